Background: an optimization exercise with open tools, aiming at small area. Do not read the settings as production practice. RTL that was checked went through simulation tests only; none was proved equivalent to the original. The runs stand in the order in which they began. Some may have run side by side, so a run need not build on the results above it, and the first need not be the original design. The series may have gaps, and a smaller design here may also do less where the tests do not look. No functional check of the RTL was part of run 1. Power is estimated from default activity; no workload was simulated.

<file path="design/flow/run.sh">
#!/bin/bash
# synth_recipe.tcl (not shown) runs the flow's synth.tcl, then flattens the netlist and writes it again
# the make line also repeats each setting of config.mk as NAME=value (left out here)
make -C /OpenROAD-flow-scripts/flow DESIGN_CONFIG=/design/flow/config.mk WORK_HOME=/design/flow/orfs CLKGATE_MAP_FILE= SYNTH_SCRIPT=/design/flow/synth_recipe.tcl finish
</file>
<file path="design/flow/config.mk">
export PLATFORM = sky130hd
export DESIGN_NAME = CNNEngine
export DESIGN_NICKNAME = CNNEngine
export VERILOG_FILES = /design/flow/design.v
export SDC_FILE = /design/flow/constraint.sdc
export NUM_CORES = 8
export LEC_CHECK = 0
export CAP_MARGIN = 20
export CORE_MARGIN = 2
export CORE_UTILIZATION = 40
export SLEW_MARGIN = 20
</file>
<file path="design/flow/constraint.sdc">
create_clock -name core_clock -period 18.0 [get_ports {clock}]
set_input_delay 3.6000 -clock core_clock [delete_from_list [all_inputs] [get_ports {clock}]]
set_output_delay 3.6000 -clock core_clock [all_outputs]
set_load 0.01 [all_outputs]
</file>
<file path="design/flow/design.v">
module full_subber(
  input  [4:0] io_in_a,
  input  [4:0] io_in_b,
  output [4:0] io_out_s,
  output       io_out_c
);
  wire [5:0] _result_T = io_in_a - io_in_b;  
  wire [6:0] _result_T_2 = _result_T - 6'h0;  
  wire [5:0] result = _result_T_2[5:0];  
  assign io_out_s = result[4:0];  
  assign io_out_c = result[5];  
endmodule
module twoscomplement(
  input  [4:0] io_in,
  output [4:0] io_out
);
  wire [4:0] x = ~io_in;  
  assign io_out = x + 5'h1;  
endmodule
module full_adder(
  input  [10:0] io_in_a,
  input  [10:0] io_in_b,
  output [10:0] io_out_s,
  output        io_out_c
);
  wire [11:0] _result_T = io_in_a + io_in_b;  
  wire [12:0] _result_T_1 = {{1'd0}, _result_T};  
  wire [11:0] result = _result_T_1[11:0];  
  assign io_out_s = result[10:0];  
  assign io_out_c = result[11];  
endmodule
module twoscomplement_1(
  input  [10:0] io_in,
  output [10:0] io_out
);
  wire [10:0] x = ~io_in;  
  assign io_out = x + 11'h1;  
endmodule
module shifter(
  input  [10:0] io_in_a,
  input  [3:0]  io_in_b,
  output [10:0] io_out_s
);
  wire [10:0] _result_T = io_in_a >> io_in_b;  
  wire [25:0] _GEN_0 = {{15'd0}, _result_T};  
  assign io_out_s = _GEN_0[10:0];  
endmodule
module leadingOneDetector(
  input  [10:0] io_in,
  output [3:0]  io_out
);
  wire [1:0] _hotValue_T = io_in[1] ? 2'h2 : 2'h1;  
  wire [1:0] _hotValue_T_1 = io_in[2] ? 2'h3 : _hotValue_T;  
  wire [2:0] _hotValue_T_2 = io_in[3] ? 3'h4 : {{1'd0}, _hotValue_T_1};  
  wire [2:0] _hotValue_T_3 = io_in[4] ? 3'h5 : _hotValue_T_2;  
  wire [2:0] _hotValue_T_4 = io_in[5] ? 3'h6 : _hotValue_T_3;  
  wire [2:0] _hotValue_T_5 = io_in[6] ? 3'h7 : _hotValue_T_4;  
  wire [3:0] _hotValue_T_6 = io_in[7] ? 4'h8 : {{1'd0}, _hotValue_T_5};  
  wire [3:0] _hotValue_T_7 = io_in[8] ? 4'h9 : _hotValue_T_6;  
  wire [3:0] _hotValue_T_8 = io_in[9] ? 4'ha : _hotValue_T_7;  
  assign io_out = io_in[10] ? 4'hb : _hotValue_T_8;  
endmodule
module FP_adder(
  input         clock,
  input         reset,
  input  [15:0] io_in_a,
  input  [15:0] io_in_b,
  output [15:0] io_out_s
);
  wire [4:0] subber_io_in_a;  
  wire [4:0] subber_io_in_b;  
  wire [4:0] subber_io_out_s;  
  wire  subber_io_out_c;  
  wire [4:0] complement_io_in;  
  wire [4:0] complement_io_out;  
  wire [10:0] adder_io_in_a;  
  wire [10:0] adder_io_in_b;  
  wire [10:0] adder_io_out_s;  
  wire  adder_io_out_c;  
  wire [10:0] complementN_0_io_in;  
  wire [10:0] complementN_0_io_out;  
  wire [10:0] complementN_1_io_in;  
  wire [10:0] complementN_1_io_out;  
  wire [10:0] shifter_io_in_a;  
  wire [3:0] shifter_io_in_b;  
  wire [10:0] shifter_io_out_s;  
  wire [10:0] complementN_2_io_in;  
  wire [10:0] complementN_2_io_out;  
  wire [10:0] leadingOneFinder_io_in;  
  wire [3:0] leadingOneFinder_io_out;  
  wire [4:0] subber2_io_in_a;  
  wire [4:0] subber2_io_in_b;  
  wire [4:0] subber2_io_out_s;  
  wire  subber2_io_out_c;  
  wire  sign_0 = io_in_a[15];  
  wire  sign_1 = io_in_b[15];  
  wire [5:0] _T_2 = 6'h20 - 6'h2;  
  wire [5:0] _GEN_31 = {{1'd0}, io_in_a[14:10]};  
  wire [5:0] _GEN_0 = _GEN_31 > _T_2 ? _T_2 : {{1'd0}, io_in_a[14:10]};  
  wire [5:0] _GEN_32 = {{1'd0}, io_in_b[14:10]};  
  wire [5:0] _GEN_1 = _GEN_32 > _T_2 ? _T_2 : {{1'd0}, io_in_b[14:10]};  
  wire [9:0] frac_0 = io_in_a[9:0];  
  wire [9:0] frac_1 = io_in_b[9:0];  
  wire [10:0] whole_frac_0 = {1'h1,frac_0};  
  wire [10:0] whole_frac_1 = {1'h1,frac_1};  
  wire [4:0] exp_1 = _GEN_1[4:0];  
  wire [4:0] exp_0 = _GEN_0[4:0];  
  wire [4:0] out_exp = subber_io_out_c ? exp_1 : exp_0;  
  wire [4:0] sub_exp = subber_io_out_c ? complement_io_out : subber_io_out_s;  
  wire  out_s = subber_io_out_c ? sign_1 : sign_0;  
  wire [9:0] out_frac = subber_io_out_c ? frac_1 : frac_0;  
  wire [10:0] _GEN_8 = subber_io_out_c ? shifter_io_out_s : whole_frac_0;  
  wire [10:0] _GEN_9 = subber_io_out_c ? whole_frac_1 : shifter_io_out_s;  
  wire  _new_s_T = ~adder_io_out_c;  
  wire  _D_T_1 = sign_0 ^ sign_1;  
  wire  D = _new_s_T | sign_0 ^ sign_1;  
  wire  E = _new_s_T & ~adder_io_out_s[10] | _new_s_T & ~_D_T_1 | adder_io_out_c & adder_io_out_s[10] & _D_T_1;  
  wire  _GEN_25 = sub_exp >= 5'ha ? out_s : ~adder_io_out_c & sign_0 | sign_0 & sign_1 | ~adder_io_out_c & sign_1;  
  wire  new_s = io_in_a[14:0] == 15'h0 & io_in_b[14:0] == 15'h0 ? 1'h0 : _GEN_25;  
  wire [10:0] adder_result = new_s & sign_0 != sign_1 ? complementN_2_io_out : adder_io_out_s;  
  wire [3:0] _subber2_io_in_b_T_1 = 4'hb - leadingOneFinder_io_out;  
  wire [5:0] _GEN_33 = {{1'd0}, out_exp};  
  wire [10:0] _new_out_frac_T_2 = 11'h400 - 11'h1;  
  wire [4:0] _new_out_exp_T_3 = out_exp + 5'h1;  
  wire [5:0] _GEN_13 = _GEN_33 == _T_2 ? _T_2 : {{1'd0}, _new_out_exp_T_3};  
  wire [10:0] _GEN_14 = _GEN_33 == _T_2 ? _new_out_frac_T_2 : {{1'd0}, adder_result[10:1]};  
  wire [24:0] _GEN_2 = {{15'd0}, adder_result[9:0]};  
  wire [24:0] _new_out_frac_T_7 = _GEN_2 << _subber2_io_in_b_T_1;  
  wire [4:0] _GEN_15 = subber2_io_out_c ? 5'h1 : subber2_io_out_s;  
  wire [24:0] _GEN_16 = subber2_io_out_c ? 25'h200 : _new_out_frac_T_7;  
  wire [4:0] _GEN_17 = leadingOneFinder_io_out == 4'h1 & adder_result == 11'h0 & (_D_T_1 & io_in_a[14:0] == io_in_b[14:0
    ]) ? 5'h0 : _GEN_15;  
  wire [24:0] _GEN_18 = leadingOneFinder_io_out == 4'h1 & adder_result == 11'h0 & (_D_T_1 & io_in_a[14:0] == io_in_b[14:
    0]) ? 25'h0 : _GEN_16;  
  wire [4:0] _GEN_19 = D ? _GEN_17 : 5'h0;  
  wire [24:0] _GEN_20 = D ? _GEN_18 : 25'h0;  
  wire [5:0] _GEN_21 = ~D ? _GEN_13 : {{1'd0}, _GEN_19};  
  wire [24:0] _GEN_22 = ~D ? {{14'd0}, _GEN_14} : _GEN_20;  
  wire [5:0] _GEN_23 = E ? {{1'd0}, out_exp} : _GEN_21;  
  wire [24:0] _GEN_24 = E ? {{15'd0}, adder_result[9:0]} : _GEN_22;  
  wire [24:0] _GEN_26 = sub_exp >= 5'ha ? {{15'd0}, out_frac} : _GEN_24;  
  wire [5:0] _GEN_27 = sub_exp >= 5'ha ? {{1'd0}, out_exp} : _GEN_23;  
  wire [5:0] _GEN_29 = io_in_a[14:0] == 15'h0 & io_in_b[14:0] == 15'h0 ? 6'h0 : _GEN_27;  
  wire [24:0] _GEN_30 = io_in_a[14:0] == 15'h0 & io_in_b[14:0] == 15'h0 ? 25'h0 : _GEN_26;  
  reg [15:0] reg_out_s;  
  wire [4:0] new_out_exp = _GEN_29[4:0];  
  wire [9:0] new_out_frac = _GEN_30[9:0];  
  wire [15:0] _reg_out_s_T_1 = {new_s,new_out_exp,new_out_frac};  
  full_subber subber (  
    .io_in_a(subber_io_in_a),
    .io_in_b(subber_io_in_b),
    .io_out_s(subber_io_out_s),
    .io_out_c(subber_io_out_c)
  );
  twoscomplement complement (  
    .io_in(complement_io_in),
    .io_out(complement_io_out)
  );
  full_adder adder (  
    .io_in_a(adder_io_in_a),
    .io_in_b(adder_io_in_b),
    .io_out_s(adder_io_out_s),
    .io_out_c(adder_io_out_c)
  );
  twoscomplement_1 complementN_0 (  
    .io_in(complementN_0_io_in),
    .io_out(complementN_0_io_out)
  );
  twoscomplement_1 complementN_1 (  
    .io_in(complementN_1_io_in),
    .io_out(complementN_1_io_out)
  );
  shifter shifter (  
    .io_in_a(shifter_io_in_a),
    .io_in_b(shifter_io_in_b),
    .io_out_s(shifter_io_out_s)
  );
  twoscomplement_1 complementN_2 (  
    .io_in(complementN_2_io_in),
    .io_out(complementN_2_io_out)
  );
  leadingOneDetector leadingOneFinder (  
    .io_in(leadingOneFinder_io_in),
    .io_out(leadingOneFinder_io_out)
  );
  full_subber subber2 (  
    .io_in_a(subber2_io_in_a),
    .io_in_b(subber2_io_in_b),
    .io_out_s(subber2_io_out_s),
    .io_out_c(subber2_io_out_c)
  );
  assign io_out_s = reg_out_s;  
  assign subber_io_in_a = _GEN_0[4:0];  
  assign subber_io_in_b = _GEN_1[4:0];  
  assign complement_io_in = subber_io_out_s;  
  assign adder_io_in_a = sign_0 & ~sign_1 ? complementN_0_io_out : _GEN_8;  
  assign adder_io_in_b = sign_1 & ~sign_0 ? complementN_1_io_out : _GEN_9;  
  assign complementN_0_io_in = subber_io_out_c ? shifter_io_out_s : whole_frac_0;  
  assign complementN_1_io_in = subber_io_out_c ? whole_frac_1 : shifter_io_out_s;  
  assign shifter_io_in_a = subber_io_out_c ? whole_frac_0 : whole_frac_1;  
  assign shifter_io_in_b = sub_exp[3:0];
  assign complementN_2_io_in = adder_io_out_s;  
  assign leadingOneFinder_io_in = new_s & sign_0 != sign_1 ? complementN_2_io_out : adder_io_out_s;  
  assign subber2_io_in_a = subber_io_out_c ? exp_1 : exp_0;  
  assign subber2_io_in_b = {{1'd0}, _subber2_io_in_b_T_1};  
  always @(posedge clock) begin
    if (reset) begin  
      reg_out_s <= 16'h0;  
    end else begin
      reg_out_s <= _reg_out_s_T_1;  
    end
  end
endmodule
module multiplier(
  input  [10:0] io_in_a,
  input  [10:0] io_in_b,
  output [21:0] io_out_s
);
  assign io_out_s = io_in_a * io_in_b;  
endmodule
module full_adder_1(
  input  [4:0] io_in_a,
  input  [4:0] io_in_b,
  output [4:0] io_out_s
);
  wire [5:0] _result_T = io_in_a + io_in_b;  
  wire [6:0] _result_T_1 = {{1'd0}, _result_T};  
  wire [5:0] result = _result_T_1[5:0];  
  assign io_out_s = result[4:0];  
endmodule
module FP_multiplier(
  input         clock,
  input         reset,
  input  [15:0] io_in_a,
  input  [15:0] io_in_b,
  output [15:0] io_out_s
);
  wire [10:0] multiplier_io_in_a;  
  wire [10:0] multiplier_io_in_b;  
  wire [21:0] multiplier_io_out_s;  
  wire [4:0] subber_io_in_a;  
  wire [4:0] subber_io_in_b;  
  wire [4:0] subber_io_out_s;  
  wire  subber_io_out_c;  
  wire [4:0] complementN_io_in;  
  wire [4:0] complementN_io_out;  
  wire [4:0] adderN_io_in_a;  
  wire [4:0] adderN_io_in_b;  
  wire [4:0] adderN_io_out_s;  
  wire  s_0 = io_in_a[15];  
  wire  s_1 = io_in_b[15];  
  wire [5:0] _T_2 = 6'h20 - 6'h2;  
  wire [5:0] _GEN_13 = {{1'd0}, io_in_a[14:10]};  
  wire [5:0] _GEN_0 = _GEN_13 > _T_2 ? _T_2 : {{1'd0}, io_in_a[14:10]};  
  wire [5:0] _GEN_14 = {{1'd0}, io_in_b[14:10]};  
  wire [5:0] _GEN_1 = _GEN_14 > _T_2 ? _T_2 : {{1'd0}, io_in_b[14:10]};  
  wire [9:0] exp_check_0 = {{5'd0}, io_in_a[14:10]};  
  wire [9:0] _cond_holder_T_1 = exp_check_0 + 10'h1;  
  wire [9:0] exp_check_1 = {{5'd0}, io_in_b[14:10]};  
  wire [9:0] _cond_holder_T_3 = 10'hf - exp_check_1;  
  wire [9:0] _cond_holder_T_4 = ~_cond_holder_T_3;  
  wire [9:0] _cond_holder_T_6 = _cond_holder_T_1 + _cond_holder_T_4;  
  wire [9:0] frac_0 = io_in_a[9:0];  
  wire [9:0] frac_1 = io_in_b[9:0];  
  wire  new_s = s_0 ^ s_1;  
  wire [4:0] _new_exp_T_1 = adderN_io_out_s + 5'h1;  
  wire [9:0] _cond_holder_T_8 = exp_check_0 + 10'h2;  
  wire [9:0] _cond_holder_T_13 = _cond_holder_T_8 + _cond_holder_T_4;  
  wire [10:0] _new_mant_T_2 = {multiplier_io_out_s[20:11], 1'h0};  
  wire [4:0] _GEN_2 = multiplier_io_out_s[21] ? _new_exp_T_1 : adderN_io_out_s;  
  wire [9:0] cond_holder = multiplier_io_out_s[21] ? _cond_holder_T_13 : _cond_holder_T_6;  
  wire [10:0] _GEN_5 = multiplier_io_out_s[21] ? {{1'd0}, multiplier_io_out_s[20:11]} : _new_mant_T_2;  
  reg [15:0] reg_out_s;  
  wire [9:0] _T_12 = ~cond_holder;  
  wire [9:0] _T_14 = 10'h1 + _T_12;  
  wire [9:0] _GEN_15 = {{4'd0}, _T_2};  
  wire [5:0] _GEN_6 = cond_holder > _GEN_15 ? _T_2 : {{1'd0}, _GEN_2};  
  wire [5:0] _GEN_9 = _GEN_15 >= _T_14 ? 6'h1 : _GEN_6;  
  wire [4:0] new_exp = _GEN_9[4:0];  
  wire [10:0] _new_mant_T_4 = 11'h400 - 11'h1;  
  wire [10:0] _GEN_7 = cond_holder > _GEN_15 ? _new_mant_T_4 : _GEN_5;  
  wire [10:0] _GEN_10 = _GEN_15 >= _T_14 ? 11'h200 : _GEN_7;  
  wire [9:0] new_mant = _GEN_10[9:0];  
  wire [15:0] _reg_out_s_T_1 = {new_s,new_exp,new_mant};  
  wire [4:0] exp_0 = _GEN_0[4:0];  
  wire [4:0] exp_1 = _GEN_1[4:0];  
  multiplier multiplier (  
    .io_in_a(multiplier_io_in_a),
    .io_in_b(multiplier_io_in_b),
    .io_out_s(multiplier_io_out_s)
  );
  full_subber subber (  
    .io_in_a(subber_io_in_a),
    .io_in_b(subber_io_in_b),
    .io_out_s(subber_io_out_s),
    .io_out_c(subber_io_out_c)
  );
  twoscomplement complementN (  
    .io_in(complementN_io_in),
    .io_out(complementN_io_out)
  );
  full_adder_1 adderN (  
    .io_in_a(adderN_io_in_a),
    .io_in_b(adderN_io_in_b),
    .io_out_s(adderN_io_out_s)
  );
  assign io_out_s = reg_out_s;  
  assign multiplier_io_in_a = {1'h1,frac_0};  
  assign multiplier_io_in_b = {1'h1,frac_1};  
  assign subber_io_in_a = 5'hf;  
  assign subber_io_in_b = _GEN_1[4:0];  
  assign complementN_io_in = subber_io_out_s;  
  assign adderN_io_in_a = _GEN_0[4:0];  
  assign adderN_io_in_b = complementN_io_out;  
  always @(posedge clock) begin
    if (reset) begin  
      reg_out_s <= 16'h0;  
    end else if (exp_0 == 5'h0 | exp_1 == 5'h0) begin  
      reg_out_s <= 16'h0;  
    end else begin
      reg_out_s <= _reg_out_s_T_1;  
    end
  end
endmodule
module FP_multiply_sum(
  input         clock,
  input         reset,
  input  [15:0] io_in_a_0,
  input  [15:0] io_in_a_1,
  input  [15:0] io_in_a_2,
  input  [15:0] io_in_a_3,
  input  [15:0] io_in_a_4,
  input  [15:0] io_in_a_5,
  input  [15:0] io_in_a_6,
  input  [15:0] io_in_a_7,
  input  [15:0] io_in_a_8,
  input  [15:0] io_in_b_0,
  input  [15:0] io_in_b_1,
  input  [15:0] io_in_b_2,
  input  [15:0] io_in_b_3,
  input  [15:0] io_in_b_4,
  input  [15:0] io_in_b_5,
  input  [15:0] io_in_b_6,
  input  [15:0] io_in_b_7,
  input  [15:0] io_in_b_8,
  output [15:0] io_out_s
);
  wire  FP_multipliers_0_clock;  
  wire  FP_multipliers_0_reset;  
  wire [15:0] FP_multipliers_0_io_in_a;  
  wire [15:0] FP_multipliers_0_io_in_b;  
  wire [15:0] FP_multipliers_0_io_out_s;  
  wire  FP_multipliers_1_clock;  
  wire  FP_multipliers_1_reset;  
  wire [15:0] FP_multipliers_1_io_in_a;  
  wire [15:0] FP_multipliers_1_io_in_b;  
  wire [15:0] FP_multipliers_1_io_out_s;  
  wire  FP_multipliers_2_clock;  
  wire  FP_multipliers_2_reset;  
  wire [15:0] FP_multipliers_2_io_in_a;  
  wire [15:0] FP_multipliers_2_io_in_b;  
  wire [15:0] FP_multipliers_2_io_out_s;  
  wire  FP_multipliers_3_clock;  
  wire  FP_multipliers_3_reset;  
  wire [15:0] FP_multipliers_3_io_in_a;  
  wire [15:0] FP_multipliers_3_io_in_b;  
  wire [15:0] FP_multipliers_3_io_out_s;  
  wire  FP_multipliers_4_clock;  
  wire  FP_multipliers_4_reset;  
  wire [15:0] FP_multipliers_4_io_in_a;  
  wire [15:0] FP_multipliers_4_io_in_b;  
  wire [15:0] FP_multipliers_4_io_out_s;  
  wire  FP_multipliers_5_clock;  
  wire  FP_multipliers_5_reset;  
  wire [15:0] FP_multipliers_5_io_in_a;  
  wire [15:0] FP_multipliers_5_io_in_b;  
  wire [15:0] FP_multipliers_5_io_out_s;  
  wire  FP_multipliers_6_clock;  
  wire  FP_multipliers_6_reset;  
  wire [15:0] FP_multipliers_6_io_in_a;  
  wire [15:0] FP_multipliers_6_io_in_b;  
  wire [15:0] FP_multipliers_6_io_out_s;  
  wire  FP_multipliers_7_clock;  
  wire  FP_multipliers_7_reset;  
  wire [15:0] FP_multipliers_7_io_in_a;  
  wire [15:0] FP_multipliers_7_io_in_b;  
  wire [15:0] FP_multipliers_7_io_out_s;  
  wire  FP_multipliers_8_clock;  
  wire  FP_multipliers_8_reset;  
  wire [15:0] FP_multipliers_8_io_in_a;  
  wire [15:0] FP_multipliers_8_io_in_b;  
  wire [15:0] FP_multipliers_8_io_out_s;  
  wire  FP_adders_0_clock;  
  wire  FP_adders_0_reset;  
  wire [15:0] FP_adders_0_io_in_a;  
  wire [15:0] FP_adders_0_io_in_b;  
  wire [15:0] FP_adders_0_io_out_s;  
  wire  FP_adders_1_clock;  
  wire  FP_adders_1_reset;  
  wire [15:0] FP_adders_1_io_in_a;  
  wire [15:0] FP_adders_1_io_in_b;  
  wire [15:0] FP_adders_1_io_out_s;  
  wire  FP_adders_2_clock;  
  wire  FP_adders_2_reset;  
  wire [15:0] FP_adders_2_io_in_a;  
  wire [15:0] FP_adders_2_io_in_b;  
  wire [15:0] FP_adders_2_io_out_s;  
  wire  FP_adders_3_clock;  
  wire  FP_adders_3_reset;  
  wire [15:0] FP_adders_3_io_in_a;  
  wire [15:0] FP_adders_3_io_in_b;  
  wire [15:0] FP_adders_3_io_out_s;  
  wire  FP_adders_4_clock;  
  wire  FP_adders_4_reset;  
  wire [15:0] FP_adders_4_io_in_a;  
  wire [15:0] FP_adders_4_io_in_b;  
  wire [15:0] FP_adders_4_io_out_s;  
  wire  FP_adders_5_clock;  
  wire  FP_adders_5_reset;  
  wire [15:0] FP_adders_5_io_in_a;  
  wire [15:0] FP_adders_5_io_in_b;  
  wire [15:0] FP_adders_5_io_out_s;  
  wire  FP_adders_6_clock;  
  wire  FP_adders_6_reset;  
  wire [15:0] FP_adders_6_io_in_a;  
  wire [15:0] FP_adders_6_io_in_b;  
  wire [15:0] FP_adders_6_io_out_s;  
  wire  FP_adders_7_clock;  
  wire  FP_adders_7_reset;  
  wire [15:0] FP_adders_7_io_in_a;  
  wire [15:0] FP_adders_7_io_in_b;  
  wire [15:0] FP_adders_7_io_out_s;  
  FP_multiplier FP_multipliers_0 (  
    .clock(FP_multipliers_0_clock),
    .reset(FP_multipliers_0_reset),
    .io_in_a(FP_multipliers_0_io_in_a),
    .io_in_b(FP_multipliers_0_io_in_b),
    .io_out_s(FP_multipliers_0_io_out_s)
  );
  FP_multiplier FP_multipliers_1 (  
    .clock(FP_multipliers_1_clock),
    .reset(FP_multipliers_1_reset),
    .io_in_a(FP_multipliers_1_io_in_a),
    .io_in_b(FP_multipliers_1_io_in_b),
    .io_out_s(FP_multipliers_1_io_out_s)
  );
  FP_multiplier FP_multipliers_2 (  
    .clock(FP_multipliers_2_clock),
    .reset(FP_multipliers_2_reset),
    .io_in_a(FP_multipliers_2_io_in_a),
    .io_in_b(FP_multipliers_2_io_in_b),
    .io_out_s(FP_multipliers_2_io_out_s)
  );
  FP_multiplier FP_multipliers_3 (  
    .clock(FP_multipliers_3_clock),
    .reset(FP_multipliers_3_reset),
    .io_in_a(FP_multipliers_3_io_in_a),
    .io_in_b(FP_multipliers_3_io_in_b),
    .io_out_s(FP_multipliers_3_io_out_s)
  );
  FP_multiplier FP_multipliers_4 (  
    .clock(FP_multipliers_4_clock),
    .reset(FP_multipliers_4_reset),
    .io_in_a(FP_multipliers_4_io_in_a),
    .io_in_b(FP_multipliers_4_io_in_b),
    .io_out_s(FP_multipliers_4_io_out_s)
  );
  FP_multiplier FP_multipliers_5 (  
    .clock(FP_multipliers_5_clock),
    .reset(FP_multipliers_5_reset),
    .io_in_a(FP_multipliers_5_io_in_a),
    .io_in_b(FP_multipliers_5_io_in_b),
    .io_out_s(FP_multipliers_5_io_out_s)
  );
  FP_multiplier FP_multipliers_6 (  
    .clock(FP_multipliers_6_clock),
    .reset(FP_multipliers_6_reset),
    .io_in_a(FP_multipliers_6_io_in_a),
    .io_in_b(FP_multipliers_6_io_in_b),
    .io_out_s(FP_multipliers_6_io_out_s)
  );
  FP_multiplier FP_multipliers_7 (  
    .clock(FP_multipliers_7_clock),
    .reset(FP_multipliers_7_reset),
    .io_in_a(FP_multipliers_7_io_in_a),
    .io_in_b(FP_multipliers_7_io_in_b),
    .io_out_s(FP_multipliers_7_io_out_s)
  );
  FP_multiplier FP_multipliers_8 (  
    .clock(FP_multipliers_8_clock),
    .reset(FP_multipliers_8_reset),
    .io_in_a(FP_multipliers_8_io_in_a),
    .io_in_b(FP_multipliers_8_io_in_b),
    .io_out_s(FP_multipliers_8_io_out_s)
  );
  FP_adder FP_adders_0 (  
    .clock(FP_adders_0_clock),
    .reset(FP_adders_0_reset),
    .io_in_a(FP_adders_0_io_in_a),
    .io_in_b(FP_adders_0_io_in_b),
    .io_out_s(FP_adders_0_io_out_s)
  );
  FP_adder FP_adders_1 (  
    .clock(FP_adders_1_clock),
    .reset(FP_adders_1_reset),
    .io_in_a(FP_adders_1_io_in_a),
    .io_in_b(FP_adders_1_io_in_b),
    .io_out_s(FP_adders_1_io_out_s)
  );
  FP_adder FP_adders_2 (  
    .clock(FP_adders_2_clock),
    .reset(FP_adders_2_reset),
    .io_in_a(FP_adders_2_io_in_a),
    .io_in_b(FP_adders_2_io_in_b),
    .io_out_s(FP_adders_2_io_out_s)
  );
  FP_adder FP_adders_3 (  
    .clock(FP_adders_3_clock),
    .reset(FP_adders_3_reset),
    .io_in_a(FP_adders_3_io_in_a),
    .io_in_b(FP_adders_3_io_in_b),
    .io_out_s(FP_adders_3_io_out_s)
  );
  FP_adder FP_adders_4 (  
    .clock(FP_adders_4_clock),
    .reset(FP_adders_4_reset),
    .io_in_a(FP_adders_4_io_in_a),
    .io_in_b(FP_adders_4_io_in_b),
    .io_out_s(FP_adders_4_io_out_s)
  );
  FP_adder FP_adders_5 (  
    .clock(FP_adders_5_clock),
    .reset(FP_adders_5_reset),
    .io_in_a(FP_adders_5_io_in_a),
    .io_in_b(FP_adders_5_io_in_b),
    .io_out_s(FP_adders_5_io_out_s)
  );
  FP_adder FP_adders_6 (  
    .clock(FP_adders_6_clock),
    .reset(FP_adders_6_reset),
    .io_in_a(FP_adders_6_io_in_a),
    .io_in_b(FP_adders_6_io_in_b),
    .io_out_s(FP_adders_6_io_out_s)
  );
  FP_adder FP_adders_7 (  
    .clock(FP_adders_7_clock),
    .reset(FP_adders_7_reset),
    .io_in_a(FP_adders_7_io_in_a),
    .io_in_b(FP_adders_7_io_in_b),
    .io_out_s(FP_adders_7_io_out_s)
  );
  assign io_out_s = FP_adders_7_io_out_s;  
  assign FP_multipliers_0_clock = clock;
  assign FP_multipliers_0_reset = reset;
  assign FP_multipliers_0_io_in_a = io_in_a_0;  
  assign FP_multipliers_0_io_in_b = io_in_b_0;  
  assign FP_multipliers_1_clock = clock;
  assign FP_multipliers_1_reset = reset;
  assign FP_multipliers_1_io_in_a = io_in_a_1;  
  assign FP_multipliers_1_io_in_b = io_in_b_1;  
  assign FP_multipliers_2_clock = clock;
  assign FP_multipliers_2_reset = reset;
  assign FP_multipliers_2_io_in_a = io_in_a_2;  
  assign FP_multipliers_2_io_in_b = io_in_b_2;  
  assign FP_multipliers_3_clock = clock;
  assign FP_multipliers_3_reset = reset;
  assign FP_multipliers_3_io_in_a = io_in_a_3;  
  assign FP_multipliers_3_io_in_b = io_in_b_3;  
  assign FP_multipliers_4_clock = clock;
  assign FP_multipliers_4_reset = reset;
  assign FP_multipliers_4_io_in_a = io_in_a_4;  
  assign FP_multipliers_4_io_in_b = io_in_b_4;  
  assign FP_multipliers_5_clock = clock;
  assign FP_multipliers_5_reset = reset;
  assign FP_multipliers_5_io_in_a = io_in_a_5;  
  assign FP_multipliers_5_io_in_b = io_in_b_5;  
  assign FP_multipliers_6_clock = clock;
  assign FP_multipliers_6_reset = reset;
  assign FP_multipliers_6_io_in_a = io_in_a_6;  
  assign FP_multipliers_6_io_in_b = io_in_b_6;  
  assign FP_multipliers_7_clock = clock;
  assign FP_multipliers_7_reset = reset;
  assign FP_multipliers_7_io_in_a = io_in_a_7;  
  assign FP_multipliers_7_io_in_b = io_in_b_7;  
  assign FP_multipliers_8_clock = clock;
  assign FP_multipliers_8_reset = reset;
  assign FP_multipliers_8_io_in_a = io_in_a_8;  
  assign FP_multipliers_8_io_in_b = io_in_b_8;  
  assign FP_adders_0_clock = clock;
  assign FP_adders_0_reset = reset;
  assign FP_adders_0_io_in_a = FP_multipliers_0_io_out_s;  
  assign FP_adders_0_io_in_b = FP_multipliers_1_io_out_s;  
  assign FP_adders_1_clock = clock;
  assign FP_adders_1_reset = reset;
  assign FP_adders_1_io_in_a = FP_multipliers_2_io_out_s;  
  assign FP_adders_1_io_in_b = FP_multipliers_3_io_out_s;  
  assign FP_adders_2_clock = clock;
  assign FP_adders_2_reset = reset;
  assign FP_adders_2_io_in_a = FP_multipliers_4_io_out_s;  
  assign FP_adders_2_io_in_b = FP_multipliers_5_io_out_s;  
  assign FP_adders_3_clock = clock;
  assign FP_adders_3_reset = reset;
  assign FP_adders_3_io_in_a = FP_multipliers_6_io_out_s;  
  assign FP_adders_3_io_in_b = FP_multipliers_7_io_out_s;  
  assign FP_adders_4_clock = clock;
  assign FP_adders_4_reset = reset;
  assign FP_adders_4_io_in_a = FP_adders_0_io_out_s;  
  assign FP_adders_4_io_in_b = FP_adders_1_io_out_s;  
  assign FP_adders_5_clock = clock;
  assign FP_adders_5_reset = reset;
  assign FP_adders_5_io_in_a = FP_adders_2_io_out_s;  
  assign FP_adders_5_io_in_b = FP_adders_3_io_out_s;  
  assign FP_adders_6_clock = clock;
  assign FP_adders_6_reset = reset;
  assign FP_adders_6_io_in_a = FP_adders_4_io_out_s;  
  assign FP_adders_6_io_in_b = FP_adders_5_io_out_s;  
  assign FP_adders_7_clock = clock;
  assign FP_adders_7_reset = reset;
  assign FP_adders_7_io_in_a = FP_adders_6_io_out_s;  
  reg [15:0] odd_dly_0;
  reg [15:0] odd_dly_1;
  reg [15:0] odd_dly_2;
  always @(posedge clock) begin
    if (reset) begin
      odd_dly_0 <= 16'h0;
      odd_dly_1 <= 16'h0;
      odd_dly_2 <= 16'h0;
    end else begin
      odd_dly_0 <= FP_multipliers_8_io_out_s;
      odd_dly_1 <= odd_dly_0;
      odd_dly_2 <= odd_dly_1;
    end
  end
  assign FP_adders_7_io_in_b = odd_dly_2;
endmodule
module MatMult1(
  input         clock,
  input         reset,
  input  [15:0] io_matA_0,
  input  [15:0] io_matA_1,
  input  [15:0] io_matA_2,
  input  [15:0] io_matA_3,
  input  [15:0] io_matA_4,
  input  [15:0] io_matA_5,
  input  [15:0] io_matA_6,
  input  [15:0] io_matA_7,
  input  [15:0] io_matA_8,
  input  [15:0] io_matB_0,
  input  [15:0] io_matB_1,
  input  [15:0] io_matB_2,
  input  [15:0] io_matB_3,
  input  [15:0] io_matB_4,
  input  [15:0] io_matB_5,
  input  [15:0] io_matB_6,
  input  [15:0] io_matB_7,
  input  [15:0] io_matB_8,
  output [15:0] io_f_mac
);
  wire  f_adder_clock;  
  wire  f_adder_reset;  
  wire [15:0] f_adder_io_in_a;  
  wire [15:0] f_adder_io_in_b;  
  wire [15:0] f_adder_io_out_s;  
  wire  mul_clock;  
  wire  mul_reset;  
  wire [15:0] mul_io_in_a_0;  
  wire [15:0] mul_io_in_a_1;  
  wire [15:0] mul_io_in_a_2;  
  wire [15:0] mul_io_in_a_3;  
  wire [15:0] mul_io_in_a_4;  
  wire [15:0] mul_io_in_a_5;  
  wire [15:0] mul_io_in_a_6;  
  wire [15:0] mul_io_in_a_7;  
  wire [15:0] mul_io_in_a_8;  
  wire [15:0] mul_io_in_b_0;  
  wire [15:0] mul_io_in_b_1;  
  wire [15:0] mul_io_in_b_2;  
  wire [15:0] mul_io_in_b_3;  
  wire [15:0] mul_io_in_b_4;  
  wire [15:0] mul_io_in_b_5;  
  wire [15:0] mul_io_in_b_6;  
  wire [15:0] mul_io_in_b_7;  
  wire [15:0] mul_io_in_b_8;  
  wire [15:0] mul_io_out_s;  
  FP_adder f_adder (  
    .clock(f_adder_clock),
    .reset(f_adder_reset),
    .io_in_a(f_adder_io_in_a),
    .io_in_b(f_adder_io_in_b),
    .io_out_s(f_adder_io_out_s)
  );
  FP_multiply_sum mul (  
    .clock(mul_clock),
    .reset(mul_reset),
    .io_in_a_0(mul_io_in_a_0),
    .io_in_a_1(mul_io_in_a_1),
    .io_in_a_2(mul_io_in_a_2),
    .io_in_a_3(mul_io_in_a_3),
    .io_in_a_4(mul_io_in_a_4),
    .io_in_a_5(mul_io_in_a_5),
    .io_in_a_6(mul_io_in_a_6),
    .io_in_a_7(mul_io_in_a_7),
    .io_in_a_8(mul_io_in_a_8),
    .io_in_b_0(mul_io_in_b_0),
    .io_in_b_1(mul_io_in_b_1),
    .io_in_b_2(mul_io_in_b_2),
    .io_in_b_3(mul_io_in_b_3),
    .io_in_b_4(mul_io_in_b_4),
    .io_in_b_5(mul_io_in_b_5),
    .io_in_b_6(mul_io_in_b_6),
    .io_in_b_7(mul_io_in_b_7),
    .io_in_b_8(mul_io_in_b_8),
    .io_out_s(mul_io_out_s)
  );
  assign io_f_mac = f_adder_io_out_s[15] ? 16'h0 : f_adder_io_out_s;  
  assign f_adder_clock = clock;
  assign f_adder_reset = reset;
  assign f_adder_io_in_a = 16'h0;  
  assign f_adder_io_in_b = mul_io_out_s;  
  assign mul_clock = clock;
  assign mul_reset = reset;
  assign mul_io_in_a_0 = io_matA_0;  
  assign mul_io_in_a_1 = io_matA_1;  
  assign mul_io_in_a_2 = io_matA_2;  
  assign mul_io_in_a_3 = io_matA_3;  
  assign mul_io_in_a_4 = io_matA_4;  
  assign mul_io_in_a_5 = io_matA_5;  
  assign mul_io_in_a_6 = io_matA_6;  
  assign mul_io_in_a_7 = io_matA_7;  
  assign mul_io_in_a_8 = io_matA_8;  
  assign mul_io_in_b_0 = io_matB_0;  
  assign mul_io_in_b_1 = io_matB_1;  
  assign mul_io_in_b_2 = io_matB_2;  
  assign mul_io_in_b_3 = io_matB_3;  
  assign mul_io_in_b_4 = io_matB_4;  
  assign mul_io_in_b_5 = io_matB_5;  
  assign mul_io_in_b_6 = io_matB_6;  
  assign mul_io_in_b_7 = io_matB_7;  
  assign mul_io_in_b_8 = io_matB_8;  
endmodule
module demux1_8(
  input         clock,
  input  [15:0] io_in,
  input  [2:0]  io_sel,
  input         io_enable_0,
  input         io_enable_1,
  input         io_enable_2,
  input         io_enable_3,
  input         io_enable_4,
  input         io_enable_5,
  input         io_enable_6,
  input         io_enable_7,
  output [15:0] io_out_0,
  output [15:0] io_out_1,
  output [15:0] io_out_2,
  output [15:0] io_out_3,
  output [15:0] io_out_4,
  output [15:0] io_out_5,
  output [15:0] io_out_6,
  output [15:0] io_out_7
);
  reg [15:0] enableReg_0;  
  reg [15:0] enableReg_1;  
  reg [15:0] enableReg_2;  
  reg [15:0] enableReg_3;  
  reg [15:0] enableReg_4;  
  reg [15:0] enableReg_5;  
  reg [15:0] enableReg_6;  
  reg [15:0] enableReg_7;  
  wire [15:0] _GEN_0 = io_sel == 3'h6 ? io_in : 16'h0;  
  wire [15:0] _GEN_1 = io_sel == 3'h6 ? 16'h0 : io_in;  
  wire [15:0] _GEN_2 = io_sel == 3'h5 ? io_in : 16'h0;  
  wire [15:0] _GEN_3 = io_sel == 3'h5 ? 16'h0 : _GEN_0;  
  wire [15:0] _GEN_4 = io_sel == 3'h5 ? 16'h0 : _GEN_1;  
  wire [15:0] _GEN_5 = io_sel == 3'h4 ? io_in : 16'h0;  
  wire [15:0] _GEN_6 = io_sel == 3'h4 ? 16'h0 : _GEN_2;  
  wire [15:0] _GEN_7 = io_sel == 3'h4 ? 16'h0 : _GEN_3;  
  wire [15:0] _GEN_8 = io_sel == 3'h4 ? 16'h0 : _GEN_4;  
  wire [15:0] _GEN_9 = io_sel == 3'h3 ? io_in : 16'h0;  
  wire [15:0] _GEN_10 = io_sel == 3'h3 ? 16'h0 : _GEN_5;  
  wire [15:0] _GEN_11 = io_sel == 3'h3 ? 16'h0 : _GEN_6;  
  wire [15:0] _GEN_12 = io_sel == 3'h3 ? 16'h0 : _GEN_7;  
  wire [15:0] _GEN_13 = io_sel == 3'h3 ? 16'h0 : _GEN_8;  
  assign io_out_0 = enableReg_0;  
  assign io_out_1 = enableReg_1;  
  assign io_out_2 = enableReg_2;  
  assign io_out_3 = enableReg_3;  
  assign io_out_4 = enableReg_4;  
  assign io_out_5 = enableReg_5;  
  assign io_out_6 = enableReg_6;  
  assign io_out_7 = enableReg_7;  
  always @(posedge clock) begin
    if (io_enable_0) begin  
      if (io_sel == 3'h0) begin  
        enableReg_0 <= io_in;  
      end else begin
        enableReg_0 <= 16'h0;  
      end
    end
    if (io_enable_1) begin  
      if (io_sel == 3'h0) begin  
        enableReg_1 <= 16'h0;  
      end else if (io_sel == 3'h1) begin  
        enableReg_1 <= io_in;  
      end else begin
        enableReg_1 <= 16'h0;  
      end
    end
    if (io_enable_2) begin  
      if (io_sel == 3'h0) begin  
        enableReg_2 <= 16'h0;  
      end else if (io_sel == 3'h1) begin  
        enableReg_2 <= 16'h0;  
      end else if (io_sel == 3'h2) begin  
        enableReg_2 <= io_in;  
      end else begin
        enableReg_2 <= 16'h0;  
      end
    end
    if (io_enable_3) begin  
      if (io_sel == 3'h0) begin  
        enableReg_3 <= 16'h0;  
      end else if (io_sel == 3'h1) begin  
        enableReg_3 <= 16'h0;  
      end else if (io_sel == 3'h2) begin  
        enableReg_3 <= 16'h0;  
      end else begin
        enableReg_3 <= _GEN_9;
      end
    end
    if (io_enable_4) begin  
      if (io_sel == 3'h0) begin  
        enableReg_4 <= 16'h0;  
      end else if (io_sel == 3'h1) begin  
        enableReg_4 <= 16'h0;  
      end else if (io_sel == 3'h2) begin  
        enableReg_4 <= 16'h0;  
      end else begin
        enableReg_4 <= _GEN_10;
      end
    end
    if (io_enable_5) begin  
      if (io_sel == 3'h0) begin  
        enableReg_5 <= 16'h0;  
      end else if (io_sel == 3'h1) begin  
        enableReg_5 <= 16'h0;  
      end else if (io_sel == 3'h2) begin  
        enableReg_5 <= 16'h0;  
      end else begin
        enableReg_5 <= _GEN_11;
      end
    end
    if (io_enable_6) begin  
      if (io_sel == 3'h0) begin  
        enableReg_6 <= 16'h0;  
      end else if (io_sel == 3'h1) begin  
        enableReg_6 <= 16'h0;  
      end else if (io_sel == 3'h2) begin  
        enableReg_6 <= 16'h0;  
      end else begin
        enableReg_6 <= _GEN_12;
      end
    end
    if (io_enable_7) begin  
      if (io_sel == 3'h0) begin  
        enableReg_7 <= 16'h0;  
      end else if (io_sel == 3'h1) begin  
        enableReg_7 <= 16'h0;  
      end else if (io_sel == 3'h2) begin  
        enableReg_7 <= 16'h0;  
      end else begin
        enableReg_7 <= _GEN_13;
      end
    end
  end
endmodule
module full_subber_28(
  input  [9:0] io_in_a,
  input  [9:0] io_in_b,
  output       io_out_c
);
  wire [10:0] _result_T = io_in_a - io_in_b;  
  wire [11:0] _result_T_2 = _result_T - 11'h0;  
  wire [10:0] result = _result_T_2[10:0];  
  assign io_out_c = result[10];  
endmodule
module FP_Comparitor(
  input  [15:0] io_in_a,
  input  [15:0] io_in_b,
  output [15:0] io_out_s
);
  wire [4:0] full_subber_io_in_a;  
  wire [4:0] full_subber_io_in_b;  
  wire [4:0] full_subber_io_out_s;  
  wire  full_subber_io_out_c;  
  wire [9:0] full_subber_1_io_in_a;  
  wire [9:0] full_subber_1_io_in_b;  
  wire  full_subber_1_io_out_c;  
  wire [5:0] _T_2 = 6'h20 - 6'h2;  
  wire [5:0] _GEN_5 = {{1'd0}, io_in_a[14:10]};  
  wire [5:0] _GEN_0 = _GEN_5 > _T_2 ? _T_2 : {{1'd0}, io_in_a[14:10]};  
  wire [5:0] _GEN_6 = {{1'd0}, io_in_b[14:10]};  
  wire [5:0] _GEN_1 = _GEN_6 > _T_2 ? _T_2 : {{1'd0}, io_in_b[14:10]};  
  wire [15:0] _GEN_2 = full_subber_1_io_out_c ? io_in_b : io_in_a;  
  wire [15:0] _GEN_3 = full_subber_io_out_s > 5'h0 ? io_in_a : _GEN_2;  
  full_subber full_subber (  
    .io_in_a(full_subber_io_in_a),
    .io_in_b(full_subber_io_in_b),
    .io_out_s(full_subber_io_out_s),
    .io_out_c(full_subber_io_out_c)
  );
  full_subber_28 full_subber_1 (  
    .io_in_a(full_subber_1_io_in_a),
    .io_in_b(full_subber_1_io_in_b),
    .io_out_c(full_subber_1_io_out_c)
  );
  assign io_out_s = full_subber_io_out_c ? io_in_b : _GEN_3;  
  assign full_subber_io_in_a = _GEN_0[4:0];  
  assign full_subber_io_in_b = _GEN_1[4:0];  
  assign full_subber_1_io_in_a = io_in_a[9:0];  
  assign full_subber_1_io_in_b = io_in_b[9:0];  
endmodule
module Max_Pooling(
  input  [15:0] io_pixel1,
  input  [15:0] io_pixel2,
  input  [15:0] io_pixel3,
  input  [15:0] io_pixel4,
  output [15:0] io_f_max
);
  wire [15:0] fp1_io_in_a;  
  wire [15:0] fp1_io_in_b;  
  wire [15:0] fp1_io_out_s;  
  wire [15:0] fp2_io_in_a;  
  wire [15:0] fp2_io_in_b;  
  wire [15:0] fp2_io_out_s;  
  wire [15:0] fp3_io_in_a;  
  wire [15:0] fp3_io_in_b;  
  wire [15:0] fp3_io_out_s;  
  FP_Comparitor fp1 (  
    .io_in_a(fp1_io_in_a),
    .io_in_b(fp1_io_in_b),
    .io_out_s(fp1_io_out_s)
  );
  FP_Comparitor fp2 (  
    .io_in_a(fp2_io_in_a),
    .io_in_b(fp2_io_in_b),
    .io_out_s(fp2_io_out_s)
  );
  FP_Comparitor fp3 (  
    .io_in_a(fp3_io_in_a),
    .io_in_b(fp3_io_in_b),
    .io_out_s(fp3_io_out_s)
  );
  assign io_f_max = fp3_io_out_s;  
  assign fp1_io_in_a = io_pixel1;  
  assign fp1_io_in_b = io_pixel2;  
  assign fp2_io_in_a = io_pixel3;  
  assign fp2_io_in_b = io_pixel4;  
  assign fp3_io_in_a = fp1_io_out_s;  
  assign fp3_io_in_b = fp2_io_out_s;  
endmodule
module Pooling_Controller(
  input  [15:0] io_InputMatrix_0,
  input  [15:0] io_InputMatrix_1,
  input  [15:0] io_InputMatrix_2,
  input  [15:0] io_InputMatrix_3,
  input  [15:0] io_InputMatrix_4,
  input  [15:0] io_InputMatrix_5,
  input  [15:0] io_InputMatrix_6,
  input  [15:0] io_InputMatrix_7,
  input  [15:0] io_InputMatrix_8,
  input  [15:0] io_InputMatrix_9,
  input  [15:0] io_InputMatrix_10,
  input  [15:0] io_InputMatrix_11,
  input  [15:0] io_InputMatrix_12,
  input  [15:0] io_InputMatrix_13,
  input  [15:0] io_InputMatrix_14,
  input  [15:0] io_InputMatrix_15,
  input  [15:0] io_InputMatrix_16,
  input  [15:0] io_InputMatrix_17,
  input  [15:0] io_InputMatrix_18,
  input  [15:0] io_InputMatrix_19,
  input  [15:0] io_InputMatrix_20,
  input  [15:0] io_InputMatrix_21,
  input  [15:0] io_InputMatrix_22,
  input  [15:0] io_InputMatrix_23,
  input  [15:0] io_InputMatrix_24,
  input  [15:0] io_InputMatrix_25,
  input  [15:0] io_InputMatrix_26,
  input  [15:0] io_InputMatrix_27,
  input  [15:0] io_InputMatrix_28,
  input  [15:0] io_InputMatrix_29,
  input  [15:0] io_InputMatrix_30,
  input  [15:0] io_InputMatrix_31,
  input  [15:0] io_InputMatrix_32,
  input  [15:0] io_InputMatrix_33,
  input  [15:0] io_InputMatrix_34,
  input  [15:0] io_InputMatrix_35,
  input  [15:0] io_InputMatrix_36,
  input  [15:0] io_InputMatrix_37,
  input  [15:0] io_InputMatrix_38,
  input  [15:0] io_InputMatrix_39,
  input  [15:0] io_InputMatrix_40,
  input  [15:0] io_InputMatrix_41,
  input  [15:0] io_InputMatrix_42,
  input  [15:0] io_InputMatrix_43,
  input  [15:0] io_InputMatrix_44,
  input  [15:0] io_InputMatrix_45,
  input  [15:0] io_InputMatrix_46,
  input  [15:0] io_InputMatrix_47,
  input  [15:0] io_InputMatrix_48,
  input  [15:0] io_InputMatrix_49,
  input  [15:0] io_InputMatrix_50,
  input  [15:0] io_InputMatrix_51,
  input  [15:0] io_InputMatrix_52,
  input  [15:0] io_InputMatrix_53,
  input  [15:0] io_InputMatrix_54,
  input  [15:0] io_InputMatrix_55,
  input  [15:0] io_InputMatrix_56,
  input  [15:0] io_InputMatrix_57,
  input  [15:0] io_InputMatrix_58,
  input  [15:0] io_InputMatrix_59,
  input  [15:0] io_InputMatrix_60,
  input  [15:0] io_InputMatrix_61,
  input  [15:0] io_InputMatrix_62,
  input  [15:0] io_InputMatrix_63,
  output [15:0] io_single_out_0,
  output [15:0] io_single_out_1,
  output [15:0] io_single_out_2,
  output [15:0] io_single_out_3,
  output [15:0] io_single_out_4,
  output [15:0] io_single_out_5,
  output [15:0] io_single_out_6,
  output [15:0] io_single_out_7,
  output [15:0] io_single_out_8,
  output [15:0] io_single_out_9,
  output [15:0] io_single_out_10,
  output [15:0] io_single_out_11,
  output [15:0] io_single_out_12,
  output [15:0] io_single_out_13,
  output [15:0] io_single_out_14,
  output [15:0] io_single_out_15
);
  wire [15:0] Max_Poolings_0_io_pixel1;  
  wire [15:0] Max_Poolings_0_io_pixel2;  
  wire [15:0] Max_Poolings_0_io_pixel3;  
  wire [15:0] Max_Poolings_0_io_pixel4;  
  wire [15:0] Max_Poolings_0_io_f_max;  
  wire [15:0] Max_Poolings_1_io_pixel1;  
  wire [15:0] Max_Poolings_1_io_pixel2;  
  wire [15:0] Max_Poolings_1_io_pixel3;  
  wire [15:0] Max_Poolings_1_io_pixel4;  
  wire [15:0] Max_Poolings_1_io_f_max;  
  wire [15:0] Max_Poolings_2_io_pixel1;  
  wire [15:0] Max_Poolings_2_io_pixel2;  
  wire [15:0] Max_Poolings_2_io_pixel3;  
  wire [15:0] Max_Poolings_2_io_pixel4;  
  wire [15:0] Max_Poolings_2_io_f_max;  
  wire [15:0] Max_Poolings_3_io_pixel1;  
  wire [15:0] Max_Poolings_3_io_pixel2;  
  wire [15:0] Max_Poolings_3_io_pixel3;  
  wire [15:0] Max_Poolings_3_io_pixel4;  
  wire [15:0] Max_Poolings_3_io_f_max;  
  wire [15:0] Max_Poolings_4_io_pixel1;  
  wire [15:0] Max_Poolings_4_io_pixel2;  
  wire [15:0] Max_Poolings_4_io_pixel3;  
  wire [15:0] Max_Poolings_4_io_pixel4;  
  wire [15:0] Max_Poolings_4_io_f_max;  
  wire [15:0] Max_Poolings_5_io_pixel1;  
  wire [15:0] Max_Poolings_5_io_pixel2;  
  wire [15:0] Max_Poolings_5_io_pixel3;  
  wire [15:0] Max_Poolings_5_io_pixel4;  
  wire [15:0] Max_Poolings_5_io_f_max;  
  wire [15:0] Max_Poolings_6_io_pixel1;  
  wire [15:0] Max_Poolings_6_io_pixel2;  
  wire [15:0] Max_Poolings_6_io_pixel3;  
  wire [15:0] Max_Poolings_6_io_pixel4;  
  wire [15:0] Max_Poolings_6_io_f_max;  
  wire [15:0] Max_Poolings_7_io_pixel1;  
  wire [15:0] Max_Poolings_7_io_pixel2;  
  wire [15:0] Max_Poolings_7_io_pixel3;  
  wire [15:0] Max_Poolings_7_io_pixel4;  
  wire [15:0] Max_Poolings_7_io_f_max;  
  wire [15:0] Max_Poolings_8_io_pixel1;  
  wire [15:0] Max_Poolings_8_io_pixel2;  
  wire [15:0] Max_Poolings_8_io_pixel3;  
  wire [15:0] Max_Poolings_8_io_pixel4;  
  wire [15:0] Max_Poolings_8_io_f_max;  
  wire [15:0] Max_Poolings_9_io_pixel1;  
  wire [15:0] Max_Poolings_9_io_pixel2;  
  wire [15:0] Max_Poolings_9_io_pixel3;  
  wire [15:0] Max_Poolings_9_io_pixel4;  
  wire [15:0] Max_Poolings_9_io_f_max;  
  wire [15:0] Max_Poolings_10_io_pixel1;  
  wire [15:0] Max_Poolings_10_io_pixel2;  
  wire [15:0] Max_Poolings_10_io_pixel3;  
  wire [15:0] Max_Poolings_10_io_pixel4;  
  wire [15:0] Max_Poolings_10_io_f_max;  
  wire [15:0] Max_Poolings_11_io_pixel1;  
  wire [15:0] Max_Poolings_11_io_pixel2;  
  wire [15:0] Max_Poolings_11_io_pixel3;  
  wire [15:0] Max_Poolings_11_io_pixel4;  
  wire [15:0] Max_Poolings_11_io_f_max;  
  wire [15:0] Max_Poolings_12_io_pixel1;  
  wire [15:0] Max_Poolings_12_io_pixel2;  
  wire [15:0] Max_Poolings_12_io_pixel3;  
  wire [15:0] Max_Poolings_12_io_pixel4;  
  wire [15:0] Max_Poolings_12_io_f_max;  
  wire [15:0] Max_Poolings_13_io_pixel1;  
  wire [15:0] Max_Poolings_13_io_pixel2;  
  wire [15:0] Max_Poolings_13_io_pixel3;  
  wire [15:0] Max_Poolings_13_io_pixel4;  
  wire [15:0] Max_Poolings_13_io_f_max;  
  wire [15:0] Max_Poolings_14_io_pixel1;  
  wire [15:0] Max_Poolings_14_io_pixel2;  
  wire [15:0] Max_Poolings_14_io_pixel3;  
  wire [15:0] Max_Poolings_14_io_pixel4;  
  wire [15:0] Max_Poolings_14_io_f_max;  
  wire [15:0] Max_Poolings_15_io_pixel1;  
  wire [15:0] Max_Poolings_15_io_pixel2;  
  wire [15:0] Max_Poolings_15_io_pixel3;  
  wire [15:0] Max_Poolings_15_io_pixel4;  
  wire [15:0] Max_Poolings_15_io_f_max;  
  Max_Pooling Max_Poolings_0 (  
    .io_pixel1(Max_Poolings_0_io_pixel1),
    .io_pixel2(Max_Poolings_0_io_pixel2),
    .io_pixel3(Max_Poolings_0_io_pixel3),
    .io_pixel4(Max_Poolings_0_io_pixel4),
    .io_f_max(Max_Poolings_0_io_f_max)
  );
  Max_Pooling Max_Poolings_1 (  
    .io_pixel1(Max_Poolings_1_io_pixel1),
    .io_pixel2(Max_Poolings_1_io_pixel2),
    .io_pixel3(Max_Poolings_1_io_pixel3),
    .io_pixel4(Max_Poolings_1_io_pixel4),
    .io_f_max(Max_Poolings_1_io_f_max)
  );
  Max_Pooling Max_Poolings_2 (  
    .io_pixel1(Max_Poolings_2_io_pixel1),
    .io_pixel2(Max_Poolings_2_io_pixel2),
    .io_pixel3(Max_Poolings_2_io_pixel3),
    .io_pixel4(Max_Poolings_2_io_pixel4),
    .io_f_max(Max_Poolings_2_io_f_max)
  );
  Max_Pooling Max_Poolings_3 (  
    .io_pixel1(Max_Poolings_3_io_pixel1),
    .io_pixel2(Max_Poolings_3_io_pixel2),
    .io_pixel3(Max_Poolings_3_io_pixel3),
    .io_pixel4(Max_Poolings_3_io_pixel4),
    .io_f_max(Max_Poolings_3_io_f_max)
  );
  Max_Pooling Max_Poolings_4 (  
    .io_pixel1(Max_Poolings_4_io_pixel1),
    .io_pixel2(Max_Poolings_4_io_pixel2),
    .io_pixel3(Max_Poolings_4_io_pixel3),
    .io_pixel4(Max_Poolings_4_io_pixel4),
    .io_f_max(Max_Poolings_4_io_f_max)
  );
  Max_Pooling Max_Poolings_5 (  
    .io_pixel1(Max_Poolings_5_io_pixel1),
    .io_pixel2(Max_Poolings_5_io_pixel2),
    .io_pixel3(Max_Poolings_5_io_pixel3),
    .io_pixel4(Max_Poolings_5_io_pixel4),
    .io_f_max(Max_Poolings_5_io_f_max)
  );
  Max_Pooling Max_Poolings_6 (  
    .io_pixel1(Max_Poolings_6_io_pixel1),
    .io_pixel2(Max_Poolings_6_io_pixel2),
    .io_pixel3(Max_Poolings_6_io_pixel3),
    .io_pixel4(Max_Poolings_6_io_pixel4),
    .io_f_max(Max_Poolings_6_io_f_max)
  );
  Max_Pooling Max_Poolings_7 (  
    .io_pixel1(Max_Poolings_7_io_pixel1),
    .io_pixel2(Max_Poolings_7_io_pixel2),
    .io_pixel3(Max_Poolings_7_io_pixel3),
    .io_pixel4(Max_Poolings_7_io_pixel4),
    .io_f_max(Max_Poolings_7_io_f_max)
  );
  Max_Pooling Max_Poolings_8 (  
    .io_pixel1(Max_Poolings_8_io_pixel1),
    .io_pixel2(Max_Poolings_8_io_pixel2),
    .io_pixel3(Max_Poolings_8_io_pixel3),
    .io_pixel4(Max_Poolings_8_io_pixel4),
    .io_f_max(Max_Poolings_8_io_f_max)
  );
  Max_Pooling Max_Poolings_9 (  
    .io_pixel1(Max_Poolings_9_io_pixel1),
    .io_pixel2(Max_Poolings_9_io_pixel2),
    .io_pixel3(Max_Poolings_9_io_pixel3),
    .io_pixel4(Max_Poolings_9_io_pixel4),
    .io_f_max(Max_Poolings_9_io_f_max)
  );
  Max_Pooling Max_Poolings_10 (  
    .io_pixel1(Max_Poolings_10_io_pixel1),
    .io_pixel2(Max_Poolings_10_io_pixel2),
    .io_pixel3(Max_Poolings_10_io_pixel3),
    .io_pixel4(Max_Poolings_10_io_pixel4),
    .io_f_max(Max_Poolings_10_io_f_max)
  );
  Max_Pooling Max_Poolings_11 (  
    .io_pixel1(Max_Poolings_11_io_pixel1),
    .io_pixel2(Max_Poolings_11_io_pixel2),
    .io_pixel3(Max_Poolings_11_io_pixel3),
    .io_pixel4(Max_Poolings_11_io_pixel4),
    .io_f_max(Max_Poolings_11_io_f_max)
  );
  Max_Pooling Max_Poolings_12 (  
    .io_pixel1(Max_Poolings_12_io_pixel1),
    .io_pixel2(Max_Poolings_12_io_pixel2),
    .io_pixel3(Max_Poolings_12_io_pixel3),
    .io_pixel4(Max_Poolings_12_io_pixel4),
    .io_f_max(Max_Poolings_12_io_f_max)
  );
  Max_Pooling Max_Poolings_13 (  
    .io_pixel1(Max_Poolings_13_io_pixel1),
    .io_pixel2(Max_Poolings_13_io_pixel2),
    .io_pixel3(Max_Poolings_13_io_pixel3),
    .io_pixel4(Max_Poolings_13_io_pixel4),
    .io_f_max(Max_Poolings_13_io_f_max)
  );
  Max_Pooling Max_Poolings_14 (  
    .io_pixel1(Max_Poolings_14_io_pixel1),
    .io_pixel2(Max_Poolings_14_io_pixel2),
    .io_pixel3(Max_Poolings_14_io_pixel3),
    .io_pixel4(Max_Poolings_14_io_pixel4),
    .io_f_max(Max_Poolings_14_io_f_max)
  );
  Max_Pooling Max_Poolings_15 (  
    .io_pixel1(Max_Poolings_15_io_pixel1),
    .io_pixel2(Max_Poolings_15_io_pixel2),
    .io_pixel3(Max_Poolings_15_io_pixel3),
    .io_pixel4(Max_Poolings_15_io_pixel4),
    .io_f_max(Max_Poolings_15_io_f_max)
  );
  assign io_single_out_0 = Max_Poolings_0_io_f_max;  
  assign io_single_out_1 = Max_Poolings_1_io_f_max;  
  assign io_single_out_2 = Max_Poolings_2_io_f_max;  
  assign io_single_out_3 = Max_Poolings_3_io_f_max;  
  assign io_single_out_4 = Max_Poolings_4_io_f_max;  
  assign io_single_out_5 = Max_Poolings_5_io_f_max;  
  assign io_single_out_6 = Max_Poolings_6_io_f_max;  
  assign io_single_out_7 = Max_Poolings_7_io_f_max;  
  assign io_single_out_8 = Max_Poolings_8_io_f_max;  
  assign io_single_out_9 = Max_Poolings_9_io_f_max;  
  assign io_single_out_10 = Max_Poolings_10_io_f_max;  
  assign io_single_out_11 = Max_Poolings_11_io_f_max;  
  assign io_single_out_12 = Max_Poolings_12_io_f_max;  
  assign io_single_out_13 = Max_Poolings_13_io_f_max;  
  assign io_single_out_14 = Max_Poolings_14_io_f_max;  
  assign io_single_out_15 = Max_Poolings_15_io_f_max;  
  assign Max_Poolings_0_io_pixel1 = io_InputMatrix_0;  
  assign Max_Poolings_0_io_pixel2 = io_InputMatrix_1;  
  assign Max_Poolings_0_io_pixel3 = io_InputMatrix_8;  
  assign Max_Poolings_0_io_pixel4 = io_InputMatrix_9;  
  assign Max_Poolings_1_io_pixel1 = io_InputMatrix_2;  
  assign Max_Poolings_1_io_pixel2 = io_InputMatrix_3;  
  assign Max_Poolings_1_io_pixel3 = io_InputMatrix_10;  
  assign Max_Poolings_1_io_pixel4 = io_InputMatrix_11;  
  assign Max_Poolings_2_io_pixel1 = io_InputMatrix_4;  
  assign Max_Poolings_2_io_pixel2 = io_InputMatrix_5;  
  assign Max_Poolings_2_io_pixel3 = io_InputMatrix_12;  
  assign Max_Poolings_2_io_pixel4 = io_InputMatrix_13;  
  assign Max_Poolings_3_io_pixel1 = io_InputMatrix_6;  
  assign Max_Poolings_3_io_pixel2 = io_InputMatrix_7;  
  assign Max_Poolings_3_io_pixel3 = io_InputMatrix_14;  
  assign Max_Poolings_3_io_pixel4 = io_InputMatrix_15;  
  assign Max_Poolings_4_io_pixel1 = io_InputMatrix_16;  
  assign Max_Poolings_4_io_pixel2 = io_InputMatrix_17;  
  assign Max_Poolings_4_io_pixel3 = io_InputMatrix_24;  
  assign Max_Poolings_4_io_pixel4 = io_InputMatrix_25;  
  assign Max_Poolings_5_io_pixel1 = io_InputMatrix_18;  
  assign Max_Poolings_5_io_pixel2 = io_InputMatrix_19;  
  assign Max_Poolings_5_io_pixel3 = io_InputMatrix_26;  
  assign Max_Poolings_5_io_pixel4 = io_InputMatrix_27;  
  assign Max_Poolings_6_io_pixel1 = io_InputMatrix_20;  
  assign Max_Poolings_6_io_pixel2 = io_InputMatrix_21;  
  assign Max_Poolings_6_io_pixel3 = io_InputMatrix_28;  
  assign Max_Poolings_6_io_pixel4 = io_InputMatrix_29;  
  assign Max_Poolings_7_io_pixel1 = io_InputMatrix_22;  
  assign Max_Poolings_7_io_pixel2 = io_InputMatrix_23;  
  assign Max_Poolings_7_io_pixel3 = io_InputMatrix_30;  
  assign Max_Poolings_7_io_pixel4 = io_InputMatrix_31;  
  assign Max_Poolings_8_io_pixel1 = io_InputMatrix_32;  
  assign Max_Poolings_8_io_pixel2 = io_InputMatrix_33;  
  assign Max_Poolings_8_io_pixel3 = io_InputMatrix_40;  
  assign Max_Poolings_8_io_pixel4 = io_InputMatrix_41;  
  assign Max_Poolings_9_io_pixel1 = io_InputMatrix_34;  
  assign Max_Poolings_9_io_pixel2 = io_InputMatrix_35;  
  assign Max_Poolings_9_io_pixel3 = io_InputMatrix_42;  
  assign Max_Poolings_9_io_pixel4 = io_InputMatrix_43;  
  assign Max_Poolings_10_io_pixel1 = io_InputMatrix_36;  
  assign Max_Poolings_10_io_pixel2 = io_InputMatrix_37;  
  assign Max_Poolings_10_io_pixel3 = io_InputMatrix_44;  
  assign Max_Poolings_10_io_pixel4 = io_InputMatrix_45;  
  assign Max_Poolings_11_io_pixel1 = io_InputMatrix_38;  
  assign Max_Poolings_11_io_pixel2 = io_InputMatrix_39;  
  assign Max_Poolings_11_io_pixel3 = io_InputMatrix_46;  
  assign Max_Poolings_11_io_pixel4 = io_InputMatrix_47;  
  assign Max_Poolings_12_io_pixel1 = io_InputMatrix_48;  
  assign Max_Poolings_12_io_pixel2 = io_InputMatrix_49;  
  assign Max_Poolings_12_io_pixel3 = io_InputMatrix_56;  
  assign Max_Poolings_12_io_pixel4 = io_InputMatrix_57;  
  assign Max_Poolings_13_io_pixel1 = io_InputMatrix_50;  
  assign Max_Poolings_13_io_pixel2 = io_InputMatrix_51;  
  assign Max_Poolings_13_io_pixel3 = io_InputMatrix_58;  
  assign Max_Poolings_13_io_pixel4 = io_InputMatrix_59;  
  assign Max_Poolings_14_io_pixel1 = io_InputMatrix_52;  
  assign Max_Poolings_14_io_pixel2 = io_InputMatrix_53;  
  assign Max_Poolings_14_io_pixel3 = io_InputMatrix_60;  
  assign Max_Poolings_14_io_pixel4 = io_InputMatrix_61;  
  assign Max_Poolings_15_io_pixel1 = io_InputMatrix_54;  
  assign Max_Poolings_15_io_pixel2 = io_InputMatrix_55;  
  assign Max_Poolings_15_io_pixel3 = io_InputMatrix_62;  
  assign Max_Poolings_15_io_pixel4 = io_InputMatrix_63;  
endmodule
module FP_multiply_sum_1(
  input         clock,
  input         reset,
  input  [15:0] io_in_a_0,
  input  [15:0] io_in_a_1,
  input  [15:0] io_in_a_2,
  input  [15:0] io_in_a_3,
  input  [15:0] io_in_a_4,
  input  [15:0] io_in_a_5,
  input  [15:0] io_in_a_6,
  input  [15:0] io_in_a_7,
  input  [15:0] io_in_a_8,
  input  [15:0] io_in_a_9,
  input  [15:0] io_in_a_10,
  input  [15:0] io_in_a_11,
  input  [15:0] io_in_a_12,
  input  [15:0] io_in_a_13,
  input  [15:0] io_in_a_14,
  input  [15:0] io_in_a_15,
  input  [15:0] io_in_b_0,
  input  [15:0] io_in_b_1,
  input  [15:0] io_in_b_2,
  input  [15:0] io_in_b_3,
  input  [15:0] io_in_b_4,
  input  [15:0] io_in_b_5,
  input  [15:0] io_in_b_6,
  input  [15:0] io_in_b_7,
  input  [15:0] io_in_b_8,
  input  [15:0] io_in_b_9,
  input  [15:0] io_in_b_10,
  input  [15:0] io_in_b_11,
  input  [15:0] io_in_b_12,
  input  [15:0] io_in_b_13,
  input  [15:0] io_in_b_14,
  input  [15:0] io_in_b_15,
  output [15:0] io_out_s
);
  wire  FP_multipliers_0_clock;  
  wire  FP_multipliers_0_reset;  
  wire [15:0] FP_multipliers_0_io_in_a;  
  wire [15:0] FP_multipliers_0_io_in_b;  
  wire [15:0] FP_multipliers_0_io_out_s;  
  wire  FP_multipliers_1_clock;  
  wire  FP_multipliers_1_reset;  
  wire [15:0] FP_multipliers_1_io_in_a;  
  wire [15:0] FP_multipliers_1_io_in_b;  
  wire [15:0] FP_multipliers_1_io_out_s;  
  wire  FP_multipliers_2_clock;  
  wire  FP_multipliers_2_reset;  
  wire [15:0] FP_multipliers_2_io_in_a;  
  wire [15:0] FP_multipliers_2_io_in_b;  
  wire [15:0] FP_multipliers_2_io_out_s;  
  wire  FP_multipliers_3_clock;  
  wire  FP_multipliers_3_reset;  
  wire [15:0] FP_multipliers_3_io_in_a;  
  wire [15:0] FP_multipliers_3_io_in_b;  
  wire [15:0] FP_multipliers_3_io_out_s;  
  wire  FP_multipliers_4_clock;  
  wire  FP_multipliers_4_reset;  
  wire [15:0] FP_multipliers_4_io_in_a;  
  wire [15:0] FP_multipliers_4_io_in_b;  
  wire [15:0] FP_multipliers_4_io_out_s;  
  wire  FP_multipliers_5_clock;  
  wire  FP_multipliers_5_reset;  
  wire [15:0] FP_multipliers_5_io_in_a;  
  wire [15:0] FP_multipliers_5_io_in_b;  
  wire [15:0] FP_multipliers_5_io_out_s;  
  wire  FP_multipliers_6_clock;  
  wire  FP_multipliers_6_reset;  
  wire [15:0] FP_multipliers_6_io_in_a;  
  wire [15:0] FP_multipliers_6_io_in_b;  
  wire [15:0] FP_multipliers_6_io_out_s;  
  wire  FP_multipliers_7_clock;  
  wire  FP_multipliers_7_reset;  
  wire [15:0] FP_multipliers_7_io_in_a;  
  wire [15:0] FP_multipliers_7_io_in_b;  
  wire [15:0] FP_multipliers_7_io_out_s;  
  wire  FP_multipliers_8_clock;  
  wire  FP_multipliers_8_reset;  
  wire [15:0] FP_multipliers_8_io_in_a;  
  wire [15:0] FP_multipliers_8_io_in_b;  
  wire [15:0] FP_multipliers_8_io_out_s;  
  wire  FP_multipliers_9_clock;  
  wire  FP_multipliers_9_reset;  
  wire [15:0] FP_multipliers_9_io_in_a;  
  wire [15:0] FP_multipliers_9_io_in_b;  
  wire [15:0] FP_multipliers_9_io_out_s;  
  wire  FP_multipliers_10_clock;  
  wire  FP_multipliers_10_reset;  
  wire [15:0] FP_multipliers_10_io_in_a;  
  wire [15:0] FP_multipliers_10_io_in_b;  
  wire [15:0] FP_multipliers_10_io_out_s;  
  wire  FP_multipliers_11_clock;  
  wire  FP_multipliers_11_reset;  
  wire [15:0] FP_multipliers_11_io_in_a;  
  wire [15:0] FP_multipliers_11_io_in_b;  
  wire [15:0] FP_multipliers_11_io_out_s;  
  wire  FP_multipliers_12_clock;  
  wire  FP_multipliers_12_reset;  
  wire [15:0] FP_multipliers_12_io_in_a;  
  wire [15:0] FP_multipliers_12_io_in_b;  
  wire [15:0] FP_multipliers_12_io_out_s;  
  wire  FP_multipliers_13_clock;  
  wire  FP_multipliers_13_reset;  
  wire [15:0] FP_multipliers_13_io_in_a;  
  wire [15:0] FP_multipliers_13_io_in_b;  
  wire [15:0] FP_multipliers_13_io_out_s;  
  wire  FP_multipliers_14_clock;  
  wire  FP_multipliers_14_reset;  
  wire [15:0] FP_multipliers_14_io_in_a;  
  wire [15:0] FP_multipliers_14_io_in_b;  
  wire [15:0] FP_multipliers_14_io_out_s;  
  wire  FP_multipliers_15_clock;  
  wire  FP_multipliers_15_reset;  
  wire [15:0] FP_multipliers_15_io_in_a;  
  wire [15:0] FP_multipliers_15_io_in_b;  
  wire [15:0] FP_multipliers_15_io_out_s;  
  wire  FP_adders_0_clock;  
  wire  FP_adders_0_reset;  
  wire [15:0] FP_adders_0_io_in_a;  
  wire [15:0] FP_adders_0_io_in_b;  
  wire [15:0] FP_adders_0_io_out_s;  
  wire  FP_adders_1_clock;  
  wire  FP_adders_1_reset;  
  wire [15:0] FP_adders_1_io_in_a;  
  wire [15:0] FP_adders_1_io_in_b;  
  wire [15:0] FP_adders_1_io_out_s;  
  wire  FP_adders_2_clock;  
  wire  FP_adders_2_reset;  
  wire [15:0] FP_adders_2_io_in_a;  
  wire [15:0] FP_adders_2_io_in_b;  
  wire [15:0] FP_adders_2_io_out_s;  
  wire  FP_adders_3_clock;  
  wire  FP_adders_3_reset;  
  wire [15:0] FP_adders_3_io_in_a;  
  wire [15:0] FP_adders_3_io_in_b;  
  wire [15:0] FP_adders_3_io_out_s;  
  wire  FP_adders_4_clock;  
  wire  FP_adders_4_reset;  
  wire [15:0] FP_adders_4_io_in_a;  
  wire [15:0] FP_adders_4_io_in_b;  
  wire [15:0] FP_adders_4_io_out_s;  
  wire  FP_adders_5_clock;  
  wire  FP_adders_5_reset;  
  wire [15:0] FP_adders_5_io_in_a;  
  wire [15:0] FP_adders_5_io_in_b;  
  wire [15:0] FP_adders_5_io_out_s;  
  wire  FP_adders_6_clock;  
  wire  FP_adders_6_reset;  
  wire [15:0] FP_adders_6_io_in_a;  
  wire [15:0] FP_adders_6_io_in_b;  
  wire [15:0] FP_adders_6_io_out_s;  
  wire  FP_adders_7_clock;  
  wire  FP_adders_7_reset;  
  wire [15:0] FP_adders_7_io_in_a;  
  wire [15:0] FP_adders_7_io_in_b;  
  wire [15:0] FP_adders_7_io_out_s;  
  wire  FP_adders_8_clock;  
  wire  FP_adders_8_reset;  
  wire [15:0] FP_adders_8_io_in_a;  
  wire [15:0] FP_adders_8_io_in_b;  
  wire [15:0] FP_adders_8_io_out_s;  
  wire  FP_adders_9_clock;  
  wire  FP_adders_9_reset;  
  wire [15:0] FP_adders_9_io_in_a;  
  wire [15:0] FP_adders_9_io_in_b;  
  wire [15:0] FP_adders_9_io_out_s;  
  wire  FP_adders_10_clock;  
  wire  FP_adders_10_reset;  
  wire [15:0] FP_adders_10_io_in_a;  
  wire [15:0] FP_adders_10_io_in_b;  
  wire [15:0] FP_adders_10_io_out_s;  
  wire  FP_adders_11_clock;  
  wire  FP_adders_11_reset;  
  wire [15:0] FP_adders_11_io_in_a;  
  wire [15:0] FP_adders_11_io_in_b;  
  wire [15:0] FP_adders_11_io_out_s;  
  wire  FP_adders_12_clock;  
  wire  FP_adders_12_reset;  
  wire [15:0] FP_adders_12_io_in_a;  
  wire [15:0] FP_adders_12_io_in_b;  
  wire [15:0] FP_adders_12_io_out_s;  
  wire  FP_adders_13_clock;  
  wire  FP_adders_13_reset;  
  wire [15:0] FP_adders_13_io_in_a;  
  wire [15:0] FP_adders_13_io_in_b;  
  wire [15:0] FP_adders_13_io_out_s;  
  wire  FP_adders_14_clock;  
  wire  FP_adders_14_reset;  
  wire [15:0] FP_adders_14_io_in_a;  
  wire [15:0] FP_adders_14_io_in_b;  
  wire [15:0] FP_adders_14_io_out_s;  
  FP_multiplier FP_multipliers_0 (  
    .clock(FP_multipliers_0_clock),
    .reset(FP_multipliers_0_reset),
    .io_in_a(FP_multipliers_0_io_in_a),
    .io_in_b(FP_multipliers_0_io_in_b),
    .io_out_s(FP_multipliers_0_io_out_s)
  );
  FP_multiplier FP_multipliers_1 (  
    .clock(FP_multipliers_1_clock),
    .reset(FP_multipliers_1_reset),
    .io_in_a(FP_multipliers_1_io_in_a),
    .io_in_b(FP_multipliers_1_io_in_b),
    .io_out_s(FP_multipliers_1_io_out_s)
  );
  FP_multiplier FP_multipliers_2 (  
    .clock(FP_multipliers_2_clock),
    .reset(FP_multipliers_2_reset),
    .io_in_a(FP_multipliers_2_io_in_a),
    .io_in_b(FP_multipliers_2_io_in_b),
    .io_out_s(FP_multipliers_2_io_out_s)
  );
  FP_multiplier FP_multipliers_3 (  
    .clock(FP_multipliers_3_clock),
    .reset(FP_multipliers_3_reset),
    .io_in_a(FP_multipliers_3_io_in_a),
    .io_in_b(FP_multipliers_3_io_in_b),
    .io_out_s(FP_multipliers_3_io_out_s)
  );
  FP_multiplier FP_multipliers_4 (  
    .clock(FP_multipliers_4_clock),
    .reset(FP_multipliers_4_reset),
    .io_in_a(FP_multipliers_4_io_in_a),
    .io_in_b(FP_multipliers_4_io_in_b),
    .io_out_s(FP_multipliers_4_io_out_s)
  );
  FP_multiplier FP_multipliers_5 (  
    .clock(FP_multipliers_5_clock),
    .reset(FP_multipliers_5_reset),
    .io_in_a(FP_multipliers_5_io_in_a),
    .io_in_b(FP_multipliers_5_io_in_b),
    .io_out_s(FP_multipliers_5_io_out_s)
  );
  FP_multiplier FP_multipliers_6 (  
    .clock(FP_multipliers_6_clock),
    .reset(FP_multipliers_6_reset),
    .io_in_a(FP_multipliers_6_io_in_a),
    .io_in_b(FP_multipliers_6_io_in_b),
    .io_out_s(FP_multipliers_6_io_out_s)
  );
  FP_multiplier FP_multipliers_7 (  
    .clock(FP_multipliers_7_clock),
    .reset(FP_multipliers_7_reset),
    .io_in_a(FP_multipliers_7_io_in_a),
    .io_in_b(FP_multipliers_7_io_in_b),
    .io_out_s(FP_multipliers_7_io_out_s)
  );
  FP_multiplier FP_multipliers_8 (  
    .clock(FP_multipliers_8_clock),
    .reset(FP_multipliers_8_reset),
    .io_in_a(FP_multipliers_8_io_in_a),
    .io_in_b(FP_multipliers_8_io_in_b),
    .io_out_s(FP_multipliers_8_io_out_s)
  );
  FP_multiplier FP_multipliers_9 (  
    .clock(FP_multipliers_9_clock),
    .reset(FP_multipliers_9_reset),
    .io_in_a(FP_multipliers_9_io_in_a),
    .io_in_b(FP_multipliers_9_io_in_b),
    .io_out_s(FP_multipliers_9_io_out_s)
  );
  FP_multiplier FP_multipliers_10 (  
    .clock(FP_multipliers_10_clock),
    .reset(FP_multipliers_10_reset),
    .io_in_a(FP_multipliers_10_io_in_a),
    .io_in_b(FP_multipliers_10_io_in_b),
    .io_out_s(FP_multipliers_10_io_out_s)
  );
  FP_multiplier FP_multipliers_11 (  
    .clock(FP_multipliers_11_clock),
    .reset(FP_multipliers_11_reset),
    .io_in_a(FP_multipliers_11_io_in_a),
    .io_in_b(FP_multipliers_11_io_in_b),
    .io_out_s(FP_multipliers_11_io_out_s)
  );
  FP_multiplier FP_multipliers_12 (  
    .clock(FP_multipliers_12_clock),
    .reset(FP_multipliers_12_reset),
    .io_in_a(FP_multipliers_12_io_in_a),
    .io_in_b(FP_multipliers_12_io_in_b),
    .io_out_s(FP_multipliers_12_io_out_s)
  );
  FP_multiplier FP_multipliers_13 (  
    .clock(FP_multipliers_13_clock),
    .reset(FP_multipliers_13_reset),
    .io_in_a(FP_multipliers_13_io_in_a),
    .io_in_b(FP_multipliers_13_io_in_b),
    .io_out_s(FP_multipliers_13_io_out_s)
  );
  FP_multiplier FP_multipliers_14 (  
    .clock(FP_multipliers_14_clock),
    .reset(FP_multipliers_14_reset),
    .io_in_a(FP_multipliers_14_io_in_a),
    .io_in_b(FP_multipliers_14_io_in_b),
    .io_out_s(FP_multipliers_14_io_out_s)
  );
  FP_multiplier FP_multipliers_15 (  
    .clock(FP_multipliers_15_clock),
    .reset(FP_multipliers_15_reset),
    .io_in_a(FP_multipliers_15_io_in_a),
    .io_in_b(FP_multipliers_15_io_in_b),
    .io_out_s(FP_multipliers_15_io_out_s)
  );
  FP_adder FP_adders_0 (  
    .clock(FP_adders_0_clock),
    .reset(FP_adders_0_reset),
    .io_in_a(FP_adders_0_io_in_a),
    .io_in_b(FP_adders_0_io_in_b),
    .io_out_s(FP_adders_0_io_out_s)
  );
  FP_adder FP_adders_1 (  
    .clock(FP_adders_1_clock),
    .reset(FP_adders_1_reset),
    .io_in_a(FP_adders_1_io_in_a),
    .io_in_b(FP_adders_1_io_in_b),
    .io_out_s(FP_adders_1_io_out_s)
  );
  FP_adder FP_adders_2 (  
    .clock(FP_adders_2_clock),
    .reset(FP_adders_2_reset),
    .io_in_a(FP_adders_2_io_in_a),
    .io_in_b(FP_adders_2_io_in_b),
    .io_out_s(FP_adders_2_io_out_s)
  );
  FP_adder FP_adders_3 (  
    .clock(FP_adders_3_clock),
    .reset(FP_adders_3_reset),
    .io_in_a(FP_adders_3_io_in_a),
    .io_in_b(FP_adders_3_io_in_b),
    .io_out_s(FP_adders_3_io_out_s)
  );
  FP_adder FP_adders_4 (  
    .clock(FP_adders_4_clock),
    .reset(FP_adders_4_reset),
    .io_in_a(FP_adders_4_io_in_a),
    .io_in_b(FP_adders_4_io_in_b),
    .io_out_s(FP_adders_4_io_out_s)
  );
  FP_adder FP_adders_5 (  
    .clock(FP_adders_5_clock),
    .reset(FP_adders_5_reset),
    .io_in_a(FP_adders_5_io_in_a),
    .io_in_b(FP_adders_5_io_in_b),
    .io_out_s(FP_adders_5_io_out_s)
  );
  FP_adder FP_adders_6 (  
    .clock(FP_adders_6_clock),
    .reset(FP_adders_6_reset),
    .io_in_a(FP_adders_6_io_in_a),
    .io_in_b(FP_adders_6_io_in_b),
    .io_out_s(FP_adders_6_io_out_s)
  );
  FP_adder FP_adders_7 (  
    .clock(FP_adders_7_clock),
    .reset(FP_adders_7_reset),
    .io_in_a(FP_adders_7_io_in_a),
    .io_in_b(FP_adders_7_io_in_b),
    .io_out_s(FP_adders_7_io_out_s)
  );
  FP_adder FP_adders_8 (  
    .clock(FP_adders_8_clock),
    .reset(FP_adders_8_reset),
    .io_in_a(FP_adders_8_io_in_a),
    .io_in_b(FP_adders_8_io_in_b),
    .io_out_s(FP_adders_8_io_out_s)
  );
  FP_adder FP_adders_9 (  
    .clock(FP_adders_9_clock),
    .reset(FP_adders_9_reset),
    .io_in_a(FP_adders_9_io_in_a),
    .io_in_b(FP_adders_9_io_in_b),
    .io_out_s(FP_adders_9_io_out_s)
  );
  FP_adder FP_adders_10 (  
    .clock(FP_adders_10_clock),
    .reset(FP_adders_10_reset),
    .io_in_a(FP_adders_10_io_in_a),
    .io_in_b(FP_adders_10_io_in_b),
    .io_out_s(FP_adders_10_io_out_s)
  );
  FP_adder FP_adders_11 (  
    .clock(FP_adders_11_clock),
    .reset(FP_adders_11_reset),
    .io_in_a(FP_adders_11_io_in_a),
    .io_in_b(FP_adders_11_io_in_b),
    .io_out_s(FP_adders_11_io_out_s)
  );
  FP_adder FP_adders_12 (  
    .clock(FP_adders_12_clock),
    .reset(FP_adders_12_reset),
    .io_in_a(FP_adders_12_io_in_a),
    .io_in_b(FP_adders_12_io_in_b),
    .io_out_s(FP_adders_12_io_out_s)
  );
  FP_adder FP_adders_13 (  
    .clock(FP_adders_13_clock),
    .reset(FP_adders_13_reset),
    .io_in_a(FP_adders_13_io_in_a),
    .io_in_b(FP_adders_13_io_in_b),
    .io_out_s(FP_adders_13_io_out_s)
  );
  FP_adder FP_adders_14 (  
    .clock(FP_adders_14_clock),
    .reset(FP_adders_14_reset),
    .io_in_a(FP_adders_14_io_in_a),
    .io_in_b(FP_adders_14_io_in_b),
    .io_out_s(FP_adders_14_io_out_s)
  );
  assign io_out_s = FP_adders_14_io_out_s;  
  assign FP_multipliers_0_clock = clock;
  assign FP_multipliers_0_reset = reset;
  assign FP_multipliers_0_io_in_a = io_in_a_0;  
  assign FP_multipliers_0_io_in_b = io_in_b_0;  
  assign FP_multipliers_1_clock = clock;
  assign FP_multipliers_1_reset = reset;
  assign FP_multipliers_1_io_in_a = io_in_a_1;  
  assign FP_multipliers_1_io_in_b = io_in_b_1;  
  assign FP_multipliers_2_clock = clock;
  assign FP_multipliers_2_reset = reset;
  assign FP_multipliers_2_io_in_a = io_in_a_2;  
  assign FP_multipliers_2_io_in_b = io_in_b_2;  
  assign FP_multipliers_3_clock = clock;
  assign FP_multipliers_3_reset = reset;
  assign FP_multipliers_3_io_in_a = io_in_a_3;  
  assign FP_multipliers_3_io_in_b = io_in_b_3;  
  assign FP_multipliers_4_clock = clock;
  assign FP_multipliers_4_reset = reset;
  assign FP_multipliers_4_io_in_a = io_in_a_4;  
  assign FP_multipliers_4_io_in_b = io_in_b_4;  
  assign FP_multipliers_5_clock = clock;
  assign FP_multipliers_5_reset = reset;
  assign FP_multipliers_5_io_in_a = io_in_a_5;  
  assign FP_multipliers_5_io_in_b = io_in_b_5;  
  assign FP_multipliers_6_clock = clock;
  assign FP_multipliers_6_reset = reset;
  assign FP_multipliers_6_io_in_a = io_in_a_6;  
  assign FP_multipliers_6_io_in_b = io_in_b_6;  
  assign FP_multipliers_7_clock = clock;
  assign FP_multipliers_7_reset = reset;
  assign FP_multipliers_7_io_in_a = io_in_a_7;  
  assign FP_multipliers_7_io_in_b = io_in_b_7;  
  assign FP_multipliers_8_clock = clock;
  assign FP_multipliers_8_reset = reset;
  assign FP_multipliers_8_io_in_a = io_in_a_8;  
  assign FP_multipliers_8_io_in_b = io_in_b_8;  
  assign FP_multipliers_9_clock = clock;
  assign FP_multipliers_9_reset = reset;
  assign FP_multipliers_9_io_in_a = io_in_a_9;  
  assign FP_multipliers_9_io_in_b = io_in_b_9;  
  assign FP_multipliers_10_clock = clock;
  assign FP_multipliers_10_reset = reset;
  assign FP_multipliers_10_io_in_a = io_in_a_10;  
  assign FP_multipliers_10_io_in_b = io_in_b_10;  
  assign FP_multipliers_11_clock = clock;
  assign FP_multipliers_11_reset = reset;
  assign FP_multipliers_11_io_in_a = io_in_a_11;  
  assign FP_multipliers_11_io_in_b = io_in_b_11;  
  assign FP_multipliers_12_clock = clock;
  assign FP_multipliers_12_reset = reset;
  assign FP_multipliers_12_io_in_a = io_in_a_12;  
  assign FP_multipliers_12_io_in_b = io_in_b_12;  
  assign FP_multipliers_13_clock = clock;
  assign FP_multipliers_13_reset = reset;
  assign FP_multipliers_13_io_in_a = io_in_a_13;  
  assign FP_multipliers_13_io_in_b = io_in_b_13;  
  assign FP_multipliers_14_clock = clock;
  assign FP_multipliers_14_reset = reset;
  assign FP_multipliers_14_io_in_a = io_in_a_14;  
  assign FP_multipliers_14_io_in_b = io_in_b_14;  
  assign FP_multipliers_15_clock = clock;
  assign FP_multipliers_15_reset = reset;
  assign FP_multipliers_15_io_in_a = io_in_a_15;  
  assign FP_multipliers_15_io_in_b = io_in_b_15;  
  assign FP_adders_0_clock = clock;
  assign FP_adders_0_reset = reset;
  assign FP_adders_0_io_in_a = FP_multipliers_0_io_out_s;  
  assign FP_adders_0_io_in_b = FP_multipliers_1_io_out_s;  
  assign FP_adders_1_clock = clock;
  assign FP_adders_1_reset = reset;
  assign FP_adders_1_io_in_a = FP_multipliers_2_io_out_s;  
  assign FP_adders_1_io_in_b = FP_multipliers_3_io_out_s;  
  assign FP_adders_2_clock = clock;
  assign FP_adders_2_reset = reset;
  assign FP_adders_2_io_in_a = FP_multipliers_4_io_out_s;  
  assign FP_adders_2_io_in_b = FP_multipliers_5_io_out_s;  
  assign FP_adders_3_clock = clock;
  assign FP_adders_3_reset = reset;
  assign FP_adders_3_io_in_a = FP_multipliers_6_io_out_s;  
  assign FP_adders_3_io_in_b = FP_multipliers_7_io_out_s;  
  assign FP_adders_4_clock = clock;
  assign FP_adders_4_reset = reset;
  assign FP_adders_4_io_in_a = FP_multipliers_8_io_out_s;  
  assign FP_adders_4_io_in_b = FP_multipliers_9_io_out_s;  
  assign FP_adders_5_clock = clock;
  assign FP_adders_5_reset = reset;
  assign FP_adders_5_io_in_a = FP_multipliers_10_io_out_s;  
  assign FP_adders_5_io_in_b = FP_multipliers_11_io_out_s;  
  assign FP_adders_6_clock = clock;
  assign FP_adders_6_reset = reset;
  assign FP_adders_6_io_in_a = FP_multipliers_12_io_out_s;  
  assign FP_adders_6_io_in_b = FP_multipliers_13_io_out_s;  
  assign FP_adders_7_clock = clock;
  assign FP_adders_7_reset = reset;
  assign FP_adders_7_io_in_a = FP_multipliers_14_io_out_s;  
  assign FP_adders_7_io_in_b = FP_multipliers_15_io_out_s;  
  assign FP_adders_8_clock = clock;
  assign FP_adders_8_reset = reset;
  assign FP_adders_8_io_in_a = FP_adders_0_io_out_s;  
  assign FP_adders_8_io_in_b = FP_adders_1_io_out_s;  
  assign FP_adders_9_clock = clock;
  assign FP_adders_9_reset = reset;
  assign FP_adders_9_io_in_a = FP_adders_2_io_out_s;  
  assign FP_adders_9_io_in_b = FP_adders_3_io_out_s;  
  assign FP_adders_10_clock = clock;
  assign FP_adders_10_reset = reset;
  assign FP_adders_10_io_in_a = FP_adders_4_io_out_s;  
  assign FP_adders_10_io_in_b = FP_adders_5_io_out_s;  
  assign FP_adders_11_clock = clock;
  assign FP_adders_11_reset = reset;
  assign FP_adders_11_io_in_a = FP_adders_6_io_out_s;  
  assign FP_adders_11_io_in_b = FP_adders_7_io_out_s;  
  assign FP_adders_12_clock = clock;
  assign FP_adders_12_reset = reset;
  assign FP_adders_12_io_in_a = FP_adders_8_io_out_s;  
  assign FP_adders_12_io_in_b = FP_adders_9_io_out_s;  
  assign FP_adders_13_clock = clock;
  assign FP_adders_13_reset = reset;
  assign FP_adders_13_io_in_a = FP_adders_10_io_out_s;  
  assign FP_adders_13_io_in_b = FP_adders_11_io_out_s;  
  assign FP_adders_14_clock = clock;
  assign FP_adders_14_reset = reset;
  assign FP_adders_14_io_in_a = FP_adders_12_io_out_s;  
  assign FP_adders_14_io_in_b = FP_adders_13_io_out_s;  
endmodule
module Mux4(
  input  [15:0] io_in_0,
  input  [15:0] io_in_1,
  input  [15:0] io_in_2,
  input  [15:0] io_in_3,
  input  [1:0]  io_sel,
  output [15:0] io_out
);
  wire [15:0] _io_out_T_2 = io_sel[0] ? io_in_3 : io_in_2;  
  wire [15:0] _io_out_T_4 = io_sel[0] ? io_in_1 : io_in_0;  
  assign io_out = io_sel[1] ? _io_out_T_2 : _io_out_T_4;  
endmodule
module Mux2(
  input  [15:0] io_in_0,
  input  [15:0] io_in_1,
  input         io_sel,
  output [15:0] io_out
);
  assign io_out = io_sel ? io_in_1 : io_in_0;  
endmodule
module Demux1_4(
  input         clock,
  input  [15:0] io_in,
  input  [1:0]  io_sel,
  input         io_enable_0,
  input         io_enable_1,
  input         io_enable_2,
  input         io_enable_3,
  output [15:0] io_out_0,
  output [15:0] io_out_1,
  output [15:0] io_out_2,
  output [15:0] io_out_3
);
  reg [15:0] enableReg_0;  
  reg [15:0] enableReg_1;  
  reg [15:0] enableReg_2;  
  reg [15:0] enableReg_3;  
  assign io_out_0 = enableReg_0;  
  assign io_out_1 = enableReg_1;  
  assign io_out_2 = enableReg_2;  
  assign io_out_3 = enableReg_3;  
  always @(posedge clock) begin
    if (io_enable_0) begin  
      if (io_sel == 2'h0) begin  
        enableReg_0 <= io_in;  
      end else begin
        enableReg_0 <= 16'h0;  
      end
    end
    if (io_enable_1) begin  
      if (io_sel == 2'h0) begin  
        enableReg_1 <= 16'h0;  
      end else if (io_sel == 2'h1) begin  
        enableReg_1 <= io_in;  
      end else begin
        enableReg_1 <= 16'h0;  
      end
    end
    if (io_enable_2) begin  
      if (io_sel == 2'h0) begin  
        enableReg_2 <= 16'h0;  
      end else if (io_sel == 2'h1) begin  
        enableReg_2 <= 16'h0;  
      end else if (io_sel == 2'h2) begin  
        enableReg_2 <= io_in;  
      end else begin
        enableReg_2 <= 16'h0;  
      end
    end
    if (io_enable_3) begin  
      if (io_sel == 2'h0) begin  
        enableReg_3 <= 16'h0;  
      end else if (io_sel == 2'h1) begin  
        enableReg_3 <= 16'h0;  
      end else if (io_sel == 2'h2) begin  
        enableReg_3 <= 16'h0;  
      end else begin
        enableReg_3 <= io_in;  
      end
    end
  end
endmodule
module Demux1_2(
  input         clock,
  input  [15:0] io_in,
  input         io_sel,
  input         io_enable_0,
  input         io_enable_1,
  output [15:0] io_out_0,
  output [15:0] io_out_1
);
  reg [15:0] enableReg_0;  
  reg [15:0] enableReg_1;  
  assign io_out_0 = enableReg_0;  
  assign io_out_1 = enableReg_1;  
  always @(posedge clock) begin
    if (io_enable_0) begin  
      if (~io_sel) begin  
        enableReg_0 <= io_in;  
      end else begin
        enableReg_0 <= 16'h0;  
      end
    end
    if (io_enable_1) begin  
      if (~io_sel) begin  
        enableReg_1 <= 16'h0;  
      end else begin
        enableReg_1 <= io_in;  
      end
    end
  end
endmodule
module FC(
  input         clock,
  input         reset,
  input  [15:0] io_matB_0,
  input  [15:0] io_matB_1,
  input  [15:0] io_matB_2,
  input  [15:0] io_matB_3,
  input  [15:0] io_matB_4,
  input  [15:0] io_matB_5,
  input  [15:0] io_matB_6,
  input  [15:0] io_matB_7,
  input  [15:0] io_matB_8,
  input  [15:0] io_matB_9,
  input  [15:0] io_matB_10,
  input  [15:0] io_matB_11,
  input  [15:0] io_matB_12,
  input  [15:0] io_matB_13,
  input  [15:0] io_matB_14,
  input  [15:0] io_matB_15,
  input  [1:0]  io_MuxSel,
  input         io_DemuxEn_0,
  input         io_DemuxEn_1,
  input         io_DemuxEn_2,
  input         io_DemuxEn_3,
  output [15:0] io_fC_out_0,
  output [15:0] io_fC_out_1,
  output [15:0] io_fC_out_2,
  output [15:0] io_fC_out_3,
  output [15:0] io_fC_out_4,
  output [15:0] io_fC_out_5,
  output [15:0] io_fC_out_6,
  output [15:0] io_fC_out_7,
  output [15:0] io_fC_out_8,
  output [15:0] io_fC_out_9
);
  wire  mul1_0_clock;  
  wire  mul1_0_reset;  
  wire [15:0] mul1_0_io_in_a_0;  
  wire [15:0] mul1_0_io_in_a_1;  
  wire [15:0] mul1_0_io_in_a_2;  
  wire [15:0] mul1_0_io_in_a_3;  
  wire [15:0] mul1_0_io_in_a_4;  
  wire [15:0] mul1_0_io_in_a_5;  
  wire [15:0] mul1_0_io_in_a_6;  
  wire [15:0] mul1_0_io_in_a_7;  
  wire [15:0] mul1_0_io_in_a_8;  
  wire [15:0] mul1_0_io_in_a_9;  
  wire [15:0] mul1_0_io_in_a_10;  
  wire [15:0] mul1_0_io_in_a_11;  
  wire [15:0] mul1_0_io_in_a_12;  
  wire [15:0] mul1_0_io_in_a_13;  
  wire [15:0] mul1_0_io_in_a_14;  
  wire [15:0] mul1_0_io_in_a_15;  
  wire [15:0] mul1_0_io_in_b_0;  
  wire [15:0] mul1_0_io_in_b_1;  
  wire [15:0] mul1_0_io_in_b_2;  
  wire [15:0] mul1_0_io_in_b_3;  
  wire [15:0] mul1_0_io_in_b_4;  
  wire [15:0] mul1_0_io_in_b_5;  
  wire [15:0] mul1_0_io_in_b_6;  
  wire [15:0] mul1_0_io_in_b_7;  
  wire [15:0] mul1_0_io_in_b_8;  
  wire [15:0] mul1_0_io_in_b_9;  
  wire [15:0] mul1_0_io_in_b_10;  
  wire [15:0] mul1_0_io_in_b_11;  
  wire [15:0] mul1_0_io_in_b_12;  
  wire [15:0] mul1_0_io_in_b_13;  
  wire [15:0] mul1_0_io_in_b_14;  
  wire [15:0] mul1_0_io_in_b_15;  
  wire [15:0] mul1_0_io_out_s;  
  wire  mul1_1_clock;  
  wire  mul1_1_reset;  
  wire [15:0] mul1_1_io_in_a_0;  
  wire [15:0] mul1_1_io_in_a_1;  
  wire [15:0] mul1_1_io_in_a_2;  
  wire [15:0] mul1_1_io_in_a_3;  
  wire [15:0] mul1_1_io_in_a_4;  
  wire [15:0] mul1_1_io_in_a_5;  
  wire [15:0] mul1_1_io_in_a_6;  
  wire [15:0] mul1_1_io_in_a_7;  
  wire [15:0] mul1_1_io_in_a_8;  
  wire [15:0] mul1_1_io_in_a_9;  
  wire [15:0] mul1_1_io_in_a_10;  
  wire [15:0] mul1_1_io_in_a_11;  
  wire [15:0] mul1_1_io_in_a_12;  
  wire [15:0] mul1_1_io_in_a_13;  
  wire [15:0] mul1_1_io_in_a_14;  
  wire [15:0] mul1_1_io_in_a_15;  
  wire [15:0] mul1_1_io_in_b_0;  
  wire [15:0] mul1_1_io_in_b_1;  
  wire [15:0] mul1_1_io_in_b_2;  
  wire [15:0] mul1_1_io_in_b_3;  
  wire [15:0] mul1_1_io_in_b_4;  
  wire [15:0] mul1_1_io_in_b_5;  
  wire [15:0] mul1_1_io_in_b_6;  
  wire [15:0] mul1_1_io_in_b_7;  
  wire [15:0] mul1_1_io_in_b_8;  
  wire [15:0] mul1_1_io_in_b_9;  
  wire [15:0] mul1_1_io_in_b_10;  
  wire [15:0] mul1_1_io_in_b_11;  
  wire [15:0] mul1_1_io_in_b_12;  
  wire [15:0] mul1_1_io_in_b_13;  
  wire [15:0] mul1_1_io_in_b_14;  
  wire [15:0] mul1_1_io_in_b_15;  
  wire [15:0] mul1_1_io_out_s;  
  wire  mul1_2_clock;  
  wire  mul1_2_reset;  
  wire [15:0] mul1_2_io_in_a_0;  
  wire [15:0] mul1_2_io_in_a_1;  
  wire [15:0] mul1_2_io_in_a_2;  
  wire [15:0] mul1_2_io_in_a_3;  
  wire [15:0] mul1_2_io_in_a_4;  
  wire [15:0] mul1_2_io_in_a_5;  
  wire [15:0] mul1_2_io_in_a_6;  
  wire [15:0] mul1_2_io_in_a_7;  
  wire [15:0] mul1_2_io_in_a_8;  
  wire [15:0] mul1_2_io_in_a_9;  
  wire [15:0] mul1_2_io_in_a_10;  
  wire [15:0] mul1_2_io_in_a_11;  
  wire [15:0] mul1_2_io_in_a_12;  
  wire [15:0] mul1_2_io_in_a_13;  
  wire [15:0] mul1_2_io_in_a_14;  
  wire [15:0] mul1_2_io_in_a_15;  
  wire [15:0] mul1_2_io_in_b_0;  
  wire [15:0] mul1_2_io_in_b_1;  
  wire [15:0] mul1_2_io_in_b_2;  
  wire [15:0] mul1_2_io_in_b_3;  
  wire [15:0] mul1_2_io_in_b_4;  
  wire [15:0] mul1_2_io_in_b_5;  
  wire [15:0] mul1_2_io_in_b_6;  
  wire [15:0] mul1_2_io_in_b_7;  
  wire [15:0] mul1_2_io_in_b_8;  
  wire [15:0] mul1_2_io_in_b_9;  
  wire [15:0] mul1_2_io_in_b_10;  
  wire [15:0] mul1_2_io_in_b_11;  
  wire [15:0] mul1_2_io_in_b_12;  
  wire [15:0] mul1_2_io_in_b_13;  
  wire [15:0] mul1_2_io_in_b_14;  
  wire [15:0] mul1_2_io_in_b_15;  
  wire [15:0] mul1_2_io_out_s;  
  wire  sum_0_clock;  
  wire  sum_0_reset;  
  wire [15:0] sum_0_io_in_a;  
  wire [15:0] sum_0_io_in_b;  
  wire [15:0] sum_0_io_out_s;  
  wire  sum_1_clock;  
  wire  sum_1_reset;  
  wire [15:0] sum_1_io_in_a;  
  wire [15:0] sum_1_io_in_b;  
  wire [15:0] sum_1_io_out_s;  
  wire  sum_2_clock;  
  wire  sum_2_reset;  
  wire [15:0] sum_2_io_in_a;  
  wire [15:0] sum_2_io_in_b;  
  wire [15:0] sum_2_io_out_s;  
  wire [15:0] Muxinst1_0_io_in_0;  
  wire [15:0] Muxinst1_0_io_in_1;  
  wire [15:0] Muxinst1_0_io_in_2;  
  wire [15:0] Muxinst1_0_io_in_3;  
  wire [1:0] Muxinst1_0_io_sel;  
  wire [15:0] Muxinst1_0_io_out;  
  wire [15:0] Muxinst1_1_io_in_0;  
  wire [15:0] Muxinst1_1_io_in_1;  
  wire [15:0] Muxinst1_1_io_in_2;  
  wire [15:0] Muxinst1_1_io_in_3;  
  wire [1:0] Muxinst1_1_io_sel;  
  wire [15:0] Muxinst1_1_io_out;  
  wire [15:0] Muxinst1_2_io_in_0;  
  wire [15:0] Muxinst1_2_io_in_1;  
  wire [15:0] Muxinst1_2_io_in_2;  
  wire [15:0] Muxinst1_2_io_in_3;  
  wire [1:0] Muxinst1_2_io_sel;  
  wire [15:0] Muxinst1_2_io_out;  
  wire [15:0] Muxinst1_3_io_in_0;  
  wire [15:0] Muxinst1_3_io_in_1;  
  wire [15:0] Muxinst1_3_io_in_2;  
  wire [15:0] Muxinst1_3_io_in_3;  
  wire [1:0] Muxinst1_3_io_sel;  
  wire [15:0] Muxinst1_3_io_out;  
  wire [15:0] Muxinst1_4_io_in_0;  
  wire [15:0] Muxinst1_4_io_in_1;  
  wire [15:0] Muxinst1_4_io_in_2;  
  wire [15:0] Muxinst1_4_io_in_3;  
  wire [1:0] Muxinst1_4_io_sel;  
  wire [15:0] Muxinst1_4_io_out;  
  wire [15:0] Muxinst1_5_io_in_0;  
  wire [15:0] Muxinst1_5_io_in_1;  
  wire [15:0] Muxinst1_5_io_in_2;  
  wire [15:0] Muxinst1_5_io_in_3;  
  wire [1:0] Muxinst1_5_io_sel;  
  wire [15:0] Muxinst1_5_io_out;  
  wire [15:0] Muxinst1_6_io_in_0;  
  wire [15:0] Muxinst1_6_io_in_1;  
  wire [15:0] Muxinst1_6_io_in_2;  
  wire [15:0] Muxinst1_6_io_in_3;  
  wire [1:0] Muxinst1_6_io_sel;  
  wire [15:0] Muxinst1_6_io_out;  
  wire [15:0] Muxinst1_7_io_in_0;  
  wire [15:0] Muxinst1_7_io_in_1;  
  wire [15:0] Muxinst1_7_io_in_2;  
  wire [15:0] Muxinst1_7_io_in_3;  
  wire [1:0] Muxinst1_7_io_sel;  
  wire [15:0] Muxinst1_7_io_out;  
  wire [15:0] Muxinst1_8_io_in_0;  
  wire [15:0] Muxinst1_8_io_in_1;  
  wire [15:0] Muxinst1_8_io_in_2;  
  wire [15:0] Muxinst1_8_io_in_3;  
  wire [1:0] Muxinst1_8_io_sel;  
  wire [15:0] Muxinst1_8_io_out;  
  wire [15:0] Muxinst1_9_io_in_0;  
  wire [15:0] Muxinst1_9_io_in_1;  
  wire [15:0] Muxinst1_9_io_in_2;  
  wire [15:0] Muxinst1_9_io_in_3;  
  wire [1:0] Muxinst1_9_io_sel;  
  wire [15:0] Muxinst1_9_io_out;  
  wire [15:0] Muxinst1_10_io_in_0;  
  wire [15:0] Muxinst1_10_io_in_1;  
  wire [15:0] Muxinst1_10_io_in_2;  
  wire [15:0] Muxinst1_10_io_in_3;  
  wire [1:0] Muxinst1_10_io_sel;  
  wire [15:0] Muxinst1_10_io_out;  
  wire [15:0] Muxinst1_11_io_in_0;  
  wire [15:0] Muxinst1_11_io_in_1;  
  wire [15:0] Muxinst1_11_io_in_2;  
  wire [15:0] Muxinst1_11_io_in_3;  
  wire [1:0] Muxinst1_11_io_sel;  
  wire [15:0] Muxinst1_11_io_out;  
  wire [15:0] Muxinst1_12_io_in_0;  
  wire [15:0] Muxinst1_12_io_in_1;  
  wire [15:0] Muxinst1_12_io_in_2;  
  wire [15:0] Muxinst1_12_io_in_3;  
  wire [1:0] Muxinst1_12_io_sel;  
  wire [15:0] Muxinst1_12_io_out;  
  wire [15:0] Muxinst1_13_io_in_0;  
  wire [15:0] Muxinst1_13_io_in_1;  
  wire [15:0] Muxinst1_13_io_in_2;  
  wire [15:0] Muxinst1_13_io_in_3;  
  wire [1:0] Muxinst1_13_io_sel;  
  wire [15:0] Muxinst1_13_io_out;  
  wire [15:0] Muxinst1_14_io_in_0;  
  wire [15:0] Muxinst1_14_io_in_1;  
  wire [15:0] Muxinst1_14_io_in_2;  
  wire [15:0] Muxinst1_14_io_in_3;  
  wire [1:0] Muxinst1_14_io_sel;  
  wire [15:0] Muxinst1_14_io_out;  
  wire [15:0] Muxinst1_15_io_in_0;  
  wire [15:0] Muxinst1_15_io_in_1;  
  wire [15:0] Muxinst1_15_io_in_2;  
  wire [15:0] Muxinst1_15_io_in_3;  
  wire [1:0] Muxinst1_15_io_sel;  
  wire [15:0] Muxinst1_15_io_out;  
  wire [15:0] Muxinst2_0_io_in_0;  
  wire [15:0] Muxinst2_0_io_in_1;  
  wire [15:0] Muxinst2_0_io_in_2;  
  wire [15:0] Muxinst2_0_io_in_3;  
  wire [1:0] Muxinst2_0_io_sel;  
  wire [15:0] Muxinst2_0_io_out;  
  wire [15:0] Muxinst2_1_io_in_0;  
  wire [15:0] Muxinst2_1_io_in_1;  
  wire [15:0] Muxinst2_1_io_in_2;  
  wire [15:0] Muxinst2_1_io_in_3;  
  wire [1:0] Muxinst2_1_io_sel;  
  wire [15:0] Muxinst2_1_io_out;  
  wire [15:0] Muxinst2_2_io_in_0;  
  wire [15:0] Muxinst2_2_io_in_1;  
  wire [15:0] Muxinst2_2_io_in_2;  
  wire [15:0] Muxinst2_2_io_in_3;  
  wire [1:0] Muxinst2_2_io_sel;  
  wire [15:0] Muxinst2_2_io_out;  
  wire [15:0] Muxinst2_3_io_in_0;  
  wire [15:0] Muxinst2_3_io_in_1;  
  wire [15:0] Muxinst2_3_io_in_2;  
  wire [15:0] Muxinst2_3_io_in_3;  
  wire [1:0] Muxinst2_3_io_sel;  
  wire [15:0] Muxinst2_3_io_out;  
  wire [15:0] Muxinst2_4_io_in_0;  
  wire [15:0] Muxinst2_4_io_in_1;  
  wire [15:0] Muxinst2_4_io_in_2;  
  wire [15:0] Muxinst2_4_io_in_3;  
  wire [1:0] Muxinst2_4_io_sel;  
  wire [15:0] Muxinst2_4_io_out;  
  wire [15:0] Muxinst2_5_io_in_0;  
  wire [15:0] Muxinst2_5_io_in_1;  
  wire [15:0] Muxinst2_5_io_in_2;  
  wire [15:0] Muxinst2_5_io_in_3;  
  wire [1:0] Muxinst2_5_io_sel;  
  wire [15:0] Muxinst2_5_io_out;  
  wire [15:0] Muxinst2_6_io_in_0;  
  wire [15:0] Muxinst2_6_io_in_1;  
  wire [15:0] Muxinst2_6_io_in_2;  
  wire [15:0] Muxinst2_6_io_in_3;  
  wire [1:0] Muxinst2_6_io_sel;  
  wire [15:0] Muxinst2_6_io_out;  
  wire [15:0] Muxinst2_7_io_in_0;  
  wire [15:0] Muxinst2_7_io_in_1;  
  wire [15:0] Muxinst2_7_io_in_2;  
  wire [15:0] Muxinst2_7_io_in_3;  
  wire [1:0] Muxinst2_7_io_sel;  
  wire [15:0] Muxinst2_7_io_out;  
  wire [15:0] Muxinst2_8_io_in_0;  
  wire [15:0] Muxinst2_8_io_in_1;  
  wire [15:0] Muxinst2_8_io_in_2;  
  wire [15:0] Muxinst2_8_io_in_3;  
  wire [1:0] Muxinst2_8_io_sel;  
  wire [15:0] Muxinst2_8_io_out;  
  wire [15:0] Muxinst2_9_io_in_0;  
  wire [15:0] Muxinst2_9_io_in_1;  
  wire [15:0] Muxinst2_9_io_in_2;  
  wire [15:0] Muxinst2_9_io_in_3;  
  wire [1:0] Muxinst2_9_io_sel;  
  wire [15:0] Muxinst2_9_io_out;  
  wire [15:0] Muxinst2_10_io_in_0;  
  wire [15:0] Muxinst2_10_io_in_1;  
  wire [15:0] Muxinst2_10_io_in_2;  
  wire [15:0] Muxinst2_10_io_in_3;  
  wire [1:0] Muxinst2_10_io_sel;  
  wire [15:0] Muxinst2_10_io_out;  
  wire [15:0] Muxinst2_11_io_in_0;  
  wire [15:0] Muxinst2_11_io_in_1;  
  wire [15:0] Muxinst2_11_io_in_2;  
  wire [15:0] Muxinst2_11_io_in_3;  
  wire [1:0] Muxinst2_11_io_sel;  
  wire [15:0] Muxinst2_11_io_out;  
  wire [15:0] Muxinst2_12_io_in_0;  
  wire [15:0] Muxinst2_12_io_in_1;  
  wire [15:0] Muxinst2_12_io_in_2;  
  wire [15:0] Muxinst2_12_io_in_3;  
  wire [1:0] Muxinst2_12_io_sel;  
  wire [15:0] Muxinst2_12_io_out;  
  wire [15:0] Muxinst2_13_io_in_0;  
  wire [15:0] Muxinst2_13_io_in_1;  
  wire [15:0] Muxinst2_13_io_in_2;  
  wire [15:0] Muxinst2_13_io_in_3;  
  wire [1:0] Muxinst2_13_io_sel;  
  wire [15:0] Muxinst2_13_io_out;  
  wire [15:0] Muxinst2_14_io_in_0;  
  wire [15:0] Muxinst2_14_io_in_1;  
  wire [15:0] Muxinst2_14_io_in_2;  
  wire [15:0] Muxinst2_14_io_in_3;  
  wire [1:0] Muxinst2_14_io_sel;  
  wire [15:0] Muxinst2_14_io_out;  
  wire [15:0] Muxinst2_15_io_in_0;  
  wire [15:0] Muxinst2_15_io_in_1;  
  wire [15:0] Muxinst2_15_io_in_2;  
  wire [15:0] Muxinst2_15_io_in_3;  
  wire [1:0] Muxinst2_15_io_sel;  
  wire [15:0] Muxinst2_15_io_out;  
  wire [15:0] Muxinst3_0_io_in_0;  
  wire [15:0] Muxinst3_0_io_in_1;  
  wire  Muxinst3_0_io_sel;  
  wire [15:0] Muxinst3_0_io_out;  
  wire [15:0] Muxinst3_1_io_in_0;  
  wire [15:0] Muxinst3_1_io_in_1;  
  wire  Muxinst3_1_io_sel;  
  wire [15:0] Muxinst3_1_io_out;  
  wire [15:0] Muxinst3_2_io_in_0;  
  wire [15:0] Muxinst3_2_io_in_1;  
  wire  Muxinst3_2_io_sel;  
  wire [15:0] Muxinst3_2_io_out;  
  wire [15:0] Muxinst3_3_io_in_0;  
  wire [15:0] Muxinst3_3_io_in_1;  
  wire  Muxinst3_3_io_sel;  
  wire [15:0] Muxinst3_3_io_out;  
  wire [15:0] Muxinst3_4_io_in_0;  
  wire [15:0] Muxinst3_4_io_in_1;  
  wire  Muxinst3_4_io_sel;  
  wire [15:0] Muxinst3_4_io_out;  
  wire [15:0] Muxinst3_5_io_in_0;  
  wire [15:0] Muxinst3_5_io_in_1;  
  wire  Muxinst3_5_io_sel;  
  wire [15:0] Muxinst3_5_io_out;  
  wire [15:0] Muxinst3_6_io_in_0;  
  wire [15:0] Muxinst3_6_io_in_1;  
  wire  Muxinst3_6_io_sel;  
  wire [15:0] Muxinst3_6_io_out;  
  wire [15:0] Muxinst3_7_io_in_0;  
  wire [15:0] Muxinst3_7_io_in_1;  
  wire  Muxinst3_7_io_sel;  
  wire [15:0] Muxinst3_7_io_out;  
  wire [15:0] Muxinst3_8_io_in_0;  
  wire [15:0] Muxinst3_8_io_in_1;  
  wire  Muxinst3_8_io_sel;  
  wire [15:0] Muxinst3_8_io_out;  
  wire [15:0] Muxinst3_9_io_in_0;  
  wire [15:0] Muxinst3_9_io_in_1;  
  wire  Muxinst3_9_io_sel;  
  wire [15:0] Muxinst3_9_io_out;  
  wire [15:0] Muxinst3_10_io_in_0;  
  wire [15:0] Muxinst3_10_io_in_1;  
  wire  Muxinst3_10_io_sel;  
  wire [15:0] Muxinst3_10_io_out;  
  wire [15:0] Muxinst3_11_io_in_0;  
  wire [15:0] Muxinst3_11_io_in_1;  
  wire  Muxinst3_11_io_sel;  
  wire [15:0] Muxinst3_11_io_out;  
  wire [15:0] Muxinst3_12_io_in_0;  
  wire [15:0] Muxinst3_12_io_in_1;  
  wire  Muxinst3_12_io_sel;  
  wire [15:0] Muxinst3_12_io_out;  
  wire [15:0] Muxinst3_13_io_in_0;  
  wire [15:0] Muxinst3_13_io_in_1;  
  wire  Muxinst3_13_io_sel;  
  wire [15:0] Muxinst3_13_io_out;  
  wire [15:0] Muxinst3_14_io_in_0;  
  wire [15:0] Muxinst3_14_io_in_1;  
  wire  Muxinst3_14_io_sel;  
  wire [15:0] Muxinst3_14_io_out;  
  wire [15:0] Muxinst3_15_io_in_0;  
  wire [15:0] Muxinst3_15_io_in_1;  
  wire  Muxinst3_15_io_sel;  
  wire [15:0] Muxinst3_15_io_out;  
  wire  DemuxInst_1_clock;  
  wire [15:0] DemuxInst_1_io_in;  
  wire [1:0] DemuxInst_1_io_sel;  
  wire  DemuxInst_1_io_enable_0;  
  wire  DemuxInst_1_io_enable_1;  
  wire  DemuxInst_1_io_enable_2;  
  wire  DemuxInst_1_io_enable_3;  
  wire [15:0] DemuxInst_1_io_out_0;  
  wire [15:0] DemuxInst_1_io_out_1;  
  wire [15:0] DemuxInst_1_io_out_2;  
  wire [15:0] DemuxInst_1_io_out_3;  
  wire  DemuxInst_2_clock;  
  wire [15:0] DemuxInst_2_io_in;  
  wire [1:0] DemuxInst_2_io_sel;  
  wire  DemuxInst_2_io_enable_0;  
  wire  DemuxInst_2_io_enable_1;  
  wire  DemuxInst_2_io_enable_2;  
  wire  DemuxInst_2_io_enable_3;  
  wire [15:0] DemuxInst_2_io_out_0;  
  wire [15:0] DemuxInst_2_io_out_1;  
  wire [15:0] DemuxInst_2_io_out_2;  
  wire [15:0] DemuxInst_2_io_out_3;  
  wire  DemuxInst_3_clock;  
  wire [15:0] DemuxInst_3_io_in;  
  wire  DemuxInst_3_io_sel;  
  wire  DemuxInst_3_io_enable_0;  
  wire  DemuxInst_3_io_enable_1;  
  wire [15:0] DemuxInst_3_io_out_0;  
  wire [15:0] DemuxInst_3_io_out_1;  
  wire [15:0] MuxInst1_io_in_0;  
  wire [15:0] MuxInst1_io_in_1;  
  wire [15:0] MuxInst1_io_in_2;  
  wire [15:0] MuxInst1_io_in_3;  
  wire [1:0] MuxInst1_io_sel;  
  wire [15:0] MuxInst1_io_out;  
  wire [15:0] MuxInst2_io_in_0;  
  wire [15:0] MuxInst2_io_in_1;  
  wire [15:0] MuxInst2_io_in_2;  
  wire [15:0] MuxInst2_io_in_3;  
  wire [1:0] MuxInst2_io_sel;  
  wire [15:0] MuxInst2_io_out;  
  wire [15:0] MuxInst3_io_in_0;  
  wire [15:0] MuxInst3_io_in_1;  
  wire  MuxInst3_io_sel;  
  wire [15:0] MuxInst3_io_out;  
  FP_multiply_sum_1 mul1_0 (  
    .clock(mul1_0_clock),
    .reset(mul1_0_reset),
    .io_in_a_0(mul1_0_io_in_a_0),
    .io_in_a_1(mul1_0_io_in_a_1),
    .io_in_a_2(mul1_0_io_in_a_2),
    .io_in_a_3(mul1_0_io_in_a_3),
    .io_in_a_4(mul1_0_io_in_a_4),
    .io_in_a_5(mul1_0_io_in_a_5),
    .io_in_a_6(mul1_0_io_in_a_6),
    .io_in_a_7(mul1_0_io_in_a_7),
    .io_in_a_8(mul1_0_io_in_a_8),
    .io_in_a_9(mul1_0_io_in_a_9),
    .io_in_a_10(mul1_0_io_in_a_10),
    .io_in_a_11(mul1_0_io_in_a_11),
    .io_in_a_12(mul1_0_io_in_a_12),
    .io_in_a_13(mul1_0_io_in_a_13),
    .io_in_a_14(mul1_0_io_in_a_14),
    .io_in_a_15(mul1_0_io_in_a_15),
    .io_in_b_0(mul1_0_io_in_b_0),
    .io_in_b_1(mul1_0_io_in_b_1),
    .io_in_b_2(mul1_0_io_in_b_2),
    .io_in_b_3(mul1_0_io_in_b_3),
    .io_in_b_4(mul1_0_io_in_b_4),
    .io_in_b_5(mul1_0_io_in_b_5),
    .io_in_b_6(mul1_0_io_in_b_6),
    .io_in_b_7(mul1_0_io_in_b_7),
    .io_in_b_8(mul1_0_io_in_b_8),
    .io_in_b_9(mul1_0_io_in_b_9),
    .io_in_b_10(mul1_0_io_in_b_10),
    .io_in_b_11(mul1_0_io_in_b_11),
    .io_in_b_12(mul1_0_io_in_b_12),
    .io_in_b_13(mul1_0_io_in_b_13),
    .io_in_b_14(mul1_0_io_in_b_14),
    .io_in_b_15(mul1_0_io_in_b_15),
    .io_out_s(mul1_0_io_out_s)
  );
  FP_multiply_sum_1 mul1_1 (  
    .clock(mul1_1_clock),
    .reset(mul1_1_reset),
    .io_in_a_0(mul1_1_io_in_a_0),
    .io_in_a_1(mul1_1_io_in_a_1),
    .io_in_a_2(mul1_1_io_in_a_2),
    .io_in_a_3(mul1_1_io_in_a_3),
    .io_in_a_4(mul1_1_io_in_a_4),
    .io_in_a_5(mul1_1_io_in_a_5),
    .io_in_a_6(mul1_1_io_in_a_6),
    .io_in_a_7(mul1_1_io_in_a_7),
    .io_in_a_8(mul1_1_io_in_a_8),
    .io_in_a_9(mul1_1_io_in_a_9),
    .io_in_a_10(mul1_1_io_in_a_10),
    .io_in_a_11(mul1_1_io_in_a_11),
    .io_in_a_12(mul1_1_io_in_a_12),
    .io_in_a_13(mul1_1_io_in_a_13),
    .io_in_a_14(mul1_1_io_in_a_14),
    .io_in_a_15(mul1_1_io_in_a_15),
    .io_in_b_0(mul1_1_io_in_b_0),
    .io_in_b_1(mul1_1_io_in_b_1),
    .io_in_b_2(mul1_1_io_in_b_2),
    .io_in_b_3(mul1_1_io_in_b_3),
    .io_in_b_4(mul1_1_io_in_b_4),
    .io_in_b_5(mul1_1_io_in_b_5),
    .io_in_b_6(mul1_1_io_in_b_6),
    .io_in_b_7(mul1_1_io_in_b_7),
    .io_in_b_8(mul1_1_io_in_b_8),
    .io_in_b_9(mul1_1_io_in_b_9),
    .io_in_b_10(mul1_1_io_in_b_10),
    .io_in_b_11(mul1_1_io_in_b_11),
    .io_in_b_12(mul1_1_io_in_b_12),
    .io_in_b_13(mul1_1_io_in_b_13),
    .io_in_b_14(mul1_1_io_in_b_14),
    .io_in_b_15(mul1_1_io_in_b_15),
    .io_out_s(mul1_1_io_out_s)
  );
  FP_multiply_sum_1 mul1_2 (  
    .clock(mul1_2_clock),
    .reset(mul1_2_reset),
    .io_in_a_0(mul1_2_io_in_a_0),
    .io_in_a_1(mul1_2_io_in_a_1),
    .io_in_a_2(mul1_2_io_in_a_2),
    .io_in_a_3(mul1_2_io_in_a_3),
    .io_in_a_4(mul1_2_io_in_a_4),
    .io_in_a_5(mul1_2_io_in_a_5),
    .io_in_a_6(mul1_2_io_in_a_6),
    .io_in_a_7(mul1_2_io_in_a_7),
    .io_in_a_8(mul1_2_io_in_a_8),
    .io_in_a_9(mul1_2_io_in_a_9),
    .io_in_a_10(mul1_2_io_in_a_10),
    .io_in_a_11(mul1_2_io_in_a_11),
    .io_in_a_12(mul1_2_io_in_a_12),
    .io_in_a_13(mul1_2_io_in_a_13),
    .io_in_a_14(mul1_2_io_in_a_14),
    .io_in_a_15(mul1_2_io_in_a_15),
    .io_in_b_0(mul1_2_io_in_b_0),
    .io_in_b_1(mul1_2_io_in_b_1),
    .io_in_b_2(mul1_2_io_in_b_2),
    .io_in_b_3(mul1_2_io_in_b_3),
    .io_in_b_4(mul1_2_io_in_b_4),
    .io_in_b_5(mul1_2_io_in_b_5),
    .io_in_b_6(mul1_2_io_in_b_6),
    .io_in_b_7(mul1_2_io_in_b_7),
    .io_in_b_8(mul1_2_io_in_b_8),
    .io_in_b_9(mul1_2_io_in_b_9),
    .io_in_b_10(mul1_2_io_in_b_10),
    .io_in_b_11(mul1_2_io_in_b_11),
    .io_in_b_12(mul1_2_io_in_b_12),
    .io_in_b_13(mul1_2_io_in_b_13),
    .io_in_b_14(mul1_2_io_in_b_14),
    .io_in_b_15(mul1_2_io_in_b_15),
    .io_out_s(mul1_2_io_out_s)
  );
  FP_adder sum_0 (  
    .clock(sum_0_clock),
    .reset(sum_0_reset),
    .io_in_a(sum_0_io_in_a),
    .io_in_b(sum_0_io_in_b),
    .io_out_s(sum_0_io_out_s)
  );
  FP_adder sum_1 (  
    .clock(sum_1_clock),
    .reset(sum_1_reset),
    .io_in_a(sum_1_io_in_a),
    .io_in_b(sum_1_io_in_b),
    .io_out_s(sum_1_io_out_s)
  );
  FP_adder sum_2 (  
    .clock(sum_2_clock),
    .reset(sum_2_reset),
    .io_in_a(sum_2_io_in_a),
    .io_in_b(sum_2_io_in_b),
    .io_out_s(sum_2_io_out_s)
  );
  Mux4 Muxinst1_0 (  
    .io_in_0(Muxinst1_0_io_in_0),
    .io_in_1(Muxinst1_0_io_in_1),
    .io_in_2(Muxinst1_0_io_in_2),
    .io_in_3(Muxinst1_0_io_in_3),
    .io_sel(Muxinst1_0_io_sel),
    .io_out(Muxinst1_0_io_out)
  );
  Mux4 Muxinst1_1 (  
    .io_in_0(Muxinst1_1_io_in_0),
    .io_in_1(Muxinst1_1_io_in_1),
    .io_in_2(Muxinst1_1_io_in_2),
    .io_in_3(Muxinst1_1_io_in_3),
    .io_sel(Muxinst1_1_io_sel),
    .io_out(Muxinst1_1_io_out)
  );
  Mux4 Muxinst1_2 (  
    .io_in_0(Muxinst1_2_io_in_0),
    .io_in_1(Muxinst1_2_io_in_1),
    .io_in_2(Muxinst1_2_io_in_2),
    .io_in_3(Muxinst1_2_io_in_3),
    .io_sel(Muxinst1_2_io_sel),
    .io_out(Muxinst1_2_io_out)
  );
  Mux4 Muxinst1_3 (  
    .io_in_0(Muxinst1_3_io_in_0),
    .io_in_1(Muxinst1_3_io_in_1),
    .io_in_2(Muxinst1_3_io_in_2),
    .io_in_3(Muxinst1_3_io_in_3),
    .io_sel(Muxinst1_3_io_sel),
    .io_out(Muxinst1_3_io_out)
  );
  Mux4 Muxinst1_4 (  
    .io_in_0(Muxinst1_4_io_in_0),
    .io_in_1(Muxinst1_4_io_in_1),
    .io_in_2(Muxinst1_4_io_in_2),
    .io_in_3(Muxinst1_4_io_in_3),
    .io_sel(Muxinst1_4_io_sel),
    .io_out(Muxinst1_4_io_out)
  );
  Mux4 Muxinst1_5 (  
    .io_in_0(Muxinst1_5_io_in_0),
    .io_in_1(Muxinst1_5_io_in_1),
    .io_in_2(Muxinst1_5_io_in_2),
    .io_in_3(Muxinst1_5_io_in_3),
    .io_sel(Muxinst1_5_io_sel),
    .io_out(Muxinst1_5_io_out)
  );
  Mux4 Muxinst1_6 (  
    .io_in_0(Muxinst1_6_io_in_0),
    .io_in_1(Muxinst1_6_io_in_1),
    .io_in_2(Muxinst1_6_io_in_2),
    .io_in_3(Muxinst1_6_io_in_3),
    .io_sel(Muxinst1_6_io_sel),
    .io_out(Muxinst1_6_io_out)
  );
  Mux4 Muxinst1_7 (  
    .io_in_0(Muxinst1_7_io_in_0),
    .io_in_1(Muxinst1_7_io_in_1),
    .io_in_2(Muxinst1_7_io_in_2),
    .io_in_3(Muxinst1_7_io_in_3),
    .io_sel(Muxinst1_7_io_sel),
    .io_out(Muxinst1_7_io_out)
  );
  Mux4 Muxinst1_8 (  
    .io_in_0(Muxinst1_8_io_in_0),
    .io_in_1(Muxinst1_8_io_in_1),
    .io_in_2(Muxinst1_8_io_in_2),
    .io_in_3(Muxinst1_8_io_in_3),
    .io_sel(Muxinst1_8_io_sel),
    .io_out(Muxinst1_8_io_out)
  );
  Mux4 Muxinst1_9 (  
    .io_in_0(Muxinst1_9_io_in_0),
    .io_in_1(Muxinst1_9_io_in_1),
    .io_in_2(Muxinst1_9_io_in_2),
    .io_in_3(Muxinst1_9_io_in_3),
    .io_sel(Muxinst1_9_io_sel),
    .io_out(Muxinst1_9_io_out)
  );
  Mux4 Muxinst1_10 (  
    .io_in_0(Muxinst1_10_io_in_0),
    .io_in_1(Muxinst1_10_io_in_1),
    .io_in_2(Muxinst1_10_io_in_2),
    .io_in_3(Muxinst1_10_io_in_3),
    .io_sel(Muxinst1_10_io_sel),
    .io_out(Muxinst1_10_io_out)
  );
  Mux4 Muxinst1_11 (  
    .io_in_0(Muxinst1_11_io_in_0),
    .io_in_1(Muxinst1_11_io_in_1),
    .io_in_2(Muxinst1_11_io_in_2),
    .io_in_3(Muxinst1_11_io_in_3),
    .io_sel(Muxinst1_11_io_sel),
    .io_out(Muxinst1_11_io_out)
  );
  Mux4 Muxinst1_12 (  
    .io_in_0(Muxinst1_12_io_in_0),
    .io_in_1(Muxinst1_12_io_in_1),
    .io_in_2(Muxinst1_12_io_in_2),
    .io_in_3(Muxinst1_12_io_in_3),
    .io_sel(Muxinst1_12_io_sel),
    .io_out(Muxinst1_12_io_out)
  );
  Mux4 Muxinst1_13 (  
    .io_in_0(Muxinst1_13_io_in_0),
    .io_in_1(Muxinst1_13_io_in_1),
    .io_in_2(Muxinst1_13_io_in_2),
    .io_in_3(Muxinst1_13_io_in_3),
    .io_sel(Muxinst1_13_io_sel),
    .io_out(Muxinst1_13_io_out)
  );
  Mux4 Muxinst1_14 (  
    .io_in_0(Muxinst1_14_io_in_0),
    .io_in_1(Muxinst1_14_io_in_1),
    .io_in_2(Muxinst1_14_io_in_2),
    .io_in_3(Muxinst1_14_io_in_3),
    .io_sel(Muxinst1_14_io_sel),
    .io_out(Muxinst1_14_io_out)
  );
  Mux4 Muxinst1_15 (  
    .io_in_0(Muxinst1_15_io_in_0),
    .io_in_1(Muxinst1_15_io_in_1),
    .io_in_2(Muxinst1_15_io_in_2),
    .io_in_3(Muxinst1_15_io_in_3),
    .io_sel(Muxinst1_15_io_sel),
    .io_out(Muxinst1_15_io_out)
  );
  Mux4 Muxinst2_0 (  
    .io_in_0(Muxinst2_0_io_in_0),
    .io_in_1(Muxinst2_0_io_in_1),
    .io_in_2(Muxinst2_0_io_in_2),
    .io_in_3(Muxinst2_0_io_in_3),
    .io_sel(Muxinst2_0_io_sel),
    .io_out(Muxinst2_0_io_out)
  );
  Mux4 Muxinst2_1 (  
    .io_in_0(Muxinst2_1_io_in_0),
    .io_in_1(Muxinst2_1_io_in_1),
    .io_in_2(Muxinst2_1_io_in_2),
    .io_in_3(Muxinst2_1_io_in_3),
    .io_sel(Muxinst2_1_io_sel),
    .io_out(Muxinst2_1_io_out)
  );
  Mux4 Muxinst2_2 (  
    .io_in_0(Muxinst2_2_io_in_0),
    .io_in_1(Muxinst2_2_io_in_1),
    .io_in_2(Muxinst2_2_io_in_2),
    .io_in_3(Muxinst2_2_io_in_3),
    .io_sel(Muxinst2_2_io_sel),
    .io_out(Muxinst2_2_io_out)
  );
  Mux4 Muxinst2_3 (  
    .io_in_0(Muxinst2_3_io_in_0),
    .io_in_1(Muxinst2_3_io_in_1),
    .io_in_2(Muxinst2_3_io_in_2),
    .io_in_3(Muxinst2_3_io_in_3),
    .io_sel(Muxinst2_3_io_sel),
    .io_out(Muxinst2_3_io_out)
  );
  Mux4 Muxinst2_4 (  
    .io_in_0(Muxinst2_4_io_in_0),
    .io_in_1(Muxinst2_4_io_in_1),
    .io_in_2(Muxinst2_4_io_in_2),
    .io_in_3(Muxinst2_4_io_in_3),
    .io_sel(Muxinst2_4_io_sel),
    .io_out(Muxinst2_4_io_out)
  );
  Mux4 Muxinst2_5 (  
    .io_in_0(Muxinst2_5_io_in_0),
    .io_in_1(Muxinst2_5_io_in_1),
    .io_in_2(Muxinst2_5_io_in_2),
    .io_in_3(Muxinst2_5_io_in_3),
    .io_sel(Muxinst2_5_io_sel),
    .io_out(Muxinst2_5_io_out)
  );
  Mux4 Muxinst2_6 (  
    .io_in_0(Muxinst2_6_io_in_0),
    .io_in_1(Muxinst2_6_io_in_1),
    .io_in_2(Muxinst2_6_io_in_2),
    .io_in_3(Muxinst2_6_io_in_3),
    .io_sel(Muxinst2_6_io_sel),
    .io_out(Muxinst2_6_io_out)
  );
  Mux4 Muxinst2_7 (  
    .io_in_0(Muxinst2_7_io_in_0),
    .io_in_1(Muxinst2_7_io_in_1),
    .io_in_2(Muxinst2_7_io_in_2),
    .io_in_3(Muxinst2_7_io_in_3),
    .io_sel(Muxinst2_7_io_sel),
    .io_out(Muxinst2_7_io_out)
  );
  Mux4 Muxinst2_8 (  
    .io_in_0(Muxinst2_8_io_in_0),
    .io_in_1(Muxinst2_8_io_in_1),
    .io_in_2(Muxinst2_8_io_in_2),
    .io_in_3(Muxinst2_8_io_in_3),
    .io_sel(Muxinst2_8_io_sel),
    .io_out(Muxinst2_8_io_out)
  );
  Mux4 Muxinst2_9 (  
    .io_in_0(Muxinst2_9_io_in_0),
    .io_in_1(Muxinst2_9_io_in_1),
    .io_in_2(Muxinst2_9_io_in_2),
    .io_in_3(Muxinst2_9_io_in_3),
    .io_sel(Muxinst2_9_io_sel),
    .io_out(Muxinst2_9_io_out)
  );
  Mux4 Muxinst2_10 (  
    .io_in_0(Muxinst2_10_io_in_0),
    .io_in_1(Muxinst2_10_io_in_1),
    .io_in_2(Muxinst2_10_io_in_2),
    .io_in_3(Muxinst2_10_io_in_3),
    .io_sel(Muxinst2_10_io_sel),
    .io_out(Muxinst2_10_io_out)
  );
  Mux4 Muxinst2_11 (  
    .io_in_0(Muxinst2_11_io_in_0),
    .io_in_1(Muxinst2_11_io_in_1),
    .io_in_2(Muxinst2_11_io_in_2),
    .io_in_3(Muxinst2_11_io_in_3),
    .io_sel(Muxinst2_11_io_sel),
    .io_out(Muxinst2_11_io_out)
  );
  Mux4 Muxinst2_12 (  
    .io_in_0(Muxinst2_12_io_in_0),
    .io_in_1(Muxinst2_12_io_in_1),
    .io_in_2(Muxinst2_12_io_in_2),
    .io_in_3(Muxinst2_12_io_in_3),
    .io_sel(Muxinst2_12_io_sel),
    .io_out(Muxinst2_12_io_out)
  );
  Mux4 Muxinst2_13 (  
    .io_in_0(Muxinst2_13_io_in_0),
    .io_in_1(Muxinst2_13_io_in_1),
    .io_in_2(Muxinst2_13_io_in_2),
    .io_in_3(Muxinst2_13_io_in_3),
    .io_sel(Muxinst2_13_io_sel),
    .io_out(Muxinst2_13_io_out)
  );
  Mux4 Muxinst2_14 (  
    .io_in_0(Muxinst2_14_io_in_0),
    .io_in_1(Muxinst2_14_io_in_1),
    .io_in_2(Muxinst2_14_io_in_2),
    .io_in_3(Muxinst2_14_io_in_3),
    .io_sel(Muxinst2_14_io_sel),
    .io_out(Muxinst2_14_io_out)
  );
  Mux4 Muxinst2_15 (  
    .io_in_0(Muxinst2_15_io_in_0),
    .io_in_1(Muxinst2_15_io_in_1),
    .io_in_2(Muxinst2_15_io_in_2),
    .io_in_3(Muxinst2_15_io_in_3),
    .io_sel(Muxinst2_15_io_sel),
    .io_out(Muxinst2_15_io_out)
  );
  Mux2 Muxinst3_0 (  
    .io_in_0(Muxinst3_0_io_in_0),
    .io_in_1(Muxinst3_0_io_in_1),
    .io_sel(Muxinst3_0_io_sel),
    .io_out(Muxinst3_0_io_out)
  );
  Mux2 Muxinst3_1 (  
    .io_in_0(Muxinst3_1_io_in_0),
    .io_in_1(Muxinst3_1_io_in_1),
    .io_sel(Muxinst3_1_io_sel),
    .io_out(Muxinst3_1_io_out)
  );
  Mux2 Muxinst3_2 (  
    .io_in_0(Muxinst3_2_io_in_0),
    .io_in_1(Muxinst3_2_io_in_1),
    .io_sel(Muxinst3_2_io_sel),
    .io_out(Muxinst3_2_io_out)
  );
  Mux2 Muxinst3_3 (  
    .io_in_0(Muxinst3_3_io_in_0),
    .io_in_1(Muxinst3_3_io_in_1),
    .io_sel(Muxinst3_3_io_sel),
    .io_out(Muxinst3_3_io_out)
  );
  Mux2 Muxinst3_4 (  
    .io_in_0(Muxinst3_4_io_in_0),
    .io_in_1(Muxinst3_4_io_in_1),
    .io_sel(Muxinst3_4_io_sel),
    .io_out(Muxinst3_4_io_out)
  );
  Mux2 Muxinst3_5 (  
    .io_in_0(Muxinst3_5_io_in_0),
    .io_in_1(Muxinst3_5_io_in_1),
    .io_sel(Muxinst3_5_io_sel),
    .io_out(Muxinst3_5_io_out)
  );
  Mux2 Muxinst3_6 (  
    .io_in_0(Muxinst3_6_io_in_0),
    .io_in_1(Muxinst3_6_io_in_1),
    .io_sel(Muxinst3_6_io_sel),
    .io_out(Muxinst3_6_io_out)
  );
  Mux2 Muxinst3_7 (  
    .io_in_0(Muxinst3_7_io_in_0),
    .io_in_1(Muxinst3_7_io_in_1),
    .io_sel(Muxinst3_7_io_sel),
    .io_out(Muxinst3_7_io_out)
  );
  Mux2 Muxinst3_8 (  
    .io_in_0(Muxinst3_8_io_in_0),
    .io_in_1(Muxinst3_8_io_in_1),
    .io_sel(Muxinst3_8_io_sel),
    .io_out(Muxinst3_8_io_out)
  );
  Mux2 Muxinst3_9 (  
    .io_in_0(Muxinst3_9_io_in_0),
    .io_in_1(Muxinst3_9_io_in_1),
    .io_sel(Muxinst3_9_io_sel),
    .io_out(Muxinst3_9_io_out)
  );
  Mux2 Muxinst3_10 (  
    .io_in_0(Muxinst3_10_io_in_0),
    .io_in_1(Muxinst3_10_io_in_1),
    .io_sel(Muxinst3_10_io_sel),
    .io_out(Muxinst3_10_io_out)
  );
  Mux2 Muxinst3_11 (  
    .io_in_0(Muxinst3_11_io_in_0),
    .io_in_1(Muxinst3_11_io_in_1),
    .io_sel(Muxinst3_11_io_sel),
    .io_out(Muxinst3_11_io_out)
  );
  Mux2 Muxinst3_12 (  
    .io_in_0(Muxinst3_12_io_in_0),
    .io_in_1(Muxinst3_12_io_in_1),
    .io_sel(Muxinst3_12_io_sel),
    .io_out(Muxinst3_12_io_out)
  );
  Mux2 Muxinst3_13 (  
    .io_in_0(Muxinst3_13_io_in_0),
    .io_in_1(Muxinst3_13_io_in_1),
    .io_sel(Muxinst3_13_io_sel),
    .io_out(Muxinst3_13_io_out)
  );
  Mux2 Muxinst3_14 (  
    .io_in_0(Muxinst3_14_io_in_0),
    .io_in_1(Muxinst3_14_io_in_1),
    .io_sel(Muxinst3_14_io_sel),
    .io_out(Muxinst3_14_io_out)
  );
  Mux2 Muxinst3_15 (  
    .io_in_0(Muxinst3_15_io_in_0),
    .io_in_1(Muxinst3_15_io_in_1),
    .io_sel(Muxinst3_15_io_sel),
    .io_out(Muxinst3_15_io_out)
  );
  Demux1_4 DemuxInst_1 (  
    .clock(DemuxInst_1_clock),
    .io_in(DemuxInst_1_io_in),
    .io_sel(DemuxInst_1_io_sel),
    .io_enable_0(DemuxInst_1_io_enable_0),
    .io_enable_1(DemuxInst_1_io_enable_1),
    .io_enable_2(DemuxInst_1_io_enable_2),
    .io_enable_3(DemuxInst_1_io_enable_3),
    .io_out_0(DemuxInst_1_io_out_0),
    .io_out_1(DemuxInst_1_io_out_1),
    .io_out_2(DemuxInst_1_io_out_2),
    .io_out_3(DemuxInst_1_io_out_3)
  );
  Demux1_4 DemuxInst_2 (  
    .clock(DemuxInst_2_clock),
    .io_in(DemuxInst_2_io_in),
    .io_sel(DemuxInst_2_io_sel),
    .io_enable_0(DemuxInst_2_io_enable_0),
    .io_enable_1(DemuxInst_2_io_enable_1),
    .io_enable_2(DemuxInst_2_io_enable_2),
    .io_enable_3(DemuxInst_2_io_enable_3),
    .io_out_0(DemuxInst_2_io_out_0),
    .io_out_1(DemuxInst_2_io_out_1),
    .io_out_2(DemuxInst_2_io_out_2),
    .io_out_3(DemuxInst_2_io_out_3)
  );
  Demux1_2 DemuxInst_3 (  
    .clock(DemuxInst_3_clock),
    .io_in(DemuxInst_3_io_in),
    .io_sel(DemuxInst_3_io_sel),
    .io_enable_0(DemuxInst_3_io_enable_0),
    .io_enable_1(DemuxInst_3_io_enable_1),
    .io_out_0(DemuxInst_3_io_out_0),
    .io_out_1(DemuxInst_3_io_out_1)
  );
  Mux4 MuxInst1 (  
    .io_in_0(MuxInst1_io_in_0),
    .io_in_1(MuxInst1_io_in_1),
    .io_in_2(MuxInst1_io_in_2),
    .io_in_3(MuxInst1_io_in_3),
    .io_sel(MuxInst1_io_sel),
    .io_out(MuxInst1_io_out)
  );
  Mux4 MuxInst2 (  
    .io_in_0(MuxInst2_io_in_0),
    .io_in_1(MuxInst2_io_in_1),
    .io_in_2(MuxInst2_io_in_2),
    .io_in_3(MuxInst2_io_in_3),
    .io_sel(MuxInst2_io_sel),
    .io_out(MuxInst2_io_out)
  );
  Mux2 MuxInst3 (  
    .io_in_0(MuxInst3_io_in_0),
    .io_in_1(MuxInst3_io_in_1),
    .io_sel(MuxInst3_io_sel),
    .io_out(MuxInst3_io_out)
  );
  assign io_fC_out_0 = DemuxInst_1_io_out_0;  
  assign io_fC_out_1 = DemuxInst_1_io_out_1;  
  assign io_fC_out_2 = DemuxInst_1_io_out_2;  
  assign io_fC_out_3 = DemuxInst_1_io_out_3;  
  assign io_fC_out_4 = DemuxInst_2_io_out_0;  
  assign io_fC_out_5 = DemuxInst_2_io_out_1;  
  assign io_fC_out_6 = DemuxInst_2_io_out_2;  
  assign io_fC_out_7 = DemuxInst_2_io_out_3;  
  assign io_fC_out_8 = DemuxInst_3_io_out_0;  
  assign io_fC_out_9 = DemuxInst_3_io_out_1;  
  assign mul1_0_clock = clock;
  assign mul1_0_reset = reset;
  assign mul1_0_io_in_a_0 = Muxinst1_0_io_out;  
  assign mul1_0_io_in_a_1 = Muxinst1_1_io_out;  
  assign mul1_0_io_in_a_2 = Muxinst1_2_io_out;  
  assign mul1_0_io_in_a_3 = Muxinst1_3_io_out;  
  assign mul1_0_io_in_a_4 = Muxinst1_4_io_out;  
  assign mul1_0_io_in_a_5 = Muxinst1_5_io_out;  
  assign mul1_0_io_in_a_6 = Muxinst1_6_io_out;  
  assign mul1_0_io_in_a_7 = Muxinst1_7_io_out;  
  assign mul1_0_io_in_a_8 = Muxinst1_8_io_out;  
  assign mul1_0_io_in_a_9 = Muxinst1_9_io_out;  
  assign mul1_0_io_in_a_10 = Muxinst1_10_io_out;  
  assign mul1_0_io_in_a_11 = Muxinst1_11_io_out;  
  assign mul1_0_io_in_a_12 = Muxinst1_12_io_out;  
  assign mul1_0_io_in_a_13 = Muxinst1_13_io_out;  
  assign mul1_0_io_in_a_14 = Muxinst1_14_io_out;  
  assign mul1_0_io_in_a_15 = Muxinst1_15_io_out;  
  assign mul1_0_io_in_b_0 = io_matB_0;  
  assign mul1_0_io_in_b_1 = io_matB_1;  
  assign mul1_0_io_in_b_2 = io_matB_2;  
  assign mul1_0_io_in_b_3 = io_matB_3;  
  assign mul1_0_io_in_b_4 = io_matB_4;  
  assign mul1_0_io_in_b_5 = io_matB_5;  
  assign mul1_0_io_in_b_6 = io_matB_6;  
  assign mul1_0_io_in_b_7 = io_matB_7;  
  assign mul1_0_io_in_b_8 = io_matB_8;  
  assign mul1_0_io_in_b_9 = io_matB_9;  
  assign mul1_0_io_in_b_10 = io_matB_10;  
  assign mul1_0_io_in_b_11 = io_matB_11;  
  assign mul1_0_io_in_b_12 = io_matB_12;  
  assign mul1_0_io_in_b_13 = io_matB_13;  
  assign mul1_0_io_in_b_14 = io_matB_14;  
  assign mul1_0_io_in_b_15 = io_matB_15;  
  assign mul1_1_clock = clock;
  assign mul1_1_reset = reset;
  assign mul1_1_io_in_a_0 = Muxinst2_0_io_out;  
  assign mul1_1_io_in_a_1 = Muxinst2_1_io_out;  
  assign mul1_1_io_in_a_2 = Muxinst2_2_io_out;  
  assign mul1_1_io_in_a_3 = Muxinst2_3_io_out;  
  assign mul1_1_io_in_a_4 = Muxinst2_4_io_out;  
  assign mul1_1_io_in_a_5 = Muxinst2_5_io_out;  
  assign mul1_1_io_in_a_6 = Muxinst2_6_io_out;  
  assign mul1_1_io_in_a_7 = Muxinst2_7_io_out;  
  assign mul1_1_io_in_a_8 = Muxinst2_8_io_out;  
  assign mul1_1_io_in_a_9 = Muxinst2_9_io_out;  
  assign mul1_1_io_in_a_10 = Muxinst2_10_io_out;  
  assign mul1_1_io_in_a_11 = Muxinst2_11_io_out;  
  assign mul1_1_io_in_a_12 = Muxinst2_12_io_out;  
  assign mul1_1_io_in_a_13 = Muxinst2_13_io_out;  
  assign mul1_1_io_in_a_14 = Muxinst2_14_io_out;  
  assign mul1_1_io_in_a_15 = Muxinst2_15_io_out;  
  assign mul1_1_io_in_b_0 = io_matB_0;  
  assign mul1_1_io_in_b_1 = io_matB_1;  
  assign mul1_1_io_in_b_2 = io_matB_2;  
  assign mul1_1_io_in_b_3 = io_matB_3;  
  assign mul1_1_io_in_b_4 = io_matB_4;  
  assign mul1_1_io_in_b_5 = io_matB_5;  
  assign mul1_1_io_in_b_6 = io_matB_6;  
  assign mul1_1_io_in_b_7 = io_matB_7;  
  assign mul1_1_io_in_b_8 = io_matB_8;  
  assign mul1_1_io_in_b_9 = io_matB_9;  
  assign mul1_1_io_in_b_10 = io_matB_10;  
  assign mul1_1_io_in_b_11 = io_matB_11;  
  assign mul1_1_io_in_b_12 = io_matB_12;  
  assign mul1_1_io_in_b_13 = io_matB_13;  
  assign mul1_1_io_in_b_14 = io_matB_14;  
  assign mul1_1_io_in_b_15 = io_matB_15;  
  assign mul1_2_clock = clock;
  assign mul1_2_reset = reset;
  assign mul1_2_io_in_a_0 = Muxinst3_0_io_out;  
  assign mul1_2_io_in_a_1 = Muxinst3_1_io_out;  
  assign mul1_2_io_in_a_2 = Muxinst3_2_io_out;  
  assign mul1_2_io_in_a_3 = Muxinst3_3_io_out;  
  assign mul1_2_io_in_a_4 = Muxinst3_4_io_out;  
  assign mul1_2_io_in_a_5 = Muxinst3_5_io_out;  
  assign mul1_2_io_in_a_6 = Muxinst3_6_io_out;  
  assign mul1_2_io_in_a_7 = Muxinst3_7_io_out;  
  assign mul1_2_io_in_a_8 = Muxinst3_8_io_out;  
  assign mul1_2_io_in_a_9 = Muxinst3_9_io_out;  
  assign mul1_2_io_in_a_10 = Muxinst3_10_io_out;  
  assign mul1_2_io_in_a_11 = Muxinst3_11_io_out;  
  assign mul1_2_io_in_a_12 = Muxinst3_12_io_out;  
  assign mul1_2_io_in_a_13 = Muxinst3_13_io_out;  
  assign mul1_2_io_in_a_14 = Muxinst3_14_io_out;  
  assign mul1_2_io_in_a_15 = Muxinst3_15_io_out;  
  assign mul1_2_io_in_b_0 = io_matB_0;  
  assign mul1_2_io_in_b_1 = io_matB_1;  
  assign mul1_2_io_in_b_2 = io_matB_2;  
  assign mul1_2_io_in_b_3 = io_matB_3;  
  assign mul1_2_io_in_b_4 = io_matB_4;  
  assign mul1_2_io_in_b_5 = io_matB_5;  
  assign mul1_2_io_in_b_6 = io_matB_6;  
  assign mul1_2_io_in_b_7 = io_matB_7;  
  assign mul1_2_io_in_b_8 = io_matB_8;  
  assign mul1_2_io_in_b_9 = io_matB_9;  
  assign mul1_2_io_in_b_10 = io_matB_10;  
  assign mul1_2_io_in_b_11 = io_matB_11;  
  assign mul1_2_io_in_b_12 = io_matB_12;  
  assign mul1_2_io_in_b_13 = io_matB_13;  
  assign mul1_2_io_in_b_14 = io_matB_14;  
  assign mul1_2_io_in_b_15 = io_matB_15;  
  assign sum_0_clock = clock;
  assign sum_0_reset = reset;
  assign sum_0_io_in_a = mul1_0_io_out_s;  
  assign sum_0_io_in_b = MuxInst1_io_out;  
  assign sum_1_clock = clock;
  assign sum_1_reset = reset;
  assign sum_1_io_in_a = mul1_1_io_out_s;  
  assign sum_1_io_in_b = MuxInst2_io_out;  
  assign sum_2_clock = clock;
  assign sum_2_reset = reset;
  assign sum_2_io_in_a = mul1_2_io_out_s;  
  assign sum_2_io_in_b = MuxInst3_io_out;  
  assign Muxinst1_0_io_in_0 = 16'h2e60;  
  assign Muxinst1_0_io_in_1 = 16'h2fa0;  
  assign Muxinst1_0_io_in_2 = 16'h3ce1;  
  assign Muxinst1_0_io_in_3 = 16'h3c70;  
  assign Muxinst1_0_io_sel = io_MuxSel;  
  assign Muxinst1_1_io_in_0 = 16'h2e60;  
  assign Muxinst1_1_io_in_1 = 16'h33a8;  
  assign Muxinst1_1_io_in_2 = 16'h4233;  
  assign Muxinst1_1_io_in_3 = 16'h3b1e;  
  assign Muxinst1_1_io_sel = io_MuxSel;  
  assign Muxinst1_2_io_in_0 = 16'h3308;  
  assign Muxinst1_2_io_in_1 = 16'h2f00;  
  assign Muxinst1_2_io_in_2 = 16'h461c;  
  assign Muxinst1_2_io_in_3 = 16'h4199;  
  assign Muxinst1_2_io_sel = io_MuxSel;  
  assign Muxinst1_3_io_in_0 = 16'h2e60;  
  assign Muxinst1_3_io_in_1 = 16'h3b1e;  
  assign Muxinst1_3_io_in_2 = 16'h488e;  
  assign Muxinst1_3_io_in_3 = 16'h4070;  
  assign Muxinst1_3_io_sel = io_MuxSel;  
  assign Muxinst1_4_io_in_0 = 16'h2f00;  
  assign Muxinst1_4_io_in_1 = 16'h4199;  
  assign Muxinst1_4_io_in_2 = 16'h4038;  
  assign Muxinst1_4_io_in_3 = 16'h4499;  
  assign Muxinst1_4_io_sel = io_MuxSel;  
  assign Muxinst1_5_io_in_0 = 16'h2f00;  
  assign Muxinst1_5_io_in_1 = 16'h3308;  
  assign Muxinst1_5_io_in_2 = 16'h3c01;  
  assign Muxinst1_5_io_in_3 = 16'h3c51;  
  assign Muxinst1_5_io_sel = io_MuxSel;  
  assign Muxinst1_6_io_in_0 = 16'h2f00;  
  assign Muxinst1_6_io_in_1 = 16'h4499;  
  assign Muxinst1_6_io_in_2 = 16'h4266;  
  assign Muxinst1_6_io_in_3 = 16'h40ae;  
  assign Muxinst1_6_io_sel = io_MuxSel;  
  assign Muxinst1_7_io_in_0 = 16'h3c01;  
  assign Muxinst1_7_io_in_1 = 16'h3c51;  
  assign Muxinst1_7_io_in_2 = 16'h46b3;  
  assign Muxinst1_7_io_in_3 = 16'h403d;  
  assign Muxinst1_7_io_sel = io_MuxSel;  
  assign Muxinst1_8_io_in_0 = 16'h3260;  
  assign Muxinst1_8_io_in_1 = 16'h3570;  
  assign Muxinst1_8_io_in_2 = 16'h4808;  
  assign Muxinst1_8_io_in_3 = 16'h47a3;  
  assign Muxinst1_8_io_sel = io_MuxSel;  
  assign Muxinst1_9_io_in_0 = 16'h3998;  
  assign Muxinst1_9_io_in_1 = 16'h403d;  
  assign Muxinst1_9_io_in_2 = 16'h4033;  
  assign Muxinst1_9_io_in_3 = 16'h4885;  
  assign Muxinst1_9_io_sel = io_MuxSel;  
  assign Muxinst1_10_io_in_0 = 16'h2c70;  
  assign Muxinst1_10_io_in_1 = 16'h391e;  
  assign Muxinst1_10_io_in_2 = 16'h3ceb;  
  assign Muxinst1_10_io_in_3 = 16'h40ae;  
  assign Muxinst1_10_io_sel = io_MuxSel;  
  assign Muxinst1_11_io_in_0 = 16'h2e60;  
  assign Muxinst1_11_io_in_1 = 16'h2900;  
  assign Muxinst1_11_io_in_2 = 16'h427a;  
  assign Muxinst1_11_io_in_3 = 16'h3ceb;  
  assign Muxinst1_11_io_sel = io_MuxSel;  
  assign Muxinst1_12_io_in_0 = 16'h3358;  
  assign Muxinst1_12_io_in_1 = 16'h3570;  
  assign Muxinst1_12_io_in_2 = 16'h3ceb;  
  assign Muxinst1_12_io_in_3 = 16'h4033;  
  assign Muxinst1_12_io_sel = io_MuxSel;  
  assign Muxinst1_13_io_in_0 = 16'h33a8;  
  assign Muxinst1_13_io_in_1 = 16'h3ceb;  
  assign Muxinst1_13_io_in_2 = 16'h4270;  
  assign Muxinst1_13_io_in_3 = 16'h3c66;  
  assign Muxinst1_13_io_sel = io_MuxSel;  
  assign Muxinst1_14_io_in_0 = 16'h3358;  
  assign Muxinst1_14_io_in_1 = 16'h4033;  
  assign Muxinst1_14_io_in_2 = 16'h451e;  
  assign Muxinst1_14_io_in_3 = 16'h3ce1;  
  assign Muxinst1_14_io_sel = io_MuxSel;  
  assign Muxinst1_15_io_in_0 = 16'h3308;  
  assign Muxinst1_15_io_in_1 = 16'h3c66;  
  assign Muxinst1_15_io_in_2 = 16'h427a;  
  assign Muxinst1_15_io_in_3 = 16'h4233;  
  assign Muxinst1_15_io_sel = io_MuxSel;  
  assign Muxinst2_0_io_in_0 = 16'h461c;  
  assign Muxinst2_0_io_in_1 = 16'h4199;  
  assign Muxinst2_0_io_in_2 = 16'h4038;  
  assign Muxinst2_0_io_in_3 = 16'h4499;  
  assign Muxinst2_0_io_sel = io_MuxSel;  
  assign Muxinst2_1_io_in_0 = 16'h488e;  
  assign Muxinst2_1_io_in_1 = 16'h4070;  
  assign Muxinst2_1_io_in_2 = 16'h3c01;  
  assign Muxinst2_1_io_in_3 = 16'h3c51;  
  assign Muxinst2_1_io_sel = io_MuxSel;  
  assign Muxinst2_2_io_in_0 = 16'h4038;  
  assign Muxinst2_2_io_in_1 = 16'h4499;  
  assign Muxinst2_2_io_in_2 = 16'h4266;  
  assign Muxinst2_2_io_in_3 = 16'h40ae;  
  assign Muxinst2_2_io_sel = io_MuxSel;  
  assign Muxinst2_3_io_in_0 = 16'h3c01;  
  assign Muxinst2_3_io_in_1 = 16'h3c51;  
  assign Muxinst2_3_io_in_2 = 16'h46b3;  
  assign Muxinst2_3_io_in_3 = 16'h403d;  
  assign Muxinst2_3_io_sel = io_MuxSel;  
  assign Muxinst2_4_io_in_0 = 16'h4266;  
  assign Muxinst2_4_io_in_1 = 16'h40ae;  
  assign Muxinst2_4_io_in_2 = 16'h4808;  
  assign Muxinst2_4_io_in_3 = 16'h47a3;  
  assign Muxinst2_4_io_sel = io_MuxSel;  
  assign Muxinst2_5_io_in_0 = 16'h46b3;  
  assign Muxinst2_5_io_in_1 = 16'h403d;  
  assign Muxinst2_5_io_in_2 = 16'h4033;  
  assign Muxinst2_5_io_in_3 = 16'h4885;  
  assign Muxinst2_5_io_sel = io_MuxSel;  
  assign Muxinst2_6_io_in_0 = 16'h4808;  
  assign Muxinst2_6_io_in_1 = 16'h47a3;  
  assign Muxinst2_6_io_in_2 = 16'h3ceb;  
  assign Muxinst2_6_io_in_3 = 16'h40ae;  
  assign Muxinst2_6_io_sel = io_MuxSel;  
  assign Muxinst2_7_io_in_0 = 16'h4033;  
  assign Muxinst2_7_io_in_1 = 16'h4885;  
  assign Muxinst2_7_io_in_2 = 16'h427a;  
  assign Muxinst2_7_io_in_3 = 16'h3ceb;  
  assign Muxinst2_7_io_sel = io_MuxSel;  
  assign Muxinst2_8_io_in_0 = 16'h3ceb;  
  assign Muxinst2_8_io_in_1 = 16'h40ae;  
  assign Muxinst2_8_io_in_2 = 16'h3ceb;  
  assign Muxinst2_8_io_in_3 = 16'h4033;  
  assign Muxinst2_8_io_sel = io_MuxSel;  
  assign Muxinst2_9_io_in_0 = 16'h427a;  
  assign Muxinst2_9_io_in_1 = 16'h3ceb;  
  assign Muxinst2_9_io_in_2 = 16'h4270;  
  assign Muxinst2_9_io_in_3 = 16'h3c66;  
  assign Muxinst2_9_io_sel = io_MuxSel;  
  assign Muxinst2_10_io_in_0 = 16'h3ceb;  
  assign Muxinst2_10_io_in_1 = 16'h4033;  
  assign Muxinst2_10_io_in_2 = 16'h451e;  
  assign Muxinst2_10_io_in_3 = 16'h3ce1;  
  assign Muxinst2_10_io_sel = io_MuxSel;  
  assign Muxinst2_11_io_in_0 = 16'h4270;  
  assign Muxinst2_11_io_in_1 = 16'h3c66;  
  assign Muxinst2_11_io_in_2 = 16'h427a;  
  assign Muxinst2_11_io_in_3 = 16'h4233;  
  assign Muxinst2_11_io_sel = io_MuxSel;  
  assign Muxinst2_12_io_in_0 = 16'h451e;  
  assign Muxinst2_12_io_in_1 = 16'h3ce1;  
  assign Muxinst2_12_io_in_2 = 16'h3c70;  
  assign Muxinst2_12_io_in_3 = 16'h461c;  
  assign Muxinst2_12_io_sel = io_MuxSel;  
  assign Muxinst2_13_io_in_0 = 16'h427a;  
  assign Muxinst2_13_io_in_1 = 16'h4233;  
  assign Muxinst2_13_io_in_2 = 16'h3b1e;  
  assign Muxinst2_13_io_in_3 = 16'h488e;  
  assign Muxinst2_13_io_sel = io_MuxSel;  
  assign Muxinst2_14_io_in_0 = 16'h3c70;  
  assign Muxinst2_14_io_in_1 = 16'h461c;  
  assign Muxinst2_14_io_in_2 = 16'h4199;  
  assign Muxinst2_14_io_in_3 = 16'h4038;  
  assign Muxinst2_14_io_sel = io_MuxSel;  
  assign Muxinst2_15_io_in_0 = 16'h3b1e;  
  assign Muxinst2_15_io_in_1 = 16'h488e;  
  assign Muxinst2_15_io_in_2 = 16'h4070;  
  assign Muxinst2_15_io_in_3 = 16'h3c01;  
  assign Muxinst2_15_io_sel = io_MuxSel;  
  assign Muxinst3_0_io_in_0 = 16'h4266;  
  assign Muxinst3_0_io_in_1 = 16'h40ae;  
  assign Muxinst3_0_io_sel = io_MuxSel[1];  
  assign Muxinst3_1_io_in_0 = 16'h46b3;  
  assign Muxinst3_1_io_in_1 = 16'h403d;  
  assign Muxinst3_1_io_sel = io_MuxSel[1];  
  assign Muxinst3_2_io_in_0 = 16'h4808;  
  assign Muxinst3_2_io_in_1 = 16'h47a3;  
  assign Muxinst3_2_io_sel = io_MuxSel[1];  
  assign Muxinst3_3_io_in_0 = 16'h4033;  
  assign Muxinst3_3_io_in_1 = 16'h4885;  
  assign Muxinst3_3_io_sel = io_MuxSel[1];  
  assign Muxinst3_4_io_in_0 = 16'h3ceb;  
  assign Muxinst3_4_io_in_1 = 16'h40ae;  
  assign Muxinst3_4_io_sel = io_MuxSel[1];  
  assign Muxinst3_5_io_in_0 = 16'h427a;  
  assign Muxinst3_5_io_in_1 = 16'h3ceb;  
  assign Muxinst3_5_io_sel = io_MuxSel[1];  
  assign Muxinst3_6_io_in_0 = 16'h3ceb;  
  assign Muxinst3_6_io_in_1 = 16'h3ceb;  
  assign Muxinst3_6_io_sel = io_MuxSel[1];  
  assign Muxinst3_7_io_in_0 = 16'h4270;  
  assign Muxinst3_7_io_in_1 = 16'h443d;  
  assign Muxinst3_7_io_sel = io_MuxSel[1];  
  assign Muxinst3_8_io_in_0 = 16'h451e;  
  assign Muxinst3_8_io_in_1 = 16'h468f;  
  assign Muxinst3_8_io_sel = io_MuxSel[1];  
  assign Muxinst3_9_io_in_0 = 16'h427a;  
  assign Muxinst3_9_io_in_1 = 16'h4000;  
  assign Muxinst3_9_io_sel = io_MuxSel[1];  
  assign Muxinst3_10_io_in_0 = 16'h3c70;  
  assign Muxinst3_10_io_in_1 = 16'h3c00;  
  assign Muxinst3_10_io_sel = io_MuxSel[1];  
  assign Muxinst3_11_io_in_0 = 16'h3b1e;  
  assign Muxinst3_11_io_in_1 = 16'h4200;  
  assign Muxinst3_11_io_sel = io_MuxSel[1];  
  assign Muxinst3_12_io_in_0 = 16'h4199;  
  assign Muxinst3_12_io_in_1 = 16'h4400;  
  assign Muxinst3_12_io_sel = io_MuxSel[1];  
  assign Muxinst3_13_io_in_0 = 16'h4070;  
  assign Muxinst3_13_io_in_1 = 16'h4500;  
  assign Muxinst3_13_io_sel = io_MuxSel[1];  
  assign Muxinst3_14_io_in_0 = 16'h4499;  
  assign Muxinst3_14_io_in_1 = 16'h4600;  
  assign Muxinst3_14_io_sel = io_MuxSel[1];  
  assign Muxinst3_15_io_in_0 = 16'h3c51;  
  assign Muxinst3_15_io_in_1 = 16'h4700;  
  assign Muxinst3_15_io_sel = io_MuxSel[1];  
  assign DemuxInst_1_clock = clock;
  assign DemuxInst_1_io_in = sum_0_io_out_s;  
  assign DemuxInst_1_io_sel = io_MuxSel;  
  assign DemuxInst_1_io_enable_0 = io_DemuxEn_0;  
  assign DemuxInst_1_io_enable_1 = io_DemuxEn_1;  
  assign DemuxInst_1_io_enable_2 = io_DemuxEn_2;  
  assign DemuxInst_1_io_enable_3 = io_DemuxEn_3;  
  assign DemuxInst_2_clock = clock;
  assign DemuxInst_2_io_in = sum_1_io_out_s;  
  assign DemuxInst_2_io_sel = io_MuxSel;  
  assign DemuxInst_2_io_enable_0 = io_DemuxEn_0;  
  assign DemuxInst_2_io_enable_1 = io_DemuxEn_1;  
  assign DemuxInst_2_io_enable_2 = io_DemuxEn_2;  
  assign DemuxInst_2_io_enable_3 = io_DemuxEn_3;  
  assign DemuxInst_3_clock = clock;
  assign DemuxInst_3_io_in = sum_2_io_out_s;  
  assign DemuxInst_3_io_sel = io_MuxSel[1];  
  assign DemuxInst_3_io_enable_0 = io_DemuxEn_0;  
  assign DemuxInst_3_io_enable_1 = io_DemuxEn_2;  
  assign MuxInst1_io_in_0 = 16'h3c00;  
  assign MuxInst1_io_in_1 = 16'h3260;  
  assign MuxInst1_io_in_2 = 16'h2e60;  
  assign MuxInst1_io_in_3 = 16'h34cc;  
  assign MuxInst1_io_sel = io_MuxSel;  
  assign MuxInst2_io_in_0 = 16'h4500;  
  assign MuxInst2_io_in_1 = 16'h4600;  
  assign MuxInst2_io_in_2 = 16'h4700;  
  assign MuxInst2_io_in_3 = 16'h4800;  
  assign MuxInst2_io_sel = io_MuxSel;  
  assign MuxInst3_io_in_0 = 16'h4033;  
  assign MuxInst3_io_in_1 = 16'h3c00;  
  assign MuxInst3_io_sel = io_MuxSel[1];  
endmodule
module DigitPrediction(
  input         clock,
  input  [15:0] io_input_0,
  input  [15:0] io_input_1,
  input  [15:0] io_input_2,
  input  [15:0] io_input_3,
  input  [15:0] io_input_4,
  input  [15:0] io_input_5,
  input  [15:0] io_input_6,
  input  [15:0] io_input_7,
  input  [15:0] io_input_8,
  input  [15:0] io_input_9,
  output [3:0]  io_Digit
);
  wire [15:0] fp1_io_in_a;  
  wire [15:0] fp1_io_in_b;  
  wire [15:0] fp1_io_out_s;  
  wire [15:0] fp2_io_in_a;  
  wire [15:0] fp2_io_in_b;  
  wire [15:0] fp2_io_out_s;  
  wire [15:0] fp3_io_in_a;  
  wire [15:0] fp3_io_in_b;  
  wire [15:0] fp3_io_out_s;  
  wire [15:0] fp4_io_in_a;  
  wire [15:0] fp4_io_in_b;  
  wire [15:0] fp4_io_out_s;  
  wire [15:0] fp5_io_in_a;  
  wire [15:0] fp5_io_in_b;  
  wire [15:0] fp5_io_out_s;  
  wire [15:0] fp6_io_in_a;  
  wire [15:0] fp6_io_in_b;  
  wire [15:0] fp6_io_out_s;  
  wire [15:0] fp7_io_in_a;  
  wire [15:0] fp7_io_in_b;  
  wire [15:0] fp7_io_out_s;  
  wire [15:0] fp8_io_in_a;  
  wire [15:0] fp8_io_in_b;  
  wire [15:0] fp8_io_out_s;  
  wire [15:0] fp9_io_in_a;  
  wire [15:0] fp9_io_in_b;  
  wire [15:0] fp9_io_out_s;  
  reg [3:0] Digit;  
  wire [15:0] maximum = fp9_io_out_s;  
  wire [3:0] _GEN_0 = maximum == io_input_8 ? 4'h8 : 4'h9;  
  wire [3:0] _GEN_1 = maximum == io_input_7 ? 4'h7 : _GEN_0;  
  wire [3:0] _GEN_2 = maximum == io_input_6 ? 4'h6 : _GEN_1;  
  wire [3:0] _GEN_3 = maximum == io_input_5 ? 4'h5 : _GEN_2;  
  wire [3:0] _GEN_4 = maximum == io_input_4 ? 4'h4 : _GEN_3;  
  FP_Comparitor fp1 (  
    .io_in_a(fp1_io_in_a),
    .io_in_b(fp1_io_in_b),
    .io_out_s(fp1_io_out_s)
  );
  FP_Comparitor fp2 (  
    .io_in_a(fp2_io_in_a),
    .io_in_b(fp2_io_in_b),
    .io_out_s(fp2_io_out_s)
  );
  FP_Comparitor fp3 (  
    .io_in_a(fp3_io_in_a),
    .io_in_b(fp3_io_in_b),
    .io_out_s(fp3_io_out_s)
  );
  FP_Comparitor fp4 (  
    .io_in_a(fp4_io_in_a),
    .io_in_b(fp4_io_in_b),
    .io_out_s(fp4_io_out_s)
  );
  FP_Comparitor fp5 (  
    .io_in_a(fp5_io_in_a),
    .io_in_b(fp5_io_in_b),
    .io_out_s(fp5_io_out_s)
  );
  FP_Comparitor fp6 (  
    .io_in_a(fp6_io_in_a),
    .io_in_b(fp6_io_in_b),
    .io_out_s(fp6_io_out_s)
  );
  FP_Comparitor fp7 (  
    .io_in_a(fp7_io_in_a),
    .io_in_b(fp7_io_in_b),
    .io_out_s(fp7_io_out_s)
  );
  FP_Comparitor fp8 (  
    .io_in_a(fp8_io_in_a),
    .io_in_b(fp8_io_in_b),
    .io_out_s(fp8_io_out_s)
  );
  FP_Comparitor fp9 (  
    .io_in_a(fp9_io_in_a),
    .io_in_b(fp9_io_in_b),
    .io_out_s(fp9_io_out_s)
  );
  assign io_Digit = Digit;  
  assign fp1_io_in_a = io_input_0;  
  assign fp1_io_in_b = io_input_1;  
  assign fp2_io_in_a = io_input_2;  
  assign fp2_io_in_b = io_input_3;  
  assign fp3_io_in_a = io_input_4;  
  assign fp3_io_in_b = io_input_5;  
  assign fp4_io_in_a = io_input_6;  
  assign fp4_io_in_b = io_input_7;  
  assign fp5_io_in_a = io_input_8;  
  assign fp5_io_in_b = io_input_9;  
  assign fp6_io_in_a = fp1_io_out_s;  
  assign fp6_io_in_b = fp2_io_out_s;  
  assign fp7_io_in_a = fp3_io_out_s;  
  assign fp7_io_in_b = fp4_io_out_s;  
  assign fp8_io_in_a = fp6_io_out_s;  
  assign fp8_io_in_b = fp7_io_out_s;  
  assign fp9_io_in_a = fp8_io_out_s;  
  assign fp9_io_in_b = fp5_io_out_s;  
  always @(posedge clock) begin
    if (maximum == io_input_0) begin  
      Digit <= 4'h0;  
    end else if (maximum == io_input_1) begin  
      Digit <= 4'h1;  
    end else if (maximum == io_input_2) begin  
      Digit <= 4'h2;  
    end else if (maximum == io_input_3) begin  
      Digit <= 4'h3;  
    end else begin
      Digit <= _GEN_4;
    end
  end
endmodule
module CNNEngine(
  input         clock,
  input         reset,
  input  [15:0] io_inputA_0,
  input  [15:0] io_inputA_1,
  input  [15:0] io_inputA_2,
  input  [15:0] io_inputA_3,
  input  [15:0] io_inputA_4,
  input  [15:0] io_inputA_5,
  input  [15:0] io_inputA_6,
  input  [15:0] io_inputA_7,
  input  [15:0] io_inputA_8,
  input  [15:0] io_inputB_0,
  input  [15:0] io_inputB_1,
  input  [15:0] io_inputB_2,
  input  [15:0] io_inputB_3,
  input  [15:0] io_inputB_4,
  input  [15:0] io_inputB_5,
  input  [15:0] io_inputB_6,
  input  [15:0] io_inputB_7,
  input  [15:0] io_inputB_8,
  input  [2:0]  io_DemuxSel0,
  input  [2:0]  io_DemuxSel,
  input         io_DemuxEn0_0,
  input         io_DemuxEn0_1,
  input         io_DemuxEn0_2,
  input         io_DemuxEn0_3,
  input         io_DemuxEn0_4,
  input         io_DemuxEn0_5,
  input         io_DemuxEn0_6,
  input         io_DemuxEn0_7,
  input         io_DemuxEn_0,
  input         io_DemuxEn_1,
  input         io_DemuxEn_2,
  input         io_DemuxEn_3,
  input         io_DemuxEn_4,
  input         io_DemuxEn_5,
  input         io_DemuxEn_6,
  input         io_DemuxEn_7,
  input         io_DemuxEn_8,
  input         io_DemuxEn_9,
  input         io_DemuxEn_10,
  input         io_DemuxEn_11,
  input         io_DemuxEn_12,
  input         io_DemuxEn_13,
  input         io_DemuxEn_14,
  input         io_DemuxEn_15,
  input         io_DemuxEn_16,
  input         io_DemuxEn_17,
  input         io_DemuxEn_18,
  input         io_DemuxEn_19,
  input         io_DemuxEn_20,
  input         io_DemuxEn_21,
  input         io_DemuxEn_22,
  input         io_DemuxEn_23,
  input         io_DemuxEn_24,
  input         io_DemuxEn_25,
  input         io_DemuxEn_26,
  input         io_DemuxEn_27,
  input         io_DemuxEn_28,
  input         io_DemuxEn_29,
  input         io_DemuxEn_30,
  input         io_DemuxEn_31,
  input         io_DemuxEn_32,
  input         io_DemuxEn_33,
  input         io_DemuxEn_34,
  input         io_DemuxEn_35,
  input         io_DemuxEn_36,
  input         io_DemuxEn_37,
  input         io_DemuxEn_38,
  input         io_DemuxEn_39,
  input         io_DemuxEn_40,
  input         io_DemuxEn_41,
  input         io_DemuxEn_42,
  input         io_DemuxEn_43,
  input         io_DemuxEn_44,
  input         io_DemuxEn_45,
  input         io_DemuxEn_46,
  input         io_DemuxEn_47,
  input         io_DemuxEn_48,
  input         io_DemuxEn_49,
  input         io_DemuxEn_50,
  input         io_DemuxEn_51,
  input         io_DemuxEn_52,
  input         io_DemuxEn_53,
  input         io_DemuxEn_54,
  input         io_DemuxEn_55,
  input         io_DemuxEn_56,
  input         io_DemuxEn_57,
  input         io_DemuxEn_58,
  input         io_DemuxEn_59,
  input         io_DemuxEn_60,
  input         io_DemuxEn_61,
  input         io_DemuxEn_62,
  input         io_DemuxEn_63,
  input  [1:0]  io_FCMuxSel,
  input         io_FCDemuxEn_0,
  input         io_FCDemuxEn_1,
  input         io_FCDemuxEn_2,
  input         io_FCDemuxEn_3,
  output [3:0]  io_Digit,
  output [15:0] io_Scores_0,
  output [15:0] io_Scores_1,
  output [15:0] io_Scores_2,
  output [15:0] io_Scores_3,
  output [15:0] io_Scores_4,
  output [15:0] io_Scores_5,
  output [15:0] io_Scores_6,
  output [15:0] io_Scores_7,
  output [15:0] io_Scores_8,
  output [15:0] io_Scores_9,
  output [15:0] io_ConvOut
);
  wire  MatrixMuls_0_clock;  
  wire  MatrixMuls_0_reset;  
  wire [15:0] MatrixMuls_0_io_matA_0;  
  wire [15:0] MatrixMuls_0_io_matA_1;  
  wire [15:0] MatrixMuls_0_io_matA_2;  
  wire [15:0] MatrixMuls_0_io_matA_3;  
  wire [15:0] MatrixMuls_0_io_matA_4;  
  wire [15:0] MatrixMuls_0_io_matA_5;  
  wire [15:0] MatrixMuls_0_io_matA_6;  
  wire [15:0] MatrixMuls_0_io_matA_7;  
  wire [15:0] MatrixMuls_0_io_matA_8;  
  wire [15:0] MatrixMuls_0_io_matB_0;  
  wire [15:0] MatrixMuls_0_io_matB_1;  
  wire [15:0] MatrixMuls_0_io_matB_2;  
  wire [15:0] MatrixMuls_0_io_matB_3;  
  wire [15:0] MatrixMuls_0_io_matB_4;  
  wire [15:0] MatrixMuls_0_io_matB_5;  
  wire [15:0] MatrixMuls_0_io_matB_6;  
  wire [15:0] MatrixMuls_0_io_matB_7;  
  wire [15:0] MatrixMuls_0_io_matB_8;  
  wire [15:0] MatrixMuls_0_io_f_mac;  
  wire  demuxinst0_0_clock;  
  wire [15:0] demuxinst0_0_io_in;  
  wire [2:0] demuxinst0_0_io_sel;  
  wire  demuxinst0_0_io_enable_0;  
  wire  demuxinst0_0_io_enable_1;  
  wire  demuxinst0_0_io_enable_2;  
  wire  demuxinst0_0_io_enable_3;  
  wire  demuxinst0_0_io_enable_4;  
  wire  demuxinst0_0_io_enable_5;  
  wire  demuxinst0_0_io_enable_6;  
  wire  demuxinst0_0_io_enable_7;  
  wire [15:0] demuxinst0_0_io_out_0;  
  wire [15:0] demuxinst0_0_io_out_1;  
  wire [15:0] demuxinst0_0_io_out_2;  
  wire [15:0] demuxinst0_0_io_out_3;  
  wire [15:0] demuxinst0_0_io_out_4;  
  wire [15:0] demuxinst0_0_io_out_5;  
  wire [15:0] demuxinst0_0_io_out_6;  
  wire [15:0] demuxinst0_0_io_out_7;  
  wire  demuxinst1_0_clock;  
  wire [15:0] demuxinst1_0_io_in;  
  wire [2:0] demuxinst1_0_io_sel;  
  wire  demuxinst1_0_io_enable_0;  
  wire  demuxinst1_0_io_enable_1;  
  wire  demuxinst1_0_io_enable_2;  
  wire  demuxinst1_0_io_enable_3;  
  wire  demuxinst1_0_io_enable_4;  
  wire  demuxinst1_0_io_enable_5;  
  wire  demuxinst1_0_io_enable_6;  
  wire  demuxinst1_0_io_enable_7;  
  wire [15:0] demuxinst1_0_io_out_0;  
  wire [15:0] demuxinst1_0_io_out_1;  
  wire [15:0] demuxinst1_0_io_out_2;  
  wire [15:0] demuxinst1_0_io_out_3;  
  wire [15:0] demuxinst1_0_io_out_4;  
  wire [15:0] demuxinst1_0_io_out_5;  
  wire [15:0] demuxinst1_0_io_out_6;  
  wire [15:0] demuxinst1_0_io_out_7;  
  wire  demuxinst1_1_clock;  
  wire [15:0] demuxinst1_1_io_in;  
  wire [2:0] demuxinst1_1_io_sel;  
  wire  demuxinst1_1_io_enable_0;  
  wire  demuxinst1_1_io_enable_1;  
  wire  demuxinst1_1_io_enable_2;  
  wire  demuxinst1_1_io_enable_3;  
  wire  demuxinst1_1_io_enable_4;  
  wire  demuxinst1_1_io_enable_5;  
  wire  demuxinst1_1_io_enable_6;  
  wire  demuxinst1_1_io_enable_7;  
  wire [15:0] demuxinst1_1_io_out_0;  
  wire [15:0] demuxinst1_1_io_out_1;  
  wire [15:0] demuxinst1_1_io_out_2;  
  wire [15:0] demuxinst1_1_io_out_3;  
  wire [15:0] demuxinst1_1_io_out_4;  
  wire [15:0] demuxinst1_1_io_out_5;  
  wire [15:0] demuxinst1_1_io_out_6;  
  wire [15:0] demuxinst1_1_io_out_7;  
  wire  demuxinst1_2_clock;  
  wire [15:0] demuxinst1_2_io_in;  
  wire [2:0] demuxinst1_2_io_sel;  
  wire  demuxinst1_2_io_enable_0;  
  wire  demuxinst1_2_io_enable_1;  
  wire  demuxinst1_2_io_enable_2;  
  wire  demuxinst1_2_io_enable_3;  
  wire  demuxinst1_2_io_enable_4;  
  wire  demuxinst1_2_io_enable_5;  
  wire  demuxinst1_2_io_enable_6;  
  wire  demuxinst1_2_io_enable_7;  
  wire [15:0] demuxinst1_2_io_out_0;  
  wire [15:0] demuxinst1_2_io_out_1;  
  wire [15:0] demuxinst1_2_io_out_2;  
  wire [15:0] demuxinst1_2_io_out_3;  
  wire [15:0] demuxinst1_2_io_out_4;  
  wire [15:0] demuxinst1_2_io_out_5;  
  wire [15:0] demuxinst1_2_io_out_6;  
  wire [15:0] demuxinst1_2_io_out_7;  
  wire  demuxinst1_3_clock;  
  wire [15:0] demuxinst1_3_io_in;  
  wire [2:0] demuxinst1_3_io_sel;  
  wire  demuxinst1_3_io_enable_0;  
  wire  demuxinst1_3_io_enable_1;  
  wire  demuxinst1_3_io_enable_2;  
  wire  demuxinst1_3_io_enable_3;  
  wire  demuxinst1_3_io_enable_4;  
  wire  demuxinst1_3_io_enable_5;  
  wire  demuxinst1_3_io_enable_6;  
  wire  demuxinst1_3_io_enable_7;  
  wire [15:0] demuxinst1_3_io_out_0;  
  wire [15:0] demuxinst1_3_io_out_1;  
  wire [15:0] demuxinst1_3_io_out_2;  
  wire [15:0] demuxinst1_3_io_out_3;  
  wire [15:0] demuxinst1_3_io_out_4;  
  wire [15:0] demuxinst1_3_io_out_5;  
  wire [15:0] demuxinst1_3_io_out_6;  
  wire [15:0] demuxinst1_3_io_out_7;  
  wire  demuxinst1_4_clock;  
  wire [15:0] demuxinst1_4_io_in;  
  wire [2:0] demuxinst1_4_io_sel;  
  wire  demuxinst1_4_io_enable_0;  
  wire  demuxinst1_4_io_enable_1;  
  wire  demuxinst1_4_io_enable_2;  
  wire  demuxinst1_4_io_enable_3;  
  wire  demuxinst1_4_io_enable_4;  
  wire  demuxinst1_4_io_enable_5;  
  wire  demuxinst1_4_io_enable_6;  
  wire  demuxinst1_4_io_enable_7;  
  wire [15:0] demuxinst1_4_io_out_0;  
  wire [15:0] demuxinst1_4_io_out_1;  
  wire [15:0] demuxinst1_4_io_out_2;  
  wire [15:0] demuxinst1_4_io_out_3;  
  wire [15:0] demuxinst1_4_io_out_4;  
  wire [15:0] demuxinst1_4_io_out_5;  
  wire [15:0] demuxinst1_4_io_out_6;  
  wire [15:0] demuxinst1_4_io_out_7;  
  wire  demuxinst1_5_clock;  
  wire [15:0] demuxinst1_5_io_in;  
  wire [2:0] demuxinst1_5_io_sel;  
  wire  demuxinst1_5_io_enable_0;  
  wire  demuxinst1_5_io_enable_1;  
  wire  demuxinst1_5_io_enable_2;  
  wire  demuxinst1_5_io_enable_3;  
  wire  demuxinst1_5_io_enable_4;  
  wire  demuxinst1_5_io_enable_5;  
  wire  demuxinst1_5_io_enable_6;  
  wire  demuxinst1_5_io_enable_7;  
  wire [15:0] demuxinst1_5_io_out_0;  
  wire [15:0] demuxinst1_5_io_out_1;  
  wire [15:0] demuxinst1_5_io_out_2;  
  wire [15:0] demuxinst1_5_io_out_3;  
  wire [15:0] demuxinst1_5_io_out_4;  
  wire [15:0] demuxinst1_5_io_out_5;  
  wire [15:0] demuxinst1_5_io_out_6;  
  wire [15:0] demuxinst1_5_io_out_7;  
  wire  demuxinst1_6_clock;  
  wire [15:0] demuxinst1_6_io_in;  
  wire [2:0] demuxinst1_6_io_sel;  
  wire  demuxinst1_6_io_enable_0;  
  wire  demuxinst1_6_io_enable_1;  
  wire  demuxinst1_6_io_enable_2;  
  wire  demuxinst1_6_io_enable_3;  
  wire  demuxinst1_6_io_enable_4;  
  wire  demuxinst1_6_io_enable_5;  
  wire  demuxinst1_6_io_enable_6;  
  wire  demuxinst1_6_io_enable_7;  
  wire [15:0] demuxinst1_6_io_out_0;  
  wire [15:0] demuxinst1_6_io_out_1;  
  wire [15:0] demuxinst1_6_io_out_2;  
  wire [15:0] demuxinst1_6_io_out_3;  
  wire [15:0] demuxinst1_6_io_out_4;  
  wire [15:0] demuxinst1_6_io_out_5;  
  wire [15:0] demuxinst1_6_io_out_6;  
  wire [15:0] demuxinst1_6_io_out_7;  
  wire  demuxinst1_7_clock;  
  wire [15:0] demuxinst1_7_io_in;  
  wire [2:0] demuxinst1_7_io_sel;  
  wire  demuxinst1_7_io_enable_0;  
  wire  demuxinst1_7_io_enable_1;  
  wire  demuxinst1_7_io_enable_2;  
  wire  demuxinst1_7_io_enable_3;  
  wire  demuxinst1_7_io_enable_4;  
  wire  demuxinst1_7_io_enable_5;  
  wire  demuxinst1_7_io_enable_6;  
  wire  demuxinst1_7_io_enable_7;  
  wire [15:0] demuxinst1_7_io_out_0;  
  wire [15:0] demuxinst1_7_io_out_1;  
  wire [15:0] demuxinst1_7_io_out_2;  
  wire [15:0] demuxinst1_7_io_out_3;  
  wire [15:0] demuxinst1_7_io_out_4;  
  wire [15:0] demuxinst1_7_io_out_5;  
  wire [15:0] demuxinst1_7_io_out_6;  
  wire [15:0] demuxinst1_7_io_out_7;  
  wire [15:0] PoolingControl_io_InputMatrix_0;  
  wire [15:0] PoolingControl_io_InputMatrix_1;  
  wire [15:0] PoolingControl_io_InputMatrix_2;  
  wire [15:0] PoolingControl_io_InputMatrix_3;  
  wire [15:0] PoolingControl_io_InputMatrix_4;  
  wire [15:0] PoolingControl_io_InputMatrix_5;  
  wire [15:0] PoolingControl_io_InputMatrix_6;  
  wire [15:0] PoolingControl_io_InputMatrix_7;  
  wire [15:0] PoolingControl_io_InputMatrix_8;  
  wire [15:0] PoolingControl_io_InputMatrix_9;  
  wire [15:0] PoolingControl_io_InputMatrix_10;  
  wire [15:0] PoolingControl_io_InputMatrix_11;  
  wire [15:0] PoolingControl_io_InputMatrix_12;  
  wire [15:0] PoolingControl_io_InputMatrix_13;  
  wire [15:0] PoolingControl_io_InputMatrix_14;  
  wire [15:0] PoolingControl_io_InputMatrix_15;  
  wire [15:0] PoolingControl_io_InputMatrix_16;  
  wire [15:0] PoolingControl_io_InputMatrix_17;  
  wire [15:0] PoolingControl_io_InputMatrix_18;  
  wire [15:0] PoolingControl_io_InputMatrix_19;  
  wire [15:0] PoolingControl_io_InputMatrix_20;  
  wire [15:0] PoolingControl_io_InputMatrix_21;  
  wire [15:0] PoolingControl_io_InputMatrix_22;  
  wire [15:0] PoolingControl_io_InputMatrix_23;  
  wire [15:0] PoolingControl_io_InputMatrix_24;  
  wire [15:0] PoolingControl_io_InputMatrix_25;  
  wire [15:0] PoolingControl_io_InputMatrix_26;  
  wire [15:0] PoolingControl_io_InputMatrix_27;  
  wire [15:0] PoolingControl_io_InputMatrix_28;  
  wire [15:0] PoolingControl_io_InputMatrix_29;  
  wire [15:0] PoolingControl_io_InputMatrix_30;  
  wire [15:0] PoolingControl_io_InputMatrix_31;  
  wire [15:0] PoolingControl_io_InputMatrix_32;  
  wire [15:0] PoolingControl_io_InputMatrix_33;  
  wire [15:0] PoolingControl_io_InputMatrix_34;  
  wire [15:0] PoolingControl_io_InputMatrix_35;  
  wire [15:0] PoolingControl_io_InputMatrix_36;  
  wire [15:0] PoolingControl_io_InputMatrix_37;  
  wire [15:0] PoolingControl_io_InputMatrix_38;  
  wire [15:0] PoolingControl_io_InputMatrix_39;  
  wire [15:0] PoolingControl_io_InputMatrix_40;  
  wire [15:0] PoolingControl_io_InputMatrix_41;  
  wire [15:0] PoolingControl_io_InputMatrix_42;  
  wire [15:0] PoolingControl_io_InputMatrix_43;  
  wire [15:0] PoolingControl_io_InputMatrix_44;  
  wire [15:0] PoolingControl_io_InputMatrix_45;  
  wire [15:0] PoolingControl_io_InputMatrix_46;  
  wire [15:0] PoolingControl_io_InputMatrix_47;  
  wire [15:0] PoolingControl_io_InputMatrix_48;  
  wire [15:0] PoolingControl_io_InputMatrix_49;  
  wire [15:0] PoolingControl_io_InputMatrix_50;  
  wire [15:0] PoolingControl_io_InputMatrix_51;  
  wire [15:0] PoolingControl_io_InputMatrix_52;  
  wire [15:0] PoolingControl_io_InputMatrix_53;  
  wire [15:0] PoolingControl_io_InputMatrix_54;  
  wire [15:0] PoolingControl_io_InputMatrix_55;  
  wire [15:0] PoolingControl_io_InputMatrix_56;  
  wire [15:0] PoolingControl_io_InputMatrix_57;  
  wire [15:0] PoolingControl_io_InputMatrix_58;  
  wire [15:0] PoolingControl_io_InputMatrix_59;  
  wire [15:0] PoolingControl_io_InputMatrix_60;  
  wire [15:0] PoolingControl_io_InputMatrix_61;  
  wire [15:0] PoolingControl_io_InputMatrix_62;  
  wire [15:0] PoolingControl_io_InputMatrix_63;  
  wire [15:0] PoolingControl_io_single_out_0;  
  wire [15:0] PoolingControl_io_single_out_1;  
  wire [15:0] PoolingControl_io_single_out_2;  
  wire [15:0] PoolingControl_io_single_out_3;  
  wire [15:0] PoolingControl_io_single_out_4;  
  wire [15:0] PoolingControl_io_single_out_5;  
  wire [15:0] PoolingControl_io_single_out_6;  
  wire [15:0] PoolingControl_io_single_out_7;  
  wire [15:0] PoolingControl_io_single_out_8;  
  wire [15:0] PoolingControl_io_single_out_9;  
  wire [15:0] PoolingControl_io_single_out_10;  
  wire [15:0] PoolingControl_io_single_out_11;  
  wire [15:0] PoolingControl_io_single_out_12;  
  wire [15:0] PoolingControl_io_single_out_13;  
  wire [15:0] PoolingControl_io_single_out_14;  
  wire [15:0] PoolingControl_io_single_out_15;  
  wire  FullyConnected_clock;  
  wire  FullyConnected_reset;  
  wire [15:0] FullyConnected_io_matB_0;  
  wire [15:0] FullyConnected_io_matB_1;  
  wire [15:0] FullyConnected_io_matB_2;  
  wire [15:0] FullyConnected_io_matB_3;  
  wire [15:0] FullyConnected_io_matB_4;  
  wire [15:0] FullyConnected_io_matB_5;  
  wire [15:0] FullyConnected_io_matB_6;  
  wire [15:0] FullyConnected_io_matB_7;  
  wire [15:0] FullyConnected_io_matB_8;  
  wire [15:0] FullyConnected_io_matB_9;  
  wire [15:0] FullyConnected_io_matB_10;  
  wire [15:0] FullyConnected_io_matB_11;  
  wire [15:0] FullyConnected_io_matB_12;  
  wire [15:0] FullyConnected_io_matB_13;  
  wire [15:0] FullyConnected_io_matB_14;  
  wire [15:0] FullyConnected_io_matB_15;  
  wire [1:0] FullyConnected_io_MuxSel;  
  wire  FullyConnected_io_DemuxEn_0;  
  wire  FullyConnected_io_DemuxEn_1;  
  wire  FullyConnected_io_DemuxEn_2;  
  wire  FullyConnected_io_DemuxEn_3;  
  wire [15:0] FullyConnected_io_fC_out_0;  
  wire [15:0] FullyConnected_io_fC_out_1;  
  wire [15:0] FullyConnected_io_fC_out_2;  
  wire [15:0] FullyConnected_io_fC_out_3;  
  wire [15:0] FullyConnected_io_fC_out_4;  
  wire [15:0] FullyConnected_io_fC_out_5;  
  wire [15:0] FullyConnected_io_fC_out_6;  
  wire [15:0] FullyConnected_io_fC_out_7;  
  wire [15:0] FullyConnected_io_fC_out_8;  
  wire [15:0] FullyConnected_io_fC_out_9;  
  wire  SoftMaxModule_clock;  
  wire [15:0] SoftMaxModule_io_input_0;  
  wire [15:0] SoftMaxModule_io_input_1;  
  wire [15:0] SoftMaxModule_io_input_2;  
  wire [15:0] SoftMaxModule_io_input_3;  
  wire [15:0] SoftMaxModule_io_input_4;  
  wire [15:0] SoftMaxModule_io_input_5;  
  wire [15:0] SoftMaxModule_io_input_6;  
  wire [15:0] SoftMaxModule_io_input_7;  
  wire [15:0] SoftMaxModule_io_input_8;  
  wire [15:0] SoftMaxModule_io_input_9;  
  wire [3:0] SoftMaxModule_io_Digit;  
  reg [15:0] reginA_0;  
  reg [15:0] reginA_1;  
  reg [15:0] reginA_2;  
  reg [15:0] reginA_3;  
  reg [15:0] reginA_4;  
  reg [15:0] reginA_5;  
  reg [15:0] reginA_6;  
  reg [15:0] reginA_7;  
  reg [15:0] reginA_8;  
  reg [15:0] reginB_0;  
  reg [15:0] reginB_1;  
  reg [15:0] reginB_2;  
  reg [15:0] reginB_3;  
  reg [15:0] reginB_4;  
  reg [15:0] reginB_5;  
  reg [15:0] reginB_6;  
  reg [15:0] reginB_7;  
  reg [15:0] reginB_8;  
  MatMult1 MatrixMuls_0 (  
    .clock(MatrixMuls_0_clock),
    .reset(MatrixMuls_0_reset),
    .io_matA_0(MatrixMuls_0_io_matA_0),
    .io_matA_1(MatrixMuls_0_io_matA_1),
    .io_matA_2(MatrixMuls_0_io_matA_2),
    .io_matA_3(MatrixMuls_0_io_matA_3),
    .io_matA_4(MatrixMuls_0_io_matA_4),
    .io_matA_5(MatrixMuls_0_io_matA_5),
    .io_matA_6(MatrixMuls_0_io_matA_6),
    .io_matA_7(MatrixMuls_0_io_matA_7),
    .io_matA_8(MatrixMuls_0_io_matA_8),
    .io_matB_0(MatrixMuls_0_io_matB_0),
    .io_matB_1(MatrixMuls_0_io_matB_1),
    .io_matB_2(MatrixMuls_0_io_matB_2),
    .io_matB_3(MatrixMuls_0_io_matB_3),
    .io_matB_4(MatrixMuls_0_io_matB_4),
    .io_matB_5(MatrixMuls_0_io_matB_5),
    .io_matB_6(MatrixMuls_0_io_matB_6),
    .io_matB_7(MatrixMuls_0_io_matB_7),
    .io_matB_8(MatrixMuls_0_io_matB_8),
    .io_f_mac(MatrixMuls_0_io_f_mac)
  );
  demux1_8 demuxinst0_0 (  
    .clock(demuxinst0_0_clock),
    .io_in(demuxinst0_0_io_in),
    .io_sel(demuxinst0_0_io_sel),
    .io_enable_0(demuxinst0_0_io_enable_0),
    .io_enable_1(demuxinst0_0_io_enable_1),
    .io_enable_2(demuxinst0_0_io_enable_2),
    .io_enable_3(demuxinst0_0_io_enable_3),
    .io_enable_4(demuxinst0_0_io_enable_4),
    .io_enable_5(demuxinst0_0_io_enable_5),
    .io_enable_6(demuxinst0_0_io_enable_6),
    .io_enable_7(demuxinst0_0_io_enable_7),
    .io_out_0(demuxinst0_0_io_out_0),
    .io_out_1(demuxinst0_0_io_out_1),
    .io_out_2(demuxinst0_0_io_out_2),
    .io_out_3(demuxinst0_0_io_out_3),
    .io_out_4(demuxinst0_0_io_out_4),
    .io_out_5(demuxinst0_0_io_out_5),
    .io_out_6(demuxinst0_0_io_out_6),
    .io_out_7(demuxinst0_0_io_out_7)
  );
  demux1_8 demuxinst1_0 (  
    .clock(demuxinst1_0_clock),
    .io_in(demuxinst1_0_io_in),
    .io_sel(demuxinst1_0_io_sel),
    .io_enable_0(demuxinst1_0_io_enable_0),
    .io_enable_1(demuxinst1_0_io_enable_1),
    .io_enable_2(demuxinst1_0_io_enable_2),
    .io_enable_3(demuxinst1_0_io_enable_3),
    .io_enable_4(demuxinst1_0_io_enable_4),
    .io_enable_5(demuxinst1_0_io_enable_5),
    .io_enable_6(demuxinst1_0_io_enable_6),
    .io_enable_7(demuxinst1_0_io_enable_7),
    .io_out_0(demuxinst1_0_io_out_0),
    .io_out_1(demuxinst1_0_io_out_1),
    .io_out_2(demuxinst1_0_io_out_2),
    .io_out_3(demuxinst1_0_io_out_3),
    .io_out_4(demuxinst1_0_io_out_4),
    .io_out_5(demuxinst1_0_io_out_5),
    .io_out_6(demuxinst1_0_io_out_6),
    .io_out_7(demuxinst1_0_io_out_7)
  );
  demux1_8 demuxinst1_1 (  
    .clock(demuxinst1_1_clock),
    .io_in(demuxinst1_1_io_in),
    .io_sel(demuxinst1_1_io_sel),
    .io_enable_0(demuxinst1_1_io_enable_0),
    .io_enable_1(demuxinst1_1_io_enable_1),
    .io_enable_2(demuxinst1_1_io_enable_2),
    .io_enable_3(demuxinst1_1_io_enable_3),
    .io_enable_4(demuxinst1_1_io_enable_4),
    .io_enable_5(demuxinst1_1_io_enable_5),
    .io_enable_6(demuxinst1_1_io_enable_6),
    .io_enable_7(demuxinst1_1_io_enable_7),
    .io_out_0(demuxinst1_1_io_out_0),
    .io_out_1(demuxinst1_1_io_out_1),
    .io_out_2(demuxinst1_1_io_out_2),
    .io_out_3(demuxinst1_1_io_out_3),
    .io_out_4(demuxinst1_1_io_out_4),
    .io_out_5(demuxinst1_1_io_out_5),
    .io_out_6(demuxinst1_1_io_out_6),
    .io_out_7(demuxinst1_1_io_out_7)
  );
  demux1_8 demuxinst1_2 (  
    .clock(demuxinst1_2_clock),
    .io_in(demuxinst1_2_io_in),
    .io_sel(demuxinst1_2_io_sel),
    .io_enable_0(demuxinst1_2_io_enable_0),
    .io_enable_1(demuxinst1_2_io_enable_1),
    .io_enable_2(demuxinst1_2_io_enable_2),
    .io_enable_3(demuxinst1_2_io_enable_3),
    .io_enable_4(demuxinst1_2_io_enable_4),
    .io_enable_5(demuxinst1_2_io_enable_5),
    .io_enable_6(demuxinst1_2_io_enable_6),
    .io_enable_7(demuxinst1_2_io_enable_7),
    .io_out_0(demuxinst1_2_io_out_0),
    .io_out_1(demuxinst1_2_io_out_1),
    .io_out_2(demuxinst1_2_io_out_2),
    .io_out_3(demuxinst1_2_io_out_3),
    .io_out_4(demuxinst1_2_io_out_4),
    .io_out_5(demuxinst1_2_io_out_5),
    .io_out_6(demuxinst1_2_io_out_6),
    .io_out_7(demuxinst1_2_io_out_7)
  );
  demux1_8 demuxinst1_3 (  
    .clock(demuxinst1_3_clock),
    .io_in(demuxinst1_3_io_in),
    .io_sel(demuxinst1_3_io_sel),
    .io_enable_0(demuxinst1_3_io_enable_0),
    .io_enable_1(demuxinst1_3_io_enable_1),
    .io_enable_2(demuxinst1_3_io_enable_2),
    .io_enable_3(demuxinst1_3_io_enable_3),
    .io_enable_4(demuxinst1_3_io_enable_4),
    .io_enable_5(demuxinst1_3_io_enable_5),
    .io_enable_6(demuxinst1_3_io_enable_6),
    .io_enable_7(demuxinst1_3_io_enable_7),
    .io_out_0(demuxinst1_3_io_out_0),
    .io_out_1(demuxinst1_3_io_out_1),
    .io_out_2(demuxinst1_3_io_out_2),
    .io_out_3(demuxinst1_3_io_out_3),
    .io_out_4(demuxinst1_3_io_out_4),
    .io_out_5(demuxinst1_3_io_out_5),
    .io_out_6(demuxinst1_3_io_out_6),
    .io_out_7(demuxinst1_3_io_out_7)
  );
  demux1_8 demuxinst1_4 (  
    .clock(demuxinst1_4_clock),
    .io_in(demuxinst1_4_io_in),
    .io_sel(demuxinst1_4_io_sel),
    .io_enable_0(demuxinst1_4_io_enable_0),
    .io_enable_1(demuxinst1_4_io_enable_1),
    .io_enable_2(demuxinst1_4_io_enable_2),
    .io_enable_3(demuxinst1_4_io_enable_3),
    .io_enable_4(demuxinst1_4_io_enable_4),
    .io_enable_5(demuxinst1_4_io_enable_5),
    .io_enable_6(demuxinst1_4_io_enable_6),
    .io_enable_7(demuxinst1_4_io_enable_7),
    .io_out_0(demuxinst1_4_io_out_0),
    .io_out_1(demuxinst1_4_io_out_1),
    .io_out_2(demuxinst1_4_io_out_2),
    .io_out_3(demuxinst1_4_io_out_3),
    .io_out_4(demuxinst1_4_io_out_4),
    .io_out_5(demuxinst1_4_io_out_5),
    .io_out_6(demuxinst1_4_io_out_6),
    .io_out_7(demuxinst1_4_io_out_7)
  );
  demux1_8 demuxinst1_5 (  
    .clock(demuxinst1_5_clock),
    .io_in(demuxinst1_5_io_in),
    .io_sel(demuxinst1_5_io_sel),
    .io_enable_0(demuxinst1_5_io_enable_0),
    .io_enable_1(demuxinst1_5_io_enable_1),
    .io_enable_2(demuxinst1_5_io_enable_2),
    .io_enable_3(demuxinst1_5_io_enable_3),
    .io_enable_4(demuxinst1_5_io_enable_4),
    .io_enable_5(demuxinst1_5_io_enable_5),
    .io_enable_6(demuxinst1_5_io_enable_6),
    .io_enable_7(demuxinst1_5_io_enable_7),
    .io_out_0(demuxinst1_5_io_out_0),
    .io_out_1(demuxinst1_5_io_out_1),
    .io_out_2(demuxinst1_5_io_out_2),
    .io_out_3(demuxinst1_5_io_out_3),
    .io_out_4(demuxinst1_5_io_out_4),
    .io_out_5(demuxinst1_5_io_out_5),
    .io_out_6(demuxinst1_5_io_out_6),
    .io_out_7(demuxinst1_5_io_out_7)
  );
  demux1_8 demuxinst1_6 (  
    .clock(demuxinst1_6_clock),
    .io_in(demuxinst1_6_io_in),
    .io_sel(demuxinst1_6_io_sel),
    .io_enable_0(demuxinst1_6_io_enable_0),
    .io_enable_1(demuxinst1_6_io_enable_1),
    .io_enable_2(demuxinst1_6_io_enable_2),
    .io_enable_3(demuxinst1_6_io_enable_3),
    .io_enable_4(demuxinst1_6_io_enable_4),
    .io_enable_5(demuxinst1_6_io_enable_5),
    .io_enable_6(demuxinst1_6_io_enable_6),
    .io_enable_7(demuxinst1_6_io_enable_7),
    .io_out_0(demuxinst1_6_io_out_0),
    .io_out_1(demuxinst1_6_io_out_1),
    .io_out_2(demuxinst1_6_io_out_2),
    .io_out_3(demuxinst1_6_io_out_3),
    .io_out_4(demuxinst1_6_io_out_4),
    .io_out_5(demuxinst1_6_io_out_5),
    .io_out_6(demuxinst1_6_io_out_6),
    .io_out_7(demuxinst1_6_io_out_7)
  );
  demux1_8 demuxinst1_7 (  
    .clock(demuxinst1_7_clock),
    .io_in(demuxinst1_7_io_in),
    .io_sel(demuxinst1_7_io_sel),
    .io_enable_0(demuxinst1_7_io_enable_0),
    .io_enable_1(demuxinst1_7_io_enable_1),
    .io_enable_2(demuxinst1_7_io_enable_2),
    .io_enable_3(demuxinst1_7_io_enable_3),
    .io_enable_4(demuxinst1_7_io_enable_4),
    .io_enable_5(demuxinst1_7_io_enable_5),
    .io_enable_6(demuxinst1_7_io_enable_6),
    .io_enable_7(demuxinst1_7_io_enable_7),
    .io_out_0(demuxinst1_7_io_out_0),
    .io_out_1(demuxinst1_7_io_out_1),
    .io_out_2(demuxinst1_7_io_out_2),
    .io_out_3(demuxinst1_7_io_out_3),
    .io_out_4(demuxinst1_7_io_out_4),
    .io_out_5(demuxinst1_7_io_out_5),
    .io_out_6(demuxinst1_7_io_out_6),
    .io_out_7(demuxinst1_7_io_out_7)
  );
  Pooling_Controller PoolingControl (  
    .io_InputMatrix_0(PoolingControl_io_InputMatrix_0),
    .io_InputMatrix_1(PoolingControl_io_InputMatrix_1),
    .io_InputMatrix_2(PoolingControl_io_InputMatrix_2),
    .io_InputMatrix_3(PoolingControl_io_InputMatrix_3),
    .io_InputMatrix_4(PoolingControl_io_InputMatrix_4),
    .io_InputMatrix_5(PoolingControl_io_InputMatrix_5),
    .io_InputMatrix_6(PoolingControl_io_InputMatrix_6),
    .io_InputMatrix_7(PoolingControl_io_InputMatrix_7),
    .io_InputMatrix_8(PoolingControl_io_InputMatrix_8),
    .io_InputMatrix_9(PoolingControl_io_InputMatrix_9),
    .io_InputMatrix_10(PoolingControl_io_InputMatrix_10),
    .io_InputMatrix_11(PoolingControl_io_InputMatrix_11),
    .io_InputMatrix_12(PoolingControl_io_InputMatrix_12),
    .io_InputMatrix_13(PoolingControl_io_InputMatrix_13),
    .io_InputMatrix_14(PoolingControl_io_InputMatrix_14),
    .io_InputMatrix_15(PoolingControl_io_InputMatrix_15),
    .io_InputMatrix_16(PoolingControl_io_InputMatrix_16),
    .io_InputMatrix_17(PoolingControl_io_InputMatrix_17),
    .io_InputMatrix_18(PoolingControl_io_InputMatrix_18),
    .io_InputMatrix_19(PoolingControl_io_InputMatrix_19),
    .io_InputMatrix_20(PoolingControl_io_InputMatrix_20),
    .io_InputMatrix_21(PoolingControl_io_InputMatrix_21),
    .io_InputMatrix_22(PoolingControl_io_InputMatrix_22),
    .io_InputMatrix_23(PoolingControl_io_InputMatrix_23),
    .io_InputMatrix_24(PoolingControl_io_InputMatrix_24),
    .io_InputMatrix_25(PoolingControl_io_InputMatrix_25),
    .io_InputMatrix_26(PoolingControl_io_InputMatrix_26),
    .io_InputMatrix_27(PoolingControl_io_InputMatrix_27),
    .io_InputMatrix_28(PoolingControl_io_InputMatrix_28),
    .io_InputMatrix_29(PoolingControl_io_InputMatrix_29),
    .io_InputMatrix_30(PoolingControl_io_InputMatrix_30),
    .io_InputMatrix_31(PoolingControl_io_InputMatrix_31),
    .io_InputMatrix_32(PoolingControl_io_InputMatrix_32),
    .io_InputMatrix_33(PoolingControl_io_InputMatrix_33),
    .io_InputMatrix_34(PoolingControl_io_InputMatrix_34),
    .io_InputMatrix_35(PoolingControl_io_InputMatrix_35),
    .io_InputMatrix_36(PoolingControl_io_InputMatrix_36),
    .io_InputMatrix_37(PoolingControl_io_InputMatrix_37),
    .io_InputMatrix_38(PoolingControl_io_InputMatrix_38),
    .io_InputMatrix_39(PoolingControl_io_InputMatrix_39),
    .io_InputMatrix_40(PoolingControl_io_InputMatrix_40),
    .io_InputMatrix_41(PoolingControl_io_InputMatrix_41),
    .io_InputMatrix_42(PoolingControl_io_InputMatrix_42),
    .io_InputMatrix_43(PoolingControl_io_InputMatrix_43),
    .io_InputMatrix_44(PoolingControl_io_InputMatrix_44),
    .io_InputMatrix_45(PoolingControl_io_InputMatrix_45),
    .io_InputMatrix_46(PoolingControl_io_InputMatrix_46),
    .io_InputMatrix_47(PoolingControl_io_InputMatrix_47),
    .io_InputMatrix_48(PoolingControl_io_InputMatrix_48),
    .io_InputMatrix_49(PoolingControl_io_InputMatrix_49),
    .io_InputMatrix_50(PoolingControl_io_InputMatrix_50),
    .io_InputMatrix_51(PoolingControl_io_InputMatrix_51),
    .io_InputMatrix_52(PoolingControl_io_InputMatrix_52),
    .io_InputMatrix_53(PoolingControl_io_InputMatrix_53),
    .io_InputMatrix_54(PoolingControl_io_InputMatrix_54),
    .io_InputMatrix_55(PoolingControl_io_InputMatrix_55),
    .io_InputMatrix_56(PoolingControl_io_InputMatrix_56),
    .io_InputMatrix_57(PoolingControl_io_InputMatrix_57),
    .io_InputMatrix_58(PoolingControl_io_InputMatrix_58),
    .io_InputMatrix_59(PoolingControl_io_InputMatrix_59),
    .io_InputMatrix_60(PoolingControl_io_InputMatrix_60),
    .io_InputMatrix_61(PoolingControl_io_InputMatrix_61),
    .io_InputMatrix_62(PoolingControl_io_InputMatrix_62),
    .io_InputMatrix_63(PoolingControl_io_InputMatrix_63),
    .io_single_out_0(PoolingControl_io_single_out_0),
    .io_single_out_1(PoolingControl_io_single_out_1),
    .io_single_out_2(PoolingControl_io_single_out_2),
    .io_single_out_3(PoolingControl_io_single_out_3),
    .io_single_out_4(PoolingControl_io_single_out_4),
    .io_single_out_5(PoolingControl_io_single_out_5),
    .io_single_out_6(PoolingControl_io_single_out_6),
    .io_single_out_7(PoolingControl_io_single_out_7),
    .io_single_out_8(PoolingControl_io_single_out_8),
    .io_single_out_9(PoolingControl_io_single_out_9),
    .io_single_out_10(PoolingControl_io_single_out_10),
    .io_single_out_11(PoolingControl_io_single_out_11),
    .io_single_out_12(PoolingControl_io_single_out_12),
    .io_single_out_13(PoolingControl_io_single_out_13),
    .io_single_out_14(PoolingControl_io_single_out_14),
    .io_single_out_15(PoolingControl_io_single_out_15)
  );
  FC FullyConnected (  
    .clock(FullyConnected_clock),
    .reset(FullyConnected_reset),
    .io_matB_0(FullyConnected_io_matB_0),
    .io_matB_1(FullyConnected_io_matB_1),
    .io_matB_2(FullyConnected_io_matB_2),
    .io_matB_3(FullyConnected_io_matB_3),
    .io_matB_4(FullyConnected_io_matB_4),
    .io_matB_5(FullyConnected_io_matB_5),
    .io_matB_6(FullyConnected_io_matB_6),
    .io_matB_7(FullyConnected_io_matB_7),
    .io_matB_8(FullyConnected_io_matB_8),
    .io_matB_9(FullyConnected_io_matB_9),
    .io_matB_10(FullyConnected_io_matB_10),
    .io_matB_11(FullyConnected_io_matB_11),
    .io_matB_12(FullyConnected_io_matB_12),
    .io_matB_13(FullyConnected_io_matB_13),
    .io_matB_14(FullyConnected_io_matB_14),
    .io_matB_15(FullyConnected_io_matB_15),
    .io_MuxSel(FullyConnected_io_MuxSel),
    .io_DemuxEn_0(FullyConnected_io_DemuxEn_0),
    .io_DemuxEn_1(FullyConnected_io_DemuxEn_1),
    .io_DemuxEn_2(FullyConnected_io_DemuxEn_2),
    .io_DemuxEn_3(FullyConnected_io_DemuxEn_3),
    .io_fC_out_0(FullyConnected_io_fC_out_0),
    .io_fC_out_1(FullyConnected_io_fC_out_1),
    .io_fC_out_2(FullyConnected_io_fC_out_2),
    .io_fC_out_3(FullyConnected_io_fC_out_3),
    .io_fC_out_4(FullyConnected_io_fC_out_4),
    .io_fC_out_5(FullyConnected_io_fC_out_5),
    .io_fC_out_6(FullyConnected_io_fC_out_6),
    .io_fC_out_7(FullyConnected_io_fC_out_7),
    .io_fC_out_8(FullyConnected_io_fC_out_8),
    .io_fC_out_9(FullyConnected_io_fC_out_9)
  );
  DigitPrediction SoftMaxModule (  
    .clock(SoftMaxModule_clock),
    .io_input_0(SoftMaxModule_io_input_0),
    .io_input_1(SoftMaxModule_io_input_1),
    .io_input_2(SoftMaxModule_io_input_2),
    .io_input_3(SoftMaxModule_io_input_3),
    .io_input_4(SoftMaxModule_io_input_4),
    .io_input_5(SoftMaxModule_io_input_5),
    .io_input_6(SoftMaxModule_io_input_6),
    .io_input_7(SoftMaxModule_io_input_7),
    .io_input_8(SoftMaxModule_io_input_8),
    .io_input_9(SoftMaxModule_io_input_9),
    .io_Digit(SoftMaxModule_io_Digit)
  );
  assign io_Digit = SoftMaxModule_io_Digit;  
  assign MatrixMuls_0_clock = clock;
  assign MatrixMuls_0_reset = reset;
  assign MatrixMuls_0_io_matA_0 = reginA_0;  
  assign MatrixMuls_0_io_matA_1 = reginA_1;  
  assign MatrixMuls_0_io_matA_2 = reginA_2;  
  assign MatrixMuls_0_io_matA_3 = reginA_3;  
  assign MatrixMuls_0_io_matA_4 = reginA_4;  
  assign MatrixMuls_0_io_matA_5 = reginA_5;  
  assign MatrixMuls_0_io_matA_6 = reginA_6;  
  assign MatrixMuls_0_io_matA_7 = reginA_7;  
  assign MatrixMuls_0_io_matA_8 = reginA_8;  
  assign MatrixMuls_0_io_matB_0 = reginB_0;  
  assign MatrixMuls_0_io_matB_1 = reginB_1;  
  assign MatrixMuls_0_io_matB_2 = reginB_2;  
  assign MatrixMuls_0_io_matB_3 = reginB_3;  
  assign MatrixMuls_0_io_matB_4 = reginB_4;  
  assign MatrixMuls_0_io_matB_5 = reginB_5;  
  assign MatrixMuls_0_io_matB_6 = reginB_6;  
  assign MatrixMuls_0_io_matB_7 = reginB_7;  
  assign MatrixMuls_0_io_matB_8 = reginB_8;  
  assign demuxinst0_0_clock = clock;
  assign demuxinst0_0_io_in = MatrixMuls_0_io_f_mac;  
  assign demuxinst0_0_io_sel = io_DemuxSel0;  
  assign demuxinst0_0_io_enable_0 = io_DemuxEn0_0;  
  assign demuxinst0_0_io_enable_1 = io_DemuxEn0_1;  
  assign demuxinst0_0_io_enable_2 = io_DemuxEn0_2;  
  assign demuxinst0_0_io_enable_3 = io_DemuxEn0_3;  
  assign demuxinst0_0_io_enable_4 = io_DemuxEn0_4;  
  assign demuxinst0_0_io_enable_5 = io_DemuxEn0_5;  
  assign demuxinst0_0_io_enable_6 = io_DemuxEn0_6;  
  assign demuxinst0_0_io_enable_7 = io_DemuxEn0_7;  
  assign demuxinst1_0_clock = clock;
  assign demuxinst1_0_io_in = demuxinst0_0_io_out_0;  
  assign demuxinst1_0_io_sel = io_DemuxSel;  
  assign demuxinst1_0_io_enable_0 = io_DemuxEn_0;  
  assign demuxinst1_0_io_enable_1 = io_DemuxEn_1;  
  assign demuxinst1_0_io_enable_2 = io_DemuxEn_2;  
  assign demuxinst1_0_io_enable_3 = io_DemuxEn_3;  
  assign demuxinst1_0_io_enable_4 = io_DemuxEn_4;  
  assign demuxinst1_0_io_enable_5 = io_DemuxEn_5;  
  assign demuxinst1_0_io_enable_6 = io_DemuxEn_6;  
  assign demuxinst1_0_io_enable_7 = io_DemuxEn_7;  
  assign demuxinst1_1_clock = clock;
  assign demuxinst1_1_io_in = demuxinst0_0_io_out_1;  
  assign demuxinst1_1_io_sel = io_DemuxSel;  
  assign demuxinst1_1_io_enable_0 = io_DemuxEn_8;  
  assign demuxinst1_1_io_enable_1 = io_DemuxEn_9;  
  assign demuxinst1_1_io_enable_2 = io_DemuxEn_10;  
  assign demuxinst1_1_io_enable_3 = io_DemuxEn_11;  
  assign demuxinst1_1_io_enable_4 = io_DemuxEn_12;  
  assign demuxinst1_1_io_enable_5 = io_DemuxEn_13;  
  assign demuxinst1_1_io_enable_6 = io_DemuxEn_14;  
  assign demuxinst1_1_io_enable_7 = io_DemuxEn_15;  
  assign demuxinst1_2_clock = clock;
  assign demuxinst1_2_io_in = demuxinst0_0_io_out_2;  
  assign demuxinst1_2_io_sel = io_DemuxSel;  
  assign demuxinst1_2_io_enable_0 = io_DemuxEn_16;  
  assign demuxinst1_2_io_enable_1 = io_DemuxEn_17;  
  assign demuxinst1_2_io_enable_2 = io_DemuxEn_18;  
  assign demuxinst1_2_io_enable_3 = io_DemuxEn_19;  
  assign demuxinst1_2_io_enable_4 = io_DemuxEn_20;  
  assign demuxinst1_2_io_enable_5 = io_DemuxEn_21;  
  assign demuxinst1_2_io_enable_6 = io_DemuxEn_22;  
  assign demuxinst1_2_io_enable_7 = io_DemuxEn_23;  
  assign demuxinst1_3_clock = clock;
  assign demuxinst1_3_io_in = demuxinst0_0_io_out_3;  
  assign demuxinst1_3_io_sel = io_DemuxSel;  
  assign demuxinst1_3_io_enable_0 = io_DemuxEn_24;  
  assign demuxinst1_3_io_enable_1 = io_DemuxEn_25;  
  assign demuxinst1_3_io_enable_2 = io_DemuxEn_26;  
  assign demuxinst1_3_io_enable_3 = io_DemuxEn_27;  
  assign demuxinst1_3_io_enable_4 = io_DemuxEn_28;  
  assign demuxinst1_3_io_enable_5 = io_DemuxEn_29;  
  assign demuxinst1_3_io_enable_6 = io_DemuxEn_30;  
  assign demuxinst1_3_io_enable_7 = io_DemuxEn_31;  
  assign demuxinst1_4_clock = clock;
  assign demuxinst1_4_io_in = demuxinst0_0_io_out_4;  
  assign demuxinst1_4_io_sel = io_DemuxSel;  
  assign demuxinst1_4_io_enable_0 = io_DemuxEn_32;  
  assign demuxinst1_4_io_enable_1 = io_DemuxEn_33;  
  assign demuxinst1_4_io_enable_2 = io_DemuxEn_34;  
  assign demuxinst1_4_io_enable_3 = io_DemuxEn_35;  
  assign demuxinst1_4_io_enable_4 = io_DemuxEn_36;  
  assign demuxinst1_4_io_enable_5 = io_DemuxEn_37;  
  assign demuxinst1_4_io_enable_6 = io_DemuxEn_38;  
  assign demuxinst1_4_io_enable_7 = io_DemuxEn_39;  
  assign demuxinst1_5_clock = clock;
  assign demuxinst1_5_io_in = demuxinst0_0_io_out_5;  
  assign demuxinst1_5_io_sel = io_DemuxSel;  
  assign demuxinst1_5_io_enable_0 = io_DemuxEn_40;  
  assign demuxinst1_5_io_enable_1 = io_DemuxEn_41;  
  assign demuxinst1_5_io_enable_2 = io_DemuxEn_42;  
  assign demuxinst1_5_io_enable_3 = io_DemuxEn_43;  
  assign demuxinst1_5_io_enable_4 = io_DemuxEn_44;  
  assign demuxinst1_5_io_enable_5 = io_DemuxEn_45;  
  assign demuxinst1_5_io_enable_6 = io_DemuxEn_46;  
  assign demuxinst1_5_io_enable_7 = io_DemuxEn_47;  
  assign demuxinst1_6_clock = clock;
  assign demuxinst1_6_io_in = demuxinst0_0_io_out_6;  
  assign demuxinst1_6_io_sel = io_DemuxSel;  
  assign demuxinst1_6_io_enable_0 = io_DemuxEn_48;  
  assign demuxinst1_6_io_enable_1 = io_DemuxEn_49;  
  assign demuxinst1_6_io_enable_2 = io_DemuxEn_50;  
  assign demuxinst1_6_io_enable_3 = io_DemuxEn_51;  
  assign demuxinst1_6_io_enable_4 = io_DemuxEn_52;  
  assign demuxinst1_6_io_enable_5 = io_DemuxEn_53;  
  assign demuxinst1_6_io_enable_6 = io_DemuxEn_54;  
  assign demuxinst1_6_io_enable_7 = io_DemuxEn_55;  
  assign demuxinst1_7_clock = clock;
  assign demuxinst1_7_io_in = demuxinst0_0_io_out_7;  
  assign demuxinst1_7_io_sel = io_DemuxSel;  
  assign demuxinst1_7_io_enable_0 = io_DemuxEn_56;  
  assign demuxinst1_7_io_enable_1 = io_DemuxEn_57;  
  assign demuxinst1_7_io_enable_2 = io_DemuxEn_58;  
  assign demuxinst1_7_io_enable_3 = io_DemuxEn_59;  
  assign demuxinst1_7_io_enable_4 = io_DemuxEn_60;  
  assign demuxinst1_7_io_enable_5 = io_DemuxEn_61;  
  assign demuxinst1_7_io_enable_6 = io_DemuxEn_62;  
  assign demuxinst1_7_io_enable_7 = io_DemuxEn_63;  
  assign PoolingControl_io_InputMatrix_0 = demuxinst1_0_io_out_0;  
  assign PoolingControl_io_InputMatrix_1 = demuxinst1_1_io_out_0;  
  assign PoolingControl_io_InputMatrix_2 = demuxinst1_2_io_out_0;  
  assign PoolingControl_io_InputMatrix_3 = demuxinst1_3_io_out_0;  
  assign PoolingControl_io_InputMatrix_4 = demuxinst1_4_io_out_0;  
  assign PoolingControl_io_InputMatrix_5 = demuxinst1_5_io_out_0;  
  assign PoolingControl_io_InputMatrix_6 = demuxinst1_6_io_out_0;  
  assign PoolingControl_io_InputMatrix_7 = demuxinst1_7_io_out_0;  
  assign PoolingControl_io_InputMatrix_8 = demuxinst1_0_io_out_1;  
  assign PoolingControl_io_InputMatrix_9 = demuxinst1_1_io_out_1;  
  assign PoolingControl_io_InputMatrix_10 = demuxinst1_2_io_out_1;  
  assign PoolingControl_io_InputMatrix_11 = demuxinst1_3_io_out_1;  
  assign PoolingControl_io_InputMatrix_12 = demuxinst1_4_io_out_1;  
  assign PoolingControl_io_InputMatrix_13 = demuxinst1_5_io_out_1;  
  assign PoolingControl_io_InputMatrix_14 = demuxinst1_6_io_out_1;  
  assign PoolingControl_io_InputMatrix_15 = demuxinst1_7_io_out_1;  
  assign PoolingControl_io_InputMatrix_16 = demuxinst1_0_io_out_2;  
  assign PoolingControl_io_InputMatrix_17 = demuxinst1_1_io_out_2;  
  assign PoolingControl_io_InputMatrix_18 = demuxinst1_2_io_out_2;  
  assign PoolingControl_io_InputMatrix_19 = demuxinst1_3_io_out_2;  
  assign PoolingControl_io_InputMatrix_20 = demuxinst1_4_io_out_2;  
  assign PoolingControl_io_InputMatrix_21 = demuxinst1_5_io_out_2;  
  assign PoolingControl_io_InputMatrix_22 = demuxinst1_6_io_out_2;  
  assign PoolingControl_io_InputMatrix_23 = demuxinst1_7_io_out_2;  
  assign PoolingControl_io_InputMatrix_24 = demuxinst1_0_io_out_3;  
  assign PoolingControl_io_InputMatrix_25 = demuxinst1_1_io_out_3;  
  assign PoolingControl_io_InputMatrix_26 = demuxinst1_2_io_out_3;  
  assign PoolingControl_io_InputMatrix_27 = demuxinst1_3_io_out_3;  
  assign PoolingControl_io_InputMatrix_28 = demuxinst1_4_io_out_3;  
  assign PoolingControl_io_InputMatrix_29 = demuxinst1_5_io_out_3;  
  assign PoolingControl_io_InputMatrix_30 = demuxinst1_6_io_out_3;  
  assign PoolingControl_io_InputMatrix_31 = demuxinst1_7_io_out_3;  
  assign PoolingControl_io_InputMatrix_32 = demuxinst1_0_io_out_4;  
  assign PoolingControl_io_InputMatrix_33 = demuxinst1_1_io_out_4;  
  assign PoolingControl_io_InputMatrix_34 = demuxinst1_2_io_out_4;  
  assign PoolingControl_io_InputMatrix_35 = demuxinst1_3_io_out_4;  
  assign PoolingControl_io_InputMatrix_36 = demuxinst1_4_io_out_4;  
  assign PoolingControl_io_InputMatrix_37 = demuxinst1_5_io_out_4;  
  assign PoolingControl_io_InputMatrix_38 = demuxinst1_6_io_out_4;  
  assign PoolingControl_io_InputMatrix_39 = demuxinst1_7_io_out_4;  
  assign PoolingControl_io_InputMatrix_40 = demuxinst1_0_io_out_5;  
  assign PoolingControl_io_InputMatrix_41 = demuxinst1_1_io_out_5;  
  assign PoolingControl_io_InputMatrix_42 = demuxinst1_2_io_out_5;  
  assign PoolingControl_io_InputMatrix_43 = demuxinst1_3_io_out_5;  
  assign PoolingControl_io_InputMatrix_44 = demuxinst1_4_io_out_5;  
  assign PoolingControl_io_InputMatrix_45 = demuxinst1_5_io_out_5;  
  assign PoolingControl_io_InputMatrix_46 = demuxinst1_6_io_out_5;  
  assign PoolingControl_io_InputMatrix_47 = demuxinst1_7_io_out_5;  
  assign PoolingControl_io_InputMatrix_48 = demuxinst1_0_io_out_6;  
  assign PoolingControl_io_InputMatrix_49 = demuxinst1_1_io_out_6;  
  assign PoolingControl_io_InputMatrix_50 = demuxinst1_2_io_out_6;  
  assign PoolingControl_io_InputMatrix_51 = demuxinst1_3_io_out_6;  
  assign PoolingControl_io_InputMatrix_52 = demuxinst1_4_io_out_6;  
  assign PoolingControl_io_InputMatrix_53 = demuxinst1_5_io_out_6;  
  assign PoolingControl_io_InputMatrix_54 = demuxinst1_6_io_out_6;  
  assign PoolingControl_io_InputMatrix_55 = demuxinst1_7_io_out_6;  
  assign PoolingControl_io_InputMatrix_56 = demuxinst1_0_io_out_7;  
  assign PoolingControl_io_InputMatrix_57 = demuxinst1_1_io_out_7;  
  assign PoolingControl_io_InputMatrix_58 = demuxinst1_2_io_out_7;  
  assign PoolingControl_io_InputMatrix_59 = demuxinst1_3_io_out_7;  
  assign PoolingControl_io_InputMatrix_60 = demuxinst1_4_io_out_7;  
  assign PoolingControl_io_InputMatrix_61 = demuxinst1_5_io_out_7;  
  assign PoolingControl_io_InputMatrix_62 = demuxinst1_6_io_out_7;  
  assign PoolingControl_io_InputMatrix_63 = demuxinst1_7_io_out_7;  
  assign FullyConnected_clock = clock;
  assign FullyConnected_reset = reset;
  assign FullyConnected_io_matB_0 = PoolingControl_io_single_out_0;  
  assign FullyConnected_io_matB_1 = PoolingControl_io_single_out_1;  
  assign FullyConnected_io_matB_2 = PoolingControl_io_single_out_2;  
  assign FullyConnected_io_matB_3 = PoolingControl_io_single_out_3;  
  assign FullyConnected_io_matB_4 = PoolingControl_io_single_out_4;  
  assign FullyConnected_io_matB_5 = PoolingControl_io_single_out_5;  
  assign FullyConnected_io_matB_6 = PoolingControl_io_single_out_6;  
  assign FullyConnected_io_matB_7 = PoolingControl_io_single_out_7;  
  assign FullyConnected_io_matB_8 = PoolingControl_io_single_out_8;  
  assign FullyConnected_io_matB_9 = PoolingControl_io_single_out_9;  
  assign FullyConnected_io_matB_10 = PoolingControl_io_single_out_10;  
  assign FullyConnected_io_matB_11 = PoolingControl_io_single_out_11;  
  assign FullyConnected_io_matB_12 = PoolingControl_io_single_out_12;  
  assign FullyConnected_io_matB_13 = PoolingControl_io_single_out_13;  
  assign FullyConnected_io_matB_14 = PoolingControl_io_single_out_14;  
  assign FullyConnected_io_matB_15 = PoolingControl_io_single_out_15;  
  assign FullyConnected_io_MuxSel = io_FCMuxSel;  
  assign FullyConnected_io_DemuxEn_0 = io_FCDemuxEn_0;  
  assign FullyConnected_io_DemuxEn_1 = io_FCDemuxEn_1;  
  assign FullyConnected_io_DemuxEn_2 = io_FCDemuxEn_2;  
  assign FullyConnected_io_DemuxEn_3 = io_FCDemuxEn_3;  
  assign SoftMaxModule_clock = clock;
  assign SoftMaxModule_io_input_0 = FullyConnected_io_fC_out_0;  
  assign SoftMaxModule_io_input_1 = FullyConnected_io_fC_out_1;  
  assign SoftMaxModule_io_input_2 = FullyConnected_io_fC_out_2;  
  assign SoftMaxModule_io_input_3 = FullyConnected_io_fC_out_3;  
  assign SoftMaxModule_io_input_4 = FullyConnected_io_fC_out_4;  
  assign SoftMaxModule_io_input_5 = FullyConnected_io_fC_out_5;  
  assign SoftMaxModule_io_input_6 = FullyConnected_io_fC_out_6;  
  assign SoftMaxModule_io_input_7 = FullyConnected_io_fC_out_7;  
  assign SoftMaxModule_io_input_8 = FullyConnected_io_fC_out_8;  
  assign SoftMaxModule_io_input_9 = FullyConnected_io_fC_out_9;  
  always @(posedge clock) begin
    reginA_0 <= io_inputA_0;  
    reginA_1 <= io_inputA_1;  
    reginA_2 <= io_inputA_2;  
    reginA_3 <= io_inputA_3;  
    reginA_4 <= io_inputA_4;  
    reginA_5 <= io_inputA_5;  
    reginA_6 <= io_inputA_6;  
    reginA_7 <= io_inputA_7;  
    reginA_8 <= io_inputA_8;  
    reginB_0 <= io_inputB_0;  
    reginB_1 <= io_inputB_1;  
    reginB_2 <= io_inputB_2;  
    reginB_3 <= io_inputB_3;  
    reginB_4 <= io_inputB_4;  
    reginB_5 <= io_inputB_5;  
    reginB_6 <= io_inputB_6;  
    reginB_7 <= io_inputB_7;  
    reginB_8 <= io_inputB_8;  
  end
  assign io_Scores_0 = FullyConnected_io_fC_out_0;  
  assign io_Scores_1 = FullyConnected_io_fC_out_1;  
  assign io_Scores_2 = FullyConnected_io_fC_out_2;  
  assign io_Scores_3 = FullyConnected_io_fC_out_3;  
  assign io_Scores_4 = FullyConnected_io_fC_out_4;  
  assign io_Scores_5 = FullyConnected_io_fC_out_5;  
  assign io_Scores_6 = FullyConnected_io_fC_out_6;  
  assign io_Scores_7 = FullyConnected_io_fC_out_7;  
  assign io_Scores_8 = FullyConnected_io_fC_out_8;  
  assign io_Scores_9 = FullyConnected_io_fC_out_9;  
  assign io_ConvOut = MatrixMuls_0_io_f_mac;  
endmodule
</file>
==> results of run 1 <==
[worst max path at each step]
stage / start / end / slack, ns / cells after the start
6_report: demuxinst1_7.enableReg_6[11] / register / 1.41 / 61
5_1_grt: demuxinst1_3.enableReg_0[11] / register / 0.12 / 59
4_1_cts: demuxinst1_7.enableReg_6[11] / register / 1.68 / 62
3_5_place_dp: demuxinst1_7.enableReg_6[11] / register / 1.66 / 61
3_3_place_gp: demuxinst1_7.enableReg_6[11] / register / 1.74 / 61
2_1_floorplan: io_FCMuxSel[1] / register / 0.54 / 51
[routing by layer]
metal	global-route usage, %	vias to the layer above
met2	40.0	12800
met1	35.6	183000
met3	5.10	2071
met5	0	-
li1	-	183000
met4	9.54	72
[worst max-delay path: cells and delay by family, from the launching register on]
| kind | cells | cell delay [ns] |
|---|---|---|
| and+or+nand+nor | 12 | 3.19 |
| muxes | 2 | 0.80 |
| adders and majority gates | 11 | 4.20 |
| xor gates and xnor gates | 1 | 0.16 |
| buffers and inverters | 9 | 1.29 |
| AOI/OAI and AO/OA | 26 | 6.41 |
| DFF | 1 | 0.42 |
[final cells by class]
cell class | instances | share of cell area [%]
diodes | 174 | 0.0881
clock inverters | 244 | 0.575
inverters | 7460 | 5.68
clock buffers | 515 | 2.27
multi-input cells | 41000 | 69.2
well taps | 15100 | 3.83
repair buffers | 1467 | 2.53
flip-flops and latches | 3298 | 15.8
[synthesized netlist by cell type, drive strengths merged, types with 328 or more instances]
cell / n
ha: 6353
clkbuf: 2095
xor2: 814
nand3: 725
a211oi: 695
nor4: 558
nor2b: 550
o21bai: 476
and2: 2034
a311oi: 600
edfxtp: 1230
a21oi: 3414
a21o: 861
dfxtp: 2068
inv: 7407
a31oi: 389
fa: 3529
nand4: 488
o21ai: 2201
nand2b: 362
o21a: 328
xnor2: 1937
nor3: 836
nand2: 4793
nor2: 4129
mux2i: 2160
[kinds of logic (layout without fill, tap and decap cells)]
| group | after synthesis | after routing |
|---|---|---|
| DFF | 3298 | 3298 |
| adders and majority gates | 9886 | 9886 |
| other | 2 | 232 |
| xor gates and xnor gates | 2751 | 2751 |
| muxes | 2385 | 2385 |
| and+or+nand+nor | 15400 | 15400 |
| AOI/OAI and AO/OA | 10500 | 10500 |
| buffers and inverters | 9809 | 9686 |
[through the flow]
| stage | area, um2 | cells |
|---|---|---|
| floorplan | 455000 | 54100 |
| global placement | 479000 | 68400 |
| detailed placement | 480000 | 68400 |
| CTS | 494000 | 69100 |
| global route | 494000 | 69200 |
| finish | 494000 | 69300 |
==> flow_summary.toml, run 1 <==
[floorplan]
dieArea_um2 = 1150000
fp.dieH_mm = 1.07
core-area_um2 = 1130000
die_width_mm = 1.07
num_rows = 391
io_pins = 554
start_util_pct = 40.1

[min_path]
min_from = "MatrixMuls_0.mul.odd_dly_0[11]"
hp-class = "reg -> reg"
holdPathStages = 1
hold_path_end = "MatrixMuls_0.mul.odd_dly_1[11]"

[outcome]
status = "finished clean"

[global_routing]
antenna_found_initial = 210
grt_pass1_vias = 365000
grt_overflow_total = 0
grt_pass1_wl_mm = 2290
track_usage_pct = 25.8
grt_max_degree = 67

[final_layout]
final_cell_mix = "inv_1 (7358), ha_1 (6345), nand2_1 (4789)"
fillers = 113000
multi_input_area_um2 = 342000
final_core_util_pct = 43.6
regArea_um2 = 78300
mostFrequentLayoutCell = "inv_1"
area_delta_synth_final_pct = 8.71
final_nets = 63900
layout-drive-gt1-share_pct = 4.89

[critical_path]
startpoint_type = "register"
r2r_slack_ns = 1.41
critPathMostFrequentCell = "inv_1"
arrival_ns = 17.58
criticalPathCategory = "reg -> reg"
timing.rr.start = "demuxinst1_7.enableReg_6[11]"
worst_r2r_path_depth = 61
critPathRequiredTime_ns = 18.99
slowest_stage = "a2111oi_0"
endpoint_kind = "register"
worstPathMaxFanout = 25
crit_path_max_incr_delay_ns = 0.89

[timing]
skew_ns = 0.126
setup_viol = 0
rsz0062_at_grt = "no"
fin_ws_ns = 1.41
worst_hold_slack_ns = 0.427
worstMarginPinSlew_ns = 1.34
period_share_pct = 92.2
maxSlewViolCount = 0
fmax_mhz = 60.3
maxSlewHeadroom_pct = 10.1
hold_viol = 0
tns_ns = 0
fin_crit_ns = 16.59

[cts]
htree_levels = 5
holdBufCountCts = 0
cts_buffers = 413
cts_resized = 0
post_cts_buffers = 0
clkLatencyLatePin_ns = 1.19
cts_tree = "done"
root_buffer = "clkbuf_16"
clock-sinks = 3298
clkTransAtPathRegs_ns = 0.07
cts_buffer_depth = 5

[synthesis]
synth_cells = 54100
yosys.area.top_type = "ha_1"
syn_avg_cell_area_um2 = 8.41
yosys.area_share.adder_pct = 33.0
synthMuxAreaShare_pct = 5.41
synth_compound_area_share_pct = 14.7
ys_ff_latch = 3298
synth-edff-count = 1230
synth-seq-area-share_pct = 17.2
yosys-top-cells-area = "ha_1 (17%), fa_1 (16%), dfxtp_1 (9.1%), edfxtp_1 (8.1%), inv_1 (6.1%)"
synthDistinctLibCells = 143
synth.cell_area_um2 = 455000
synth-xor-area-share_pct = 5.33
synth_top_family_by_area = "adder cells"
yosys.area_share.simple_pct = 16.1
netlist.area_leader.share_pct = 17.5
synthFlopType = "dfxtp_1"
ys_warn_count = 8
async_flop_share_pct = 0

[detailed_routing]
drt_iter0_drc = 34100
wl_met1_mm = 675
top_layer = "met5"
wire_per_inst_um = 22.0
met2RoutedLength_mm = 658
drc = 0
vias = 381000
vias_per_cell = 5.50
wirelength_mm = 1530
wl_met3_mm = 129
detail-route-antenna-nets = 0
first_pass_iters = 7

[flow_run]
max_cap_violations = 0

[place]
hpwl_mm = 1250
pre_cts_ws_ns = 1.66
place.gp.congestion = 0.972
portBuffers = 542
Power of run 1 is not shown: default switching activity piles up to over one toggle a cycle in this logic, so the estimate is an artifact.
==> run 2: too many edits to list; what changed since run 1 <==
design/flow/design.v: 4492 -> 7178 lines; modules unchanged: 0
  rca: new, 18 lines
  ge_r: new, 15 lines
  fpadd: new, 49 lines
  fpmul_tail: new, 22 lines
  mant_mul: new, 327 lines, not shown
  fpmul: new, 9 lines
  mulc_0_0: new, 124 lines, not shown
  mulc_0_1: new, 125 lines, not shown
  mulc_0_2: new, 122 lines, not shown
  mulc_0_3: new, 124 lines, not shown
  mulc_0_4: new, 122 lines, not shown
  mulc_0_5: new, 122 lines, not shown
  mulc_0_6: new, 125 lines, not shown
  mulc_0_7: new, 118 lines, not shown
  mulc_0_8: new, 125 lines, not shown
  mulc_0_9: new, 125 lines, not shown
  mulc_0_10: new, 125 lines, not shown
  mulc_0_11: new, 125 lines, not shown
  mulc_0_12: new, 125 lines, not shown
  mulc_0_13: new, 125 lines, not shown
  mulc_0_14: new, 125 lines, not shown
  mulc_0_15: new, 125 lines, not shown
  mulc_1_0: new, 122 lines, not shown
  mulc_1_1: new, 105 lines, not shown
  mulc_1_2: new, 122 lines, not shown
  mulc_1_3: new, 118 lines, not shown
  mulc_1_4: new, 122 lines, not shown
  mulc_1_5: new, 121 lines, not shown
  mulc_1_6: new, 122 lines, not shown
  mulc_1_7: new, 122 lines, not shown
  CNNEngine: edited, 1041 -> 1100 lines, shown in part
  and 24 more new or edited modules, 4 of them shown
  removed: full_subber, twoscomplement, full_adder, twoscomplement_1, shifter, leadingOneDetector, FP_adder, multiplier, full_adder_1, FP_multiplier, FP_multiply_sum, MatMult1, demux1_8, full_subber_28, FP_Comparitor, Max_Pooling, Pooling_Controller, FP_multiply_sum_1, Mux4, Mux2, Demux1_4, Demux1_2, FC, DigitPrediction
==> module rca as of run 2 <==
module rca #(parameter N = 8) (
  input  [N-1:0] a,
  input  [N-1:0] b,
  input          ci,
  output [N-1:0] s,
  output         co
);
  wire [N:0] c;
  assign c[0] = ci;
  genvar i;
  generate
    for (i = 0; i < N; i = i + 1) begin : g
      assign s[i] = a[i] ^ b[i] ^ c[i];
      assign c[i+1] = (a[i] & b[i]) | (c[i] & (a[i] ^ b[i]));
    end
  endgenerate
  assign co = c[N];
endmodule
==> module ge_r as of run 2 <==
module ge_r #(parameter N = 15) (
  input  [N-1:0] a,
  input  [N-1:0] b,
  output         ge
);
  wire [N:0] c;
  assign c[0] = 1'b1;
  genvar i;
  generate
    for (i = 0; i < N; i = i + 1) begin : g
      assign c[i+1] = (a[i] & ~b[i]) | (a[i] & c[i]) | (~b[i] & c[i]);
    end
  endgenerate
  assign ge = c[N];
endmodule
==> module fpadd as of run 2 <==
module fpadd (
  input  [15:0] a,
  input  [15:0] b,
  output [15:0] y
);
  wire [4:0] ea = {a[14:11], a[10] & ~(&a[14:11])};
  wire [4:0] eb = {b[14:11], b[10] & ~(&b[14:11])};
  wire nswap;
  ge_r #(15) cmp (.a({ea, a[9:0]}), .b({eb, b[9:0]}), .ge(nswap));
  wire swap = ~nswap;
  wire [4:0] eB = swap ? eb : ea;
  wire [4:0] eS = swap ? ea : eb;
  wire [9:0] fB = swap ? b[9:0] : a[9:0];
  wire [9:0] fS = swap ? a[9:0] : b[9:0];
  wire       sB = swap ? b[15] : a[15];
  wire [4:0] d;
  wire       dco;
  rca #(5) dsub (.a(eB), .b(~eS), .ci(1'b1), .s(d), .co(dco));
  wire far = d[4] | (d[3] & (d[2] | d[1]));
  wire [10:0] mS = {1'b1, fS};
  wire [10:0] sh = far ? 11'd0 : (mS >> d[3:0]);
  wire X = a[15] ^ b[15];
  wire [10:0] s11;
  wire co;
  rca #(11) add (.a({1'b1, fB}), .b(sh ^ {11{X}}), .ci(X), .s(s11), .co(co));
  wire [11:0] S = {co & ~X, s11};
  wire z3 = ~|S[11:4];
  wire [11:0] Z1 = z3 ? {S[3:0], 8'd0} : S;
  wire z2 = ~|Z1[11:8];
  wire [11:0] Z2 = z2 ? {Z1[7:0], 4'd0} : Z1;
  wire z1 = ~|Z2[11:10];
  wire [11:0] Z3 = z1 ? {Z2[9:0], 2'd0} : Z2;
  wire z0 = ~Z3[11];
  wire [11:0] Z4 = z0 ? {Z3[10:0], 1'b0} : Z3;
  wire [3:0] L = {z3, z2, z1, z0};
  wire [5:0] E2 = {1'b0, eB} + 6'd1 - {2'b0, L};
  wire bothzero = ~|{a[14:0], b[14:0]};
  wire magzero = X & ~|s11;
  wire sign = X ? (sB & ~magzero) : a[15];
  reg [15:0] r;
  always @(*) begin
    if (bothzero) r = 16'h0;
    else if (magzero) r = (a[14:10] == b[14:10]) ? 16'h0 : 16'h5000;
    else if (L == 4'd0 && eB == 5'd30) r = {sign, 5'd30, 10'h3ff};
    else if (E2[5]) r = {sign, 5'd1, 10'h200};
    else r = {sign, E2[4:0], Z4[10:1]};
  end
  assign y = r;
endmodule
==> module fpmul_tail as of run 2 <==
module fpmul_tail (
  input  [15:0] a,
  input  [15:0] b,
  input  [10:0] ph,
  output [15:0] y
);
  wire [4:0] ra = a[14:10];
  wire [4:0] rb = b[14:10];
  wire [4:0] ea = {ra[4:1], ra[0] & ~(&ra[4:1])};
  wire [4:0] eb = {rb[4:1], rb[0] & ~(&rb[4:1])};
  wire        h = ph[10];
  wire [6:0] cond = {2'b0, ra} + {2'b0, rb} + {6'b0, h} - 7'd15;
  wire [4:0] e5 = ea + eb + {4'b0, h} - 5'd15;
  wire       under = cond[6] | (cond == 7'd0);
  wire       over  = ~cond[6] & (cond > 7'd30);
  wire [9:0] m = h ? ph[9:0] : {ph[8:0], 1'b0};
  wire       s = a[15] ^ b[15];
  assign y = ((ra == 5'd0) | (rb == 5'd0)) ? 16'h0 :
             under ? {s, 5'd1, 10'h200} :
             over  ? {s, 5'd30, 10'h3ff} :
                     {s, e5, m};
endmodule
==> module fpmul as of run 2 <==
module fpmul (
  input  [15:0] a,
  input  [15:0] b,
  output [15:0] y
);
  wire [10:0] ph;
  mant_mul mm (.fa(a[9:0]), .fb(b[9:0]), .ph(ph));
  fpmul_tail t (.a(a), .b(b), .ph(ph), .y(y));
endmodule
==> module mulc_2_3 as of run 2 <==
module mulc_2_3 (
  input  [14:0] x,
  input  [14:0] m1,
  input  [14:0] m3,
  input  [14:0] m5,
  input  [14:0] m7,
  input  [14:0] m9,
  input  [14:0] m11,
  input  [14:0] m13,
  input  [14:0] m15,
  input  [0:0] sel,
  output [15:0] y
);
  wire q0_0 = (((sel == 1'd0)) & m3[0]) | (((sel == 1'd1)) & m5[0]);
  wire q0_1 = (((sel == 1'd0)) & m3[1]) | (((sel == 1'd1)) & m5[1]);
  wire q0_2 = (((sel == 1'd0)) & m3[2]) | (((sel == 1'd1)) & m5[2]);
  wire q0_3 = (((sel == 1'd0)) & m3[3]) | (((sel == 1'd1)) & m5[3]);
  wire q0_4 = (((sel == 1'd0)) & m3[4]) | (((sel == 1'd1)) & m5[4]);
  wire q0_5 = (((sel == 1'd0)) & m3[5]) | (((sel == 1'd1)) & m5[5]);
  wire q0_6 = (((sel == 1'd0)) & m3[6]) | (((sel == 1'd1)) & m5[6]);
  wire q0_7 = (((sel == 1'd0)) & m3[7]) | (((sel == 1'd1)) & m5[7]);
  wire q0_8 = (((sel == 1'd0)) & m3[8]) | (((sel == 1'd1)) & m5[8]);
  wire q0_9 = (((sel == 1'd0)) & m3[9]) | (((sel == 1'd1)) & m5[9]);
  wire q0_10 = (((sel == 1'd0)) & m3[10]) | (((sel == 1'd1)) & m5[10]);
  wire q0_11 = (((sel == 1'd0)) & m3[11]) | (((sel == 1'd1)) & m5[11]);
  wire q0_12 = (((sel == 1'd0)) & m3[12]) | (((sel == 1'd1)) & m5[12]);
  wire q0_13 = (((sel == 1'd0)) & m3[13]) | (((sel == 1'd1)) & m5[13]);
  wire q0_14 = (((sel == 1'd0)) & m3[14]) | (((sel == 1'd1)) & m5[14]);
  wire q1_0 = (((sel == 1'd0)) & m3[0]);
  wire q1_1 = (((sel == 1'd0)) & m3[1]);
  wire q1_2 = (((sel == 1'd0)) & m3[2]);
  wire q1_3 = (((sel == 1'd0)) & m3[3]) | (((sel == 1'd1)) & m1[0]);
  wire q1_4 = (((sel == 1'd0)) & m3[4]) | (((sel == 1'd1)) & m1[1]);
  wire q1_5 = (((sel == 1'd0)) & m3[5]) | (((sel == 1'd1)) & m1[2]);
  wire q1_6 = (((sel == 1'd0)) & m3[6]) | (((sel == 1'd1)) & m1[3]);
  wire q1_7 = (((sel == 1'd0)) & m3[7]) | (((sel == 1'd1)) & m1[4]);
  wire q1_8 = (((sel == 1'd0)) & m3[8]) | (((sel == 1'd1)) & m1[5]);
  wire q1_9 = (((sel == 1'd0)) & m3[9]) | (((sel == 1'd1)) & m1[6]);
  wire q1_10 = (((sel == 1'd0)) & m3[10]) | (((sel == 1'd1)) & m1[7]);
  wire q1_11 = (((sel == 1'd0)) & m3[11]) | (((sel == 1'd1)) & m1[8]);
  wire q1_12 = (((sel == 1'd0)) & m3[12]) | (((sel == 1'd1)) & m1[9]);
  wire q1_13 = (((sel == 1'd0)) & m3[13]) | (((sel == 1'd1)) & m1[10]);
  wire q1_14 = (((sel == 1'd0)) & m3[14]) | (((sel == 1'd1)) & m1[11]);
  wire q1_15 = (((sel == 1'd1)) & m1[12]);
  wire t1 = q0_10 ^ q1_6;
  wire t2 = q0_10 & q1_6;
  wire t3 = q0_11 ^ q1_7 ^ m1[1];
  wire t4 = (q0_11 & q1_7) | (q0_11 & m1[1]) | (q1_7 & m1[1]);
  wire t5 = q0_12 ^ q1_8 ^ m1[2];
  wire t6 = (q0_12 & q1_8) | (q0_12 & m1[2]) | (q1_8 & m1[2]);
  wire t7 = q0_13 ^ q1_9 ^ m1[3];
  wire t8 = (q0_13 & q1_9) | (q0_13 & m1[3]) | (q1_9 & m1[3]);
  wire t9 = q0_14 ^ q1_10 ^ m1[4];
  wire t10 = (q0_14 & q1_10) | (q0_14 & m1[4]) | (q1_10 & m1[4]);
  wire t11 = q1_11 ^ m1[5];
  wire t12 = q1_11 & m1[5];
  wire t13 = q1_12 ^ m1[6];
  wire t14 = q1_12 & m1[6];
  wire t15 = q1_13 ^ m1[7];
  wire t16 = q1_13 & m1[7];
  wire t17 = q1_14 ^ m1[8];
  wire t18 = q1_14 & m1[8];
  wire t19 = q1_15 ^ m1[9];
  wire t20 = q1_15 & m1[9];
  wire t21 = q0_4 ^ q1_0;
  wire t22 = q0_4 & q1_0;
  wire t23 = q0_5 ^ q1_1 ^ t22;
  wire t24 = (q0_5 & q1_1) | (q0_5 & t22) | (q1_1 & t22);
  wire t25 = q0_6 ^ q1_2 ^ t24;
  wire t26 = (q0_6 & q1_2) | (q0_6 & t24) | (q1_2 & t24);
  wire t27 = q0_7 ^ q1_3 ^ t26;
  wire t28 = (q0_7 & q1_3) | (q0_7 & t26) | (q1_3 & t26);
  wire t29 = q0_8 ^ q1_4 ^ t28;
  wire t30 = (q0_8 & q1_4) | (q0_8 & t28) | (q1_4 & t28);
  wire t31 = q0_9 ^ q1_5 ^ t30;
  wire t32 = (q0_9 & q1_5) | (q0_9 & t30) | (q1_5 & t30);
  wire t33 = m1[0] ^ t1 ^ t32;
  wire t34 = (m1[0] & t1) | (m1[0] & t32) | (t1 & t32);
  wire t35 = t2 ^ t3 ^ t34;
  wire t36 = (t2 & t3) | (t2 & t34) | (t3 & t34);
  wire t37 = t4 ^ t5 ^ t36;
  wire t38 = (t4 & t5) | (t4 & t36) | (t5 & t36);
  wire t39 = t6 ^ t7 ^ t38;
  wire t40 = (t6 & t7) | (t6 & t38) | (t7 & t38);
  wire t41 = t8 ^ t9 ^ t40;
  wire t42 = (t8 & t9) | (t8 & t40) | (t9 & t40);
  wire t43 = t10 ^ t11 ^ t42;
  wire t44 = (t10 & t11) | (t10 & t42) | (t11 & t42);
  wire t45 = t12 ^ t13 ^ t44;
  wire t46 = (t12 & t13) | (t12 & t44) | (t13 & t44);
  wire t47 = t14 ^ t15 ^ t46;
  wire t48 = (t14 & t15) | (t14 & t46) | (t15 & t46);
  wire t49 = t16 ^ t17 ^ t48;
  wire t50 = (t16 & t17) | (t16 & t48) | (t17 & t48);
  wire t51 = t18 ^ t19 ^ t50;
  wire t52 = (t18 & t19) | (t18 & t50) | (t19 & t50);
  wire t53 = m1[10] ^ t20 ^ t52;
  wire t54 = (m1[10] & t20) | (m1[10] & t52) | (t20 & t52);
  wire t55 = m1[11] ^ t54;
  wire t56 = m1[11] & t54;
  wire [10:0] ph = {t55, t53, t51, t49, t47, t45, t43, t41, t39, t37, t35};
  wire [15:0] w = (sel == 1'd0) ? 16'h4033 : 16'h4885;
  fpmul_tail t (.a(w), .b({1'b0, x}), .ph(ph), .y(y));
endmodule
==> module mulc_2_6 as of run 2 <==
module mulc_2_6 (
  input  [14:0] x,
  input  [14:0] m1,
  input  [14:0] m3,
  input  [14:0] m5,
  input  [14:0] m7,
  input  [14:0] m9,
  input  [14:0] m11,
  input  [14:0] m13,
  input  [14:0] m15,
  input  [0:0] sel,
  output [15:0] y
);
  wire t1 = m11[10] ^ m7[5];
  wire t2 = m11[10] & m7[5];
  wire t3 = m11[11] ^ m7[6] ^ m1[1];
  wire t4 = (m11[11] & m7[6]) | (m11[11] & m1[1]) | (m7[6] & m1[1]);
  wire t5 = m11[12] ^ m7[7] ^ m1[2];
  wire t6 = (m11[12] & m7[7]) | (m11[12] & m1[2]) | (m7[7] & m1[2]);
  wire t7 = m11[13] ^ m7[8] ^ m1[3];
  wire t8 = (m11[13] & m7[8]) | (m11[13] & m1[3]) | (m7[8] & m1[3]);
  wire t9 = m11[14] ^ m7[9] ^ m1[4];
  wire t10 = (m11[14] & m7[9]) | (m11[14] & m1[4]) | (m7[9] & m1[4]);
  wire t11 = m7[10] ^ m1[5];
  wire t12 = m7[10] & m1[5];
  wire t13 = m7[11] ^ m1[6];
  wire t14 = m7[11] & m1[6];
  wire t15 = m7[12] ^ m1[7];
  wire t16 = m7[12] & m1[7];
  wire t17 = m7[13] ^ m1[8];
  wire t18 = m7[13] & m1[8];
  wire t19 = m7[14] ^ m1[9];
  wire t20 = m7[14] & m1[9];
  wire t21 = m11[5] ^ m7[0];
  wire t22 = m11[5] & m7[0];
  wire t23 = m11[6] ^ m7[1] ^ t22;
  wire t24 = (m11[6] & m7[1]) | (m11[6] & t22) | (m7[1] & t22);
  wire t25 = m11[7] ^ m7[2] ^ t24;
  wire t26 = (m11[7] & m7[2]) | (m11[7] & t24) | (m7[2] & t24);
  wire t27 = m11[8] ^ m7[3] ^ t26;
  wire t28 = (m11[8] & m7[3]) | (m11[8] & t26) | (m7[3] & t26);
  wire t29 = m11[9] ^ m7[4] ^ t28;
  wire t30 = (m11[9] & m7[4]) | (m11[9] & t28) | (m7[4] & t28);
  wire t31 = m1[0] ^ t1 ^ t30;
  wire t32 = (m1[0] & t1) | (m1[0] & t30) | (t1 & t30);
  wire t33 = t2 ^ t3 ^ t32;
  wire t34 = (t2 & t3) | (t2 & t32) | (t3 & t32);
  wire t35 = t4 ^ t5 ^ t34;
  wire t36 = (t4 & t5) | (t4 & t34) | (t5 & t34);
  wire t37 = t6 ^ t7 ^ t36;
  wire t38 = (t6 & t7) | (t6 & t36) | (t7 & t36);
  wire t39 = t8 ^ t9 ^ t38;
  wire t40 = (t8 & t9) | (t8 & t38) | (t9 & t38);
  wire t41 = t10 ^ t11 ^ t40;
  wire t42 = (t10 & t11) | (t10 & t40) | (t11 & t40);
  wire t43 = t12 ^ t13 ^ t42;
  wire t44 = (t12 & t13) | (t12 & t42) | (t13 & t42);
  wire t45 = t14 ^ t15 ^ t44;
  wire t46 = (t14 & t15) | (t14 & t44) | (t15 & t44);
  wire t47 = t16 ^ t17 ^ t46;
  wire t48 = (t16 & t17) | (t16 & t46) | (t17 & t46);
  wire t49 = t18 ^ t19 ^ t48;
  wire t50 = (t18 & t19) | (t18 & t48) | (t19 & t48);
  wire t51 = m1[10] ^ t20 ^ t50;
  wire t52 = (m1[10] & t20) | (m1[10] & t50) | (t20 & t50);
  wire t53 = m1[11] ^ t52;
  wire t54 = m1[11] & t52;
  wire [10:0] ph = {t53, t51, t49, t47, t45, t43, t41, t39, t37, t35, t33};
  wire [15:0] w = (sel == 1'd0) ? 16'h3ceb : 16'h3ceb;
  fpmul_tail t (.a(w), .b({1'b0, x}), .ph(ph), .y(y));
endmodule
==> module mulc_2_10 as of run 2 <==
module mulc_2_10 (
  input  [14:0] x,
  input  [14:0] m1,
  input  [14:0] m3,
  input  [14:0] m5,
  input  [14:0] m7,
  input  [14:0] m9,
  input  [14:0] m11,
  input  [14:0] m13,
  input  [14:0] m15,
  input  [0:0] sel,
  output [15:0] y
);
  wire q1_0 = (((sel == 1'd0)) & m7[0]);
  wire q1_1 = (((sel == 1'd0)) & m7[1]);
  wire q1_2 = (((sel == 1'd0)) & m7[2]);
  wire q1_3 = (((sel == 1'd0)) & m7[3]);
  wire q1_4 = (((sel == 1'd0)) & m7[4]);
  wire q1_5 = (((sel == 1'd0)) & m7[5]);
  wire q1_6 = (((sel == 1'd0)) & m7[6]);
  wire q1_7 = (((sel == 1'd0)) & m7[7]);
  wire q1_8 = (((sel == 1'd0)) & m7[8]);
  wire q1_9 = (((sel == 1'd0)) & m7[9]);
  wire q1_10 = (((sel == 1'd0)) & m7[10]);
  wire q1_11 = (((sel == 1'd0)) & m7[11]);
  wire q1_12 = (((sel == 1'd0)) & m7[12]);
  wire q1_13 = (((sel == 1'd0)) & m7[13]);
  wire q1_14 = (((sel == 1'd0)) & m7[14]);
  wire t1 = q1_6 ^ m1[0];
  wire t2 = q1_6 & m1[0];
  wire t3 = q1_7 ^ m1[1] ^ t2;
  wire t4 = (q1_7 & m1[1]) | (q1_7 & t2) | (m1[1] & t2);
  wire t5 = q1_8 ^ m1[2] ^ t4;
  wire t6 = (q1_8 & m1[2]) | (q1_8 & t4) | (m1[2] & t4);
  wire t7 = q1_9 ^ m1[3] ^ t6;
  wire t8 = (q1_9 & m1[3]) | (q1_9 & t6) | (m1[3] & t6);
  wire t9 = q1_10 ^ m1[4] ^ t8;
  wire t10 = (q1_10 & m1[4]) | (q1_10 & t8) | (m1[4] & t8);
  wire t11 = q1_11 ^ m1[5] ^ t10;
  wire t12 = (q1_11 & m1[5]) | (q1_11 & t10) | (m1[5] & t10);
  wire t13 = q1_12 ^ m1[6] ^ t12;
  wire t14 = (q1_12 & m1[6]) | (q1_12 & t12) | (m1[6] & t12);
  wire t15 = q1_13 ^ m1[7] ^ t14;
  wire t16 = (q1_13 & m1[7]) | (q1_13 & t14) | (m1[7] & t14);
  wire t17 = q1_14 ^ m1[8] ^ t16;
  wire t18 = (q1_14 & m1[8]) | (q1_14 & t16) | (m1[8] & t16);
  wire t19 = m1[9] ^ t18;
  wire t20 = m1[9] & t18;
  wire t21 = m1[10] ^ t20;
  wire t22 = m1[10] & t20;
  wire t23 = m1[11] ^ t22;
  wire t24 = m1[11] & t22;
  wire [10:0] ph = {t23, t21, t19, t17, t15, t13, t11, t9, t7, t5, t3};
  wire [15:0] w = (sel == 1'd0) ? 16'h3c70 : 16'h3c00;
  fpmul_tail t (.a(w), .b({1'b0, x}), .ph(ph), .y(y));
endmodule
==> module mulc_2_13 as of run 2 <==
module mulc_2_13 (
  input  [14:0] x,
  input  [14:0] m1,
  input  [14:0] m3,
  input  [14:0] m5,
  input  [14:0] m7,
  input  [14:0] m9,
  input  [14:0] m11,
  input  [14:0] m13,
  input  [14:0] m15,
  input  [0:0] sel,
  output [15:0] y
);
  wire q1_0 = (((sel == 1'd0)) & m7[0]);
  wire q1_1 = (((sel == 1'd0)) & m7[1]);
  wire q1_2 = (((sel == 1'd0)) & m7[2]);
  wire q1_3 = (((sel == 1'd0)) & m7[3]);
  wire q1_4 = (((sel == 1'd0)) & m7[4]);
  wire q1_5 = (((sel == 1'd0)) & m7[5]);
  wire q1_6 = (((sel == 1'd0)) & m7[6]);
  wire q1_7 = (((sel == 1'd0)) & m7[7]);
  wire q1_8 = (((sel == 1'd0)) & m7[8]);
  wire q1_9 = (((sel == 1'd0)) & m7[9]);
  wire q1_10 = (((sel == 1'd0)) & m7[10]);
  wire q1_11 = (((sel == 1'd0)) & m7[11]);
  wire q1_12 = (((sel == 1'd0)) & m7[12]);
  wire q1_13 = (((sel == 1'd0)) & m7[13]);
  wire q1_14 = (((sel == 1'd0)) & m7[14]);
  wire q2_0 = (((sel == 1'd1)) & m5[0]);
  wire q2_1 = (((sel == 1'd1)) & m5[1]);
  wire q2_2 = (((sel == 1'd0)) & m1[0]) | (((sel == 1'd1)) & m5[2]);
  wire q2_3 = (((sel == 1'd0)) & m1[1]) | (((sel == 1'd1)) & m5[3]);
  wire q2_4 = (((sel == 1'd0)) & m1[2]) | (((sel == 1'd1)) & m5[4]);
  wire q2_5 = (((sel == 1'd0)) & m1[3]) | (((sel == 1'd1)) & m5[5]);
  wire q2_6 = (((sel == 1'd0)) & m1[4]) | (((sel == 1'd1)) & m5[6]);
  wire q2_7 = (((sel == 1'd0)) & m1[5]) | (((sel == 1'd1)) & m5[7]);
  wire q2_8 = (((sel == 1'd0)) & m1[6]) | (((sel == 1'd1)) & m5[8]);
  wire q2_9 = (((sel == 1'd0)) & m1[7]) | (((sel == 1'd1)) & m5[9]);
  wire q2_10 = (((sel == 1'd0)) & m1[8]) | (((sel == 1'd1)) & m5[10]);
  wire q2_11 = (((sel == 1'd0)) & m1[9]) | (((sel == 1'd1)) & m5[11]);
  wire q2_12 = (((sel == 1'd0)) & m1[10]) | (((sel == 1'd1)) & m5[12]);
  wire q2_13 = (((sel == 1'd0)) & m1[11]) | (((sel == 1'd1)) & m5[13]);
  wire q2_14 = (((sel == 1'd0)) & m1[12]) | (((sel == 1'd1)) & m5[14]);
  wire q2_15 = (((sel == 1'd0)) & m1[13]);
  wire t1 = q1_4 ^ q2_0;
  wire t2 = q1_4 & q2_0;
  wire t3 = q1_5 ^ q2_1 ^ t2;
  wire t4 = (q1_5 & q2_1) | (q1_5 & t2) | (q2_1 & t2);
  wire t5 = q1_6 ^ q2_2 ^ t4;
  wire t6 = (q1_6 & q2_2) | (q1_6 & t4) | (q2_2 & t4);
  wire t7 = q1_7 ^ q2_3 ^ t6;
  wire t8 = (q1_7 & q2_3) | (q1_7 & t6) | (q2_3 & t6);
  wire t9 = q1_8 ^ q2_4 ^ t8;
  wire t10 = (q1_8 & q2_4) | (q1_8 & t8) | (q2_4 & t8);
  wire t11 = q1_9 ^ q2_5 ^ t10;
  wire t12 = (q1_9 & q2_5) | (q1_9 & t10) | (q2_5 & t10);
  wire t13 = q1_10 ^ q2_6 ^ t12;
  wire t14 = (q1_10 & q2_6) | (q1_10 & t12) | (q2_6 & t12);
  wire t15 = q1_11 ^ q2_7 ^ t14;
  wire t16 = (q1_11 & q2_7) | (q1_11 & t14) | (q2_7 & t14);
  wire t17 = q1_12 ^ q2_8 ^ t16;
  wire t18 = (q1_12 & q2_8) | (q1_12 & t16) | (q2_8 & t16);
  wire t19 = q1_13 ^ q2_9 ^ t18;
  wire t20 = (q1_13 & q2_9) | (q1_13 & t18) | (q2_9 & t18);
  wire t21 = q1_14 ^ q2_10 ^ t20;
  wire t22 = (q1_14 & q2_10) | (q1_14 & t20) | (q2_10 & t20);
  wire t23 = q2_11 ^ t22;
  wire t24 = q2_11 & t22;
  wire t25 = q2_12 ^ t24;
  wire t26 = q2_12 & t24;
  wire t27 = q2_13 ^ t26;
  wire t28 = q2_13 & t26;
  wire [10:0] ph = {t27, t25, t23, t21, t19, t17, t15, t13, t11, t9, t7};
  wire [15:0] w = (sel == 1'd0) ? 16'h4070 : 16'h4500;
  fpmul_tail t (.a(w), .b({1'b0, x}), .ph(ph), .y(y));
endmodule
==> module CNNEngine as of run 2, first 60 of 1100 lines <==
module CNNEngine(
  input         clock,
  input         reset,
  input  [15:0] io_inputA_0,
  input  [15:0] io_inputA_1,
  input  [15:0] io_inputA_2,
  input  [15:0] io_inputA_3,
  input  [15:0] io_inputA_4,
  input  [15:0] io_inputA_5,
  input  [15:0] io_inputA_6,
  input  [15:0] io_inputA_7,
  input  [15:0] io_inputA_8,
  input  [15:0] io_inputB_0,
  input  [15:0] io_inputB_1,
  input  [15:0] io_inputB_2,
  input  [15:0] io_inputB_3,
  input  [15:0] io_inputB_4,
  input  [15:0] io_inputB_5,
  input  [15:0] io_inputB_6,
  input  [15:0] io_inputB_7,
  input  [15:0] io_inputB_8,
  input  [2:0]  io_DemuxSel0,
  input  [2:0]  io_DemuxSel,
  input         io_DemuxEn0_0,
  input         io_DemuxEn0_1,
  input         io_DemuxEn0_2,
  input         io_DemuxEn0_3,
  input         io_DemuxEn0_4,
  input         io_DemuxEn0_5,
  input         io_DemuxEn0_6,
  input         io_DemuxEn0_7,
  input         io_DemuxEn_0,
  input         io_DemuxEn_1,
  input         io_DemuxEn_2,
  input         io_DemuxEn_3,
  input         io_DemuxEn_4,
  input         io_DemuxEn_5,
  input         io_DemuxEn_6,
  input         io_DemuxEn_7,
  input         io_DemuxEn_8,
  input         io_DemuxEn_9,
  input         io_DemuxEn_10,
  input         io_DemuxEn_11,
  input         io_DemuxEn_12,
  input         io_DemuxEn_13,
  input         io_DemuxEn_14,
  input         io_DemuxEn_15,
  input         io_DemuxEn_16,
  input         io_DemuxEn_17,
  input         io_DemuxEn_18,
  input         io_DemuxEn_19,
  input         io_DemuxEn_20,
  input         io_DemuxEn_21,
  input         io_DemuxEn_22,
  input         io_DemuxEn_23,
  input         io_DemuxEn_24,
  input         io_DemuxEn_25,
  input         io_DemuxEn_26,
  input         io_DemuxEn_27,
  input         io_DemuxEn_28,
==> flow_summary.toml, run 2 <==
[power_and_ir_drop]
ir_drop_mv = 0.304
power_frac_clock_pct = 16.5
cellLeakagePower_nw = 149
swShare_pct = 49.1
p_comb_share_pct = 67.2
seqPwrFrac_pct = 16.3
p_int_w = 0.0254
p_switching_w = 0.0245
power_density_nw_per_um2 = 136

[cts]
clkTransAtPathRegs_ns = 0.07
clock-sinks = 3032
post_cts_buffers = 0
cts_buffer_depth = 4
htree_levels = 5
cts_tree = "done"
cts_buffers = 366
root_buffer = "clkbuf_16"
clkLatencyLatePin_ns = 1.13

[timing]
period_share_pct = 95.8
maxSlewHeadroom_pct = 4.68
maxSlewViolCount = 0
setup_viol = 0
fmax_mhz = 58.0
hold_viol = 0
skew_ns = 0.147
rsz0062_at_grt = "no"
tns_ns = 0
worstMarginPinSlew_ns = 1.43
fin_crit_ns = 17.25

[floorplan]
fp.dieH_um = 925
start_util_pct = 40.1
num_rows = 338
io_pins = 554
die_width_um = 925
core-area_um2 = 846000
dieArea_um2 = 855000

[global_routing]
grt_max_degree = 102
grt_pass1_wl_mm = 1830
track_usage_pct = 27.1
grt_overflow_total = 0
grt_pass1_vias = 297000
antenna_found_initial = 119

[detailed_routing]
vias = 309000
detail-route-antenna-nets = 0
wirelength_mm = 1220
drc = 0
first_pass_iters = 10
drt_iter0_drc = 32900
wire_per_inst_um = 22.9
vias_per_cell = 5.82

[synthesis]
synth-xor-area-share_pct = 1.88
yosysMostFrequentCell = "inv_1"
yosys.area.top_type = "dfxtp_1"
synthFlopType = "dfxtp_1"
synth_cells = 42300
yosys-top-cells-area = "dfxtp_1 (17%), fa_1 (16%), ha_1 (9.1%), inv_1 (6.0%), mux2i_1 (5.8%)"
ys_ff_latch = 3032
synth_commonest_cells = "inv_1 (5440), nand2_1 (4729), a21oi_1 (3516)"
async_flop_share_pct = 0
synth_compound_area_share_pct = 19.8
netlist.area_leader.share_pct = 17.0
synth-seq-area-share_pct = 18.3
yosys.area_share.simple_pct = 16.4
synth_top_family_by_area = "adder cells"
synthDistinctLibCells = 135
ys_warn_count = 2
syn_avg_cell_area_um2 = 8.02
synthMuxAreaShare_pct = 8.51
yosys.area_share.adder_pct = 26.4
synth-edff-count = 150
synth.cell_area_um2 = 339000

[critical_path]
startpoint_type = "register"
critPathMostFrequentCell = "fa_1"
worstPathMaxFanout = 20
crit_path_max_incr_delay_ns = 0.91
slowest_stage = "mux2i_1"
r2r_slack_ns = 0.75
criticalPathCategory = "reg -> reg"
critPathRequiredTime_ns = 18.90
arrival_ns = 18.15
endpoint_kind = "register"

[place]
hpwl_mm = 978
portBuffers = 542
place.gp.congestion = 0.998
place_area_um2 = 354000

[min_path]
hp-class = "reg -> reg"

[final_layout]
mostFrequentLayoutCell = "inv_1"
layout-drive-gt1-share_pct = 5.77
final_nets = 47000
area_delta_synth_final_pct = 8.61
fin_area_um2 = 368000
final_cell_mix = "inv_1 (5433), nand2_1 (4724), a21oi_1 (3477)"
final_core_util_pct = 43.5

[flow_run]
max_cap_violations = 0

[outcome]
status = "finished clean"
run 2: cell types whose count changed after synthesis, sizes merged, moves of 552 or more:
cell    previous run  this run
ha              6353      2456
and2            2034       778
dfxtp           2068      2882
o22ai             68      1031
a311oi           600        48
xnor2           1937       400
inv             7407      5461
maj3               4       572
nor2            4129      2455
edfxtp          1230       150
fa              3529      2648
run 2: cell families (layout without fill, tap and decap cells):
family,after synthesis,after routing
and+or+nand+nor,11800,11800
other,2,108
adders and majority gates,5676,5676
muxes,2616,2616
xor gates and xnor gates,729,729
buffers and inverters,7669,7231
DFF,3032,3032
AOI/OAI and AO/OA,10700,10700
run 2: critical path: cells and delay by family (launching register included):
kind / cells / cell delay (ns)
fa+ha+maj: 25 / 9.69
compound gates: 12 / 2.72
simple gates: 5 / 1.75
buf+inv: 9 / 1.38
mux: 1 / 0.91
flops: 1 / 0.39
xor+xnor: 2 / 0.26
run 2: final timing paths:
| path | start | to | cells after the start |
|---|---|---|---|
| max | M_3_2[4] | fp_1_5[11] | 54 |
| min | cp_8[1] | c1_8[1] | 0 |
| max reg2reg | M_3_2[4] | fp_1_5[11] | 54 |
| min reg2reg | cp_8[1] | c1_8[1] | 0 |
run 2: stage by stage:
step	power (W)	cells	setup WS (ns)	hold slack (ns)
floorplan	0.0333	42300	2.23	0.310
global placement	0.0409	52300	1.08	0.310
detailed placement	0.0412	52400	0.821	0.312
CTS	0.0497	53000	0.775	0.320
global route	0.0544	53100	0.0189	0.326
finish	0.0500	53100	0.754	0.322
run 2: final cells by class:
class	count	area [um2]
inverters	5533	20800
diodes	95	238
well taps	11200	14000
clock buffers	482	10400
fillers	84100	478000
flip-flops and latches	3032	62200
repair buffers	1018	9130
clock inverters	198	2910
multi-input cells	31600	249000
run 2: per-layer routing:
metal / global-route usage, % / part of all wire, % / vias up
met5: 0 / 0.025 / -
met4: 10.3 / 4.5 / 46
met3: 5.38 / 8.5 / 2090
met2: 42.6 / 44 / 12000
met1: 36.8 / 43 / 150000
li1: - / - / 145000
run 2: timing repair:
item                                    in CTS  in global routing
gates resized for setup                      0                  4
endpoints found under the setup margin       0                 33
hold buffers                                 0                  0
run 2: power by group through the flow:
stage	Combinational [W]	Clock [W]	Sequential, W
after floorplan	0.0253	0	0.00800
after global placement	0.0326	0	0.00828
after detailed placement	0.0329	0	0.00829
after CTS	0.0332	0.00836	0.00815
after global routing	0.0376	0.00862	0.00821
final	0.0336	0.00822	0.00816
==> run 3: changes to the inputs <==
--- a/design/flow/design.v
+++ b/design/flow/design.v
@@ -82,2 +82,29 @@
 endmodule
+module fpadd_pos (
+  input  [14:0] a,
+  input  [14:0] b,
+  output [14:0] y
+);
+  wire [4:0] ea = a[14:10];
+  wire [4:0] eb = b[14:10];
+  wire [4:0] dab, dba;
+  wire cab, cba;
+  rca #(5) s1 (.a(ea), .b(~eb), .ci(1'b1), .s(dab), .co(cab));   
+  wire swap = ~cab;
+  wire [4:0] d = swap ? (5'd0 - dab) : dab;
+  wire [4:0] eB = swap ? eb : ea;
+  wire [9:0] fB = swap ? b[9:0] : a[9:0];
+  wire [9:0] fS = swap ? a[9:0] : b[9:0];
+  wire far = d[4] | (d[3] & (d[2] | d[1]));
+  wire [10:0] sh = far ? 11'd0 : ({1'b1, fS} >> d[3:0]);
+  wire [10:0] s11;
+  wire co;
+  rca #(11) add (.a({1'b1, fB}), .b(sh), .ci(1'b0), .s(s11), .co(co));
+  wire bothzero = ~|{a, b};
+  wire sat = co & (eB == 5'd30);
+  wire [4:0] e1 = eB + 5'd1;
+  assign y = bothzero ? 15'd0 :
+             sat ? {5'd30, 10'h3ff} :
+             co ? {e1, s11[10:1]} : {eB, s11[9:0]};
+endmodule
 module fpmul_tail (
@@ -6710,123 +6737,123 @@
   mulc_0_0 fm_0_0 (.x(pool_0), .m1(mm1_0), .m3(mm3_0), .m5(mm5_0), .m7(mm7_0), .m9(mm9_0), .m11(mm11_0), .m13(mm13_0), .m15(mm15_0), .sel(io_FCMuxSel), .y(fpw_0_0));
-  reg [15:0] fp_0_0;
-  always @(posedge clock) fp_0_0 <= fpw_0_0;
+  reg [14:0] fp_0_0;   
+  always @(posedge clock) fp_0_0 <= fpw_0_0[14:0];
   wire [15:0] fpw_0_1;
   mulc_0_1 fm_0_1 (.x(pool_1), .m1(mm1_1), .m3(mm3_1), .m5(mm5_1), .m7(mm7_1), .m9(mm9_1), .m11(mm11_1), .m13(mm13_1), .m15(mm15_1), .sel(io_FCMuxSel), .y(fpw_0_1));
-  reg [15:0] fp_0_1;
-  always @(posedge clock) fp_0_1 <= fpw_0_1;
+  reg [14:0] fp_0_1;   
+  always @(posedge clock) fp_0_1 <= fpw_0_1[14:0];
   wire [15:0] fpw_0_2;
   mulc_0_2 fm_0_2 (.x(pool_2), .m1(mm1_2), .m3(mm3_2), .m5(mm5_2), .m7(mm7_2), .m9(mm9_2), .m11(mm11_2), .m13(mm13_2), .m15(mm15_2), .sel(io_FCMuxSel), .y(fpw_0_2));
-  reg [15:0] fp_0_2;
-  always @(posedge clock) fp_0_2 <= fpw_0_2;
+  reg [14:0] fp_0_2;   
+  always @(posedge clock) fp_0_2 <= fpw_0_2[14:0];
   wire [15:0] fpw_0_3;
   mulc_0_3 fm_0_3 (.x(pool_3), .m1(mm1_3), .m3(mm3_3), .m5(mm5_3), .m7(mm7_3), .m9(mm9_3), .m11(mm11_3), .m13(mm13_3), .m15(mm15_3), .sel(io_FCMuxSel), .y(fpw_0_3));
-  reg [15:0] fp_0_3;
-  always @(posedge clock) fp_0_3 <= fpw_0_3;
+  reg [14:0] fp_0_3;   
+  always @(posedge clock) fp_0_3 <= fpw_0_3[14:0];
   wire [15:0] fpw_0_4;
   mulc_0_4 fm_0_4 (.x(pool_4), .m1(mm1_4), .m3(mm3_4), .m5(mm5_4), .m7(mm7_4), .m9(mm9_4), .m11(mm11_4), .m13(mm13_4), .m15(mm15_4), .sel(io_FCMuxSel), .y(fpw_0_4));
-  reg [15:0] fp_0_4;
-  always @(posedge clock) fp_0_4 <= fpw_0_4;
+  reg [14:0] fp_0_4;   
+  always @(posedge clock) fp_0_4 <= fpw_0_4[14:0];
   wire [15:0] fpw_0_5;
   mulc_0_5 fm_0_5 (.x(pool_5), .m1(mm1_5), .m3(mm3_5), .m5(mm5_5), .m7(mm7_5), .m9(mm9_5), .m11(mm11_5), .m13(mm13_5), .m15(mm15_5), .sel(io_FCMuxSel), .y(fpw_0_5));
-  reg [15:0] fp_0_5;
-  always @(posedge clock) fp_0_5 <= fpw_0_5;
+  reg [14:0] fp_0_5;   
+  always @(posedge clock) fp_0_5 <= fpw_0_5[14:0];
   wire [15:0] fpw_0_6;
   mulc_0_6 fm_0_6 (.x(pool_6), .m1(mm1_6), .m3(mm3_6), .m5(mm5_6), .m7(mm7_6), .m9(mm9_6), .m11(mm11_6), .m13(mm13_6), .m15(mm15_6), .sel(io_FCMuxSel), .y(fpw_0_6));
-  reg [15:0] fp_0_6;
-  always @(posedge clock) fp_0_6 <= fpw_0_6;
+  reg [14:0] fp_0_6;   
+  always @(posedge clock) fp_0_6 <= fpw_0_6[14:0];
   wire [15:0] fpw_0_7;
   mulc_0_7 fm_0_7 (.x(pool_7), .m1(mm1_7), .m3(mm3_7), .m5(mm5_7), .m7(mm7_7), .m9(mm9_7), .m11(mm11_7), .m13(mm13_7), .m15(mm15_7), .sel(io_FCMuxSel), .y(fpw_0_7));
-  reg [15:0] fp_0_7;
-  always @(posedge clock) fp_0_7 <= fpw_0_7;
+  reg [14:0] fp_0_7;   
+  always @(posedge clock) fp_0_7 <= fpw_0_7[14:0];
   wire [15:0] fpw_0_8;
   mulc_0_8 fm_0_8 (.x(pool_8), .m1(mm1_8), .m3(mm3_8), .m5(mm5_8), .m7(mm7_8), .m9(mm9_8), .m11(mm11_8), .m13(mm13_8), .m15(mm15_8), .sel(io_FCMuxSel), .y(fpw_0_8));
-  reg [15:0] fp_0_8;
-  always @(posedge clock) fp_0_8 <= fpw_0_8;
+  reg [14:0] fp_0_8;   
+  always @(posedge clock) fp_0_8 <= fpw_0_8[14:0];
   wire [15:0] fpw_0_9;
   mulc_0_9 fm_0_9 (.x(pool_9), .m1(mm1_9), .m3(mm3_9), .m5(mm5_9), .m7(mm7_9), .m9(mm9_9), .m11(mm11_9), .m13(mm13_9), .m15(mm15_9), .sel(io_FCMuxSel), .y(fpw_0_9));
-  reg [15:0] fp_0_9;
-  always @(posedge clock) fp_0_9 <= fpw_0_9;
+  reg [14:0] fp_0_9;   
+  always @(posedge clock) fp_0_9 <= fpw_0_9[14:0];
   wire [15:0] fpw_0_10;
   mulc_0_10 fm_0_10 (.x(pool_10), .m1(mm1_10), .m3(mm3_10), .m5(mm5_10), .m7(mm7_10), .m9(mm9_10), .m11(mm11_10), .m13(mm13_10), .m15(mm15_10), .sel(io_FCMuxSel), .y(fpw_0_10));
-  reg [15:0] fp_0_10;
-  always @(posedge clock) fp_0_10 <= fpw_0_10;
+  reg [14:0] fp_0_10;   
+  always @(posedge clock) fp_0_10 <= fpw_0_10[14:0];
   wire [15:0] fpw_0_11;
   mulc_0_11 fm_0_11 (.x(pool_11), .m1(mm1_11), .m3(mm3_11), .m5(mm5_11), .m7(mm7_11), .m9(mm9_11), .m11(mm11_11), .m13(mm13_11), .m15(mm15_11), .sel(io_FCMuxSel), .y(fpw_0_11));
-  reg [15:0] fp_0_11;
-  always @(posedge clock) fp_0_11 <= fpw_0_11;
+  reg [14:0] fp_0_11;   
+  always @(posedge clock) fp_0_11 <= fpw_0_11[14:0];
   wire [15:0] fpw_0_12;
   mulc_0_12 fm_0_12 (.x(pool_12), .m1(mm1_12), .m3(mm3_12), .m5(mm5_12), .m7(mm7_12), .m9(mm9_12), .m11(mm11_12), .m13(mm13_12), .m15(mm15_12), .sel(io_FCMuxSel), .y(fpw_0_12));
-  reg [15:0] fp_0_12;
-  always @(posedge clock) fp_0_12 <= fpw_0_12;
+  reg [14:0] fp_0_12;   
+  always @(posedge clock) fp_0_12 <= fpw_0_12[14:0];
   wire [15:0] fpw_0_13;
   mulc_0_13 fm_0_13 (.x(pool_13), .m1(mm1_13), .m3(mm3_13), .m5(mm5_13), .m7(mm7_13), .m9(mm9_13), .m11(mm11_13), .m13(mm13_13), .m15(mm15_13), .sel(io_FCMuxSel), .y(fpw_0_13));
-  reg [15:0] fp_0_13;
-  always @(posedge clock) fp_0_13 <= fpw_0_13;
+  reg [14:0] fp_0_13;   
+  always @(posedge clock) fp_0_13 <= fpw_0_13[14:0];
   wire [15:0] fpw_0_14;
   mulc_0_14 fm_0_14 (.x(pool_14), .m1(mm1_14), .m3(mm3_14), .m5(mm5_14), .m7(mm7_14), .m9(mm9_14), .m11(mm11_14), .m13(mm13_14), .m15(mm15_14), .sel(io_FCMuxSel), .y(fpw_0_14));
-  reg [15:0] fp_0_14;
-  always @(posedge clock) fp_0_14 <= fpw_0_14;
+  reg [14:0] fp_0_14;   
+  always @(posedge clock) fp_0_14 <= fpw_0_14[14:0];
   wire [15:0] fpw_0_15;
   mulc_0_15 fm_0_15 (.x(pool_15), .m1(mm1_15), .m3(mm3_15), .m5(mm5_15), .m7(mm7_15), .m9(mm9_15), .m11(mm11_15), .m13(mm13_15), .m15(mm15_15), .sel(io_FCMuxSel), .y(fpw_0_15));
-  reg [15:0] fp_0_15;
-  always @(posedge clock) fp_0_15 <= fpw_0_15;
-  wire [15:0] fl1w_0_0;
-  fpadd fa1_0_0 (.a(fp_0_0), .b(fp_0_1), .y(fl1w_0_0));
-  reg [15:0] fl1_0_0;
+  reg [14:0] fp_0_15;   
+  always @(posedge clock) fp_0_15 <= fpw_0_15[14:0];
+  wire [14:0] fl1w_0_0;
+  fpadd_pos fa1_0_0 (.a(fp_0_0), .b(fp_0_1), .y(fl1w_0_0));
+  reg [14:0] fl1_0_0;
   always @(posedge clock) fl1_0_0 <= fl1w_0_0;
-  wire [15:0] fl1w_0_1;
-  fpadd fa1_0_1 (.a(fp_0_2), .b(fp_0_3), .y(fl1w_0_1));
-  reg [15:0] fl1_0_1;
+  wire [14:0] fl1w_0_1;
+  fpadd_pos fa1_0_1 (.a(fp_0_2), .b(fp_0_3), .y(fl1w_0_1));
+  reg [14:0] fl1_0_1;
   always @(posedge clock) fl1_0_1 <= fl1w_0_1;
-  wire [15:0] fl1w_0_2;
-  fpadd fa1_0_2 (.a(fp_0_4), .b(fp_0_5), .y(fl1w_0_2));
-  reg [15:0] fl1_0_2;
+  wire [14:0] fl1w_0_2;
+  fpadd_pos fa1_0_2 (.a(fp_0_4), .b(fp_0_5), .y(fl1w_0_2));
+  reg [14:0] fl1_0_2;
   always @(posedge clock) fl1_0_2 <= fl1w_0_2;
-  wire [15:0] fl1w_0_3;
-  fpadd fa1_0_3 (.a(fp_0_6), .b(fp_0_7), .y(fl1w_0_3));
-  reg [15:0] fl1_0_3;
+  wire [14:0] fl1w_0_3;
+  fpadd_pos fa1_0_3 (.a(fp_0_6), .b(fp_0_7), .y(fl1w_0_3));
+  reg [14:0] fl1_0_3;
   always @(posedge clock) fl1_0_3 <= fl1w_0_3;
-  wire [15:0] fl1w_0_4;
-  fpadd fa1_0_4 (.a(fp_0_8), .b(fp_0_9), .y(fl1w_0_4));
-  reg [15:0] fl1_0_4;
+  wire [14:0] fl1w_0_4;
+  fpadd_pos fa1_0_4 (.a(fp_0_8), .b(fp_0_9), .y(fl1w_0_4));
+  reg [14:0] fl1_0_4;
   always @(posedge clock) fl1_0_4 <= fl1w_0_4;
-  wire [15:0] fl1w_0_5;
-  fpadd fa1_0_5 (.a(fp_0_10), .b(fp_0_11), .y(fl1w_0_5));
-  reg [15:0] fl1_0_5;
+  wire [14:0] fl1w_0_5;
+  fpadd_pos fa1_0_5 (.a(fp_0_10), .b(fp_0_11), .y(fl1w_0_5));
+  reg [14:0] fl1_0_5;
   always @(posedge clock) fl1_0_5 <= fl1w_0_5;
-  wire [15:0] fl1w_0_6;
-  fpadd fa1_0_6 (.a(fp_0_12), .b(fp_0_13), .y(fl1w_0_6));
-  reg [15:0] fl1_0_6;
+  wire [14:0] fl1w_0_6;
+  fpadd_pos fa1_0_6 (.a(fp_0_12), .b(fp_0_13), .y(fl1w_0_6));
+  reg [14:0] fl1_0_6;
   always @(posedge clock) fl1_0_6 <= fl1w_0_6;
-  wire [15:0] fl1w_0_7;
-  fpadd fa1_0_7 (.a(fp_0_14), .b(fp_0_15), .y(fl1w_0_7));
-  reg [15:0] fl1_0_7;
+  wire [14:0] fl1w_0_7;
+  fpadd_pos fa1_0_7 (.a(fp_0_14), .b(fp_0_15), .y(fl1w_0_7));
+  reg [14:0] fl1_0_7;
   always @(posedge clock) fl1_0_7 <= fl1w_0_7;
-  wire [15:0] fl2w_0_0;
-  fpadd fa2_0_0 (.a(fl1_0_0), .b(fl1_0_1), .y(fl2w_0_0));
-  reg [15:0] fl2_0_0;
+  wire [14:0] fl2w_0_0;
+  fpadd_pos fa2_0_0 (.a(fl1_0_0), .b(fl1_0_1), .y(fl2w_0_0));
+  reg [14:0] fl2_0_0;
   always @(posedge clock) fl2_0_0 <= fl2w_0_0;
-  wire [15:0] fl2w_0_1;
-  fpadd fa2_0_1 (.a(fl1_0_2), .b(fl1_0_3), .y(fl2w_0_1));
-  reg [15:0] fl2_0_1;
+  wire [14:0] fl2w_0_1;
+  fpadd_pos fa2_0_1 (.a(fl1_0_2), .b(fl1_0_3), .y(fl2w_0_1));
+  reg [14:0] fl2_0_1;
   always @(posedge clock) fl2_0_1 <= fl2w_0_1;
-  wire [15:0] fl2w_0_2;
-  fpadd fa2_0_2 (.a(fl1_0_4), .b(fl1_0_5), .y(fl2w_0_2));
-  reg [15:0] fl2_0_2;
+  wire [14:0] fl2w_0_2;
+  fpadd_pos fa2_0_2 (.a(fl1_0_4), .b(fl1_0_5), .y(fl2w_0_2));
+  reg [14:0] fl2_0_2;
   always @(posedge clock) fl2_0_2 <= fl2w_0_2;
-  wire [15:0] fl2w_0_3;
-  fpadd fa2_0_3 (.a(fl1_0_6), .b(fl1_0_7), .y(fl2w_0_3));
-  reg [15:0] fl2_0_3;
+  wire [14:0] fl2w_0_3;
+  fpadd_pos fa2_0_3 (.a(fl1_0_6), .b(fl1_0_7), .y(fl2w_0_3));
+  reg [14:0] fl2_0_3;
   always @(posedge clock) fl2_0_3 <= fl2w_0_3;
-  wire [15:0] fl3w_0_0;
-  fpadd fa3_0_0 (.a(fl2_0_0), .b(fl2_0_1), .y(fl3w_0_0));
-  reg [15:0] fl3_0_0;
+  wire [14:0] fl3w_0_0;
+  fpadd_pos fa3_0_0 (.a(fl2_0_0), .b(fl2_0_1), .y(fl3w_0_0));
+  reg [14:0] fl3_0_0;
   always @(posedge clock) fl3_0_0 <= fl3w_0_0;
-  wire [15:0] fl3w_0_1;
-  fpadd fa3_0_1 (.a(fl2_0_2), .b(fl2_0_3), .y(fl3w_0_1));
-  reg [15:0] fl3_0_1;
+  wire [14:0] fl3w_0_1;
+  fpadd_pos fa3_0_1 (.a(fl2_0_2), .b(fl2_0_3), .y(fl3w_0_1));
+  reg [14:0] fl3_0_1;
   always @(posedge clock) fl3_0_1 <= fl3w_0_1;
-  wire [15:0] fl4w_0_0;
-  fpadd fa4_0_0 (.a(fl3_0_0), .b(fl3_0_1), .y(fl4w_0_0));
-  reg [15:0] fl4_0_0;
+  wire [14:0] fl4w_0_0;
+  fpadd_pos fa4_0_0 (.a(fl3_0_0), .b(fl3_0_1), .y(fl4w_0_0));
+  reg [14:0] fl4_0_0;
   always @(posedge clock) fl4_0_0 <= fl4w_0_0;
@@ -6834,123 +6861,123 @@
   mulc_1_0 fm_1_0 (.x(pool_0), .m1(mm1_0), .m3(mm3_0), .m5(mm5_0), .m7(mm7_0), .m9(mm9_0), .m11(mm11_0), .m13(mm13_0), .m15(mm15_0), .sel(io_FCMuxSel), .y(fpw_1_0));
-  reg [15:0] fp_1_0;
-  always @(posedge clock) fp_1_0 <= fpw_1_0;
+  reg [14:0] fp_1_0;   
+  always @(posedge clock) fp_1_0 <= fpw_1_0[14:0];
   wire [15:0] fpw_1_1;
   mulc_1_1 fm_1_1 (.x(pool_1), .m1(mm1_1), .m3(mm3_1), .m5(mm5_1), .m7(mm7_1), .m9(mm9_1), .m11(mm11_1), .m13(mm13_1), .m15(mm15_1), .sel(io_FCMuxSel), .y(fpw_1_1));
-  reg [15:0] fp_1_1;
-  always @(posedge clock) fp_1_1 <= fpw_1_1;
+  reg [14:0] fp_1_1;   
+  always @(posedge clock) fp_1_1 <= fpw_1_1[14:0];
   wire [15:0] fpw_1_2;
   mulc_1_2 fm_1_2 (.x(pool_2), .m1(mm1_2), .m3(mm3_2), .m5(mm5_2), .m7(mm7_2), .m9(mm9_2), .m11(mm11_2), .m13(mm13_2), .m15(mm15_2), .sel(io_FCMuxSel), .y(fpw_1_2));
-  reg [15:0] fp_1_2;
-  always @(posedge clock) fp_1_2 <= fpw_1_2;
+  reg [14:0] fp_1_2;   
+  always @(posedge clock) fp_1_2 <= fpw_1_2[14:0];
   wire [15:0] fpw_1_3;
   mulc_1_3 fm_1_3 (.x(pool_3), .m1(mm1_3), .m3(mm3_3), .m5(mm5_3), .m7(mm7_3), .m9(mm9_3), .m11(mm11_3), .m13(mm13_3), .m15(mm15_3), .sel(io_FCMuxSel), .y(fpw_1_3));
-  reg [15:0] fp_1_3;
-  always @(posedge clock) fp_1_3 <= fpw_1_3;
+  reg [14:0] fp_1_3;   
+  always @(posedge clock) fp_1_3 <= fpw_1_3[14:0];
   wire [15:0] fpw_1_4;
   mulc_1_4 fm_1_4 (.x(pool_4), .m1(mm1_4), .m3(mm3_4), .m5(mm5_4), .m7(mm7_4), .m9(mm9_4), .m11(mm11_4), .m13(mm13_4), .m15(mm15_4), .sel(io_FCMuxSel), .y(fpw_1_4));
-  reg [15:0] fp_1_4;
-  always @(posedge clock) fp_1_4 <= fpw_1_4;
+  reg [14:0] fp_1_4;   
+  always @(posedge clock) fp_1_4 <= fpw_1_4[14:0];
   wire [15:0] fpw_1_5;
   mulc_1_5 fm_1_5 (.x(pool_5), .m1(mm1_5), .m3(mm3_5), .m5(mm5_5), .m7(mm7_5), .m9(mm9_5), .m11(mm11_5), .m13(mm13_5), .m15(mm15_5), .sel(io_FCMuxSel), .y(fpw_1_5));
-  reg [15:0] fp_1_5;
-  always @(posedge clock) fp_1_5 <= fpw_1_5;
+  reg [14:0] fp_1_5;   
+  always @(posedge clock) fp_1_5 <= fpw_1_5[14:0];
   wire [15:0] fpw_1_6;
   mulc_1_6 fm_1_6 (.x(pool_6), .m1(mm1_6), .m3(mm3_6), .m5(mm5_6), .m7(mm7_6), .m9(mm9_6), .m11(mm11_6), .m13(mm13_6), .m15(mm15_6), .sel(io_FCMuxSel), .y(fpw_1_6));
-  reg [15:0] fp_1_6;
-  always @(posedge clock) fp_1_6 <= fpw_1_6;
+  reg [14:0] fp_1_6;   
+  always @(posedge clock) fp_1_6 <= fpw_1_6[14:0];
   wire [15:0] fpw_1_7;
   mulc_1_7 fm_1_7 (.x(pool_7), .m1(mm1_7), .m3(mm3_7), .m5(mm5_7), .m7(mm7_7), .m9(mm9_7), .m11(mm11_7), .m13(mm13_7), .m15(mm15_7), .sel(io_FCMuxSel), .y(fpw_1_7));
-  reg [15:0] fp_1_7;
-  always @(posedge clock) fp_1_7 <= fpw_1_7;
+  reg [14:0] fp_1_7;   
+  always @(posedge clock) fp_1_7 <= fpw_1_7[14:0];
   wire [15:0] fpw_1_8;
   mulc_1_8 fm_1_8 (.x(pool_8), .m1(mm1_8), .m3(mm3_8), .m5(mm5_8), .m7(mm7_8), .m9(mm9_8), .m11(mm11_8), .m13(mm13_8), .m15(mm15_8), .sel(io_FCMuxSel), .y(fpw_1_8));
-  reg [15:0] fp_1_8;
-  always @(posedge clock) fp_1_8 <= fpw_1_8;
+  reg [14:0] fp_1_8;   
+  always @(posedge clock) fp_1_8 <= fpw_1_8[14:0];
   wire [15:0] fpw_1_9;
   mulc_1_9 fm_1_9 (.x(pool_9), .m1(mm1_9), .m3(mm3_9), .m5(mm5_9), .m7(mm7_9), .m9(mm9_9), .m11(mm11_9), .m13(mm13_9), .m15(mm15_9), .sel(io_FCMuxSel), .y(fpw_1_9));
-  reg [15:0] fp_1_9;
-  always @(posedge clock) fp_1_9 <= fpw_1_9;
+  reg [14:0] fp_1_9;   
+  always @(posedge clock) fp_1_9 <= fpw_1_9[14:0];
   wire [15:0] fpw_1_10;
   mulc_1_10 fm_1_10 (.x(pool_10), .m1(mm1_10), .m3(mm3_10), .m5(mm5_10), .m7(mm7_10), .m9(mm9_10), .m11(mm11_10), .m13(mm13_10), .m15(mm15_10), .sel(io_FCMuxSel), .y(fpw_1_10));
-  reg [15:0] fp_1_10;
-  always @(posedge clock) fp_1_10 <= fpw_1_10;
+  reg [14:0] fp_1_10;   
+  always @(posedge clock) fp_1_10 <= fpw_1_10[14:0];
   wire [15:0] fpw_1_11;
   mulc_1_11 fm_1_11 (.x(pool_11), .m1(mm1_11), .m3(mm3_11), .m5(mm5_11), .m7(mm7_11), .m9(mm9_11), .m11(mm11_11), .m13(mm13_11), .m15(mm15_11), .sel(io_FCMuxSel), .y(fpw_1_11));
-  reg [15:0] fp_1_11;
-  always @(posedge clock) fp_1_11 <= fpw_1_11;
+  reg [14:0] fp_1_11;   
+  always @(posedge clock) fp_1_11 <= fpw_1_11[14:0];
   wire [15:0] fpw_1_12;
   mulc_1_12 fm_1_12 (.x(pool_12), .m1(mm1_12), .m3(mm3_12), .m5(mm5_12), .m7(mm7_12), .m9(mm9_12), .m11(mm11_12), .m13(mm13_12), .m15(mm15_12), .sel(io_FCMuxSel), .y(fpw_1_12));
-  reg [15:0] fp_1_12;
-  always @(posedge clock) fp_1_12 <= fpw_1_12;
+  reg [14:0] fp_1_12;   
+  always @(posedge clock) fp_1_12 <= fpw_1_12[14:0];
   wire [15:0] fpw_1_13;
   mulc_1_13 fm_1_13 (.x(pool_13), .m1(mm1_13), .m3(mm3_13), .m5(mm5_13), .m7(mm7_13), .m9(mm9_13), .m11(mm11_13), .m13(mm13_13), .m15(mm15_13), .sel(io_FCMuxSel), .y(fpw_1_13));
-  reg [15:0] fp_1_13;
-  always @(posedge clock) fp_1_13 <= fpw_1_13;
+  reg [14:0] fp_1_13;   
+  always @(posedge clock) fp_1_13 <= fpw_1_13[14:0];
   wire [15:0] fpw_1_14;
   mulc_1_14 fm_1_14 (.x(pool_14), .m1(mm1_14), .m3(mm3_14), .m5(mm5_14), .m7(mm7_14), .m9(mm9_14), .m11(mm11_14), .m13(mm13_14), .m15(mm15_14), .sel(io_FCMuxSel), .y(fpw_1_14));
-  reg [15:0] fp_1_14;
-  always @(posedge clock) fp_1_14 <= fpw_1_14;
+  reg [14:0] fp_1_14;   
+  always @(posedge clock) fp_1_14 <= fpw_1_14[14:0];
   wire [15:0] fpw_1_15;
   mulc_1_15 fm_1_15 (.x(pool_15), .m1(mm1_15), .m3(mm3_15), .m5(mm5_15), .m7(mm7_15), .m9(mm9_15), .m11(mm11_15), .m13(mm13_15), .m15(mm15_15), .sel(io_FCMuxSel), .y(fpw_1_15));
-  reg [15:0] fp_1_15;
-  always @(posedge clock) fp_1_15 <= fpw_1_15;
-  wire [15:0] fl1w_1_0;
-  fpadd fa1_1_0 (.a(fp_1_0), .b(fp_1_1), .y(fl1w_1_0));
-  reg [15:0] fl1_1_0;
+  reg [14:0] fp_1_15;   
+  always @(posedge clock) fp_1_15 <= fpw_1_15[14:0];
+  wire [14:0] fl1w_1_0;
+  fpadd_pos fa1_1_0 (.a(fp_1_0), .b(fp_1_1), .y(fl1w_1_0));
+  reg [14:0] fl1_1_0;
   always @(posedge clock) fl1_1_0 <= fl1w_1_0;
-  wire [15:0] fl1w_1_1;
-  fpadd fa1_1_1 (.a(fp_1_2), .b(fp_1_3), .y(fl1w_1_1));
-  reg [15:0] fl1_1_1;
+  wire [14:0] fl1w_1_1;
+  fpadd_pos fa1_1_1 (.a(fp_1_2), .b(fp_1_3), .y(fl1w_1_1));
+  reg [14:0] fl1_1_1;
   always @(posedge clock) fl1_1_1 <= fl1w_1_1;
-  wire [15:0] fl1w_1_2;
-  fpadd fa1_1_2 (.a(fp_1_4), .b(fp_1_5), .y(fl1w_1_2));
-  reg [15:0] fl1_1_2;
+  wire [14:0] fl1w_1_2;
+  fpadd_pos fa1_1_2 (.a(fp_1_4), .b(fp_1_5), .y(fl1w_1_2));
+  reg [14:0] fl1_1_2;
   always @(posedge clock) fl1_1_2 <= fl1w_1_2;
-  wire [15:0] fl1w_1_3;
-  fpadd fa1_1_3 (.a(fp_1_6), .b(fp_1_7), .y(fl1w_1_3));
-  reg [15:0] fl1_1_3;
+  wire [14:0] fl1w_1_3;
+  fpadd_pos fa1_1_3 (.a(fp_1_6), .b(fp_1_7), .y(fl1w_1_3));
+  reg [14:0] fl1_1_3;
   always @(posedge clock) fl1_1_3 <= fl1w_1_3;
-  wire [15:0] fl1w_1_4;
-  fpadd fa1_1_4 (.a(fp_1_8), .b(fp_1_9), .y(fl1w_1_4));
-  reg [15:0] fl1_1_4;
+  wire [14:0] fl1w_1_4;
+  fpadd_pos fa1_1_4 (.a(fp_1_8), .b(fp_1_9), .y(fl1w_1_4));
+  reg [14:0] fl1_1_4;
   always @(posedge clock) fl1_1_4 <= fl1w_1_4;
-  wire [15:0] fl1w_1_5;
-  fpadd fa1_1_5 (.a(fp_1_10), .b(fp_1_11), .y(fl1w_1_5));
-  reg [15:0] fl1_1_5;
+  wire [14:0] fl1w_1_5;
+  fpadd_pos fa1_1_5 (.a(fp_1_10), .b(fp_1_11), .y(fl1w_1_5));
+  reg [14:0] fl1_1_5;
   always @(posedge clock) fl1_1_5 <= fl1w_1_5;
-  wire [15:0] fl1w_1_6;
-  fpadd fa1_1_6 (.a(fp_1_12), .b(fp_1_13), .y(fl1w_1_6));
-  reg [15:0] fl1_1_6;
+  wire [14:0] fl1w_1_6;
+  fpadd_pos fa1_1_6 (.a(fp_1_12), .b(fp_1_13), .y(fl1w_1_6));
+  reg [14:0] fl1_1_6;
   always @(posedge clock) fl1_1_6 <= fl1w_1_6;
-  wire [15:0] fl1w_1_7;
-  fpadd fa1_1_7 (.a(fp_1_14), .b(fp_1_15), .y(fl1w_1_7));
-  reg [15:0] fl1_1_7;
+  wire [14:0] fl1w_1_7;
+  fpadd_pos fa1_1_7 (.a(fp_1_14), .b(fp_1_15), .y(fl1w_1_7));
+  reg [14:0] fl1_1_7;
   always @(posedge clock) fl1_1_7 <= fl1w_1_7;
-  wire [15:0] fl2w_1_0;
-  fpadd fa2_1_0 (.a(fl1_1_0), .b(fl1_1_1), .y(fl2w_1_0));
-  reg [15:0] fl2_1_0;
+  wire [14:0] fl2w_1_0;
+  fpadd_pos fa2_1_0 (.a(fl1_1_0), .b(fl1_1_1), .y(fl2w_1_0));
+  reg [14:0] fl2_1_0;
   always @(posedge clock) fl2_1_0 <= fl2w_1_0;
-  wire [15:0] fl2w_1_1;
-  fpadd fa2_1_1 (.a(fl1_1_2), .b(fl1_1_3), .y(fl2w_1_1));
-  reg [15:0] fl2_1_1;
+  wire [14:0] fl2w_1_1;
+  fpadd_pos fa2_1_1 (.a(fl1_1_2), .b(fl1_1_3), .y(fl2w_1_1));
+  reg [14:0] fl2_1_1;
   always @(posedge clock) fl2_1_1 <= fl2w_1_1;
-  wire [15:0] fl2w_1_2;
-  fpadd fa2_1_2 (.a(fl1_1_4), .b(fl1_1_5), .y(fl2w_1_2));
-  reg [15:0] fl2_1_2;
+  wire [14:0] fl2w_1_2;
+  fpadd_pos fa2_1_2 (.a(fl1_1_4), .b(fl1_1_5), .y(fl2w_1_2));
+  reg [14:0] fl2_1_2;
   always @(posedge clock) fl2_1_2 <= fl2w_1_2;
-  wire [15:0] fl2w_1_3;
-  fpadd fa2_1_3 (.a(fl1_1_6), .b(fl1_1_7), .y(fl2w_1_3));
-  reg [15:0] fl2_1_3;
+  wire [14:0] fl2w_1_3;
+  fpadd_pos fa2_1_3 (.a(fl1_1_6), .b(fl1_1_7), .y(fl2w_1_3));
+  reg [14:0] fl2_1_3;
   always @(posedge clock) fl2_1_3 <= fl2w_1_3;
-  wire [15:0] fl3w_1_0;
-  fpadd fa3_1_0 (.a(fl2_1_0), .b(fl2_1_1), .y(fl3w_1_0));
-  reg [15:0] fl3_1_0;
+  wire [14:0] fl3w_1_0;
+  fpadd_pos fa3_1_0 (.a(fl2_1_0), .b(fl2_1_1), .y(fl3w_1_0));
+  reg [14:0] fl3_1_0;
   always @(posedge clock) fl3_1_0 <= fl3w_1_0;
-  wire [15:0] fl3w_1_1;
-  fpadd fa3_1_1 (.a(fl2_1_2), .b(fl2_1_3), .y(fl3w_1_1));
-  reg [15:0] fl3_1_1;
+  wire [14:0] fl3w_1_1;
+  fpadd_pos fa3_1_1 (.a(fl2_1_2), .b(fl2_1_3), .y(fl3w_1_1));
+  reg [14:0] fl3_1_1;
   always @(posedge clock) fl3_1_1 <= fl3w_1_1;
-  wire [15:0] fl4w_1_0;
-  fpadd fa4_1_0 (.a(fl3_1_0), .b(fl3_1_1), .y(fl4w_1_0));
-  reg [15:0] fl4_1_0;
+  wire [14:0] fl4w_1_0;
+  fpadd_pos fa4_1_0 (.a(fl3_1_0), .b(fl3_1_1), .y(fl4w_1_0));
+  reg [14:0] fl4_1_0;
   always @(posedge clock) fl4_1_0 <= fl4w_1_0;
@@ -6958,123 +6985,123 @@
   mulc_2_0 fm_2_0 (.x(pool_0), .m1(mm1_0), .m3(mm3_0), .m5(mm5_0), .m7(mm7_0), .m9(mm9_0), .m11(mm11_0), .m13(mm13_0), .m15(mm15_0), .sel(io_FCMuxSel[1]), .y(fpw_2_0));
-  reg [15:0] fp_2_0;
-  always @(posedge clock) fp_2_0 <= fpw_2_0;
+  reg [14:0] fp_2_0;   
+  always @(posedge clock) fp_2_0 <= fpw_2_0[14:0];
   wire [15:0] fpw_2_1;
   mulc_2_1 fm_2_1 (.x(pool_1), .m1(mm1_1), .m3(mm3_1), .m5(mm5_1), .m7(mm7_1), .m9(mm9_1), .m11(mm11_1), .m13(mm13_1), .m15(mm15_1), .sel(io_FCMuxSel[1]), .y(fpw_2_1));
-  reg [15:0] fp_2_1;
-  always @(posedge clock) fp_2_1 <= fpw_2_1;
+  reg [14:0] fp_2_1;   
+  always @(posedge clock) fp_2_1 <= fpw_2_1[14:0];
   wire [15:0] fpw_2_2;
   mulc_2_2 fm_2_2 (.x(pool_2), .m1(mm1_2), .m3(mm3_2), .m5(mm5_2), .m7(mm7_2), .m9(mm9_2), .m11(mm11_2), .m13(mm13_2), .m15(mm15_2), .sel(io_FCMuxSel[1]), .y(fpw_2_2));
-  reg [15:0] fp_2_2;
-  always @(posedge clock) fp_2_2 <= fpw_2_2;
+  reg [14:0] fp_2_2;   
+  always @(posedge clock) fp_2_2 <= fpw_2_2[14:0];
   wire [15:0] fpw_2_3;
   mulc_2_3 fm_2_3 (.x(pool_3), .m1(mm1_3), .m3(mm3_3), .m5(mm5_3), .m7(mm7_3), .m9(mm9_3), .m11(mm11_3), .m13(mm13_3), .m15(mm15_3), .sel(io_FCMuxSel[1]), .y(fpw_2_3));
-  reg [15:0] fp_2_3;
-  always @(posedge clock) fp_2_3 <= fpw_2_3;
+  reg [14:0] fp_2_3;   
+  always @(posedge clock) fp_2_3 <= fpw_2_3[14:0];
   wire [15:0] fpw_2_4;
   mulc_2_4 fm_2_4 (.x(pool_4), .m1(mm1_4), .m3(mm3_4), .m5(mm5_4), .m7(mm7_4), .m9(mm9_4), .m11(mm11_4), .m13(mm13_4), .m15(mm15_4), .sel(io_FCMuxSel[1]), .y(fpw_2_4));
-  reg [15:0] fp_2_4;
-  always @(posedge clock) fp_2_4 <= fpw_2_4;
+  reg [14:0] fp_2_4;   
+  always @(posedge clock) fp_2_4 <= fpw_2_4[14:0];
   wire [15:0] fpw_2_5;
   mulc_2_5 fm_2_5 (.x(pool_5), .m1(mm1_5), .m3(mm3_5), .m5(mm5_5), .m7(mm7_5), .m9(mm9_5), .m11(mm11_5), .m13(mm13_5), .m15(mm15_5), .sel(io_FCMuxSel[1]), .y(fpw_2_5));
-  reg [15:0] fp_2_5;
-  always @(posedge clock) fp_2_5 <= fpw_2_5;
+  reg [14:0] fp_2_5;   
+  always @(posedge clock) fp_2_5 <= fpw_2_5[14:0];
   wire [15:0] fpw_2_6;
   mulc_2_6 fm_2_6 (.x(pool_6), .m1(mm1_6), .m3(mm3_6), .m5(mm5_6), .m7(mm7_6), .m9(mm9_6), .m11(mm11_6), .m13(mm13_6), .m15(mm15_6), .sel(io_FCMuxSel[1]), .y(fpw_2_6));
-  reg [15:0] fp_2_6;
-  always @(posedge clock) fp_2_6 <= fpw_2_6;
+  reg [14:0] fp_2_6;   
+  always @(posedge clock) fp_2_6 <= fpw_2_6[14:0];
   wire [15:0] fpw_2_7;
   mulc_2_7 fm_2_7 (.x(pool_7), .m1(mm1_7), .m3(mm3_7), .m5(mm5_7), .m7(mm7_7), .m9(mm9_7), .m11(mm11_7), .m13(mm13_7), .m15(mm15_7), .sel(io_FCMuxSel[1]), .y(fpw_2_7));
-  reg [15:0] fp_2_7;
-  always @(posedge clock) fp_2_7 <= fpw_2_7;
+  reg [14:0] fp_2_7;   
+  always @(posedge clock) fp_2_7 <= fpw_2_7[14:0];
   wire [15:0] fpw_2_8;
   mulc_2_8 fm_2_8 (.x(pool_8), .m1(mm1_8), .m3(mm3_8), .m5(mm5_8), .m7(mm7_8), .m9(mm9_8), .m11(mm11_8), .m13(mm13_8), .m15(mm15_8), .sel(io_FCMuxSel[1]), .y(fpw_2_8));
-  reg [15:0] fp_2_8;
-  always @(posedge clock) fp_2_8 <= fpw_2_8;
+  reg [14:0] fp_2_8;   
+  always @(posedge clock) fp_2_8 <= fpw_2_8[14:0];
   wire [15:0] fpw_2_9;
   mulc_2_9 fm_2_9 (.x(pool_9), .m1(mm1_9), .m3(mm3_9), .m5(mm5_9), .m7(mm7_9), .m9(mm9_9), .m11(mm11_9), .m13(mm13_9), .m15(mm15_9), .sel(io_FCMuxSel[1]), .y(fpw_2_9));
-  reg [15:0] fp_2_9;
-  always @(posedge clock) fp_2_9 <= fpw_2_9;
+  reg [14:0] fp_2_9;   
+  always @(posedge clock) fp_2_9 <= fpw_2_9[14:0];
   wire [15:0] fpw_2_10;
   mulc_2_10 fm_2_10 (.x(pool_10), .m1(mm1_10), .m3(mm3_10), .m5(mm5_10), .m7(mm7_10), .m9(mm9_10), .m11(mm11_10), .m13(mm13_10), .m15(mm15_10), .sel(io_FCMuxSel[1]), .y(fpw_2_10));
-  reg [15:0] fp_2_10;
-  always @(posedge clock) fp_2_10 <= fpw_2_10;
+  reg [14:0] fp_2_10;   
+  always @(posedge clock) fp_2_10 <= fpw_2_10[14:0];
   wire [15:0] fpw_2_11;
   mulc_2_11 fm_2_11 (.x(pool_11), .m1(mm1_11), .m3(mm3_11), .m5(mm5_11), .m7(mm7_11), .m9(mm9_11), .m11(mm11_11), .m13(mm13_11), .m15(mm15_11), .sel(io_FCMuxSel[1]), .y(fpw_2_11));
-  reg [15:0] fp_2_11;
-  always @(posedge clock) fp_2_11 <= fpw_2_11;
+  reg [14:0] fp_2_11;   
+  always @(posedge clock) fp_2_11 <= fpw_2_11[14:0];
   wire [15:0] fpw_2_12;
   mulc_2_12 fm_2_12 (.x(pool_12), .m1(mm1_12), .m3(mm3_12), .m5(mm5_12), .m7(mm7_12), .m9(mm9_12), .m11(mm11_12), .m13(mm13_12), .m15(mm15_12), .sel(io_FCMuxSel[1]), .y(fpw_2_12));
-  reg [15:0] fp_2_12;
-  always @(posedge clock) fp_2_12 <= fpw_2_12;
+  reg [14:0] fp_2_12;   
+  always @(posedge clock) fp_2_12 <= fpw_2_12[14:0];
   wire [15:0] fpw_2_13;
   mulc_2_13 fm_2_13 (.x(pool_13), .m1(mm1_13), .m3(mm3_13), .m5(mm5_13), .m7(mm7_13), .m9(mm9_13), .m11(mm11_13), .m13(mm13_13), .m15(mm15_13), .sel(io_FCMuxSel[1]), .y(fpw_2_13));
-  reg [15:0] fp_2_13;
-  always @(posedge clock) fp_2_13 <= fpw_2_13;
+  reg [14:0] fp_2_13;   
+  always @(posedge clock) fp_2_13 <= fpw_2_13[14:0];
   wire [15:0] fpw_2_14;
   mulc_2_14 fm_2_14 (.x(pool_14), .m1(mm1_14), .m3(mm3_14), .m5(mm5_14), .m7(mm7_14), .m9(mm9_14), .m11(mm11_14), .m13(mm13_14), .m15(mm15_14), .sel(io_FCMuxSel[1]), .y(fpw_2_14));
-  reg [15:0] fp_2_14;
-  always @(posedge clock) fp_2_14 <= fpw_2_14;
+  reg [14:0] fp_2_14;   
+  always @(posedge clock) fp_2_14 <= fpw_2_14[14:0];
   wire [15:0] fpw_2_15;
   mulc_2_15 fm_2_15 (.x(pool_15), .m1(mm1_15), .m3(mm3_15), .m5(mm5_15), .m7(mm7_15), .m9(mm9_15), .m11(mm11_15), .m13(mm13_15), .m15(mm15_15), .sel(io_FCMuxSel[1]), .y(fpw_2_15));
-  reg [15:0] fp_2_15;
-  always @(posedge clock) fp_2_15 <= fpw_2_15;
-  wire [15:0] fl1w_2_0;
-  fpadd fa1_2_0 (.a(fp_2_0), .b(fp_2_1), .y(fl1w_2_0));
-  reg [15:0] fl1_2_0;
+  reg [14:0] fp_2_15;   
+  always @(posedge clock) fp_2_15 <= fpw_2_15[14:0];
+  wire [14:0] fl1w_2_0;
+  fpadd_pos fa1_2_0 (.a(fp_2_0), .b(fp_2_1), .y(fl1w_2_0));
+  reg [14:0] fl1_2_0;
   always @(posedge clock) fl1_2_0 <= fl1w_2_0;
-  wire [15:0] fl1w_2_1;
-  fpadd fa1_2_1 (.a(fp_2_2), .b(fp_2_3), .y(fl1w_2_1));
-  reg [15:0] fl1_2_1;
+  wire [14:0] fl1w_2_1;
+  fpadd_pos fa1_2_1 (.a(fp_2_2), .b(fp_2_3), .y(fl1w_2_1));
+  reg [14:0] fl1_2_1;
   always @(posedge clock) fl1_2_1 <= fl1w_2_1;
-  wire [15:0] fl1w_2_2;
-  fpadd fa1_2_2 (.a(fp_2_4), .b(fp_2_5), .y(fl1w_2_2));
-  reg [15:0] fl1_2_2;
+  wire [14:0] fl1w_2_2;
+  fpadd_pos fa1_2_2 (.a(fp_2_4), .b(fp_2_5), .y(fl1w_2_2));
+  reg [14:0] fl1_2_2;
   always @(posedge clock) fl1_2_2 <= fl1w_2_2;
-  wire [15:0] fl1w_2_3;
-  fpadd fa1_2_3 (.a(fp_2_6), .b(fp_2_7), .y(fl1w_2_3));
-  reg [15:0] fl1_2_3;
+  wire [14:0] fl1w_2_3;
+  fpadd_pos fa1_2_3 (.a(fp_2_6), .b(fp_2_7), .y(fl1w_2_3));
+  reg [14:0] fl1_2_3;
   always @(posedge clock) fl1_2_3 <= fl1w_2_3;
-  wire [15:0] fl1w_2_4;
-  fpadd fa1_2_4 (.a(fp_2_8), .b(fp_2_9), .y(fl1w_2_4));
-  reg [15:0] fl1_2_4;
+  wire [14:0] fl1w_2_4;
+  fpadd_pos fa1_2_4 (.a(fp_2_8), .b(fp_2_9), .y(fl1w_2_4));
+  reg [14:0] fl1_2_4;
   always @(posedge clock) fl1_2_4 <= fl1w_2_4;
-  wire [15:0] fl1w_2_5;
-  fpadd fa1_2_5 (.a(fp_2_10), .b(fp_2_11), .y(fl1w_2_5));
-  reg [15:0] fl1_2_5;
+  wire [14:0] fl1w_2_5;
+  fpadd_pos fa1_2_5 (.a(fp_2_10), .b(fp_2_11), .y(fl1w_2_5));
+  reg [14:0] fl1_2_5;
   always @(posedge clock) fl1_2_5 <= fl1w_2_5;
-  wire [15:0] fl1w_2_6;
-  fpadd fa1_2_6 (.a(fp_2_12), .b(fp_2_13), .y(fl1w_2_6));
-  reg [15:0] fl1_2_6;
+  wire [14:0] fl1w_2_6;
+  fpadd_pos fa1_2_6 (.a(fp_2_12), .b(fp_2_13), .y(fl1w_2_6));
+  reg [14:0] fl1_2_6;
   always @(posedge clock) fl1_2_6 <= fl1w_2_6;
-  wire [15:0] fl1w_2_7;
-  fpadd fa1_2_7 (.a(fp_2_14), .b(fp_2_15), .y(fl1w_2_7));
-  reg [15:0] fl1_2_7;
+  wire [14:0] fl1w_2_7;
+  fpadd_pos fa1_2_7 (.a(fp_2_14), .b(fp_2_15), .y(fl1w_2_7));
+  reg [14:0] fl1_2_7;
   always @(posedge clock) fl1_2_7 <= fl1w_2_7;
-  wire [15:0] fl2w_2_0;
-  fpadd fa2_2_0 (.a(fl1_2_0), .b(fl1_2_1), .y(fl2w_2_0));
-  reg [15:0] fl2_2_0;
+  wire [14:0] fl2w_2_0;
+  fpadd_pos fa2_2_0 (.a(fl1_2_0), .b(fl1_2_1), .y(fl2w_2_0));
+  reg [14:0] fl2_2_0;
   always @(posedge clock) fl2_2_0 <= fl2w_2_0;
-  wire [15:0] fl2w_2_1;
-  fpadd fa2_2_1 (.a(fl1_2_2), .b(fl1_2_3), .y(fl2w_2_1));
-  reg [15:0] fl2_2_1;
+  wire [14:0] fl2w_2_1;
+  fpadd_pos fa2_2_1 (.a(fl1_2_2), .b(fl1_2_3), .y(fl2w_2_1));
+  reg [14:0] fl2_2_1;
   always @(posedge clock) fl2_2_1 <= fl2w_2_1;
-  wire [15:0] fl2w_2_2;
-  fpadd fa2_2_2 (.a(fl1_2_4), .b(fl1_2_5), .y(fl2w_2_2));
-  reg [15:0] fl2_2_2;
+  wire [14:0] fl2w_2_2;
+  fpadd_pos fa2_2_2 (.a(fl1_2_4), .b(fl1_2_5), .y(fl2w_2_2));
+  reg [14:0] fl2_2_2;
   always @(posedge clock) fl2_2_2 <= fl2w_2_2;
-  wire [15:0] fl2w_2_3;
-  fpadd fa2_2_3 (.a(fl1_2_6), .b(fl1_2_7), .y(fl2w_2_3));
-  reg [15:0] fl2_2_3;
+  wire [14:0] fl2w_2_3;
+  fpadd_pos fa2_2_3 (.a(fl1_2_6), .b(fl1_2_7), .y(fl2w_2_3));
+  reg [14:0] fl2_2_3;
   always @(posedge clock) fl2_2_3 <= fl2w_2_3;
-  wire [15:0] fl3w_2_0;
-  fpadd fa3_2_0 (.a(fl2_2_0), .b(fl2_2_1), .y(fl3w_2_0));
-  reg [15:0] fl3_2_0;
+  wire [14:0] fl3w_2_0;
+  fpadd_pos fa3_2_0 (.a(fl2_2_0), .b(fl2_2_1), .y(fl3w_2_0));
+  reg [14:0] fl3_2_0;
   always @(posedge clock) fl3_2_0 <= fl3w_2_0;
-  wire [15:0] fl3w_2_1;
-  fpadd fa3_2_1 (.a(fl2_2_2), .b(fl2_2_3), .y(fl3w_2_1));
-  reg [15:0] fl3_2_1;
+  wire [14:0] fl3w_2_1;
+  fpadd_pos fa3_2_1 (.a(fl2_2_2), .b(fl2_2_3), .y(fl3w_2_1));
+  reg [14:0] fl3_2_1;
   always @(posedge clock) fl3_2_1 <= fl3w_2_1;
-  wire [15:0] fl4w_2_0;
-  fpadd fa4_2_0 (.a(fl3_2_0), .b(fl3_2_1), .y(fl4w_2_0));
-  reg [15:0] fl4_2_0;
+  wire [14:0] fl4w_2_0;
+  fpadd_pos fa4_2_0 (.a(fl3_2_0), .b(fl3_2_1), .y(fl4w_2_0));
+  reg [14:0] fl4_2_0;
   always @(posedge clock) fl4_2_0 <= fl4w_2_0;
@@ -7086,5 +7113,5 @@
   reg [1:0] fbsel;
-  reg [15:0] fl5_0;
-  reg [15:0] fl5_1;
-  reg [15:0] fl5_2;
+  reg [14:0] fl5_0;
+  reg [14:0] fl5_1;
+  reg [14:0] fl5_2;
   always @(posedge clock) begin
@@ -7096,53 +7123,63 @@
   wire [15:0] fbias_0 = (fbsel == 2'd0) ? 16'h3c00 : (fbsel == 2'd1) ? 16'h3260 : (fbsel == 2'd2) ? 16'h2e60 : 16'h34cc;
-  wire [15:0] fbw_0;
-  fpadd fb_0 (.a(fbk ? 16'h0 : fl5_0), .b(fbias_0), .y(fbw_0));
-  wire [15:0] fb_0r = fbz ? 16'h0 : fbw_0;
+  wire [14:0] fbw_0;
+  fpadd_pos fb_0 (.a(fbk ? 15'h0 : fl5_0), .b(fbias_0[14:0]), .y(fbw_0));
+  wire [14:0] fb_0r = fbz ? 15'h0 : fbw_0;
   wire [15:0] fbias_1 = (fbsel == 2'd0) ? 16'h4500 : (fbsel == 2'd1) ? 16'h4600 : (fbsel == 2'd2) ? 16'h4700 : 16'h4800;
-  wire [15:0] fbw_1;
-  fpadd fb_1 (.a(fbk ? 16'h0 : fl5_1), .b(fbias_1), .y(fbw_1));
-  wire [15:0] fb_1r = fbz ? 16'h0 : fbw_1;
+  wire [14:0] fbw_1;
+  fpadd_pos fb_1 (.a(fbk ? 15'h0 : fl5_1), .b(fbias_1[14:0]), .y(fbw_1));
+  wire [14:0] fb_1r = fbz ? 15'h0 : fbw_1;
   wire [15:0] fbias_2 = fbsel[1] ? 16'h3c00 : 16'h4033;
-  wire [15:0] fbw_2;
-  fpadd fb_2 (.a(fbk ? 16'h0 : fl5_2), .b(fbias_2), .y(fbw_2));
-  wire [15:0] fb_2r = fbz ? 16'h0 : fbw_2;
-  reg [15:0] S_0;
-  reg [15:0] S_1;
-  reg [15:0] S_2;
-  reg [15:0] S_3;
-  reg [15:0] S_4;
-  reg [15:0] S_5;
-  reg [15:0] S_6;
-  reg [15:0] S_7;
-  reg [15:0] S_8;
-  reg [15:0] S_9;
-  always @(posedge clock) if (io_FCDemuxEn_0) S_0 <= (io_FCMuxSel == 2'd0) ? fb_0r : 16'h0;
-  always @(posedge clock) if (io_FCDemuxEn_0) S_4 <= (io_FCMuxSel == 2'd0) ? fb_1r : 16'h0;
-  always @(posedge clock) if (io_FCDemuxEn_1) S_1 <= (io_FCMuxSel == 2'd1) ? fb_0r : 16'h0;
-  always @(posedge clock) if (io_FCDemuxEn_1) S_5 <= (io_FCMuxSel == 2'd1) ? fb_1r : 16'h0;
-  always @(posedge clock) if (io_FCDemuxEn_2) S_2 <= (io_FCMuxSel == 2'd2) ? fb_0r : 16'h0;
-  always @(posedge clock) if (io_FCDemuxEn_2) S_6 <= (io_FCMuxSel == 2'd2) ? fb_1r : 16'h0;
-  always @(posedge clock) if (io_FCDemuxEn_3) S_3 <= (io_FCMuxSel == 2'd3) ? fb_0r : 16'h0;
-  always @(posedge clock) if (io_FCDemuxEn_3) S_7 <= (io_FCMuxSel == 2'd3) ? fb_1r : 16'h0;
-  always @(posedge clock) if (io_FCDemuxEn_0) S_8 <= io_FCMuxSel[1] ? 16'h0 : fb_2r;
-  always @(posedge clock) if (io_FCDemuxEn_2) S_9 <= io_FCMuxSel[1] ? fb_2r : 16'h0;
-  assign io_Scores_0 = S_0;
-  assign io_Scores_1 = S_1;
-  assign io_Scores_2 = S_2;
-  assign io_Scores_3 = S_3;
-  assign io_Scores_4 = S_4;
-  assign io_Scores_5 = S_5;
-  assign io_Scores_6 = S_6;
-  assign io_Scores_7 = S_7;
-  assign io_Scores_8 = S_8;
-  assign io_Scores_9 = S_9;
-  wire [14:0] am_0 = {S_0[14:11], S_0[10] & ~(&S_0[14:11]), S_0[9:0]};
-  wire [14:0] am_1 = {S_1[14:11], S_1[10] & ~(&S_1[14:11]), S_1[9:0]};
-  wire [14:0] am_2 = {S_2[14:11], S_2[10] & ~(&S_2[14:11]), S_2[9:0]};
-  wire [14:0] am_3 = {S_3[14:11], S_3[10] & ~(&S_3[14:11]), S_3[9:0]};
-  wire [14:0] am_4 = {S_4[14:11], S_4[10] & ~(&S_4[14:11]), S_4[9:0]};
-  wire [14:0] am_5 = {S_5[14:11], S_5[10] & ~(&S_5[14:11]), S_5[9:0]};
-  wire [14:0] am_6 = {S_6[14:11], S_6[10] & ~(&S_6[14:11]), S_6[9:0]};
-  wire [14:0] am_7 = {S_7[14:11], S_7[10] & ~(&S_7[14:11]), S_7[9:0]};
-  wire [14:0] am_8 = {S_8[14:11], S_8[10] & ~(&S_8[14:11]), S_8[9:0]};
-  wire [14:0] am_9 = {S_9[14:11], S_9[10] & ~(&S_9[14:11]), S_9[9:0]};
+  wire [14:0] fbw_2;
+  fpadd_pos fb_2 (.a(fbk ? 15'h0 : fl5_2), .b(fbias_2[14:0]), .y(fbw_2));
+  wire [14:0] fb_2r = fbz ? 15'h0 : fbw_2;
+  reg [14:0] S_0;
+  reg [14:0] S_1;
+  reg [14:0] S_2;
+  reg [14:0] S_3;
+  reg [14:0] S_4;
+  reg [14:0] S_5;
+  reg [14:0] S_6;
+  reg [14:0] S_7;
+  reg [14:0] S_8;
+  reg [14:0] S_9;
+  wire sw_0 = io_FCDemuxEn_0 & (io_FCMuxSel == 2'd0);
+  always @(posedge clock) S_0 <= ({15{sw_0}} & fb_0r) | ({15{~io_FCDemuxEn_0}} & S_0);
+  wire sw_4 = io_FCDemuxEn_0 & (io_FCMuxSel == 2'd0);
+  always @(posedge clock) S_4 <= ({15{sw_4}} & fb_1r) | ({15{~io_FCDemuxEn_0}} & S_4);
+  wire sw_1 = io_FCDemuxEn_1 & (io_FCMuxSel == 2'd1);
+  always @(posedge clock) S_1 <= ({15{sw_1}} & fb_0r) | ({15{~io_FCDemuxEn_1}} & S_1);
+  wire sw_5 = io_FCDemuxEn_1 & (io_FCMuxSel == 2'd1);
+  always @(posedge clock) S_5 <= ({15{sw_5}} & fb_1r) | ({15{~io_FCDemuxEn_1}} & S_5);
+  wire sw_2 = io_FCDemuxEn_2 & (io_FCMuxSel == 2'd2);
+  always @(posedge clock) S_2 <= ({15{sw_2}} & fb_0r) | ({15{~io_FCDemuxEn_2}} & S_2);
+  wire sw_6 = io_FCDemuxEn_2 & (io_FCMuxSel == 2'd2);
+  always @(posedge clock) S_6 <= ({15{sw_6}} & fb_1r) | ({15{~io_FCDemuxEn_2}} & S_6);
+  wire sw_3 = io_FCDemuxEn_3 & (io_FCMuxSel == 2'd3);
+  always @(posedge clock) S_3 <= ({15{sw_3}} & fb_0r) | ({15{~io_FCDemuxEn_3}} & S_3);
+  wire sw_7 = io_FCDemuxEn_3 & (io_FCMuxSel == 2'd3);
+  always @(posedge clock) S_7 <= ({15{sw_7}} & fb_1r) | ({15{~io_FCDemuxEn_3}} & S_7);
+  wire sw_8 = io_FCDemuxEn_0 & ~io_FCMuxSel[1];
+  always @(posedge clock) S_8 <= ({15{sw_8}} & fb_2r) | ({15{~io_FCDemuxEn_0}} & S_8);
+  wire sw_9 = io_FCDemuxEn_2 & io_FCMuxSel[1];
+  always @(posedge clock) S_9 <= ({15{sw_9}} & fb_2r) | ({15{~io_FCDemuxEn_2}} & S_9);
+  assign io_Scores_0 = {1'b0, S_0};
+  assign io_Scores_1 = {1'b0, S_1};
+  assign io_Scores_2 = {1'b0, S_2};
+  assign io_Scores_3 = {1'b0, S_3};
+  assign io_Scores_4 = {1'b0, S_4};
+  assign io_Scores_5 = {1'b0, S_5};
+  assign io_Scores_6 = {1'b0, S_6};
+  assign io_Scores_7 = {1'b0, S_7};
+  assign io_Scores_8 = {1'b0, S_8};
+  assign io_Scores_9 = {1'b0, S_9};
+  wire [14:0] am_0 = S_0;   
+  wire [14:0] am_1 = S_1;   
+  wire [14:0] am_2 = S_2;   
+  wire [14:0] am_3 = S_3;   
+  wire [14:0] am_4 = S_4;   
+  wire [14:0] am_5 = S_5;   
+  wire [14:0] am_6 = S_6;   
+  wire [14:0] am_7 = S_7;   
+  wire [14:0] am_8 = S_8;   
+  wire [14:0] am_9 = S_9;   
   wire ge_n1 = am_0 >= am_1;
==> flow_summary.toml, run 3 <==
[synthesis]
synth-edff-count = 0
yosysMostFrequentCell = "inv_1"
synth_cells = 35900
syn_avg_cell_area_um2 = 8.58
synthDistinctLibCells = 140
synth-seq-area-share_pct = 19.7
synth.cell_area_um2 = 308000
yosys-top-cells-area = "dfxtp_1 (20%), fa_1 (18%), ha_1 (7.7%), mux2i_1 (6.3%), inv_1 (6.1%)"
synthFlopType = "dfxtp_1"
async_flop_share_pct = 0
ys_ff_latch = 3032
synth_commonest_cells = "inv_1 (5007), nand2_1 (3219), dfxtp_1 (3032)"
yosys.area.top_type = "dfxtp_1"
ys_warn_count = 2
netlist.area_leader.share_pct = 19.7

[detailed_routing]
first_pass_iters = 11
drt_iter0_drc = 26800
detail-route-antenna-nets = 0
vias_per_cell = 5.75
wirelength_mm = 1070
vias = 264000
drc = 0
wire_per_inst_um = 23.3

[critical_path]
crit_path_max_incr_delay_ns = 0.71
criticalPathCategory = "reg -> reg"
critPathRequiredTime_ns = 18.87
r2r_slack_ns = 0.79
cp_top_family = "adder cells"
startpoint_type = "register"
crit_start = "M_7_2[0]"
critPathMostFrequentCell = "fa_1"
worst_r2r_path_depth = 57
worstPathMaxFanout = 14
timing.rr.end = "fp_1_7[4]"
arrival_ns = 18.08
critPathBufInv = 9
endpoint_kind = "register"
timing.rr.start = "M_7_2[0]"
slowest_stage = "fa_1"

[timing]
fin_ws_ns = 0.793
setup_viol = 0
worstMarginPinSlew_ns = 1.32
rsz0062_at_grt = "no"
period_share_pct = 95.6
maxSlewHeadroom_pct = 12.0
tns_ns = 0
fmax_mhz = 58.1
fin_crit_ns = 17.21
skew_ns = 0.100
maxSlewViolCount = 0
hold_viol = 0

[final_layout]
area_delta_synth_final_pct = 9.03
final_cell_mix = "inv_1 (5002), nand2_1 (3214), dfxtp_1 (3017)"
multi_input_area_um2 = 221000
fillers = 75300
mostFrequentLayoutCell = "inv_1"
layout-drive-gt1-share_pct = 7.94
final_nets = 40400
regArea_um2 = 60700

[floorplan]
core-area_um2 = 769000
num_rows = 322
dieArea_um2 = 778000
io_pins = 554
start_util_pct = 40.1
fp.dieH_um = 882
die_width_um = 882

[min_path]
hp-class = "reg -> reg"
hold_path_end = "c3_8[5]"
min_from = "c2_8[5]"
holdPathStages = 0

[power_and_ir_drop]
ir_drop_mv = 0.306
cellLeakagePower_nw = 143
fin_total_pwr_w = 0.0408
power_density_nw_per_um2 = 121

[cts]
htree_levels = 5
cts_tree = "done"
cts_buffer_depth = 4
clkTransAtPathRegs_ns = 0.06
clkLatencyLatePin_ns = 1.08
root_buffer = "clkbuf_16"
clock-sinks = 3032
holdBufCountCts = 0
cts_buffers = 357

[global_routing]
grt_pass1_wl_mm = 1600
track_usage_pct = 26.5
grt_overflow_total = 0
grt_max_degree = 146
grt_pass1_vias = 257000
grt-busiest-layer = "met2"
grt_use_met3_pct = 5.17
antenna_found_initial = 134
met1_usage_pct = 36.4
gr-usage-met2_pct = 41.2

[flow_run]
max_cap_violations = 0

[place]
portBuffers = 542
pre_cts_ws_ns = 0.700
place.gp.congestion = 0.984
hpwl_mm = 854

[outcome]
status = "finished clean"
-- run 3: changes by cell type in the layout (fill, tap and decap cells not counted), moves of 275 or more --
cell	before	now
ha_1	2452	1890
o21ai_0	2281	1484
inv_1	5433	5002
a21oi_1	3477	2457
nor2_1	2430	1867
mux2_2	462	737
mux4_2	158	456
nand2_1	4724	3214
-- run 3: cells by family (layout without fill, tap and decap cells) --
kind of cell | count (synthesis) | in the layout | synth area share, %
simple gates | 8809 | 8809 | 13.5
compound gates | 7954 | 7954 | 16.2
buf+inv | 7075 | 6738 | 8.73
fa+ha+maj | 5012 | 5012 | 26.9
mux | 3157 | 3157 | 12.4
flops | 3032 | 3032 | 19.7
xor+xnor | 898 | 898 | 2.55
other cells | 2 | 182 | 0.00244
-- run 3: cell type report --
type	count	area share, %
Inverter	5048	5.65
Clock buffer	460	2.96
Timing Repair Buffer	1044	2.75
Antenna cell	170	0.127
Tap cell	10200	3.80
Clock inverter	186	0.813
Multi-Input combinational cell	25800	65.9
Sequential cell	3032	18.1
-- run 3: metal layers --
metal	wire length [um]	share of wire, %
met1	463000	43
met2	469000	44
met3	92600	8.7
met4	46200	4.3
met5	344	0.032
-- run 3: through the flow --
| stage | instances | utilization [%] | cell area (um2) | hold slack, ns |
|---|---|---|---|---|
| after floorplan | 35900 | - | 308000 | 0.310 |
| after global placement | 45200 | 42.0 | 323000 | 0.312 |
| after detailed placement | 45200 | 42.0 | 323000 | 0.312 |
| after CTS | 45800 | 43.7 | 336000 | 0.324 |
| after global routing | 45900 | 43.7 | 336000 | 0.327 |
| final | 46000 | 43.7 | 336000 | 0.320 |
-- run 3: worst register-to-register path, delay by kind of cell, from the launching register on --
family,cells,cell delay (ns)
mux,2,1.00
buf+inv,9,1.13
fa+ha+maj,26,10.03
flops,1,0.32
xor+xnor,2,0.24
simple gates,6,1.26
compound gates,12,3.11
-- run 3: power by group --
group | leakage (nW) | internal (W) | switching (W)
Sequential | 24.5 | 0.00736 | 0.000529
Combinational | 112 | 0.0101 | 0.0150
Clock | 6.17 | 0.00461 | 0.00325
-- run 3: how the worst max path moves through the flow --
stage,end,slack (ns),cells after the start
3_5_place_dp,fp_1_7[1],0.70,56
3_3_place_gp,fp_1_7[0],0.86,58
4_1_cts,fp_1_7[1],0.65,56
6_report,fp_1_7[4],0.79,57
2_1_floorplan,fp_1_7[12],1.88,60
5_1_grt,fp_1_7[1],0.12,59
-- run 3: timing repair --
action	4_1_cts	5_1_grt
setup buffers	0	2
hold endpoints to repair	0	0
gates resized for setup	0	4
setup endpoints to repair	0	29
==> run 4: changes to the inputs <==
--- a/design/flow/design.v
+++ b/design/flow/design.v
@@ -89,4 +89,4 @@
   wire [4:0] eb = b[14:10];
-  wire [4:0] dab, dba;
-  wire cab, cba;
+  wire [4:0] dab;
+  wire cab;
   rca #(5) s1 (.a(ea), .b(~eb), .ci(1'b1), .s(dab), .co(cab));   
@@ -103,7 +103,7 @@
   wire bothzero = ~|{a, b};
-  wire sat = co & (eB == 5'd30);
   wire [4:0] e1 = eB + 5'd1;
-  assign y = bothzero ? 15'd0 :
-             sat ? {5'd30, 10'h3ff} :
-             co ? {e1, s11[10:1]} : {eB, s11[9:0]};
+  wire sat = co & (&e1);
+  wire [4:0] ex = co ? {e1[4:1], e1[0] & ~sat} : eB;
+  wire [9:0] fr = (co ? s11[10:1] : s11[9:0]) | {10{sat}};
+  assign y = {ex[4:1], ex[0] & ~bothzero, fr};
 endmodule
@@ -117,12 +117,14 @@
   wire [4:0] rb = b[14:10];
-  wire [4:0] ea = {ra[4:1], ra[0] & ~(&ra[4:1])};
-  wire [4:0] eb = {rb[4:1], rb[0] & ~(&rb[4:1])};
   wire        h = ph[10];
-  wire [6:0] cond = {2'b0, ra} + {2'b0, rb} + {6'b0, h} - 7'd15;
-  wire [4:0] e5 = ea + eb + {4'b0, h} - 5'd15;
-  wire       under = cond[6] | (cond == 7'd0);
-  wire       over  = ~cond[6] & (cond > 7'd30);
+  wire [4:0] t5;
+  wire       t6;
+  rca #(5) es (.a(ra), .b(rb), .ci(h), .s(t5), .co(t6));    
+  wire under = ~t6 & ~t5[4];                                 
+  wire over  = t6 & (t5[4] | (t5[3] & t5[2] & t5[1]));       
+  wire n31 = (&ra) | (&rb);
+  wire [4:0] e5 = {~t5[4], t5[3:0]} + {4'b0, ~n31};          
   wire [9:0] m = h ? ph[9:0] : {ph[8:0], 1'b0};
   wire       s = a[15] ^ b[15];
-  assign y = ((ra == 5'd0) | (rb == 5'd0)) ? 16'h0 :
+  wire zero = ~|ra | ~|rb;
+  assign y = zero  ? 16'h0 :
              under ? {s, 5'd1, 10'h200} :
@@ -6305,304 +6307,400 @@
   wire mw_0_0 = io_DemuxEn_0 & (io_DemuxSel == 3'd0);
-  always @(posedge clock) M_0_0 <= ({15{mw_0_0}} & R_0) | ({15{~io_DemuxEn_0}} & M_0_0);
+  wire [14:0] Mn_0_0 = ({15{mw_0_0}} & R_0) | ({15{~io_DemuxEn_0}} & M_0_0);
+  always @(posedge clock) M_0_0 <= Mn_0_0;
   reg [14:0] M_0_1;
   wire mw_0_1 = io_DemuxEn_1 & (io_DemuxSel == 3'd1);
-  always @(posedge clock) M_0_1 <= ({15{mw_0_1}} & R_0) | ({15{~io_DemuxEn_1}} & M_0_1);
+  wire [14:0] Mn_0_1 = ({15{mw_0_1}} & R_0) | ({15{~io_DemuxEn_1}} & M_0_1);
+  always @(posedge clock) M_0_1 <= Mn_0_1;
   reg [14:0] M_0_2;
   wire mw_0_2 = io_DemuxEn_2 & (io_DemuxSel == 3'd2);
-  always @(posedge clock) M_0_2 <= ({15{mw_0_2}} & R_0) | ({15{~io_DemuxEn_2}} & M_0_2);
+  wire [14:0] Mn_0_2 = ({15{mw_0_2}} & R_0) | ({15{~io_DemuxEn_2}} & M_0_2);
+  always @(posedge clock) M_0_2 <= Mn_0_2;
   reg [14:0] M_0_3;
   wire mw_0_3 = io_DemuxEn_3 & (io_DemuxSel == 3'd3);
-  always @(posedge clock) M_0_3 <= ({15{mw_0_3}} & R_0) | ({15{~io_DemuxEn_3}} & M_0_3);
+  wire [14:0] Mn_0_3 = ({15{mw_0_3}} & R_0) | ({15{~io_DemuxEn_3}} & M_0_3);
+  always @(posedge clock) M_0_3 <= Mn_0_3;
   reg [14:0] M_0_4;
   wire mw_0_4 = io_DemuxEn_4 & (io_DemuxSel == 3'd4);
-  always @(posedge clock) M_0_4 <= ({15{mw_0_4}} & R_0) | ({15{~io_DemuxEn_4}} & M_0_4);
+  wire [14:0] Mn_0_4 = ({15{mw_0_4}} & R_0) | ({15{~io_DemuxEn_4}} & M_0_4);
+  always @(posedge clock) M_0_4 <= Mn_0_4;
   reg [14:0] M_0_5;
   wire mw_0_5 = io_DemuxEn_5 & (io_DemuxSel == 3'd5);
-  always @(posedge clock) M_0_5 <= ({15{mw_0_5}} & R_0) | ({15{~io_DemuxEn_5}} & M_0_5);
+  wire [14:0] Mn_0_5 = ({15{mw_0_5}} & R_0) | ({15{~io_DemuxEn_5}} & M_0_5);
+  always @(posedge clock) M_0_5 <= Mn_0_5;
   reg [14:0] M_0_6;
   wire mw_0_6 = io_DemuxEn_6 & (io_DemuxSel == 3'd6);
-  always @(posedge clock) M_0_6 <= ({15{mw_0_6}} & R_0) | ({15{~io_DemuxEn_6}} & M_0_6);
+  wire [14:0] Mn_0_6 = ({15{mw_0_6}} & R_0) | ({15{~io_DemuxEn_6}} & M_0_6);
+  always @(posedge clock) M_0_6 <= Mn_0_6;
   reg [14:0] M_0_7;
   wire mw_0_7 = io_DemuxEn_7 & (io_DemuxSel == 3'd7);
-  always @(posedge clock) M_0_7 <= ({15{mw_0_7}} & R_0) | ({15{~io_DemuxEn_7}} & M_0_7);
+  wire [14:0] Mn_0_7 = ({15{mw_0_7}} & R_0) | ({15{~io_DemuxEn_7}} & M_0_7);
+  always @(posedge clock) M_0_7 <= Mn_0_7;
   reg [14:0] M_1_0;
   wire mw_1_0 = io_DemuxEn_8 & (io_DemuxSel == 3'd0);
-  always @(posedge clock) M_1_0 <= ({15{mw_1_0}} & R_1) | ({15{~io_DemuxEn_8}} & M_1_0);
+  wire [14:0] Mn_1_0 = ({15{mw_1_0}} & R_1) | ({15{~io_DemuxEn_8}} & M_1_0);
+  always @(posedge clock) M_1_0 <= Mn_1_0;
   reg [14:0] M_1_1;
   wire mw_1_1 = io_DemuxEn_9 & (io_DemuxSel == 3'd1);
-  always @(posedge clock) M_1_1 <= ({15{mw_1_1}} & R_1) | ({15{~io_DemuxEn_9}} & M_1_1);
+  wire [14:0] Mn_1_1 = ({15{mw_1_1}} & R_1) | ({15{~io_DemuxEn_9}} & M_1_1);
+  always @(posedge clock) M_1_1 <= Mn_1_1;
   reg [14:0] M_1_2;
   wire mw_1_2 = io_DemuxEn_10 & (io_DemuxSel == 3'd2);
-  always @(posedge clock) M_1_2 <= ({15{mw_1_2}} & R_1) | ({15{~io_DemuxEn_10}} & M_1_2);
+  wire [14:0] Mn_1_2 = ({15{mw_1_2}} & R_1) | ({15{~io_DemuxEn_10}} & M_1_2);
+  always @(posedge clock) M_1_2 <= Mn_1_2;
   reg [14:0] M_1_3;
   wire mw_1_3 = io_DemuxEn_11 & (io_DemuxSel == 3'd3);
-  always @(posedge clock) M_1_3 <= ({15{mw_1_3}} & R_1) | ({15{~io_DemuxEn_11}} & M_1_3);
+  wire [14:0] Mn_1_3 = ({15{mw_1_3}} & R_1) | ({15{~io_DemuxEn_11}} & M_1_3);
+  always @(posedge clock) M_1_3 <= Mn_1_3;
   reg [14:0] M_1_4;
   wire mw_1_4 = io_DemuxEn_12 & (io_DemuxSel == 3'd4);
-  always @(posedge clock) M_1_4 <= ({15{mw_1_4}} & R_1) | ({15{~io_DemuxEn_12}} & M_1_4);
+  wire [14:0] Mn_1_4 = ({15{mw_1_4}} & R_1) | ({15{~io_DemuxEn_12}} & M_1_4);
+  always @(posedge clock) M_1_4 <= Mn_1_4;
   reg [14:0] M_1_5;
   wire mw_1_5 = io_DemuxEn_13 & (io_DemuxSel == 3'd5);
-  always @(posedge clock) M_1_5 <= ({15{mw_1_5}} & R_1) | ({15{~io_DemuxEn_13}} & M_1_5);
+  wire [14:0] Mn_1_5 = ({15{mw_1_5}} & R_1) | ({15{~io_DemuxEn_13}} & M_1_5);
+  always @(posedge clock) M_1_5 <= Mn_1_5;
   reg [14:0] M_1_6;
   wire mw_1_6 = io_DemuxEn_14 & (io_DemuxSel == 3'd6);
-  always @(posedge clock) M_1_6 <= ({15{mw_1_6}} & R_1) | ({15{~io_DemuxEn_14}} & M_1_6);
+  wire [14:0] Mn_1_6 = ({15{mw_1_6}} & R_1) | ({15{~io_DemuxEn_14}} & M_1_6);
+  always @(posedge clock) M_1_6 <= Mn_1_6;
   reg [14:0] M_1_7;
   wire mw_1_7 = io_DemuxEn_15 & (io_DemuxSel == 3'd7);
-  always @(posedge clock) M_1_7 <= ({15{mw_1_7}} & R_1) | ({15{~io_DemuxEn_15}} & M_1_7);
+  wire [14:0] Mn_1_7 = ({15{mw_1_7}} & R_1) | ({15{~io_DemuxEn_15}} & M_1_7);
+  always @(posedge clock) M_1_7 <= Mn_1_7;
   reg [14:0] M_2_0;
   wire mw_2_0 = io_DemuxEn_16 & (io_DemuxSel == 3'd0);
-  always @(posedge clock) M_2_0 <= ({15{mw_2_0}} & R_2) | ({15{~io_DemuxEn_16}} & M_2_0);
+  wire [14:0] Mn_2_0 = ({15{mw_2_0}} & R_2) | ({15{~io_DemuxEn_16}} & M_2_0);
+  always @(posedge clock) M_2_0 <= Mn_2_0;
   reg [14:0] M_2_1;
   wire mw_2_1 = io_DemuxEn_17 & (io_DemuxSel == 3'd1);
-  always @(posedge clock) M_2_1 <= ({15{mw_2_1}} & R_2) | ({15{~io_DemuxEn_17}} & M_2_1);
+  wire [14:0] Mn_2_1 = ({15{mw_2_1}} & R_2) | ({15{~io_DemuxEn_17}} & M_2_1);
+  always @(posedge clock) M_2_1 <= Mn_2_1;
   reg [14:0] M_2_2;
   wire mw_2_2 = io_DemuxEn_18 & (io_DemuxSel == 3'd2);
-  always @(posedge clock) M_2_2 <= ({15{mw_2_2}} & R_2) | ({15{~io_DemuxEn_18}} & M_2_2);
+  wire [14:0] Mn_2_2 = ({15{mw_2_2}} & R_2) | ({15{~io_DemuxEn_18}} & M_2_2);
+  always @(posedge clock) M_2_2 <= Mn_2_2;
   reg [14:0] M_2_3;
   wire mw_2_3 = io_DemuxEn_19 & (io_DemuxSel == 3'd3);
-  always @(posedge clock) M_2_3 <= ({15{mw_2_3}} & R_2) | ({15{~io_DemuxEn_19}} & M_2_3);
+  wire [14:0] Mn_2_3 = ({15{mw_2_3}} & R_2) | ({15{~io_DemuxEn_19}} & M_2_3);
+  always @(posedge clock) M_2_3 <= Mn_2_3;
   reg [14:0] M_2_4;
   wire mw_2_4 = io_DemuxEn_20 & (io_DemuxSel == 3'd4);
-  always @(posedge clock) M_2_4 <= ({15{mw_2_4}} & R_2) | ({15{~io_DemuxEn_20}} & M_2_4);
+  wire [14:0] Mn_2_4 = ({15{mw_2_4}} & R_2) | ({15{~io_DemuxEn_20}} & M_2_4);
+  always @(posedge clock) M_2_4 <= Mn_2_4;
   reg [14:0] M_2_5;
   wire mw_2_5 = io_DemuxEn_21 & (io_DemuxSel == 3'd5);
-  always @(posedge clock) M_2_5 <= ({15{mw_2_5}} & R_2) | ({15{~io_DemuxEn_21}} & M_2_5);
+  wire [14:0] Mn_2_5 = ({15{mw_2_5}} & R_2) | ({15{~io_DemuxEn_21}} & M_2_5);
+  always @(posedge clock) M_2_5 <= Mn_2_5;
   reg [14:0] M_2_6;
   wire mw_2_6 = io_DemuxEn_22 & (io_DemuxSel == 3'd6);
-  always @(posedge clock) M_2_6 <= ({15{mw_2_6}} & R_2) | ({15{~io_DemuxEn_22}} & M_2_6);
+  wire [14:0] Mn_2_6 = ({15{mw_2_6}} & R_2) | ({15{~io_DemuxEn_22}} & M_2_6);
+  always @(posedge clock) M_2_6 <= Mn_2_6;
   reg [14:0] M_2_7;
   wire mw_2_7 = io_DemuxEn_23 & (io_DemuxSel == 3'd7);
-  always @(posedge clock) M_2_7 <= ({15{mw_2_7}} & R_2) | ({15{~io_DemuxEn_23}} & M_2_7);
+  wire [14:0] Mn_2_7 = ({15{mw_2_7}} & R_2) | ({15{~io_DemuxEn_23}} & M_2_7);
+  always @(posedge clock) M_2_7 <= Mn_2_7;
   reg [14:0] M_3_0;
   wire mw_3_0 = io_DemuxEn_24 & (io_DemuxSel == 3'd0);
-  always @(posedge clock) M_3_0 <= ({15{mw_3_0}} & R_3) | ({15{~io_DemuxEn_24}} & M_3_0);
+  wire [14:0] Mn_3_0 = ({15{mw_3_0}} & R_3) | ({15{~io_DemuxEn_24}} & M_3_0);
+  always @(posedge clock) M_3_0 <= Mn_3_0;
   reg [14:0] M_3_1;
   wire mw_3_1 = io_DemuxEn_25 & (io_DemuxSel == 3'd1);
-  always @(posedge clock) M_3_1 <= ({15{mw_3_1}} & R_3) | ({15{~io_DemuxEn_25}} & M_3_1);
+  wire [14:0] Mn_3_1 = ({15{mw_3_1}} & R_3) | ({15{~io_DemuxEn_25}} & M_3_1);
+  always @(posedge clock) M_3_1 <= Mn_3_1;
   reg [14:0] M_3_2;
   wire mw_3_2 = io_DemuxEn_26 & (io_DemuxSel == 3'd2);
-  always @(posedge clock) M_3_2 <= ({15{mw_3_2}} & R_3) | ({15{~io_DemuxEn_26}} & M_3_2);
+  wire [14:0] Mn_3_2 = ({15{mw_3_2}} & R_3) | ({15{~io_DemuxEn_26}} & M_3_2);
+  always @(posedge clock) M_3_2 <= Mn_3_2;
   reg [14:0] M_3_3;
   wire mw_3_3 = io_DemuxEn_27 & (io_DemuxSel == 3'd3);
-  always @(posedge clock) M_3_3 <= ({15{mw_3_3}} & R_3) | ({15{~io_DemuxEn_27}} & M_3_3);
+  wire [14:0] Mn_3_3 = ({15{mw_3_3}} & R_3) | ({15{~io_DemuxEn_27}} & M_3_3);
+  always @(posedge clock) M_3_3 <= Mn_3_3;
   reg [14:0] M_3_4;
   wire mw_3_4 = io_DemuxEn_28 & (io_DemuxSel == 3'd4);
-  always @(posedge clock) M_3_4 <= ({15{mw_3_4}} & R_3) | ({15{~io_DemuxEn_28}} & M_3_4);
+  wire [14:0] Mn_3_4 = ({15{mw_3_4}} & R_3) | ({15{~io_DemuxEn_28}} & M_3_4);
+  always @(posedge clock) M_3_4 <= Mn_3_4;
   reg [14:0] M_3_5;
   wire mw_3_5 = io_DemuxEn_29 & (io_DemuxSel == 3'd5);
-  always @(posedge clock) M_3_5 <= ({15{mw_3_5}} & R_3) | ({15{~io_DemuxEn_29}} & M_3_5);
+  wire [14:0] Mn_3_5 = ({15{mw_3_5}} & R_3) | ({15{~io_DemuxEn_29}} & M_3_5);
+  always @(posedge clock) M_3_5 <= Mn_3_5;
   reg [14:0] M_3_6;
   wire mw_3_6 = io_DemuxEn_30 & (io_DemuxSel == 3'd6);
-  always @(posedge clock) M_3_6 <= ({15{mw_3_6}} & R_3) | ({15{~io_DemuxEn_30}} & M_3_6);
+  wire [14:0] Mn_3_6 = ({15{mw_3_6}} & R_3) | ({15{~io_DemuxEn_30}} & M_3_6);
+  always @(posedge clock) M_3_6 <= Mn_3_6;
   reg [14:0] M_3_7;
   wire mw_3_7 = io_DemuxEn_31 & (io_DemuxSel == 3'd7);
-  always @(posedge clock) M_3_7 <= ({15{mw_3_7}} & R_3) | ({15{~io_DemuxEn_31}} & M_3_7);
+  wire [14:0] Mn_3_7 = ({15{mw_3_7}} & R_3) | ({15{~io_DemuxEn_31}} & M_3_7);
+  always @(posedge clock) M_3_7 <= Mn_3_7;
   reg [14:0] M_4_0;
   wire mw_4_0 = io_DemuxEn_32 & (io_DemuxSel == 3'd0);
-  always @(posedge clock) M_4_0 <= ({15{mw_4_0}} & R_4) | ({15{~io_DemuxEn_32}} & M_4_0);
+  wire [14:0] Mn_4_0 = ({15{mw_4_0}} & R_4) | ({15{~io_DemuxEn_32}} & M_4_0);
+  always @(posedge clock) M_4_0 <= Mn_4_0;
   reg [14:0] M_4_1;
   wire mw_4_1 = io_DemuxEn_33 & (io_DemuxSel == 3'd1);
-  always @(posedge clock) M_4_1 <= ({15{mw_4_1}} & R_4) | ({15{~io_DemuxEn_33}} & M_4_1);
+  wire [14:0] Mn_4_1 = ({15{mw_4_1}} & R_4) | ({15{~io_DemuxEn_33}} & M_4_1);
+  always @(posedge clock) M_4_1 <= Mn_4_1;
   reg [14:0] M_4_2;
   wire mw_4_2 = io_DemuxEn_34 & (io_DemuxSel == 3'd2);
-  always @(posedge clock) M_4_2 <= ({15{mw_4_2}} & R_4) | ({15{~io_DemuxEn_34}} & M_4_2);
+  wire [14:0] Mn_4_2 = ({15{mw_4_2}} & R_4) | ({15{~io_DemuxEn_34}} & M_4_2);
+  always @(posedge clock) M_4_2 <= Mn_4_2;
   reg [14:0] M_4_3;
   wire mw_4_3 = io_DemuxEn_35 & (io_DemuxSel == 3'd3);
-  always @(posedge clock) M_4_3 <= ({15{mw_4_3}} & R_4) | ({15{~io_DemuxEn_35}} & M_4_3);
+  wire [14:0] Mn_4_3 = ({15{mw_4_3}} & R_4) | ({15{~io_DemuxEn_35}} & M_4_3);
+  always @(posedge clock) M_4_3 <= Mn_4_3;
   reg [14:0] M_4_4;
   wire mw_4_4 = io_DemuxEn_36 & (io_DemuxSel == 3'd4);
-  always @(posedge clock) M_4_4 <= ({15{mw_4_4}} & R_4) | ({15{~io_DemuxEn_36}} & M_4_4);
+  wire [14:0] Mn_4_4 = ({15{mw_4_4}} & R_4) | ({15{~io_DemuxEn_36}} & M_4_4);
+  always @(posedge clock) M_4_4 <= Mn_4_4;
   reg [14:0] M_4_5;
   wire mw_4_5 = io_DemuxEn_37 & (io_DemuxSel == 3'd5);
-  always @(posedge clock) M_4_5 <= ({15{mw_4_5}} & R_4) | ({15{~io_DemuxEn_37}} & M_4_5);
+  wire [14:0] Mn_4_5 = ({15{mw_4_5}} & R_4) | ({15{~io_DemuxEn_37}} & M_4_5);
+  always @(posedge clock) M_4_5 <= Mn_4_5;
   reg [14:0] M_4_6;
   wire mw_4_6 = io_DemuxEn_38 & (io_DemuxSel == 3'd6);
-  always @(posedge clock) M_4_6 <= ({15{mw_4_6}} & R_4) | ({15{~io_DemuxEn_38}} & M_4_6);
+  wire [14:0] Mn_4_6 = ({15{mw_4_6}} & R_4) | ({15{~io_DemuxEn_38}} & M_4_6);
+  always @(posedge clock) M_4_6 <= Mn_4_6;
   reg [14:0] M_4_7;
   wire mw_4_7 = io_DemuxEn_39 & (io_DemuxSel == 3'd7);
-  always @(posedge clock) M_4_7 <= ({15{mw_4_7}} & R_4) | ({15{~io_DemuxEn_39}} & M_4_7);
+  wire [14:0] Mn_4_7 = ({15{mw_4_7}} & R_4) | ({15{~io_DemuxEn_39}} & M_4_7);
+  always @(posedge clock) M_4_7 <= Mn_4_7;
   reg [14:0] M_5_0;
   wire mw_5_0 = io_DemuxEn_40 & (io_DemuxSel == 3'd0);
-  always @(posedge clock) M_5_0 <= ({15{mw_5_0}} & R_5) | ({15{~io_DemuxEn_40}} & M_5_0);
+  wire [14:0] Mn_5_0 = ({15{mw_5_0}} & R_5) | ({15{~io_DemuxEn_40}} & M_5_0);
+  always @(posedge clock) M_5_0 <= Mn_5_0;
   reg [14:0] M_5_1;
   wire mw_5_1 = io_DemuxEn_41 & (io_DemuxSel == 3'd1);
-  always @(posedge clock) M_5_1 <= ({15{mw_5_1}} & R_5) | ({15{~io_DemuxEn_41}} & M_5_1);
+  wire [14:0] Mn_5_1 = ({15{mw_5_1}} & R_5) | ({15{~io_DemuxEn_41}} & M_5_1);
+  always @(posedge clock) M_5_1 <= Mn_5_1;
   reg [14:0] M_5_2;
   wire mw_5_2 = io_DemuxEn_42 & (io_DemuxSel == 3'd2);
-  always @(posedge clock) M_5_2 <= ({15{mw_5_2}} & R_5) | ({15{~io_DemuxEn_42}} & M_5_2);
+  wire [14:0] Mn_5_2 = ({15{mw_5_2}} & R_5) | ({15{~io_DemuxEn_42}} & M_5_2);
+  always @(posedge clock) M_5_2 <= Mn_5_2;
   reg [14:0] M_5_3;
   wire mw_5_3 = io_DemuxEn_43 & (io_DemuxSel == 3'd3);
-  always @(posedge clock) M_5_3 <= ({15{mw_5_3}} & R_5) | ({15{~io_DemuxEn_43}} & M_5_3);
+  wire [14:0] Mn_5_3 = ({15{mw_5_3}} & R_5) | ({15{~io_DemuxEn_43}} & M_5_3);
+  always @(posedge clock) M_5_3 <= Mn_5_3;
   reg [14:0] M_5_4;
   wire mw_5_4 = io_DemuxEn_44 & (io_DemuxSel == 3'd4);
-  always @(posedge clock) M_5_4 <= ({15{mw_5_4}} & R_5) | ({15{~io_DemuxEn_44}} & M_5_4);
+  wire [14:0] Mn_5_4 = ({15{mw_5_4}} & R_5) | ({15{~io_DemuxEn_44}} & M_5_4);
+  always @(posedge clock) M_5_4 <= Mn_5_4;
   reg [14:0] M_5_5;
   wire mw_5_5 = io_DemuxEn_45 & (io_DemuxSel == 3'd5);
-  always @(posedge clock) M_5_5 <= ({15{mw_5_5}} & R_5) | ({15{~io_DemuxEn_45}} & M_5_5);
+  wire [14:0] Mn_5_5 = ({15{mw_5_5}} & R_5) | ({15{~io_DemuxEn_45}} & M_5_5);
+  always @(posedge clock) M_5_5 <= Mn_5_5;
   reg [14:0] M_5_6;
   wire mw_5_6 = io_DemuxEn_46 & (io_DemuxSel == 3'd6);
-  always @(posedge clock) M_5_6 <= ({15{mw_5_6}} & R_5) | ({15{~io_DemuxEn_46}} & M_5_6);
+  wire [14:0] Mn_5_6 = ({15{mw_5_6}} & R_5) | ({15{~io_DemuxEn_46}} & M_5_6);
+  always @(posedge clock) M_5_6 <= Mn_5_6;
   reg [14:0] M_5_7;
   wire mw_5_7 = io_DemuxEn_47 & (io_DemuxSel == 3'd7);
-  always @(posedge clock) M_5_7 <= ({15{mw_5_7}} & R_5) | ({15{~io_DemuxEn_47}} & M_5_7);
+  wire [14:0] Mn_5_7 = ({15{mw_5_7}} & R_5) | ({15{~io_DemuxEn_47}} & M_5_7);
+  always @(posedge clock) M_5_7 <= Mn_5_7;
   reg [14:0] M_6_0;
   wire mw_6_0 = io_DemuxEn_48 & (io_DemuxSel == 3'd0);
-  always @(posedge clock) M_6_0 <= ({15{mw_6_0}} & R_6) | ({15{~io_DemuxEn_48}} & M_6_0);
+  wire [14:0] Mn_6_0 = ({15{mw_6_0}} & R_6) | ({15{~io_DemuxEn_48}} & M_6_0);
+  always @(posedge clock) M_6_0 <= Mn_6_0;
   reg [14:0] M_6_1;
   wire mw_6_1 = io_DemuxEn_49 & (io_DemuxSel == 3'd1);
-  always @(posedge clock) M_6_1 <= ({15{mw_6_1}} & R_6) | ({15{~io_DemuxEn_49}} & M_6_1);
+  wire [14:0] Mn_6_1 = ({15{mw_6_1}} & R_6) | ({15{~io_DemuxEn_49}} & M_6_1);
+  always @(posedge clock) M_6_1 <= Mn_6_1;
   reg [14:0] M_6_2;
   wire mw_6_2 = io_DemuxEn_50 & (io_DemuxSel == 3'd2);
-  always @(posedge clock) M_6_2 <= ({15{mw_6_2}} & R_6) | ({15{~io_DemuxEn_50}} & M_6_2);
+  wire [14:0] Mn_6_2 = ({15{mw_6_2}} & R_6) | ({15{~io_DemuxEn_50}} & M_6_2);
+  always @(posedge clock) M_6_2 <= Mn_6_2;
   reg [14:0] M_6_3;
   wire mw_6_3 = io_DemuxEn_51 & (io_DemuxSel == 3'd3);
-  always @(posedge clock) M_6_3 <= ({15{mw_6_3}} & R_6) | ({15{~io_DemuxEn_51}} & M_6_3);
+  wire [14:0] Mn_6_3 = ({15{mw_6_3}} & R_6) | ({15{~io_DemuxEn_51}} & M_6_3);
+  always @(posedge clock) M_6_3 <= Mn_6_3;
   reg [14:0] M_6_4;
   wire mw_6_4 = io_DemuxEn_52 & (io_DemuxSel == 3'd4);
-  always @(posedge clock) M_6_4 <= ({15{mw_6_4}} & R_6) | ({15{~io_DemuxEn_52}} & M_6_4);
+  wire [14:0] Mn_6_4 = ({15{mw_6_4}} & R_6) | ({15{~io_DemuxEn_52}} & M_6_4);
+  always @(posedge clock) M_6_4 <= Mn_6_4;
   reg [14:0] M_6_5;
   wire mw_6_5 = io_DemuxEn_53 & (io_DemuxSel == 3'd5);
-  always @(posedge clock) M_6_5 <= ({15{mw_6_5}} & R_6) | ({15{~io_DemuxEn_53}} & M_6_5);
+  wire [14:0] Mn_6_5 = ({15{mw_6_5}} & R_6) | ({15{~io_DemuxEn_53}} & M_6_5);
+  always @(posedge clock) M_6_5 <= Mn_6_5;
   reg [14:0] M_6_6;
   wire mw_6_6 = io_DemuxEn_54 & (io_DemuxSel == 3'd6);
-  always @(posedge clock) M_6_6 <= ({15{mw_6_6}} & R_6) | ({15{~io_DemuxEn_54}} & M_6_6);
+  wire [14:0] Mn_6_6 = ({15{mw_6_6}} & R_6) | ({15{~io_DemuxEn_54}} & M_6_6);
+  always @(posedge clock) M_6_6 <= Mn_6_6;
   reg [14:0] M_6_7;
   wire mw_6_7 = io_DemuxEn_55 & (io_DemuxSel == 3'd7);
-  always @(posedge clock) M_6_7 <= ({15{mw_6_7}} & R_6) | ({15{~io_DemuxEn_55}} & M_6_7);
+  wire [14:0] Mn_6_7 = ({15{mw_6_7}} & R_6) | ({15{~io_DemuxEn_55}} & M_6_7);
+  always @(posedge clock) M_6_7 <= Mn_6_7;
   reg [14:0] M_7_0;
   wire mw_7_0 = io_DemuxEn_56 & (io_DemuxSel == 3'd0);
-  always @(posedge clock) M_7_0 <= ({15{mw_7_0}} & R_7) | ({15{~io_DemuxEn_56}} & M_7_0);
+  wire [14:0] Mn_7_0 = ({15{mw_7_0}} & R_7) | ({15{~io_DemuxEn_56}} & M_7_0);
+  always @(posedge clock) M_7_0 <= Mn_7_0;
   reg [14:0] M_7_1;
   wire mw_7_1 = io_DemuxEn_57 & (io_DemuxSel == 3'd1);
-  always @(posedge clock) M_7_1 <= ({15{mw_7_1}} & R_7) | ({15{~io_DemuxEn_57}} & M_7_1);
+  wire [14:0] Mn_7_1 = ({15{mw_7_1}} & R_7) | ({15{~io_DemuxEn_57}} & M_7_1);
+  always @(posedge clock) M_7_1 <= Mn_7_1;
   reg [14:0] M_7_2;
   wire mw_7_2 = io_DemuxEn_58 & (io_DemuxSel == 3'd2);
-  always @(posedge clock) M_7_2 <= ({15{mw_7_2}} & R_7) | ({15{~io_DemuxEn_58}} & M_7_2);
+  wire [14:0] Mn_7_2 = ({15{mw_7_2}} & R_7) | ({15{~io_DemuxEn_58}} & M_7_2);
+  always @(posedge clock) M_7_2 <= Mn_7_2;
   reg [14:0] M_7_3;
   wire mw_7_3 = io_DemuxEn_59 & (io_DemuxSel == 3'd3);
-  always @(posedge clock) M_7_3 <= ({15{mw_7_3}} & R_7) | ({15{~io_DemuxEn_59}} & M_7_3);
+  wire [14:0] Mn_7_3 = ({15{mw_7_3}} & R_7) | ({15{~io_DemuxEn_59}} & M_7_3);
+  always @(posedge clock) M_7_3 <= Mn_7_3;
   reg [14:0] M_7_4;
   wire mw_7_4 = io_DemuxEn_60 & (io_DemuxSel == 3'd4);
-  always @(posedge clock) M_7_4 <= ({15{mw_7_4}} & R_7) | ({15{~io_DemuxEn_60}} & M_7_4);
+  wire [14:0] Mn_7_4 = ({15{mw_7_4}} & R_7) | ({15{~io_DemuxEn_60}} & M_7_4);
+  always @(posedge clock) M_7_4 <= Mn_7_4;
   reg [14:0] M_7_5;
   wire mw_7_5 = io_DemuxEn_61 & (io_DemuxSel == 3'd5);
-  always @(posedge clock) M_7_5 <= ({15{mw_7_5}} & R_7) | ({15{~io_DemuxEn_61}} & M_7_5);
+  wire [14:0] Mn_7_5 = ({15{mw_7_5}} & R_7) | ({15{~io_DemuxEn_61}} & M_7_5);
+  always @(posedge clock) M_7_5 <= Mn_7_5;
   reg [14:0] M_7_6;
   wire mw_7_6 = io_DemuxEn_62 & (io_DemuxSel == 3'd6);
-  always @(posedge clock) M_7_6 <= ({15{mw_7_6}} & R_7) | ({15{~io_DemuxEn_62}} & M_7_6);
+  wire [14:0] Mn_7_6 = ({15{mw_7_6}} & R_7) | ({15{~io_DemuxEn_62}} & M_7_6);
+  always @(posedge clock) M_7_6 <= Mn_7_6;
   reg [14:0] M_7_7;
   wire mw_7_7 = io_DemuxEn_63 & (io_DemuxSel == 3'd7);
-  always @(posedge clock) M_7_7 <= ({15{mw_7_7}} & R_7) | ({15{~io_DemuxEn_63}} & M_7_7);
+  wire [14:0] Mn_7_7 = ({15{mw_7_7}} & R_7) | ({15{~io_DemuxEn_63}} & M_7_7);
+  always @(posedge clock) M_7_7 <= Mn_7_7;
   wire ga_0, gb_0, gc_0;
-  ge_r #(15) pga_0 (.a(M_0_0), .b(M_1_0), .ge(ga_0));
-  ge_r #(15) pgb_0 (.a(M_0_1), .b(M_1_1), .ge(gb_0));
-  wire [14:0] pa_0 = ga_0 ? M_0_0 : M_1_0;
-  wire [14:0] pb_0 = gb_0 ? M_0_1 : M_1_1;
+  ge_r #(15) pga_0 (.a(Mn_0_0), .b(Mn_1_0), .ge(ga_0));
+  ge_r #(15) pgb_0 (.a(Mn_0_1), .b(Mn_1_1), .ge(gb_0));
+  wire [14:0] pa_0 = ga_0 ? Mn_0_0 : Mn_1_0;
+  wire [14:0] pb_0 = gb_0 ? Mn_0_1 : Mn_1_1;
   ge_r #(15) pgc_0 (.a(pa_0), .b(pb_0), .ge(gc_0));
-  wire [14:0] pool_0 = gc_0 ? pa_0 : pb_0;
+  wire [14:0] pooln_0 = gc_0 ? pa_0 : pb_0;
+  reg [14:0] pool_0;
+  always @(posedge clock) pool_0 <= pooln_0;
   wire ga_1, gb_1, gc_1;
-  ge_r #(15) pga_1 (.a(M_2_0), .b(M_3_0), .ge(ga_1));
-  ge_r #(15) pgb_1 (.a(M_2_1), .b(M_3_1), .ge(gb_1));
-  wire [14:0] pa_1 = ga_1 ? M_2_0 : M_3_0;
-  wire [14:0] pb_1 = gb_1 ? M_2_1 : M_3_1;
+  ge_r #(15) pga_1 (.a(Mn_2_0), .b(Mn_3_0), .ge(ga_1));
+  ge_r #(15) pgb_1 (.a(Mn_2_1), .b(Mn_3_1), .ge(gb_1));
+  wire [14:0] pa_1 = ga_1 ? Mn_2_0 : Mn_3_0;
+  wire [14:0] pb_1 = gb_1 ? Mn_2_1 : Mn_3_1;
   ge_r #(15) pgc_1 (.a(pa_1), .b(pb_1), .ge(gc_1));
-  wire [14:0] pool_1 = gc_1 ? pa_1 : pb_1;
+  wire [14:0] pooln_1 = gc_1 ? pa_1 : pb_1;
+  reg [14:0] pool_1;
+  always @(posedge clock) pool_1 <= pooln_1;
   wire ga_2, gb_2, gc_2;
-  ge_r #(15) pga_2 (.a(M_4_0), .b(M_5_0), .ge(ga_2));
-  ge_r #(15) pgb_2 (.a(M_4_1), .b(M_5_1), .ge(gb_2));
-  wire [14:0] pa_2 = ga_2 ? M_4_0 : M_5_0;
-  wire [14:0] pb_2 = gb_2 ? M_4_1 : M_5_1;
+  ge_r #(15) pga_2 (.a(Mn_4_0), .b(Mn_5_0), .ge(ga_2));
+  ge_r #(15) pgb_2 (.a(Mn_4_1), .b(Mn_5_1), .ge(gb_2));
+  wire [14:0] pa_2 = ga_2 ? Mn_4_0 : Mn_5_0;
+  wire [14:0] pb_2 = gb_2 ? Mn_4_1 : Mn_5_1;
   ge_r #(15) pgc_2 (.a(pa_2), .b(pb_2), .ge(gc_2));
-  wire [14:0] pool_2 = gc_2 ? pa_2 : pb_2;
+  wire [14:0] pooln_2 = gc_2 ? pa_2 : pb_2;
+  reg [14:0] pool_2;
+  always @(posedge clock) pool_2 <= pooln_2;
   wire ga_3, gb_3, gc_3;
-  ge_r #(15) pga_3 (.a(M_6_0), .b(M_7_0), .ge(ga_3));
-  ge_r #(15) pgb_3 (.a(M_6_1), .b(M_7_1), .ge(gb_3));
-  wire [14:0] pa_3 = ga_3 ? M_6_0 : M_7_0;
-  wire [14:0] pb_3 = gb_3 ? M_6_1 : M_7_1;
+  ge_r #(15) pga_3 (.a(Mn_6_0), .b(Mn_7_0), .ge(ga_3));
+  ge_r #(15) pgb_3 (.a(Mn_6_1), .b(Mn_7_1), .ge(gb_3));
+  wire [14:0] pa_3 = ga_3 ? Mn_6_0 : Mn_7_0;
+  wire [14:0] pb_3 = gb_3 ? Mn_6_1 : Mn_7_1;
   ge_r #(15) pgc_3 (.a(pa_3), .b(pb_3), .ge(gc_3));
-  wire [14:0] pool_3 = gc_3 ? pa_3 : pb_3;
+  wire [14:0] pooln_3 = gc_3 ? pa_3 : pb_3;
+  reg [14:0] pool_3;
+  always @(posedge clock) pool_3 <= pooln_3;
   wire ga_4, gb_4, gc_4;
-  ge_r #(15) pga_4 (.a(M_0_2), .b(M_1_2), .ge(ga_4));
-  ge_r #(15) pgb_4 (.a(M_0_3), .b(M_1_3), .ge(gb_4));
-  wire [14:0] pa_4 = ga_4 ? M_0_2 : M_1_2;
-  wire [14:0] pb_4 = gb_4 ? M_0_3 : M_1_3;
+  ge_r #(15) pga_4 (.a(Mn_0_2), .b(Mn_1_2), .ge(ga_4));
+  ge_r #(15) pgb_4 (.a(Mn_0_3), .b(Mn_1_3), .ge(gb_4));
+  wire [14:0] pa_4 = ga_4 ? Mn_0_2 : Mn_1_2;
+  wire [14:0] pb_4 = gb_4 ? Mn_0_3 : Mn_1_3;
   ge_r #(15) pgc_4 (.a(pa_4), .b(pb_4), .ge(gc_4));
-  wire [14:0] pool_4 = gc_4 ? pa_4 : pb_4;
+  wire [14:0] pooln_4 = gc_4 ? pa_4 : pb_4;
+  reg [14:0] pool_4;
+  always @(posedge clock) pool_4 <= pooln_4;
   wire ga_5, gb_5, gc_5;
-  ge_r #(15) pga_5 (.a(M_2_2), .b(M_3_2), .ge(ga_5));
-  ge_r #(15) pgb_5 (.a(M_2_3), .b(M_3_3), .ge(gb_5));
-  wire [14:0] pa_5 = ga_5 ? M_2_2 : M_3_2;
-  wire [14:0] pb_5 = gb_5 ? M_2_3 : M_3_3;
+  ge_r #(15) pga_5 (.a(Mn_2_2), .b(Mn_3_2), .ge(ga_5));
+  ge_r #(15) pgb_5 (.a(Mn_2_3), .b(Mn_3_3), .ge(gb_5));
+  wire [14:0] pa_5 = ga_5 ? Mn_2_2 : Mn_3_2;
+  wire [14:0] pb_5 = gb_5 ? Mn_2_3 : Mn_3_3;
   ge_r #(15) pgc_5 (.a(pa_5), .b(pb_5), .ge(gc_5));
-  wire [14:0] pool_5 = gc_5 ? pa_5 : pb_5;
+  wire [14:0] pooln_5 = gc_5 ? pa_5 : pb_5;
+  reg [14:0] pool_5;
+  always @(posedge clock) pool_5 <= pooln_5;
   wire ga_6, gb_6, gc_6;
-  ge_r #(15) pga_6 (.a(M_4_2), .b(M_5_2), .ge(ga_6));
-  ge_r #(15) pgb_6 (.a(M_4_3), .b(M_5_3), .ge(gb_6));
-  wire [14:0] pa_6 = ga_6 ? M_4_2 : M_5_2;
-  wire [14:0] pb_6 = gb_6 ? M_4_3 : M_5_3;
+  ge_r #(15) pga_6 (.a(Mn_4_2), .b(Mn_5_2), .ge(ga_6));
+  ge_r #(15) pgb_6 (.a(Mn_4_3), .b(Mn_5_3), .ge(gb_6));
+  wire [14:0] pa_6 = ga_6 ? Mn_4_2 : Mn_5_2;
+  wire [14:0] pb_6 = gb_6 ? Mn_4_3 : Mn_5_3;
   ge_r #(15) pgc_6 (.a(pa_6), .b(pb_6), .ge(gc_6));
-  wire [14:0] pool_6 = gc_6 ? pa_6 : pb_6;
+  wire [14:0] pooln_6 = gc_6 ? pa_6 : pb_6;
+  reg [14:0] pool_6;
+  always @(posedge clock) pool_6 <= pooln_6;
   wire ga_7, gb_7, gc_7;
-  ge_r #(15) pga_7 (.a(M_6_2), .b(M_7_2), .ge(ga_7));
-  ge_r #(15) pgb_7 (.a(M_6_3), .b(M_7_3), .ge(gb_7));
-  wire [14:0] pa_7 = ga_7 ? M_6_2 : M_7_2;
-  wire [14:0] pb_7 = gb_7 ? M_6_3 : M_7_3;
+  ge_r #(15) pga_7 (.a(Mn_6_2), .b(Mn_7_2), .ge(ga_7));
+  ge_r #(15) pgb_7 (.a(Mn_6_3), .b(Mn_7_3), .ge(gb_7));
+  wire [14:0] pa_7 = ga_7 ? Mn_6_2 : Mn_7_2;
+  wire [14:0] pb_7 = gb_7 ? Mn_6_3 : Mn_7_3;
   ge_r #(15) pgc_7 (.a(pa_7), .b(pb_7), .ge(gc_7));
-  wire [14:0] pool_7 = gc_7 ? pa_7 : pb_7;
+  wire [14:0] pooln_7 = gc_7 ? pa_7 : pb_7;
+  reg [14:0] pool_7;
+  always @(posedge clock) pool_7 <= pooln_7;
   wire ga_8, gb_8, gc_8;
-  ge_r #(15) pga_8 (.a(M_0_4), .b(M_1_4), .ge(ga_8));
-  ge_r #(15) pgb_8 (.a(M_0_5), .b(M_1_5), .ge(gb_8));
-  wire [14:0] pa_8 = ga_8 ? M_0_4 : M_1_4;
-  wire [14:0] pb_8 = gb_8 ? M_0_5 : M_1_5;
+  ge_r #(15) pga_8 (.a(Mn_0_4), .b(Mn_1_4), .ge(ga_8));
+  ge_r #(15) pgb_8 (.a(Mn_0_5), .b(Mn_1_5), .ge(gb_8));
+  wire [14:0] pa_8 = ga_8 ? Mn_0_4 : Mn_1_4;
+  wire [14:0] pb_8 = gb_8 ? Mn_0_5 : Mn_1_5;
   ge_r #(15) pgc_8 (.a(pa_8), .b(pb_8), .ge(gc_8));
-  wire [14:0] pool_8 = gc_8 ? pa_8 : pb_8;
+  wire [14:0] pooln_8 = gc_8 ? pa_8 : pb_8;
+  reg [14:0] pool_8;
+  always @(posedge clock) pool_8 <= pooln_8;
   wire ga_9, gb_9, gc_9;
-  ge_r #(15) pga_9 (.a(M_2_4), .b(M_3_4), .ge(ga_9));
-  ge_r #(15) pgb_9 (.a(M_2_5), .b(M_3_5), .ge(gb_9));
-  wire [14:0] pa_9 = ga_9 ? M_2_4 : M_3_4;
-  wire [14:0] pb_9 = gb_9 ? M_2_5 : M_3_5;
+  ge_r #(15) pga_9 (.a(Mn_2_4), .b(Mn_3_4), .ge(ga_9));
+  ge_r #(15) pgb_9 (.a(Mn_2_5), .b(Mn_3_5), .ge(gb_9));
+  wire [14:0] pa_9 = ga_9 ? Mn_2_4 : Mn_3_4;
+  wire [14:0] pb_9 = gb_9 ? Mn_2_5 : Mn_3_5;
   ge_r #(15) pgc_9 (.a(pa_9), .b(pb_9), .ge(gc_9));
-  wire [14:0] pool_9 = gc_9 ? pa_9 : pb_9;
+  wire [14:0] pooln_9 = gc_9 ? pa_9 : pb_9;
+  reg [14:0] pool_9;
+  always @(posedge clock) pool_9 <= pooln_9;
   wire ga_10, gb_10, gc_10;
-  ge_r #(15) pga_10 (.a(M_4_4), .b(M_5_4), .ge(ga_10));
-  ge_r #(15) pgb_10 (.a(M_4_5), .b(M_5_5), .ge(gb_10));
-  wire [14:0] pa_10 = ga_10 ? M_4_4 : M_5_4;
-  wire [14:0] pb_10 = gb_10 ? M_4_5 : M_5_5;
+  ge_r #(15) pga_10 (.a(Mn_4_4), .b(Mn_5_4), .ge(ga_10));
+  ge_r #(15) pgb_10 (.a(Mn_4_5), .b(Mn_5_5), .ge(gb_10));
+  wire [14:0] pa_10 = ga_10 ? Mn_4_4 : Mn_5_4;
+  wire [14:0] pb_10 = gb_10 ? Mn_4_5 : Mn_5_5;
   ge_r #(15) pgc_10 (.a(pa_10), .b(pb_10), .ge(gc_10));
-  wire [14:0] pool_10 = gc_10 ? pa_10 : pb_10;
+  wire [14:0] pooln_10 = gc_10 ? pa_10 : pb_10;
+  reg [14:0] pool_10;
+  always @(posedge clock) pool_10 <= pooln_10;
   wire ga_11, gb_11, gc_11;
-  ge_r #(15) pga_11 (.a(M_6_4), .b(M_7_4), .ge(ga_11));
-  ge_r #(15) pgb_11 (.a(M_6_5), .b(M_7_5), .ge(gb_11));
-  wire [14:0] pa_11 = ga_11 ? M_6_4 : M_7_4;
-  wire [14:0] pb_11 = gb_11 ? M_6_5 : M_7_5;
+  ge_r #(15) pga_11 (.a(Mn_6_4), .b(Mn_7_4), .ge(ga_11));
+  ge_r #(15) pgb_11 (.a(Mn_6_5), .b(Mn_7_5), .ge(gb_11));
+  wire [14:0] pa_11 = ga_11 ? Mn_6_4 : Mn_7_4;
+  wire [14:0] pb_11 = gb_11 ? Mn_6_5 : Mn_7_5;
   ge_r #(15) pgc_11 (.a(pa_11), .b(pb_11), .ge(gc_11));
-  wire [14:0] pool_11 = gc_11 ? pa_11 : pb_11;
+  wire [14:0] pooln_11 = gc_11 ? pa_11 : pb_11;
+  reg [14:0] pool_11;
+  always @(posedge clock) pool_11 <= pooln_11;
   wire ga_12, gb_12, gc_12;
-  ge_r #(15) pga_12 (.a(M_0_6), .b(M_1_6), .ge(ga_12));
-  ge_r #(15) pgb_12 (.a(M_0_7), .b(M_1_7), .ge(gb_12));
-  wire [14:0] pa_12 = ga_12 ? M_0_6 : M_1_6;
-  wire [14:0] pb_12 = gb_12 ? M_0_7 : M_1_7;
+  ge_r #(15) pga_12 (.a(Mn_0_6), .b(Mn_1_6), .ge(ga_12));
+  ge_r #(15) pgb_12 (.a(Mn_0_7), .b(Mn_1_7), .ge(gb_12));
+  wire [14:0] pa_12 = ga_12 ? Mn_0_6 : Mn_1_6;
+  wire [14:0] pb_12 = gb_12 ? Mn_0_7 : Mn_1_7;
   ge_r #(15) pgc_12 (.a(pa_12), .b(pb_12), .ge(gc_12));
-  wire [14:0] pool_12 = gc_12 ? pa_12 : pb_12;
+  wire [14:0] pooln_12 = gc_12 ? pa_12 : pb_12;
+  reg [14:0] pool_12;
+  always @(posedge clock) pool_12 <= pooln_12;
   wire ga_13, gb_13, gc_13;
-  ge_r #(15) pga_13 (.a(M_2_6), .b(M_3_6), .ge(ga_13));
-  ge_r #(15) pgb_13 (.a(M_2_7), .b(M_3_7), .ge(gb_13));
-  wire [14:0] pa_13 = ga_13 ? M_2_6 : M_3_6;
-  wire [14:0] pb_13 = gb_13 ? M_2_7 : M_3_7;
+  ge_r #(15) pga_13 (.a(Mn_2_6), .b(Mn_3_6), .ge(ga_13));
+  ge_r #(15) pgb_13 (.a(Mn_2_7), .b(Mn_3_7), .ge(gb_13));
+  wire [14:0] pa_13 = ga_13 ? Mn_2_6 : Mn_3_6;
+  wire [14:0] pb_13 = gb_13 ? Mn_2_7 : Mn_3_7;
   ge_r #(15) pgc_13 (.a(pa_13), .b(pb_13), .ge(gc_13));
-  wire [14:0] pool_13 = gc_13 ? pa_13 : pb_13;
+  wire [14:0] pooln_13 = gc_13 ? pa_13 : pb_13;
+  reg [14:0] pool_13;
+  always @(posedge clock) pool_13 <= pooln_13;
   wire ga_14, gb_14, gc_14;
-  ge_r #(15) pga_14 (.a(M_4_6), .b(M_5_6), .ge(ga_14));
-  ge_r #(15) pgb_14 (.a(M_4_7), .b(M_5_7), .ge(gb_14));
-  wire [14:0] pa_14 = ga_14 ? M_4_6 : M_5_6;
-  wire [14:0] pb_14 = gb_14 ? M_4_7 : M_5_7;
+  ge_r #(15) pga_14 (.a(Mn_4_6), .b(Mn_5_6), .ge(ga_14));
+  ge_r #(15) pgb_14 (.a(Mn_4_7), .b(Mn_5_7), .ge(gb_14));
+  wire [14:0] pa_14 = ga_14 ? Mn_4_6 : Mn_5_6;
+  wire [14:0] pb_14 = gb_14 ? Mn_4_7 : Mn_5_7;
   ge_r #(15) pgc_14 (.a(pa_14), .b(pb_14), .ge(gc_14));
-  wire [14:0] pool_14 = gc_14 ? pa_14 : pb_14;
+  wire [14:0] pooln_14 = gc_14 ? pa_14 : pb_14;
+  reg [14:0] pool_14;
+  always @(posedge clock) pool_14 <= pooln_14;
   wire ga_15, gb_15, gc_15;
-  ge_r #(15) pga_15 (.a(M_6_6), .b(M_7_6), .ge(ga_15));
-  ge_r #(15) pgb_15 (.a(M_6_7), .b(M_7_7), .ge(gb_15));
-  wire [14:0] pa_15 = ga_15 ? M_6_6 : M_7_6;
-  wire [14:0] pb_15 = gb_15 ? M_6_7 : M_7_7;
+  ge_r #(15) pga_15 (.a(Mn_6_6), .b(Mn_7_6), .ge(ga_15));
+  ge_r #(15) pgb_15 (.a(Mn_6_7), .b(Mn_7_7), .ge(gb_15));
+  wire [14:0] pa_15 = ga_15 ? Mn_6_6 : Mn_7_6;
+  wire [14:0] pb_15 = gb_15 ? Mn_6_7 : Mn_7_7;
   ge_r #(15) pgc_15 (.a(pa_15), .b(pb_15), .ge(gc_15));
-  wire [14:0] pool_15 = gc_15 ? pa_15 : pb_15;
+  wire [14:0] pooln_15 = gc_15 ? pa_15 : pb_15;
+  reg [14:0] pool_15;
+  always @(posedge clock) pool_15 <= pooln_15;
   wire [14:0] mm1_0 = {4'b0, 1'b1, pool_0[9:0]};
==> design/flow/flow/run.sh (new file) <==
#!/bin/bash
set -euo pipefail
WORK=$(pwd)
rm -rf "$WORK/scripts_abc"
cp -r "$FLOW_HOME/scripts" "$WORK/scripts_abc"
cp "$WORK/flow/abc.script" "$WORK/scripts_abc/abc_speed.script"
export SCRIPTS_DIR="$WORK/scripts_abc"
bash "$WORK/standard.sh" > "$WORK/standard_flow.log" 2>&1
==> design/flow/flow/abc.script (new file) <==
strash
&get -n
&fraig -x
&put
dc2
strash
dch -f
amap
==> design/flow/standard.sh (new file) <==
#!/bin/bash
# synth_recipe.tcl (not shown) runs the flow's synth.tcl, then flattens the netlist and writes it again
# the make line also repeats each setting of config.mk as NAME=value (left out here)
make -C /OpenROAD-flow-scripts/flow DESIGN_CONFIG=/design/flow/config.mk WORK_HOME=/design/flow/orfs CLKGATE_MAP_FILE= SYNTH_SCRIPT=/design/flow/synth_recipe.tcl "${@:-finish}"
removed: design/flow/run.sh
==> flow_summary.toml, run 4 <==
[outcome]
status = "finished clean"

[detailed_routing]
wire_per_inst_um = 22.7
vias_per_cell = 5.83
detail-route-antenna-nets = 0
vias = 259000
first_pass_iters = 10
drt_iter0_drc = 25200
wirelength_mm = 1010
drc = 0

[floorplan]
die_width_um = 835
fp.dieH_um = 835
io_pins = 554
start_util_pct = 40.1
dieArea_um2 = 697000
core-area_um2 = 689000
num_rows = 305

[final_layout]
final_core_util_pct = 45.1
fin_area_um2 = 311000
layout-drive-gt1-share_pct = 4.20
area_delta_synth_final_pct = 12.6
final_nets = 39500
final_cell_mix = "clkinv_1 (6591), nor2_1 (4316), dfxtp_1 (3272)"
mostFrequentLayoutCell = "clkinv_1"

[cts]
post_cts_buffers = 0
root_buffer = "clkbuf_16"
clock-sinks = 3272
clkTransAtPathRegs_ns = 0.07
htree_levels = 5
clkLatencyLatePin_ns = 1.09
cts_resized = 0
cts_buffer_depth = 4
cts_buffers = 369
holdBufCountCts = 0
cts_tree = "done"

[min_path]
hp-class = "reg -> reg"

[power_and_ir_drop]
seqPwrFrac_pct = 18.4
power_frac_clock_pct = 16.1
p_int_w = 0.0252
p_comb_share_pct = 65.5
p_switching_w = 0.0246
cellLeakagePower_nw = 112
power_density_nw_per_um2 = 160
ir_drop_mv = 0.437
fin_total_pwr_w = 0.0498
swShare_pct = 49.5

[synthesis]
async_flop_share_pct = 0
synth.cell_area_um2 = 276000
ys_warn_count = 2
netlist.area_leader.share_pct = 23.7
ys_ff_latch = 3272
yosys-top-cells-area = "dfxtp_1 (24%), fa_1 (21%), clkinv_1 (9.2%), o22ai_1 (7.4%), ha_1 (6.8%)"
syn_avg_cell_area_um2 = 8.22
synth-seq-area-share_pct = 23.7
yosys.area.top_type = "dfxtp_1"
synth_cells = 33600
synthFlopType = "dfxtp_1"
synth-edff-count = 0
synthDistinctLibCells = 63
yosysMostFrequentCell = "clkinv_1"
synth_commonest_cells = "clkinv_1 (6734), nor2_1 (4342), o22ai_1 (3280)"

[global_routing]
grt_max_degree = 117
grt_pass1_vias = 246000
antenna_found_initial = 153
track_usage_pct = 27.9
grt_overflow_total = 0
grt_pass1_wl_mm = 1510

[timing]
worst_hold_slack_ns = 0.317
period_share_pct = 83.2
hold_viol = 0
maxSlewHeadroom_pct = 7.44
worstMarginPinSlew_ns = 1.38
setup_viol = 0
fmax_mhz = 66.8
tns_ns = 0
fin_crit_ns = 14.97
rsz0062_at_grt = "no"
maxSlewViolCount = 0
skew_ns = 0.124

[place]
portBuffers = 542
place_area_um2 = 297000
hpwl_mm = 816
place.gp.congestion = 1.01

[critical_path]
critPathRequiredTime_ns = 18.89
criticalPathCategory = "reg -> reg"
startpoint_type = "register"
critPathMostFrequentCell = "fa_1"
arrival_ns = 15.86
slowest_stage = "o21ai_0"
crit_path_max_incr_delay_ns = 0.79
worstPathMaxFanout = 11
endpoint_kind = "register"

[flow_run]
max_cap_violations = 0
## run 4: kinds of logic (layout without fill, tap and decap cells)
logic type | after synthesis | count (layout) | synth area share [%]
xor gates and xnor gates | 19 | 19 | 0.0603
AOI/OAI and AO/OA | 10200 | 10200 | 25.1
DFF | 3272 | 3272 | 23.7
other | 1 | 99 | 0.00136
buffers and inverters | 6753 | 8222 | 9.20
adders and majority gates | 4394 | 4394 | 27.8
and+or+nand+nor | 8950 | 8950 | 14.1
## run 4: path summary, 6_finish.rpt
path                                  from         to  slack (ns)  cells after the start
worst max-delay path             pool_5[0]  fp_2_5[9]        3.03                     47
worst min-delay path            fl4_0_0[6]   fl5_0[6]        0.32                      0
worst max register to register   pool_5[0]  fp_2_5[9]        3.03                     47
worst min register to register  fl4_0_0[6]   fl5_0[6]        0.32                      0
## run 4: layout make-up
| type | count | area, um2 |
|---|---|---|
| inverters | 6734 | 25600 |
| clock inverters | 200 | 2580 |
| flip-flops and latches | 3272 | 65500 |
| well taps | 9210 | 11500 |
| repair buffers | 808 | 7540 |
| clock buffers | 480 | 10300 |
| fillers | 68200 | 378000 |
| multi-input cells | 23600 | 187000 |
| diodes | 88 | 220 |
## run 4: through the flow
stage	cells	worst slack, ns
after global routing	44300	1.24
after CTS	44300	3.09
after global placement	43600	2.98
final	44400	3.03
after detailed placement	43600	2.92
after floorplan	33600	-1.07
## run 4: power groups by stage
| stage | registers, W | logic, W | clock network, W |
|---|---|---|---|
| 4_1_cts | 0.00913 | 0.0322 | 0.00816 |
| 3_3_place_gp | 0.00928 | 0.0315 | 0 |
| 5_1_grt | 0.00920 | 0.0364 | 0.00844 |
| 2_1_floorplan | 0.00885 | 0.0231 | 0 |
| 3_5_place_dp | 0.00928 | 0.0319 | 0 |
| 6_report | 0.00914 | 0.0326 | 0.00803 |
## run 4: routing by layer
metal	up-vias	global-route usage, %	part of all wire [%]
met5	-	0	0.042
met4	70	10.5	4.4
met3	1854	6.07	9.1
met2	10700	43.0	43
met1	125000	38.4	43
li1	121000	-	-
## run 4: critical path, delay by kind of cell (launching register included)
family	cells	cell delay [ns]
AO/OA/AOI/OAI	4	2.19
adder cells (fa/ha/maj)	28	9.66
buffers and inverters	13	2.11
flip-flops	1	0.65
AND/OR/NAND/NOR	2	0.15
==> run 5: changes to the inputs <==
==> design/flow/run.sh (new file) <==
#!/bin/bash
# synth_recipe.tcl (not shown) runs the flow's synth.tcl, then flattens the netlist and writes it again
# the make line also repeats each setting of config.mk as NAME=value (left out here)
make -C /OpenROAD-flow-scripts/flow DESIGN_CONFIG=/design/flow/config.mk WORK_HOME=/design/flow/orfs CLKGATE_MAP_FILE= SYNTH_SCRIPT=/design/flow/synth_recipe.tcl finish
removed: design/flow/flow/run.sh
removed: design/flow/flow/abc.script
removed: design/flow/standard.sh
==> flow_summary.toml, run 5 <==
[detailed_routing]
first_pass_iters = 10
vias_per_cell = 5.67
detail-route-antenna-nets = 0
wire_per_inst_um = 23.6
wirelength_mm = 1060
vias = 255000
drt_iter0_drc = 26100
drc = 0

[synthesis]
yosys.area.top_type = "dfxtp_1"
synth-seq-area-share_pct = 21.5
ys_warn_count = 2
synth-edff-count = 0
synth_cells = 34700
synthDistinctLibCells = 142
async_flop_share_pct = 0
synth.cell_area_um2 = 305000
netlist.area_leader.share_pct = 21.5
yosysMostFrequentCell = "inv_1"
synthFlopType = "dfxtp_1"
syn_avg_cell_area_um2 = 8.80
yosys-top-cells-area = "dfxtp_1 (21%), fa_1 (19%), ha_1 (6.2%), mux2i_1 (5.7%), inv_1 (5.7%)"
synth_commonest_cells = "inv_1 (4644), nand2_1 (3364), dfxtp_1 (3272)"
ys_ff_latch = 3272

[global_routing]
grt_pass1_vias = 247000
grt_pass1_wl_mm = 1580
antenna_found_initial = 182
grt_max_degree = 138
track_usage_pct = 26.4
grt_overflow_total = 0

[cts]
root_buffer = "clkbuf_16"
cts_buffer_depth = 4
clock-sinks = 3272
clkTransAtPathRegs_ns = 0.06
htree_levels = 5
cts_tree = "done"
cts_resized = 0
post_cts_buffers = 0
holdBufCountCts = 0
clkLatencyLatePin_ns = 1.11
cts_buffers = 372

[timing]
hold_viol = 0
maxSlewViolCount = 0
fin_crit_ns = 15.39
setup_viol = 0
worstMarginPinSlew_ns = 1.25
maxSlewHeadroom_pct = 16.5
period_share_pct = 85.5
fmax_mhz = 65.0
skew_ns = 0.110
rsz0062_at_grt = "no"
tns_ns = 0

[outcome]
status = "finished clean"

[place]
placed_cells = 44000
place.gp.congestion = 1.02
portBuffers = 542
hpwl_mm = 848

[critical_path]
startpoint_type = "input port"
cp_top_family = "adder cells"
crit_path_max_incr_delay_ns = 0.87
critPathMostFrequentCell = "fa_1"
worstPathMaxFanout = 58
criticalPathCategory = "in -> reg"
critPathBufInv = 10
slowest_stage = "nand2_1"
arrival_ns = 16.32
critPathRequiredTime_ns = 18.93
endpoint_kind = "register"

[flow_run]
max_cap_violations = 0

[floorplan]
fp.dieH_um = 878
io_pins = 554
dieArea_um2 = 770000
num_rows = 320
start_util_pct = 40.2
core-area_um2 = 760000
die_width_um = 878

[power_and_ir_drop]
ir_drop_mv = 0.686
cellLeakagePower_nw = 147
power_density_nw_per_um2 = 141

[final_layout]
area_delta_synth_final_pct = 9.09
final_cell_mix = "inv_1 (4639), nand2_1 (3356), dfxtp_1 (3272)"
layout-drive-gt1-share_pct = 8.44
stdcell_count = 44900
mostFrequentLayoutCell = "inv_1"
fillers = 74600
final_nets = 39000

[min_path]
hp-class = "reg -> reg"
[run 5: power breakdown]
group,internal (W),leakage [nW],switching (W)
Combinational,0.0119,114,0.0181
Sequential,0.00810,26.5,0.000736
Clock,0.00476,6.37,0.00346
[run 5: kinds of logic (layout without fill, tap and decap cells)]
group                      count (synthesis)  in the layout  synth area share, %
AOI/OAI and AO/OA                       6955           6955                 14.8
xor gates and xnor gates                 765            765                 2.19
adders and majority gates               4753           4753                 26.3
buffers and inverters                   6465           6309                 8.27
DFF                                     3272           3272                 21.5
muxes                                   3059           3059                 12.2
other                                      1            220              0.00123
and+or+nand+nor                         9422           9422                 14.8
[run 5: path summary, 6_finish.rpt]
kind                   from  depth (start not counted)          end  slack, ns
min             fl4_1_0[14]                          0    fl5_1[14]       0.30
max reg2reg      pool_12[1]                         36   fp_0_12[9]       2.93
max          io_FCMuxSel[1]                         39  fp_0_14[11]       2.61
min reg2reg     fl4_1_0[14]                          0    fl5_1[14]       0.30
[run 5: area by class of cell]
class                      count  area [um2]  share of cell area, %
multi-input combinational  25000      215000                   64.6
sequential                  3272       65500                   19.7
clock buffer                 477       10400                   3.13
tap                        10100       12700                   3.81
timing repair buffer         952        8570                   2.57
inverter                    4678       17600                   5.28
antenna                      209         523                  0.157
clock inverter               202        2730                  0.820
[run 5: through the flow]
step	cell area, um2	hold slack [ns]	utilization [%]	setup WS (ns)	power (W)
after global placement	319000	0.312	42.0	1.85	0.0382
after CTS	332000	0.304	43.7	2.91	0.0469
after global routing	333000	0.314	43.8	2.13	0.0508
after floorplan	305000	0.310	-	0.463	0.0306
final	333000	0.305	43.8	2.61	0.0470
after detailed placement	319000	0.312	42.0	1.75	0.0385
[run 5: routing by layer]
metal  vias to the layer above  routed length, um  track usage (%)
met2                      9973             457000             40.2
met4                        88              47400             10.7
met5                         -                543                0
met1                    125000             463000             36.8
met3                      1705              90300             5.34
li1                     118000                  -                -
==> run 6: changes to the inputs <==
--- a/design/flow/design.v
+++ b/design/flow/design.v
@@ -6281,282 +6281,354 @@
   assign io_ConvOut = {1'b0, conv};
-  reg [14:0] R_0;
+  reg [14:0] Ri_0;   
+  wire [14:0] R_0 = ~Ri_0;
   wire rw_0 = io_DemuxEn0_0 & (io_DemuxSel0 == 3'd0);
-  always @(posedge clock) R_0 <= ({15{rw_0}} & conv) | ({15{~io_DemuxEn0_0}} & R_0);
-  reg [14:0] R_1;
+  always @(posedge clock) Ri_0 <= ~(({15{rw_0}} & conv) | ({15{~io_DemuxEn0_0}} & R_0));
+  reg [14:0] Ri_1;   
+  wire [14:0] R_1 = ~Ri_1;
   wire rw_1 = io_DemuxEn0_1 & (io_DemuxSel0 == 3'd1);
-  always @(posedge clock) R_1 <= ({15{rw_1}} & conv) | ({15{~io_DemuxEn0_1}} & R_1);
-  reg [14:0] R_2;
+  always @(posedge clock) Ri_1 <= ~(({15{rw_1}} & conv) | ({15{~io_DemuxEn0_1}} & R_1));
+  reg [14:0] Ri_2;   
+  wire [14:0] R_2 = ~Ri_2;
   wire rw_2 = io_DemuxEn0_2 & (io_DemuxSel0 == 3'd2);
-  always @(posedge clock) R_2 <= ({15{rw_2}} & conv) | ({15{~io_DemuxEn0_2}} & R_2);
-  reg [14:0] R_3;
+  always @(posedge clock) Ri_2 <= ~(({15{rw_2}} & conv) | ({15{~io_DemuxEn0_2}} & R_2));
+  reg [14:0] Ri_3;   
+  wire [14:0] R_3 = ~Ri_3;
   wire rw_3 = io_DemuxEn0_3 & (io_DemuxSel0 == 3'd3);
-  always @(posedge clock) R_3 <= ({15{rw_3}} & conv) | ({15{~io_DemuxEn0_3}} & R_3);
-  reg [14:0] R_4;
+  always @(posedge clock) Ri_3 <= ~(({15{rw_3}} & conv) | ({15{~io_DemuxEn0_3}} & R_3));
+  reg [14:0] Ri_4;   
+  wire [14:0] R_4 = ~Ri_4;
   wire rw_4 = io_DemuxEn0_4 & (io_DemuxSel0 == 3'd4);
-  always @(posedge clock) R_4 <= ({15{rw_4}} & conv) | ({15{~io_DemuxEn0_4}} & R_4);
-  reg [14:0] R_5;
+  always @(posedge clock) Ri_4 <= ~(({15{rw_4}} & conv) | ({15{~io_DemuxEn0_4}} & R_4));
+  reg [14:0] Ri_5;   
+  wire [14:0] R_5 = ~Ri_5;
   wire rw_5 = io_DemuxEn0_5 & (io_DemuxSel0 == 3'd5);
-  always @(posedge clock) R_5 <= ({15{rw_5}} & conv) | ({15{~io_DemuxEn0_5}} & R_5);
-  reg [14:0] R_6;
+  always @(posedge clock) Ri_5 <= ~(({15{rw_5}} & conv) | ({15{~io_DemuxEn0_5}} & R_5));
+  reg [14:0] Ri_6;   
+  wire [14:0] R_6 = ~Ri_6;
   wire rw_6 = io_DemuxEn0_6 & (io_DemuxSel0 == 3'd6);
-  always @(posedge clock) R_6 <= ({15{rw_6}} & conv) | ({15{~io_DemuxEn0_6}} & R_6);
-  reg [14:0] R_7;
+  always @(posedge clock) Ri_6 <= ~(({15{rw_6}} & conv) | ({15{~io_DemuxEn0_6}} & R_6));
+  reg [14:0] Ri_7;   
+  wire [14:0] R_7 = ~Ri_7;
   wire rw_7 = io_DemuxEn0_7 & (io_DemuxSel0 == 3'd7);
-  always @(posedge clock) R_7 <= ({15{rw_7}} & conv) | ({15{~io_DemuxEn0_7}} & R_7);
-  reg [14:0] M_0_0;
+  always @(posedge clock) Ri_7 <= ~(({15{rw_7}} & conv) | ({15{~io_DemuxEn0_7}} & R_7));
+  reg [14:0] Mi_0_0;   
+  wire [14:0] M_0_0 = ~Mi_0_0;
   wire mw_0_0 = io_DemuxEn_0 & (io_DemuxSel == 3'd0);
   wire [14:0] Mn_0_0 = ({15{mw_0_0}} & R_0) | ({15{~io_DemuxEn_0}} & M_0_0);
-  always @(posedge clock) M_0_0 <= Mn_0_0;
-  reg [14:0] M_0_1;
+  always @(posedge clock) Mi_0_0 <= ~Mn_0_0;
+  reg [14:0] Mi_0_1;   
+  wire [14:0] M_0_1 = ~Mi_0_1;
   wire mw_0_1 = io_DemuxEn_1 & (io_DemuxSel == 3'd1);
   wire [14:0] Mn_0_1 = ({15{mw_0_1}} & R_0) | ({15{~io_DemuxEn_1}} & M_0_1);
-  always @(posedge clock) M_0_1 <= Mn_0_1;
-  reg [14:0] M_0_2;
+  always @(posedge clock) Mi_0_1 <= ~Mn_0_1;
+  reg [14:0] Mi_0_2;   
+  wire [14:0] M_0_2 = ~Mi_0_2;
   wire mw_0_2 = io_DemuxEn_2 & (io_DemuxSel == 3'd2);
   wire [14:0] Mn_0_2 = ({15{mw_0_2}} & R_0) | ({15{~io_DemuxEn_2}} & M_0_2);
-  always @(posedge clock) M_0_2 <= Mn_0_2;
-  reg [14:0] M_0_3;
+  always @(posedge clock) Mi_0_2 <= ~Mn_0_2;
+  reg [14:0] Mi_0_3;   
+  wire [14:0] M_0_3 = ~Mi_0_3;
   wire mw_0_3 = io_DemuxEn_3 & (io_DemuxSel == 3'd3);
   wire [14:0] Mn_0_3 = ({15{mw_0_3}} & R_0) | ({15{~io_DemuxEn_3}} & M_0_3);
-  always @(posedge clock) M_0_3 <= Mn_0_3;
-  reg [14:0] M_0_4;
+  always @(posedge clock) Mi_0_3 <= ~Mn_0_3;
+  reg [14:0] Mi_0_4;   
+  wire [14:0] M_0_4 = ~Mi_0_4;
   wire mw_0_4 = io_DemuxEn_4 & (io_DemuxSel == 3'd4);
   wire [14:0] Mn_0_4 = ({15{mw_0_4}} & R_0) | ({15{~io_DemuxEn_4}} & M_0_4);
-  always @(posedge clock) M_0_4 <= Mn_0_4;
-  reg [14:0] M_0_5;
+  always @(posedge clock) Mi_0_4 <= ~Mn_0_4;
+  reg [14:0] Mi_0_5;   
+  wire [14:0] M_0_5 = ~Mi_0_5;
   wire mw_0_5 = io_DemuxEn_5 & (io_DemuxSel == 3'd5);
   wire [14:0] Mn_0_5 = ({15{mw_0_5}} & R_0) | ({15{~io_DemuxEn_5}} & M_0_5);
-  always @(posedge clock) M_0_5 <= Mn_0_5;
-  reg [14:0] M_0_6;
+  always @(posedge clock) Mi_0_5 <= ~Mn_0_5;
+  reg [14:0] Mi_0_6;   
+  wire [14:0] M_0_6 = ~Mi_0_6;
   wire mw_0_6 = io_DemuxEn_6 & (io_DemuxSel == 3'd6);
   wire [14:0] Mn_0_6 = ({15{mw_0_6}} & R_0) | ({15{~io_DemuxEn_6}} & M_0_6);
-  always @(posedge clock) M_0_6 <= Mn_0_6;
-  reg [14:0] M_0_7;
+  always @(posedge clock) Mi_0_6 <= ~Mn_0_6;
+  reg [14:0] Mi_0_7;   
+  wire [14:0] M_0_7 = ~Mi_0_7;
   wire mw_0_7 = io_DemuxEn_7 & (io_DemuxSel == 3'd7);
   wire [14:0] Mn_0_7 = ({15{mw_0_7}} & R_0) | ({15{~io_DemuxEn_7}} & M_0_7);
-  always @(posedge clock) M_0_7 <= Mn_0_7;
-  reg [14:0] M_1_0;
+  always @(posedge clock) Mi_0_7 <= ~Mn_0_7;
+  reg [14:0] Mi_1_0;   
+  wire [14:0] M_1_0 = ~Mi_1_0;
   wire mw_1_0 = io_DemuxEn_8 & (io_DemuxSel == 3'd0);
   wire [14:0] Mn_1_0 = ({15{mw_1_0}} & R_1) | ({15{~io_DemuxEn_8}} & M_1_0);
-  always @(posedge clock) M_1_0 <= Mn_1_0;
-  reg [14:0] M_1_1;
+  always @(posedge clock) Mi_1_0 <= ~Mn_1_0;
+  reg [14:0] Mi_1_1;   
+  wire [14:0] M_1_1 = ~Mi_1_1;
   wire mw_1_1 = io_DemuxEn_9 & (io_DemuxSel == 3'd1);
   wire [14:0] Mn_1_1 = ({15{mw_1_1}} & R_1) | ({15{~io_DemuxEn_9}} & M_1_1);
-  always @(posedge clock) M_1_1 <= Mn_1_1;
-  reg [14:0] M_1_2;
+  always @(posedge clock) Mi_1_1 <= ~Mn_1_1;
+  reg [14:0] Mi_1_2;   
+  wire [14:0] M_1_2 = ~Mi_1_2;
   wire mw_1_2 = io_DemuxEn_10 & (io_DemuxSel == 3'd2);
   wire [14:0] Mn_1_2 = ({15{mw_1_2}} & R_1) | ({15{~io_DemuxEn_10}} & M_1_2);
-  always @(posedge clock) M_1_2 <= Mn_1_2;
-  reg [14:0] M_1_3;
+  always @(posedge clock) Mi_1_2 <= ~Mn_1_2;
+  reg [14:0] Mi_1_3;   
+  wire [14:0] M_1_3 = ~Mi_1_3;
   wire mw_1_3 = io_DemuxEn_11 & (io_DemuxSel == 3'd3);
   wire [14:0] Mn_1_3 = ({15{mw_1_3}} & R_1) | ({15{~io_DemuxEn_11}} & M_1_3);
-  always @(posedge clock) M_1_3 <= Mn_1_3;
-  reg [14:0] M_1_4;
+  always @(posedge clock) Mi_1_3 <= ~Mn_1_3;
+  reg [14:0] Mi_1_4;   
+  wire [14:0] M_1_4 = ~Mi_1_4;
   wire mw_1_4 = io_DemuxEn_12 & (io_DemuxSel == 3'd4);
   wire [14:0] Mn_1_4 = ({15{mw_1_4}} & R_1) | ({15{~io_DemuxEn_12}} & M_1_4);
-  always @(posedge clock) M_1_4 <= Mn_1_4;
-  reg [14:0] M_1_5;
+  always @(posedge clock) Mi_1_4 <= ~Mn_1_4;
+  reg [14:0] Mi_1_5;   
+  wire [14:0] M_1_5 = ~Mi_1_5;
   wire mw_1_5 = io_DemuxEn_13 & (io_DemuxSel == 3'd5);
   wire [14:0] Mn_1_5 = ({15{mw_1_5}} & R_1) | ({15{~io_DemuxEn_13}} & M_1_5);
-  always @(posedge clock) M_1_5 <= Mn_1_5;
-  reg [14:0] M_1_6;
+  always @(posedge clock) Mi_1_5 <= ~Mn_1_5;
+  reg [14:0] Mi_1_6;   
+  wire [14:0] M_1_6 = ~Mi_1_6;
   wire mw_1_6 = io_DemuxEn_14 & (io_DemuxSel == 3'd6);
   wire [14:0] Mn_1_6 = ({15{mw_1_6}} & R_1) | ({15{~io_DemuxEn_14}} & M_1_6);
-  always @(posedge clock) M_1_6 <= Mn_1_6;
-  reg [14:0] M_1_7;
+  always @(posedge clock) Mi_1_6 <= ~Mn_1_6;
+  reg [14:0] Mi_1_7;   
+  wire [14:0] M_1_7 = ~Mi_1_7;
   wire mw_1_7 = io_DemuxEn_15 & (io_DemuxSel == 3'd7);
   wire [14:0] Mn_1_7 = ({15{mw_1_7}} & R_1) | ({15{~io_DemuxEn_15}} & M_1_7);
-  always @(posedge clock) M_1_7 <= Mn_1_7;
-  reg [14:0] M_2_0;
+  always @(posedge clock) Mi_1_7 <= ~Mn_1_7;
+  reg [14:0] Mi_2_0;   
+  wire [14:0] M_2_0 = ~Mi_2_0;
   wire mw_2_0 = io_DemuxEn_16 & (io_DemuxSel == 3'd0);
   wire [14:0] Mn_2_0 = ({15{mw_2_0}} & R_2) | ({15{~io_DemuxEn_16}} & M_2_0);
-  always @(posedge clock) M_2_0 <= Mn_2_0;
-  reg [14:0] M_2_1;
+  always @(posedge clock) Mi_2_0 <= ~Mn_2_0;
+  reg [14:0] Mi_2_1;   
+  wire [14:0] M_2_1 = ~Mi_2_1;
   wire mw_2_1 = io_DemuxEn_17 & (io_DemuxSel == 3'd1);
   wire [14:0] Mn_2_1 = ({15{mw_2_1}} & R_2) | ({15{~io_DemuxEn_17}} & M_2_1);
-  always @(posedge clock) M_2_1 <= Mn_2_1;
-  reg [14:0] M_2_2;
+  always @(posedge clock) Mi_2_1 <= ~Mn_2_1;
+  reg [14:0] Mi_2_2;   
+  wire [14:0] M_2_2 = ~Mi_2_2;
   wire mw_2_2 = io_DemuxEn_18 & (io_DemuxSel == 3'd2);
   wire [14:0] Mn_2_2 = ({15{mw_2_2}} & R_2) | ({15{~io_DemuxEn_18}} & M_2_2);
-  always @(posedge clock) M_2_2 <= Mn_2_2;
-  reg [14:0] M_2_3;
+  always @(posedge clock) Mi_2_2 <= ~Mn_2_2;
+  reg [14:0] Mi_2_3;   
+  wire [14:0] M_2_3 = ~Mi_2_3;
   wire mw_2_3 = io_DemuxEn_19 & (io_DemuxSel == 3'd3);
   wire [14:0] Mn_2_3 = ({15{mw_2_3}} & R_2) | ({15{~io_DemuxEn_19}} & M_2_3);
-  always @(posedge clock) M_2_3 <= Mn_2_3;
-  reg [14:0] M_2_4;
+  always @(posedge clock) Mi_2_3 <= ~Mn_2_3;
+  reg [14:0] Mi_2_4;   
+  wire [14:0] M_2_4 = ~Mi_2_4;
   wire mw_2_4 = io_DemuxEn_20 & (io_DemuxSel == 3'd4);
   wire [14:0] Mn_2_4 = ({15{mw_2_4}} & R_2) | ({15{~io_DemuxEn_20}} & M_2_4);
-  always @(posedge clock) M_2_4 <= Mn_2_4;
-  reg [14:0] M_2_5;
+  always @(posedge clock) Mi_2_4 <= ~Mn_2_4;
+  reg [14:0] Mi_2_5;   
+  wire [14:0] M_2_5 = ~Mi_2_5;
   wire mw_2_5 = io_DemuxEn_21 & (io_DemuxSel == 3'd5);
   wire [14:0] Mn_2_5 = ({15{mw_2_5}} & R_2) | ({15{~io_DemuxEn_21}} & M_2_5);
-  always @(posedge clock) M_2_5 <= Mn_2_5;
-  reg [14:0] M_2_6;
+  always @(posedge clock) Mi_2_5 <= ~Mn_2_5;
+  reg [14:0] Mi_2_6;   
+  wire [14:0] M_2_6 = ~Mi_2_6;
   wire mw_2_6 = io_DemuxEn_22 & (io_DemuxSel == 3'd6);
   wire [14:0] Mn_2_6 = ({15{mw_2_6}} & R_2) | ({15{~io_DemuxEn_22}} & M_2_6);
-  always @(posedge clock) M_2_6 <= Mn_2_6;
-  reg [14:0] M_2_7;
+  always @(posedge clock) Mi_2_6 <= ~Mn_2_6;
+  reg [14:0] Mi_2_7;   
+  wire [14:0] M_2_7 = ~Mi_2_7;
   wire mw_2_7 = io_DemuxEn_23 & (io_DemuxSel == 3'd7);
   wire [14:0] Mn_2_7 = ({15{mw_2_7}} & R_2) | ({15{~io_DemuxEn_23}} & M_2_7);
-  always @(posedge clock) M_2_7 <= Mn_2_7;
-  reg [14:0] M_3_0;
+  always @(posedge clock) Mi_2_7 <= ~Mn_2_7;
+  reg [14:0] Mi_3_0;   
+  wire [14:0] M_3_0 = ~Mi_3_0;
   wire mw_3_0 = io_DemuxEn_24 & (io_DemuxSel == 3'd0);
   wire [14:0] Mn_3_0 = ({15{mw_3_0}} & R_3) | ({15{~io_DemuxEn_24}} & M_3_0);
-  always @(posedge clock) M_3_0 <= Mn_3_0;
-  reg [14:0] M_3_1;
+  always @(posedge clock) Mi_3_0 <= ~Mn_3_0;
+  reg [14:0] Mi_3_1;   
+  wire [14:0] M_3_1 = ~Mi_3_1;
   wire mw_3_1 = io_DemuxEn_25 & (io_DemuxSel == 3'd1);
   wire [14:0] Mn_3_1 = ({15{mw_3_1}} & R_3) | ({15{~io_DemuxEn_25}} & M_3_1);
-  always @(posedge clock) M_3_1 <= Mn_3_1;
-  reg [14:0] M_3_2;
+  always @(posedge clock) Mi_3_1 <= ~Mn_3_1;
+  reg [14:0] Mi_3_2;   
+  wire [14:0] M_3_2 = ~Mi_3_2;
   wire mw_3_2 = io_DemuxEn_26 & (io_DemuxSel == 3'd2);
   wire [14:0] Mn_3_2 = ({15{mw_3_2}} & R_3) | ({15{~io_DemuxEn_26}} & M_3_2);
-  always @(posedge clock) M_3_2 <= Mn_3_2;
-  reg [14:0] M_3_3;
+  always @(posedge clock) Mi_3_2 <= ~Mn_3_2;
+  reg [14:0] Mi_3_3;   
+  wire [14:0] M_3_3 = ~Mi_3_3;
   wire mw_3_3 = io_DemuxEn_27 & (io_DemuxSel == 3'd3);
   wire [14:0] Mn_3_3 = ({15{mw_3_3}} & R_3) | ({15{~io_DemuxEn_27}} & M_3_3);
-  always @(posedge clock) M_3_3 <= Mn_3_3;
-  reg [14:0] M_3_4;
+  always @(posedge clock) Mi_3_3 <= ~Mn_3_3;
+  reg [14:0] Mi_3_4;   
+  wire [14:0] M_3_4 = ~Mi_3_4;
   wire mw_3_4 = io_DemuxEn_28 & (io_DemuxSel == 3'd4);
   wire [14:0] Mn_3_4 = ({15{mw_3_4}} & R_3) | ({15{~io_DemuxEn_28}} & M_3_4);
-  always @(posedge clock) M_3_4 <= Mn_3_4;
-  reg [14:0] M_3_5;
+  always @(posedge clock) Mi_3_4 <= ~Mn_3_4;
+  reg [14:0] Mi_3_5;   
+  wire [14:0] M_3_5 = ~Mi_3_5;
   wire mw_3_5 = io_DemuxEn_29 & (io_DemuxSel == 3'd5);
   wire [14:0] Mn_3_5 = ({15{mw_3_5}} & R_3) | ({15{~io_DemuxEn_29}} & M_3_5);
-  always @(posedge clock) M_3_5 <= Mn_3_5;
-  reg [14:0] M_3_6;
+  always @(posedge clock) Mi_3_5 <= ~Mn_3_5;
+  reg [14:0] Mi_3_6;   
+  wire [14:0] M_3_6 = ~Mi_3_6;
   wire mw_3_6 = io_DemuxEn_30 & (io_DemuxSel == 3'd6);
   wire [14:0] Mn_3_6 = ({15{mw_3_6}} & R_3) | ({15{~io_DemuxEn_30}} & M_3_6);
-  always @(posedge clock) M_3_6 <= Mn_3_6;
-  reg [14:0] M_3_7;
+  always @(posedge clock) Mi_3_6 <= ~Mn_3_6;
+  reg [14:0] Mi_3_7;   
+  wire [14:0] M_3_7 = ~Mi_3_7;
   wire mw_3_7 = io_DemuxEn_31 & (io_DemuxSel == 3'd7);
   wire [14:0] Mn_3_7 = ({15{mw_3_7}} & R_3) | ({15{~io_DemuxEn_31}} & M_3_7);
-  always @(posedge clock) M_3_7 <= Mn_3_7;
-  reg [14:0] M_4_0;
+  always @(posedge clock) Mi_3_7 <= ~Mn_3_7;
+  reg [14:0] Mi_4_0;   
+  wire [14:0] M_4_0 = ~Mi_4_0;
   wire mw_4_0 = io_DemuxEn_32 & (io_DemuxSel == 3'd0);
   wire [14:0] Mn_4_0 = ({15{mw_4_0}} & R_4) | ({15{~io_DemuxEn_32}} & M_4_0);
-  always @(posedge clock) M_4_0 <= Mn_4_0;
-  reg [14:0] M_4_1;
+  always @(posedge clock) Mi_4_0 <= ~Mn_4_0;
+  reg [14:0] Mi_4_1;   
+  wire [14:0] M_4_1 = ~Mi_4_1;
   wire mw_4_1 = io_DemuxEn_33 & (io_DemuxSel == 3'd1);
   wire [14:0] Mn_4_1 = ({15{mw_4_1}} & R_4) | ({15{~io_DemuxEn_33}} & M_4_1);
-  always @(posedge clock) M_4_1 <= Mn_4_1;
-  reg [14:0] M_4_2;
+  always @(posedge clock) Mi_4_1 <= ~Mn_4_1;
+  reg [14:0] Mi_4_2;   
+  wire [14:0] M_4_2 = ~Mi_4_2;
   wire mw_4_2 = io_DemuxEn_34 & (io_DemuxSel == 3'd2);
   wire [14:0] Mn_4_2 = ({15{mw_4_2}} & R_4) | ({15{~io_DemuxEn_34}} & M_4_2);
-  always @(posedge clock) M_4_2 <= Mn_4_2;
-  reg [14:0] M_4_3;
+  always @(posedge clock) Mi_4_2 <= ~Mn_4_2;
+  reg [14:0] Mi_4_3;   
+  wire [14:0] M_4_3 = ~Mi_4_3;
   wire mw_4_3 = io_DemuxEn_35 & (io_DemuxSel == 3'd3);
   wire [14:0] Mn_4_3 = ({15{mw_4_3}} & R_4) | ({15{~io_DemuxEn_35}} & M_4_3);
-  always @(posedge clock) M_4_3 <= Mn_4_3;
-  reg [14:0] M_4_4;
+  always @(posedge clock) Mi_4_3 <= ~Mn_4_3;
+  reg [14:0] Mi_4_4;   
+  wire [14:0] M_4_4 = ~Mi_4_4;
   wire mw_4_4 = io_DemuxEn_36 & (io_DemuxSel == 3'd4);
   wire [14:0] Mn_4_4 = ({15{mw_4_4}} & R_4) | ({15{~io_DemuxEn_36}} & M_4_4);
-  always @(posedge clock) M_4_4 <= Mn_4_4;
-  reg [14:0] M_4_5;
+  always @(posedge clock) Mi_4_4 <= ~Mn_4_4;
+  reg [14:0] Mi_4_5;   
+  wire [14:0] M_4_5 = ~Mi_4_5;
   wire mw_4_5 = io_DemuxEn_37 & (io_DemuxSel == 3'd5);
   wire [14:0] Mn_4_5 = ({15{mw_4_5}} & R_4) | ({15{~io_DemuxEn_37}} & M_4_5);
-  always @(posedge clock) M_4_5 <= Mn_4_5;
-  reg [14:0] M_4_6;
+  always @(posedge clock) Mi_4_5 <= ~Mn_4_5;
+  reg [14:0] Mi_4_6;   
+  wire [14:0] M_4_6 = ~Mi_4_6;
   wire mw_4_6 = io_DemuxEn_38 & (io_DemuxSel == 3'd6);
   wire [14:0] Mn_4_6 = ({15{mw_4_6}} & R_4) | ({15{~io_DemuxEn_38}} & M_4_6);
-  always @(posedge clock) M_4_6 <= Mn_4_6;
-  reg [14:0] M_4_7;
+  always @(posedge clock) Mi_4_6 <= ~Mn_4_6;
+  reg [14:0] Mi_4_7;   
+  wire [14:0] M_4_7 = ~Mi_4_7;
   wire mw_4_7 = io_DemuxEn_39 & (io_DemuxSel == 3'd7);
   wire [14:0] Mn_4_7 = ({15{mw_4_7}} & R_4) | ({15{~io_DemuxEn_39}} & M_4_7);
-  always @(posedge clock) M_4_7 <= Mn_4_7;
-  reg [14:0] M_5_0;
+  always @(posedge clock) Mi_4_7 <= ~Mn_4_7;
+  reg [14:0] Mi_5_0;   
+  wire [14:0] M_5_0 = ~Mi_5_0;
   wire mw_5_0 = io_DemuxEn_40 & (io_DemuxSel == 3'd0);
   wire [14:0] Mn_5_0 = ({15{mw_5_0}} & R_5) | ({15{~io_DemuxEn_40}} & M_5_0);
-  always @(posedge clock) M_5_0 <= Mn_5_0;
-  reg [14:0] M_5_1;
+  always @(posedge clock) Mi_5_0 <= ~Mn_5_0;
+  reg [14:0] Mi_5_1;   
+  wire [14:0] M_5_1 = ~Mi_5_1;
   wire mw_5_1 = io_DemuxEn_41 & (io_DemuxSel == 3'd1);
   wire [14:0] Mn_5_1 = ({15{mw_5_1}} & R_5) | ({15{~io_DemuxEn_41}} & M_5_1);
-  always @(posedge clock) M_5_1 <= Mn_5_1;
-  reg [14:0] M_5_2;
+  always @(posedge clock) Mi_5_1 <= ~Mn_5_1;
+  reg [14:0] Mi_5_2;   
+  wire [14:0] M_5_2 = ~Mi_5_2;
   wire mw_5_2 = io_DemuxEn_42 & (io_DemuxSel == 3'd2);
   wire [14:0] Mn_5_2 = ({15{mw_5_2}} & R_5) | ({15{~io_DemuxEn_42}} & M_5_2);
-  always @(posedge clock) M_5_2 <= Mn_5_2;
-  reg [14:0] M_5_3;
+  always @(posedge clock) Mi_5_2 <= ~Mn_5_2;
+  reg [14:0] Mi_5_3;   
+  wire [14:0] M_5_3 = ~Mi_5_3;
   wire mw_5_3 = io_DemuxEn_43 & (io_DemuxSel == 3'd3);
   wire [14:0] Mn_5_3 = ({15{mw_5_3}} & R_5) | ({15{~io_DemuxEn_43}} & M_5_3);
-  always @(posedge clock) M_5_3 <= Mn_5_3;
-  reg [14:0] M_5_4;
+  always @(posedge clock) Mi_5_3 <= ~Mn_5_3;
+  reg [14:0] Mi_5_4;   
+  wire [14:0] M_5_4 = ~Mi_5_4;
   wire mw_5_4 = io_DemuxEn_44 & (io_DemuxSel == 3'd4);
   wire [14:0] Mn_5_4 = ({15{mw_5_4}} & R_5) | ({15{~io_DemuxEn_44}} & M_5_4);
-  always @(posedge clock) M_5_4 <= Mn_5_4;
-  reg [14:0] M_5_5;
+  always @(posedge clock) Mi_5_4 <= ~Mn_5_4;
+  reg [14:0] Mi_5_5;   
+  wire [14:0] M_5_5 = ~Mi_5_5;
   wire mw_5_5 = io_DemuxEn_45 & (io_DemuxSel == 3'd5);
   wire [14:0] Mn_5_5 = ({15{mw_5_5}} & R_5) | ({15{~io_DemuxEn_45}} & M_5_5);
-  always @(posedge clock) M_5_5 <= Mn_5_5;
-  reg [14:0] M_5_6;
+  always @(posedge clock) Mi_5_5 <= ~Mn_5_5;
+  reg [14:0] Mi_5_6;   
+  wire [14:0] M_5_6 = ~Mi_5_6;
   wire mw_5_6 = io_DemuxEn_46 & (io_DemuxSel == 3'd6);
   wire [14:0] Mn_5_6 = ({15{mw_5_6}} & R_5) | ({15{~io_DemuxEn_46}} & M_5_6);
-  always @(posedge clock) M_5_6 <= Mn_5_6;
-  reg [14:0] M_5_7;
+  always @(posedge clock) Mi_5_6 <= ~Mn_5_6;
+  reg [14:0] Mi_5_7;   
+  wire [14:0] M_5_7 = ~Mi_5_7;
   wire mw_5_7 = io_DemuxEn_47 & (io_DemuxSel == 3'd7);
   wire [14:0] Mn_5_7 = ({15{mw_5_7}} & R_5) | ({15{~io_DemuxEn_47}} & M_5_7);
-  always @(posedge clock) M_5_7 <= Mn_5_7;
-  reg [14:0] M_6_0;
+  always @(posedge clock) Mi_5_7 <= ~Mn_5_7;
+  reg [14:0] Mi_6_0;   
+  wire [14:0] M_6_0 = ~Mi_6_0;
   wire mw_6_0 = io_DemuxEn_48 & (io_DemuxSel == 3'd0);
   wire [14:0] Mn_6_0 = ({15{mw_6_0}} & R_6) | ({15{~io_DemuxEn_48}} & M_6_0);
-  always @(posedge clock) M_6_0 <= Mn_6_0;
-  reg [14:0] M_6_1;
+  always @(posedge clock) Mi_6_0 <= ~Mn_6_0;
+  reg [14:0] Mi_6_1;   
+  wire [14:0] M_6_1 = ~Mi_6_1;
   wire mw_6_1 = io_DemuxEn_49 & (io_DemuxSel == 3'd1);
   wire [14:0] Mn_6_1 = ({15{mw_6_1}} & R_6) | ({15{~io_DemuxEn_49}} & M_6_1);
-  always @(posedge clock) M_6_1 <= Mn_6_1;
-  reg [14:0] M_6_2;
+  always @(posedge clock) Mi_6_1 <= ~Mn_6_1;
+  reg [14:0] Mi_6_2;   
+  wire [14:0] M_6_2 = ~Mi_6_2;
   wire mw_6_2 = io_DemuxEn_50 & (io_DemuxSel == 3'd2);
   wire [14:0] Mn_6_2 = ({15{mw_6_2}} & R_6) | ({15{~io_DemuxEn_50}} & M_6_2);
-  always @(posedge clock) M_6_2 <= Mn_6_2;
-  reg [14:0] M_6_3;
+  always @(posedge clock) Mi_6_2 <= ~Mn_6_2;
+  reg [14:0] Mi_6_3;   
+  wire [14:0] M_6_3 = ~Mi_6_3;
   wire mw_6_3 = io_DemuxEn_51 & (io_DemuxSel == 3'd3);
   wire [14:0] Mn_6_3 = ({15{mw_6_3}} & R_6) | ({15{~io_DemuxEn_51}} & M_6_3);
-  always @(posedge clock) M_6_3 <= Mn_6_3;
-  reg [14:0] M_6_4;
+  always @(posedge clock) Mi_6_3 <= ~Mn_6_3;
+  reg [14:0] Mi_6_4;   
+  wire [14:0] M_6_4 = ~Mi_6_4;
   wire mw_6_4 = io_DemuxEn_52 & (io_DemuxSel == 3'd4);
   wire [14:0] Mn_6_4 = ({15{mw_6_4}} & R_6) | ({15{~io_DemuxEn_52}} & M_6_4);
-  always @(posedge clock) M_6_4 <= Mn_6_4;
-  reg [14:0] M_6_5;
+  always @(posedge clock) Mi_6_4 <= ~Mn_6_4;
+  reg [14:0] Mi_6_5;   
+  wire [14:0] M_6_5 = ~Mi_6_5;
   wire mw_6_5 = io_DemuxEn_53 & (io_DemuxSel == 3'd5);
   wire [14:0] Mn_6_5 = ({15{mw_6_5}} & R_6) | ({15{~io_DemuxEn_53}} & M_6_5);
-  always @(posedge clock) M_6_5 <= Mn_6_5;
-  reg [14:0] M_6_6;
+  always @(posedge clock) Mi_6_5 <= ~Mn_6_5;
+  reg [14:0] Mi_6_6;   
+  wire [14:0] M_6_6 = ~Mi_6_6;
   wire mw_6_6 = io_DemuxEn_54 & (io_DemuxSel == 3'd6);
   wire [14:0] Mn_6_6 = ({15{mw_6_6}} & R_6) | ({15{~io_DemuxEn_54}} & M_6_6);
-  always @(posedge clock) M_6_6 <= Mn_6_6;
-  reg [14:0] M_6_7;
+  always @(posedge clock) Mi_6_6 <= ~Mn_6_6;
+  reg [14:0] Mi_6_7;   
+  wire [14:0] M_6_7 = ~Mi_6_7;
   wire mw_6_7 = io_DemuxEn_55 & (io_DemuxSel == 3'd7);
   wire [14:0] Mn_6_7 = ({15{mw_6_7}} & R_6) | ({15{~io_DemuxEn_55}} & M_6_7);
-  always @(posedge clock) M_6_7 <= Mn_6_7;
-  reg [14:0] M_7_0;
+  always @(posedge clock) Mi_6_7 <= ~Mn_6_7;
+  reg [14:0] Mi_7_0;   
+  wire [14:0] M_7_0 = ~Mi_7_0;
   wire mw_7_0 = io_DemuxEn_56 & (io_DemuxSel == 3'd0);
   wire [14:0] Mn_7_0 = ({15{mw_7_0}} & R_7) | ({15{~io_DemuxEn_56}} & M_7_0);
-  always @(posedge clock) M_7_0 <= Mn_7_0;
-  reg [14:0] M_7_1;
+  always @(posedge clock) Mi_7_0 <= ~Mn_7_0;
+  reg [14:0] Mi_7_1;   
+  wire [14:0] M_7_1 = ~Mi_7_1;
   wire mw_7_1 = io_DemuxEn_57 & (io_DemuxSel == 3'd1);
   wire [14:0] Mn_7_1 = ({15{mw_7_1}} & R_7) | ({15{~io_DemuxEn_57}} & M_7_1);
-  always @(posedge clock) M_7_1 <= Mn_7_1;
-  reg [14:0] M_7_2;
+  always @(posedge clock) Mi_7_1 <= ~Mn_7_1;
+  reg [14:0] Mi_7_2;   
+  wire [14:0] M_7_2 = ~Mi_7_2;
   wire mw_7_2 = io_DemuxEn_58 & (io_DemuxSel == 3'd2);
   wire [14:0] Mn_7_2 = ({15{mw_7_2}} & R_7) | ({15{~io_DemuxEn_58}} & M_7_2);
-  always @(posedge clock) M_7_2 <= Mn_7_2;
-  reg [14:0] M_7_3;
+  always @(posedge clock) Mi_7_2 <= ~Mn_7_2;
+  reg [14:0] Mi_7_3;   
+  wire [14:0] M_7_3 = ~Mi_7_3;
   wire mw_7_3 = io_DemuxEn_59 & (io_DemuxSel == 3'd3);
   wire [14:0] Mn_7_3 = ({15{mw_7_3}} & R_7) | ({15{~io_DemuxEn_59}} & M_7_3);
-  always @(posedge clock) M_7_3 <= Mn_7_3;
-  reg [14:0] M_7_4;
+  always @(posedge clock) Mi_7_3 <= ~Mn_7_3;
+  reg [14:0] Mi_7_4;   
+  wire [14:0] M_7_4 = ~Mi_7_4;
   wire mw_7_4 = io_DemuxEn_60 & (io_DemuxSel == 3'd4);
   wire [14:0] Mn_7_4 = ({15{mw_7_4}} & R_7) | ({15{~io_DemuxEn_60}} & M_7_4);
-  always @(posedge clock) M_7_4 <= Mn_7_4;
-  reg [14:0] M_7_5;
+  always @(posedge clock) Mi_7_4 <= ~Mn_7_4;
+  reg [14:0] Mi_7_5;   
+  wire [14:0] M_7_5 = ~Mi_7_5;
   wire mw_7_5 = io_DemuxEn_61 & (io_DemuxSel == 3'd5);
   wire [14:0] Mn_7_5 = ({15{mw_7_5}} & R_7) | ({15{~io_DemuxEn_61}} & M_7_5);
-  always @(posedge clock) M_7_5 <= Mn_7_5;
-  reg [14:0] M_7_6;
+  always @(posedge clock) Mi_7_5 <= ~Mn_7_5;
+  reg [14:0] Mi_7_6;   
+  wire [14:0] M_7_6 = ~Mi_7_6;
   wire mw_7_6 = io_DemuxEn_62 & (io_DemuxSel == 3'd6);
   wire [14:0] Mn_7_6 = ({15{mw_7_6}} & R_7) | ({15{~io_DemuxEn_62}} & M_7_6);
-  always @(posedge clock) M_7_6 <= Mn_7_6;
-  reg [14:0] M_7_7;
+  always @(posedge clock) Mi_7_6 <= ~Mn_7_6;
+  reg [14:0] Mi_7_7;   
+  wire [14:0] M_7_7 = ~Mi_7_7;
   wire mw_7_7 = io_DemuxEn_63 & (io_DemuxSel == 3'd7);
   wire [14:0] Mn_7_7 = ({15{mw_7_7}} & R_7) | ({15{~io_DemuxEn_63}} & M_7_7);
-  always @(posedge clock) M_7_7 <= Mn_7_7;
+  always @(posedge clock) Mi_7_7 <= ~Mn_7_7;
   wire ga_0, gb_0, gc_0;
==> design/flow/flow/run.sh (new file) <==
#!/bin/bash
set -euo pipefail
WORK=$(pwd)
rm -rf "$WORK/scripts_abc"
cp -r "$FLOW_HOME/scripts" "$WORK/scripts_abc"
cp "$WORK/flow/abc.script" "$WORK/scripts_abc/abc_speed.script"
export SCRIPTS_DIR="$WORK/scripts_abc"
export ADDER_MAP_FILE=""
bash "$WORK/standard.sh" > "$WORK/standard_flow.log" 2>&1
==> design/flow/flow/abc.script (new file) <==
strash
&get -n
&fraig -x
&put
dc2
strash
dch -f
amap -m -F 3 -A 8
strash
dc2
dch -f
amap -m -F 3 -A 8
==> design/flow/standard.sh (new file) <==
#!/bin/bash
# synth_recipe.tcl (not shown) runs the flow's synth.tcl, then flattens the netlist and writes it again
# the make line also repeats each setting of config.mk as NAME=value (left out here)
make -C /OpenROAD-flow-scripts/flow DESIGN_CONFIG=/design/flow/config.mk WORK_HOME=/design/flow/orfs CLKGATE_MAP_FILE= SYNTH_SCRIPT=/design/flow/synth_recipe.tcl "${@:-finish}"
--- a/design/flow/config.mk
+++ b/design/flow/config.mk
@@ -10,2 +10,3 @@
 export CORE_UTILIZATION = 40
+export CTS_BUF_LIST = sky130_fd_sc_hd__clkbuf_4
 export SLEW_MARGIN = 20
removed: design/flow/run.sh
==> flow_summary.toml, run 6 <==
[critical_path]
critPathBufInv = 8
arrival_ns = 15.65
critPathMostFrequentCell = "nor2_1"
criticalPathCategory = "reg -> reg"
crit_path_max_incr_delay_ns = 0.71
cp_top_family = "compound AO/OA/AOI/OAI gates"
critPathRequiredTime_ns = 19.71
worstPathMaxFanout = 32
slowest_stage = "o21ai_0"
startpoint_type = "register"
endpoint_kind = "register"

[final_layout]
fin_area_um2 = 294000
layout-drive-gt1-share_pct = 4.21
final_nets = 43800
final_core_util_pct = 45.0
final_cell_mix = "nor2_1 (7855), o21ai_0 (5777), nand2_1 (4743)"
area_delta_synth_final_pct = 12.1
mostFrequentLayoutCell = "nor2_1"

[global_routing]
antenna_found_initial = 91
track_usage_pct = 31.4
grt_pass1_wl_mm = 1660
grt_pass1_vias = 283000
grt_max_degree = 134
grt_overflow_total = 0

[floorplan]
io_pins = 554
dieArea_um2 = 663000
die_width_um = 814
core-area_um2 = 654000
start_util_pct = 40.1
fp.dieH_um = 814
num_rows = 297

[place]
pre_cts_ws_ns = 4.14
place.gp.congestion = 0.999
portBuffers = 542
place_area_um2 = 282000
hpwl_mm = 874

[power_and_ir_drop]
power_density_nw_per_um2 = 133
ir_drop_mv = 0.199
fin_total_pwr_w = 0.0393
cellLeakagePower_nw = 103

[synthesis]
synth_cells = 41600
ys_warn_count = 2
synth.cell_area_um2 = 263000
synthFlopType = "dfxtp_1"
syn_avg_cell_area_um2 = 6.31
netlist.area_leader.share_pct = 25.0
synth_commonest_cells = "nor2_1 (7863), o21ai_0 (5810), nand2_1 (4745)"
synth-seq-area-share_pct = 25.0
synthDistinctLibCells = 66
ys_ff_latch = 3272
yosysMostFrequentCell = "nor2_1"
yosys-top-cells-area = "dfxtp_1 (25%), nor2_1 (11%), o21ai_0 (11%), o22ai_1 (11%), nand2_1 (6.8%)"
async_flop_share_pct = 0
yosys.area.top_type = "dfxtp_1"
synth-edff-count = 0

[timing]
setup_viol = 0
period_share_pct = 77.5
maxSlewViolCount = 0
fin_ws_ns = 4.06
skew_ns = 0.251
maxSlewHeadroom_pct = 9.38
fin_crit_ns = 13.94
fmax_mhz = 71.7
hold_viol = 0
rsz0062_at_grt = "no"
worstMarginPinSlew_ns = 1.35
tns_ns = 0

[detailed_routing]
vias_per_cell = 6.10
wire_per_inst_um = 21.0
wirelength_mm = 1110
drt_iter0_drc = 33600
first_pass_iters = 9
detail-route-antenna-nets = 0
drc = 0
vias = 322000

[min_path]
hp-class = "reg -> reg"

[cts]
cts_resized = 0
root_buffer = "clkbuf_4"
cts_tree = "done"
clock-sinks = 3272
cts_buffer_depth = 4
holdBufCountCts = 0
htree_levels = 6
cts_buffers = 869
clkTransAtPathRegs_ns = 0.08
clkLatencyLatePin_ns = 1.91
post_cts_buffers = 0

[flow_run]
max_cap_violations = 0

[outcome]
status = "finished clean"
[run 6: stage by stage]
stage          hold slack, ns  cells
6_report                0.294  52800
5_1_grt                 0.276  52800
4_1_cts                 0.268  52800
3_5_place_dp            0.312  51200
3_3_place_gp            0.311  51200
2_1_floorplan           0.310  41600
[run 6: worst register-to-register path, delay by kind of cell, from the launching register on]
family	cells	cell delay [ns]
simple gates	31	4.39
buf+inv	8	2.71
flops	1	0.35
compound gates	29	6.57
[run 6: kinds of logic (layout without fill, tap and decap cells)]
family / after synthesis / count (layout) / share of synthesized area, %
flip-flops: 3272 / 3272 / 25.0
AND/OR/NAND/NOR: 14900 / 14900 / 23.3
other: 1 / 92 / 0.00143
XOR/XNOR: 21 / 21 / 0.0701
AO/OA/AOI/OAI: 19100 / 19100 / 45.6
buffers and inverters: 4203 / 6693 / 6.02
multiplexers: 4 / 4 / 0.0167
[run 6: power by group]
| group | internal [W] | total (W) | switching, W | leakage (nW) |
|---|---|---|---|---|
| clock network | 0.00360 | 0.00700 | 0.00340 | 6.81 |
| logic | 0.00784 | 0.0230 | 0.0152 | 69.9 |
| registers | 0.00829 | 0.00926 | 0.000967 | 26.7 |
[run 6: path summary, 6_finish.rpt]
check,from,endpoint,slack (ns),depth (start not counted)
setup / recovery,c2_1[1],c3[13],4.06,68
hold reg to reg,fl4_2_0[4],fl5_2[4],0.29,0
hold / removal,fl4_2_0[4],fl5_2[4],0.29,0
setup reg to reg,c2_1[1],c3[13],4.06,68
[run 6: cell type report]
cell class / instances / area [um2]
antenna: 81 / 203
clock buffer: 1191 / 8940
clock inverter: 344 / 2660
fill: 68800 / 360000
inverter: 4192 / 15800
multi-input combinational: 34100 / 182000
sequential: 3272 / 65500
tap: 8671 / 10800
timing repair buffer: 966 / 8730
[run 6: routing by layer]
metal  global-route usage [%]  vias to the layer above  wire, um
met5                        0                        -       349
met4                     14.7                       54     58200
met3                     5.86                     2301    102000
met2                     48.4                    13900    467000
met1                     42.4                   146000    483000
li1                         -                   160000         -
==> run 7: changes to the inputs <==
--- a/design/flow/design.v
+++ b/design/flow/design.v
@@ -89,4 +89,4 @@
   wire [4:0] eb = b[14:10];
-  wire [4:0] dab;
-  wire cab;
+  wire [4:0] dab, dba;
+  wire cab, cba;
   rca #(5) s1 (.a(ea), .b(~eb), .ci(1'b1), .s(dab), .co(cab));   
@@ -103,7 +103,7 @@
   wire bothzero = ~|{a, b};
+  wire sat = co & (eB == 5'd30);
   wire [4:0] e1 = eB + 5'd1;
-  wire sat = co & (&e1);
-  wire [4:0] ex = co ? {e1[4:1], e1[0] & ~sat} : eB;
-  wire [9:0] fr = (co ? s11[10:1] : s11[9:0]) | {10{sat}};
-  assign y = {ex[4:1], ex[0] & ~bothzero, fr};
+  assign y = bothzero ? 15'd0 :
+             sat ? {5'd30, 10'h3ff} :
+             co ? {e1, s11[10:1]} : {eB, s11[9:0]};
 endmodule
@@ -138,323 +138,258 @@
 );
-  wire p0_0 = fa[0] & fb[0];
-  wire p0_1 = fa[0] & fb[1];
-  wire p0_2 = fa[0] & fb[2];
-  wire p0_3 = fa[0] & fb[3];
-  wire p0_4 = fa[0] & fb[4];
-  wire p0_5 = fa[0] & fb[5];
-  wire p0_6 = fa[0] & fb[6];
-  wire p0_7 = fa[0] & fb[7];
-  wire p0_8 = fa[0] & fb[8];
-  wire p0_9 = fa[0] & fb[9];
-  wire p1_0 = fa[1] & fb[0];
-  wire p1_1 = fa[1] & fb[1];
-  wire p1_2 = fa[1] & fb[2];
-  wire p1_3 = fa[1] & fb[3];
-  wire p1_4 = fa[1] & fb[4];
-  wire p1_5 = fa[1] & fb[5];
-  wire p1_6 = fa[1] & fb[6];
-  wire p1_7 = fa[1] & fb[7];
-  wire p1_8 = fa[1] & fb[8];
-  wire p1_9 = fa[1] & fb[9];
-  wire p2_0 = fa[2] & fb[0];
-  wire p2_1 = fa[2] & fb[1];
-  wire p2_2 = fa[2] & fb[2];
-  wire p2_3 = fa[2] & fb[3];
-  wire p2_4 = fa[2] & fb[4];
-  wire p2_5 = fa[2] & fb[5];
-  wire p2_6 = fa[2] & fb[6];
-  wire p2_7 = fa[2] & fb[7];
-  wire p2_8 = fa[2] & fb[8];
-  wire p2_9 = fa[2] & fb[9];
-  wire p3_0 = fa[3] & fb[0];
-  wire p3_1 = fa[3] & fb[1];
-  wire p3_2 = fa[3] & fb[2];
-  wire p3_3 = fa[3] & fb[3];
-  wire p3_4 = fa[3] & fb[4];
-  wire p3_5 = fa[3] & fb[5];
-  wire p3_6 = fa[3] & fb[6];
-  wire p3_7 = fa[3] & fb[7];
-  wire p3_8 = fa[3] & fb[8];
-  wire p3_9 = fa[3] & fb[9];
-  wire p4_0 = fa[4] & fb[0];
-  wire p4_1 = fa[4] & fb[1];
-  wire p4_2 = fa[4] & fb[2];
-  wire p4_3 = fa[4] & fb[3];
-  wire p4_4 = fa[4] & fb[4];
-  wire p4_5 = fa[4] & fb[5];
-  wire p4_6 = fa[4] & fb[6];
-  wire p4_7 = fa[4] & fb[7];
-  wire p4_8 = fa[4] & fb[8];
-  wire p4_9 = fa[4] & fb[9];
-  wire p5_0 = fa[5] & fb[0];
-  wire p5_1 = fa[5] & fb[1];
-  wire p5_2 = fa[5] & fb[2];
-  wire p5_3 = fa[5] & fb[3];
-  wire p5_4 = fa[5] & fb[4];
-  wire p5_5 = fa[5] & fb[5];
-  wire p5_6 = fa[5] & fb[6];
-  wire p5_7 = fa[5] & fb[7];
-  wire p5_8 = fa[5] & fb[8];
-  wire p5_9 = fa[5] & fb[9];
-  wire p6_0 = fa[6] & fb[0];
-  wire p6_1 = fa[6] & fb[1];
-  wire p6_2 = fa[6] & fb[2];
-  wire p6_3 = fa[6] & fb[3];
-  wire p6_4 = fa[6] & fb[4];
-  wire p6_5 = fa[6] & fb[5];
-  wire p6_6 = fa[6] & fb[6];
-  wire p6_7 = fa[6] & fb[7];
-  wire p6_8 = fa[6] & fb[8];
-  wire p6_9 = fa[6] & fb[9];
-  wire p7_0 = fa[7] & fb[0];
-  wire p7_1 = fa[7] & fb[1];
-  wire p7_2 = fa[7] & fb[2];
-  wire p7_3 = fa[7] & fb[3];
-  wire p7_4 = fa[7] & fb[4];
-  wire p7_5 = fa[7] & fb[5];
-  wire p7_6 = fa[7] & fb[6];
-  wire p7_7 = fa[7] & fb[7];
-  wire p7_8 = fa[7] & fb[8];
-  wire p7_9 = fa[7] & fb[9];
-  wire p8_0 = fa[8] & fb[0];
-  wire p8_1 = fa[8] & fb[1];
-  wire p8_2 = fa[8] & fb[2];
-  wire p8_3 = fa[8] & fb[3];
-  wire p8_4 = fa[8] & fb[4];
-  wire p8_5 = fa[8] & fb[5];
-  wire p8_6 = fa[8] & fb[6];
-  wire p8_7 = fa[8] & fb[7];
-  wire p8_8 = fa[8] & fb[8];
-  wire p8_9 = fa[8] & fb[9];
-  wire p9_0 = fa[9] & fb[0];
-  wire p9_1 = fa[9] & fb[1];
-  wire p9_2 = fa[9] & fb[2];
-  wire p9_3 = fa[9] & fb[3];
-  wire p9_4 = fa[9] & fb[4];
-  wire p9_5 = fa[9] & fb[5];
-  wire p9_6 = fa[9] & fb[6];
-  wire p9_7 = fa[9] & fb[7];
-  wire p9_8 = fa[9] & fb[8];
-  wire p9_9 = fa[9] & fb[9];
-  wire t1 = p0_9 ^ p1_8;
-  wire t2 = p0_9 & p1_8;
-  wire t3 = fa[0] ^ p1_9 ^ p2_8;
-  wire t4 = (fa[0] & p1_9) | (fa[0] & p2_8) | (p1_9 & p2_8);
-  wire t5 = p3_7 ^ p4_6;
-  wire t6 = p3_7 & p4_6;
-  wire t7 = fa[1] ^ p2_9 ^ p3_8;
-  wire t8 = (fa[1] & p2_9) | (fa[1] & p3_8) | (p2_9 & p3_8);
-  wire t9 = p4_7 ^ p5_6;
-  wire t10 = p4_7 & p5_6;
-  wire t11 = fa[2] ^ p3_9 ^ p4_8;
-  wire t12 = (fa[2] & p3_9) | (fa[2] & p4_8) | (p3_9 & p4_8);
-  wire t13 = p0_6 ^ p1_5;
-  wire t14 = p0_6 & p1_5;
-  wire t15 = p0_7 ^ p1_6 ^ p2_5;
-  wire t16 = (p0_7 & p1_6) | (p0_7 & p2_5) | (p1_6 & p2_5);
-  wire t17 = p3_4 ^ p4_3;
-  wire t18 = p3_4 & p4_3;
-  wire t19 = p0_8 ^ p1_7 ^ p2_6;
-  wire t20 = (p0_8 & p1_7) | (p0_8 & p2_6) | (p1_7 & p2_6);
-  wire t21 = p3_5 ^ p4_4 ^ p5_3;
-  wire t22 = (p3_5 & p4_4) | (p3_5 & p5_3) | (p4_4 & p5_3);
-  wire t23 = p6_2 ^ p7_1;
-  wire t24 = p6_2 & p7_1;
-  wire t25 = p2_7 ^ p3_6 ^ p4_5;
-  wire t26 = (p2_7 & p3_6) | (p2_7 & p4_5) | (p3_6 & p4_5);
-  wire t27 = p5_4 ^ p6_3 ^ p7_2;
-  wire t28 = (p5_4 & p6_3) | (p5_4 & p7_2) | (p6_3 & p7_2);
-  wire t29 = p8_1 ^ p9_0 ^ t1;
-  wire t30 = (p8_1 & p9_0) | (p8_1 & t1) | (p9_0 & t1);
-  wire t31 = p5_5 ^ p6_4 ^ p7_3;
-  wire t32 = (p5_5 & p6_4) | (p5_5 & p7_3) | (p6_4 & p7_3);
-  wire t33 = p8_2 ^ p9_1 ^ fb[0];
-  wire t34 = (p8_2 & p9_1) | (p8_2 & fb[0]) | (p9_1 & fb[0]);
-  wire t35 = t2 ^ t3 ^ t5;
-  wire t36 = (t2 & t3) | (t2 & t5) | (t3 & t5);
-  wire t37 = p6_5 ^ p7_4 ^ p8_3;
-  wire t38 = (p6_5 & p7_4) | (p6_5 & p8_3) | (p7_4 & p8_3);
-  wire t39 = p9_2 ^ fb[1] ^ t4;
-  wire t40 = (p9_2 & fb[1]) | (p9_2 & t4) | (fb[1] & t4);
-  wire t41 = t6 ^ t7 ^ t9;
-  wire t42 = (t6 & t7) | (t6 & t9) | (t7 & t9);
-  wire t43 = p5_7 ^ p6_6 ^ p7_5;
-  wire t44 = (p5_7 & p6_6) | (p5_7 & p7_5) | (p6_6 & p7_5);
-  wire t45 = p8_4 ^ p9_3 ^ fb[2];
-  wire t46 = (p8_4 & p9_3) | (p8_4 & fb[2]) | (p9_3 & fb[2]);
-  wire t47 = t8 ^ t10 ^ t11;
-  wire t48 = (t8 & t10) | (t8 & t11) | (t10 & t11);
-  wire t49 = fa[3] ^ p4_9 ^ p5_8;
-  wire t50 = (fa[3] & p4_9) | (fa[3] & p5_8) | (p4_9 & p5_8);
-  wire t51 = p6_7 ^ p7_6 ^ p8_5;
-  wire t52 = (p6_7 & p7_6) | (p6_7 & p8_5) | (p7_6 & p8_5);
-  wire t53 = p9_4 ^ fb[3] ^ t12;
-  wire t54 = (p9_4 & fb[3]) | (p9_4 & t12) | (fb[3] & t12);
-  wire t55 = fa[4] ^ p5_9 ^ p6_8;
-  wire t56 = (fa[4] & p5_9) | (fa[4] & p6_8) | (p5_9 & p6_8);
-  wire t57 = p7_7 ^ p8_6 ^ p9_5;
-  wire t58 = (p7_7 & p8_6) | (p7_7 & p9_5) | (p8_6 & p9_5);
-  wire t59 = fa[5] ^ p6_9 ^ p7_8;
-  wire t60 = (fa[5] & p6_9) | (fa[5] & p7_8) | (p6_9 & p7_8);
-  wire t61 = p0_4 ^ p1_3;
-  wire t62 = p0_4 & p1_3;
-  wire t63 = p0_5 ^ p1_4 ^ p2_3;
-  wire t64 = (p0_5 & p1_4) | (p0_5 & p2_3) | (p1_4 & p2_3);
-  wire t65 = p3_2 ^ p4_1;
-  wire t66 = p3_2 & p4_1;
-  wire t67 = p2_4 ^ p3_3 ^ p4_2;
-  wire t68 = (p2_4 & p3_3) | (p2_4 & p4_2) | (p3_3 & p4_2);
-  wire t69 = p5_1 ^ p6_0 ^ t13;
-  wire t70 = (p5_1 & p6_0) | (p5_1 & t13) | (p6_0 & t13);
-  wire t71 = p5_2 ^ p6_1 ^ p7_0;
-  wire t72 = (p5_2 & p6_1) | (p5_2 & p7_0) | (p6_1 & p7_0);
-  wire t73 = t14 ^ t15 ^ t17;
-  wire t74 = (t14 & t15) | (t14 & t17) | (t15 & t17);
-  wire t75 = p8_0 ^ t16 ^ t18;
-  wire t76 = (p8_0 & t16) | (p8_0 & t18) | (t16 & t18);
-  wire t77 = t19 ^ t21 ^ t23;
-  wire t78 = (t19 & t21) | (t19 & t23) | (t21 & t23);
-  wire t79 = t20 ^ t22 ^ t24;
-  wire t80 = (t20 & t22) | (t20 & t24) | (t22 & t24);
-  wire t81 = t25 ^ t27 ^ t29;
-  wire t82 = (t25 & t27) | (t25 & t29) | (t27 & t29);
-  wire t83 = t26 ^ t28 ^ t30;
-  wire t84 = (t26 & t28) | (t26 & t30) | (t28 & t30);
-  wire t85 = t31 ^ t33 ^ t35;
-  wire t86 = (t31 & t33) | (t31 & t35) | (t33 & t35);
-  wire t87 = t32 ^ t34 ^ t36;
-  wire t88 = (t32 & t34) | (t32 & t36) | (t34 & t36);
-  wire t89 = t37 ^ t39 ^ t41;
-  wire t90 = (t37 & t39) | (t37 & t41) | (t39 & t41);
-  wire t91 = t38 ^ t40 ^ t42;
-  wire t92 = (t38 & t40) | (t38 & t42) | (t40 & t42);
-  wire t93 = t43 ^ t45 ^ t47;
-  wire t94 = (t43 & t45) | (t43 & t47) | (t45 & t47);
-  wire t95 = t44 ^ t46 ^ t48;
-  wire t96 = (t44 & t46) | (t44 & t48) | (t46 & t48);
-  wire t97 = t49 ^ t51 ^ t53;
-  wire t98 = (t49 & t51) | (t49 & t53) | (t51 & t53);
-  wire t99 = fb[4] ^ t50 ^ t52;
-  wire t100 = (fb[4] & t50) | (fb[4] & t52) | (t50 & t52);
-  wire t101 = t54 ^ t55 ^ t57;
-  wire t102 = (t54 & t55) | (t54 & t57) | (t55 & t57);
-  wire t103 = p8_7 ^ p9_6 ^ fb[5];
-  wire t104 = (p8_7 & p9_6) | (p8_7 & fb[5]) | (p9_6 & fb[5]);
-  wire t105 = t56 ^ t58 ^ t59;
-  wire t106 = (t56 & t58) | (t56 & t59) | (t58 & t59);
-  wire t107 = fa[6] ^ p7_9 ^ p8_8;
-  wire t108 = (fa[6] & p7_9) | (fa[6] & p8_8) | (p7_9 & p8_8);
-  wire t109 = p9_7 ^ fb[6] ^ t60;
-  wire t110 = (p9_7 & fb[6]) | (p9_7 & t60) | (fb[6] & t60);
-  wire t111 = fa[7] ^ p8_9 ^ p9_8;
-  wire t112 = (fa[7] & p8_9) | (fa[7] & p9_8) | (p8_9 & p9_8);
-  wire t113 = p0_3 ^ p1_2;
-  wire t114 = p0_3 & p1_2;
-  wire t115 = p2_2 ^ p3_1 ^ p4_0;
-  wire t116 = (p2_2 & p3_1) | (p2_2 & p4_0) | (p3_1 & p4_0);
-  wire t117 = p5_0 ^ t62 ^ t63;
-  wire t118 = (p5_0 & t62) | (p5_0 & t63) | (t62 & t63);
-  wire t119 = t64 ^ t66 ^ t67;
-  wire t120 = (t64 & t66) | (t64 & t67) | (t66 & t67);
-  wire t121 = t68 ^ t70 ^ t71;
-  wire t122 = (t68 & t70) | (t68 & t71) | (t70 & t71);
-  wire t123 = t72 ^ t74 ^ t75;
-  wire t124 = (t72 & t74) | (t72 & t75) | (t74 & t75);
-  wire t125 = t76 ^ t78 ^ t79;
-  wire t126 = (t76 & t78) | (t76 & t79) | (t78 & t79);
-  wire t127 = t80 ^ t82 ^ t83;
-  wire t128 = (t80 & t82) | (t80 & t83) | (t82 & t83);
-  wire t129 = t84 ^ t86 ^ t87;
-  wire t130 = (t84 & t86) | (t84 & t87) | (t86 & t87);
-  wire t131 = t88 ^ t90 ^ t91;
-  wire t132 = (t88 & t90) | (t88 & t91) | (t90 & t91);
-  wire t133 = t92 ^ t94 ^ t95;
-  wire t134 = (t92 & t94) | (t92 & t95) | (t94 & t95);
-  wire t135 = t96 ^ t98 ^ t99;
-  wire t136 = (t96 & t98) | (t96 & t99) | (t98 & t99);
-  wire t137 = t100 ^ t102 ^ t103;
-  wire t138 = (t100 & t102) | (t100 & t103) | (t102 & t103);
-  wire t139 = t104 ^ t106 ^ t107;
-  wire t140 = (t104 & t106) | (t104 & t107) | (t106 & t107);
-  wire t141 = fb[7] ^ t108 ^ t110;
-  wire t142 = (fb[7] & t108) | (fb[7] & t110) | (t108 & t110);
-  wire t143 = fa[8] ^ p9_9 ^ fb[8];
-  wire t144 = (fa[8] & p9_9) | (fa[8] & fb[8]) | (p9_9 & fb[8]);
-  wire t145 = p0_2 ^ p1_1;
-  wire t146 = p0_2 & p1_1;
-  wire t147 = p2_1 ^ p3_0 ^ t113;
-  wire t148 = (p2_1 & p3_0) | (p2_1 & t113) | (p3_0 & t113);
-  wire t149 = t61 ^ t114 ^ t115;
-  wire t150 = (t61 & t114) | (t61 & t115) | (t114 & t115);
-  wire t151 = t65 ^ t116 ^ t117;
-  wire t152 = (t65 & t116) | (t65 & t117) | (t116 & t117);
-  wire t153 = t69 ^ t118 ^ t119;
-  wire t154 = (t69 & t118) | (t69 & t119) | (t118 & t119);
-  wire t155 = t73 ^ t120 ^ t121;
-  wire t156 = (t73 & t120) | (t73 & t121) | (t120 & t121);
-  wire t157 = t77 ^ t122 ^ t123;
-  wire t158 = (t77 & t122) | (t77 & t123) | (t122 & t123);
-  wire t159 = t81 ^ t124 ^ t125;
-  wire t160 = (t81 & t124) | (t81 & t125) | (t124 & t125);
-  wire t161 = t85 ^ t126 ^ t127;
-  wire t162 = (t85 & t126) | (t85 & t127) | (t126 & t127);
-  wire t163 = t89 ^ t128 ^ t129;
-  wire t164 = (t89 & t128) | (t89 & t129) | (t128 & t129);
-  wire t165 = t93 ^ t130 ^ t131;
-  wire t166 = (t93 & t130) | (t93 & t131) | (t130 & t131);
-  wire t167 = t97 ^ t132 ^ t133;
-  wire t168 = (t97 & t132) | (t97 & t133) | (t132 & t133);
-  wire t169 = t101 ^ t134 ^ t135;
-  wire t170 = (t101 & t134) | (t101 & t135) | (t134 & t135);
-  wire t171 = t105 ^ t136 ^ t137;
-  wire t172 = (t105 & t136) | (t105 & t137) | (t136 & t137);
-  wire t173 = t109 ^ t138 ^ t139;
-  wire t174 = (t109 & t138) | (t109 & t139) | (t138 & t139);
-  wire t175 = t111 ^ t140 ^ t141;
-  wire t176 = (t111 & t140) | (t111 & t141) | (t140 & t141);
-  wire t177 = t112 ^ t142 ^ t143;
-  wire t178 = (t112 & t142) | (t112 & t143) | (t142 & t143);
-  wire t179 = fa[9] ^ fb[9] ^ t144;
-  wire t180 = (fa[9] & fb[9]) | (fa[9] & t144) | (fb[9] & t144);
-  wire t181 = p0_1 ^ p1_0;
-  wire t182 = p0_1 & p1_0;
-  wire t183 = p2_0 ^ t145 ^ t182;
-  wire t184 = (p2_0 & t145) | (p2_0 & t182) | (t145 & t182);
-  wire t185 = t146 ^ t147 ^ t184;
-  wire t186 = (t146 & t147) | (t146 & t184) | (t147 & t184);
-  wire t187 = t148 ^ t149 ^ t186;
-  wire t188 = (t148 & t149) | (t148 & t186) | (t149 & t186);
-  wire t189 = t150 ^ t151 ^ t188;
-  wire t190 = (t150 & t151) | (t150 & t188) | (t151 & t188);
-  wire t191 = t152 ^ t153 ^ t190;
-  wire t192 = (t152 & t153) | (t152 & t190) | (t153 & t190);
-  wire t193 = t154 ^ t155 ^ t192;
-  wire t194 = (t154 & t155) | (t154 & t192) | (t155 & t192);
-  wire t195 = t156 ^ t157 ^ t194;
-  wire t196 = (t156 & t157) | (t156 & t194) | (t157 & t194);
-  wire t197 = t158 ^ t159 ^ t196;
-  wire t198 = (t158 & t159) | (t158 & t196) | (t159 & t196);
-  wire t199 = t160 ^ t161 ^ t198;
-  wire t200 = (t160 & t161) | (t160 & t198) | (t161 & t198);
-  wire t201 = t162 ^ t163 ^ t200;
-  wire t202 = (t162 & t163) | (t162 & t200) | (t163 & t200);
-  wire t203 = t164 ^ t165 ^ t202;
-  wire t204 = (t164 & t165) | (t164 & t202) | (t165 & t202);
-  wire t205 = t166 ^ t167 ^ t204;
-  wire t206 = (t166 & t167) | (t166 & t204) | (t167 & t204);
-  wire t207 = t168 ^ t169 ^ t206;
-  wire t208 = (t168 & t169) | (t168 & t206) | (t169 & t206);
-  wire t209 = t170 ^ t171 ^ t208;
-  wire t210 = (t170 & t171) | (t170 & t208) | (t171 & t208);
-  wire t211 = t172 ^ t173 ^ t210;
-  wire t212 = (t172 & t173) | (t172 & t210) | (t173 & t210);
-  wire t213 = t174 ^ t175 ^ t212;
-  wire t214 = (t174 & t175) | (t174 & t212) | (t175 & t212);
-  wire t215 = t176 ^ t177 ^ t214;
-  wire t216 = (t176 & t177) | (t176 & t214) | (t177 & t214);
-  wire t217 = t178 ^ t179 ^ t216;
-  wire t218 = (t178 & t179) | (t178 & t216) | (t179 & t216);
-  wire t219 = 1'b1 ^ t180 ^ t218;
-  wire t220 = (1'b1 & t180) | (1'b1 & t218) | (t180 & t218);
-  assign ph = {t220, t219, t217, t215, t213, t211, t209, t207, t205, t203, t201};
+  wire ng0 = fb[1];
+  wire on0 = fb[0] ^ 1'b0;
+  wire tw0 = (fb[1] & ~fb[0] & ~1'b0) | (~fb[1] & fb[0] & 1'b0);
+  wire m0_0 = ((on0 & fa[0]) | (tw0 & 1'b0)) ^ ng0;
+  wire m0_1 = ((on0 & fa[1]) | (tw0 & fa[0])) ^ ng0;
+  wire m0_2 = ((on0 & fa[2]) | (tw0 & fa[1])) ^ ng0;
+  wire m0_3 = ((on0 & fa[3]) | (tw0 & fa[2])) ^ ng0;
+  wire m0_4 = ((on0 & fa[4]) | (tw0 & fa[3])) ^ ng0;
+  wire m0_5 = ((on0 & fa[5]) | (tw0 & fa[4])) ^ ng0;
+  wire m0_6 = ((on0 & fa[6]) | (tw0 & fa[5])) ^ ng0;
+  wire m0_7 = ((on0 & fa[7]) | (tw0 & fa[6])) ^ ng0;
+  wire m0_8 = ((on0 & fa[8]) | (tw0 & fa[7])) ^ ng0;
+  wire m0_9 = ((on0 & fa[9]) | (tw0 & fa[8])) ^ ng0;
+  wire m0_10 = ((on0 & 1'b1) | (tw0 & fa[9])) ^ ng0;
+  wire m0_11 = ((on0 & 1'b0) | (tw0 & 1'b1)) ^ ng0;
+  wire nn0 = ~ng0;
+  wire ng1 = fb[3];
+  wire on1 = fb[2] ^ fb[1];
+  wire tw1 = (fb[3] & ~fb[2] & ~fb[1]) | (~fb[3] & fb[2] & fb[1]);
+  wire m1_0 = ((on1 & fa[0]) | (tw1 & 1'b0)) ^ ng1;
+  wire m1_1 = ((on1 & fa[1]) | (tw1 & fa[0])) ^ ng1;
+  wire m1_2 = ((on1 & fa[2]) | (tw1 & fa[1])) ^ ng1;
+  wire m1_3 = ((on1 & fa[3]) | (tw1 & fa[2])) ^ ng1;
+  wire m1_4 = ((on1 & fa[4]) | (tw1 & fa[3])) ^ ng1;
+  wire m1_5 = ((on1 & fa[5]) | (tw1 & fa[4])) ^ ng1;
+  wire m1_6 = ((on1 & fa[6]) | (tw1 & fa[5])) ^ ng1;
+  wire m1_7 = ((on1 & fa[7]) | (tw1 & fa[6])) ^ ng1;
+  wire m1_8 = ((on1 & fa[8]) | (tw1 & fa[7])) ^ ng1;
+  wire m1_9 = ((on1 & fa[9]) | (tw1 & fa[8])) ^ ng1;
+  wire m1_10 = ((on1 & 1'b1) | (tw1 & fa[9])) ^ ng1;
+  wire m1_11 = ((on1 & 1'b0) | (tw1 & 1'b1)) ^ ng1;
+  wire nn1 = ~ng1;
+  wire ng2 = fb[5];
+  wire on2 = fb[4] ^ fb[3];
+  wire tw2 = (fb[5] & ~fb[4] & ~fb[3]) | (~fb[5] & fb[4] & fb[3]);
+  wire m2_0 = ((on2 & fa[0]) | (tw2 & 1'b0)) ^ ng2;
+  wire m2_1 = ((on2 & fa[1]) | (tw2 & fa[0])) ^ ng2;
+  wire m2_2 = ((on2 & fa[2]) | (tw2 & fa[1])) ^ ng2;
+  wire m2_3 = ((on2 & fa[3]) | (tw2 & fa[2])) ^ ng2;
+  wire m2_4 = ((on2 & fa[4]) | (tw2 & fa[3])) ^ ng2;
+  wire m2_5 = ((on2 & fa[5]) | (tw2 & fa[4])) ^ ng2;
+  wire m2_6 = ((on2 & fa[6]) | (tw2 & fa[5])) ^ ng2;
+  wire m2_7 = ((on2 & fa[7]) | (tw2 & fa[6])) ^ ng2;
+  wire m2_8 = ((on2 & fa[8]) | (tw2 & fa[7])) ^ ng2;
+  wire m2_9 = ((on2 & fa[9]) | (tw2 & fa[8])) ^ ng2;
+  wire m2_10 = ((on2 & 1'b1) | (tw2 & fa[9])) ^ ng2;
+  wire m2_11 = ((on2 & 1'b0) | (tw2 & 1'b1)) ^ ng2;
+  wire nn2 = ~ng2;
+  wire ng3 = fb[7];
+  wire on3 = fb[6] ^ fb[5];
+  wire tw3 = (fb[7] & ~fb[6] & ~fb[5]) | (~fb[7] & fb[6] & fb[5]);
+  wire m3_0 = ((on3 & fa[0]) | (tw3 & 1'b0)) ^ ng3;
+  wire m3_1 = ((on3 & fa[1]) | (tw3 & fa[0])) ^ ng3;
+  wire m3_2 = ((on3 & fa[2]) | (tw3 & fa[1])) ^ ng3;
+  wire m3_3 = ((on3 & fa[3]) | (tw3 & fa[2])) ^ ng3;
+  wire m3_4 = ((on3 & fa[4]) | (tw3 & fa[3])) ^ ng3;
+  wire m3_5 = ((on3 & fa[5]) | (tw3 & fa[4])) ^ ng3;
+  wire m3_6 = ((on3 & fa[6]) | (tw3 & fa[5])) ^ ng3;
+  wire m3_7 = ((on3 & fa[7]) | (tw3 & fa[6])) ^ ng3;
+  wire m3_8 = ((on3 & fa[8]) | (tw3 & fa[7])) ^ ng3;
+  wire m3_9 = ((on3 & fa[9]) | (tw3 & fa[8])) ^ ng3;
+  wire m3_10 = ((on3 & 1'b1) | (tw3 & fa[9])) ^ ng3;
+  wire m3_11 = ((on3 & 1'b0) | (tw3 & 1'b1)) ^ ng3;
+  wire nn3 = ~ng3;
+  wire ng4 = fb[9];
+  wire on4 = fb[8] ^ fb[7];
+  wire tw4 = (fb[9] & ~fb[8] & ~fb[7]) | (~fb[9] & fb[8] & fb[7]);
+  wire m4_0 = ((on4 & fa[0]) | (tw4 & 1'b0)) ^ ng4;
+  wire m4_1 = ((on4 & fa[1]) | (tw4 & fa[0])) ^ ng4;
+  wire m4_2 = ((on4 & fa[2]) | (tw4 & fa[1])) ^ ng4;
+  wire m4_3 = ((on4 & fa[3]) | (tw4 & fa[2])) ^ ng4;
+  wire m4_4 = ((on4 & fa[4]) | (tw4 & fa[3])) ^ ng4;
+  wire m4_5 = ((on4 & fa[5]) | (tw4 & fa[4])) ^ ng4;
+  wire m4_6 = ((on4 & fa[6]) | (tw4 & fa[5])) ^ ng4;
+  wire m4_7 = ((on4 & fa[7]) | (tw4 & fa[6])) ^ ng4;
+  wire m4_8 = ((on4 & fa[8]) | (tw4 & fa[7])) ^ ng4;
+  wire m4_9 = ((on4 & fa[9]) | (tw4 & fa[8])) ^ ng4;
+  wire m4_10 = ((on4 & 1'b1) | (tw4 & fa[9])) ^ ng4;
+  wire m4_11 = ((on4 & 1'b0) | (tw4 & 1'b1)) ^ ng4;
+  wire nn4 = ~ng4;
+  wire ng5 = 1'b0;
+  wire on5 = 1'b1 ^ fb[9];
+  wire tw5 = (1'b0 & ~1'b1 & ~fb[9]) | (~1'b0 & 1'b1 & fb[9]);
+  wire m5_0 = ((on5 & fa[0]) | (tw5 & 1'b0)) ^ ng5;
+  wire m5_1 = ((on5 & fa[1]) | (tw5 & fa[0])) ^ ng5;
+  wire m5_2 = ((on5 & fa[2]) | (tw5 & fa[1])) ^ ng5;
+  wire m5_3 = ((on5 & fa[3]) | (tw5 & fa[2])) ^ ng5;
+  wire m5_4 = ((on5 & fa[4]) | (tw5 & fa[3])) ^ ng5;
+  wire m5_5 = ((on5 & fa[5]) | (tw5 & fa[4])) ^ ng5;
+  wire m5_6 = ((on5 & fa[6]) | (tw5 & fa[5])) ^ ng5;
+  wire m5_7 = ((on5 & fa[7]) | (tw5 & fa[6])) ^ ng5;
+  wire m5_8 = ((on5 & fa[8]) | (tw5 & fa[7])) ^ ng5;
+  wire m5_9 = ((on5 & fa[9]) | (tw5 & fa[8])) ^ ng5;
+  wire m5_10 = ((on5 & 1'b1) | (tw5 & fa[9])) ^ ng5;
+  wire m5_11 = ((on5 & 1'b0) | (tw5 & 1'b1)) ^ ng5;
+  wire t1 = nn0 ^ m1_10;
+  wire t2 = nn0 & m1_10;
+  wire t3 = m1_11 ^ m2_9;
+  wire t4 = m1_11 & m2_9;
+  wire t5 = m0_6 ^ m1_4;
+  wire t6 = m0_6 & m1_4;
+  wire t7 = m0_7 ^ m1_5;
+  wire t8 = m0_7 & m1_5;
+  wire t9 = m0_8 ^ m1_6 ^ m2_4;
+  wire t10 = (m0_8 & m1_6) | (m0_8 & m2_4) | (m1_6 & m2_4);
+  wire t11 = m3_2 ^ m4_0;
+  wire t12 = m3_2 & m4_0;
+  wire t13 = m0_9 ^ m1_7 ^ m2_5;
+  wire t14 = (m0_9 & m1_7) | (m0_9 & m2_5) | (m1_7 & m2_5);
+  wire t15 = m3_3 ^ m4_1;
+  wire t16 = m3_3 & m4_1;
+  wire t17 = m0_10 ^ m1_8 ^ m2_6;
+  wire t18 = (m0_10 & m1_8) | (m0_10 & m2_6) | (m1_8 & m2_6);
+  wire t19 = m3_4 ^ m4_2 ^ m5_0;
+  wire t20 = (m3_4 & m4_2) | (m3_4 & m5_0) | (m4_2 & m5_0);
+  wire t21 = m0_11 ^ m1_9 ^ m2_7;
+  wire t22 = (m0_11 & m1_9) | (m0_11 & m2_7) | (m1_9 & m2_7);
+  wire t23 = m3_5 ^ m4_3 ^ m5_1;
+  wire t24 = (m3_5 & m4_3) | (m3_5 & m5_1) | (m4_3 & m5_1);
+  wire t25 = m2_8 ^ m3_6 ^ m4_4;
+  wire t26 = (m2_8 & m3_6) | (m2_8 & m4_4) | (m3_6 & m4_4);
+  wire t27 = m5_2 ^ 1'b1 ^ t1;
+  wire t28 = (m5_2 & 1'b1) | (m5_2 & t1) | (1'b1 & t1);
+  wire t29 = m3_7 ^ m4_5 ^ m5_3;
+  wire t30 = (m3_7 & m4_5) | (m3_7 & m5_3) | (m4_5 & m5_3);
+  wire t31 = 1'b1 ^ t2 ^ t3;
+  wire t32 = (1'b1 & t2) | (1'b1 & t3) | (t2 & t3);
+  wire t33 = nn1 ^ m2_10 ^ m3_8;
+  wire t34 = (nn1 & m2_10) | (nn1 & m3_8) | (m2_10 & m3_8);
+  wire t35 = m4_6 ^ m5_4 ^ t4;
+  wire t36 = (m4_6 & m5_4) | (m4_6 & t4) | (m5_4 & t4);
+  wire t37 = m2_11 ^ m3_9 ^ m4_7;
+  wire t38 = (m2_11 & m3_9) | (m2_11 & m4_7) | (m3_9 & m4_7);
+  wire t39 = m5_5 ^ 1'b1;
+  wire t40 = m5_5 & 1'b1;
+  wire t41 = nn2 ^ m3_10 ^ m4_8;
+  wire t42 = (nn2 & m3_10) | (nn2 & m4_8) | (m3_10 & m4_8);
+  wire t43 = m3_11 ^ m4_9;
+  wire t44 = m3_11 & m4_9;
+  wire t45 = m0_4 ^ m1_2;
+  wire t46 = m0_4 & m1_2;
+  wire t47 = m0_5 ^ m1_3;
+  wire t48 = m0_5 & m1_3;
+  wire t49 = m2_2 ^ m3_0 ^ ng3;
+  wire t50 = (m2_2 & m3_0) | (m2_2 & ng3) | (m3_0 & ng3);
+  wire t51 = m2_3 ^ m3_1 ^ t6;
+  wire t52 = (m2_3 & m3_1) | (m2_3 & t6) | (m3_1 & t6);
+  wire t53 = ng4 ^ t8 ^ t9;
+  wire t54 = (ng4 & t8) | (ng4 & t9) | (t8 & t9);
+  wire t55 = t10 ^ t12 ^ t13;
+  wire t56 = (t10 & t12) | (t10 & t13) | (t12 & t13);
+  wire t57 = t14 ^ t16 ^ t17;
+  wire t58 = (t14 & t16) | (t14 & t17) | (t16 & t17);
+  wire t59 = t18 ^ t20 ^ t21;
+  wire t60 = (t18 & t20) | (t18 & t21) | (t20 & t21);
+  wire t61 = t22 ^ t24 ^ t25;
+  wire t62 = (t22 & t24) | (t22 & t25) | (t24 & t25);
+  wire t63 = t26 ^ t28 ^ t29;
+  wire t64 = (t26 & t28) | (t26 & t29) | (t28 & t29);
+  wire t65 = t30 ^ t32 ^ t33;
+  wire t66 = (t30 & t32) | (t30 & t33) | (t32 & t33);
+  wire t67 = t34 ^ t36 ^ t37;
+  wire t68 = (t34 & t36) | (t34 & t37) | (t36 & t37);
+  wire t69 = m5_6 ^ t38 ^ t40;
+  wire t70 = (m5_6 & t38) | (m5_6 & t40) | (t38 & t40);
+  wire t71 = m5_7 ^ 1'b1 ^ t42;
+  wire t72 = (m5_7 & 1'b1) | (m5_7 & t42) | (1'b1 & t42);
+  wire t73 = nn3 ^ m4_10 ^ m5_8;
+  wire t74 = (nn3 & m4_10) | (nn3 & m5_8) | (m4_10 & m5_8);
+  wire t75 = m4_11 ^ m5_9;
+  wire t76 = m4_11 & m5_9;
+  wire t77 = m0_2 ^ m1_0;
+  wire t78 = m0_2 & m1_0;
+  wire t79 = m0_3 ^ m1_1;
+  wire t80 = m0_3 & m1_1;
+  wire t81 = m2_0 ^ ng2 ^ t45;
+  wire t82 = (m2_0 & ng2) | (m2_0 & t45) | (ng2 & t45);
+  wire t83 = m2_1 ^ t46 ^ t47;
+  wire t84 = (m2_1 & t46) | (m2_1 & t47) | (t46 & t47);
+  wire t85 = t5 ^ t48 ^ t49;
+  wire t86 = (t5 & t48) | (t5 & t49) | (t48 & t49);
+  wire t87 = t7 ^ t50 ^ t51;
+  wire t88 = (t7 & t50) | (t7 & t51) | (t50 & t51);
+  wire t89 = t11 ^ t52 ^ t53;
+  wire t90 = (t11 & t52) | (t11 & t53) | (t52 & t53);
+  wire t91 = t15 ^ t54 ^ t55;
+  wire t92 = (t15 & t54) | (t15 & t55) | (t54 & t55);
+  wire t93 = t19 ^ t56 ^ t57;
+  wire t94 = (t19 & t56) | (t19 & t57) | (t56 & t57);
+  wire t95 = t23 ^ t58 ^ t59;
+  wire t96 = (t23 & t58) | (t23 & t59) | (t58 & t59);
+  wire t97 = t27 ^ t60 ^ t61;
+  wire t98 = (t27 & t60) | (t27 & t61) | (t60 & t61);
+  wire t99 = t31 ^ t62 ^ t63;
+  wire t100 = (t31 & t62) | (t31 & t63) | (t62 & t63);
+  wire t101 = t35 ^ t64 ^ t65;
+  wire t102 = (t35 & t64) | (t35 & t65) | (t64 & t65);
+  wire t103 = t39 ^ t66 ^ t67;
+  wire t104 = (t39 & t66) | (t39 & t67) | (t66 & t67);
+  wire t105 = t41 ^ t68 ^ t69;
+  wire t106 = (t41 & t68) | (t41 & t69) | (t68 & t69);
+  wire t107 = t43 ^ t70 ^ t71;
+  wire t108 = (t43 & t70) | (t43 & t71) | (t70 & t71);
+  wire t109 = t44 ^ t72 ^ t73;
+  wire t110 = (t44 & t72) | (t44 & t73) | (t72 & t73);
+  wire t111 = 1'b1 ^ t74 ^ t75;
+  wire t112 = (1'b1 & t74) | (1'b1 & t75) | (t74 & t75);
+  wire t113 = nn4 ^ m5_10 ^ t76;
+  wire t114 = (nn4 & m5_10) | (nn4 & t76) | (m5_10 & t76);
+  wire t115 = m5_11 ^ 1'b1;
+  wire t116 = m5_11 & 1'b1;
+  wire t117 = m0_0 ^ ng0;
+  wire t118 = m0_0 & ng0;
+  wire t119 = m0_1 ^ t118;
+  wire t120 = m0_1 & t118;
+  wire t121 = ng1 ^ t77 ^ t120;
+  wire t122 = (ng1 & t77) | (ng1 & t120) | (t77 & t120);
+  wire t123 = t78 ^ t79 ^ t122;
+  wire t124 = (t78 & t79) | (t78 & t122) | (t79 & t122);
+  wire t125 = t80 ^ t81 ^ t124;
+  wire t126 = (t80 & t81) | (t80 & t124) | (t81 & t124);
+  wire t127 = t82 ^ t83 ^ t126;
+  wire t128 = (t82 & t83) | (t82 & t126) | (t83 & t126);
+  wire t129 = t84 ^ t85 ^ t128;
+  wire t130 = (t84 & t85) | (t84 & t128) | (t85 & t128);
+  wire t131 = t86 ^ t87 ^ t130;
+  wire t132 = (t86 & t87) | (t86 & t130) | (t87 & t130);
+  wire t133 = t88 ^ t89 ^ t132;
+  wire t134 = (t88 & t89) | (t88 & t132) | (t89 & t132);
+  wire t135 = t90 ^ t91 ^ t134;
+  wire t136 = (t90 & t91) | (t90 & t134) | (t91 & t134);
+  wire t137 = t92 ^ t93 ^ t136;
+  wire t138 = (t92 & t93) | (t92 & t136) | (t93 & t136);
+  wire t139 = t94 ^ t95 ^ t138;
+  wire t140 = (t94 & t95) | (t94 & t138) | (t95 & t138);
+  wire t141 = t96 ^ t97 ^ t140;
+  wire t142 = (t96 & t97) | (t96 & t140) | (t97 & t140);
+  wire t143 = t98 ^ t99 ^ t142;
+  wire t144 = (t98 & t99) | (t98 & t142) | (t99 & t142);
+  wire t145 = t100 ^ t101 ^ t144;
+  wire t146 = (t100 & t101) | (t100 & t144) | (t101 & t144);
+  wire t147 = t102 ^ t103 ^ t146;
+  wire t148 = (t102 & t103) | (t102 & t146) | (t103 & t146);
+  wire t149 = t104 ^ t105 ^ t148;
+  wire t150 = (t104 & t105) | (t104 & t148) | (t105 & t148);
+  wire t151 = t106 ^ t107 ^ t150;
+  wire t152 = (t106 & t107) | (t106 & t150) | (t107 & t150);
+  wire t153 = t108 ^ t109 ^ t152;
+  wire t154 = (t108 & t109) | (t108 & t152) | (t109 & t152);
+  wire t155 = t110 ^ t111 ^ t154;
+  wire t156 = (t110 & t111) | (t110 & t154) | (t111 & t154);
+  wire t157 = t112 ^ t113 ^ t156;
+  wire t158 = (t112 & t113) | (t112 & t156) | (t113 & t156);
+  wire t159 = t114 ^ t115 ^ t158;
+  wire t160 = (t114 & t115) | (t114 & t158) | (t115 & t158);
+  assign ph = {t159, t157, t155, t153, t151, t149, t147, t145, t143, t141, t139};
 endmodule
--- a/design/flow/flow/run.sh
+++ b/design/flow/flow/run.sh
@@ -8,2 +8,3 @@
 export ADDER_MAP_FILE=""
+export BUFFER_PORTS_ARGS="-buffer_cell sky130_fd_sc_hd__buf_1"
 bash "$WORK/standard.sh" > "$WORK/standard_flow.log" 2>&1
==> design/flow/flow/abc.script (replaced) <==
strash
&get -n
&fraig -x
&put
balance
rewrite
refactor
balance
rewrite
rewrite -z
balance
refactor -z
rewrite -z
balance
dc2
dch -f
amap -m -F 3 -A 8
strash
balance
rewrite
refactor
balance
rewrite
rewrite -z
balance
refactor -z
rewrite -z
balance
dc2
dch -f
amap -m -F 3 -A 8
strash
dc2
dch -f
amap -m -F 3 -A 8
==> flow_summary.toml, run 7 <==
[critical_path]
worstPathMaxFanout = 27
crit_path_max_incr_delay_ns = 0.78
startpoint_type = "register"
criticalPathCategory = "reg -> reg"
slowest_stage = "clkinv_1"
endpoint_kind = "register"
critPathMostFrequentCell = "nor2_1"
critPathRequiredTime_ns = 19.77
arrival_ns = 15.47

[timing]
setup_viol = 0
worstMarginPinSlew_ns = 1.22
period_share_pct = 76.1
fin_ws_ns = 4.30
skew_ns = 0.167
fin_crit_ns = 13.70
tns_ns = 0
hold_viol = 0
maxSlewViolCount = 0
rsz0062_at_grt = "no"
maxSlewHeadroom_pct = 17.9
fmax_mhz = 73.0

[detailed_routing]
first_pass_iters = 9
vias_per_cell = 6.09
vias = 312000
wire_per_inst_um = 20.6
drc = 0
wirelength_mm = 1050
detail-route-antenna-nets = 0
drt_iter0_drc = 30700

[final_layout]
mostFrequentLayoutCell = "nor2_1"
area_delta_synth_final_pct = 11.2
final_nets = 42400
final_cell_mix = "nor2_1 (7931), o22ai_1 (5535), o21ai_0 (4934)"
final_core_util_pct = 44.6
layout-drive-gt1-share_pct = 4.53
stdcell_count = 51200

[synthesis]
synth-edff-count = 0
ys_ff_latch = 3272
synth_compound_area_share_pct = 45.5
synth-xor-area-share_pct = 0.0619
async_flop_share_pct = 0
synth.cell_area_um2 = 255000
synth_commonest_cells = "nor2_1 (7944), o22ai_1 (5536), o21ai_0 (4988)"
yosys.area_share.adder_pct = 0
synthDistinctLibCells = 63
synthFlopType = "dfxtp_1"
yosys-top-cells-area = "dfxtp_1 (26%), o22ai_1 (14%), nor2_1 (12%), o21ai_0 (9.8%), a21oi_1 (6.6%)"
syn_avg_cell_area_um2 = 6.34
yosysMostFrequentCell = "nor2_1"
synth-seq-area-share_pct = 25.7
ys_warn_count = 2
yosys.area_share.simple_pct = 23.1
synth_cells = 40100
synth_top_family_by_area = "compound AO/OA/AOI/OAI gates"
netlist.area_leader.share_pct = 25.7
synthMuxAreaShare_pct = 0
yosys.area.top_type = "dfxtp_1"

[power_and_ir_drop]
cellLeakagePower_nw = 98.1
power_density_nw_per_um2 = 178
fin_total_pwr_w = 0.0505
ir_drop_mv = 0.325

[cts]
cts_buffer_depth = 4
clkLatencyLatePin_ns = 1.95
holdBufCountCts = 0
post_cts_buffers = 0
root_buffer = "clkbuf_4"
cts_buffers = 864
cts_tree = "done"
clkTransAtPathRegs_ns = 0.07
htree_levels = 6
clock-sinks = 3272
cts_resized = 0

[floorplan]
die_width_um = 802
num_rows = 293
start_util_pct = 40.1
dieArea_um2 = 643000
core-area_um2 = 635000
io_pins = 554
fp.dieH_um = 802

[global_routing]
track_usage_pct = 30.7
grt_pass1_wl_mm = 1590
grt_pass1_vias = 276000
antenna_found_initial = 157
grt_max_degree = 130
grt_overflow_total = 0

[place]
pre_cts_ws_ns = 4.21
place.gp.congestion = 1.00
hpwl_mm = 822
placed_cells = 49600
portBuffers = 542

[flow_run]
max_cap_violations = 0

[outcome]
status = "finished clean"

[min_path]
hp-class = "reg -> reg"
run 7: cell count changes after synthesis, sizes merged, moves of 81 or more:
cell / previous run / this run
a21o: 340 / 532
a21oi: 3108 / 3373
a22oi: 475 / 369
a31oi: 282 / 430
and2: 324 / 409
clkinv: 4192 / 3776
nand2: 4745 / 3924
nor2: 7863 / 7944
o211ai: 308 / 216
o21ai: 5810 / 4988
o221ai: 905 / 439
o22a: 1587 / 1064
o22ai: 4560 / 5536
run 7: area by class of cell:
class                   count  area [um2]
flip-flops and latches   3272       65500
fillers                 67100      352000
inverters                3776       14300
clock inverters           322        2530
multi-input cells       33100      175000
diodes                     99         248
repair buffers           1052        6020
clock buffers            1201        9020
well taps                8407       10500
run 7: logic make-up after synthesis:
family / Yosys count
buffers and inverters: 3787
xor gates and xnor gates: 18
AOI/OAI and AO/OA: 18800
and+or+nand+nor: 14300
other: 1
DFF: 3272
run 7: per-layer routing:
layer / global-route usage, % / wire length, um / share of wire, %
met3: 4.94 / 88300 / 8.4
met5: 0 / 416 / 0.039
met4: 15.2 / 56700 / 5.4
met1: 40.0 / 446000 / 42
met2: 49.1 / 463000 / 44
run 7: final timing paths:
check / end / cells past startpoint / slack, ns / from
max: c2_0[14] / 68 / 4.30 / c1_0[1]
max reg2reg: c2_0[14] / 68 / 4.30 / c1_0[1]
min: c2_8[5] / 0 / 0.28 / c1_8[5]
min reg2reg: c2_8[5] / 0 / 0.28 / c1_8[5]
run 7: where the power goes:
part	internal, W	total, W	leakage (nW)	switching, W
clock network	0.00362	0.00696	6.79	0.00334
registers	0.00873	0.0100	26.8	0.00129
logic	0.0116	0.0335	64.5	0.0219
run 7: worst max-delay path, delay by kind of cell, from the launching register on:
| kind | cells | cell delay, ns |
|---|---|---|
| and+or+nand+nor | 33 | 5.37 |
| DFF | 1 | 0.41 |
| buffers and inverters | 7 | 2.32 |
| AOI/OAI and AO/OA | 28 | 5.39 |
run 7: stage by stage:
| stage | hold slack (ns) | area [um2] |
|---|---|---|
| after floorplan | 0.310 | 255000 |
| after global placement | 0.310 | 271000 |
| after detailed placement | 0.312 | 271000 |
| after CTS | 0.266 | 283000 |
| after global routing | 0.282 | 283000 |
| final | 0.282 | 283000 |
==> run 8: changes to the inputs <==
--- a/design/flow/config.mk
+++ b/design/flow/config.mk
@@ -7,3 +7,3 @@
 export LEC_CHECK = 0
-export CAP_MARGIN = 20
+export CAP_MARGIN = 35
 export CORE_MARGIN = 2
@@ -11,2 +11,2 @@
 export CTS_BUF_LIST = sky130_fd_sc_hd__clkbuf_4
-export SLEW_MARGIN = 20
+export SLEW_MARGIN = 30
==> flow_summary.toml, run 8 <==
[outcome]
status = "finished clean"

[cts]
cts_resized = 0
clkTransAtPathRegs_ns = 0.06
clkLatencyLatePin_ns = 1.93
htree_levels = 6
clock-sinks = 3272
cts_buffer_depth = 4
post_cts_buffers = 0
holdBufCountCts = 0
root_buffer = "clkbuf_4"
cts_buffers = 866
cts_tree = "done"

[critical_path]
crit_path_max_incr_delay_ns = 0.78
startpoint_type = "register"
endpoint_kind = "register"
criticalPathCategory = "reg -> reg"
critPathCapture = "c4[12]"
r2r_slack_ns = 4.41
worst_r2r_path_depth = 68
timing.rr.end = "c4[12]"
worstPathMaxFanout = 27
critPathMostFrequentCell = "nor2_1"
crit_start = "c3[1]"
timing.rr.start = "c3[1]"
slowest_stage = "clkinv_1"
arrival_ns = 15.30
critPathRequiredTime_ns = 19.71

[final_layout]
fillers = 67100
layout-drive-gt1-share_pct = 4.67
area_delta_synth_final_pct = 11.3
mostFrequentLayoutCell = "nor2_1"
final_cell_mix = "nor2_1 (7930), o22ai_1 (5535), o21ai_0 (4921)"
final_core_util_pct = 44.6
final_nets = 42500
fin_area_um2 = 283000

[synthesis]
synth-seq-area-share_pct = 25.7
synth_top_family_by_area = "compound AO/OA/AOI/OAI gates"
synthDistinctLibCells = 63
synth_cells = 40100
ys_ff_latch = 3272
yosys.area.top_type = "dfxtp_1"
synthMuxAreaShare_pct = 0
async_flop_share_pct = 0
synth_commonest_cells = "nor2_1 (7944), o22ai_1 (5536), o21ai_0 (4988)"
yosys-top-cells-area = "dfxtp_1 (26%), o22ai_1 (14%), nor2_1 (12%), o21ai_0 (9.8%), a21oi_1 (6.6%)"
synth-xor-area-share_pct = 0.0619
yosys.area_share.simple_pct = 23.1
synth-edff-count = 0
synth.cell_area_um2 = 255000
yosysMostFrequentCell = "nor2_1"
ys_warn_count = 2
netlist.area_leader.share_pct = 25.7
synth_compound_area_share_pct = 45.5
yosys.area_share.adder_pct = 0
syn_avg_cell_area_um2 = 6.34
synthFlopType = "dfxtp_1"

[global_routing]
grt_pass1_wl_mm = 1590
grt_max_degree = 130
grt_overflow_total = 0
antenna_found_initial = 158
track_usage_pct = 30.6
grt_pass1_vias = 277000

[detailed_routing]
vias = 312000
wirelength_mm = 1060
wire_per_inst_um = 20.6
detail-route-antenna-nets = 0
drc = 0
first_pass_iters = 9
drt_iter0_drc = 31200
vias_per_cell = 6.09

[floorplan]
core-area_um2 = 635000
dieArea_um2 = 643000
die_width_um = 802
start_util_pct = 40.1
io_pins = 554
num_rows = 293
fp.dieH_um = 802

[timing]
rsz0062_at_grt = "no"
worst_hold_slack_ns = 0.292
maxSlewViolCount = 0
fin_crit_ns = 13.59
setup_viol = 0
period_share_pct = 75.5
worstMarginPinSlew_ns = 1.04
hold_viol = 0
maxSlewHeadroom_pct = 30.8
fmax_mhz = 73.6
skew_ns = 0.155

[place]
place_area_um2 = 272000
place.gp.congestion = 1.00
hpwl_mm = 823
portBuffers = 542

[power_and_ir_drop]
ir_drop_mv = 0.335
cellLeakagePower_nw = 98.3
power_density_nw_per_um2 = 178

[min_path]
hp-class = "reg -> reg"
holdPathStages = 0

[flow_run]
max_cap_violations = 0
==> run 8: cell counts after synthesis <==
Identical to the previous run, type by type.
==> run 8: how the worst min path moves through the flow <==
stage	start	end	slack, ns
after detailed placement	c1_8[12]	c2_8[12]	0.31
final	fl4_0_0[2]	fl5_0[2]	0.29
after floorplan	cp_8[0]	c1_8[0]	0.31
after CTS	fl4_0_0[2]	fl5_0[2]	0.27
after global routing	fl4_0_0[2]	fl5_0[2]	0.30
after global placement	c1_8[15]	c2_8[15]	0.31
==> run 8: report_power, final <==
group	leakage [nW]	switching (W)	internal [W]
sequential	26.8	0.00129	0.00872
clock	6.69	0.00338	0.00346
combinational	64.8	0.0220	0.0116
==> run 8: worst max-delay path: cells and delay by family (launching register included) <==
family	cells	cell delay, ns
buffers and inverters	7	2.37
flip-flops	1	0.39
AND/OR/NAND/NOR	30	4.43
AO/OA/AOI/OAI	31	6.22
==> run 8: layer usage <==
| metal | wire (um) | vias to the layer above | track usage (%) |
|---|---|---|---|
| met2 | 464000 | 13200 | 49.3 |
| li1 | - | 156000 | - |
| met1 | 444000 | 141000 | 39.7 |
| met4 | 56100 | 78 | 15.1 |
| met5 | 532 | - | 0 |
| met3 | 90300 | 2357 | 5.13 |
==> run 8: metrics by stage <==
stage               TNS [ns]  total power [W]  setup slack [ns]  std cells
finish                     0           0.0505              4.41      51300
global route               0           0.0547              2.49      51200
CTS                        0           0.0499              4.53      51200
detailed placement         0           0.0428              4.62      49600
global placement           0           0.0427              3.93      49600
floorplan              -3.85           0.0339            -0.294      40200
==> run 8: final cells by class <==
cell class | instances | area (um2) | area share [%]
Multi-Input combinational cell | 33100 | 175000 | 61.8
Inverter | 3776 | 14300 | 5.03
Sequential cell | 3272 | 65500 | 23.1
Clock buffer | 1186 | 8900 | 3.14
Timing Repair Buffer | 1106 | 6420 | 2.26
Tap cell | 8407 | 10500 | 3.71
Clock inverter | 354 | 2410 | 0.850
Antenna cell | 82 | 205 | 0.0724
==> run 8: cells by family after synthesis <==
logic type             after synthesis
AO/OA/AOI/OAI                    18800
AND/OR/NAND/NOR                  14300
buffers and inverters             3787
flip-flops                        3272
XOR/XNOR                            18
other                                1
==> run 9: changes to the inputs <==
--- a/design/flow/design.v
+++ b/design/flow/design.v
@@ -6569,145 +6569,129 @@
   wire ga_0, gb_0, gc_0;
-  ge_r #(15) pga_0 (.a(Mn_0_0), .b(Mn_1_0), .ge(ga_0));
-  ge_r #(15) pgb_0 (.a(Mn_0_1), .b(Mn_1_1), .ge(gb_0));
-  wire [14:0] pa_0 = ga_0 ? Mn_0_0 : Mn_1_0;
-  wire [14:0] pb_0 = gb_0 ? Mn_0_1 : Mn_1_1;
+  ge_r #(15) pga_0 (.a(M_0_0), .b(M_1_0), .ge(ga_0));
+  ge_r #(15) pgb_0 (.a(M_0_1), .b(M_1_1), .ge(gb_0));
+  wire [14:0] pa_0 = ga_0 ? M_0_0 : M_1_0;
+  wire [14:0] pb_0 = gb_0 ? M_0_1 : M_1_1;
   ge_r #(15) pgc_0 (.a(pa_0), .b(pb_0), .ge(gc_0));
   wire [14:0] pooln_0 = gc_0 ? pa_0 : pb_0;
-  reg [14:0] pool_0;
-  always @(posedge clock) pool_0 <= pooln_0;
+  wire [14:0] pool_0 = pooln_0;
   wire ga_1, gb_1, gc_1;
-  ge_r #(15) pga_1 (.a(Mn_2_0), .b(Mn_3_0), .ge(ga_1));
-  ge_r #(15) pgb_1 (.a(Mn_2_1), .b(Mn_3_1), .ge(gb_1));
-  wire [14:0] pa_1 = ga_1 ? Mn_2_0 : Mn_3_0;
-  wire [14:0] pb_1 = gb_1 ? Mn_2_1 : Mn_3_1;
+  ge_r #(15) pga_1 (.a(M_2_0), .b(M_3_0), .ge(ga_1));
+  ge_r #(15) pgb_1 (.a(M_2_1), .b(M_3_1), .ge(gb_1));
+  wire [14:0] pa_1 = ga_1 ? M_2_0 : M_3_0;
+  wire [14:0] pb_1 = gb_1 ? M_2_1 : M_3_1;
   ge_r #(15) pgc_1 (.a(pa_1), .b(pb_1), .ge(gc_1));
   wire [14:0] pooln_1 = gc_1 ? pa_1 : pb_1;
-  reg [14:0] pool_1;
-  always @(posedge clock) pool_1 <= pooln_1;
+  wire [14:0] pool_1 = pooln_1;
   wire ga_2, gb_2, gc_2;
-  ge_r #(15) pga_2 (.a(Mn_4_0), .b(Mn_5_0), .ge(ga_2));
-  ge_r #(15) pgb_2 (.a(Mn_4_1), .b(Mn_5_1), .ge(gb_2));
-  wire [14:0] pa_2 = ga_2 ? Mn_4_0 : Mn_5_0;
-  wire [14:0] pb_2 = gb_2 ? Mn_4_1 : Mn_5_1;
+  ge_r #(15) pga_2 (.a(M_4_0), .b(M_5_0), .ge(ga_2));
+  ge_r #(15) pgb_2 (.a(M_4_1), .b(M_5_1), .ge(gb_2));
+  wire [14:0] pa_2 = ga_2 ? M_4_0 : M_5_0;
+  wire [14:0] pb_2 = gb_2 ? M_4_1 : M_5_1;
   ge_r #(15) pgc_2 (.a(pa_2), .b(pb_2), .ge(gc_2));
   wire [14:0] pooln_2 = gc_2 ? pa_2 : pb_2;
-  reg [14:0] pool_2;
-  always @(posedge clock) pool_2 <= pooln_2;
+  wire [14:0] pool_2 = pooln_2;
   wire ga_3, gb_3, gc_3;
-  ge_r #(15) pga_3 (.a(Mn_6_0), .b(Mn_7_0), .ge(ga_3));
-  ge_r #(15) pgb_3 (.a(Mn_6_1), .b(Mn_7_1), .ge(gb_3));
-  wire [14:0] pa_3 = ga_3 ? Mn_6_0 : Mn_7_0;
-  wire [14:0] pb_3 = gb_3 ? Mn_6_1 : Mn_7_1;
+  ge_r #(15) pga_3 (.a(M_6_0), .b(M_7_0), .ge(ga_3));
+  ge_r #(15) pgb_3 (.a(M_6_1), .b(M_7_1), .ge(gb_3));
+  wire [14:0] pa_3 = ga_3 ? M_6_0 : M_7_0;
+  wire [14:0] pb_3 = gb_3 ? M_6_1 : M_7_1;
   ge_r #(15) pgc_3 (.a(pa_3), .b(pb_3), .ge(gc_3));
   wire [14:0] pooln_3 = gc_3 ? pa_3 : pb_3;
-  reg [14:0] pool_3;
-  always @(posedge clock) pool_3 <= pooln_3;
+  wire [14:0] pool_3 = pooln_3;
   wire ga_4, gb_4, gc_4;
-  ge_r #(15) pga_4 (.a(Mn_0_2), .b(Mn_1_2), .ge(ga_4));
-  ge_r #(15) pgb_4 (.a(Mn_0_3), .b(Mn_1_3), .ge(gb_4));
-  wire [14:0] pa_4 = ga_4 ? Mn_0_2 : Mn_1_2;
-  wire [14:0] pb_4 = gb_4 ? Mn_0_3 : Mn_1_3;
+  ge_r #(15) pga_4 (.a(M_0_2), .b(M_1_2), .ge(ga_4));
+  ge_r #(15) pgb_4 (.a(M_0_3), .b(M_1_3), .ge(gb_4));
+  wire [14:0] pa_4 = ga_4 ? M_0_2 : M_1_2;
+  wire [14:0] pb_4 = gb_4 ? M_0_3 : M_1_3;
   ge_r #(15) pgc_4 (.a(pa_4), .b(pb_4), .ge(gc_4));
   wire [14:0] pooln_4 = gc_4 ? pa_4 : pb_4;
-  reg [14:0] pool_4;
-  always @(posedge clock) pool_4 <= pooln_4;
+  wire [14:0] pool_4 = pooln_4;
   wire ga_5, gb_5, gc_5;
-  ge_r #(15) pga_5 (.a(Mn_2_2), .b(Mn_3_2), .ge(ga_5));
-  ge_r #(15) pgb_5 (.a(Mn_2_3), .b(Mn_3_3), .ge(gb_5));
-  wire [14:0] pa_5 = ga_5 ? Mn_2_2 : Mn_3_2;
-  wire [14:0] pb_5 = gb_5 ? Mn_2_3 : Mn_3_3;
+  ge_r #(15) pga_5 (.a(M_2_2), .b(M_3_2), .ge(ga_5));
+  ge_r #(15) pgb_5 (.a(M_2_3), .b(M_3_3), .ge(gb_5));
+  wire [14:0] pa_5 = ga_5 ? M_2_2 : M_3_2;
+  wire [14:0] pb_5 = gb_5 ? M_2_3 : M_3_3;
   ge_r #(15) pgc_5 (.a(pa_5), .b(pb_5), .ge(gc_5));
   wire [14:0] pooln_5 = gc_5 ? pa_5 : pb_5;
-  reg [14:0] pool_5;
-  always @(posedge clock) pool_5 <= pooln_5;
+  wire [14:0] pool_5 = pooln_5;
   wire ga_6, gb_6, gc_6;
-  ge_r #(15) pga_6 (.a(Mn_4_2), .b(Mn_5_2), .ge(ga_6));
-  ge_r #(15) pgb_6 (.a(Mn_4_3), .b(Mn_5_3), .ge(gb_6));
-  wire [14:0] pa_6 = ga_6 ? Mn_4_2 : Mn_5_2;
-  wire [14:0] pb_6 = gb_6 ? Mn_4_3 : Mn_5_3;
+  ge_r #(15) pga_6 (.a(M_4_2), .b(M_5_2), .ge(ga_6));
+  ge_r #(15) pgb_6 (.a(M_4_3), .b(M_5_3), .ge(gb_6));
+  wire [14:0] pa_6 = ga_6 ? M_4_2 : M_5_2;
+  wire [14:0] pb_6 = gb_6 ? M_4_3 : M_5_3;
   ge_r #(15) pgc_6 (.a(pa_6), .b(pb_6), .ge(gc_6));
   wire [14:0] pooln_6 = gc_6 ? pa_6 : pb_6;
-  reg [14:0] pool_6;
-  always @(posedge clock) pool_6 <= pooln_6;
+  wire [14:0] pool_6 = pooln_6;
   wire ga_7, gb_7, gc_7;
-  ge_r #(15) pga_7 (.a(Mn_6_2), .b(Mn_7_2), .ge(ga_7));
-  ge_r #(15) pgb_7 (.a(Mn_6_3), .b(Mn_7_3), .ge(gb_7));
-  wire [14:0] pa_7 = ga_7 ? Mn_6_2 : Mn_7_2;
-  wire [14:0] pb_7 = gb_7 ? Mn_6_3 : Mn_7_3;
+  ge_r #(15) pga_7 (.a(M_6_2), .b(M_7_2), .ge(ga_7));
+  ge_r #(15) pgb_7 (.a(M_6_3), .b(M_7_3), .ge(gb_7));
+  wire [14:0] pa_7 = ga_7 ? M_6_2 : M_7_2;
+  wire [14:0] pb_7 = gb_7 ? M_6_3 : M_7_3;
   ge_r #(15) pgc_7 (.a(pa_7), .b(pb_7), .ge(gc_7));
   wire [14:0] pooln_7 = gc_7 ? pa_7 : pb_7;
-  reg [14:0] pool_7;
-  always @(posedge clock) pool_7 <= pooln_7;
+  wire [14:0] pool_7 = pooln_7;
   wire ga_8, gb_8, gc_8;
-  ge_r #(15) pga_8 (.a(Mn_0_4), .b(Mn_1_4), .ge(ga_8));
-  ge_r #(15) pgb_8 (.a(Mn_0_5), .b(Mn_1_5), .ge(gb_8));
-  wire [14:0] pa_8 = ga_8 ? Mn_0_4 : Mn_1_4;
-  wire [14:0] pb_8 = gb_8 ? Mn_0_5 : Mn_1_5;
+  ge_r #(15) pga_8 (.a(M_0_4), .b(M_1_4), .ge(ga_8));
+  ge_r #(15) pgb_8 (.a(M_0_5), .b(M_1_5), .ge(gb_8));
+  wire [14:0] pa_8 = ga_8 ? M_0_4 : M_1_4;
+  wire [14:0] pb_8 = gb_8 ? M_0_5 : M_1_5;
   ge_r #(15) pgc_8 (.a(pa_8), .b(pb_8), .ge(gc_8));
   wire [14:0] pooln_8 = gc_8 ? pa_8 : pb_8;
-  reg [14:0] pool_8;
-  always @(posedge clock) pool_8 <= pooln_8;
+  wire [14:0] pool_8 = pooln_8;
   wire ga_9, gb_9, gc_9;
-  ge_r #(15) pga_9 (.a(Mn_2_4), .b(Mn_3_4), .ge(ga_9));
-  ge_r #(15) pgb_9 (.a(Mn_2_5), .b(Mn_3_5), .ge(gb_9));
-  wire [14:0] pa_9 = ga_9 ? Mn_2_4 : Mn_3_4;
-  wire [14:0] pb_9 = gb_9 ? Mn_2_5 : Mn_3_5;
+  ge_r #(15) pga_9 (.a(M_2_4), .b(M_3_4), .ge(ga_9));
+  ge_r #(15) pgb_9 (.a(M_2_5), .b(M_3_5), .ge(gb_9));
+  wire [14:0] pa_9 = ga_9 ? M_2_4 : M_3_4;
+  wire [14:0] pb_9 = gb_9 ? M_2_5 : M_3_5;
   ge_r #(15) pgc_9 (.a(pa_9), .b(pb_9), .ge(gc_9));
   wire [14:0] pooln_9 = gc_9 ? pa_9 : pb_9;
-  reg [14:0] pool_9;
-  always @(posedge clock) pool_9 <= pooln_9;
+  wire [14:0] pool_9 = pooln_9;
   wire ga_10, gb_10, gc_10;
-  ge_r #(15) pga_10 (.a(Mn_4_4), .b(Mn_5_4), .ge(ga_10));
-  ge_r #(15) pgb_10 (.a(Mn_4_5), .b(Mn_5_5), .ge(gb_10));
-  wire [14:0] pa_10 = ga_10 ? Mn_4_4 : Mn_5_4;
-  wire [14:0] pb_10 = gb_10 ? Mn_4_5 : Mn_5_5;
+  ge_r #(15) pga_10 (.a(M_4_4), .b(M_5_4), .ge(ga_10));
+  ge_r #(15) pgb_10 (.a(M_4_5), .b(M_5_5), .ge(gb_10));
+  wire [14:0] pa_10 = ga_10 ? M_4_4 : M_5_4;
+  wire [14:0] pb_10 = gb_10 ? M_4_5 : M_5_5;
   ge_r #(15) pgc_10 (.a(pa_10), .b(pb_10), .ge(gc_10));
   wire [14:0] pooln_10 = gc_10 ? pa_10 : pb_10;
-  reg [14:0] pool_10;
-  always @(posedge clock) pool_10 <= pooln_10;
+  wire [14:0] pool_10 = pooln_10;
   wire ga_11, gb_11, gc_11;
-  ge_r #(15) pga_11 (.a(Mn_6_4), .b(Mn_7_4), .ge(ga_11));
-  ge_r #(15) pgb_11 (.a(Mn_6_5), .b(Mn_7_5), .ge(gb_11));
-  wire [14:0] pa_11 = ga_11 ? Mn_6_4 : Mn_7_4;
-  wire [14:0] pb_11 = gb_11 ? Mn_6_5 : Mn_7_5;
+  ge_r #(15) pga_11 (.a(M_6_4), .b(M_7_4), .ge(ga_11));
+  ge_r #(15) pgb_11 (.a(M_6_5), .b(M_7_5), .ge(gb_11));
+  wire [14:0] pa_11 = ga_11 ? M_6_4 : M_7_4;
+  wire [14:0] pb_11 = gb_11 ? M_6_5 : M_7_5;
   ge_r #(15) pgc_11 (.a(pa_11), .b(pb_11), .ge(gc_11));
   wire [14:0] pooln_11 = gc_11 ? pa_11 : pb_11;
-  reg [14:0] pool_11;
-  always @(posedge clock) pool_11 <= pooln_11;
+  wire [14:0] pool_11 = pooln_11;
   wire ga_12, gb_12, gc_12;
-  ge_r #(15) pga_12 (.a(Mn_0_6), .b(Mn_1_6), .ge(ga_12));
-  ge_r #(15) pgb_12 (.a(Mn_0_7), .b(Mn_1_7), .ge(gb_12));
-  wire [14:0] pa_12 = ga_12 ? Mn_0_6 : Mn_1_6;
-  wire [14:0] pb_12 = gb_12 ? Mn_0_7 : Mn_1_7;
+  ge_r #(15) pga_12 (.a(M_0_6), .b(M_1_6), .ge(ga_12));
+  ge_r #(15) pgb_12 (.a(M_0_7), .b(M_1_7), .ge(gb_12));
+  wire [14:0] pa_12 = ga_12 ? M_0_6 : M_1_6;
+  wire [14:0] pb_12 = gb_12 ? M_0_7 : M_1_7;
   ge_r #(15) pgc_12 (.a(pa_12), .b(pb_12), .ge(gc_12));
   wire [14:0] pooln_12 = gc_12 ? pa_12 : pb_12;
-  reg [14:0] pool_12;
-  always @(posedge clock) pool_12 <= pooln_12;
+  wire [14:0] pool_12 = pooln_12;
   wire ga_13, gb_13, gc_13;
-  ge_r #(15) pga_13 (.a(Mn_2_6), .b(Mn_3_6), .ge(ga_13));
-  ge_r #(15) pgb_13 (.a(Mn_2_7), .b(Mn_3_7), .ge(gb_13));
-  wire [14:0] pa_13 = ga_13 ? Mn_2_6 : Mn_3_6;
-  wire [14:0] pb_13 = gb_13 ? Mn_2_7 : Mn_3_7;
+  ge_r #(15) pga_13 (.a(M_2_6), .b(M_3_6), .ge(ga_13));
+  ge_r #(15) pgb_13 (.a(M_2_7), .b(M_3_7), .ge(gb_13));
+  wire [14:0] pa_13 = ga_13 ? M_2_6 : M_3_6;
+  wire [14:0] pb_13 = gb_13 ? M_2_7 : M_3_7;
   ge_r #(15) pgc_13 (.a(pa_13), .b(pb_13), .ge(gc_13));
   wire [14:0] pooln_13 = gc_13 ? pa_13 : pb_13;
-  reg [14:0] pool_13;
-  always @(posedge clock) pool_13 <= pooln_13;
+  wire [14:0] pool_13 = pooln_13;
   wire ga_14, gb_14, gc_14;
-  ge_r #(15) pga_14 (.a(Mn_4_6), .b(Mn_5_6), .ge(ga_14));
-  ge_r #(15) pgb_14 (.a(Mn_4_7), .b(Mn_5_7), .ge(gb_14));
-  wire [14:0] pa_14 = ga_14 ? Mn_4_6 : Mn_5_6;
-  wire [14:0] pb_14 = gb_14 ? Mn_4_7 : Mn_5_7;
+  ge_r #(15) pga_14 (.a(M_4_6), .b(M_5_6), .ge(ga_14));
+  ge_r #(15) pgb_14 (.a(M_4_7), .b(M_5_7), .ge(gb_14));
+  wire [14:0] pa_14 = ga_14 ? M_4_6 : M_5_6;
+  wire [14:0] pb_14 = gb_14 ? M_4_7 : M_5_7;
   ge_r #(15) pgc_14 (.a(pa_14), .b(pb_14), .ge(gc_14));
   wire [14:0] pooln_14 = gc_14 ? pa_14 : pb_14;
-  reg [14:0] pool_14;
-  always @(posedge clock) pool_14 <= pooln_14;
+  wire [14:0] pool_14 = pooln_14;
   wire ga_15, gb_15, gc_15;
-  ge_r #(15) pga_15 (.a(Mn_6_6), .b(Mn_7_6), .ge(ga_15));
-  ge_r #(15) pgb_15 (.a(Mn_6_7), .b(Mn_7_7), .ge(gb_15));
-  wire [14:0] pa_15 = ga_15 ? Mn_6_6 : Mn_7_6;
-  wire [14:0] pb_15 = gb_15 ? Mn_6_7 : Mn_7_7;
+  ge_r #(15) pga_15 (.a(M_6_6), .b(M_7_6), .ge(ga_15));
+  ge_r #(15) pgb_15 (.a(M_6_7), .b(M_7_7), .ge(gb_15));
+  wire [14:0] pa_15 = ga_15 ? M_6_6 : M_7_6;
+  wire [14:0] pb_15 = gb_15 ? M_6_7 : M_7_7;
   ge_r #(15) pgc_15 (.a(pa_15), .b(pb_15), .ge(gc_15));
   wire [14:0] pooln_15 = gc_15 ? pa_15 : pb_15;
-  reg [14:0] pool_15;
-  always @(posedge clock) pool_15 <= pooln_15;
+  wire [14:0] pool_15 = pooln_15;
   wire [14:0] mm1_0 = {4'b0, 1'b1, pool_0[9:0]};
--- a/design/flow/config.mk
+++ b/design/flow/config.mk
@@ -11,2 +11,3 @@
 export CTS_BUF_LIST = sky130_fd_sc_hd__clkbuf_4
+export SETUP_SLACK_MARGIN = 0.3
 export SLEW_MARGIN = 30
==> flow_summary.toml, run 9 <==
[timing]
fmax_mhz = 62.0
skew_ns = 0.279
rsz0062_at_grt = "no"
worstMarginPinSlew_ns = 1.21
maxSlewViolCount = 0
period_share_pct = 89.6
fin_crit_ns = 16.14
tns_ns = 0
maxSlewHeadroom_pct = 19.1
hold_viol = 0
setup_viol = 0

[final_layout]
area_delta_synth_final_pct = 12.0
stdcell_count = 51000
mostFrequentLayoutCell = "nor2_1"
final_nets = 42300
layout-drive-gt1-share_pct = 5.30
fillers = 66400
final_cell_mix = "nor2_1 (8160), o22ai_1 (4750), o21ai_0 (4641)"

[synthesis]
synth.cell_area_um2 = 252000
yosys.area_share.adder_pct = 0
synth_compound_area_share_pct = 46.4
synthFlopType = "dfxtp_1"
ys_warn_count = 2
yosys.area.top_type = "dfxtp_1"
synthMuxAreaShare_pct = 0
syn_avg_cell_area_um2 = 6.32
synth_top_family_by_area = "compound AO/OA/AOI/OAI gates"
synth-xor-area-share_pct = 0.0661
yosys-top-cells-area = "dfxtp_1 (24%), nor2_1 (12%), o22ai_1 (12%), o21ai_0 (9.5%), a21oi_1 (6.6%)"
synth-edff-count = 0
synth_commonest_cells = "nor2_1 (8190), o22ai_1 (4791), o21ai_0 (4759)"
yosys.area_share.simple_pct = 23.9
synth_cells = 39800
netlist.area_leader.share_pct = 24.1
synthDistinctLibCells = 67
synth-seq-area-share_pct = 24.1
ys_ff_latch = 3032
yosysMostFrequentCell = "nor2_1"
async_flop_share_pct = 0

[detailed_routing]
first_pass_iters = 9
wirelength_mm = 1100
detail-route-antenna-nets = 0
drc = 0
met2RoutedLength_mm = 461
wire_per_inst_um = 21.6
wl_met1_mm = 484
vias_per_cell = 6.15
top_layer = "met5"
drt_iter0_drc = 35100
vias = 314000
wl_met3_mm = 104

[power_and_ir_drop]
p_switching_w = 0.0236
p_int_w = 0.0213
ir_drop_mv = 0.335
seqPwrFrac_pct = 20.5
power_density_nw_per_um2 = 160
cellLeakagePower_nw = 98.9
power_frac_clock_pct = 14.1
swShare_pct = 52.6
p_comb_share_pct = 65.3

[place]
portBuffers = 542
placed_cells = 49400
place.gp.congestion = 1.02
hpwl_mm = 871

[cts]
clkTransAtPathRegs_ns = 0.07
root_buffer = "clkbuf_4"
clkLatencyLatePin_ns = 1.92
clock-sinks = 3032
htree_levels = 6
cts_buffers = 811
cts_tree = "done"
holdBufCountCts = 0
cts_buffer_depth = 4

[critical_path]
startpoint_type = "register"
endpoint_kind = "register"
critPathRequiredTime_ns = 19.70
slowest_stage = "clkinv_1"
arrival_ns = 17.84
critPathMostFrequentCell = "o21ai_0"
crit_path_max_incr_delay_ns = 0.48
criticalPathCategory = "reg -> reg"
worstPathMaxFanout = 17
timing.rr.start = "Mi_6_1[1]"
crit_start = "Mi_6_1[1]"

[floorplan]
die_width_um = 797
start_util_pct = 40.1
num_rows = 291
io_pins = 554
core-area_um2 = 627000
fp.dieH_um = 797
dieArea_um2 = 636000

[global_routing]
grt_pass1_wl_mm = 1640
grt_overflow_total = 0
track_usage_pct = 32.5
grt_pass1_vias = 274000
antenna_found_initial = 127
grt_max_degree = 115

[flow_run]
max_cap_violations = 0

[outcome]
status = "finished clean"

[min_path]
min_from = "fl4_0_0[14]"
hp-class = "reg -> reg"
[run 9: final timing paths]
kind                              endpoint  slack [ns]  cells after the start
worst max-delay path            fp_1_3[10]        1.86                     97
worst min-delay path             fl5_0[14]        0.31                      0
worst max register to register  fp_1_3[10]        1.86                     97
worst min register to register   fl5_0[14]        0.31                      0
[run 9: logic make-up after synthesis]
logic type / after synthesis
compound gates: 18600
xor+xnor: 19
buf+inv: 3666
flops: 3032
other cells: 1
simple gates: 14600
[run 9: stage by stage]
stage | utilization [%] | total power, W | setup WS, ns | area [um2] | hold WS [ns]
floorplan | - | 0.0297 | 0.000901 | 252000 | 0.310
global placement | 43.0 | 0.0377 | 1.16 | 270000 | 0.311
detailed placement | 43.1 | 0.0379 | 1.40 | 270000 | 0.312
CTS | 44.8 | 0.0445 | 1.32 | 281000 | 0.261
global route | 44.9 | 0.0487 | 0.263 | 282000 | 0.271
finish | 44.9 | 0.0450 | 1.86 | 282000 | 0.312
[run 9: critical path: cells and delay by family, from the launching register on]
family | cells | cell delay [ns]
flip-flops | 1 | 0.36
AND/OR/NAND/NOR | 30 | 3.92
AO/OA/AOI/OAI | 59 | 9.74
buffers and inverters | 8 | 2.06
[run 9: timing repair]
item,in CTS,in global routing
resized for setup,0,119
buffers inserted,0,10
endpoints found under the setup margin,0,307
[run 9: cell type report]
type	count	area (um2)	area share (%)
Multi-Input combinational cell	33200	178000	63.2
Sequential cell	3032	60700	21.5
Inverter	3655	13900	4.95
Tap cell	8350	10400	3.71
Clock buffer	1104	8290	2.94
Timing Repair Buffer	1268	7810	2.77
Clock inverter	340	2270	0.804
Antenna cell	88	220	0.0781
[run 9: power by group through the flow]
stage / Clock [W] / Combinational, W / Sequential [W]
2_1_floorplan: 0 / 0.0209 / 0.00875
3_3_place_gp: 0 / 0.0284 / 0.00933
5_1_grt: 0.00685 / 0.0326 / 0.00931
4_1_cts: 0.00650 / 0.0288 / 0.00920
3_5_place_dp: 0 / 0.0286 / 0.00934
6_report: 0.00636 / 0.0294 / 0.00923
[run 9: metal layers]
layer | vias to the layer above | GRT usage, %
met2 | 14000 | 49.4
met5 | - | 0
met1 | 142000 | 44.5
met4 | 78 | 14.6
met3 | 2278 | 6.20
li1 | 155000 | -
==> run 10: changes to the inputs <==
==> design/flow/design.v: back to that of run 7 <==
==> design/flow/flow/abc.script (replaced) <==
strash
&get -n
&fraig -x
&put
balance -l
resub -K 6 -l
rewrite -l
resub -K 6 -N 2 -l
refactor -l
resub -K 8 -l
balance -l
resub -K 8 -N 2 -l
rewrite -l
resub -K 10 -l
rewrite -z -l
resub -K 10 -N 2 -l
balance -l
resub -K 12 -l
refactor -z -l
resub -K 12 -N 2 -l
rewrite -z -l
balance -l
dc2
dch -f
amap -m -F 3 -A 8
strash
balance -l
resub -K 6 -l
rewrite -l
resub -K 6 -N 2 -l
refactor -l
resub -K 8 -l
balance -l
resub -K 8 -N 2 -l
rewrite -l
resub -K 10 -l
rewrite -z -l
resub -K 10 -N 2 -l
balance -l
resub -K 12 -l
refactor -z -l
resub -K 12 -N 2 -l
rewrite -z -l
balance -l
dc2
dch -f
amap -m -F 3 -A 8
strash
dc2
dch -f
amap -m -F 3 -A 8
--- a/design/flow/config.mk
+++ b/design/flow/config.mk
@@ -11,3 +11,2 @@
 export CTS_BUF_LIST = sky130_fd_sc_hd__clkbuf_4
-export SETUP_SLACK_MARGIN = 0.3
 export SLEW_MARGIN = 30
==> flow_summary.toml, run 10 <==
[floorplan]
dieArea_um2 = 638000
core-area_um2 = 628000
die_width_um = 799
start_util_pct = 40.2
io_pins = 554
num_rows = 291
fp.dieH_um = 799

[cts]
cts_buffer_depth = 4
root_buffer = "clkbuf_4"
cts_buffers = 858
clkLatencyLatePin_ns = 1.93
holdBufCountCts = 0
cts_resized = 0
htree_levels = 6
cts_tree = "done"
post_cts_buffers = 0
clkTransAtPathRegs_ns = 0.07
clock-sinks = 3272

[timing]
worstMarginPinSlew_ns = 1.14
skew_ns = 0.299
period_share_pct = 74.7
rsz0062_at_grt = "no"
setup_viol = 0
fin_crit_ns = 13.45
maxSlewViolCount = 0
maxSlewHeadroom_pct = 23.8
fmax_mhz = 74.3
tns_ns = 0
hold_viol = 0

[global_routing]
grt_max_degree = 111
grt_pass1_vias = 272000
grt_overflow_total = 0
track_usage_pct = 31.7
antenna_found_initial = 119
grt_pass1_wl_mm = 1600

[critical_path]
arrival_ns = 15.11
worst_r2r_path_depth = 71
r2r_slack_ns = 4.55
startpoint_type = "register"
critPathMostFrequentCell = "nor2_1"
timing.rr.end = "c1_3[10]"
slowest_stage = "o21ai_0"
endpoint_kind = "register"
criticalPathCategory = "reg -> reg"
timing.rr.start = "cp_6[0]"
crit_path_max_incr_delay_ns = 0.70
worstPathMaxFanout = 26
critPathRequiredTime_ns = 19.65

[synthesis]
synth_cells = 39300
synth-edff-count = 0
yosys.area.top_type = "dfxtp_1"
netlist.area_leader.share_pct = 25.9
synthFlopType = "dfxtp_1"
syn_avg_cell_area_um2 = 6.43
synth.cell_area_um2 = 253000
async_flop_share_pct = 0
ys_warn_count = 2
synth_commonest_cells = "nor2_1 (7224), o22ai_1 (5519), o21ai_0 (4786)"
yosys-top-cells-area = "dfxtp_1 (26%), o22ai_1 (14%), nor2_1 (11%), o21ai_0 (9.5%), a21oi_1 (6.5%)"
synthDistinctLibCells = 60
yosysMostFrequentCell = "nor2_1"
synth-seq-area-share_pct = 25.9
ys_ff_latch = 3272

[detailed_routing]
drc = 0
detail-route-antenna-nets = 0
wirelength_mm = 1080
vias = 309000
wire_per_inst_um = 21.4
first_pass_iters = 11
drt_iter0_drc = 33500
vias_per_cell = 6.14

[power_and_ir_drop]
seqPwrFrac_pct = 19.8
p_switching_w = 0.0269
ir_drop_mv = 0.196
power_density_nw_per_um2 = 181
power_frac_clock_pct = 13.6
swShare_pct = 52.9
fin_total_pwr_w = 0.0509
p_comb_share_pct = 66.6
p_int_w = 0.0240
cellLeakagePower_nw = 97.9

[final_layout]
final_cell_mix = "nor2_1 (7214), o22ai_1 (5517), o21ai_0 (4727)"
layout-drive-gt1-share_pct = 4.62
final_core_util_pct = 44.8
area_delta_synth_final_pct = 11.5
mostFrequentLayoutCell = "nor2_1"
final_nets = 41600

[flow_run]
max_cap_violations = 0

[min_path]
hold_path_end = "fl5_2[2]"
min_from = "fl4_2_0[2]"
hp-class = "reg -> reg"
holdPathStages = 0

[place]
place.gp.congestion = 1.01
hpwl_mm = 842
portBuffers = 542

[outcome]
status = "finished clean"
run 10: worst max path at each step:
stage	to	depth (start not counted)	startpoint
6_report	c1_3[10]	71	cp_6[0]
5_1_grt	c2_1[12]	72	c1_3[1]
4_1_cts	c1_3[2]	68	cp_6[0]
3_5_place_dp	c1_3[9]	69	cp_6[0]
3_3_place_gp	c1_3[9]	69	cp_6[0]
2_1_floorplan	fp_1_14[12]	43	io_FCMuxSel[0]
run 10: layout make-up:
class	count	area, um2
flip-flops and latches	3272	65500
multi-input cells	32300	173000
inverters	3732	14100
fillers	66400	347000
repair buffers	1071	6430
well taps	8350	10400
diodes	170	425
clock buffers	1179	8850
clock inverters	347	2620
run 10: through the flow:
stage                     hold WS [ns]  cell area (um2)  setup WS (ns)  std cells
after floorplan                  0.310           253000         0.0529      39300
after global placement           0.312           269000           3.94      48600
after detailed placement         0.312           269000           4.63      48700
after CTS                        0.291           281000           4.56      50200
after global routing             0.278           281000           2.70      50300
final                            0.289           282000           4.55      50400
run 10: kinds of logic (layout without fill, tap and decap cells):
group | count (synthesis) | in the layout | share of synthesized area [%]
AO/OA/AOI/OAI | 18900 | 18900 | 46.9
XOR/XNOR | 1 | 1 | 0.00347
buffers and inverters | 3743 | 6329 | 5.58
flip-flops | 3272 | 3272 | 25.9
other | 1 | 181 | 0.00149
AND/OR/NAND/NOR | 13300 | 13300 | 21.6
run 10: metal layers:
metal	part of all wire, %	wire [um]	up-vias	global-route usage (%)
li1	-	-	153000	-
met1	42	452000	140000	40.8
met2	43	465000	13900	49.7
met3	9.1	98100	2558	6.21
met4	6.0	64500	60	17.4
met5	0.043	460	-	0
run 10: critical path: cells and delay by family (launching register included):
kind                   cells  cell delay (ns)
AOI/OAI and AO/OA         29             5.85
and+or+nand+nor           35             5.17
buffers and inverters      7             1.92
DFF                        1             0.38
run 10: power by group through the flow:
stage / clock (W) / sequential, W / combinational (W)
final: 0.00694 / 0.0101 / 0.0339
after global routing: 0.00745 / 0.0102 / 0.0375
after CTS: 0.00710 / 0.0100 / 0.0332
after detailed placement: 0 / 0.0102 / 0.0330
after global placement: 0 / 0.0102 / 0.0328
after floorplan: 0 / 0.00945 / 0.0243

==> separate check: timing with driven ports <==
Ports are ideal in the flow. The routed layouts listed here were re-timed in OpenROAD. Step 1 (the two cells are an assumption about what drives the block):
set clk [get_ports {clock}]
set_driving_cell -lib_cell sky130_fd_sc_hd__clkbuf_16 $clk
set_driving_cell -lib_cell sky130_fd_sc_hd__buf_2 [delete_from_list [all_inputs] $clk]
Step 2 moves the port delays by t, midway between the first and last clock arrival at a register: inputs arrive t later, outputs are due t later. That takes back most of the time a late clock gives input paths. Slacks: ideal / step 1 / step 2; pairs: ideal / step 1.
run	t, ns	slack for setup (ns)	clock arrival spread, ns	worst register clock-pin slew, ns
run 1	1.287	1.413 / 1.413 / 1.413	0.132 / 0.132	0.09 / 0.09
run 2	1.200	0.754 / 0.754 / 0.754	0.152 / 0.151	0.08 / 0.08
run 3	1.169	0.793 / 0.793 / 0.793	0.129 / 0.129	0.07 / 0.07
run 4	1.160	3.029 / 3.029 / 2.943	0.128 / 0.128	0.08 / 0.08
run 5	1.201	2.611 / 2.658 / 1.457	0.115 / 0.116	0.08 / 0.08
run 6	1.904	4.056 / 4.056 / 4.056	0.285 / 0.286	0.09 / 0.09
run 7	2.012	4.301 / 4.301 / 4.029	0.205 / 0.204	0.09 / 0.09
run 8	1.998	4.412 / 4.412 / 4.340	0.193 / 0.193	0.09 / 0.09
run 9	1.921	1.865 / 1.865 / 1.865	0.284 / 0.285	0.09 / 0.09
run 10	1.924	4.546 / 4.546 / 4.546	0.306 / 0.306	0.09 / 0.09
After both steps every run listed still meets setup and hold. The setup slack of run 5, which loses most, moves by +0.047 ns with the drivers and by -1.154 ns with both steps.
